This is an optimization exercise on Yosys and OpenROAD, whose aim is small area, a short achievable clock period and few clock cycles, not a production implementation. Where RTL was checked, it was by simulation tests only, not by an equivalence proof against the original. The runs stand in the order in which they began. Some may have run side by side, so a run need not build on the results above it, and the first need not be the original design. Some runs may be left out. An edit can pass the tests and still lose a function that they never use. For runs 2 to 15 and 17 to 19, only the layout was checked, not whether the RTL still works.

### design/flow/design.v
module md5(
    input clk,
    input reset_n,
    input done,
    input [63:0] pwd,
    output [127:0] hash_pwd,
    output en
);
reg [63:0] passwd;
integer i;
reg [31:0] f;
reg [31:0] w;
reg [31:0] a;
reg [31:0] b;
reg [31:0] c;
reg [31:0] d;
reg [31:0] tmp;
assign en = (i == 66);
assign hash_pwd = {a, b, c, d};
always@(posedge clk)begin
    if(~reset_n)begin
        i = 0;
    end
    else if(!done)
        i <= 0;
    else if(done) begin
        case(i)
             0:begin   a = 32'h67452301; b = 32'hefcdab89; c = 32'h98badcfe; d = 32'h10325476;
                      f = (b & c) | ((~b) & d);   w = a + f + 32'hd76aa478 + pwd[63:32];  tmp = d; d = c; c = b; b = b + ((w <<  7) | (w >> 25)); a = tmp; i = i + 1; end
             1:begin  f = (b & c) | ((~b) & d);   w = a + f + 32'he8c7b756 + pwd[31:0];   tmp = d; d = c; c = b; b = b + ((w << 12) | (w >> 20)); a = tmp; i = i + 1; end
             2:begin  f = (b & c) | ((~b) & d);   w = a + f + 32'h242070db + 32'h80;      tmp = d; d = c; c = b; b = b + ((w << 17) | (w >> 15)); a = tmp; i = i + 1; end
             3:begin  f = (b & c) | ((~b) & d);   w = a + f + 32'hc1bdceee;               tmp = d; d = c; c = b; b = b + ((w << 22) | (w >> 10)); a = tmp; i = i + 1; end
             4:begin  f = (b & c) | ((~b) & d);   w = a + f + 32'hf57c0faf;               tmp = d; d = c; c = b; b = b + ((w <<  7) | (w >> 25)); a = tmp; i = i + 1; end
             5:begin  f = (b & c) | ((~b) & d);   w = a + f + 32'h4787c62a;               tmp = d; d = c; c = b; b = b + ((w << 12) | (w >> 20)); a = tmp; i = i + 1; end
             6:begin  f = (b & c) | ((~b) & d);   w = a + f + 32'ha8304613;               tmp = d; d = c; c = b; b = b + ((w << 17) | (w >> 15)); a = tmp; i = i + 1; end
             7:begin  f = (b & c) | ((~b) & d);   w = a + f + 32'hfd469501;               tmp = d; d = c; c = b; b = b + ((w << 22) | (w >> 10)); a = tmp; i = i + 1; end
             8:begin  f = (b & c) | ((~b) & d);   w = a + f + 32'h698098d8;               tmp = d; d = c; c = b; b = b + ((w <<  7) | (w >> 25)); a = tmp; i = i + 1; end
             9:begin  f = (b & c) | ((~b) & d);   w = a + f + 32'h8b44f7af;               tmp = d; d = c; c = b; b = b + ((w << 12) | (w >> 20)); a = tmp; i = i + 1; end
            10:begin  f = (b & c) | ((~b) & d);   w = a + f + 32'hffff5bb1;               tmp = d; d = c; c = b; b = b + ((w << 17) | (w >> 15)); a = tmp; i = i + 1; end
            11:begin  f = (b & c) | ((~b) & d);   w = a + f + 32'h895cd7be;               tmp = d; d = c; c = b; b = b + ((w << 22) | (w >> 10)); a = tmp; i = i + 1; end
            12:begin  f = (b & c) | ((~b) & d);   w = a + f + 32'h6b901122;               tmp = d; d = c; c = b; b = b + ((w <<  7) | (w >> 25)); a = tmp; i = i + 1; end
            13:begin  f = (b & c) | ((~b) & d);   w = a + f + 32'hfd987193;               tmp = d; d = c; c = b; b = b + ((w << 12) | (w >> 20)); a = tmp; i = i + 1; end
            14:begin  f = (b & c) | ((~b) & d);   w = a + f + 32'ha679438e + 32'h40;      tmp = d; d = c; c = b; b = b + ((w << 17) | (w >> 15)); a = tmp; i = i + 1; end
            15:begin  f = (b & c) | ((~b) & d);   w = a + f + 32'h49b40821;               tmp = d; d = c; c = b; b = b + ((w << 22) | (w >> 10)); a = tmp; i = i + 1; end 
            16:begin  f = (d & b) | ((~d) & c);  w = a + f + 32'hf61e2562 + pwd[31:0];    tmp = d; d = c; c = b; b = b + ((w <<  5) | (w >> 27)); a = tmp; i = i + 1; end  
            17:begin  f = (d & b) | ((~d) & c);  w = a + f + 32'hc040b340;                tmp = d; d = c; c = b; b = b + ((w <<  9) | (w >> 23)); a = tmp; i = i + 1; end  
            18:begin  f = (d & b) | ((~d) & c);  w = a + f + 32'h265e5a51;                tmp = d; d = c; c = b; b = b + ((w << 14) | (w >> 18)); a = tmp; i = i + 1; end  
            19:begin  f = (d & b) | ((~d) & c);  w = a + f + 32'he9b6c7aa + pwd[63:32];   tmp = d; d = c; c = b; b = b + ((w << 20) | (w >> 12)); a = tmp; i = i + 1; end  
            20:begin  f = (d & b) | ((~d) & c);  w = a + f + 32'hd62f105d;                tmp = d; d = c; c = b; b = b + ((w <<  5) | (w >> 27)); a = tmp; i = i + 1; end  
            21:begin  f = (d & b) | ((~d) & c);  w = a + f + 32'h02441453;                tmp = d; d = c; c = b; b = b + ((w <<  9) | (w >> 23)); a = tmp; i = i + 1; end  
            22:begin  f = (d & b) | ((~d) & c);  w = a + f + 32'hd8a1e681;                tmp = d; d = c; c = b; b = b + ((w << 14) | (w >> 18)); a = tmp; i = i + 1; end  
            23:begin  f = (d & b) | ((~d) & c);  w = a + f + 32'he7d3fbc8;                tmp = d; d = c; c = b; b = b + ((w << 20) | (w >> 12)); a = tmp; i = i + 1; end  
            24:begin  f = (d & b) | ((~d) & c);  w = a + f + 32'h21e1cde6;                tmp = d; d = c; c = b; b = b + ((w <<  5) | (w >> 27)); a = tmp; i = i + 1; end  
            25:begin  f = (d & b) | ((~d) & c);  w = a + f + 32'hc33707d6 + 32'h40;       tmp = d; d = c; c = b; b = b + ((w <<  9) | (w >> 23)); a = tmp; i = i + 1; end  
            26:begin  f = (d & b) | ((~d) & c);  w = a + f + 32'hf4d50d87;                tmp = d; d = c; c = b; b = b + ((w << 14) | (w >> 18)); a = tmp; i = i + 1; end  
            27:begin  f = (d & b) | ((~d) & c);  w = a + f + 32'h455a14ed;                tmp = d; d = c; c = b; b = b + ((w << 20) | (w >> 12)); a = tmp; i = i + 1; end  
            28:begin  f = (d & b) | ((~d) & c);  w = a + f + 32'ha9e3e905;                tmp = d; d = c; c = b; b = b + ((w <<  5) | (w >> 27)); a = tmp; i = i + 1; end  
            29:begin  f = (d & b) | ((~d) & c);  w = a + f + 32'hfcefa3f8 + 32'h80;       tmp = d; d = c; c = b; b = b + ((w <<  9) | (w >> 23)); a = tmp; i = i + 1; end  
            30:begin  f = (d & b) | ((~d) & c);  w = a + f + 32'h676f02d9;                tmp = d; d = c; c = b; b = b + ((w << 14) | (w >> 18)); a = tmp; i = i + 1; end  
            31:begin  f = (d & b) | ((~d) & c);  w = a + f + 32'h8d2a4c8a;                tmp = d; d = c; c = b; b = b + ((w << 20) | (w >> 12)); a = tmp; i = i + 1; end  
            32:begin  f = b ^ c ^ d;             w = a + f + 32'hfffa3942;                tmp = d; d = c; c = b; b = b + ((w <<  4) | (w >> 28)); a = tmp; i = i + 1; end  
            33:begin  f = b ^ c ^ d;             w = a + f + 32'h8771f681;                tmp = d; d = c; c = b; b = b + ((w << 11) | (w >> 21)); a = tmp; i = i + 1; end  
            34:begin  f = b ^ c ^ d;             w = a + f + 32'h6d9d6122;                tmp = d; d = c; c = b; b = b + ((w << 16) | (w >> 16)); a = tmp; i = i + 1; end  
            35:begin  f = b ^ c ^ d;             w = a + f + 32'hfde5380c + 32'h40;       tmp = d; d = c; c = b; b = b + ((w << 23) | (w >>  9)); a = tmp; i = i + 1; end  
            36:begin  f = b ^ c ^ d;             w = a + f + 32'ha4beea44 + pwd[31:0];    tmp = d; d = c; c = b; b = b + ((w <<  4) | (w >> 28)); a = tmp; i = i + 1; end  
            37:begin  f = b ^ c ^ d;             w = a + f + 32'h4bdecfa9;                tmp = d; d = c; c = b; b = b + ((w << 11) | (w >> 21)); a = tmp; i = i + 1; end  
            38:begin  f = b ^ c ^ d;             w = a + f + 32'hf6bb4b60;                tmp = d; d = c; c = b; b = b + ((w << 16) | (w >> 16)); a = tmp; i = i + 1; end  
            39:begin  f = b ^ c ^ d;             w = a + f + 32'hbebfbc70;                tmp = d; d = c; c = b; b = b + ((w << 23) | (w >>  9)); a = tmp; i = i + 1; end  
            40:begin  f = b ^ c ^ d;             w = a + f + 32'h289b7ec6;                tmp = d; d = c; c = b; b = b + ((w <<  4) | (w >> 28)); a = tmp; i = i + 1; end  
            41:begin  f = b ^ c ^ d;             w = a + f + 32'heaa127fa + pwd[63:32];   tmp = d; d = c; c = b; b = b + ((w << 11) | (w >> 21)); a = tmp; i = i + 1; end  
            42:begin  f = b ^ c ^ d;             w = a + f + 32'hd4ef3085;                tmp = d; d = c; c = b; b = b + ((w << 16) | (w >> 16)); a = tmp; i = i + 1; end  
            43:begin  f = b ^ c ^ d;             w = a + f + 32'h04881d05;                tmp = d; d = c; c = b; b = b + ((w << 23) | (w >>  9)); a = tmp; i = i + 1; end  
            44:begin  f = b ^ c ^ d;             w = a + f + 32'hd9d4d039;                tmp = d; d = c; c = b; b = b + ((w <<  4) | (w >> 28)); a = tmp; i = i + 1; end  
            45:begin  f = b ^ c ^ d;             w = a + f + 32'he6db99e5;                tmp = d; d = c; c = b; b = b + ((w << 11) | (w >> 21)); a = tmp; i = i + 1; end  
            46:begin  f = b ^ c ^ d;             w = a + f + 32'h1fa27cf8;                tmp = d; d = c; c = b; b = b + ((w << 16) | (w >> 16)); a = tmp; i = i + 1; end  
            47:begin  f = b ^ c ^ d;             w = a + f + 32'hc4ac5665 + 32'h80;       tmp = d; d = c; c = b; b = b + ((w << 23) | (w >>  9)); a = tmp; i = i + 1; end  
            48:begin  f = c ^ (b | (~d));        w = a + f + 32'hf4292244 + pwd[63:32];   tmp = d; d = c; c = b; b = b + ((w <<  6) | (w >> 26)); a = tmp; i = i + 1; end  
            49:begin  f = c ^ (b | (~d));        w = a + f + 32'h432aff97;                tmp = d; d = c; c = b; b = b + ((w << 10) | (w >> 22)); a = tmp; i = i + 1; end  
            50:begin  f = c ^ (b | (~d));        w = a + f + 32'hab9423a7 + 32'h40;       tmp = d; d = c; c = b; b = b + ((w << 15) | (w >> 17)); a = tmp; i = i + 1; end  
            51:begin  f = c ^ (b | (~d));        w = a + f + 32'hfc93a039;                tmp = d; d = c; c = b; b = b + ((w << 21) | (w >> 11)); a = tmp; i = i + 1; end  
            52:begin  f = c ^ (b | (~d));        w = a + f +32'h655b59c3;                 tmp = d; d = c; c = b; b = b + ((w <<  6) | (w >> 26)); a = tmp; i = i + 1; end  
            53:begin  f = c ^ (b | (~d));        w = a + f + 32'h8f0ccc92;                tmp = d; d = c; c = b; b = b + ((w << 10) | (w >> 22)); a = tmp; i = i + 1; end  
            54:begin  f = c ^ (b | (~d));        w = a + f + 32'hffeff47d;                tmp = d; d = c; c = b; b = b + ((w << 15) | (w >> 17)); a = tmp; i = i + 1; end  
            55:begin  f = c ^ (b | (~d));        w = a + f + 32'h85845dd1 + pwd[31:0];    tmp = d; d = c; c = b; b = b + ((w << 21) | (w >> 11)); a = tmp; i = i + 1; end  
            56:begin  f = c ^ (b | (~d));        w = a + f + 32'h6fa87e4f;                tmp = d; d = c; c = b; b = b + ((w <<  6) | (w >> 26)); a = tmp; i = i + 1; end  
            57:begin  f = c ^ (b | (~d));        w = a + f + 32'hfe2ce6e0;                tmp = d; d = c; c = b; b = b + ((w << 10) | (w >> 22)); a = tmp; i = i + 1; end  
            58:begin  f = c ^ (b | (~d));        w = a + f + 32'ha3014314;                tmp = d; d = c; c = b; b = b + ((w << 15) | (w >> 17)); a = tmp; i = i + 1; end  
            59:begin  f = c ^ (b | (~d));        w = a + f + 32'h4e0811a1;                tmp = d; d = c; c = b; b = b + ((w << 21) | (w >> 11)); a = tmp; i = i + 1; end  
            60:begin  f = c ^ (b | (~d));        w = a + f + 32'hf7537e82;                tmp = d; d = c; c = b; b = b + ((w <<  6) | (w >> 26)); a = tmp; i = i + 1; end  
            61:begin  f = c ^ (b | (~d));        w = a + f + 32'hbd3af235;                tmp = d; d = c; c = b; b = b + ((w << 10) | (w >> 22)); a = tmp; i = i + 1; end  
            62:begin  f = c ^ (b | (~d));        w = a + f + 32'h2ad7d2bb + 32'h80;       tmp = d; d = c; c = b; b = b + ((w << 15) | (w >> 17)); a = tmp; i = i + 1; end  
            63:begin  f = c ^ (b | (~d));        w = a + f + 32'heb86d391;                tmp = d; d = c; c = b; b = b + ((w << 21) | (w >> 11)); a = tmp; i = i + 1; end  
            64:begin  a = a + 32'h67452301; b = b + 32'hefcdab89; c = c + 32'h98badcfe; d = d + 32'h10325476; i = i + 1; end 
            65:begin  a = {a[7:0], a[15:8], a[23:16], a[31:24]}; b = {b[7:0],b[15:8], b[23:16], b[31:24]}; c = {c[7:0], c[15:8], c[23:16], c[31:24]}; d = {d[7:0], d[15:8], d[23:16], d[31:24]};i = i + 1;end
            66:begin i = 66; end
        endcase
    end
end
endmodule
### design/flow/run.sh
#!/bin/bash
# synth_recipe.tcl (not shown) runs the flow's synth.tcl, then flattens the netlist and writes it again
# the make line also repeats each setting of config.mk as NAME=value (left out here)
make -C /OpenROAD-flow-scripts/flow DESIGN_CONFIG=/design/flow/config.mk WORK_HOME=/design/flow/orfs CLKGATE_MAP_FILE= SYNTH_SCRIPT=/design/flow/synth_recipe.tcl finish
### design/flow/config.mk
export PLATFORM = sky130hd
export DESIGN_NAME = md5
export DESIGN_NICKNAME = md5
export VERILOG_FILES = /design/flow/design.v
export SDC_FILE = /design/flow/constraint.sdc
export NUM_CORES = 4
export LEC_CHECK = 0
export CAP_MARGIN = 40
export CORE_MARGIN = 2
export CORE_UTILIZATION = 14
export PLACE_DENSITY = 0.25
export SLEW_MARGIN = 30
### design/flow/constraint.sdc
create_clock -name core_clock -period 16.0 [get_ports {clk}]
set_input_delay 3.2000 -clock core_clock [delete_from_list [all_inputs] [get_ports {clk}]]
set_output_delay 3.2000 -clock core_clock [all_outputs]
set_load 0.01 [all_outputs]
==> results of run 1 <==
-- synth_stat cells, types with 78 or more instances --
library cell,count,area [um2]
a31oi_1,186,1160
nand2_1,1050,3940
o21ai_0,817,4090
xnor2_1,1106,9690
a21o_1,195,1460
ha_1,627,7850
and3_1,91,569
xor2_1,179,1570
o31ai_1,88,661
clkbuf_1,710,2670
inv_1,411,1540
o2111ai_1,125,1090
o22ai_1,270,1690
a211oi_1,147,1100
o21a_1,119,893
o221ai_1,118,1030
a2111oi_0,106,928
a221o_1,78,781
nor2_1,968,3630
and2_1,103,644
nand2b_1,101,632
nand3_1,322,1610
nor4_1,123,769
nand4_1,123,769
a22oi_1,168,1260
buf_1,143,537
a21oi_1,880,4400
nor2b_1,89,557
or3_1,96,601
o211ai_1,139,1040
nor3_1,357,1790
edfxtp_1,128,3840
a221oi_1,173,1520
-- worst max-delay path, delay by kind of cell (launching register included) --
| kind | cells | cell delay (ns) |
|---|---|---|
| buffers and inverters | 4 | 0.68 |
| adders and majority gates | 4 | 1.82 |
| xor gates and xnor gates | 3 | 1.07 |
| DFF | 1 | 0.86 |
| and+or+nand+nor | 13 | 3.93 |
| AOI/OAI and AO/OA | 22 | 6.64 |
-- cell families (layout without fill, tap and decap cells) --
group / Yosys count / in the layout / synth area share, %
buffers and inverters: 1340 / 1793 / 6.69
AOI/OAI and AO/OA: 4269 / 4269 / 38.4
xor gates and xnor gates: 1289 / 1289 / 14.9
other: 0 / 119 / 0
muxes: 70 / 70 / 1.01
and+or+nand+nor: 3610 / 3610 / 22.4
DFF: 160 / 160 / 5.92
adders and majority gates: 639 / 639 / 10.7
-- metal layers --
layer | part of all wire [%] | GRT usage, % | vias to the layer above
met3 | 12 | 13.6 | 2020
met2 | 41 | 46.7 | 8391
met5 | 0.062 | 0 | -
met4 | 7.7 | 19.5 | 88
li1 | - | - | 44000
met1 | 40 | 38.5 | 56600
-- layout make-up --
class | instances | share of cell area (%)
clock inverters | 6 | 0.114
multi-input cells | 9877 | 71.8
repair buffers | 1302 | 11.1
clock buffers | 27 | 0.679
inverters | 458 | 1.81
well taps | 7208 | 9.52
diodes | 119 | 0.314
flip-flops and latches | 160 | 4.73
-- metrics by stage --
step	setup TNS, ns	setup slack [ns]
floorplan	0	4.92
detailed placement	0	1.16
global placement	-6.80	-1.54
CTS	0	1.15
finish	0	0.668
global route	0	0.386
-- worst min-delay path by stage --
stage / end / slack [ns]
after CTS: i[19]$_SDFFE_PN0P_ / 0.47
after global placement: i[10]$_SDFFE_PN0P_ / 0.45
final: i[24]$_SDFFE_PN0P_ / 0.46
after floorplan: i[10]$_SDFFE_PN0P_ / 0.43
after global routing: i[15]$_SDFFE_PN0P_ / 0.48
after detailed placement: i[10]$_SDFFE_PN0P_ / 0.45
-- registers in the layout (all words and copies together), names as in the netlist --
name and count:
d 32, b 32, c 32, i 32, a 32
==> out/metrics.csv, run 1 <==
stage,metric,value,unit
min_path,hp-class,flip-flop to flip-flop,
yosys,async_flop_share,0,%
worst_setup_path,r2r-end,b[31]$_DFFE_PP_,
finish,final_cell_area,94800,um2
finish,multiInputGateArea,68000,um2
floorplan,die_y,740,um
global_route,overflow,0,
sta,period_needed,15.33,ns
sta,rsz0062_at_grt,no,
clock_network,cts_resized,0,
routing,drtIter0Drc,17400,
finish,layout_commonest_cell,xnor2_1,
yosys,synth_area_per_cell,6.66,um2
worst_setup_path,crit_required,16.32,ns
finish,regArea,4490,um2
sta,tightest_slew,1.12,ns
finish,fillers,62600,
sta,clock_skew,0.0432,ns
clock_network,clock_path_buffers,3,
finish,layout-drive-gt1-share,13.4,%
placed_design,gp_routability_congestion,1.12,
floorplan,rows,270,
global_route,antenna_found_initial,143,
worst_setup_path,cp_slowest_stage_delay,0.86,ns
finish,nNetsFinal,12500,
yosys,ys_ff_latch,160,
sta,slew_headroom,24.4,%
routing,routed_via_density,5.80,
clock_network,cts-buffers-inserted,25,
global_route,grt_max_degree,72,
min_path,holdPathStages,1,
flow_run,max-cap-violations,0,
floorplan,start_util,14.0,%
finish,post-route-util,17.6,%
worst_setup_path,rr_worst_depth,46,
yosys,syn_area,75800,um2
floorplan,pin_count,196,
finish,layoutNonFillerInstCount,19200,
clock_network,post-cts-setup-buffers,0,
worst_setup_path,path_class,flip-flop to flip-flop,
sta,timing.final.crit_share,95.8,%
floorplan,dieArea,547000,um2
outcome,outcome,"complete, no violations",
placed_design,placed_cells,18900,
floorplan,die_w,740,um
worst_setup_path,startpoint,b[5]$_DFFE_PP_,
sta,setup_viol,0,
routing,wire_per_inst,48.1,um
routing,routed_wl,922,mm
routing,vias,111000,
global_route,grt_pass1_vias,101000,
global_route,track_usage,31.9,%
min_path,hp-start,i[24]$_SDFFE_PN0P_,
yosys,synth-edff-count,128,
clock_network,clk_pin_slew,0.09,ns
floorplan,core_area,540000,um2
sta,hold_violations,0,
worst_setup_path,crit_path_max_fanout,13,
worst_setup_path,critPathSlowestCell,edfxtp_1,
yosys,syn_nets,12100,
placed_design,hpwl,758,mm
sta,timing.hold.ws,0.462,ns
finish,most-common-layout-cells,"1,053 x xnor2_1, 1,049 x nand2_1, 959 x buf_4",
worst_setup_path,ff2ff_setup_slack,0.67,ns
finish,area_delta_synth_final,25.1,%
routing,ant_nets,0,
routing,firstDrtPassIters,7,
clock_network,cts_tree,built,
worst_setup_path,worstSetupStartpointType,flip-flop,
worst_setup_path,endpoint,b[31]$_DFFE_PP_,
worst_setup_path,reg2reg_from,b[5]$_DFFE_PP_,
clock_network,cts_root_buf,clkbuf_16,
yosys,ys_seq_area_share,5.92,%
clock_network,clk_latency,0.56,ns
clock_network,h-tree-depth,4,
yosys,yosysWarnings,1,
routing,drc,0,
placed_design,post_dp_cell_area,93200,um2
placed_design,io_buffers,195,
clock_network,holdBufCountCts,0,
yosys,yosys_most_used_dff,edfxtp_1,
worst_setup_path,crit_arrival,15.65,ns
yosys,yosysUniqueCellTypes,110,
sta,slew_viol_final,0,
worst_setup_path,cp-end-kind,flip-flop,
global_route,grt_first_pass_wirelength,1150,mm
yosys,syn_inst,11400,
clock_network,clock_sinks,160,
sta,max_freq,65.2,MHz
Testbench counts, summed over its fixed seeds: cycles 26,104.
Power of run 1 is not shown: the default activity estimate is doubtful for this run.
==> inputs of run 2 (changes only) <==
==> design/flow/design.v (replaced) <==
module md5(
    input clk,
    input reset_n,
    input done,
    input [63:0] pwd,
    output [127:0] hash_pwd,
    output en
);
reg [31:0] p, b, c, d;
reg [6:0] cnt;
reg en_r;
wire job = reset_n & done;
wire [6:0] cnt_n = !job ? 7'd0 : (cnt == 7'd68) ? cnt : cnt + 7'd1;
reg ld, hold, run, sel0, sel1;
reg [3:0] rf;      
reg [3:0] rj;      
reg [3:0] rt;      
always @(posedge clk) begin
    ld <= !job;
    hold <= (cnt_n == 7'd68);
    run <= (cnt_n >= 7'd1) && (cnt_n <= 7'd64);
    sel0 <= (cnt_n == 7'd0) | (cnt_n == 7'd19) | (cnt_n == 7'd41) | (cnt_n == 7'd48);
    sel1 <= (cnt_n == 7'd1) | (cnt_n == 7'd16) | (cnt_n == 7'd36) | (cnt_n == 7'd55);
    rf <= 4'd0; rj <= 4'd0; rt <= 4'd0;
    case (cnt_n)
        7'd1: begin rf <= 4'd1; rj <= 4'd1; rt <= 4'd8; end
        7'd2: begin rf <= 4'd1; rj <= 4'd2; rt <= 4'd8; end
        7'd3: begin rf <= 4'd1; rj <= 4'd4; rt <= 4'd8; end
        7'd4: begin rf <= 4'd1; rj <= 4'd8; rt <= 4'd4; end
        7'd5: begin rf <= 4'd1; rj <= 4'd1; rt <= 4'd8; end
        7'd6: begin rf <= 4'd1; rj <= 4'd2; rt <= 4'd8; end
        7'd7: begin rf <= 4'd1; rj <= 4'd4; rt <= 4'd8; end
        7'd8: begin rf <= 4'd1; rj <= 4'd8; rt <= 4'd4; end
        7'd9: begin rf <= 4'd1; rj <= 4'd1; rt <= 4'd8; end
        7'd10: begin rf <= 4'd1; rj <= 4'd2; rt <= 4'd8; end
        7'd11: begin rf <= 4'd1; rj <= 4'd4; rt <= 4'd8; end
        7'd12: begin rf <= 4'd1; rj <= 4'd8; rt <= 4'd4; end
        7'd13: begin rf <= 4'd1; rj <= 4'd1; rt <= 4'd8; end
        7'd14: begin rf <= 4'd1; rj <= 4'd2; rt <= 4'd8; end
        7'd15: begin rf <= 4'd1; rj <= 4'd4; rt <= 4'd8; end
        7'd16: begin rf <= 4'd1; rj <= 4'd8; rt <= 4'd4; end
        7'd17: begin rf <= 4'd2; rj <= 4'd1; rt <= 4'd2; end
        7'd18: begin rf <= 4'd2; rj <= 4'd2; rt <= 4'd1; end
        7'd19: begin rf <= 4'd2; rj <= 4'd4; rt <= 4'd1; end
        7'd20: begin rf <= 4'd2; rj <= 4'd8; rt <= 4'd1; end
        7'd21: begin rf <= 4'd2; rj <= 4'd1; rt <= 4'd2; end
        7'd22: begin rf <= 4'd2; rj <= 4'd2; rt <= 4'd1; end
        7'd23: begin rf <= 4'd2; rj <= 4'd4; rt <= 4'd1; end
        7'd24: begin rf <= 4'd2; rj <= 4'd8; rt <= 4'd1; end
        7'd25: begin rf <= 4'd2; rj <= 4'd1; rt <= 4'd2; end
        7'd26: begin rf <= 4'd2; rj <= 4'd2; rt <= 4'd1; end
        7'd27: begin rf <= 4'd2; rj <= 4'd4; rt <= 4'd1; end
        7'd28: begin rf <= 4'd2; rj <= 4'd8; rt <= 4'd1; end
        7'd29: begin rf <= 4'd2; rj <= 4'd1; rt <= 4'd2; end
        7'd30: begin rf <= 4'd2; rj <= 4'd2; rt <= 4'd1; end
        7'd31: begin rf <= 4'd2; rj <= 4'd4; rt <= 4'd1; end
        7'd32: begin rf <= 4'd2; rj <= 4'd8; rt <= 4'd1; end
        7'd33: begin rf <= 4'd4; rj <= 4'd1; rt <= 4'd1; end
        7'd34: begin rf <= 4'd4; rj <= 4'd2; rt <= 4'd4; end
        7'd35: begin rf <= 4'd4; rj <= 4'd4; rt <= 4'd4; end
        7'd36: begin rf <= 4'd4; rj <= 4'd8; rt <= 4'd8; end
        7'd37: begin rf <= 4'd4; rj <= 4'd1; rt <= 4'd1; end
        7'd38: begin rf <= 4'd4; rj <= 4'd2; rt <= 4'd4; end
        7'd39: begin rf <= 4'd4; rj <= 4'd4; rt <= 4'd4; end
        7'd40: begin rf <= 4'd4; rj <= 4'd8; rt <= 4'd8; end
        7'd41: begin rf <= 4'd4; rj <= 4'd1; rt <= 4'd1; end
        7'd42: begin rf <= 4'd4; rj <= 4'd2; rt <= 4'd4; end
        7'd43: begin rf <= 4'd4; rj <= 4'd4; rt <= 4'd4; end
        7'd44: begin rf <= 4'd4; rj <= 4'd8; rt <= 4'd8; end
        7'd45: begin rf <= 4'd4; rj <= 4'd1; rt <= 4'd1; end
        7'd46: begin rf <= 4'd4; rj <= 4'd2; rt <= 4'd4; end
        7'd47: begin rf <= 4'd4; rj <= 4'd4; rt <= 4'd4; end
        7'd48: begin rf <= 4'd4; rj <= 4'd8; rt <= 4'd8; end
        7'd49: begin rf <= 4'd8; rj <= 4'd1; rt <= 4'd4; end
        7'd50: begin rf <= 4'd8; rj <= 4'd2; rt <= 4'd2; end
        7'd51: begin rf <= 4'd8; rj <= 4'd4; rt <= 4'd2; end
        7'd52: begin rf <= 4'd8; rj <= 4'd8; rt <= 4'd2; end
        7'd53: begin rf <= 4'd8; rj <= 4'd1; rt <= 4'd4; end
        7'd54: begin rf <= 4'd8; rj <= 4'd2; rt <= 4'd2; end
        7'd55: begin rf <= 4'd8; rj <= 4'd4; rt <= 4'd2; end
        7'd56: begin rf <= 4'd8; rj <= 4'd8; rt <= 4'd2; end
        7'd57: begin rf <= 4'd8; rj <= 4'd1; rt <= 4'd4; end
        7'd58: begin rf <= 4'd8; rj <= 4'd2; rt <= 4'd2; end
        7'd59: begin rf <= 4'd8; rj <= 4'd4; rt <= 4'd2; end
        7'd60: begin rf <= 4'd8; rj <= 4'd8; rt <= 4'd2; end
        7'd61: begin rf <= 4'd8; rj <= 4'd1; rt <= 4'd4; end
        7'd62: begin rf <= 4'd8; rj <= 4'd2; rt <= 4'd2; end
        7'd63: begin rf <= 4'd8; rj <= 4'd4; rt <= 4'd2; end
        7'd64: begin rf <= 4'd8; rj <= 4'd8; rt <= 4'd2; end
        7'd65: begin rf <= 4'd0; rj <= 4'd1; rt <= 4'd8; end
        7'd66: begin rf <= 4'd0; rj <= 4'd2; rt <= 4'd8; end
        7'd67: begin rf <= 4'd0; rj <= 4'd4; rt <= 4'd8; end
        default: ;
    endcase
end
reg [31:0] kc;
always @(*) begin
    case (cnt)
        7'd0: kc = 32'h3eafc779;
        7'd1: kc = 32'he8c7b756;
        7'd2: kc = 32'h2420715b;
        7'd3: kc = 32'hc1bdceee;
        7'd4: kc = 32'hf57c0faf;
        7'd5: kc = 32'h4787c62a;
        7'd6: kc = 32'ha8304613;
        7'd7: kc = 32'hfd469501;
        7'd8: kc = 32'h698098d8;
        7'd9: kc = 32'h8b44f7af;
        7'd10: kc = 32'hffff5bb1;
        7'd11: kc = 32'h895cd7be;
        7'd12: kc = 32'h6b901122;
        7'd13: kc = 32'hfd987193;
        7'd14: kc = 32'ha67943ce;
        7'd15: kc = 32'h49b40821;
        7'd16: kc = 32'hf61e2562;
        7'd17: kc = 32'hc040b340;
        7'd18: kc = 32'h265e5a51;
        7'd19: kc = 32'he9b6c7aa;
        7'd20: kc = 32'hd62f105d;
        7'd21: kc = 32'h02441453;
        7'd22: kc = 32'hd8a1e681;
        7'd23: kc = 32'he7d3fbc8;
        7'd24: kc = 32'h21e1cde6;
        7'd25: kc = 32'hc3370816;
        7'd26: kc = 32'hf4d50d87;
        7'd27: kc = 32'h455a14ed;
        7'd28: kc = 32'ha9e3e905;
        7'd29: kc = 32'hfcefa478;
        7'd30: kc = 32'h676f02d9;
        7'd31: kc = 32'h8d2a4c8a;
        7'd32: kc = 32'hfffa3942;
        7'd33: kc = 32'h8771f681;
        7'd34: kc = 32'h6d9d6122;
        7'd35: kc = 32'hfde5384c;
        7'd36: kc = 32'ha4beea44;
        7'd37: kc = 32'h4bdecfa9;
        7'd38: kc = 32'hf6bb4b60;
        7'd39: kc = 32'hbebfbc70;
        7'd40: kc = 32'h289b7ec6;
        7'd41: kc = 32'heaa127fa;
        7'd42: kc = 32'hd4ef3085;
        7'd43: kc = 32'h04881d05;
        7'd44: kc = 32'hd9d4d039;
        7'd45: kc = 32'he6db99e5;
        7'd46: kc = 32'h1fa27cf8;
        7'd47: kc = 32'hc4ac56e5;
        7'd48: kc = 32'hf4292244;
        7'd49: kc = 32'h432aff97;
        7'd50: kc = 32'hab9423e7;
        7'd51: kc = 32'hfc93a039;
        7'd52: kc = 32'h655b59c3;
        7'd53: kc = 32'h8f0ccc92;
        7'd54: kc = 32'hffeff47d;
        7'd55: kc = 32'h85845dd1;
        7'd56: kc = 32'h6fa87e4f;
        7'd57: kc = 32'hfe2ce6e0;
        7'd58: kc = 32'ha3014314;
        7'd59: kc = 32'h4e0811a1;
        7'd60: kc = 32'hf7537e82;
        7'd61: kc = 32'hbd3af235;
        7'd62: kc = 32'h2ad7d33b;
        7'd63: kc = 32'heb86d391;
        7'd64: kc = 32'h67452301;
        7'd65: kc = 32'h10325476;
        7'd66: kc = 32'h98badcfe;
        7'd67: kc = 32'hefcdab89;
        default: kc = 32'h00000000;
    endcase
end
wire [31:0] m = ({32{sel0}} & pwd[63:32]) | ({32{sel1}} & pwd[31:0]);
wire [31:0] x = ld ? 32'd0 : d;
wire [31:0] p_next = (x + kc) + m;
wire [31:0] f = ({32{rf[0]}} & ((b & c) | (~b & d)))
              | ({32{rf[1]}} & ((d & b) | (~d & c)))
              | ({32{rf[2]}} & (b ^ c ^ d))
              | ({32{rf[3]}} & (c ^ (b | ~d)));
wire [31:0] w = p + f;
wire [31:0] wt = ({32{rt[0]}} & w)
               | ({32{rt[1]}} & {w[30:0], w[31]})
               | ({32{rt[2]}} & {w[29:0], w[31:30]})
               | ({32{rt[3]}} & {w[28:0], w[31:29]});
wire [31:0] r = ({32{rj[0]}} & {wt[27:0], wt[31:28]})
              | ({32{rj[1]}} & {wt[22:0], wt[31:23]})
              | ({32{rj[2]}} & {wt[17:0], wt[31:18]})
              | ({32{rj[3]}} & {wt[11:0], wt[31:12]});
wire [31:0] b_next = ({32{run}} & b) + r;
always @(posedge clk) begin
    cnt <= cnt_n;
    en_r <= job && (cnt == 7'd67 || cnt == 7'd68);
end
always @(posedge clk) begin
    if (ld) begin
        p <= p_next;
        b <= 32'hefcdab89;
        c <= 32'h98badcfe;
        d <= 32'h10325476;
    end else if (!hold) begin
        p <= p_next;
        b <= b_next;
        c <= b;
        d <= c;
    end
end
function [31:0] bswap(input [31:0] v);
    bswap = {v[7:0], v[15:8], v[23:16], v[31:24]};
endfunction
assign en = en_r;
assign hash_pwd = {bswap({d[6:0], d[31:7]}), bswap(p),
                   bswap({b[16:0], b[31:17]}), bswap({c[11:0], c[31:12]})};
endmodule
==> run 2 against run 1 <==
Clock skew is 0.030 ns lower. Cell count shrank 77%. Maximum frequency increased by 90%. Sequential cell count is 25 higher. Sequential share of layout area up 12 points. Global-route usage decreased by 17 points. Area after synthesis fell by 75%. Non-clock buffer count shrank 1042. Count of clock-buffer cells in the layout is 10 lower. Highest routed layer is now met4.
==> out/metrics.csv, run 2 <==
stage,metric,value,unit
sta,clock_skew,0.0134,ns
yosys,synth-edff-count,32,
outcome,outcome,"complete, no violations",
sta,tns,0,ns
routing,wire_per_inst,23.7,um
sta,max_freq,124,MHz
worst_setup_path,critPathSlowestCell,dfxtp_2,
yosys,syn_area,19100,um2
worst_setup_path,startpoint,rf[0]$_DFF_P_,
clock_network,post-cts-setup-buffers,0,
worst_setup_path,cp_slowest_stage_delay,0.86,ns
clock_network,cts_root_buf,clkbuf_16,
sta,rsz0062_at_grt,no,
yosys,syn_nets,2821,
yosys,yosys-top-cells-count,"375 x nand2_1, 219 x nor2_1, 185 x o21ai_0",
yosys,synth_compound_gate_area_share,27.5,%
placed_design,hpwl,82.5,mm
clock_network,cts_tree,built,
sta,period_needed,8.05,ns
min_path,hp-class,flip-flop to flip-flop,
yosys,synth_area_leaders,"dfxtp_1 16%, ha_1 7.8%, nand2_1 7.4%, xnor2_1 5.3%, edfxtp_1 5.0%",
floorplan,pin_count,196,
sta,slew_headroom,43.5,%
global_route,grt_max_degree,55,
yosys,synth-simple-area-share,21.7,%
yosys,yosysUniqueCellTypes,91,
clock_network,h-tree-depth,4,
yosys,synth_area_per_cell,7.34,um2
routing,drtIter0Drc,1709,
floorplan,start_util,14.1,%
yosys,yosysWarnings,1,
worst_setup_path,crit_arrival,8.53,ns
yosys,synth_top_family_by_area,compound AO/OA/AOI/OAI gates,
routing,routed_wl,107,mm
yosys,syn_inst,2601,
yosys,synth.most_common_cell,nand2_1,
yosys,synthMuxAreaShare,5.05,%
yosys,async_flop_share,0,%
sta,tightest_slew,0.845,ns
global_route,grt_first_pass_wirelength,153,mm
placed_design,gp_routability_congestion,0.872,
global_route,track_usage,15.0,%
routing,firstDrtPassIters,12,
worst_setup_path,crit_required,16.48,ns
clock_network,clock_sinks,185,
yosys,synth_top_cell_area_share,16.1,%
clock_network,cts_resized,0,
clock_network,clock_path_buffers,2,
worst_setup_path,crit_path_max_fanout,33,
sta,slew_viol_final,0,
floorplan,die_w,373,um
finish,final_cell_area,23700,um2
finish,fillers,15200,
yosys,yosys_most_used_dff,dfxtp_1,
finish,most-common-layout-cells,"372 x nand2_1, 216 x nor2_1, 195 x clkdlybuf4s50_1",
floorplan,die_y,373,um
floorplan,dieArea,139000,um2
finish,area_delta_synth_final,24.4,%
yosys,ys_seq_area_share,21.1,%
global_route,overflow,0,
clock_network,clk_latency,0.53,ns
worst_setup_path,worstSetupStartpointType,flip-flop,
routing,vias,20300,
placed_design,io_buffers,195,
routing,routed_via_density,4.52,
sta,hold_violations,0,
floorplan,core_area,135000,um2
placed_design,post_dp_cell_area,23100,um2
sta,setup_viol,0,
worst_setup_path,cp-end-kind,flip-flop,
min_path,hp-start,d[4]$_SDFFE_PP1N_,
routing,drc,0,
finish,multiInputGateArea,13800,um2
clock_network,cts-buffers-inserted,17,
sta,timing.final.crit_share,50.3,%
flow_run,max-cap-violations,0,
global_route,antenna_found_initial,5,
yosys,ys_ff_latch,185,
finish,nNetsFinal,2915,
yosys,synth-xor-area-share,6.79,%
finish,regArea,4040,um2
clock_network,clk_pin_slew,0.08,ns
global_route,grt_pass1_vias,20200,
yosys,synthAdderAreaFrac,11.4,%
placed_design,placed_cells,4455,
worst_setup_path,reg2reg_from,rf[0]$_DFF_P_,
clock_network,holdBufCountCts,0,
yosys,yosysTopAreaCell,dfxtp_1,
worst_setup_path,path_class,flip-flop to flip-flop,
floorplan,rows,135,
routing,ant_nets,0,
finish,layout_commonest_cell,nand2_1,
finish,layout-drive-gt1-share,5.06,%
finish,layoutNonFillerInstCount,4491,
==> run 2: changes by cell type after synthesis, moves of 508 or more <==
| cell | change |
|---|---|
| nand2_1 | -675 |
| o21ai_0 | -632 |
| xnor2_1 | -991 |
| a21oi_1 | -711 |
| ha_1 | -508 |
| nor2_1 | -749 |
| clkbuf_1 | -559 |
==> run 2: area by class of cell <==
| cell class | count | area share (%) |
|---|---|---|
| repair buffers | 260 | 10.6 |
| flip-flops and latches | 185 | 17.0 |
| inverters | 140 | 2.22 |
| well taps | 1781 | 9.39 |
| multi-input cells | 2091 | 58.3 |
| clock inverters | 15 | 0.664 |
| clock buffers | 17 | 1.79 |
| diodes | 2 | 0.0211 |
==> run 2: layer usage <==
layer,up-vias,share of wire [%],global-route usage (%)
met1,10100,46,19.7
met5,-,0,0
met4,0,2.0,3.90
met3,86,3.7,2.04
met2,554,48,25.7
li1,9577,-,-
==> run 2: per-stage QoR <==
stage | utilization [%] | hold WS, ns | setup WS (ns)
final | 17.5 | 0.627 | 7.95
after global routing | 17.5 | 0.663 | 7.35
after global placement | 17.0 | 0.618 | 7.44
after floorplan | - | 0.558 | 9.25
after detailed placement | 17.1 | 0.620 | 7.64
after CTS | 17.5 | 0.641 | 7.91
==> run 2: cell families after synthesis <==
group	Yosys count
and+or+nand+nor	912
muxes	96
adders and majority gates	153
DFF	185
xor gates and xnor gates	148
AOI/OAI and AO/OA	782
buffers and inverters	325
==> run 2: critical path, delay by kind of cell (launching register included) <==
family | cells | cell delay, ns
compound gates | 13 | 3.63
flops | 1 | 0.86
buf+inv | 1 | 0.49
fa+ha+maj | 2 | 0.69
simple gates | 12 | 2.08
xor+xnor | 1 | 0.22
==> run 2: worst paths after layout <==
| kind | to | slack, ns | depth (start not counted) |
|---|---|---|---|
| worst min-delay path | d[4]$_SDFFE_PP1N_ | 0.63 | 2 |
| worst min register to register | d[4]$_SDFFE_PP1N_ | 0.63 | 2 |
| worst max-delay path | b[31]$_SDFFE_PP1N_ | 7.95 | 29 |
| worst max register to register | b[31]$_SDFFE_PP1N_ | 7.95 | 29 |
Power of run 2 is not shown: the default activity estimate is doubtful for this run.
==> inputs of run 3 (changes only) <==
--- a/design/flow/design.v
+++ b/design/flow/design.v
@@ -93,80 +93,41 @@
         default: ;
     endcase
 end
-reg [31:0] kc;
-always @(*) begin
-    case (cnt)
-        7'd0: kc = 32'h3eafc779;
-        7'd1: kc = 32'he8c7b756;
-        7'd2: kc = 32'h2420715b;
-        7'd3: kc = 32'hc1bdceee;
-        7'd4: kc = 32'hf57c0faf;
-        7'd5: kc = 32'h4787c62a;
-        7'd6: kc = 32'ha8304613;
-        7'd7: kc = 32'hfd469501;
-        7'd8: kc = 32'h698098d8;
-        7'd9: kc = 32'h8b44f7af;
-        7'd10: kc = 32'hffff5bb1;
-        7'd11: kc = 32'h895cd7be;
-        7'd12: kc = 32'h6b901122;
-        7'd13: kc = 32'hfd987193;
-        7'd14: kc = 32'ha67943ce;
-        7'd15: kc = 32'h49b40821;
-        7'd16: kc = 32'hf61e2562;
-        7'd17: kc = 32'hc040b340;
-        7'd18: kc = 32'h265e5a51;
-        7'd19: kc = 32'he9b6c7aa;
-        7'd20: kc = 32'hd62f105d;
-        7'd21: kc = 32'h02441453;
-        7'd22: kc = 32'hd8a1e681;
-        7'd23: kc = 32'he7d3fbc8;
-        7'd24: kc = 32'h21e1cde6;
-        7'd25: kc = 32'hc3370816;
-        7'd26: kc = 32'hf4d50d87;
-        7'd27: kc = 32'h455a14ed;
-        7'd28: kc = 32'ha9e3e905;
-        7'd29: kc = 32'hfcefa478;
-        7'd30: kc = 32'h676f02d9;
-        7'd31: kc = 32'h8d2a4c8a;
-        7'd32: kc = 32'hfffa3942;
-        7'd33: kc = 32'h8771f681;
-        7'd34: kc = 32'h6d9d6122;
-        7'd35: kc = 32'hfde5384c;
-        7'd36: kc = 32'ha4beea44;
-        7'd37: kc = 32'h4bdecfa9;
-        7'd38: kc = 32'hf6bb4b60;
-        7'd39: kc = 32'hbebfbc70;
-        7'd40: kc = 32'h289b7ec6;
-        7'd41: kc = 32'heaa127fa;
-        7'd42: kc = 32'hd4ef3085;
-        7'd43: kc = 32'h04881d05;
-        7'd44: kc = 32'hd9d4d039;
-        7'd45: kc = 32'he6db99e5;
-        7'd46: kc = 32'h1fa27cf8;
-        7'd47: kc = 32'hc4ac56e5;
-        7'd48: kc = 32'hf4292244;
-        7'd49: kc = 32'h432aff97;
-        7'd50: kc = 32'hab9423e7;
-        7'd51: kc = 32'hfc93a039;
-        7'd52: kc = 32'h655b59c3;
-        7'd53: kc = 32'h8f0ccc92;
-        7'd54: kc = 32'hffeff47d;
-        7'd55: kc = 32'h85845dd1;
-        7'd56: kc = 32'h6fa87e4f;
-        7'd57: kc = 32'hfe2ce6e0;
-        7'd58: kc = 32'ha3014314;
-        7'd59: kc = 32'h4e0811a1;
-        7'd60: kc = 32'hf7537e82;
-        7'd61: kc = 32'hbd3af235;
-        7'd62: kc = 32'h2ad7d33b;
-        7'd63: kc = 32'heb86d391;
-        7'd64: kc = 32'h67452301;
-        7'd65: kc = 32'h10325476;
-        7'd66: kc = 32'h98badcfe;
-        7'd67: kc = 32'hefcdab89;
-        default: kc = 32'h00000000;
-    endcase
-end
+wire [16:0] hi = 17'd1 << cnt[6:2];
+wire [3:0] lo = 4'd1 << cnt[1:0];
+wire [31:0] kc;
+assign kc[0] = (hi[0] & (lo[0] | lo[2])) | (hi[1] & (lo[0] | lo[2] | lo[3])) | (hi[2] & (lo[1] | lo[2])) | (hi[3] & (lo[1] | lo[3])) | (hi[4] & (lo[2])) | (hi[5] & (lo[0] | lo[1] | lo[2])) | (hi[6] & (lo[2] | lo[3])) | (hi[7] & (lo[0] | lo[2])) | (hi[8] & (lo[1])) | (hi[9] & (lo[1])) | (hi[10] & (lo[2] | lo[3])) | (hi[11] & (lo[0] | lo[1] | lo[3])) | (hi[12] & (lo[1] | lo[2] | lo[3])) | (hi[13] & (lo[0] | lo[2] | lo[3])) | (hi[14] & (lo[0] | lo[3])) | (hi[15] & (lo[1] | lo[2] | lo[3])) | (hi[16] & (lo[0] | lo[3]));
+assign kc[1] = (hi[0] & (lo[1] | lo[2] | lo[3])) | (hi[1] & (lo[0] | lo[1] | lo[2])) | (hi[2] & (lo[1] | lo[3])) | (hi[3] & (lo[0] | lo[1] | lo[2])) | (hi[4] & (lo[0] | lo[3])) | (hi[5] & (lo[1])) | (hi[6] & (lo[0] | lo[1] | lo[2])) | (hi[7] & (lo[3])) | (hi[8] & (lo[0] | lo[2])) | (hi[10] & (lo[0] | lo[1])) | (hi[12] & (lo[1] | lo[2])) | (hi[13] & (lo[0] | lo[1])) | (hi[14] & (lo[0])) | (hi[15] & (lo[0] | lo[2])) | (hi[16] & (lo[1] | lo[2]));
+assign kc[2] = (hi[0] & (lo[1] | lo[3])) | (hi[1] & (lo[0])) | (hi[2] & (lo[1] | lo[3])) | (hi[3] & (lo[2])) | (hi[5] & (lo[0])) | hi[6] | (hi[7] & (lo[0])) | (hi[8] & (lo[3])) | (hi[9] & (lo[0])) | (hi[10] & (lo[0] | lo[2] | lo[3])) | (hi[11] & (lo[1] | lo[3])) | (hi[12] & (lo[0] | lo[1] | lo[2])) | (hi[13] & (lo[2])) | (hi[14] & (lo[0] | lo[2])) | (hi[15] & (lo[1])) | (hi[16] & (lo[1] | lo[2]));
+assign kc[3] = (hi[0] & (lo[0] | lo[2] | lo[3])) | (hi[1] & (lo[0] | lo[1])) | (hi[2] & (lo[0] | lo[1] | lo[3])) | (hi[3] & (lo[2])) | (hi[4] & (lo[3])) | (hi[5] & (lo[0] | lo[3])) | (hi[6] & (lo[3])) | (hi[7] & (lo[1] | lo[2] | lo[3])) | (hi[8] & (lo[3])) | (hi[9] & (lo[1])) | (hi[10] & (lo[1])) | (hi[11] & (lo[0] | lo[2])) | (hi[12] & (lo[3])) | (hi[13] & (lo[2])) | (hi[14] & (lo[0])) | (hi[15] & (lo[2])) | (hi[16] & (lo[2] | lo[3]));
+assign kc[4] = (hi[0] & (lo[0] | lo[1] | lo[2])) | (hi[1] & (lo[2])) | (hi[2] & (lo[0] | lo[2] | lo[3])) | (hi[3] & (lo[1])) | (hi[4] & (lo[2])) | (hi[5] & (lo[0] | lo[1])) | (hi[6] & (lo[1])) | (hi[7] & (lo[1] | lo[2])) | (hi[9] & (lo[3])) | (hi[10] & (lo[1])) | (hi[11] & (lo[0] | lo[2])) | (hi[12] & (lo[1] | lo[3])) | (hi[13] & (lo[1] | lo[2] | lo[3])) | (hi[14] & (lo[2])) | (hi[15] & (lo[1] | lo[2] | lo[3])) | (hi[16] & (lo[1] | lo[2]));
+assign kc[5] = (hi[0] & (lo[0] | lo[3])) | (hi[1] & (lo[0] | lo[1])) | (hi[2] & (lo[1] | lo[2] | lo[3])) | (hi[3] & (lo[0] | lo[3])) | (hi[4] & (lo[0] | lo[3])) | (hi[6] & (lo[0] | lo[3])) | (hi[7] & (lo[1])) | (hi[8] & (lo[2])) | (hi[9] & (lo[1] | lo[2] | lo[3])) | (hi[10] & (lo[1])) | hi[11] | (hi[12] & (lo[2] | lo[3])) | (hi[13] & (lo[2])) | (hi[14] & (lo[1] | lo[3])) | (hi[15] & (lo[1] | lo[2])) | (hi[16] & (lo[1] | lo[2]));
+assign kc[6] = hi[0] | (hi[2] & (lo[0])) | (hi[3] & (lo[2])) | (hi[4] & (lo[0] | lo[1] | lo[2])) | (hi[5] & (lo[0] | lo[1] | lo[3])) | (hi[6] & (lo[0] | lo[3])) | (hi[7] & (lo[1] | lo[2])) | (hi[8] & (lo[0] | lo[3])) | (hi[9] & (lo[0] | lo[2] | lo[3])) | (hi[10] & (lo[0] | lo[1])) | (hi[11] & (lo[1] | lo[2] | lo[3])) | (hi[12] & (lo[0] | lo[2])) | (hi[13] & (lo[0] | lo[2] | lo[3])) | (hi[14] & (lo[0] | lo[1])) | (hi[16] & (lo[1] | lo[2]));
+assign kc[7] = (hi[0] & (lo[3])) | (hi[1] & (lo[0])) | hi[2] | (hi[3] & (lo[1] | lo[2])) | (hi[4] & (lo[3])) | (hi[5] & (lo[2] | lo[3])) | (hi[6] & (lo[0] | lo[2] | lo[3])) | (hi[7] & (lo[2] | lo[3])) | (hi[8] & (lo[1])) | (hi[9] & (lo[1])) | (hi[10] & (lo[0] | lo[1] | lo[2])) | (hi[11] & (lo[1] | lo[2] | lo[3])) | (hi[12] & (lo[1] | lo[2])) | (hi[13] & (lo[0] | lo[1] | lo[3])) | (hi[14] & (lo[1] | lo[3])) | (hi[15] & (lo[0] | lo[3])) | (hi[16] & (lo[2] | lo[3]));
+assign kc[8] = (hi[0] & (lo[0] | lo[1] | lo[2])) | (hi[1] & (lo[0] | lo[3])) | (hi[2] & (lo[1] | lo[2] | lo[3])) | (hi[3] & (lo[0] | lo[1] | lo[2])) | (hi[4] & (lo[0] | lo[1] | lo[3])) | (hi[5] & (lo[3])) | (hi[6] & (lo[0] | lo[2])) | (hi[7] & (lo[0])) | (hi[8] & (lo[0] | lo[2])) | (hi[9] & (lo[1] | lo[2])) | (hi[10] & (lo[1] | lo[3])) | (hi[11] & (lo[1])) | (hi[12] & (lo[1] | lo[2])) | (hi[13] & (lo[0] | lo[3])) | (hi[14] & (lo[2] | lo[3])) | (hi[15] & (lo[2] | lo[3])) | (hi[16] & (lo[0] | lo[3]));
+assign kc[9] = (hi[0] & (lo[0] | lo[1] | lo[3])) | (hi[1] & (lo[0] | lo[1] | lo[2])) | (hi[2] & (lo[1] | lo[2] | lo[3])) | (hi[3] & (lo[2])) | (hi[4] & (lo[1] | lo[2] | lo[3])) | (hi[5] & (lo[2] | lo[3])) | (hi[7] & (lo[2])) | (hi[8] & (lo[1])) | (hi[9] & (lo[0] | lo[1] | lo[2])) | (hi[10] & (lo[0] | lo[1])) | (hi[11] & (lo[3])) | (hi[12] & (lo[0] | lo[1] | lo[2])) | (hi[14] & (lo[0] | lo[1] | lo[2])) | hi[15] | (hi[16] & (lo[0] | lo[3]));
+assign kc[10] = (hi[0] & (lo[0] | lo[1] | lo[3])) | hi[1] | (hi[2] & (lo[1] | lo[3])) | (hi[4] & (lo[0] | lo[3])) | (hi[5] & (lo[1] | lo[2])) | (hi[6] & (lo[0] | lo[2] | lo[3])) | (hi[7] & (lo[1] | lo[3])) | (hi[8] & (lo[1])) | (hi[9] & (lo[1] | lo[3])) | (hi[10] & (lo[0] | lo[1] | lo[3])) | (hi[11] & (lo[2] | lo[3])) | (hi[12] & (lo[1])) | (hi[13] & (lo[1] | lo[2] | lo[3])) | (hi[14] & (lo[0] | lo[1])) | (hi[15] & (lo[0])) | (hi[16] & (lo[1] | lo[2]));
+assign kc[11] = (hi[0] & (lo[3])) | (hi[1] & (lo[0])) | (hi[2] & (lo[0] | lo[2])) | (hi[3] & (lo[3])) | (hi[4] & (lo[2])) | (hi[5] & (lo[3])) | (hi[6] & (lo[0] | lo[1] | lo[2])) | (hi[7] & (lo[0] | lo[3])) | (hi[8] & (lo[0] | lo[3])) | hi[9] | (hi[10] & (lo[0] | lo[3])) | (hi[11] & (lo[1] | lo[2])) | (hi[12] & (lo[1])) | (hi[13] & (lo[0] | lo[1] | lo[3])) | (hi[14] & (lo[0])) | (hi[15] & (lo[0])) | (hi[16] & (lo[2] | lo[3]));
+assign kc[12] = (hi[0] & (lo[1] | lo[2])) | (hi[1] & (lo[3])) | hi[2] | (hi[3] & (lo[0] | lo[1])) | (hi[4] & (lo[1] | lo[2])) | (hi[5] & (lo[0] | lo[1] | lo[3])) | (hi[6] & (lo[3])) | (hi[8] & (lo[0] | lo[1] | lo[3])) | (hi[9] & (lo[3])) | (hi[10] & (lo[0] | lo[2] | lo[3])) | hi[11] | (hi[12] & (lo[1])) | (hi[13] & (lo[0] | lo[2] | lo[3])) | (hi[14] & (lo[0] | lo[3])) | hi[15] | (hi[16] & (lo[1] | lo[2]));
+assign kc[13] = (hi[0] & (lo[1] | lo[2])) | (hi[2] & (lo[1])) | (hi[3] & (lo[1])) | (hi[4] & (lo[0] | lo[1])) | (hi[5] & (lo[2] | lo[3])) | (hi[7] & (lo[0] | lo[1])) | hi[8] | (hi[9] & (lo[0] | lo[3])) | (hi[10] & (lo[0] | lo[1] | lo[2])) | (hi[11] & (lo[2])) | hi[12] | (hi[13] & (lo[2])) | (hi[14] & (lo[0] | lo[1])) | (hi[15] & (lo[0] | lo[1])) | (hi[16] & (lo[0] | lo[3]));
+assign kc[14] = (hi[0] & (lo[0] | lo[2] | lo[3])) | (hi[1] & (lo[1] | lo[2])) | (hi[2] & (lo[1] | lo[2] | lo[3])) | (hi[3] & (lo[1] | lo[2])) | (hi[4] & (lo[2] | lo[3])) | (hi[5] & (lo[2] | lo[3])) | (hi[6] & (lo[0])) | (hi[7] & (lo[0] | lo[3])) | (hi[8] & (lo[1] | lo[2])) | (hi[9] & (lo[0] | lo[1] | lo[2])) | (hi[10] & (lo[0])) | (hi[11] & (lo[0] | lo[2] | lo[3])) | (hi[12] & (lo[1])) | hi[13] | (hi[14] & (lo[0] | lo[1] | lo[2])) | hi[15] | (hi[16] & (lo[1] | lo[2]));
+assign kc[15] = (hi[0] & (lo[0] | lo[1] | lo[3])) | (hi[1] & (lo[1] | lo[3])) | (hi[2] & (lo[0] | lo[1] | lo[3])) | (hi[4] & (lo[1] | lo[3])) | (hi[5] & (lo[2] | lo[3])) | (hi[6] & (lo[0])) | (hi[7] & (lo[0] | lo[1])) | (hi[8] & (lo[1])) | (hi[9] & (lo[0] | lo[1] | lo[3])) | (hi[11] & (lo[0] | lo[1])) | (hi[12] & (lo[1] | lo[3])) | (hi[13] & (lo[1] | lo[2])) | (hi[14] & (lo[1])) | (hi[15] & (lo[1] | lo[2] | lo[3])) | (hi[16] & (lo[2] | lo[3]));
+assign kc[16] = (hi[0] & (lo[0] | lo[1] | lo[3])) | (hi[1] & (lo[1])) | (hi[2] & (lo[2])) | (hi[3] & (lo[2])) | (hi[5] & (lo[0] | lo[2] | lo[3])) | (hi[6] & (lo[0] | lo[1] | lo[2])) | (hi[7] & (lo[0] | lo[1] | lo[2])) | (hi[8] & (lo[1] | lo[2] | lo[3])) | (hi[9] & (lo[2] | lo[3])) | (hi[10] & (lo[0] | lo[1] | lo[2])) | (hi[11] & (lo[1])) | (hi[12] & (lo[0] | lo[3])) | (hi[13] & (lo[0] | lo[2])) | (hi[14] & (lo[2])) | (hi[15] & (lo[0] | lo[2])) | (hi[16] & (lo[0] | lo[3]));
+assign kc[17] = (hi[0] & (lo[0] | lo[1])) | (hi[1] & (lo[1] | lo[3])) | (hi[2] & (lo[2])) | (hi[4] & (lo[0] | lo[2] | lo[3])) | (hi[5] & (lo[0] | lo[3])) | (hi[6] & (lo[1] | lo[3])) | hi[7] | (hi[8] & (lo[0])) | hi[9] | (hi[10] & (lo[0] | lo[2])) | (hi[11] & (lo[1] | lo[2])) | (hi[12] & (lo[1] | lo[3])) | (hi[13] & (lo[0] | lo[2])) | hi[15] | (hi[16] & (lo[1] | lo[2]));
+assign kc[18] = (hi[0] & (lo[0] | lo[1] | lo[3])) | (hi[1] & (lo[0] | lo[1] | lo[3])) | (hi[2] & (lo[1] | lo[2] | lo[3])) | (hi[3] & (lo[3])) | (hi[4] & (lo[0] | lo[2] | lo[3])) | (hi[5] & (lo[0] | lo[1])) | (hi[6] & (lo[1] | lo[2])) | (hi[7] & (lo[1] | lo[2])) | (hi[8] & (lo[2] | lo[3])) | (hi[9] & (lo[0] | lo[1] | lo[3])) | (hi[10] & (lo[2])) | (hi[11] & (lo[0] | lo[3])) | (hi[12] & (lo[2])) | (hi[13] & (lo[1] | lo[2] | lo[3])) | (hi[14] & (lo[1])) | (hi[15] & (lo[2] | lo[3])) | (hi[16] & (lo[0] | lo[3]));
+assign kc[19] = (hi[0] & (lo[0] | lo[3])) | (hi[1] & (lo[0])) | (hi[2] & (lo[2] | lo[3])) | (hi[3] & (lo[1] | lo[2])) | (hi[4] & (lo[0] | lo[2])) | (hi[5] & (lo[0])) | (hi[6] & (lo[3])) | (hi[7] & (lo[1] | lo[2] | lo[3])) | (hi[8] & (lo[0] | lo[2])) | hi[9] | (hi[10] & (lo[0] | lo[2] | lo[3])) | (hi[11] & (lo[1] | lo[3])) | (hi[12] & (lo[0] | lo[1])) | (hi[13] & (lo[0] | lo[1] | lo[2])) | (hi[14] & (lo[0] | lo[1] | lo[3])) | (hi[15] & (lo[1])) | (hi[16] & (lo[2] | lo[3]));
+assign kc[20] = (hi[0] & (lo[3])) | (hi[1] & (lo[0] | lo[2])) | (hi[2] & (lo[2] | lo[3])) | hi[3] | (hi[4] & (lo[0] | lo[2] | lo[3])) | (hi[5] & (lo[3])) | (hi[6] & (lo[1] | lo[2] | lo[3])) | (hi[8] & (lo[0] | lo[1] | lo[2])) | hi[9] | (hi[10] & (lo[0])) | (hi[11] & (lo[0] | lo[1])) | (hi[12] & (lo[2] | lo[3])) | (hi[13] & (lo[0])) | (hi[15] & (lo[0] | lo[1] | lo[2])) | (hi[16] & (lo[1] | lo[2]));
+assign kc[21] = (hi[0] & (lo[0] | lo[2] | lo[3])) | (hi[1] & (lo[0] | lo[2])) | (hi[2] & (lo[2])) | (hi[3] & (lo[2] | lo[3])) | (hi[4] & (lo[3])) | (hi[5] & (lo[0] | lo[2])) | (hi[6] & (lo[0] | lo[1])) | hi[7] | (hi[8] & (lo[0] | lo[1] | lo[3])) | (hi[9] & (lo[0] | lo[2] | lo[3])) | (hi[10] & (lo[1] | lo[2])) | (hi[11] & (lo[2] | lo[3])) | (hi[12] & (lo[0] | lo[1])) | (hi[13] & (lo[2])) | (hi[14] & (lo[0] | lo[1])) | (hi[15] & (lo[1])) | (hi[16] & (lo[1] | lo[2]));
+assign kc[22] = (hi[0] & (lo[1])) | (hi[1] & (lo[0] | lo[3])) | (hi[2] & (lo[1] | lo[2] | lo[3])) | (hi[3] & (lo[2])) | (hi[4] & (lo[1] | lo[2])) | (hi[5] & (lo[1] | lo[3])) | (hi[6] & (lo[0] | lo[2] | lo[3])) | (hi[7] & (lo[0] | lo[1] | lo[2])) | (hi[8] & (lo[0] | lo[1] | lo[3])) | (hi[9] & (lo[1])) | (hi[10] & (lo[2])) | (hi[11] & (lo[0] | lo[1])) | (hi[13] & (lo[0] | lo[2])) | (hi[15] & (lo[0] | lo[2])) | (hi[16] & (lo[0] | lo[3]));
+assign kc[23] = (hi[0] & (lo[0] | lo[1] | lo[3])) | (hi[1] & (lo[1])) | (hi[2] & (lo[0] | lo[2])) | (hi[3] & (lo[0] | lo[1] | lo[3])) | (hi[4] & (lo[3])) | (hi[5] & (lo[2] | lo[3])) | (hi[6] & (lo[0] | lo[2])) | (hi[7] & (lo[0] | lo[1])) | (hi[8] & (lo[0] | lo[2] | lo[3])) | hi[9] | hi[10] | hi[11] | (hi[12] & (lo[2] | lo[3])) | (hi[13] & (lo[2] | lo[3])) | (hi[14] & (lo[0])) | (hi[15] & (lo[2] | lo[3])) | (hi[16] & (lo[2] | lo[3]));
+assign kc[24] = (hi[0] & (lo[3])) | (hi[1] & (lo[0] | lo[1] | lo[3])) | hi[2] | (hi[3] & (lo[0] | lo[1] | lo[3])) | (hi[4] & (lo[3])) | (hi[5] & (lo[3])) | (hi[6] & (lo[0] | lo[1] | lo[3])) | (hi[7] & (lo[0] | lo[2] | lo[3])) | hi[8] | (hi[9] & (lo[1])) | (hi[11] & (lo[0] | lo[2])) | (hi[12] & (lo[1] | lo[2])) | hi[13] | (hi[14] & (lo[0] | lo[2])) | (hi[15] & (lo[0] | lo[1] | lo[3])) | (hi[16] & (lo[0] | lo[3]));
+assign kc[25] = (hi[0] & (lo[0])) | (hi[1] & (lo[1])) | (hi[2] & (lo[1] | lo[2])) | (hi[3] & (lo[0] | lo[2])) | (hi[4] & (lo[0] | lo[2])) | (hi[5] & (lo[0] | lo[1] | lo[3])) | (hi[6] & (lo[1])) | (hi[7] & (lo[2])) | (hi[8] & (lo[0] | lo[1])) | (hi[9] & (lo[1] | lo[2] | lo[3])) | (hi[10] & (lo[1])) | (hi[11] & (lo[1] | lo[2])) | (hi[12] & (lo[1] | lo[2])) | (hi[13] & (lo[1] | lo[2])) | hi[14] | (hi[15] & (lo[0] | lo[2] | lo[3])) | (hi[16] & (lo[0] | lo[3]));
+assign kc[26] = (hi[0] & (lo[0] | lo[2])) | (hi[1] & (lo[0] | lo[1] | lo[3])) | (hi[2] & (lo[2])) | (hi[3] & (lo[1] | lo[2])) | (hi[4] & (lo[0] | lo[2])) | (hi[5] & (lo[0] | lo[3])) | (hi[6] & (lo[2] | lo[3])) | (hi[7] & (lo[1] | lo[2] | lo[3])) | hi[8] | (hi[9] & (lo[0] | lo[2] | lo[3])) | (hi[10] & (lo[2] | lo[3])) | (hi[11] & (lo[1] | lo[2] | lo[3])) | (hi[12] & (lo[0] | lo[3])) | hi[13] | (hi[14] & (lo[0] | lo[1] | lo[3])) | (hi[15] & (lo[0] | lo[1])) | (hi[16] & (lo[0] | lo[3]));
+assign kc[27] = (hi[0] & (lo[0] | lo[1])) | (hi[1] & (lo[2] | lo[3])) | hi[2] | (hi[3] & (lo[0] | lo[1] | lo[3])) | (hi[4] & (lo[3])) | (hi[5] & (lo[2])) | (hi[7] & (lo[0] | lo[1] | lo[3])) | (hi[8] & (lo[0] | lo[2] | lo[3])) | (hi[9] & (lo[1] | lo[3])) | (hi[10] & (lo[0] | lo[1])) | (hi[11] & (lo[0] | lo[2])) | (hi[12] & (lo[2] | lo[3])) | (hi[13] & (lo[1] | lo[2])) | (hi[14] & (lo[0] | lo[1] | lo[3])) | (hi[15] & (lo[1] | lo[2] | lo[3])) | (hi[16] & (lo[2] | lo[3]));
+assign kc[28] = (hi[0] & (lo[0])) | (hi[1] & (lo[0] | lo[3])) | (hi[2] & (lo[2])) | (hi[3] & (lo[1])) | (hi[4] & (lo[0])) | (hi[5] & (lo[0] | lo[2])) | (hi[6] & (lo[2])) | (hi[7] & (lo[1])) | (hi[8] & (lo[0] | lo[3])) | (hi[9] & (lo[2] | lo[3])) | (hi[10] & (lo[2])) | (hi[11] & (lo[0] | lo[2])) | (hi[12] & (lo[0] | lo[3])) | (hi[13] & (lo[2])) | (hi[14] & (lo[1])) | (hi[15] & (lo[0] | lo[1])) | (hi[16] & (lo[1] | lo[2]));
+assign kc[29] = (hi[0] & (lo[0] | lo[1] | lo[2])) | (hi[1] & (lo[0] | lo[2] | lo[3])) | (hi[2] & (lo[0] | lo[2])) | (hi[3] & (lo[0] | lo[1] | lo[2])) | (hi[4] & (lo[0] | lo[2] | lo[3])) | (hi[5] & (lo[3])) | (hi[6] & (lo[0] | lo[2])) | (hi[7] & (lo[0] | lo[1] | lo[2])) | (hi[8] & (lo[0] | lo[2] | lo[3])) | (hi[9] & (lo[0] | lo[2] | lo[3])) | (hi[10] & (lo[0] | lo[1])) | (hi[11] & (lo[1])) | (hi[12] & (lo[0] | lo[2] | lo[3])) | (hi[13] & (lo[0] | lo[2])) | (hi[14] & (lo[0] | lo[1] | lo[2])) | hi[15] | (hi[16] & (lo[0] | lo[3]));
+assign kc[30] = (hi[0] & (lo[1] | lo[3])) | (hi[1] & (lo[0] | lo[1] | lo[3])) | (hi[2] & (lo[0] | lo[2])) | (hi[3] & (lo[0] | lo[1] | lo[3])) | (hi[4] & (lo[0] | lo[1] | lo[3])) | (hi[5] & (lo[0] | lo[2] | lo[3])) | (hi[6] & (lo[1] | lo[2] | lo[3])) | (hi[7] & (lo[1] | lo[2])) | (hi[8] & (lo[0] | lo[2] | lo[3])) | (hi[9] & (lo[1] | lo[2])) | (hi[10] & (lo[1] | lo[2])) | (hi[11] & (lo[0] | lo[1] | lo[3])) | (hi[12] & (lo[0] | lo[1] | lo[3])) | (hi[13] & (lo[0] | lo[2])) | (hi[14] & (lo[0] | lo[1] | lo[3])) | (hi[15] & (lo[0] | lo[3])) | (hi[16] & (lo[0] | lo[3]));
+assign kc[31] = (hi[0] & (lo[1] | lo[3])) | (hi[1] & (lo[0] | lo[2] | lo[3])) | (hi[2] & (lo[1] | lo[2] | lo[3])) | (hi[3] & (lo[1] | lo[2])) | (hi[4] & (lo[0] | lo[1] | lo[3])) | (hi[5] & (lo[0] | lo[2] | lo[3])) | (hi[6] & (lo[1] | lo[2])) | (hi[7] & (lo[0] | lo[1] | lo[3])) | (hi[8] & (lo[0] | lo[1] | lo[3])) | (hi[9] & (lo[0] | lo[2] | lo[3])) | (hi[10] & (lo[1] | lo[2])) | (hi[11] & (lo[0] | lo[1] | lo[3])) | (hi[12] & (lo[0] | lo[2] | lo[3])) | (hi[13] & (lo[1] | lo[2] | lo[3])) | (hi[14] & (lo[1] | lo[2])) | (hi[15] & (lo[0] | lo[1] | lo[3])) | (hi[16] & (lo[2] | lo[3]));
 wire [31:0] m = ({32{sel0}} & pwd[63:32]) | ({32{sel1}} & pwd[31:0]);
 wire [31:0] x = ld ? 32'd0 : d;
 wire [31:0] p_next = (x + kc) + m;
--- a/design/flow/config.mk
+++ b/design/flow/config.mk
@@ -7,6 +7,6 @@
 export LEC_CHECK = 0
 export CAP_MARGIN = 40
 export CORE_MARGIN = 2
-export CORE_UTILIZATION = 14
-export PLACE_DENSITY = 0.25
+export CORE_UTILIZATION = 45
+export PLACE_DENSITY = 0.6
 export SLEW_MARGIN = 30
==> run 3 against run 2 <==
Still clean. Worst setup slack got worse by 0.025 ns. Register-to-register slack got worse by 0.03 ns. Sequential cell count decreased by 32. Cell count decreased by 31%. Count of clock-buffer cells in the layout increased by 1. Non-clock buffer count decreased by 15. Critical path depth increased by 4. Worst hold slack got worse by 0.0022 ns. Clock skew increased by 0.0011 ns. Critical path type unchanged. Critical endpoint is now b[30]$_SDFFE_PP1N_.
==> out/metrics.csv, run 3 <==
stage,metric,value,unit
global_route,overflow,0,
yosys,synth_area_per_cell,7.27,um2
global_route,grt_pass1_vias,18800,
floorplan,die_w,205,um
global_route,grt_max_degree,97,
sta,clock_skew,0.0145,ns
yosys,synth-edff-count,32,
finish,most-common-layout-cells,"381 x nand2_1, 214 x nor2_1, 195 x clkdlybuf4s50_1",
yosys,syn_area,18200,um2
yosys,synth_top_cell_area_share,13.3,%
sta,timing.final.crit_share,50.5,%
routing,vias,20200,
worst_setup_path,cp_slowest_stage_delay,0.58,ns
yosys,ys_ff_latch,153,
floorplan,core_area,39800,um2
routing,firstDrtPassIters,9,
floorplan,pin_count,196,
clock_network,cts_resized,0,
clock_network,h-tree-depth,4,
clock_network,clk_latency,0.50,ns
sta,slew_headroom,37.8,%
clock_network,holdBufCountCts,0,
routing,routed_wl,80.3,mm
yosys,synth_area_leaders,"dfxtp_1 13%, nand2_1 7.9%, ha_1 7.1%, mux2i_1 5.9%, xnor2_1 5.8%",
yosys,yosysUniqueCellTypes,90,
worst_setup_path,crit_arrival,8.50,ns
yosys,synth.most_common_cell,nand2_1,
min_path,hp-class,flip-flop to flip-flop,
floorplan,die_y,205,um
clock_network,cts_root_buf,clkbuf_16,
routing,ant_nets,0,
placed_design,hpwl,61.8,mm
flow_run,max-cap-violations,0,
routing,wire_per_inst,25.8,um
floorplan,dieArea,42100,um2
routing,drc,0,
worst_setup_path,worstSetupStartpointType,flip-flop,
worst_setup_path,path_class,flip-flop to flip-flop,
sta,slew_viol_final,0,
sta,tightest_slew,0.929,ns
finish,multiInputGateArea,13600,um2
finish,fillers,3936,
global_route,grt_first_pass_wirelength,118,mm
finish,regArea,3390,um2
finish,layout_commonest_cell,nand2_1,
worst_setup_path,cp-end-kind,flip-flop,
yosys,async_flop_share,0,%
sta,period_needed,8.08,ns
sta,rsz0062_at_grt,no,
global_route,track_usage,37.7,%
yosys,ys_seq_area_share,18.6,%
yosys,yosys-top-cells-count,"381 x nand2_1, 216 x nor2_1, 185 x a21oi_1",
clock_network,post-cts-setup-buffers,0,
finish,nNetsFinal,2782,
yosys,yosysTopAreaCell,dfxtp_1,
yosys,syn_inst,2505,
floorplan,rows,73,
placed_design,gp_routability_congestion,1.02,
yosys,yosysWarnings,1,
global_route,antenna_found_initial,5,
clock_network,cts-buffers-inserted,17,
sta,tns,0,ns
finish,layout-drive-gt1-share,4.98,%
placed_design,io_buffers,195,
worst_setup_path,crit_path_max_fanout,64,
yosys,syn_nets,2709,
worst_setup_path,crit_path_frequent_cell,nand2_1,
worst_setup_path,critPathSlowestCell,buf_4,
finish,area_delta_synth_final,15.3,%
outcome,outcome,"complete, no violations",
clock_network,cts_tree,built,
sta,hold_violations,0,
clock_network,clk_pin_slew,0.08,ns
sta,max_freq,124,MHz
yosys,yosys_most_used_dff,dfxtp_1,
clock_network,clock_path_buffers,2,
floorplan,start_util,45.7,%
routing,routed_via_density,6.49,
routing,drtIter0Drc,2602,
clock_network,clock_sinks,153,
sta,setup_viol,0,
worst_setup_path,crit_required,16.43,ns
==> run 3: kinds of logic after synthesis <==
logic type / count (synthesis) / synth area share, %
AND/OR/NAND/NOR: 949 / 24.1
buffers and inverters: 288 / 6.70
AO/OA/AOI/OAI: 717 / 26.5
flip-flops: 153 / 18.6
adder cells (fa/ha/maj): 137 / 10.8
multiplexers: 109 / 6.01
XOR/XNOR: 152 / 7.31
==> run 3: critical path: cells and delay by family, from the launching register on <==
family | cells | cell delay (ns)
compound gates | 14 | 3.50
xor+xnor | 1 | 0.28
simple gates | 10 | 1.78
buf+inv | 3 | 0.71
fa+ha+maj | 4 | 1.21
flops | 1 | 0.32
mux | 1 | 0.16
==> run 3: per-stage QoR <==
step	worst slack (ns)	hold WS (ns)	std cells	utilization [%]	instance area, um2
after floorplan	9.32	0.557	2505	-	18200
after global placement	8.09	0.596	3074	50.9	20300
after detailed placement	8.05	0.609	3083	51.1	20400
final	7.92	0.625	3117	52.7	21000
after CTS	8.03	0.622	3115	52.7	21000
after global routing	7.52	0.663	3116	52.7	21000
==> run 3: worst paths after layout <==
kind,start,to,slack [ns],cells after the start
hold reg to reg,d[13]$_SDFFE_PP0N_,d[13]$_SDFFE_PP0N_,0.63,2
hold / removal,d[13]$_SDFFE_PP0N_,d[13]$_SDFFE_PP0N_,0.63,2
setup reg to reg,rf[0]$_DFF_P_,b[30]$_SDFFE_PP1N_,7.92,33
setup / recovery,rf[0]$_DFF_P_,b[30]$_SDFFE_PP1N_,7.92,33
==> run 3: area by class of cell <==
cell class,count,share of cell area (%)
Antenna cell,1,0.0119
Sequential cell,153,16.2
Multi-Input combinational cell,2064,64.9
Timing Repair Buffer,245,11.2
Clock buffer,18,2.15
Inverter,97,1.74
Tap cell,525,3.13
Clock inverter,14,0.769
==> run 3: metal layers <==
layer | vias to the layer above | wire length, um | global-route usage [%] | share of wire (%)
li1 | 9225 | - | - | -
met1 | 9643 | 32400 | 47.4 | 40
met2 | 1127 | 35600 | 58.7 | 44
met3 | 234 | 6870 | 7.72 | 8.6
met4 | 4 | 5480 | 24.2 | 6.8
met5 | - | 32 | 0 | 0.040
Power of run 3 is not shown: the default activity estimate is doubtful for this run.
==> inputs of run 4 (changes only) <==
--- a/design/flow/config.mk
+++ b/design/flow/config.mk
@@ -7,6 +7,6 @@
 export LEC_CHECK = 0
 export CAP_MARGIN = 40
 export CORE_MARGIN = 2
-export CORE_UTILIZATION = 45
-export PLACE_DENSITY = 0.6
+export CORE_UTILIZATION = 14
+export PLACE_DENSITY = 0.25
 export SLEW_MARGIN = 30
==> run 4 against run 3 <==
Worst setup slack better by 0.0061 ns. First-iteration DRC count is 32% lower. Sequential cell count stayed put. Core utilization is 35 points lower. Critical path type unchanged. Critical endpoint is now b[31]$_SDFFE_PP1N_.
==> out/metrics.csv, run 4 <==
stage,metric,value,unit
clock_network,clock_sinks,153,
global_route,grt_max_degree,65,
worst_setup_path,crit_arrival,8.49,ns
placed_design,gp_routability_congestion,0.863,
routing,drc,0,
clock_network,post-cts-setup-buffers,0,
finish,area_delta_synth_final,24.0,%
yosys,syn_nets,2709,
clock_network,clk_pin_slew,0.09,ns
clock_network,cts_root_buf,clkbuf_16,
worst_setup_path,path_class,flip-flop to flip-flop,
routing,met3_length,4.57,mm
outcome,outcome,"complete, no violations",
routing,drtIter0Drc,1782,
yosys,synth_area_leaders,"dfxtp_1 13%, nand2_1 7.9%, ha_1 7.1%, mux2i_1 5.9%, xnor2_1 5.8%",
clock_network,cts_tree,built,
yosys,yosysWarnings,1,
placed_design,pre_cts_slack,7.43,ns
sta,hold_violations,0,
yosys,synth-edff-count,32,
yosys,ys_ff_latch,153,
placed_design,hpwl,83.6,mm
clock_network,h-tree-depth,4,
routing,vias,19700,
sta,clock_skew,0.0257,ns
floorplan,start_util,14.1,%
sta,tns,0,ns
yosys,synth.most_common_cell,nand2_1,
finish,post-route-util,17.5,%
worst_setup_path,critPathSlowestCell,buf_4,
global_route,grt_first_pass_wirelength,147,mm
yosys,syn_inst,2505,
sta,slew_viol_final,0,
worst_setup_path,crit_path_frequent_cell,o21ai_0,
yosys,ys_seq_area_share,18.6,%
routing,top_layer,met4,
floorplan,core_area,129000,um2
yosys,yosysTopAreaCell,dfxtp_1,
routing,wire_per_inst,24.3,um
worst_setup_path,crit_path_max_fanout,51,
finish,layoutNonFillerInstCount,4346,
flow_run,max-cap-violations,0,
routing,firstDrtPassIters,10,
clock_network,cts-buffers-inserted,17,
routing,met2_length,50.2,mm
clock_network,holdBufCountCts,0,
floorplan,die_y,365,um
yosys,yosys_most_used_dff,dfxtp_1,
routing,routed_wl,106,mm
worst_setup_path,cp_slowest_stage_delay,0.48,ns
global_route,grt_pass1_vias,18800,
finish,layout-drive-gt1-share,5.42,%
global_route,overflow,0,
min_path,hp-class,flip-flop to flip-flop,
finish,nNetsFinal,2793,
yosys,yosys-top-cells-count,"381 x nand2_1, 216 x nor2_1, 185 x a21oi_1",
clock_network,clk_latency,0.51,ns
placed_design,placed_cells,4311,
worst_setup_path,rr_worst_depth,30,
floorplan,rows,132,
finish,layout_commonest_cell,nand2_1,
routing,ant_nets,0,
yosys,async_flop_share,0,%
worst_setup_path,worstSetupStartpointType,flip-flop,
min_path,holdPathStages,2,
floorplan,pin_count,196,
routing,route.layer.met1.wl,48.9,mm
placed_design,io_buffers,195,
clock_network,clock_path_buffers,2,
clock_network,cts_resized,0,
sta,tightest_slew,0.952,ns
floorplan,die_w,365,um
sta,layout_setup_ws,7.93,ns
sta,max_freq,124,MHz
sta,setup_viol,0,
finish,fillers,14600,
sta,period_needed,8.07,ns
global_route,antenna_found_initial,5,
routing,routed_via_density,4.53,
yosys,yosysUniqueCellTypes,90,
yosys,synth_top_cell_area_share,13.3,%
worst_setup_path,crit_required,16.42,ns
global_route,track_usage,15.5,%
yosys,synth_area_per_cell,7.27,um2
worst_setup_path,cp-end-kind,flip-flop,
sta,timing.final.crit_share,50.4,%
yosys,syn_area,18200,um2
finish,most-common-layout-cells,"381 x nand2_1, 215 x nor2_1, 195 x clkdlybuf4s50_1",
sta,slew_headroom,36.0,%
sta,rsz0062_at_grt,no,
floorplan,dieArea,133000,um2
==> run 4: cell types whose count changed in the layout (fill, tap and decap cells not counted), sizes merged <==
cell / before / now
clkbuf: 19 / 17
clkinv: 1 / 8
inv: 107 / 103
diode: 1 / 2
clkinvlp: 2 / 0
buf: 49 / 61
==> run 4: stage by stage <==
| step | hold slack [ns] | instance area [um2] |
|---|---|---|
| after global placement | 0.615 | 21900 |
| final | 0.635 | 22600 |
| after CTS | 0.639 | 22600 |
| after global routing | 0.676 | 22600 |
| after detailed placement | 0.624 | 22000 |
| after floorplan | 0.557 | 18200 |
==> run 4: final timing paths <==
check                           slack, ns                  to          startpoint
worst max register to register       7.93  b[31]$_SDFFE_PP1N_       rf[3]$_DFF_P_
worst max-delay path                 7.93  b[31]$_SDFFE_PP1N_       rf[3]$_DFF_P_
worst min-delay path                 0.63  d[31]$_SDFFE_PP0N_  c[31]$_SDFFE_PP1N_
worst min register to register       0.63  d[31]$_SDFFE_PP0N_  c[31]$_SDFFE_PP1N_
==> run 4: area by class of cell <==
cell class                 count  area (um2)  share of cell area [%]
antenna                        2        5.00                  0.0222
multi-input combinational   2064       13600                    60.3
tap                         1742        2180                    9.65
sequential                   153        3390                    15.0
clock inverter                15         159                   0.704
inverter                      97         365                    1.62
clock buffer                  17         425                    1.88
timing repair buffer         256        2430                    10.8
==> run 4: cells by family after synthesis <==
family	count (synthesis)	synth area share, %
compound gates	717	26.5
xor+xnor	152	7.31
fa+ha+maj	137	10.8
buf+inv	288	6.70
flops	153	18.6
mux	109	6.01
simple gates	949	24.1
==> run 4: critical path, delay by kind of cell, from the launching register on <==
kind                       cells  cell delay (ns)
xor gates and xnor gates       2             0.45
adders and majority gates      2             0.73
buffers and inverters          2             0.76
and+or+nand+nor                6             1.40
muxes                          2             0.24
DFF                            1             0.39
AOI/OAI and AO/OA             16             3.95
==> run 4: per-layer routing <==
layer  vias to the layer above  track usage, %
li1                       9243               -
met1                      9751            21.1
met3                        65            1.88
met4                         0            3.44
met5                         -               0
met2                       630            26.1
Power of run 4 is not shown: the default activity estimate is doubtful for this run.
==> inputs of run 5 (changes only) <==
--- a/design/flow/design.v
+++ b/design/flow/design.v
@@ -130,12 +130,19 @@
 assign kc[31] = (hi[0] & (lo[1] | lo[3])) | (hi[1] & (lo[0] | lo[2] | lo[3])) | (hi[2] & (lo[1] | lo[2] | lo[3])) | (hi[3] & (lo[1] | lo[2])) | (hi[4] & (lo[0] | lo[1] | lo[3])) | (hi[5] & (lo[0] | lo[2] | lo[3])) | (hi[6] & (lo[1] | lo[2])) | (hi[7] & (lo[0] | lo[1] | lo[3])) | (hi[8] & (lo[0] | lo[1] | lo[3])) | (hi[9] & (lo[0] | lo[2] | lo[3])) | (hi[10] & (lo[1] | lo[2])) | (hi[11] & (lo[0] | lo[1] | lo[3])) | (hi[12] & (lo[0] | lo[2] | lo[3])) | (hi[13] & (lo[1] | lo[2] | lo[3])) | (hi[14] & (lo[1] | lo[2])) | (hi[15] & (lo[0] | lo[1] | lo[3])) | (hi[16] & (lo[2] | lo[3]));
 wire [31:0] m = ({32{sel0}} & pwd[63:32]) | ({32{sel1}} & pwd[31:0]);
 wire [31:0] x = ld ? 32'd0 : d;
-wire [31:0] p_next = (x + kc) + m;
-wire [31:0] f = ({32{rf[0]}} & ((b & c) | (~b & d)))
-              | ({32{rf[1]}} & ((d & b) | (~d & c)))
-              | ({32{rf[2]}} & (b ^ c ^ d))
-              | ({32{rf[3]}} & (c ^ (b | ~d)));
-wire [31:0] w = p + f;
+wire [31:0] p_next;
+md5_addp u_addp (.x(x), .y(kc), .z(m), .s(p_next));
+wire [31:0] u = ({32{rf[0]}} & c)
+              | ({32{rf[1]}} & (c | d))
+              | ({32{rf[2]}} & ~(c ^ d))
+              | ({32{rf[3]}} & ~c);
+wire [31:0] v = ({32{rf[0]}} & d)
+              | ({32{rf[1]}} & (c & ~d))
+              | ({32{rf[2]}} & (c ^ d))
+              | ({32{rf[3]}} & ~(c ^ d));
+wire [31:0] f = (b & u) | (~b & v);
+wire [31:0] w;
+md5_addw u_addw (.x(p), .y(f), .s(w));
 wire [31:0] wt = ({32{rt[0]}} & w)
                | ({32{rt[1]}} & {w[30:0], w[31]})
                | ({32{rt[2]}} & {w[29:0], w[31:30]})
@@ -144,7 +151,8 @@
               | ({32{rj[1]}} & {wt[22:0], wt[31:23]})
               | ({32{rj[2]}} & {wt[17:0], wt[31:18]})
               | ({32{rj[3]}} & {wt[11:0], wt[31:12]});
-wire [31:0] b_next = ({32{run}} & b) + r;
+wire [31:0] b_next;
+md5_addb u_addb (.x({32{run}} & b), .y(r), .s(b_next));
 always @(posedge clk) begin
     cnt <= cnt_n;
     en_r <= job && (cnt == 7'd67 || cnt == 7'd68);
@@ -169,3 +177,12 @@
 assign hash_pwd = {bswap({d[6:0], d[31:7]}), bswap(p),
                    bswap({b[16:0], b[31:17]}), bswap({c[11:0], c[31:12]})};
 endmodule
+module md5_addp(input [31:0] x, input [31:0] y, input [31:0] z, output [31:0] s);
+assign s = x + y + z;
+endmodule
+module md5_addw(input [31:0] x, input [31:0] y, output [31:0] s);
+assign s = x + y;
+endmodule
+module md5_addb(input [31:0] x, input [31:0] y, output [31:0] s);
+assign s = x + y;
+endmodule
==> design/flow/flow/run.sh (new file) <==
#!/bin/bash
set -o pipefail
MARGIN=$(cat flow/margin.txt)
bash standard.sh SETUP_SLACK_MARGIN=$MARGIN finish > standard.log 2>&1
==> design/flow/flow/margin.txt (new file) <==
10
==> design/flow/standard.sh (new file) <==
#!/bin/bash
# synth_recipe.tcl (not shown) runs the flow's synth.tcl, then flattens the netlist and writes it again
# the make line also repeats each setting of config.mk as NAME=value (left out here)
make -C /OpenROAD-flow-scripts/flow DESIGN_CONFIG=/design/flow/config.mk WORK_HOME=/design/flow/orfs CLKGATE_MAP_FILE= SYNTH_SCRIPT=/design/flow/synth_recipe.tcl "${@:-finish}"
--- a/design/flow/config.mk
+++ b/design/flow/config.mk
@@ -7,6 +7,6 @@
 export LEC_CHECK = 0
 export CAP_MARGIN = 40
 export CORE_MARGIN = 2
-export CORE_UTILIZATION = 14
-export PLACE_DENSITY = 0.25
+export CORE_UTILIZATION = 40
+export PLACE_DENSITY = 0.6
 export SLEW_MARGIN = 30
removed: design/flow/run.sh
==> run 5 against run 4 <==
Still clean. Clock skew down 0.0017 ns. Critical path depth unchanged. Area after synthesis down 2.1%. Critical endpoint unchanged. Synthesized cell count down 7.4%.
==> out/metrics.csv, run 5 <==
stage,metric,value,unit
sta,max_freq,146,MHz
clock_network,holdBufCountCts,0,
worst_setup_path,crit_arrival,7.25,ns
routing,routed_wl,88.4,mm
flow_run,max-cap-violations,0,
finish,layoutNonFillerInstCount,3215,
clock_network,clk_pin_slew,0.08,ns
clock_network,clock_path_buffers,2,
worst_setup_path,worstSetupStartpointType,flip-flop,
floorplan,start_util,40.4,%
yosys,yosysUniqueCellTypes,83,
worst_setup_path,rr_worst_depth,30,
yosys,ys_seq_area_share,19.0,%
global_route,overflow,0,
sta,layout_setup_ws,9.14,ns
yosys,synth_area_per_cell,7.69,um2
sta,slew_viol_final,0,
global_route,use_met1,44.2,%
floorplan,die_y,215,um
routing,ant_nets,0,
placed_design,hpwl,62.3,mm
floorplan,die_w,215,um
worst_setup_path,r2r-end,b[31]$_SDFFE_PP1N_,
yosys,yosys_most_used_dff,dfxtp_1,
worst_setup_path,crit_path_frequent_cell,o21a_1,
min_path,holdPathStages,2,
yosys,synth-edff-count,32,
finish,nNetsFinal,2877,
worst_setup_path,startpoint,rf[0]$_DFF_P_,
global_route,antenna_found_initial,1,
min_path,min_to,d[14]$_SDFFE_PP1N_,
sta,period_needed,6.86,ns
finish,layout_commonest_cell,nand2_1,
clock_network,cts_root_buf,clkbuf_16,
routing,wire_per_inst,27.5,um
floorplan,core_area,44100,um2
finish,fillers,4011,
outcome,outcome,"complete, no violations",
global_route,use_met2,61.7,%
worst_setup_path,path_class,flip-flop to flip-flop,
global_route,grt_first_pass_wirelength,127,mm
min_path,hp-start,d[14]$_SDFFE_PP1N_,
min_path,hp-class,flip-flop to flip-flop,
worst_setup_path,reg2reg_from,rf[0]$_DFF_P_,
worst_setup_path,ff2ff_setup_slack,9.14,ns
yosys,async_flop_share,0,%
worst_setup_path,critPathSlowestCell,or3_4,
sta,rsz0062_at_grt,yes,
global_route,busiest_layer,met2,
worst_setup_path,crit_required,16.39,ns
finish,area_delta_synth_final,38.6,%
sta,tns,0,ns
placed_design,gp_routability_congestion,0.987,
clock_network,clock_sinks,153,
routing,vias,20600,
finish,layout-drive-gt1-share,22.8,%
sta,tightest_slew,0.965,ns
worst_setup_path,cp-end-kind,flip-flop,
routing,firstDrtPassIters,13,
floorplan,dieArea,46300,um2
yosys,syn_inst,2319,
sta,clock_skew,0.0240,ns
routing,drc,0,
yosys,yosys-top-cells-count,"217 x nand2_1, 208 x nor2_1, 167 x ha_1",
clock_network,clk_latency,0.50,ns
yosys,syn_nets,2587,
finish,regArea,3490,um2
yosys,ys_ff_latch,153,
clock_network,cts-buffers-inserted,17,
yosys,yosysWarnings,1,
sta,timing.final.crit_share,42.9,%
yosys,synth.most_common_cell,nand2_1,
finish,multiInputGateArea,15400,um2
yosys,synth_area_leaders,"dfxtp_1 14%, ha_1 12%, edfxtp_1 5.4%, mux2i_1 5.2%, nand2_1 4.6%",
worst_setup_path,crit_path_max_fanout,8,
yosys,synth_top_cell_area_share,13.6,%
clock_network,cts_tree,built,
sta,hold_violations,0,
finish,most-common-layout-cells,"212 x nand2_1, 196 x nor2_1, 182 x buf_4",
sta,slew_headroom,35.2,%
placed_design,pre_cts_slack,8.11,ns
global_route,track_usage,36.5,%
global_route,grt_max_degree,65,
clock_network,h-tree-depth,4,
worst_setup_path,cp_slowest_stage_delay,0.42,ns
routing,drtIter0Drc,2220,
sta,setup_viol,0,
global_route,grtUsageMet3,5.49,%
routing,routed_via_density,6.40,
yosys,syn_area,17800,um2
floorplan,pin_count,196,
global_route,grt_pass1_vias,19800,
placed_design,placed_cells,3007,
placed_design,io_buffers,195,
floorplan,rows,77,
yosys,yosysTopAreaCell,dfxtp_1,
run 5: worst max-delay path: cells and delay by family (launching register included):
kind                     cells  cell delay (ns)
flip-flops                   1             0.36
AO/OA/AOI/OAI               21             4.63
adder cells (fa/ha/maj)      2             0.68
buffers and inverters        3             0.45
AND/OR/NAND/NOR              3             0.50
XOR/XNOR                     1             0.11
run 5: worst max-delay path by stage:
stage,depth (start not counted),end
after floorplan,30,b[31]$_SDFFE_PP1N_
after global placement,28,b[31]$_SDFFE_PP1N_
after detailed placement,29,b[30]$_SDFFE_PP1N_
after CTS,30,b[31]$_SDFFE_PP1N_
after global routing,29,b[31]$_SDFFE_PP1N_
final,30,b[31]$_SDFFE_PP1N_
run 5: layout make-up:
type,count,area share (%)
multi-input cells,1870,62.3
flip-flops and latches,153,14.1
inverters,144,2.21
diodes,1,0.0101
well taps,592,3.00
repair buffers,423,16.1
clock inverters,14,0.461
clock buffers,18,1.74
run 5: kinds of logic after synthesis:
| logic type | synth area share, % |
|---|---|
| xor gates and xnor gates | 4.27 |
| DFF | 19.0 |
| and+or+nand+nor | 18.9 |
| buffers and inverters | 6.27 |
| muxes | 5.22 |
| AOI/OAI and AO/OA | 30.8 |
| adders and majority gates | 15.5 |
run 5: metal layers:
| layer | share of wire, % | vias up |
|---|---|---|
| li1 | - | 9223 |
| met1 | 39 | 10000 |
| met2 | 47 | 1067 |
| met3 | 7.1 | 274 |
| met4 | 6.9 | 0 |
| met5 | 0 | - |
run 5: through the flow:
step,hold WS [ns],instance area [um2],utilization (%)
final,0.526,24700,56.0
after CTS,0.536,23500,53.1
after detailed placement,0.490,20600,46.7
after floorplan,0.501,18100,-
after global placement,0.479,20500,46.5
after global routing,0.554,24700,56.0
run 5: timing repair:
item / CTS / global route
gates cloned: 6 / 0
setup endpoints to repair: 42 / 37
gates resized for setup: 307 / 167
pin swaps: 170 / 151
setup buffers: 118 / 49
Power of run 5 is not shown: the default activity estimate is doubtful for this run.
==> inputs of run 6 (changes only) <==
==> design/flow/run.sh (new file) <==
#!/bin/bash
# synth_recipe.tcl (not shown) runs the flow's synth.tcl, then flattens the netlist and writes it again
# the make line also repeats each setting of config.mk as NAME=value (left out here)
make -C /OpenROAD-flow-scripts/flow DESIGN_CONFIG=/design/flow/config.mk WORK_HOME=/design/flow/orfs CLKGATE_MAP_FILE= SYNTH_SCRIPT=/design/flow/synth_recipe.tcl finish
--- a/design/flow/config.mk
+++ b/design/flow/config.mk
@@ -7,6 +7,6 @@
 export LEC_CHECK = 0
 export CAP_MARGIN = 40
 export CORE_MARGIN = 2
-export CORE_UTILIZATION = 40
-export PLACE_DENSITY = 0.6
+export CORE_UTILIZATION = 14
+export PLACE_DENSITY = 0.25
 export SLEW_MARGIN = 30
removed: design/flow/flow/run.sh
removed: design/flow/flow/margin.txt
removed: design/flow/standard.sh
==> run 6 against run 5 <==
Still clean on timing, DRC and antenna. Via count is 7.6% lower. First-iteration DRC count is 26% lower. Wire length is 19% higher. Critical path depth is 1 lower. Global-route usage is 21 points lower. Non-clock buffer count is 167 lower. Worst hold slack better by 0.035 ns. Design area is 9.3% lower. Maximum frequency is 22% lower. Die area grew to 2.8 times the previous value. Critical endpoint unchanged. Largest cell class unchanged.
==> out/metrics.csv, run 6 <==
stage,metric,value,unit
clock_network,post-cts-setup-buffers,0,
sta,setup_viol,0,
yosys,synth_top_cell_area_share,13.6,%
routing,routed_via_density,4.63,
placed_design,hpwl,84.2,mm
yosys,async_flop_share,0,%
finish,multiInputGateArea,13300,um2
routing,firstDrtPassIters,7,
yosys,ys_ff_latch,153,
yosys,synth-edff-count,32,
worst_setup_path,crit_family,compound AO/OA/AOI/OAI gates,
clock_network,cts_resized,0,
clock_network,clock_sinks,153,
yosys,synth-xor-area-share,4.27,%
yosys,synth_top_family_by_area,compound AO/OA/AOI/OAI gates,
worst_setup_path,crit_arrival,9.21,ns
routing,routed_wl,105,mm
yosys,synth_compound_gate_area_share,30.8,%
yosys,synthMuxAreaShare,5.22,%
worst_setup_path,cp_slowest_stage_delay,0.69,ns
sta,slew_headroom,39.4,%
worst_setup_path,crit_required,16.42,ns
global_route,grt_max_degree,65,
yosys,yosysWarnings,1,
clock_network,cts-buffers-inserted,17,
clock_network,cts_tree,built,
finish,regArea,3400,um2
floorplan,die_w,361,um
clock_network,cts_root_buf,clkbuf_16,
sta,hold_violations,0,
sta,timing.final.crit_share,54.9,%
finish,area_delta_synth_final,25.7,%
floorplan,core_area,126000,um2
finish,fillers,14200,
global_route,grt_first_pass_wirelength,149,mm
worst_setup_path,cp-end-kind,flip-flop,
yosys,ys_seq_area_share,19.0,%
floorplan,dieArea,130000,um2
finish,layout-drive-gt1-share,5.17,%
worst_setup_path,cp_num_buf_inv,3,
sta,period_needed,8.79,ns
sta,tightest_slew,0.905,ns
worst_setup_path,worstSetupStartpointType,flip-flop,
worst_setup_path,path_class,flip-flop to flip-flop,
yosys,synthAdderAreaFrac,15.5,%
min_path,hp-class,flip-flop to flip-flop,
yosys,syn_inst,2319,
outcome,outcome,"complete, no violations",
routing,vias,19000,
yosys,synth-simple-area-share,18.9,%
routing,ant_nets,0,
finish,layoutNonFillerInstCount,4110,
placed_design,io_buffers,195,
finish,most-common-layout-cells,"216 x nand2_1, 207 x nor2_1, 195 x clkdlybuf4s50_1",
yosys,yosys_most_used_dff,dfxtp_1,
sta,slew_viol_final,0,
yosys,synth.most_common_cell,nand2_1,
finish,nNetsFinal,2710,
floorplan,pin_count,196,
floorplan,rows,130,
global_route,grt_pass1_vias,19100,
clock_network,clk_latency,0.51,ns
clock_network,holdBufCountCts,0,
worst_setup_path,crit_path_max_fanout,30,
routing,wire_per_inst,25.6,um
floorplan,start_util,14.2,%
sta,tns,0,ns
routing,drc,0,
yosys,synth_area_leaders,"dfxtp_1 14%, ha_1 12%, edfxtp_1 5.4%, mux2i_1 5.2%, nand2_1 4.6%",
placed_design,gp_routability_congestion,0.896,
yosys,syn_area,17800,um2
sta,clock_skew,0.0175,ns
flow_run,max-cap-violations,0,
floorplan,die_y,361,um
clock_network,clk_pin_slew,0.08,ns
sta,max_freq,114,MHz
yosys,yosys-top-cells-count,"217 x nand2_1, 208 x nor2_1, 167 x ha_1",
global_route,overflow,0,
global_route,track_usage,15.9,%
yosys,synth_area_per_cell,7.69,um2
routing,drtIter0Drc,1638,
yosys,syn_nets,2587,
clock_network,clock_path_buffers,2,
yosys,yosysTopAreaCell,dfxtp_1,
clock_network,h-tree-depth,4,
global_route,antenna_found_initial,7,
finish,layout_commonest_cell,nand2_1,
sta,rsz0062_at_grt,no,
yosys,yosysUniqueCellTypes,83,
placed_design,placed_cells,4070,
worst_setup_path,critPathSlowestCell,a211oi_1,
-- run 6: cell count changes in the layout (fill, tap and decap cells not counted), moves of 19 or more --
cell / change
ha_1: +48
dfxtp_1: +34
ha_4: -30
a21oi_1: +29
dfxtp_4: -21
buf_4: -127
o21ai_0: +26
a21oi_2: -19
a2111oi_0: +23
a31oi_1: +21
clkdlybuf4s50_1: +25
buf_6: -25
-- run 6: path summary, 6_finish.rpt --
kind	to	depth (start not counted)	from	slack (ns)
worst max-delay path	b[31]$_SDFFE_PP1N_	29	rf[1]$_DFF_P_	7.21
worst min register to register	d[20]$_SDFFE_PP1N_	2	d[20]$_SDFFE_PP1N_	0.56
worst max register to register	b[31]$_SDFFE_PP1N_	29	rf[1]$_DFF_P_	7.21
worst min-delay path	d[20]$_SDFFE_PP1N_	2	d[20]$_SDFFE_PP1N_	0.56
-- run 6: tightest hold or removal path, cell delays in order, from the launching register on --
cell and delay, ns:
dfxtp_1 0.35, nand2_1 0.08, o211ai_1 0.07
-- run 6: cell families after synthesis --
logic type	after synthesis
AOI/OAI and AO/OA	770
and+or+nand+nor	720
buffers and inverters	296
adders and majority gates	201
DFF	153
muxes	93
xor gates and xnor gates	86
-- run 6: through the flow --
| stage | util (%) | area, um2 | hold WS [ns] | worst slack, ns |
|---|---|---|---|---|
| after floorplan | - | 17800 | 0.526 | 9.11 |
| after global placement | 17.2 | 21700 | 0.536 | 7.29 |
| after detailed placement | 17.3 | 21700 | 0.540 | 7.18 |
| after CTS | 17.8 | 22400 | 0.567 | 7.13 |
| after global routing | 17.8 | 22400 | 0.600 | 6.51 |
| final | 17.8 | 22400 | 0.560 | 7.21 |
-- run 6: final cells by class --
| cell class | count | share of cell area [%] |
|---|---|---|
| Antenna cell | 5 | 0.0558 |
| Tap cell | 1650 | 9.21 |
| Timing Repair Buffer | 256 | 10.8 |
| Clock inverter | 12 | 0.642 |
| Multi-Input combinational cell | 1870 | 59.6 |
| Clock buffer | 20 | 2.13 |
| Sequential cell | 153 | 15.2 |
| Inverter | 144 | 2.41 |
-- run 6: metal layers --
metal	up-vias	routed length, um	global-route usage, %
met1	9412	48000	20.9
met4	2	2960	5.18
met3	111	4150	1.72
met5	-	13	0
met2	616	50000	26.9
li1	8890	-	-
Power of run 6 is not shown: the default activity estimate is doubtful for this run.
==> inputs of run 7 (changes only) <==
--- a/design/flow/config.mk
+++ b/design/flow/config.mk
@@ -5,6 +5,7 @@
 export SDC_FILE = /design/flow/constraint.sdc
 export NUM_CORES = 4
 export LEC_CHECK = 0
+export ABC_AREA = 1
 export CAP_MARGIN = 40
 export CORE_MARGIN = 2
 export CORE_UTILIZATION = 14
==> run 7 against run 6 <==
Clock skew up 0.010 ns. Core utilization down 0.075 points. Wire length up 18%. Still clean. Via count up 14%. Global-route usage up 2.0 points. Critical path depth up 8. Worst hold slack better by 0.017 ns. Worst setup slack better by 1.5 ns. Area after synthesis up 4.9%. Die area up 4.9%. Highest routed layer is now met4. Register-to-register slack better by 1.5 ns. Maximum frequency up 20%.
==> out/metrics.csv, run 7 <==
stage,metric,value,unit
finish,area_delta_synth_final,26.0,%
finish,layout_commonest_cell,nand2_1,
finish,layout-drive-gt1-share,5.38,%
yosys,ys_seq_area_share,18.1,%
sta,timing.final.crit_share,45.9,%
yosys,syn_area,18700,um2
sta,slew_viol_final,0,
sta,period_needed,7.34,ns
floorplan,pin_count,196,
yosys,yosys_most_used_dff,dfxtp_1,
worst_setup_path,crit_path_frequent_cell,nand2_1,
yosys,synth.most_common_cell,nand2_1,
routing,drtIter0Drc,2034,
global_route,use_met1,24.7,%
global_route,overflow,0,
worst_setup_path,worstSetupStartpointType,flip-flop,
finish,nNetsFinal,3394,
flow_run,max-cap-violations,0,
floorplan,dieArea,137000,um2
clock_network,clock_path_buffers,2,
worst_setup_path,crit_path_max_fanout,33,
yosys,yosysTopAreaCell,dfxtp_1,
floorplan,start_util,14.1,%
routing,routed_via_density,4.44,
sta,tightest_slew,0.978,ns
sta,setup_viol,0,
global_route,use_met2,29.5,%
floorplan,die_w,370,um
clock_network,cts_tree,built,
clock_network,cts-buffers-inserted,17,
sta,tns,0,ns
global_route,busiest_layer,met2,
sta,rsz0062_at_grt,no,
routing,ant_nets,0,
sta,timing.hold.ws,0.577,ns
clock_network,h-tree-depth,4,
floorplan,rows,134,
yosys,ys_ff_latch,153,
routing,wire_per_inst,25.3,um
yosys,synth_area_per_cell,6.32,um2
sta,clock_skew,0.0279,ns
global_route,grt_max_degree,52,
placed_design,io_buffers,195,
clock_network,post-cts-setup-buffers,0,
placed_design,hpwl,102,mm
routing,routed_wl,124,mm
sta,slew_headroom,33.1,%
yosys,yosys-top-cells-count,"642 x nand2_1, 409 x inv_1, 313 x nor2_1",
global_route,antenna_found_initial,10,
worst_setup_path,cp_slowest_stage_delay,0.45,ns
yosys,syn_nets,3226,
clock_network,cts_resized,0,
routing,drc,0,
yosys,synth-edff-count,32,
worst_setup_path,crit_required,16.43,ns
clock_network,clk_latency,0.53,ns
clock_network,holdBufCountCts,0,
yosys,synth_top_cell_area_share,13.0,%
global_route,grt_pass1_vias,21600,
global_route,track_usage,17.9,%
yosys,yosysUniqueCellTypes,61,
clock_network,cts_root_buf,clkbuf_16,
routing,firstDrtPassIters,8,
outcome,outcome,"complete, no violations",
floorplan,die_y,370,um
routing,vias,21800,
yosys,async_flop_share,0,%
yosys,syn_inst,2958,
floorplan,core_area,133000,um2
min_path,hp-class,flip-flop to flip-flop,
worst_setup_path,cp-end-kind,flip-flop,
placed_design,gp_routability_congestion,0.904,
global_route,grt_first_pass_wirelength,173,mm
sta,hold_violations,0,
finish,most-common-layout-cells,"642 x nand2_1, 408 x inv_1, 310 x nor2_1",
worst_setup_path,path_class,flip-flop to flip-flop,
yosys,yosysWarnings,1,
global_route,grtUsageMet3,1.79,%
yosys,synth_area_leaders,"dfxtp_1 13%, nand2_1 13%, ha_1 11%, inv_1 8.2%, a21oi_1 6.8%",
clock_network,clk_pin_slew,0.09,ns
sta,max_freq,136,MHz
worst_setup_path,crit_arrival,7.77,ns
clock_network,clock_sinks,153,
worst_setup_path,critPathSlowestCell,fa_1,
## run 7: critical path, delay by kind of cell, from the launching register on
| kind | cells | cell delay (ns) |
|---|---|---|
| flip-flops | 1 | 0.31 |
| adder cells (fa/ha/maj) | 4 | 1.34 |
| buffers and inverters | 7 | 1.46 |
| AO/OA/AOI/OAI | 9 | 1.88 |
| XOR/XNOR | 1 | 0.39 |
| AND/OR/NAND/NOR | 16 | 1.83 |
## run 7: per-stage QoR
| stage | cells | worst slack [ns] | instance area, um2 | util (%) |
|---|---|---|---|---|
| CTS | 4905 | 8.66 | 23500 | 17.7 |
| floorplan | 2958 | 9.94 | 18700 | - |
| global placement | 4863 | 8.51 | 22800 | 17.2 |
| global route | 4907 | 8.16 | 23600 | 17.7 |
| finish | 4910 | 8.66 | 23600 | 17.7 |
| detailed placement | 4873 | 8.65 | 23000 | 17.3 |
## run 7: kinds of logic (layout without fill, tap and decap cells)
group	count (synthesis)	count (layout)	share of synthesized area, %
XOR/XNOR	51	51	2.39
flip-flops	153	153	18.1
AO/OA/AOI/OAI	668	668	22.6
buffers and inverters	544	725	11.0
other	0	3	0
adder cells (fa/ha/maj)	201	201	14.8
AND/OR/NAND/NOR	1341	1341	31.2
## run 7: cell type report
cell class / count / area, um2
fill: 15300 / 109000
multi-input combinational: 2261 / 13300
sequential: 153 / 3390
timing repair buffer: 251 / 2400
tap: 1768 / 2210
inverter: 442 / 1660
clock buffer: 20 / 468
clock inverter: 12 / 126
antenna: 3 / 7.51
## run 7: final timing paths
check	startpoint	end	slack [ns]	cells after the start
worst max-delay path	rf[2]$_DFF_P_	b[18]$_SDFFE_PP1N_	8.66	37
worst min-delay path	d[2]$_SDFFE_PP1N_	d[2]$_SDFFE_PP1N_	0.58	2
worst max register to register	rf[2]$_DFF_P_	b[18]$_SDFFE_PP1N_	8.66	37
worst min register to register	d[2]$_SDFFE_PP1N_	d[2]$_SDFFE_PP1N_	0.58	2
## run 7: per-layer routing
metal / vias to the layer above / wire length, um / part of all wire, %
li1: 10400 / - / -
met1: 10600 / 59000 / 48
met2: 630 / 57800 / 47
met3: 133 / 4310 / 3.5
met4: 0 / 3030 / 2.4
met5: - / 0 / 0
Power of run 7 is not shown: the default activity estimate is doubtful for this run.
==> inputs of run 8 (changes only) <==
--- a/design/flow/design.v
+++ b/design/flow/design.v
@@ -12,86 +12,106 @@
 wire job = reset_n & done;
 wire [6:0] cnt_n = !job ? 7'd0 : (cnt == 7'd68) ? cnt : cnt + 7'd1;
 reg ld, hold, run, sel0, sel1;
-reg [3:0] rf;      
+reg [3:0] rf_n;    
 reg [3:0] rj;      
 reg [3:0] rt;      
+always @(*) begin
+    rf_n = 4'd0;
+    if (cnt_n >= 7'd1 && cnt_n <= 7'd16) rf_n = 4'd1;
+    if (cnt_n >= 7'd17 && cnt_n <= 7'd32) rf_n = 4'd2;
+    if (cnt_n >= 7'd33 && cnt_n <= 7'd48) rf_n = 4'd4;
+    if (cnt_n >= 7'd49 && cnt_n <= 7'd64) rf_n = 4'd8;
+end
 always @(posedge clk) begin
     ld <= !job;
     hold <= (cnt_n == 7'd68);
     run <= (cnt_n >= 7'd1) && (cnt_n <= 7'd64);
     sel0 <= (cnt_n == 7'd0) | (cnt_n == 7'd19) | (cnt_n == 7'd41) | (cnt_n == 7'd48);
     sel1 <= (cnt_n == 7'd1) | (cnt_n == 7'd16) | (cnt_n == 7'd36) | (cnt_n == 7'd55);
-    rf <= 4'd0; rj <= 4'd0; rt <= 4'd0;
+    rj <= 4'd0; rt <= 4'd0;
     case (cnt_n)
-        7'd1: begin rf <= 4'd1; rj <= 4'd1; rt <= 4'd8; end
-        7'd2: begin rf <= 4'd1; rj <= 4'd2; rt <= 4'd8; end
-        7'd3: begin rf <= 4'd1; rj <= 4'd4; rt <= 4'd8; end
-        7'd4: begin rf <= 4'd1; rj <= 4'd8; rt <= 4'd4; end
-        7'd5: begin rf <= 4'd1; rj <= 4'd1; rt <= 4'd8; end
-        7'd6: begin rf <= 4'd1; rj <= 4'd2; rt <= 4'd8; end
-        7'd7: begin rf <= 4'd1; rj <= 4'd4; rt <= 4'd8; end
-        7'd8: begin rf <= 4'd1; rj <= 4'd8; rt <= 4'd4; end
-        7'd9: begin rf <= 4'd1; rj <= 4'd1; rt <= 4'd8; end
-        7'd10: begin rf <= 4'd1; rj <= 4'd2; rt <= 4'd8; end
-        7'd11: begin rf <= 4'd1; rj <= 4'd4; rt <= 4'd8; end
-        7'd12: begin rf <= 4'd1; rj <= 4'd8; rt <= 4'd4; end
-        7'd13: begin rf <= 4'd1; rj <= 4'd1; rt <= 4'd8; end
-        7'd14: begin rf <= 4'd1; rj <= 4'd2; rt <= 4'd8; end
-        7'd15: begin rf <= 4'd1; rj <= 4'd4; rt <= 4'd8; end
-        7'd16: begin rf <= 4'd1; rj <= 4'd8; rt <= 4'd4; end
-        7'd17: begin rf <= 4'd2; rj <= 4'd1; rt <= 4'd2; end
-        7'd18: begin rf <= 4'd2; rj <= 4'd2; rt <= 4'd1; end
-        7'd19: begin rf <= 4'd2; rj <= 4'd4; rt <= 4'd1; end
-        7'd20: begin rf <= 4'd2; rj <= 4'd8; rt <= 4'd1; end
-        7'd21: begin rf <= 4'd2; rj <= 4'd1; rt <= 4'd2; end
-        7'd22: begin rf <= 4'd2; rj <= 4'd2; rt <= 4'd1; end
-        7'd23: begin rf <= 4'd2; rj <= 4'd4; rt <= 4'd1; end
-        7'd24: begin rf <= 4'd2; rj <= 4'd8; rt <= 4'd1; end
-        7'd25: begin rf <= 4'd2; rj <= 4'd1; rt <= 4'd2; end
-        7'd26: begin rf <= 4'd2; rj <= 4'd2; rt <= 4'd1; end
-        7'd27: begin rf <= 4'd2; rj <= 4'd4; rt <= 4'd1; end
-        7'd28: begin rf <= 4'd2; rj <= 4'd8; rt <= 4'd1; end
-        7'd29: begin rf <= 4'd2; rj <= 4'd1; rt <= 4'd2; end
-        7'd30: begin rf <= 4'd2; rj <= 4'd2; rt <= 4'd1; end
-        7'd31: begin rf <= 4'd2; rj <= 4'd4; rt <= 4'd1; end
-        7'd32: begin rf <= 4'd2; rj <= 4'd8; rt <= 4'd1; end
-        7'd33: begin rf <= 4'd4; rj <= 4'd1; rt <= 4'd1; end
-        7'd34: begin rf <= 4'd4; rj <= 4'd2; rt <= 4'd4; end
-        7'd35: begin rf <= 4'd4; rj <= 4'd4; rt <= 4'd4; end
-        7'd36: begin rf <= 4'd4; rj <= 4'd8; rt <= 4'd8; end
-        7'd37: begin rf <= 4'd4; rj <= 4'd1; rt <= 4'd1; end
-        7'd38: begin rf <= 4'd4; rj <= 4'd2; rt <= 4'd4; end
-        7'd39: begin rf <= 4'd4; rj <= 4'd4; rt <= 4'd4; end
-        7'd40: begin rf <= 4'd4; rj <= 4'd8; rt <= 4'd8; end
-        7'd41: begin rf <= 4'd4; rj <= 4'd1; rt <= 4'd1; end
-        7'd42: begin rf <= 4'd4; rj <= 4'd2; rt <= 4'd4; end
-        7'd43: begin rf <= 4'd4; rj <= 4'd4; rt <= 4'd4; end
-        7'd44: begin rf <= 4'd4; rj <= 4'd8; rt <= 4'd8; end
-        7'd45: begin rf <= 4'd4; rj <= 4'd1; rt <= 4'd1; end
-        7'd46: begin rf <= 4'd4; rj <= 4'd2; rt <= 4'd4; end
-        7'd47: begin rf <= 4'd4; rj <= 4'd4; rt <= 4'd4; end
-        7'd48: begin rf <= 4'd4; rj <= 4'd8; rt <= 4'd8; end
-        7'd49: begin rf <= 4'd8; rj <= 4'd1; rt <= 4'd4; end
-        7'd50: begin rf <= 4'd8; rj <= 4'd2; rt <= 4'd2; end
-        7'd51: begin rf <= 4'd8; rj <= 4'd4; rt <= 4'd2; end
-        7'd52: begin rf <= 4'd8; rj <= 4'd8; rt <= 4'd2; end
-        7'd53: begin rf <= 4'd8; rj <= 4'd1; rt <= 4'd4; end
-        7'd54: begin rf <= 4'd8; rj <= 4'd2; rt <= 4'd2; end
-        7'd55: begin rf <= 4'd8; rj <= 4'd4; rt <= 4'd2; end
-        7'd56: begin rf <= 4'd8; rj <= 4'd8; rt <= 4'd2; end
-        7'd57: begin rf <= 4'd8; rj <= 4'd1; rt <= 4'd4; end
-        7'd58: begin rf <= 4'd8; rj <= 4'd2; rt <= 4'd2; end
-        7'd59: begin rf <= 4'd8; rj <= 4'd4; rt <= 4'd2; end
-        7'd60: begin rf <= 4'd8; rj <= 4'd8; rt <= 4'd2; end
-        7'd61: begin rf <= 4'd8; rj <= 4'd1; rt <= 4'd4; end
-        7'd62: begin rf <= 4'd8; rj <= 4'd2; rt <= 4'd2; end
-        7'd63: begin rf <= 4'd8; rj <= 4'd4; rt <= 4'd2; end
-        7'd64: begin rf <= 4'd8; rj <= 4'd8; rt <= 4'd2; end
-        7'd65: begin rf <= 4'd0; rj <= 4'd1; rt <= 4'd8; end
-        7'd66: begin rf <= 4'd0; rj <= 4'd2; rt <= 4'd8; end
-        7'd67: begin rf <= 4'd0; rj <= 4'd4; rt <= 4'd8; end
+        7'd1: begin rj <= 4'd1; rt <= 4'd8; end
+        7'd2: begin rj <= 4'd2; rt <= 4'd8; end
+        7'd3: begin rj <= 4'd4; rt <= 4'd8; end
+        7'd4: begin rj <= 4'd8; rt <= 4'd4; end
+        7'd5: begin rj <= 4'd1; rt <= 4'd8; end
+        7'd6: begin rj <= 4'd2; rt <= 4'd8; end
+        7'd7: begin rj <= 4'd4; rt <= 4'd8; end
+        7'd8: begin rj <= 4'd8; rt <= 4'd4; end
+        7'd9: begin rj <= 4'd1; rt <= 4'd8; end
+        7'd10: begin rj <= 4'd2; rt <= 4'd8; end
+        7'd11: begin rj <= 4'd4; rt <= 4'd8; end
+        7'd12: begin rj <= 4'd8; rt <= 4'd4; end
+        7'd13: begin rj <= 4'd1; rt <= 4'd8; end
+        7'd14: begin rj <= 4'd2; rt <= 4'd8; end
+        7'd15: begin rj <= 4'd4; rt <= 4'd8; end
+        7'd16: begin rj <= 4'd8; rt <= 4'd4; end
+        7'd17: begin rj <= 4'd1; rt <= 4'd2; end
+        7'd18: begin rj <= 4'd2; rt <= 4'd1; end
+        7'd19: begin rj <= 4'd4; rt <= 4'd1; end
+        7'd20: begin rj <= 4'd8; rt <= 4'd1; end
+        7'd21: begin rj <= 4'd1; rt <= 4'd2; end
+        7'd22: begin rj <= 4'd2; rt <= 4'd1; end
+        7'd23: begin rj <= 4'd4; rt <= 4'd1; end
+        7'd24: begin rj <= 4'd8; rt <= 4'd1; end
+        7'd25: begin rj <= 4'd1; rt <= 4'd2; end
+        7'd26: begin rj <= 4'd2; rt <= 4'd1; end
+        7'd27: begin rj <= 4'd4; rt <= 4'd1; end
+        7'd28: begin rj <= 4'd8; rt <= 4'd1; end
+        7'd29: begin rj <= 4'd1; rt <= 4'd2; end
+        7'd30: begin rj <= 4'd2; rt <= 4'd1; end
+        7'd31: begin rj <= 4'd4; rt <= 4'd1; end
+        7'd32: begin rj <= 4'd8; rt <= 4'd1; end
+        7'd33: begin rj <= 4'd1; rt <= 4'd1; end
+        7'd34: begin rj <= 4'd2; rt <= 4'd4; end
+        7'd35: begin rj <= 4'd4; rt <= 4'd4; end
+        7'd36: begin rj <= 4'd8; rt <= 4'd8; end
+        7'd37: begin rj <= 4'd1; rt <= 4'd1; end
+        7'd38: begin rj <= 4'd2; rt <= 4'd4; end
+        7'd39: begin rj <= 4'd4; rt <= 4'd4; end
+        7'd40: begin rj <= 4'd8; rt <= 4'd8; end
+        7'd41: begin rj <= 4'd1; rt <= 4'd1; end
+        7'd42: begin rj <= 4'd2; rt <= 4'd4; end
+        7'd43: begin rj <= 4'd4; rt <= 4'd4; end
+        7'd44: begin rj <= 4'd8; rt <= 4'd8; end
+        7'd45: begin rj <= 4'd1; rt <= 4'd1; end
+        7'd46: begin rj <= 4'd2; rt <= 4'd4; end
+        7'd47: begin rj <= 4'd4; rt <= 4'd4; end
+        7'd48: begin rj <= 4'd8; rt <= 4'd8; end
+        7'd49: begin rj <= 4'd1; rt <= 4'd4; end
+        7'd50: begin rj <= 4'd2; rt <= 4'd2; end
+        7'd51: begin rj <= 4'd4; rt <= 4'd2; end
+        7'd52: begin rj <= 4'd8; rt <= 4'd2; end
+        7'd53: begin rj <= 4'd1; rt <= 4'd4; end
+        7'd54: begin rj <= 4'd2; rt <= 4'd2; end
+        7'd55: begin rj <= 4'd4; rt <= 4'd2; end
+        7'd56: begin rj <= 4'd8; rt <= 4'd2; end
+        7'd57: begin rj <= 4'd1; rt <= 4'd4; end
+        7'd58: begin rj <= 4'd2; rt <= 4'd2; end
+        7'd59: begin rj <= 4'd4; rt <= 4'd2; end
+        7'd60: begin rj <= 4'd8; rt <= 4'd2; end
+        7'd61: begin rj <= 4'd1; rt <= 4'd4; end
+        7'd62: begin rj <= 4'd2; rt <= 4'd2; end
+        7'd63: begin rj <= 4'd4; rt <= 4'd2; end
+        7'd64: begin rj <= 4'd8; rt <= 4'd2; end
+        7'd65: begin rj <= 4'd1; rt <= 4'd8; end
+        7'd66: begin rj <= 4'd2; rt <= 4'd8; end
+        7'd67: begin rj <= 4'd4; rt <= 4'd8; end
         default: ;
     endcase
+end
+wire [31:0] c_d = ld ? 32'h98badcfe : hold ? c : b;
+wire [31:0] d_d = ld ? 32'h10325476 : hold ? d : c;
+reg [31:0] u, v;
+always @(posedge clk) begin
+    u <= ({32{rf_n[0]}} & c_d)
+       | ({32{rf_n[1]}} & (c_d | d_d))
+       | ({32{rf_n[2]}} & ~(c_d ^ d_d))
+       | ({32{rf_n[3]}} & ~c_d);
+    v <= ({32{rf_n[0]}} & d_d)
+       | ({32{rf_n[1]}} & (c_d & ~d_d))
+       | ({32{rf_n[2]}} & (c_d ^ d_d))
+       | ({32{rf_n[3]}} & ~(c_d ^ d_d));
 end
 wire [16:0] hi = 17'd1 << cnt[6:2];
 wire [3:0] lo = 4'd1 << cnt[1:0];
@@ -132,14 +152,6 @@
 wire [31:0] x = ld ? 32'd0 : d;
 wire [31:0] p_next;
 md5_addp u_addp (.x(x), .y(kc), .z(m), .s(p_next));
-wire [31:0] u = ({32{rf[0]}} & c)
-              | ({32{rf[1]}} & (c | d))
-              | ({32{rf[2]}} & ~(c ^ d))
-              | ({32{rf[3]}} & ~c);
-wire [31:0] v = ({32{rf[0]}} & d)
-              | ({32{rf[1]}} & (c & ~d))
-              | ({32{rf[2]}} & (c ^ d))
-              | ({32{rf[3]}} & ~(c ^ d));
 wire [31:0] f = (b & u) | (~b & v);
 wire [31:0] w;
 md5_addw u_addw (.x(p), .y(f), .s(w));
@@ -161,13 +173,13 @@
     if (ld) begin
         p <= p_next;
         b <= 32'hefcdab89;
-        c <= 32'h98badcfe;
-        d <= 32'h10325476;
+        c <= c_d;
+        d <= d_d;
     end else if (!hold) begin
         p <= p_next;
         b <= b_next;
-        c <= b;
-        d <= c;
+        c <= c_d;
+        d <= d_d;
     end
 end
 function [31:0] bswap(input [31:0] v);
==> run 8 against run 7 <==
Still clean. Cell count rose by 4.8%. Wire length increased by 0.40%. Count of clock-buffer cells in the layout increased by 25. Global-route usage is 1.8 points lower. First-iteration DRC count decreased by 25%. Maximum frequency up 7.9%. Sequential share of layout area grew 5.9 points. Via count increased by 1.7%. Highest routed layer unchanged.
==> out/metrics.csv, run 8 <==
stage,metric,value,unit
sta,rsz0062_at_grt,no,
yosys,yosys_most_used_dff,dfxtp_1,
finish,area_delta_synth_final,26.2,%
yosys,yosysTopAreaCell,nand2_1,
clock_network,cts_resized,0,
sta,tns,0,ns
clock_network,cts-buffers-inserted,28,
clock_network,cts_root_buf,clkbuf_16,
yosys,synth-simple-area-share,29.0,%
worst_setup_path,path_class,primary input to flip-flop,
routing,wire_per_inst,24.2,um
worst_setup_path,crit_required,16.34,ns
routing,routed_wl,125,mm
routing,firstDrtPassIters,6,
yosys,yosys-top-cells-count,"788 x nand2_1, 447 x inv_1, 247 x nor2_1",
clock_network,h-tree-depth,1,
clock_network,clk_latency,0.60,ns
global_route,antenna_found_initial,6,
sta,max_freq,147,MHz
global_route,grt_first_pass_wirelength,174,mm
sta,timing.final.crit_share,42.5,%
sta,slew_headroom,41.8,%
min_path,hp-class,flip-flop to flip-flop,
clock_network,holdBufCountCts,0,
sta,setup_viol,0,
sta,layout_setup_ws,9.20,ns
sta,clock_skew,0.0151,ns
yosys,synth_compound_gate_area_share,18.6,%
finish,most-common-layout-cells,"788 x nand2_1, 446 x inv_1, 244 x nor2_1",
clock_network,cts_tree,built,
routing,drtIter0Drc,1520,
sta,tightest_slew,0.870,ns
routing,routed_via_density,4.30,
floorplan,start_util,14.1,%
finish,nNetsFinal,3465,
yosys,synth.most_common_cell,nand2_1,
floorplan,pin_count,196,
yosys,async_flop_share,0,%
yosys,syn_area,20500,um2
yosys,syn_inst,3024,
yosys,synth-xor-area-share,2.18,%
worst_setup_path,worstSetupStartpointType,primary input,
yosys,synth-edff-count,96,
yosys,synthAdderAreaFrac,13.2,%
yosys,yosysWarnings,1,
clock_network,clk_pin_slew,0.06,ns
yosys,synthMuxAreaShare,0.654,%
placed_design,gp_routability_congestion,0.905,
worst_setup_path,crit_arrival,7.14,ns
sta,hold_violations,0,
floorplan,rows,140,
global_route,grt_max_degree,49,
sta,slew_viol_final,0,
yosys,ys_seq_area_share,25.5,%
routing,vias,22100,
yosys,synth_area_leaders,"nand2_1 14%, edfxtp_1 14%, dfxtp_1 11%, ha_1 9.8%, inv_1 8.2%",
floorplan,die_w,386,um
global_route,overflow,0,
placed_design,io_buffers,195,
yosys,syn_nets,3286,
clock_network,clock_path_buffers,3,
flow_run,max-cap-violations,0,
routing,ant_nets,0,
placed_design,hpwl,99.7,mm
floorplan,dieArea,149000,um2
sta,period_needed,6.80,ns
yosys,synth_area_per_cell,6.77,um2
worst_setup_path,crit_path_max_fanout,3,
floorplan,core_area,145000,um2
global_route,grt_pass1_vias,22200,
finish,layout-drive-gt1-share,5.67,%
finish,layout_commonest_cell,nand2_1,
placed_design,pre_cts_slack,8.50,ns
floorplan,die_y,386,um
routing,drc,0,
clock_network,clock_sinks,213,
yosys,ys_ff_latch,213,
global_route,track_usage,16.1,%
yosys,synth_top_cell_area_share,14.4,%
yosys,synth_top_family_by_area,simple AND/OR/NAND/NOR gates,
worst_setup_path,cp-end-kind,flip-flop,
outcome,outcome,"complete, no violations",
clock_network,post-cts-setup-buffers,0,
yosys,yosysUniqueCellTypes,66,
run 8: cell count changes after synthesis, moves of 14 or more:
cell,previous run,this run
nand3_1,170,156
buf_2,3,20
o22ai_1,29,71
o2111ai_1,21,70
a221oi_1,18,3
o221ai_1,29,6
o21ai_1,7,24
clkbuf_1,86,70
edfxtp_1,32,96
nor2_1,313,247
inv_1,409,447
a21oi_1,256,155
nand2_1,642,788
a22oi_1,48,16
run 8: per-layer routing:
| metal | vias up | wire (um) | global-route usage (%) |
|---|---|---|---|
| met5 | - | 0 | 0 |
| met4 | 0 | 2460 | 3.21 |
| met3 | 115 | 4250 | 1.23 |
| met2 | 551 | 59100 | 27.6 |
| met1 | 10900 | 58800 | 22.1 |
| li1 | 10600 | - | - |
run 8: cells by family (layout without fill, tap and decap cells):
| family | Yosys count | in the layout |
|---|---|---|
| buffers and inverters | 577 | 778 |
| AOI/OAI and AO/OA | 589 | 589 |
| adders and majority gates | 195 | 195 |
| muxes | 12 | 12 |
| DFF | 213 | 213 |
| other | 0 | 2 |
| and+or+nand+nor | 1387 | 1387 |
| xor gates and xnor gates | 51 | 51 |
run 8: worst paths after layout:
| path | slack, ns | cells after the start | from | to |
|---|---|---|---|---|
| worst max-delay path | 9.20 | 16 | pwd[33] | p[27]$_DFFE_PP_ |
| worst max register to register | 9.21 | 21 | cnt[0]$_DFF_P_ | p[27]$_DFFE_PP_ |
| worst min-delay path | 0.58 | 2 | b[3]$_SDFFE_PP1N_ | b[3]$_SDFFE_PP1N_ |
| worst min register to register | 0.58 | 2 | b[3]$_SDFFE_PP1N_ | b[3]$_SDFFE_PP1N_ |
run 8: area by class of cell:
cell class	count	area, um2
fill	16800	120000
clock inverter	7	108
antenna	2	5.00
sequential	213	5230
clock buffer	45	825
timing repair buffer	257	2450
inverter	469	1770
multi-input combinational	2234	13000
tap	1917	2400
run 8: per-stage QoR:
| step | cell area (um2) | util [%] | std cells | hold slack (ns) |
|---|---|---|---|---|
| CTS | 25800 | 17.8 | 5141 | 0.577 |
| global placement | 24800 | 17.1 | 5082 | 0.535 |
| detailed placement | 24900 | 17.1 | 5089 | 0.560 |
| floorplan | 20500 | - | 3024 | 0.532 |
| finish | 25800 | 17.8 | 5144 | 0.581 |
| global route | 25800 | 17.8 | 5142 | 0.603 |
run 8: critical path, stage by stage:
cell	delay, ns
clkdlybuf4s50_1	0.40
a22o_1	0.26
fa_1	0.44
ha_1	0.23
fa_1	0.47
nand3_1	0.09
nand2_1	0.09
a21oi_1	0.25
o21ai_1	0.19
a21boi_0	0.54
o21ai_1	0.17
a21boi_0	0.37
o21ai_1	0.15
nand2_1	0.09
nand2_1	0.06
xor2_1	0.15
Power of run 8 is not shown: the default activity estimate is doubtful for this run.
==> inputs of run 9 (changes only) <==
==> design/flow/flow/run.sh (new file) <==
#!/bin/bash
set -o pipefail
MARGIN=$(cat flow/margin.txt)
bash standard.sh SETUP_SLACK_MARGIN=$MARGIN finish > standard.log 2>&1
==> design/flow/flow/margin.txt (new file) <==
10
==> design/flow/standard.sh (new file) <==
#!/bin/bash
# synth_recipe.tcl (not shown) runs the flow's synth.tcl, then flattens the netlist and writes it again
# the make line also repeats each setting of config.mk as NAME=value (left out here)
make -C /OpenROAD-flow-scripts/flow DESIGN_CONFIG=/design/flow/config.mk WORK_HOME=/design/flow/orfs CLKGATE_MAP_FILE= SYNTH_SCRIPT=/design/flow/synth_recipe.tcl "${@:-finish}"
--- a/design/flow/config.mk
+++ b/design/flow/config.mk
@@ -8,6 +8,6 @@
 export ABC_AREA = 1
 export CAP_MARGIN = 40
 export CORE_MARGIN = 2
-export CORE_UTILIZATION = 14
-export PLACE_DENSITY = 0.25
+export CORE_UTILIZATION = 40
+export PLACE_DENSITY = 0.6
 export SLEW_MARGIN = 30
removed: design/flow/run.sh
==> run 9 against run 8 <==
Critical path depth down 1. Die area down 64%. Highest routed layer is now met5. Core utilization rose by 31 points.
==> out/metrics.csv, run 9 <==
stage,metric,value,unit
outcome,outcome,"complete, no violations",
floorplan,pin_count,196,
yosys,yosysUniqueCellTypes,66,
finish,layout-drive-gt1-share,7.88,%
global_route,track_usage,35.8,%
global_route,overflow,0,
yosys,synth.most_common_cell,nand2_1,
placed_design,post_dp_cell_area,23200,um2
clock_network,cts-buffers-inserted,26,
sta,slew_viol_final,0,
worst_setup_path,r2r-end,p[29]$_DFFE_PP_,
routing,vias,23300,
worst_setup_path,reg2reg_from,cnt[0]$_DFF_P_,
min_path,hp-start,b[0]$_SDFFE_PP1N_,
sta,hold_violations,0,
yosys,yosys_most_used_dff,dfxtp_1,
clock_network,holdBufCountCts,0,
finish,most-common-layout-cells,"783 x nand2_1, 445 x inv_1, 242 x nor2_1",
sta,slew_headroom,35.8,%
min_path,hp-class,flip-flop to flip-flop,
clock_network,clk_latency,0.57,ns
clock_network,clock_sinks,213,
placed_design,io_buffers,195,
sta,rsz0062_at_grt,no,
finish,fillers,5125,
yosys,synth-edff-count,96,
routing,drc,0,
worst_setup_path,crit_path_max_fanout,3,
yosys,ys_ff_latch,213,
flow_run,max-cap-violations,0,
routing,routed_via_density,5.97,
routing,firstDrtPassIters,5,
worst_setup_path,crit_arrival,6.19,ns
finish,area_delta_synth_final,19.8,%
sta,timing.final.crit_share,36.9,%
sta,tns,0,ns
worst_setup_path,worstSetupStartpointType,primary input,
sta,period_needed,5.90,ns
finish,post-route-util,48.7,%
yosys,async_flop_share,0,%
worst_setup_path,path_class,primary input to flip-flop,
floorplan,die_w,230,um
floorplan,start_util,40.6,%
global_route,antenna_found_initial,2,
yosys,yosysTopAreaCell,nand2_1,
yosys,synth_area_leaders,"nand2_1 14%, edfxtp_1 14%, dfxtp_1 11%, ha_1 9.8%, inv_1 8.2%",
floorplan,dieArea,53000,um2
finish,final_cell_area,24500,um2
worst_setup_path,ff2ff_setup_slack,10.17,ns
placed_design,hpwl,77.1,mm
worst_setup_path,cp-end-kind,flip-flop,
finish,n_antenna_cell,0,
yosys,yosysWarnings,1,
placed_design,gp_routability_congestion,1.07,
worst_setup_path,crit_required,16.30,ns
floorplan,rows,82,
finish,layoutNonFillerInstCount,3896,
routing,ant_nets,0,
yosys,yosys-top-cells-count,"788 x nand2_1, 447 x inv_1, 247 x nor2_1",
yosys,syn_inst,3024,
clock_network,h-tree-depth,1,
routing,drtIter0Drc,2689,
clock_network,cts_tree,built,
routing,wire_per_inst,25.1,um
yosys,syn_area,20500,um2
finish,nNetsFinal,3466,
routing,routed_wl,98.0,mm
sta,tightest_slew,0.954,ns
worst_setup_path,endpoint,p[27]$_DFFE_PP_,
sta,clock_skew,0.0293,ns
global_route,grt_first_pass_wirelength,142,mm
global_route,grt_pass1_vias,21800,
yosys,ys_seq_area_share,25.5,%
yosys,syn_nets,3286,
sta,setup_viol,0,
worst_setup_path,rr_worst_depth,19,
yosys,synth_area_per_cell,6.77,um2
global_route,grt_max_degree,78,
placed_design,placed_cells,3830,
floorplan,die_y,230,um
clock_network,clock_path_buffers,3,
worst_setup_path,startpoint,pwd[34],
yosys,synth_top_cell_area_share,14.4,%
sta,max_freq,170,MHz
clock_network,clk_pin_slew,0.06,ns
clock_network,cts_root_buf,clkbuf_16,
finish,layout_commonest_cell,nand2_1,
floorplan,core_area,50400,um2
## run 9: cell counts after synthesis
Identical to the previous run, type by type.
## run 9: kinds of logic (layout without fill, tap and decap cells)
kind of cell,after synthesis,in the layout,share of synthesized area [%]
AO/OA/AOI/OAI,589,589,18.6
XOR/XNOR,51,51,2.18
adder cells (fa/ha/maj),195,195,13.2
buffers and inverters,577,777,10.9
flip-flops,213,213,25.5
multiplexers,12,12,0.654
AND/OR/NAND/NOR,1387,1387,29.0
## run 9: routing by layer
metal | up-vias | track usage (%) | routed length (um)
met4 | 2 | 17.5 | 5460
met3 | 262 | 5.89 | 8980
li1 | 10600 | - | -
met2 | 1330 | 56.1 | 42800
met5 | - | 0 | 10
met1 | 11100 | 47.8 | 40700
## run 9: critical path, cell delays in order
cell and delay, ns:
clkdlybuf4s50_1 0.40, a22o_1 0.26, fa_1 0.50, fa_2 0.42, nand3_2 0.08, nand2_2 0.08, a21oi_4 0.20, o21ai_4 0.11
a21boi_4 0.22, o21ai_2 0.11, a21boi_2 0.24, o21ai_2 0.09, nand2_1 0.09, nand2_1 0.06, xor2_1 0.15
## run 9: timing repair
item                       in CTS  in global routing
gates resized for setup        20                 82
setup endpoints to repair      67                 89
buffers inserted                7                  8
pin swaps                       3                 15
hold endpoints to repair        0                  0
cloned                          0                  0
## run 9: worst min path at each step
stage	to	slack (ns)	depth (start not counted)
final	b[0]$_SDFFE_PP1N_	0.57	2
after floorplan	b[0]$_SDFFE_PP1N_	0.53	2
after detailed placement	b[0]$_SDFFE_PP1N_	0.58	2
after global routing	b[0]$_SDFFE_PP1N_	0.60	2
after global placement	b[0]$_SDFFE_PP1N_	0.56	2
after CTS	b[0]$_SDFFE_PP1N_	0.59	2
## run 9: final cells by class
| cell class | instances | area [um2] | area share [%] |
|---|---|---|---|
| well taps | 672 | 841 | 3.43 |
| clock inverters | 7 | 103 | 0.418 |
| repair buffers | 260 | 2490 | 10.2 |
| inverters | 469 | 1780 | 7.25 |
| clock buffers | 41 | 757 | 3.09 |
| multi-input cells | 2234 | 13300 | 54.2 |
| flip-flops and latches | 213 | 5260 | 21.5 |
## run 9: through the flow
step           setup slack, ns  hold WS [ns]
2_1_floorplan            10.01         0.532
3_3_place_gp              9.13         0.558
3_5_place_dp              9.12         0.577
4_1_cts                   10.0         0.586
5_1_grt                  10.01         0.602
6_report                 10.10         0.568
Power of run 9 is not shown: the default activity estimate is doubtful for this run.
==> inputs of run 10 (changes only) <==
==> design/flow/flow/margin.txt (replaced) <==
11
==> run 10 against run 9 <==
Register-to-register slack better by 0.27 ns. Still clean on timing, DRC and antenna. Highest routed layer is now met4. Via count is 4.4% higher. Sequential share of layout area is 2.3 points lower.
==> out/metrics.csv, run 10 <==
stage,metric,value,unit
outcome,outcome,"complete, no violations",
sta,hold_violations,0,
yosys,yosysWarnings,1,
worst_setup_path,path_cells,buf_6 > a22o_1 > fa_1 > ha_4 > fa_2 > nand3_2 > nand2_2 > a21oi_4 > o21ai_4 > a21boi_2 > o21ai_2 > a21boi_2 > o21ai_2 > nand2_1 > nand2_1 > xor2_1,
clock_network,cts_root_buf,clkbuf_16,
worst_setup_path,crit_arrival,5.90,ns
worst_setup_path,ff2ff_setup_slack,10.44,ns
worst_setup_path,critPathSlowestCell,fa_1,
sta,clock_skew,0.0258,ns
sta,setup_viol,0,
worst_setup_path,worstSetupStartpointType,primary input,
yosys,yosysUniqueCellTypes,66,
routing,wire_per_inst,26.4,um
min_path,hp-class,flip-flop to flip-flop,
floorplan,rows,82,
worst_setup_path,rr_worst_depth,23,
yosys,synth_area_leaders,"nand2_1 14%, edfxtp_1 14%, dfxtp_1 11%, ha_1 9.8%, inv_1 8.2%",
routing,routed_wl,106,mm
placed_design,gp_routability_congestion,1.05,
yosys,ys_seq_area_share,25.5,%
min_path,min_to,b[0]$_SDFFE_PP1N_,
yosys,synth_top_cell_area_share,14.4,%
floorplan,start_util,40.6,%
finish,post-route-util,55.1,%
yosys,yosys-top-cells-count,"788 x nand2_1, 447 x inv_1, 247 x nor2_1",
sta,rsz0062_at_grt,yes,
sta,max_freq,179,MHz
sta,tns,0,ns
sta,slew_viol_final,0,
placed_design,hpwl,78.1,mm
floorplan,pin_count,196,
routing,drtIter0Drc,2753,
routing,firstDrtPassIters,8,
worst_setup_path,path_class,primary input to flip-flop,
worst_setup_path,cp-end-kind,flip-flop,
floorplan,core_area,50400,um2
clock_network,h-tree-depth,1,
global_route,grt_first_pass_wirelength,150,mm
floorplan,dieArea,53000,um2
clock_network,clock_path_buffers,3,
yosys,ys_ff_latch,213,
worst_setup_path,cp_slowest_stage_delay,0.49,ns
sta,tightest_slew,0.929,ns
routing,routed_via_density,6.03,
routing,ant_nets,0,
global_route,antenna_found_initial,1,
clock_network,clk_latency,0.59,ns
sta,slew_headroom,36.5,%
yosys,synth.most_common_cell,nand2_1,
worst_setup_path,r2r-end,p[27]$_DFFE_PP_,
clock_network,clock_sinks,213,
sta,timing.hold.ws,0.515,ns
min_path,holdPathStages,2,
global_route,grt_pass1_vias,22600,
yosys,yosysTopAreaCell,nand2_1,
sta,timing.final.crit_share,34.9,%
finish,layout-drive-gt1-share,21.5,%
finish,nNetsFinal,3597,
finish,layout_commonest_cell,nand2_1,
flow_run,max-cap-violations,0,
placed_design,io_buffers,195,
finish,area_delta_synth_final,35.6,%
worst_setup_path,reg2reg_from,cnt[0]$_DFF_P_,
yosys,synth_area_per_cell,6.77,um2
yosys,syn_inst,3024,
global_route,track_usage,38.1,%
yosys,syn_area,20500,um2
finish,most-common-layout-cells,"716 x nand2_1, 407 x inv_1, 223 x nor2_1",
worst_setup_path,crit_path_max_fanout,3,
yosys,yosys_most_used_dff,dfxtp_1,
clock_network,clk_pin_slew,0.06,ns
floorplan,die_w,230,um
yosys,async_flop_share,0,%
routing,drc,0,
clock_network,cts-buffers-inserted,27,
yosys,synth-edff-count,96,
worst_setup_path,crit_required,16.32,ns
global_route,grt_max_degree,93,
worst_setup_path,cp_num_buf_inv,1,
floorplan,die_y,230,um
yosys,syn_nets,3286,
global_route,overflow,0,
clock_network,cts_tree,built,
min_path,hp-start,b[0]$_SDFFE_PP1N_,
worst_setup_path,crit_family,compound AO/OA/AOI/OAI gates,
sta,period_needed,5.58,ns
routing,vias,24300,
[run 10: layout make-up]
| type | count | area [um2] |
|---|---|---|
| clock inverter | 13 | 165 |
| multi-input combinational | 2237 | 15200 |
| sequential | 213 | 5310 |
| timing repair buffer | 387 | 3690 |
| inverter | 469 | 1820 |
| antenna | 2 | 5.00 |
| clock buffer | 37 | 763 |
| fill | 4649 | 22600 |
| tap | 672 | 841 |
[run 10: cells by family after synthesis]
group                    after synthesis  share of synthesized area, %
flip-flops                           213                          25.5
buffers and inverters                577                          10.9
multiplexers                          12                         0.654
AND/OR/NAND/NOR                     1387                          29.0
adder cells (fa/ha/maj)              195                          13.2
XOR/XNOR                              51                          2.18
AO/OA/AOI/OAI                        589                          18.6
[run 10: worst max-delay path by stage]
stage | start | to | slack, ns | cells past startpoint
after floorplan | pwd[33] | p[27]$_DFFE_PP_ | 10.09 | 15
after global placement | pwd[33] | p[31]$_DFFE_PP_ | 9.46 | 17
after detailed placement | reset_n | v[24]$_DFF_P_ | 9.39 | 14
after CTS | pwd[33] | p[27]$_DFFE_PP_ | 10.54 | 16
after global routing | pwd[33] | p[31]$_DFFE_PP_ | 10.37 | 17
final | pwd[33] | p[27]$_DFFE_PP_ | 10.42 | 16
[run 10: timing repair]
action / in CTS / in global routing
pin swaps: 99 / 157
hold buffers: 0 / 0
gates resized for setup: 328 / 319
setup buffers: 65 / 79
setup endpoints to repair: 122 / 112
cloned: 6 / 0
[run 10: worst register-to-register path, stage by stage (launching register included)]
cell,delay (ns)
dfxtp_1,0.48
inv_1,0.15
ha_1,0.38
clkinvlp_4,0.24
buf_8,0.20
nor2_1,0.14
inv_1,0.31
o211ai_1,0.21
a2111oi_0,0.38
nand3_1,0.31
fa_1,0.58
ha_4,0.19
fa_2,0.37
nand3_2,0.08
nand2_2,0.07
a21oi_4,0.18
o21ai_4,0.09
a21boi_2,0.20
o21ai_2,0.10
a21boi_2,0.21
o21ai_2,0.09
nand2_1,0.08
nand2_1,0.08
xor2_1,0.16
[run 10: through the flow]
step	setup slack (ns)	instances	cell area (um2)
finish	10.42	4030	27800
global route	10.37	4028	27800
CTS	10.54	3948	25900
detailed placement	9.39	3827	23300
global placement	9.46	3822	23200
floorplan	10.09	3024	20600
[run 10: per-layer routing]
layer | global-route usage, % | vias up | wire length (um)
li1 | - | 10900 | -
met1 | 49.0 | 11600 | 41500
met2 | 60.2 | 1441 | 46700
met3 | 7.09 | 374 | 10300
met4 | 20.8 | 0 | 7900
met5 | 0 | - | 0
Power of run 10 is not shown: the default activity estimate is doubtful for this run.
==> inputs of run 11 (changes only) <==
==> design/flow/flow/margin.txt (replaced) <==
12
==> run 11 against run 10 <==
Maximum frequency down 2.2%. Clock skew up 0.027 ns. Critical path depth down 2. Die area unchanged. Core utilization up 8.7 points. Cell count up 6.7%. Via count up 8.6%. Critical path type unchanged.
==> out/metrics.csv, run 11 <==
stage,metric,value,unit
yosys,syn_area,20500,um2
yosys,synth-edff-count,96,
sta,slew_viol_final,0,
floorplan,start_util,40.6,%
yosys,syn_nets,3286,
finish,layout-drive-gt1-share,38.4,%
yosys,synth-simple-area-share,29.0,%
floorplan,pin_count,196,
sta,max_freq,175,MHz
floorplan,rows,82,
finish,final_cell_area,32200,um2
floorplan,die_w,230,um
yosys,async_flop_share,0,%
global_route,track_usage,41.6,%
yosys,synth_area_per_cell,6.77,um2
routing,vias,26400,
placed_design,io_buffers,195,
yosys,synth_top_family_by_area,simple AND/OR/NAND/NOR gates,
sta,tightest_slew,0.879,ns
placed_design,post_dp_cell_area,23600,um2
routing,ant_nets,0,
clock_network,clk_pin_slew,0.06,ns
worst_setup_path,crit_arrival,6.00,ns
sta,period_needed,5.71,ns
floorplan,dieArea,53000,um2
yosys,yosysTopAreaCell,nand2_1,
worst_setup_path,crit_family,compound AO/OA/AOI/OAI gates,
yosys,synth-xor-area-share,2.18,%
finish,layout_commonest_cell,nand2_1,
routing,drc,0,
sta,hold_violations,0,
finish,area_delta_synth_final,57.0,%
worst_setup_path,crit_required,16.29,ns
clock_network,cts-buffers-inserted,25,
sta,tns,0,ns
floorplan,die_y,230,um
global_route,grt_pass1_vias,24700,
routing,routed_via_density,6.14,
floorplan,core_area,50400,um2
worst_setup_path,cp-end-kind,flip-flop,
sta,timing.final.crit_share,35.7,%
sta,slew_headroom,41.3,%
worst_setup_path,path_cells,dlygate4sd2_1 > a22o_1 > fa_2 > ha_4 > a21oi_1 > inv_1 > a31oi_2 > a21boi_4 > o21ai_2 > a21boi_2 > o21ai_2 > nand2_1 > nand2_1 > xor2_1,
routing,routed_wl,119,mm
routing,firstDrtPassIters,6,
yosys,yosys_most_used_dff,dfxtp_1,
clock_network,clock_path_buffers,3,
clock_network,clk_latency,0.59,ns
flow_run,max-cap-violations,0,
sta,rsz0062_at_grt,yes,
finish,nNetsFinal,3868,
yosys,synthMuxAreaShare,0.654,%
clock_network,cts_root_buf,clkbuf_16,
min_path,hp-class,flip-flop to flip-flop,
placed_design,gp_routability_congestion,1.06,
global_route,overflow,0,
global_route,antenna_found_initial,2,
yosys,yosys-top-cells-count,"788 x nand2_1, 447 x inv_1, 247 x nor2_1",
placed_design,hpwl,76.9,mm
sta,setup_viol,0,
finish,fillers,4086,
sta,timing.hold.ws,0.527,ns
yosys,syn_inst,3024,
worst_setup_path,path_class,primary input to flip-flop,
yosys,ys_ff_latch,213,
worst_setup_path,crit_path_max_fanout,2,
routing,wire_per_inst,27.8,um
worst_setup_path,worstSetupStartpointType,primary input,
yosys,synth_area_leaders,"nand2_1 14%, edfxtp_1 14%, dfxtp_1 11%, ha_1 9.8%, inv_1 8.2%",
yosys,yosysWarnings,1,
yosys,synthAdderAreaFrac,13.2,%
yosys,yosysUniqueCellTypes,66,
outcome,outcome,"complete, no violations",
yosys,synth.most_common_cell,nand2_1,
global_route,grt_max_degree,92,
worst_setup_path,critPathSlowestCell,fa_2,
yosys,synth_compound_gate_area_share,18.6,%
finish,most-common-layout-cells,"596 x nand2_1, 396 x inv_1, 302 x buf_4",
sta,clock_skew,0.0528,ns
routing,drtIter0Drc,3433,
global_route,grt_first_pass_wirelength,163,mm
clock_network,clock_sinks,213,
clock_network,h-tree-depth,1,
yosys,ys_seq_area_share,25.5,%
worst_setup_path,cp_num_buf_inv,2,
worst_setup_path,cp_slowest_stage_delay,0.58,ns
yosys,synth_top_cell_area_share,14.4,%
clock_network,cts_tree,built,
[run 11: final cells by class]
cell class | count | area, um2 | area share, %
antenna | 1 | 2.50 | 0.00778
clock buffer | 31 | 658 | 2.05
clock inverter | 15 | 145 | 0.451
inverter | 469 | 1890 | 5.88
multi-input combinational | 2239 | 17000 | 52.9
sequential | 213 | 5350 | 16.6
tap | 672 | 841 | 2.62
timing repair buffer | 656 | 6200 | 19.3
timing repair inverter | 2 | 40.0 | 0.125
[run 11: timing repair]
item / 4_1_cts / 5_1_grt
cloned: 22 / 1
pin swaps: 230 / 200
hold buffers: 0 / 0
setup buffers: 276 / 129
gates resized for setup: 1256 / 458
setup endpoints to repair: 268 / 266
[run 11: worst paths after layout]
kind,startpoint,end,slack [ns],cells after the start
worst max-delay path,pwd[12],p[27]$_DFFE_PP_,10.29,14
worst min-delay path,b[1]$_SDFFE_PP0N_,b[1]$_SDFFE_PP0N_,0.53,2
worst max register to register,cnt[0]$_DFF_P_,p[27]$_DFFE_PP_,10.48,24
worst min register to register,b[1]$_SDFFE_PP0N_,b[1]$_SDFFE_PP0N_,0.53,2
[run 11: per-stage QoR]
step	std cells	setup slack, ns	utilization (%)
6_report	4298	10.29	63.8
3_5_place_dp	3822	9.36	46.9
2_1_floorplan	3024	10.09	-
4_1_cts	4166	10.44	58.2
5_1_grt	4297	10.30	63.8
3_3_place_gp	3817	9.43	46.8
[run 11: kinds of logic (layout without fill, tap and decap cells)]
group,count (synthesis),after routing
buffers and inverters,577,1173
adders and majority gates,195,195
DFF,213,213
and+or+nand+nor,1387,1392
xor gates and xnor gates,51,51
AOI/OAI and AO/OA,589,589
muxes,12,12
other,0,1
[run 11: worst reg2reg max path, delay by kind of cell, from the launching register on]
| family | cells | cell delay [ns] |
|---|---|---|
| buf+inv | 5 | 0.98 |
| compound gates | 8 | 1.40 |
| flops | 1 | 0.44 |
| xor+xnor | 1 | 0.15 |
| fa+ha+maj | 4 | 1.50 |
| simple gates | 6 | 0.79 |
[run 11: layer usage]
| layer | wire length (um) | global-route usage [%] | up-vias |
|---|---|---|---|
| met4 | 9590 | 25.2 | 0 |
| met5 | 0 | 0 | - |
| met1 | 44900 | 53.4 | 12600 |
| met3 | 13200 | 7.50 | 494 |
| met2 | 51700 | 64.9 | 1884 |
| li1 | - | - | 11400 |
Power of run 11 is not shown: the default activity estimate is doubtful for this run.
==> inputs of run 12 (changes only) <==
==> design/flow/design.v (replaced) <==
module md5(
    input clk,
    input reset_n,
    input done,
    input [63:0] pwd,
    output [127:0] hash_pwd,
    output en
);
reg [31:0] p, b, c, d;
reg [6:0] cnt;
reg en_r;
wire job = reset_n & done;
wire [6:0] cnt_s = (cnt == 7'd68) ? cnt : cnt + 7'd1;
wire [6:0] cnt_n = job ? cnt_s : 7'd0;
reg ld, hold, run;
reg [4:0] rf_n;    
reg [3:0] rj;      
reg [3:0] rt;      
always @(*) begin
    rf_n = 5'd0;
    if (cnt_s == 7'd1) rf_n = 5'd16;
    if (cnt_s >= 7'd2 && cnt_s <= 7'd16) rf_n = 5'd1;
    if (cnt_s >= 7'd17 && cnt_s <= 7'd32) rf_n = 5'd2;
    if (cnt_s >= 7'd33 && cnt_s <= 7'd48) rf_n = 5'd4;
    if (cnt_s >= 7'd49 && cnt_s <= 7'd64) rf_n = 5'd8;
end
always @(posedge clk) begin
    ld <= !job;
    hold <= (cnt_s == 7'd68);
    run <= (cnt_s >= 7'd1) && (cnt_s <= 7'd64);
    rj <= 4'd0; rt <= 4'd0;
    case (cnt_s)
        7'd1: begin rj <= 4'd1; rt <= 4'd8; end
        7'd2: begin rj <= 4'd2; rt <= 4'd8; end
        7'd3: begin rj <= 4'd4; rt <= 4'd8; end
        7'd4: begin rj <= 4'd8; rt <= 4'd4; end
        7'd5: begin rj <= 4'd1; rt <= 4'd8; end
        7'd6: begin rj <= 4'd2; rt <= 4'd8; end
        7'd7: begin rj <= 4'd4; rt <= 4'd8; end
        7'd8: begin rj <= 4'd8; rt <= 4'd4; end
        7'd9: begin rj <= 4'd1; rt <= 4'd8; end
        7'd10: begin rj <= 4'd2; rt <= 4'd8; end
        7'd11: begin rj <= 4'd4; rt <= 4'd8; end
        7'd12: begin rj <= 4'd8; rt <= 4'd4; end
        7'd13: begin rj <= 4'd1; rt <= 4'd8; end
        7'd14: begin rj <= 4'd2; rt <= 4'd8; end
        7'd15: begin rj <= 4'd4; rt <= 4'd8; end
        7'd16: begin rj <= 4'd8; rt <= 4'd4; end
        7'd17: begin rj <= 4'd1; rt <= 4'd2; end
        7'd18: begin rj <= 4'd2; rt <= 4'd1; end
        7'd19: begin rj <= 4'd4; rt <= 4'd1; end
        7'd20: begin rj <= 4'd8; rt <= 4'd1; end
        7'd21: begin rj <= 4'd1; rt <= 4'd2; end
        7'd22: begin rj <= 4'd2; rt <= 4'd1; end
        7'd23: begin rj <= 4'd4; rt <= 4'd1; end
        7'd24: begin rj <= 4'd8; rt <= 4'd1; end
        7'd25: begin rj <= 4'd1; rt <= 4'd2; end
        7'd26: begin rj <= 4'd2; rt <= 4'd1; end
        7'd27: begin rj <= 4'd4; rt <= 4'd1; end
        7'd28: begin rj <= 4'd8; rt <= 4'd1; end
        7'd29: begin rj <= 4'd1; rt <= 4'd2; end
        7'd30: begin rj <= 4'd2; rt <= 4'd1; end
        7'd31: begin rj <= 4'd4; rt <= 4'd1; end
        7'd32: begin rj <= 4'd8; rt <= 4'd1; end
        7'd33: begin rj <= 4'd1; rt <= 4'd1; end
        7'd34: begin rj <= 4'd2; rt <= 4'd4; end
        7'd35: begin rj <= 4'd4; rt <= 4'd4; end
        7'd36: begin rj <= 4'd8; rt <= 4'd8; end
        7'd37: begin rj <= 4'd1; rt <= 4'd1; end
        7'd38: begin rj <= 4'd2; rt <= 4'd4; end
        7'd39: begin rj <= 4'd4; rt <= 4'd4; end
        7'd40: begin rj <= 4'd8; rt <= 4'd8; end
        7'd41: begin rj <= 4'd1; rt <= 4'd1; end
        7'd42: begin rj <= 4'd2; rt <= 4'd4; end
        7'd43: begin rj <= 4'd4; rt <= 4'd4; end
        7'd44: begin rj <= 4'd8; rt <= 4'd8; end
        7'd45: begin rj <= 4'd1; rt <= 4'd1; end
        7'd46: begin rj <= 4'd2; rt <= 4'd4; end
        7'd47: begin rj <= 4'd4; rt <= 4'd4; end
        7'd48: begin rj <= 4'd8; rt <= 4'd8; end
        7'd49: begin rj <= 4'd1; rt <= 4'd4; end
        7'd50: begin rj <= 4'd2; rt <= 4'd2; end
        7'd51: begin rj <= 4'd4; rt <= 4'd2; end
        7'd52: begin rj <= 4'd8; rt <= 4'd2; end
        7'd53: begin rj <= 4'd1; rt <= 4'd4; end
        7'd54: begin rj <= 4'd2; rt <= 4'd2; end
        7'd55: begin rj <= 4'd4; rt <= 4'd2; end
        7'd56: begin rj <= 4'd8; rt <= 4'd2; end
        7'd57: begin rj <= 4'd1; rt <= 4'd4; end
        7'd58: begin rj <= 4'd2; rt <= 4'd2; end
        7'd59: begin rj <= 4'd4; rt <= 4'd2; end
        7'd60: begin rj <= 4'd8; rt <= 4'd2; end
        7'd61: begin rj <= 4'd1; rt <= 4'd4; end
        7'd62: begin rj <= 4'd2; rt <= 4'd2; end
        7'd63: begin rj <= 4'd4; rt <= 4'd2; end
        7'd64: begin rj <= 4'd8; rt <= 4'd2; end
        7'd65: begin rj <= 4'd1; rt <= 4'd8; end
        7'd66: begin rj <= 4'd2; rt <= 4'd8; end
        7'd67: begin rj <= 4'd4; rt <= 4'd8; end
        default: ;
    endcase
end
wire [31:0] c_d = ld ? 32'h98badcfe : hold ? c : b;
wire [31:0] d_d = ld ? 32'h10325476 : hold ? d : c;
reg [31:0] u, v;
always @(posedge clk) begin
    u <= ({32{rf_n[0]}} & c_d)
       | ({32{rf_n[1]}} & (c_d | d_d))
       | ({32{rf_n[2]}} & ~(c_d ^ d_d))
       | ({32{rf_n[3]}} & ~c_d)
       | ({32{rf_n[4]}} & 32'hd76aa477);
    v <= ({32{rf_n[0]}} & d_d)
       | ({32{rf_n[1]}} & (c_d & ~d_d))
       | ({32{rf_n[2]}} & (c_d ^ d_d))
       | ({32{rf_n[3]}} & ~(c_d ^ d_d))
       | ({32{rf_n[4]}} & 32'hd76aa477);
end
reg [31:0] mr;
always @(posedge clk)
    mr <= ({32{(cnt_s == 7'd19) | (cnt_s == 7'd41) | (cnt_s == 7'd48)}} & pwd[63:32])
        | ({32{(cnt_s == 7'd1) | (cnt_s == 7'd16) | (cnt_s == 7'd36) | (cnt_s == 7'd55)}} & pwd[31:0]);
wire [16:0] hi = 17'd1 << cnt[6:2];
wire [3:0] lo = 4'd1 << cnt[1:0];
wire [31:0] kc;
assign kc[0] = (hi[0] & (lo[2])) | (hi[1] & (lo[0] | lo[2] | lo[3])) | (hi[2] & (lo[1] | lo[2])) | (hi[3] & (lo[1] | lo[3])) | (hi[4] & (lo[2])) | (hi[5] & (lo[0] | lo[1] | lo[2])) | (hi[6] & (lo[2] | lo[3])) | (hi[7] & (lo[0] | lo[2])) | (hi[8] & (lo[1])) | (hi[9] & (lo[1])) | (hi[10] & (lo[2] | lo[3])) | (hi[11] & (lo[0] | lo[1] | lo[3])) | (hi[12] & (lo[1] | lo[2] | lo[3])) | (hi[13] & (lo[0] | lo[2] | lo[3])) | (hi[14] & (lo[0] | lo[3])) | (hi[15] & (lo[1] | lo[2] | lo[3])) | (hi[16] & (lo[0] | lo[3]));
assign kc[1] = (hi[0] & (lo[1] | lo[2] | lo[3])) | (hi[1] & (lo[0] | lo[1] | lo[2])) | (hi[2] & (lo[1] | lo[3])) | (hi[3] & (lo[0] | lo[1] | lo[2])) | (hi[4] & (lo[0] | lo[3])) | (hi[5] & (lo[1])) | (hi[6] & (lo[0] | lo[1] | lo[2])) | (hi[7] & (lo[3])) | (hi[8] & (lo[0] | lo[2])) | (hi[10] & (lo[0] | lo[1])) | (hi[12] & (lo[1] | lo[2])) | (hi[13] & (lo[0] | lo[1])) | (hi[14] & (lo[0])) | (hi[15] & (lo[0] | lo[2])) | (hi[16] & (lo[1] | lo[2]));
assign kc[2] = (hi[0] & (lo[1] | lo[3])) | (hi[1] & (lo[0])) | (hi[2] & (lo[1] | lo[3])) | (hi[3] & (lo[2])) | (hi[5] & (lo[0])) | hi[6] | (hi[7] & (lo[0])) | (hi[8] & (lo[3])) | (hi[9] & (lo[0])) | (hi[10] & (lo[0] | lo[2] | lo[3])) | (hi[11] & (lo[1] | lo[3])) | (hi[12] & (lo[0] | lo[1] | lo[2])) | (hi[13] & (lo[2])) | (hi[14] & (lo[0] | lo[2])) | (hi[15] & (lo[1])) | (hi[16] & (lo[1] | lo[2]));
assign kc[3] = (hi[0] & (lo[2] | lo[3])) | (hi[1] & (lo[0] | lo[1])) | (hi[2] & (lo[0] | lo[1] | lo[3])) | (hi[3] & (lo[2])) | (hi[4] & (lo[3])) | (hi[5] & (lo[0] | lo[3])) | (hi[6] & (lo[3])) | (hi[7] & (lo[1] | lo[2] | lo[3])) | (hi[8] & (lo[3])) | (hi[9] & (lo[1])) | (hi[10] & (lo[1])) | (hi[11] & (lo[0] | lo[2])) | (hi[12] & (lo[3])) | (hi[13] & (lo[2])) | (hi[14] & (lo[0])) | (hi[15] & (lo[2])) | (hi[16] & (lo[2] | lo[3]));
assign kc[4] = (hi[0] & (lo[1] | lo[2])) | (hi[1] & (lo[2])) | (hi[2] & (lo[0] | lo[2] | lo[3])) | (hi[3] & (lo[1])) | (hi[4] & (lo[2])) | (hi[5] & (lo[0] | lo[1])) | (hi[6] & (lo[1])) | (hi[7] & (lo[1] | lo[2])) | (hi[9] & (lo[3])) | (hi[10] & (lo[1])) | (hi[11] & (lo[0] | lo[2])) | (hi[12] & (lo[1] | lo[3])) | (hi[13] & (lo[1] | lo[2] | lo[3])) | (hi[14] & (lo[2])) | (hi[15] & (lo[1] | lo[2] | lo[3])) | (hi[16] & (lo[1] | lo[2]));
assign kc[5] = (hi[0] & (lo[3])) | (hi[1] & (lo[0] | lo[1])) | (hi[2] & (lo[1] | lo[2] | lo[3])) | (hi[3] & (lo[0] | lo[3])) | (hi[4] & (lo[0] | lo[3])) | (hi[6] & (lo[0] | lo[3])) | (hi[7] & (lo[1])) | (hi[8] & (lo[2])) | (hi[9] & (lo[1] | lo[2] | lo[3])) | (hi[10] & (lo[1])) | hi[11] | (hi[12] & (lo[2] | lo[3])) | (hi[13] & (lo[2])) | (hi[14] & (lo[1] | lo[3])) | (hi[15] & (lo[1] | lo[2])) | (hi[16] & (lo[1] | lo[2]));
assign kc[6] = (hi[0] & (lo[1] | lo[2] | lo[3])) | (hi[2] & (lo[0])) | (hi[3] & (lo[2])) | (hi[4] & (lo[0] | lo[1] | lo[2])) | (hi[5] & (lo[0] | lo[1] | lo[3])) | (hi[6] & (lo[0] | lo[3])) | (hi[7] & (lo[1] | lo[2])) | (hi[8] & (lo[0] | lo[3])) | (hi[9] & (lo[0] | lo[2] | lo[3])) | (hi[10] & (lo[0] | lo[1])) | (hi[11] & (lo[1] | lo[2] | lo[3])) | (hi[12] & (lo[0] | lo[2])) | (hi[13] & (lo[0] | lo[2] | lo[3])) | (hi[14] & (lo[0] | lo[1])) | (hi[16] & (lo[1] | lo[2]));
assign kc[7] = (hi[0] & (lo[3])) | (hi[1] & (lo[0])) | hi[2] | (hi[3] & (lo[1] | lo[2])) | (hi[4] & (lo[3])) | (hi[5] & (lo[2] | lo[3])) | (hi[6] & (lo[0] | lo[2] | lo[3])) | (hi[7] & (lo[2] | lo[3])) | (hi[8] & (lo[1])) | (hi[9] & (lo[1])) | (hi[10] & (lo[0] | lo[1] | lo[2])) | (hi[11] & (lo[1] | lo[2] | lo[3])) | (hi[12] & (lo[1] | lo[2])) | (hi[13] & (lo[0] | lo[1] | lo[3])) | (hi[14] & (lo[1] | lo[3])) | (hi[15] & (lo[0] | lo[3])) | (hi[16] & (lo[2] | lo[3]));
assign kc[8] = (hi[0] & (lo[1] | lo[2])) | (hi[1] & (lo[0] | lo[3])) | (hi[2] & (lo[1] | lo[2] | lo[3])) | (hi[3] & (lo[0] | lo[1] | lo[2])) | (hi[4] & (lo[0] | lo[1] | lo[3])) | (hi[5] & (lo[3])) | (hi[6] & (lo[0] | lo[2])) | (hi[7] & (lo[0])) | (hi[8] & (lo[0] | lo[2])) | (hi[9] & (lo[1] | lo[2])) | (hi[10] & (lo[1] | lo[3])) | (hi[11] & (lo[1])) | (hi[12] & (lo[1] | lo[2])) | (hi[13] & (lo[0] | lo[3])) | (hi[14] & (lo[2] | lo[3])) | (hi[15] & (lo[2] | lo[3])) | (hi[16] & (lo[0] | lo[3]));
assign kc[9] = (hi[0] & (lo[1] | lo[3])) | (hi[1] & (lo[0] | lo[1] | lo[2])) | (hi[2] & (lo[1] | lo[2] | lo[3])) | (hi[3] & (lo[2])) | (hi[4] & (lo[1] | lo[2] | lo[3])) | (hi[5] & (lo[2] | lo[3])) | (hi[7] & (lo[2])) | (hi[8] & (lo[1])) | (hi[9] & (lo[0] | lo[1] | lo[2])) | (hi[10] & (lo[0] | lo[1])) | (hi[11] & (lo[3])) | (hi[12] & (lo[0] | lo[1] | lo[2])) | (hi[14] & (lo[0] | lo[1] | lo[2])) | hi[15] | (hi[16] & (lo[0] | lo[3]));
assign kc[10] = (hi[0] & (lo[1] | lo[3])) | hi[1] | (hi[2] & (lo[1] | lo[3])) | (hi[4] & (lo[0] | lo[3])) | (hi[5] & (lo[1] | lo[2])) | (hi[6] & (lo[0] | lo[2] | lo[3])) | (hi[7] & (lo[1] | lo[3])) | (hi[8] & (lo[1])) | (hi[9] & (lo[1] | lo[3])) | (hi[10] & (lo[0] | lo[1] | lo[3])) | (hi[11] & (lo[2] | lo[3])) | (hi[12] & (lo[1])) | (hi[13] & (lo[1] | lo[2] | lo[3])) | (hi[14] & (lo[0] | lo[1])) | (hi[15] & (lo[0])) | (hi[16] & (lo[1] | lo[2]));
assign kc[11] = (hi[0] & (lo[3])) | (hi[1] & (lo[0])) | (hi[2] & (lo[0] | lo[2])) | (hi[3] & (lo[3])) | (hi[4] & (lo[2])) | (hi[5] & (lo[3])) | (hi[6] & (lo[0] | lo[1] | lo[2])) | (hi[7] & (lo[0] | lo[3])) | (hi[8] & (lo[0] | lo[3])) | hi[9] | (hi[10] & (lo[0] | lo[3])) | (hi[11] & (lo[1] | lo[2])) | (hi[12] & (lo[1])) | (hi[13] & (lo[0] | lo[1] | lo[3])) | (hi[14] & (lo[0])) | (hi[15] & (lo[0])) | (hi[16] & (lo[2] | lo[3]));
assign kc[12] = (hi[0] & (lo[1] | lo[2])) | (hi[1] & (lo[3])) | hi[2] | (hi[3] & (lo[0] | lo[1])) | (hi[4] & (lo[1] | lo[2])) | (hi[5] & (lo[0] | lo[1] | lo[3])) | (hi[6] & (lo[3])) | (hi[8] & (lo[0] | lo[1] | lo[3])) | (hi[9] & (lo[3])) | (hi[10] & (lo[0] | lo[2] | lo[3])) | hi[11] | (hi[12] & (lo[1])) | (hi[13] & (lo[0] | lo[2] | lo[3])) | (hi[14] & (lo[0] | lo[3])) | hi[15] | (hi[16] & (lo[1] | lo[2]));
assign kc[13] = (hi[0] & (lo[1] | lo[2])) | (hi[2] & (lo[1])) | (hi[3] & (lo[1])) | (hi[4] & (lo[0] | lo[1])) | (hi[5] & (lo[2] | lo[3])) | (hi[7] & (lo[0] | lo[1])) | hi[8] | (hi[9] & (lo[0] | lo[3])) | (hi[10] & (lo[0] | lo[1] | lo[2])) | (hi[11] & (lo[2])) | hi[12] | (hi[13] & (lo[2])) | (hi[14] & (lo[0] | lo[1])) | (hi[15] & (lo[0] | lo[1])) | (hi[16] & (lo[0] | lo[3]));
assign kc[14] = (hi[0] & (lo[2] | lo[3])) | (hi[1] & (lo[1] | lo[2])) | (hi[2] & (lo[1] | lo[2] | lo[3])) | (hi[3] & (lo[1] | lo[2])) | (hi[4] & (lo[2] | lo[3])) | (hi[5] & (lo[2] | lo[3])) | (hi[6] & (lo[0])) | (hi[7] & (lo[0] | lo[3])) | (hi[8] & (lo[1] | lo[2])) | (hi[9] & (lo[0] | lo[1] | lo[2])) | (hi[10] & (lo[0])) | (hi[11] & (lo[0] | lo[2] | lo[3])) | (hi[12] & (lo[1])) | hi[13] | (hi[14] & (lo[0] | lo[1] | lo[2])) | hi[15] | (hi[16] & (lo[1] | lo[2]));
assign kc[15] = (hi[0] & (lo[1] | lo[3])) | (hi[1] & (lo[1] | lo[3])) | (hi[2] & (lo[0] | lo[1] | lo[3])) | (hi[4] & (lo[1] | lo[3])) | (hi[5] & (lo[2] | lo[3])) | (hi[6] & (lo[0])) | (hi[7] & (lo[0] | lo[1])) | (hi[8] & (lo[1])) | (hi[9] & (lo[0] | lo[1] | lo[3])) | (hi[11] & (lo[0] | lo[1])) | (hi[12] & (lo[1] | lo[3])) | (hi[13] & (lo[1] | lo[2])) | (hi[14] & (lo[1])) | (hi[15] & (lo[1] | lo[2] | lo[3])) | (hi[16] & (lo[2] | lo[3]));
assign kc[16] = (hi[0] & (lo[1] | lo[3])) | (hi[1] & (lo[1])) | (hi[2] & (lo[2])) | (hi[3] & (lo[2])) | (hi[5] & (lo[0] | lo[2] | lo[3])) | (hi[6] & (lo[0] | lo[1] | lo[2])) | (hi[7] & (lo[0] | lo[1] | lo[2])) | (hi[8] & (lo[1] | lo[2] | lo[3])) | (hi[9] & (lo[2] | lo[3])) | (hi[10] & (lo[0] | lo[1] | lo[2])) | (hi[11] & (lo[1])) | (hi[12] & (lo[0] | lo[3])) | (hi[13] & (lo[0] | lo[2])) | (hi[14] & (lo[2])) | (hi[15] & (lo[0] | lo[2])) | (hi[16] & (lo[0] | lo[3]));
assign kc[17] = (hi[0] & (lo[1])) | (hi[1] & (lo[1] | lo[3])) | (hi[2] & (lo[2])) | (hi[4] & (lo[0] | lo[2] | lo[3])) | (hi[5] & (lo[0] | lo[3])) | (hi[6] & (lo[1] | lo[3])) | hi[7] | (hi[8] & (lo[0])) | hi[9] | (hi[10] & (lo[0] | lo[2])) | (hi[11] & (lo[1] | lo[2])) | (hi[12] & (lo[1] | lo[3])) | (hi[13] & (lo[0] | lo[2])) | hi[15] | (hi[16] & (lo[1] | lo[2]));
assign kc[18] = (hi[0] & (lo[1] | lo[3])) | (hi[1] & (lo[0] | lo[1] | lo[3])) | (hi[2] & (lo[1] | lo[2] | lo[3])) | (hi[3] & (lo[3])) | (hi[4] & (lo[0] | lo[2] | lo[3])) | (hi[5] & (lo[0] | lo[1])) | (hi[6] & (lo[1] | lo[2])) | (hi[7] & (lo[1] | lo[2])) | (hi[8] & (lo[2] | lo[3])) | (hi[9] & (lo[0] | lo[1] | lo[3])) | (hi[10] & (lo[2])) | (hi[11] & (lo[0] | lo[3])) | (hi[12] & (lo[2])) | (hi[13] & (lo[1] | lo[2] | lo[3])) | (hi[14] & (lo[1])) | (hi[15] & (lo[2] | lo[3])) | (hi[16] & (lo[0] | lo[3]));
assign kc[19] = (hi[0] & (lo[3])) | (hi[1] & (lo[0])) | (hi[2] & (lo[2] | lo[3])) | (hi[3] & (lo[1] | lo[2])) | (hi[4] & (lo[0] | lo[2])) | (hi[5] & (lo[0])) | (hi[6] & (lo[3])) | (hi[7] & (lo[1] | lo[2] | lo[3])) | (hi[8] & (lo[0] | lo[2])) | hi[9] | (hi[10] & (lo[0] | lo[2] | lo[3])) | (hi[11] & (lo[1] | lo[3])) | (hi[12] & (lo[0] | lo[1])) | (hi[13] & (lo[0] | lo[1] | lo[2])) | (hi[14] & (lo[0] | lo[1] | lo[3])) | (hi[15] & (lo[1])) | (hi[16] & (lo[2] | lo[3]));
assign kc[20] = (hi[0] & (lo[3])) | (hi[1] & (lo[0] | lo[2])) | (hi[2] & (lo[2] | lo[3])) | hi[3] | (hi[4] & (lo[0] | lo[2] | lo[3])) | (hi[5] & (lo[3])) | (hi[6] & (lo[1] | lo[2] | lo[3])) | (hi[8] & (lo[0] | lo[1] | lo[2])) | hi[9] | (hi[10] & (lo[0])) | (hi[11] & (lo[0] | lo[1])) | (hi[12] & (lo[2] | lo[3])) | (hi[13] & (lo[0])) | (hi[15] & (lo[0] | lo[1] | lo[2])) | (hi[16] & (lo[1] | lo[2]));
assign kc[21] = (hi[0] & (lo[2] | lo[3])) | (hi[1] & (lo[0] | lo[2])) | (hi[2] & (lo[2])) | (hi[3] & (lo[2] | lo[3])) | (hi[4] & (lo[3])) | (hi[5] & (lo[0] | lo[2])) | (hi[6] & (lo[0] | lo[1])) | hi[7] | (hi[8] & (lo[0] | lo[1] | lo[3])) | (hi[9] & (lo[0] | lo[2] | lo[3])) | (hi[10] & (lo[1] | lo[2])) | (hi[11] & (lo[2] | lo[3])) | (hi[12] & (lo[0] | lo[1])) | (hi[13] & (lo[2])) | (hi[14] & (lo[0] | lo[1])) | (hi[15] & (lo[1])) | (hi[16] & (lo[1] | lo[2]));
assign kc[22] = (hi[0] & (lo[1])) | (hi[1] & (lo[0] | lo[3])) | (hi[2] & (lo[1] | lo[2] | lo[3])) | (hi[3] & (lo[2])) | (hi[4] & (lo[1] | lo[2])) | (hi[5] & (lo[1] | lo[3])) | (hi[6] & (lo[0] | lo[2] | lo[3])) | (hi[7] & (lo[0] | lo[1] | lo[2])) | (hi[8] & (lo[0] | lo[1] | lo[3])) | (hi[9] & (lo[1])) | (hi[10] & (lo[2])) | (hi[11] & (lo[0] | lo[1])) | (hi[13] & (lo[0] | lo[2])) | (hi[15] & (lo[0] | lo[2])) | (hi[16] & (lo[0] | lo[3]));
assign kc[23] = (hi[0] & (lo[1] | lo[3])) | (hi[1] & (lo[1])) | (hi[2] & (lo[0] | lo[2])) | (hi[3] & (lo[0] | lo[1] | lo[3])) | (hi[4] & (lo[3])) | (hi[5] & (lo[2] | lo[3])) | (hi[6] & (lo[0] | lo[2])) | (hi[7] & (lo[0] | lo[1])) | (hi[8] & (lo[0] | lo[2] | lo[3])) | hi[9] | hi[10] | hi[11] | (hi[12] & (lo[2] | lo[3])) | (hi[13] & (lo[2] | lo[3])) | (hi[14] & (lo[0])) | (hi[15] & (lo[2] | lo[3])) | (hi[16] & (lo[2] | lo[3]));
assign kc[24] = (hi[0] & (lo[3])) | (hi[1] & (lo[0] | lo[1] | lo[3])) | hi[2] | (hi[3] & (lo[0] | lo[1] | lo[3])) | (hi[4] & (lo[3])) | (hi[5] & (lo[3])) | (hi[6] & (lo[0] | lo[1] | lo[3])) | (hi[7] & (lo[0] | lo[2] | lo[3])) | hi[8] | (hi[9] & (lo[1])) | (hi[11] & (lo[0] | lo[2])) | (hi[12] & (lo[1] | lo[2])) | hi[13] | (hi[14] & (lo[0] | lo[2])) | (hi[15] & (lo[0] | lo[1] | lo[3])) | (hi[16] & (lo[0] | lo[3]));
assign kc[25] = (hi[1] & (lo[1])) | (hi[2] & (lo[1] | lo[2])) | (hi[3] & (lo[0] | lo[2])) | (hi[4] & (lo[0] | lo[2])) | (hi[5] & (lo[0] | lo[1] | lo[3])) | (hi[6] & (lo[1])) | (hi[7] & (lo[2])) | (hi[8] & (lo[0] | lo[1])) | (hi[9] & (lo[1] | lo[2] | lo[3])) | (hi[10] & (lo[1])) | (hi[11] & (lo[1] | lo[2])) | (hi[12] & (lo[1] | lo[2])) | (hi[13] & (lo[1] | lo[2])) | hi[14] | (hi[15] & (lo[0] | lo[2] | lo[3])) | (hi[16] & (lo[0] | lo[3]));
assign kc[26] = (hi[0] & (lo[2])) | (hi[1] & (lo[0] | lo[1] | lo[3])) | (hi[2] & (lo[2])) | (hi[3] & (lo[1] | lo[2])) | (hi[4] & (lo[0] | lo[2])) | (hi[5] & (lo[0] | lo[3])) | (hi[6] & (lo[2] | lo[3])) | (hi[7] & (lo[1] | lo[2] | lo[3])) | hi[8] | (hi[9] & (lo[0] | lo[2] | lo[3])) | (hi[10] & (lo[2] | lo[3])) | (hi[11] & (lo[1] | lo[2] | lo[3])) | (hi[12] & (lo[0] | lo[3])) | hi[13] | (hi[14] & (lo[0] | lo[1] | lo[3])) | (hi[15] & (lo[0] | lo[1])) | (hi[16] & (lo[0] | lo[3]));
assign kc[27] = (hi[0] & (lo[1])) | (hi[1] & (lo[2] | lo[3])) | hi[2] | (hi[3] & (lo[0] | lo[1] | lo[3])) | (hi[4] & (lo[3])) | (hi[5] & (lo[2])) | (hi[7] & (lo[0] | lo[1] | lo[3])) | (hi[8] & (lo[0] | lo[2] | lo[3])) | (hi[9] & (lo[1] | lo[3])) | (hi[10] & (lo[0] | lo[1])) | (hi[11] & (lo[0] | lo[2])) | (hi[12] & (lo[2] | lo[3])) | (hi[13] & (lo[1] | lo[2])) | (hi[14] & (lo[0] | lo[1] | lo[3])) | (hi[15] & (lo[1] | lo[2] | lo[3])) | (hi[16] & (lo[2] | lo[3]));
assign kc[28] = (hi[1] & (lo[0] | lo[3])) | (hi[2] & (lo[2])) | (hi[3] & (lo[1])) | (hi[4] & (lo[0])) | (hi[5] & (lo[0] | lo[2])) | (hi[6] & (lo[2])) | (hi[7] & (lo[1])) | (hi[8] & (lo[0] | lo[3])) | (hi[9] & (lo[2] | lo[3])) | (hi[10] & (lo[2])) | (hi[11] & (lo[0] | lo[2])) | (hi[12] & (lo[0] | lo[3])) | (hi[13] & (lo[2])) | (hi[14] & (lo[1])) | (hi[15] & (lo[0] | lo[1])) | (hi[16] & (lo[1] | lo[2]));
assign kc[29] = (hi[0] & (lo[1] | lo[2])) | (hi[1] & (lo[0] | lo[2] | lo[3])) | (hi[2] & (lo[0] | lo[2])) | (hi[3] & (lo[0] | lo[1] | lo[2])) | (hi[4] & (lo[0] | lo[2] | lo[3])) | (hi[5] & (lo[3])) | (hi[6] & (lo[0] | lo[2])) | (hi[7] & (lo[0] | lo[1] | lo[2])) | (hi[8] & (lo[0] | lo[2] | lo[3])) | (hi[9] & (lo[0] | lo[2] | lo[3])) | (hi[10] & (lo[0] | lo[1])) | (hi[11] & (lo[1])) | (hi[12] & (lo[0] | lo[2] | lo[3])) | (hi[13] & (lo[0] | lo[2])) | (hi[14] & (lo[0] | lo[1] | lo[2])) | hi[15] | (hi[16] & (lo[0] | lo[3]));
assign kc[30] = (hi[0] & (lo[1] | lo[3])) | (hi[1] & (lo[0] | lo[1] | lo[3])) | (hi[2] & (lo[0] | lo[2])) | (hi[3] & (lo[0] | lo[1] | lo[3])) | (hi[4] & (lo[0] | lo[1] | lo[3])) | (hi[5] & (lo[0] | lo[2] | lo[3])) | (hi[6] & (lo[1] | lo[2] | lo[3])) | (hi[7] & (lo[1] | lo[2])) | (hi[8] & (lo[0] | lo[2] | lo[3])) | (hi[9] & (lo[1] | lo[2])) | (hi[10] & (lo[1] | lo[2])) | (hi[11] & (lo[0] | lo[1] | lo[3])) | (hi[12] & (lo[0] | lo[1] | lo[3])) | (hi[13] & (lo[0] | lo[2])) | (hi[14] & (lo[0] | lo[1] | lo[3])) | (hi[15] & (lo[0] | lo[3])) | (hi[16] & (lo[0] | lo[3]));
assign kc[31] = (hi[0] & (lo[1] | lo[3])) | (hi[1] & (lo[0] | lo[2] | lo[3])) | (hi[2] & (lo[1] | lo[2] | lo[3])) | (hi[3] & (lo[1] | lo[2])) | (hi[4] & (lo[0] | lo[1] | lo[3])) | (hi[5] & (lo[0] | lo[2] | lo[3])) | (hi[6] & (lo[1] | lo[2])) | (hi[7] & (lo[0] | lo[1] | lo[3])) | (hi[8] & (lo[0] | lo[1] | lo[3])) | (hi[9] & (lo[0] | lo[2] | lo[3])) | (hi[10] & (lo[1] | lo[2])) | (hi[11] & (lo[0] | lo[1] | lo[3])) | (hi[12] & (lo[0] | lo[2] | lo[3])) | (hi[13] & (lo[1] | lo[2] | lo[3])) | (hi[14] & (lo[1] | lo[2])) | (hi[15] & (lo[0] | lo[1] | lo[3])) | (hi[16] & (lo[2] | lo[3]));
wire [31:0] p_next;
md5_addp u_addp (.x(d), .y(kc), .z(mr), .s(p_next));
wire [31:0] f = (b & u) | (~b & v);
wire [31:0] w;
md5_addw u_addw (.x(p), .y(f), .s(w));
wire [31:0] wt = ({32{rt[0]}} & w)
               | ({32{rt[1]}} & {w[30:0], w[31]})
               | ({32{rt[2]}} & {w[29:0], w[31:30]})
               | ({32{rt[3]}} & {w[28:0], w[31:29]});
wire [31:0] r = ({32{rj[0]}} & {wt[27:0], wt[31:28]})
              | ({32{rj[1]}} & {wt[22:0], wt[31:23]})
              | ({32{rj[2]}} & {wt[17:0], wt[31:18]})
              | ({32{rj[3]}} & {wt[11:0], wt[31:12]});
wire [31:0] b_next;
md5_addb u_addb (.x({32{run}} & b), .y(r), .s(b_next));
always @(posedge clk) begin
    cnt <= cnt_n;
    en_r <= job && (cnt == 7'd67 || cnt == 7'd68);
end
always @(posedge clk) begin
    if (ld) begin
        p <= pwd[63:32];
        b <= 32'hefcdab89;
        c <= c_d;
        d <= d_d;
    end else if (!hold) begin
        p <= p_next;
        b <= b_next;
        c <= c_d;
        d <= d_d;
    end
end
function [31:0] bswap(input [31:0] v);
    bswap = {v[7:0], v[15:8], v[23:16], v[31:24]};
endfunction
assign en = en_r;
assign hash_pwd = {bswap({d[6:0], d[31:7]}), bswap(p),
                   bswap({b[16:0], b[31:17]}), bswap({c[11:0], c[31:12]})};
endmodule
module md5_addp(input [31:0] x, input [31:0] y, input [31:0] z, output [31:0] s);
assign s = x + y + z;
endmodule
module md5_addw(input [31:0] x, input [31:0] y, output [31:0] s);
assign s = x + y;
endmodule
module md5_addb(input [31:0] x, input [31:0] y, output [31:0] s);
assign s = x + y;
endmodule
==> design/flow/flow/margin.txt (replaced) <==
10
==> run 12 against run 11 <==
Via count is 6.6% lower. First-iteration DRC count shrank 18%. Design area is 20% lower. Die area grew 5.9%. Worst setup slack gained 0.012 ns. Worst hold slack improved by 0.031 ns. Wire length down 7.5%. Critical path depth rose by 10. Area after synthesis up 6.0%. Core utilization down 16 points. Sequential cell count is 30 higher. Critical path type is now flip-flop to flip-flop.
==> out/metrics.csv, run 12 <==
stage,metric,value,unit
clock_network,cts-buffers-inserted,30,
min_path,hp-start,b[3]$_SDFFE_PP1N_,
worst_setup_path,rr_worst_depth,24,
routing,routed_wl,110,mm
worst_setup_path,path_class,flip-flop to flip-flop,
worst_setup_path,crit_path_max_fanout,14,
yosys,synth_compound_gate_area_share,18.8,%
yosys,yosys_most_used_dff,dfxtp_1,
finish,layout-drive-gt1-share,7.40,%
yosys,syn_nets,3504,
placed_design,gp_routability_congestion,1.10,
yosys,synth_top_family_by_area,simple AND/OR/NAND/NOR gates,
placed_design,hpwl,87.8,mm
sta,rsz0062_at_grt,no,
clock_network,h-tree-depth,1,
floorplan,core_area,53700,um2
yosys,synth-simple-area-share,28.6,%
worst_setup_path,crit_arrival,6.02,ns
sta,tns,0,ns
sta,slew_viol_final,0,
floorplan,dieArea,56100,um2
clock_network,clock_sinks,243,
routing,drtIter0Drc,2824,
worst_setup_path,worstSetupStartpointType,flip-flop,
routing,wire_per_inst,26.7,um
routing,met3_length,10.2,mm
finish,nNetsFinal,3672,
sta,slew_headroom,40.6,%
routing,routed_via_density,5.96,
yosys,synth.most_common_cell,nand2_1,
routing,drc,0,
worst_setup_path,ff2ff_setup_slack,10.31,ns
yosys,synthAdderAreaFrac,12.4,%
clock_network,cts_root_buf,clkbuf_16,
finish,post-route-util,48.1,%
floorplan,start_util,40.4,%
yosys,synthMuxAreaShare,0.565,%
floorplan,die_w,237,um
finish,most-common-layout-cells,"805 x nand2_1, 501 x inv_1, 244 x nor2_1",
sta,timing.final.crit_share,35.6,%
clock_network,cts_tree,built,
sta,period_needed,5.69,ns
sta,tightest_slew,0.890,ns
yosys,synth_top_cell_area_share,14.0,%
min_path,holdPathStages,2,
yosys,async_flop_share,0,%
placed_design,io_buffers,195,
clock_network,clock_path_buffers,3,
global_route,antenna_found_initial,4,
yosys,synth_area_per_cell,6.69,um2
routing,vias,24600,
flow_run,max-cap-violations,0,
finish,area_delta_synth_final,19.0,%
routing,top_layer,met5,
worst_setup_path,crit_required,16.32,ns
min_path,hp-class,flip-flop to flip-flop,
routing,firstDrtPassIters,8,
global_route,grt_pass1_vias,23600,
floorplan,rows,85,
yosys,syn_area,21700,um2
floorplan,die_y,237,um
yosys,syn_inst,3242,
routing,ant_nets,0,
yosys,yosysUniqueCellTypes,58,
routing,met2_length,48.1,mm
yosys,yosys-top-cells-count,"808 x nand2_1, 504 x inv_1, 255 x nor2_1",
clock_network,clk_latency,0.60,ns
global_route,grt_max_degree,86,
routing,route.layer.met1.wl,44.0,mm
yosys,ys_seq_area_share,26.8,%
worst_setup_path,r2r-end,p[19]$_DFFE_PP_,
global_route,track_usage,38.3,%
finish,layout_commonest_cell,nand2_1,
yosys,synth-edff-count,96,
sta,hold_violations,0,
clock_network,clk_pin_slew,0.06,ns
yosys,yosysWarnings,1,
worst_setup_path,reg2reg_from,cnt[0]$_SDFF_PN0_,
global_route,grt_first_pass_wirelength,159,mm
global_route,overflow,0,
sta,max_freq,176,MHz
yosys,yosysTopAreaCell,nand2_1,
sta,clock_skew,0.0244,ns
outcome,outcome,"complete, no violations",
yosys,synth_area_leaders,"nand2_1 14%, dfxtp_1 14%, edfxtp_1 13%, ha_1 9.3%, inv_1 8.7%",
yosys,synth-xor-area-share,1.48,%
yosys,ys_ff_latch,243,
min_path,min_to,b[3]$_SDFFE_PP1N_,
sta,setup_viol,0,
worst_setup_path,cp-end-kind,flip-flop,
floorplan,pin_count,196,
## run 12: cell count changes after synthesis, moves of 15 or more
cell / before / now
nand2_1: 788 / 808
inv_1: 447 / 504
o21ai_0: 106 / 179
xor2_1: 35 / 20
o22ai_1: 71 / 88
or2_2: 16 / 32
dfxtp_1: 117 / 147
a22o_1: 32 / 0
o211ai_1: 19 / 36
o2111ai_1: 70 / 42
nand4_1: 61 / 76
## run 12: critical path: stages, from the launching register on
cell	delay, ns
dfxtp_1	0.48
ha_1	0.21
buf_4	0.29
clkinvlp_4	0.29
buf_4	0.28
nand2_1	0.22
o2111ai_1	0.22
a2111oi_0	0.33
clkbuf_1	0.23
nand3_1	0.15
fa_1	0.46
ha_1	0.36
inv_1	0.10
o21ai_0	0.11
a21oi_2	0.20
o21ai_1	0.18
a21oi_1	0.26
inv_1	0.11
nand2_1	0.07
nand2_1	0.12
a21oi_1	0.22
inv_1	0.07
or2_2	0.27
nand3_1	0.06
o21ai_0	0.09
## run 12: worst max-delay path by stage
stage	start	endpoint	slack, ns	depth (start not counted)
6_report	cnt[0]$_SDFF_PN0_	p[19]$_DFFE_PP_	10.31	24
5_1_grt	b[6]$_SDFFE_PP0N_	b[18]$_SDFFE_PP1N_	10.01	31
4_1_cts	cnt[0]$_SDFF_PN0_	p[19]$_DFFE_PP_	9.98	23
3_5_place_dp	cnt[0]$_SDFF_PN0_	p[19]$_DFFE_PP_	9.65	24
3_3_place_gp	b[17]$_SDFFE_PP0N_	b[18]$_SDFFE_PP1N_	9.66	30
2_1_floorplan	ld$_DFF_P_	v[17]$_DFF_P_	10.82	9
## run 12: logic make-up after synthesis
group	after synthesis
AOI/OAI and AO/OA	665
and+or+nand+nor	1454
adders and majority gates	195
buffers and inverters	639
muxes	11
xor gates and xnor gates	35
DFF	243
## run 12: through the flow
stage | std cells | area (um2) | hold slack (ns) | setup slack [ns]
6_report | 4133 | 25800 | 0.558 | 10.31
2_1_floorplan | 3242 | 21700 | 0.520 | 10.82
4_1_cts | 4125 | 25500 | 0.563 | 9.98
3_3_place_gp | 4059 | 24400 | 0.536 | 9.66
5_1_grt | 4132 | 25800 | 0.581 | 10.01
3_5_place_dp | 4065 | 24500 | 0.554 | 9.65
## run 12: area by class of cell
type / count / area [um2]
diodes: 3 / 7.51
clock buffers: 47 / 896
clock inverters: 9 / 115
fillers: 5459 / 27900
inverters: 527 / 2000
multi-input cells: 2360 / 13700
flip-flops and latches: 243 / 5860
well taps: 696 / 871
repair buffers: 248 / 2410
## run 12: metal layers
layer / track usage, % / vias up
met1: 49.0 / 11700
met5: 0 / -
li1: - / 11200
met2: 59.6 / 1417
met3: 7.11 / 296
met4: 24.0 / 4
## run 12: what timing repair did
| action | CTS | global route |
|---|---|---|
| resized for setup | 11 | 72 |
| hold endpoints to repair | 0 | 0 |
| hold buffers | 0 | 0 |
| pin swaps | 1 | 2 |
| setup endpoints to repair | 10 | 24 |
| buffers inserted | 4 | 0 |
| cloned | 0 | 0 |
Power of run 12 is not shown: the default activity estimate is doubtful for this run.
==> inputs of run 13 (changes only) <==
==> design/flow/flow/margin.txt (replaced) <==
11
==> run 13 against run 12 <==
Sequential cell count unchanged. First-iteration DRC count down 2.2%. Area after synthesis unchanged. Register-to-register slack better by 0.70 ns. Wire length up 1.8%. Critical path type is now flip-flop to output port. Largest cell class unchanged. Highest routed layer unchanged.
==> out/metrics.csv, run 13 <==
stage,metric,value,unit
outcome,outcome,"complete, no violations",
placed_design,io_buffers,195,
yosys,ys_ff_latch,243,
flow_run,max-cap-violations,0,
yosys,synth_top_family_by_area,simple AND/OR/NAND/NOR gates,
yosys,synthAdderAreaFrac,12.4,%
clock_network,clock_path_buffers,3,
finish,fillers,5267,
yosys,async_flop_share,0,%
clock_network,clk_pin_slew,0.07,ns
routing,drtIter0Drc,2763,
worst_setup_path,crit_required,12.80,ns
floorplan,die_w,237,um
worst_setup_path,crit_family,buffers and inverters,
floorplan,pin_count,196,
worst_setup_path,cp-end-kind,output port,
yosys,synth_area_per_cell,6.69,um2
placed_design,gp_routability_congestion,1.06,
floorplan,die_y,237,um
finish,nNetsFinal,3784,
worst_setup_path,path_cells,clkdlybuf4s50_1,
yosys,synthMuxAreaShare,0.565,%
worst_setup_path,cp_num_buf_inv,1,
sta,clock_skew,0.0135,ns
global_route,use_met2,60.4,%
finish,layoutNonFillerInstCount,4240,
floorplan,core_area,53700,um2
sta,hold_violations,0,
clock_network,clock_sinks,243,
worst_setup_path,ff2ff_setup_slack,11.01,ns
clock_network,clk_latency,0.57,ns
floorplan,start_util,40.4,%
sta,tns,0,ns
sta,tightest_slew,0.874,ns
worst_setup_path,cp_slowest_stage_delay,0.62,ns
worst_setup_path,crit_arrival,1.81,ns
placed_design,hpwl,86.5,mm
sta,period_needed,5.01,ns
global_route,track_usage,38.5,%
routing,routed_via_density,6.01,
yosys,syn_area,21700,um2
yosys,synth.most_common_cell,nand2_1,
clock_network,cts-buffers-inserted,29,
sta,timing.hold.ws,0.513,ns
sta,setup_viol,0,
sta,rsz0062_at_grt,yes,
yosys,yosysTopAreaCell,nand2_1,
yosys,synth_area_leaders,"nand2_1 14%, dfxtp_1 14%, edfxtp_1 13%, ha_1 9.3%, inv_1 8.7%",
placed_design,placed_cells,4067,
yosys,yosysWarnings,1,
yosys,synth-edff-count,96,
sta,slew_headroom,41.2,%
worst_setup_path,cp_num_cells,1,
yosys,synth-xor-area-share,1.48,%
yosys,yosysUniqueCellTypes,58,
clock_network,cts_tree,built,
worst_setup_path,crit_path_max_fanout,2,
routing,drc,0,
worst_setup_path,path_class,flip-flop to output port,
sta,max_freq,200,MHz
finish,most-common-layout-cells,"742 x nand2_1, 473 x inv_1, 202 x nor2_1",
finish,area_delta_synth_final,30.6,%
global_route,overflow,0,
yosys,ys_seq_area_share,26.8,%
routing,routed_wl,112,mm
global_route,grtUsageMet3,5.93,%
worst_setup_path,critPathSlowestCell,clkdlybuf4s50_1,
yosys,yosys_most_used_dff,dfxtp_1,
global_route,grt_max_degree,70,
global_route,grt_first_pass_wirelength,161,mm
clock_network,cts_root_buf,clkbuf_16,
routing,wire_per_inst,26.5,um
global_route,busiest_layer,met2,
worst_setup_path,startpoint,p[18]$_DFFE_PP_,
clock_network,holdBufCountCts,0,
floorplan,dieArea,56100,um2
finish,layout-drive-gt1-share,18.3,%
yosys,synth-simple-area-share,28.6,%
worst_setup_path,r2r-end,p[19]$_DFFE_PP_,
sta,timing.final.crit_share,31.3,%
floorplan,rows,85,
yosys,syn_nets,3504,
yosys,synth_top_cell_area_share,14.0,%
routing,ant_nets,0,
yosys,yosys-top-cells-count,"808 x nand2_1, 504 x inv_1, 255 x nor2_1",
min_path,hp-class,flip-flop to flip-flop,
finish,layout_commonest_cell,nand2_1,
finish,n_antenna_cell,0,
yosys,syn_inst,3242,
global_route,use_met1,49.2,%
worst_setup_path,endpoint,hash_pwd[74],
global_route,grt_pass1_vias,24100,
routing,vias,25500,
routing,firstDrtPassIters,7,
global_route,antenna_found_initial,4,
yosys,synth_compound_gate_area_share,18.8,%
worst_setup_path,reg2reg_from,cnt[0]$_SDFF_PN0_,
clock_network,h-tree-depth,1,
worst_setup_path,rr_worst_depth,22,
sta,slew_viol_final,0,
worst_setup_path,worstSetupStartpointType,flip-flop,
[run 13: per-layer routing]
| layer | vias to the layer above | wire length (um) | share of wire, % |
|---|---|---|---|
| met5 | - | 19 | 0.017 |
| met4 | 4 | 9050 | 8.0 |
| met3 | 375 | 10000 | 8.9 |
| met2 | 1535 | 49200 | 44 |
| met1 | 12100 | 44100 | 39 |
| li1 | 11500 | - | - |
[run 13: how the worst min path moves through the flow]
stage,depth (start not counted),from,endpoint
final,2,b[3]$_SDFFE_PP1N_,b[3]$_SDFFE_PP1N_
after detailed placement,2,b[0]$_SDFFE_PP1N_,b[0]$_SDFFE_PP1N_
after CTS,2,b[0]$_SDFFE_PP1N_,b[0]$_SDFFE_PP1N_
after global placement,2,b[0]$_SDFFE_PP1N_,b[0]$_SDFFE_PP1N_
after floorplan,2,b[7]$_SDFFE_PP1N_,b[7]$_SDFFE_PP1N_
after global routing,2,b[2]$_SDFFE_PP0N_,b[2]$_SDFFE_PP0N_
[run 13: cell families after synthesis]
family,after synthesis
and+or+nand+nor,1454
AOI/OAI and AO/OA,665
buffers and inverters,639
xor gates and xnor gates,35
muxes,11
DFF,243
adders and majority gates,195
[run 13: area by class of cell]
type / instances / area [um2] / share of cell area (%)
clock buffers: 42 / 815 / 2.88
clock inverters: 11 / 111 / 0.393
flip-flops and latches: 243 / 5910 / 20.9
multi-input cells: 2360 / 15200 / 53.7
inverters: 527 / 2060 / 7.28
well taps: 696 / 871 / 3.07
repair buffers: 361 / 3350 / 11.8
[run 13: metrics by stage]
stage          util (%)  instance area [um2]  worst slack (ns)
4_1_cts            49.7                26700             11.00
3_3_place_gp       45.3                24300              9.55
3_5_place_dp       45.6                24500              9.57
6_report           52.7                28300             10.99
5_1_grt            52.7                28300             10.87
2_1_floorplan         -                21700             11.03
[run 13: repair_timing]
item                       CTS  global route
resized for setup          238           264
pin swaps                   27            80
setup buffers               45            73
cloned                       0             1
setup endpoints to repair   63            42
Power of run 13 is not shown: the default activity estimate is doubtful for this run.
==> inputs of run 14 (changes only) <==
==> design/flow/flow/run.sh (replaced) <==
#!/bin/bash
# Own flow: the standard layout (standard.sh: unchanged synthesis, SDC and
# clock period). Two settings differ from the standard ones:
#  - every input and output port still gets its own buffer, but a plain
#    sky130_fd_sc_hd__buf_1 instead of the delay buffer buffer_ports picks.
# All tool output goes to standard.log in this folder.
set -o pipefail
MARGIN=$(cat flow/margin.txt)
bash standard.sh SETUP_SLACK_MARGIN=$MARGIN "BUFFER_PORTS_ARGS=-buffer_cell sky130_fd_sc_hd__buf_1" finish > standard.log 2>&1
==> run 14 against run 13 <==
Maximum frequency up 0.63%. Clock skew up 0.011 ns. Sequential share of layout area up 1.3 points. Register-to-register slack about the same. Via count down 3.6%. Critical path type is now flip-flop to flip-flop. Critical endpoint is now p[26]$_DFFE_PP_.
==> out/metrics.csv, run 14 <==
stage,metric,value,unit
routing,drtIter0Drc,2547,
global_route,use_met1,48.7,%
finish,layoutNonFillerInstCount,4208,
global_route,grtUsageMet3,6.18,%
sta,timing.final.crit_share,31.1,%
routing,routed_wl,106,mm
worst_setup_path,crit_arrival,5.29,ns
clock_network,clock_sinks,243,
sta,period_needed,4.98,ns
sta,rsz0062_at_grt,yes,
clock_network,holdBufCountCts,0,
worst_setup_path,rr_worst_depth,20,
global_route,track_usage,36.5,%
finish,layout-drive-gt1-share,16.7,%
yosys,ys_ff_latch,243,
sta,tightest_slew,0.888,ns
routing,firstDrtPassIters,6,
worst_setup_path,path_cells,inv_2 > ha_4 > buf_12 > clkinvlp_4 > nor2_2 > inv_2 > nand2_1 > nor4_1 > nand4_1 > fa_1 > ha_1 > a21oi_1 > o21ai_0 > a21oi_1 > nand3_2 > nand2_1 > o211ai_1 > or2_2 > nand3_1 > o21ai_0,
yosys,yosysUniqueCellTypes,58,
routing,drc,0,
worst_setup_path,worstSetupStartpointType,flip-flop,
min_path,min_to,b[0]$_SDFFE_PP1N_,
yosys,syn_nets,3504,
placed_design,hpwl,82.2,mm
worst_setup_path,crit_path_max_fanout,26,
worst_setup_path,reg2reg_from,cnt[0]$_SDFF_PN0_,
floorplan,dieArea,56100,um2
yosys,yosys_most_used_dff,dfxtp_1,
yosys,synth-edff-count,96,
sta,slew_viol_final,0,
yosys,synth_compound_gate_area_share,18.8,%
yosys,yosys-top-cells-count,"808 x nand2_1, 504 x inv_1, 255 x nor2_1",
worst_setup_path,ff2ff_setup_slack,11.02,ns
routing,wire_per_inst,25.2,um
sta,clock_skew,0.0247,ns
yosys,synth-xor-area-share,1.48,%
sta,setup_viol,0,
clock_network,cts_tree,built,
clock_network,cts-buffers-inserted,30,
worst_setup_path,cp_num_buf_inv,4,
finish,most-common-layout-cells,"749 x nand2_1, 478 x inv_1, 208 x nor2_1",
min_path,hp-class,flip-flop to flip-flop,
worst_setup_path,cp_slowest_stage_delay,0.47,ns
worst_setup_path,r2r-end,p[26]$_DFFE_PP_,
yosys,synth-simple-area-share,28.6,%
routing,vias,24500,
global_route,overflow,0,
clock_network,clk_pin_slew,0.06,ns
finish,area_delta_synth_final,23.0,%
yosys,synth_area_per_cell,6.69,um2
outcome,outcome,"complete, no violations",
placed_design,io_buffers,195,
worst_setup_path,path_class,flip-flop to flip-flop,
yosys,async_flop_share,0,%
global_route,busiest_layer,met2,
routing,ant_nets,0,
sta,max_freq,201,MHz
worst_setup_path,critPathSlowestCell,fa_1,
yosys,synth_top_family_by_area,simple AND/OR/NAND/NOR gates,
flow_run,max-cap-violations,0,
min_path,hp-start,b[0]$_SDFFE_PP1N_,
global_route,grt_pass1_vias,22300,
clock_network,cts_root_buf,clkbuf_16,
yosys,syn_inst,3242,
worst_setup_path,crit_family,simple AND/OR/NAND/NOR gates,
finish,nNetsFinal,3748,
floorplan,rows,85,
sta,hold_violations,0,
yosys,synth.most_common_cell,nand2_1,
clock_network,h-tree-depth,1,
clock_network,clk_latency,0.63,ns
global_route,grt_first_pass_wirelength,152,mm
yosys,yosysWarnings,1,
routing,routed_via_density,5.83,
global_route,grt_max_degree,78,
placed_design,placed_cells,4070,
placed_design,gp_routability_congestion,1.09,
floorplan,core_area,53700,um2
sta,tns,0,ns
finish,layout_commonest_cell,nand2_1,
sta,slew_headroom,40.8,%
floorplan,pin_count,196,
yosys,synth_top_cell_area_share,14.0,%
yosys,yosysTopAreaCell,nand2_1,
clock_network,clock_path_buffers,3,
floorplan,die_y,237,um
yosys,ys_seq_area_share,26.8,%
worst_setup_path,crit_required,16.32,ns
yosys,synth_area_leaders,"nand2_1 14%, dfxtp_1 14%, edfxtp_1 13%, ha_1 9.3%, inv_1 8.7%",
global_route,antenna_found_initial,5,
global_route,use_met2,57.2,%
floorplan,die_w,237,um
yosys,syn_area,21700,um2
yosys,synthMuxAreaShare,0.565,%
min_path,holdPathStages,2,
yosys,synthAdderAreaFrac,12.4,%
worst_setup_path,cp_num_cells,20,
floorplan,start_util,40.4,%
worst_setup_path,cp-end-kind,flip-flop,
==> run 14: cell counts after synthesis <==
Identical to the previous run, type by type.
==> run 14: through the flow <==
step / util, % / instance area [um2] / setup slack, ns / hold WS [ns]
2_1_floorplan: - / 21700 / 11.03 / 0.520
3_3_place_gp: 43.1 / 23200 / 9.95 / 0.525
3_5_place_dp: 43.3 / 23300 / 9.95 / 0.526
4_1_cts: 47.0 / 25200 / 10.93 / 0.518
5_1_grt: 49.7 / 26700 / 10.91 / 0.536
6_report: 49.7 / 26700 / 11.02 / 0.496
==> run 14: what timing repair did <==
action                                  CTS  global route
endpoints found under the setup margin   49            44
gates resized for setup                 198           249
pin swaps                                14            76
hold endpoints to repair                  0             0
buffers inserted                         17            63
gates cloned                              0             0
==> run 14: how the worst max path moves through the flow <==
| stage | endpoint | startpoint | slack (ns) |
|---|---|---|---|
| floorplan | v[17]$_DFF_P_ | ld$_DFF_P_ | 11.03 |
| global placement | p[19]$_DFFE_PP_ | cnt[0]$_SDFF_PN0_ | 9.95 |
| detailed placement | p[23]$_DFFE_PP_ | cnt[0]$_SDFF_PN0_ | 9.95 |
| CTS | p[31]$_DFFE_PP_ | cnt[0]$_SDFF_PN0_ | 10.93 |
| global route | b[31]$_SDFFE_PP1N_ | b[0]$_SDFFE_PP1N_ | 10.91 |
| finish | p[26]$_DFFE_PP_ | cnt[0]$_SDFF_PN0_ | 11.02 |
==> run 14: kinds of logic (layout without fill, tap and decap cells) <==
group / Yosys count / after routing
mux: 11 / 11
other cells: 0 / 2
compound gates: 665 / 665
flops: 243 / 243
simple gates: 1454 / 1454
buf+inv: 639 / 907
fa+ha+maj: 195 / 195
xor+xnor: 35 / 35
==> run 14: final cells by class <==
cell class | instances | area (um2)
tap | 696 | 871
inverter | 527 | 2060
sequential | 243 | 5920
fill | 5458 | 27000
multi-input combinational | 2360 | 14900
timing repair buffer | 324 | 1810
clock inverter | 13 | 186
clock buffer | 43 | 901
antenna | 2 | 5.00
==> run 14: tightest hold or removal path: cells and delay by family (launching register included) <==
family          cells  cell delay (ns)
compound gates      1             0.06
buf+inv             1             0.07
flops               1             0.34
==> run 14: layer usage <==
layer  vias up  share of wire, %
met5         -             0.026
met4         4               5.6
met3       264               9.1
met2      1301                44
met1     11600                41
li1      11400                 -
Power of run 14 is not shown: the default activity estimate is doubtful for this run.
==> inputs of run 15 (changes only) <==
==> design/flow/design.v (replaced) <==
module md5(
    input clk,
    input reset_n,
    input done,
    input [63:0] pwd,
    output [127:0] hash_pwd,
    output en
);
reg [31:0] p, b, c, d;
reg [6:0] cnt;
reg en_r;
wire job = reset_n & done;
wire [6:0] cnt_s = (cnt == 7'd68) ? cnt : cnt + 7'd1;
wire [6:0] cnt_n = job ? cnt_s : 7'd0;
reg ld, hold, zb;
reg [4:0] rf_n;    
reg [3:0] rj;      
reg [3:0] rt;      
always @(*) begin
    rf_n = 5'd0;
    if (cnt_s == 7'd1) rf_n = 5'd16;
    if (cnt_s >= 7'd2 && cnt_s <= 7'd16) rf_n = 5'd1;
    if (cnt_s >= 7'd17 && cnt_s <= 7'd32) rf_n = 5'd2;
    if (cnt_s >= 7'd33 && cnt_s <= 7'd48) rf_n = 5'd4;
    if (cnt_s >= 7'd49 && cnt_s <= 7'd64) rf_n = 5'd8;
end
always @(posedge clk) begin
    ld <= !job;
    hold <= (cnt_s == 7'd68);
    zb <= (cnt_s >= 7'd65) && (cnt_s <= 7'd67);
    rj <= 4'd0; rt <= 4'd0;
    if (job) case (cnt_s)
        7'd1: begin rj <= 4'd1; rt <= 4'd8; end
        7'd2: begin rj <= 4'd2; rt <= 4'd8; end
        7'd3: begin rj <= 4'd4; rt <= 4'd8; end
        7'd4: begin rj <= 4'd8; rt <= 4'd4; end
        7'd5: begin rj <= 4'd1; rt <= 4'd8; end
        7'd6: begin rj <= 4'd2; rt <= 4'd8; end
        7'd7: begin rj <= 4'd4; rt <= 4'd8; end
        7'd8: begin rj <= 4'd8; rt <= 4'd4; end
        7'd9: begin rj <= 4'd1; rt <= 4'd8; end
        7'd10: begin rj <= 4'd2; rt <= 4'd8; end
        7'd11: begin rj <= 4'd4; rt <= 4'd8; end
        7'd12: begin rj <= 4'd8; rt <= 4'd4; end
        7'd13: begin rj <= 4'd1; rt <= 4'd8; end
        7'd14: begin rj <= 4'd2; rt <= 4'd8; end
        7'd15: begin rj <= 4'd4; rt <= 4'd8; end
        7'd16: begin rj <= 4'd8; rt <= 4'd4; end
        7'd17: begin rj <= 4'd1; rt <= 4'd2; end
        7'd18: begin rj <= 4'd2; rt <= 4'd1; end
        7'd19: begin rj <= 4'd4; rt <= 4'd1; end
        7'd20: begin rj <= 4'd8; rt <= 4'd1; end
        7'd21: begin rj <= 4'd1; rt <= 4'd2; end
        7'd22: begin rj <= 4'd2; rt <= 4'd1; end
        7'd23: begin rj <= 4'd4; rt <= 4'd1; end
        7'd24: begin rj <= 4'd8; rt <= 4'd1; end
        7'd25: begin rj <= 4'd1; rt <= 4'd2; end
        7'd26: begin rj <= 4'd2; rt <= 4'd1; end
        7'd27: begin rj <= 4'd4; rt <= 4'd1; end
        7'd28: begin rj <= 4'd8; rt <= 4'd1; end
        7'd29: begin rj <= 4'd1; rt <= 4'd2; end
        7'd30: begin rj <= 4'd2; rt <= 4'd1; end
        7'd31: begin rj <= 4'd4; rt <= 4'd1; end
        7'd32: begin rj <= 4'd8; rt <= 4'd1; end
        7'd33: begin rj <= 4'd1; rt <= 4'd1; end
        7'd34: begin rj <= 4'd2; rt <= 4'd4; end
        7'd35: begin rj <= 4'd4; rt <= 4'd4; end
        7'd36: begin rj <= 4'd8; rt <= 4'd8; end
        7'd37: begin rj <= 4'd1; rt <= 4'd1; end
        7'd38: begin rj <= 4'd2; rt <= 4'd4; end
        7'd39: begin rj <= 4'd4; rt <= 4'd4; end
        7'd40: begin rj <= 4'd8; rt <= 4'd8; end
        7'd41: begin rj <= 4'd1; rt <= 4'd1; end
        7'd42: begin rj <= 4'd2; rt <= 4'd4; end
        7'd43: begin rj <= 4'd4; rt <= 4'd4; end
        7'd44: begin rj <= 4'd8; rt <= 4'd8; end
        7'd45: begin rj <= 4'd1; rt <= 4'd1; end
        7'd46: begin rj <= 4'd2; rt <= 4'd4; end
        7'd47: begin rj <= 4'd4; rt <= 4'd4; end
        7'd48: begin rj <= 4'd8; rt <= 4'd8; end
        7'd49: begin rj <= 4'd1; rt <= 4'd4; end
        7'd50: begin rj <= 4'd2; rt <= 4'd2; end
        7'd51: begin rj <= 4'd4; rt <= 4'd2; end
        7'd52: begin rj <= 4'd8; rt <= 4'd2; end
        7'd53: begin rj <= 4'd1; rt <= 4'd4; end
        7'd54: begin rj <= 4'd2; rt <= 4'd2; end
        7'd55: begin rj <= 4'd4; rt <= 4'd2; end
        7'd56: begin rj <= 4'd8; rt <= 4'd2; end
        7'd57: begin rj <= 4'd1; rt <= 4'd4; end
        7'd58: begin rj <= 4'd2; rt <= 4'd2; end
        7'd59: begin rj <= 4'd4; rt <= 4'd2; end
        7'd60: begin rj <= 4'd8; rt <= 4'd2; end
        7'd61: begin rj <= 4'd1; rt <= 4'd4; end
        7'd62: begin rj <= 4'd2; rt <= 4'd2; end
        7'd63: begin rj <= 4'd4; rt <= 4'd2; end
        7'd64: begin rj <= 4'd8; rt <= 4'd2; end
        7'd65: begin rj <= 4'd1; rt <= 4'd8; end
        7'd66: begin rj <= 4'd2; rt <= 4'd8; end
        7'd67: begin rj <= 4'd4; rt <= 4'd8; end
        default: ;
    endcase
end
wire [31:0] c_d = ld ? 32'h98badcfe : hold ? c : b;
wire [31:0] d_d = ld ? 32'h10325476 : hold ? d : c;
reg [31:0] u, v;
always @(posedge clk) begin
    u <= ({32{rf_n[0]}} & c_d)
       | ({32{rf_n[1]}} & (c_d | d_d))
       | ({32{rf_n[2]}} & ~(c_d ^ d_d))
       | ({32{rf_n[3]}} & ~c_d)
       | ({32{rf_n[4]}} & 32'hd76aa477);
    v <= ({32{rf_n[0]}} & d_d)
       | ({32{rf_n[1]}} & (c_d & ~d_d))
       | ({32{rf_n[2]}} & (c_d ^ d_d))
       | ({32{rf_n[3]}} & ~(c_d ^ d_d))
       | ({32{rf_n[4]}} & 32'hd76aa477);
end
reg [31:0] mr;
always @(posedge clk)
    mr <= ({32{(cnt_s == 7'd19) | (cnt_s == 7'd41) | (cnt_s == 7'd48)}} & pwd[63:32])
        | ({32{(cnt_s == 7'd1) | (cnt_s == 7'd16) | (cnt_s == 7'd36) | (cnt_s == 7'd55)}} & pwd[31:0]);
wire [16:0] hi = 17'd1 << cnt_s[6:2];
wire [3:0] lo = 4'd1 << cnt_s[1:0];
wire [31:0] kt;
reg [31:0] kc;
always @(posedge clk) kc <= kt;
assign kt[0] = (hi[0] & (lo[2])) | (hi[1] & (lo[0] | lo[2] | lo[3])) | (hi[2] & (lo[1] | lo[2])) | (hi[3] & (lo[1] | lo[3])) | (hi[4] & (lo[2])) | (hi[5] & (lo[0] | lo[1] | lo[2])) | (hi[6] & (lo[2] | lo[3])) | (hi[7] & (lo[0] | lo[2])) | (hi[8] & (lo[1])) | (hi[9] & (lo[1])) | (hi[10] & (lo[2] | lo[3])) | (hi[11] & (lo[0] | lo[1] | lo[3])) | (hi[12] & (lo[1] | lo[2] | lo[3])) | (hi[13] & (lo[0] | lo[2] | lo[3])) | (hi[14] & (lo[0] | lo[3])) | (hi[15] & (lo[1] | lo[2] | lo[3])) | (hi[16] & (lo[0] | lo[3]));
assign kt[1] = (hi[0] & (lo[1] | lo[2] | lo[3])) | (hi[1] & (lo[0] | lo[1] | lo[2])) | (hi[2] & (lo[1] | lo[3])) | (hi[3] & (lo[0] | lo[1] | lo[2])) | (hi[4] & (lo[0] | lo[3])) | (hi[5] & (lo[1])) | (hi[6] & (lo[0] | lo[1] | lo[2])) | (hi[7] & (lo[3])) | (hi[8] & (lo[0] | lo[2])) | (hi[10] & (lo[0] | lo[1])) | (hi[12] & (lo[1] | lo[2])) | (hi[13] & (lo[0] | lo[1])) | (hi[14] & (lo[0])) | (hi[15] & (lo[0] | lo[2])) | (hi[16] & (lo[1] | lo[2]));
assign kt[2] = (hi[0] & (lo[1] | lo[3])) | (hi[1] & (lo[0])) | (hi[2] & (lo[1] | lo[3])) | (hi[3] & (lo[2])) | (hi[5] & (lo[0])) | hi[6] | (hi[7] & (lo[0])) | (hi[8] & (lo[3])) | (hi[9] & (lo[0])) | (hi[10] & (lo[0] | lo[2] | lo[3])) | (hi[11] & (lo[1] | lo[3])) | (hi[12] & (lo[0] | lo[1] | lo[2])) | (hi[13] & (lo[2])) | (hi[14] & (lo[0] | lo[2])) | (hi[15] & (lo[1])) | (hi[16] & (lo[1] | lo[2]));
assign kt[3] = (hi[0] & (lo[2] | lo[3])) | (hi[1] & (lo[0] | lo[1])) | (hi[2] & (lo[0] | lo[1] | lo[3])) | (hi[3] & (lo[2])) | (hi[4] & (lo[3])) | (hi[5] & (lo[0] | lo[3])) | (hi[6] & (lo[3])) | (hi[7] & (lo[1] | lo[2] | lo[3])) | (hi[8] & (lo[3])) | (hi[9] & (lo[1])) | (hi[10] & (lo[1])) | (hi[11] & (lo[0] | lo[2])) | (hi[12] & (lo[3])) | (hi[13] & (lo[2])) | (hi[14] & (lo[0])) | (hi[15] & (lo[2])) | (hi[16] & (lo[2] | lo[3]));
assign kt[4] = (hi[0] & (lo[1] | lo[2])) | (hi[1] & (lo[2])) | (hi[2] & (lo[0] | lo[2] | lo[3])) | (hi[3] & (lo[1])) | (hi[4] & (lo[2])) | (hi[5] & (lo[0] | lo[1])) | (hi[6] & (lo[1])) | (hi[7] & (lo[1] | lo[2])) | (hi[9] & (lo[3])) | (hi[10] & (lo[1])) | (hi[11] & (lo[0] | lo[2])) | (hi[12] & (lo[1] | lo[3])) | (hi[13] & (lo[1] | lo[2] | lo[3])) | (hi[14] & (lo[2])) | (hi[15] & (lo[1] | lo[2] | lo[3])) | (hi[16] & (lo[1] | lo[2]));
assign kt[5] = (hi[0] & (lo[3])) | (hi[1] & (lo[0] | lo[1])) | (hi[2] & (lo[1] | lo[2] | lo[3])) | (hi[3] & (lo[0] | lo[3])) | (hi[4] & (lo[0] | lo[3])) | (hi[6] & (lo[0] | lo[3])) | (hi[7] & (lo[1])) | (hi[8] & (lo[2])) | (hi[9] & (lo[1] | lo[2] | lo[3])) | (hi[10] & (lo[1])) | hi[11] | (hi[12] & (lo[2] | lo[3])) | (hi[13] & (lo[2])) | (hi[14] & (lo[1] | lo[3])) | (hi[15] & (lo[1] | lo[2])) | (hi[16] & (lo[1] | lo[2]));
assign kt[6] = (hi[0] & (lo[1] | lo[2] | lo[3])) | (hi[2] & (lo[0])) | (hi[3] & (lo[2])) | (hi[4] & (lo[0] | lo[1] | lo[2])) | (hi[5] & (lo[0] | lo[1] | lo[3])) | (hi[6] & (lo[0] | lo[3])) | (hi[7] & (lo[1] | lo[2])) | (hi[8] & (lo[0] | lo[3])) | (hi[9] & (lo[0] | lo[2] | lo[3])) | (hi[10] & (lo[0] | lo[1])) | (hi[11] & (lo[1] | lo[2] | lo[3])) | (hi[12] & (lo[0] | lo[2])) | (hi[13] & (lo[0] | lo[2] | lo[3])) | (hi[14] & (lo[0] | lo[1])) | (hi[16] & (lo[1] | lo[2]));
assign kt[7] = (hi[0] & (lo[3])) | (hi[1] & (lo[0])) | hi[2] | (hi[3] & (lo[1] | lo[2])) | (hi[4] & (lo[3])) | (hi[5] & (lo[2] | lo[3])) | (hi[6] & (lo[0] | lo[2] | lo[3])) | (hi[7] & (lo[2] | lo[3])) | (hi[8] & (lo[1])) | (hi[9] & (lo[1])) | (hi[10] & (lo[0] | lo[1] | lo[2])) | (hi[11] & (lo[1] | lo[2] | lo[3])) | (hi[12] & (lo[1] | lo[2])) | (hi[13] & (lo[0] | lo[1] | lo[3])) | (hi[14] & (lo[1] | lo[3])) | (hi[15] & (lo[0] | lo[3])) | (hi[16] & (lo[2] | lo[3]));
assign kt[8] = (hi[0] & (lo[1] | lo[2])) | (hi[1] & (lo[0] | lo[3])) | (hi[2] & (lo[1] | lo[2] | lo[3])) | (hi[3] & (lo[0] | lo[1] | lo[2])) | (hi[4] & (lo[0] | lo[1] | lo[3])) | (hi[5] & (lo[3])) | (hi[6] & (lo[0] | lo[2])) | (hi[7] & (lo[0])) | (hi[8] & (lo[0] | lo[2])) | (hi[9] & (lo[1] | lo[2])) | (hi[10] & (lo[1] | lo[3])) | (hi[11] & (lo[1])) | (hi[12] & (lo[1] | lo[2])) | (hi[13] & (lo[0] | lo[3])) | (hi[14] & (lo[2] | lo[3])) | (hi[15] & (lo[2] | lo[3])) | (hi[16] & (lo[0] | lo[3]));
assign kt[9] = (hi[0] & (lo[1] | lo[3])) | (hi[1] & (lo[0] | lo[1] | lo[2])) | (hi[2] & (lo[1] | lo[2] | lo[3])) | (hi[3] & (lo[2])) | (hi[4] & (lo[1] | lo[2] | lo[3])) | (hi[5] & (lo[2] | lo[3])) | (hi[7] & (lo[2])) | (hi[8] & (lo[1])) | (hi[9] & (lo[0] | lo[1] | lo[2])) | (hi[10] & (lo[0] | lo[1])) | (hi[11] & (lo[3])) | (hi[12] & (lo[0] | lo[1] | lo[2])) | (hi[14] & (lo[0] | lo[1] | lo[2])) | hi[15] | (hi[16] & (lo[0] | lo[3]));
assign kt[10] = (hi[0] & (lo[1] | lo[3])) | hi[1] | (hi[2] & (lo[1] | lo[3])) | (hi[4] & (lo[0] | lo[3])) | (hi[5] & (lo[1] | lo[2])) | (hi[6] & (lo[0] | lo[2] | lo[3])) | (hi[7] & (lo[1] | lo[3])) | (hi[8] & (lo[1])) | (hi[9] & (lo[1] | lo[3])) | (hi[10] & (lo[0] | lo[1] | lo[3])) | (hi[11] & (lo[2] | lo[3])) | (hi[12] & (lo[1])) | (hi[13] & (lo[1] | lo[2] | lo[3])) | (hi[14] & (lo[0] | lo[1])) | (hi[15] & (lo[0])) | (hi[16] & (lo[1] | lo[2]));
assign kt[11] = (hi[0] & (lo[3])) | (hi[1] & (lo[0])) | (hi[2] & (lo[0] | lo[2])) | (hi[3] & (lo[3])) | (hi[4] & (lo[2])) | (hi[5] & (lo[3])) | (hi[6] & (lo[0] | lo[1] | lo[2])) | (hi[7] & (lo[0] | lo[3])) | (hi[8] & (lo[0] | lo[3])) | hi[9] | (hi[10] & (lo[0] | lo[3])) | (hi[11] & (lo[1] | lo[2])) | (hi[12] & (lo[1])) | (hi[13] & (lo[0] | lo[1] | lo[3])) | (hi[14] & (lo[0])) | (hi[15] & (lo[0])) | (hi[16] & (lo[2] | lo[3]));
assign kt[12] = (hi[0] & (lo[1] | lo[2])) | (hi[1] & (lo[3])) | hi[2] | (hi[3] & (lo[0] | lo[1])) | (hi[4] & (lo[1] | lo[2])) | (hi[5] & (lo[0] | lo[1] | lo[3])) | (hi[6] & (lo[3])) | (hi[8] & (lo[0] | lo[1] | lo[3])) | (hi[9] & (lo[3])) | (hi[10] & (lo[0] | lo[2] | lo[3])) | hi[11] | (hi[12] & (lo[1])) | (hi[13] & (lo[0] | lo[2] | lo[3])) | (hi[14] & (lo[0] | lo[3])) | hi[15] | (hi[16] & (lo[1] | lo[2]));
assign kt[13] = (hi[0] & (lo[1] | lo[2])) | (hi[2] & (lo[1])) | (hi[3] & (lo[1])) | (hi[4] & (lo[0] | lo[1])) | (hi[5] & (lo[2] | lo[3])) | (hi[7] & (lo[0] | lo[1])) | hi[8] | (hi[9] & (lo[0] | lo[3])) | (hi[10] & (lo[0] | lo[1] | lo[2])) | (hi[11] & (lo[2])) | hi[12] | (hi[13] & (lo[2])) | (hi[14] & (lo[0] | lo[1])) | (hi[15] & (lo[0] | lo[1])) | (hi[16] & (lo[0] | lo[3]));
assign kt[14] = (hi[0] & (lo[2] | lo[3])) | (hi[1] & (lo[1] | lo[2])) | (hi[2] & (lo[1] | lo[2] | lo[3])) | (hi[3] & (lo[1] | lo[2])) | (hi[4] & (lo[2] | lo[3])) | (hi[5] & (lo[2] | lo[3])) | (hi[6] & (lo[0])) | (hi[7] & (lo[0] | lo[3])) | (hi[8] & (lo[1] | lo[2])) | (hi[9] & (lo[0] | lo[1] | lo[2])) | (hi[10] & (lo[0])) | (hi[11] & (lo[0] | lo[2] | lo[3])) | (hi[12] & (lo[1])) | hi[13] | (hi[14] & (lo[0] | lo[1] | lo[2])) | hi[15] | (hi[16] & (lo[1] | lo[2]));
assign kt[15] = (hi[0] & (lo[1] | lo[3])) | (hi[1] & (lo[1] | lo[3])) | (hi[2] & (lo[0] | lo[1] | lo[3])) | (hi[4] & (lo[1] | lo[3])) | (hi[5] & (lo[2] | lo[3])) | (hi[6] & (lo[0])) | (hi[7] & (lo[0] | lo[1])) | (hi[8] & (lo[1])) | (hi[9] & (lo[0] | lo[1] | lo[3])) | (hi[11] & (lo[0] | lo[1])) | (hi[12] & (lo[1] | lo[3])) | (hi[13] & (lo[1] | lo[2])) | (hi[14] & (lo[1])) | (hi[15] & (lo[1] | lo[2] | lo[3])) | (hi[16] & (lo[2] | lo[3]));
assign kt[16] = (hi[0] & (lo[1] | lo[3])) | (hi[1] & (lo[1])) | (hi[2] & (lo[2])) | (hi[3] & (lo[2])) | (hi[5] & (lo[0] | lo[2] | lo[3])) | (hi[6] & (lo[0] | lo[1] | lo[2])) | (hi[7] & (lo[0] | lo[1] | lo[2])) | (hi[8] & (lo[1] | lo[2] | lo[3])) | (hi[9] & (lo[2] | lo[3])) | (hi[10] & (lo[0] | lo[1] | lo[2])) | (hi[11] & (lo[1])) | (hi[12] & (lo[0] | lo[3])) | (hi[13] & (lo[0] | lo[2])) | (hi[14] & (lo[2])) | (hi[15] & (lo[0] | lo[2])) | (hi[16] & (lo[0] | lo[3]));
assign kt[17] = (hi[0] & (lo[1])) | (hi[1] & (lo[1] | lo[3])) | (hi[2] & (lo[2])) | (hi[4] & (lo[0] | lo[2] | lo[3])) | (hi[5] & (lo[0] | lo[3])) | (hi[6] & (lo[1] | lo[3])) | hi[7] | (hi[8] & (lo[0])) | hi[9] | (hi[10] & (lo[0] | lo[2])) | (hi[11] & (lo[1] | lo[2])) | (hi[12] & (lo[1] | lo[3])) | (hi[13] & (lo[0] | lo[2])) | hi[15] | (hi[16] & (lo[1] | lo[2]));
assign kt[18] = (hi[0] & (lo[1] | lo[3])) | (hi[1] & (lo[0] | lo[1] | lo[3])) | (hi[2] & (lo[1] | lo[2] | lo[3])) | (hi[3] & (lo[3])) | (hi[4] & (lo[0] | lo[2] | lo[3])) | (hi[5] & (lo[0] | lo[1])) | (hi[6] & (lo[1] | lo[2])) | (hi[7] & (lo[1] | lo[2])) | (hi[8] & (lo[2] | lo[3])) | (hi[9] & (lo[0] | lo[1] | lo[3])) | (hi[10] & (lo[2])) | (hi[11] & (lo[0] | lo[3])) | (hi[12] & (lo[2])) | (hi[13] & (lo[1] | lo[2] | lo[3])) | (hi[14] & (lo[1])) | (hi[15] & (lo[2] | lo[3])) | (hi[16] & (lo[0] | lo[3]));
assign kt[19] = (hi[0] & (lo[3])) | (hi[1] & (lo[0])) | (hi[2] & (lo[2] | lo[3])) | (hi[3] & (lo[1] | lo[2])) | (hi[4] & (lo[0] | lo[2])) | (hi[5] & (lo[0])) | (hi[6] & (lo[3])) | (hi[7] & (lo[1] | lo[2] | lo[3])) | (hi[8] & (lo[0] | lo[2])) | hi[9] | (hi[10] & (lo[0] | lo[2] | lo[3])) | (hi[11] & (lo[1] | lo[3])) | (hi[12] & (lo[0] | lo[1])) | (hi[13] & (lo[0] | lo[1] | lo[2])) | (hi[14] & (lo[0] | lo[1] | lo[3])) | (hi[15] & (lo[1])) | (hi[16] & (lo[2] | lo[3]));
assign kt[20] = (hi[0] & (lo[3])) | (hi[1] & (lo[0] | lo[2])) | (hi[2] & (lo[2] | lo[3])) | hi[3] | (hi[4] & (lo[0] | lo[2] | lo[3])) | (hi[5] & (lo[3])) | (hi[6] & (lo[1] | lo[2] | lo[3])) | (hi[8] & (lo[0] | lo[1] | lo[2])) | hi[9] | (hi[10] & (lo[0])) | (hi[11] & (lo[0] | lo[1])) | (hi[12] & (lo[2] | lo[3])) | (hi[13] & (lo[0])) | (hi[15] & (lo[0] | lo[1] | lo[2])) | (hi[16] & (lo[1] | lo[2]));
assign kt[21] = (hi[0] & (lo[2] | lo[3])) | (hi[1] & (lo[0] | lo[2])) | (hi[2] & (lo[2])) | (hi[3] & (lo[2] | lo[3])) | (hi[4] & (lo[3])) | (hi[5] & (lo[0] | lo[2])) | (hi[6] & (lo[0] | lo[1])) | hi[7] | (hi[8] & (lo[0] | lo[1] | lo[3])) | (hi[9] & (lo[0] | lo[2] | lo[3])) | (hi[10] & (lo[1] | lo[2])) | (hi[11] & (lo[2] | lo[3])) | (hi[12] & (lo[0] | lo[1])) | (hi[13] & (lo[2])) | (hi[14] & (lo[0] | lo[1])) | (hi[15] & (lo[1])) | (hi[16] & (lo[1] | lo[2]));
assign kt[22] = (hi[0] & (lo[1])) | (hi[1] & (lo[0] | lo[3])) | (hi[2] & (lo[1] | lo[2] | lo[3])) | (hi[3] & (lo[2])) | (hi[4] & (lo[1] | lo[2])) | (hi[5] & (lo[1] | lo[3])) | (hi[6] & (lo[0] | lo[2] | lo[3])) | (hi[7] & (lo[0] | lo[1] | lo[2])) | (hi[8] & (lo[0] | lo[1] | lo[3])) | (hi[9] & (lo[1])) | (hi[10] & (lo[2])) | (hi[11] & (lo[0] | lo[1])) | (hi[13] & (lo[0] | lo[2])) | (hi[15] & (lo[0] | lo[2])) | (hi[16] & (lo[0] | lo[3]));
assign kt[23] = (hi[0] & (lo[1] | lo[3])) | (hi[1] & (lo[1])) | (hi[2] & (lo[0] | lo[2])) | (hi[3] & (lo[0] | lo[1] | lo[3])) | (hi[4] & (lo[3])) | (hi[5] & (lo[2] | lo[3])) | (hi[6] & (lo[0] | lo[2])) | (hi[7] & (lo[0] | lo[1])) | (hi[8] & (lo[0] | lo[2] | lo[3])) | hi[9] | hi[10] | hi[11] | (hi[12] & (lo[2] | lo[3])) | (hi[13] & (lo[2] | lo[3])) | (hi[14] & (lo[0])) | (hi[15] & (lo[2] | lo[3])) | (hi[16] & (lo[2] | lo[3]));
assign kt[24] = (hi[0] & (lo[3])) | (hi[1] & (lo[0] | lo[1] | lo[3])) | hi[2] | (hi[3] & (lo[0] | lo[1] | lo[3])) | (hi[4] & (lo[3])) | (hi[5] & (lo[3])) | (hi[6] & (lo[0] | lo[1] | lo[3])) | (hi[7] & (lo[0] | lo[2] | lo[3])) | hi[8] | (hi[9] & (lo[1])) | (hi[11] & (lo[0] | lo[2])) | (hi[12] & (lo[1] | lo[2])) | hi[13] | (hi[14] & (lo[0] | lo[2])) | (hi[15] & (lo[0] | lo[1] | lo[3])) | (hi[16] & (lo[0] | lo[3]));
assign kt[25] = (hi[1] & (lo[1])) | (hi[2] & (lo[1] | lo[2])) | (hi[3] & (lo[0] | lo[2])) | (hi[4] & (lo[0] | lo[2])) | (hi[5] & (lo[0] | lo[1] | lo[3])) | (hi[6] & (lo[1])) | (hi[7] & (lo[2])) | (hi[8] & (lo[0] | lo[1])) | (hi[9] & (lo[1] | lo[2] | lo[3])) | (hi[10] & (lo[1])) | (hi[11] & (lo[1] | lo[2])) | (hi[12] & (lo[1] | lo[2])) | (hi[13] & (lo[1] | lo[2])) | hi[14] | (hi[15] & (lo[0] | lo[2] | lo[3])) | (hi[16] & (lo[0] | lo[3]));
assign kt[26] = (hi[0] & (lo[2])) | (hi[1] & (lo[0] | lo[1] | lo[3])) | (hi[2] & (lo[2])) | (hi[3] & (lo[1] | lo[2])) | (hi[4] & (lo[0] | lo[2])) | (hi[5] & (lo[0] | lo[3])) | (hi[6] & (lo[2] | lo[3])) | (hi[7] & (lo[1] | lo[2] | lo[3])) | hi[8] | (hi[9] & (lo[0] | lo[2] | lo[3])) | (hi[10] & (lo[2] | lo[3])) | (hi[11] & (lo[1] | lo[2] | lo[3])) | (hi[12] & (lo[0] | lo[3])) | hi[13] | (hi[14] & (lo[0] | lo[1] | lo[3])) | (hi[15] & (lo[0] | lo[1])) | (hi[16] & (lo[0] | lo[3]));
assign kt[27] = (hi[0] & (lo[1])) | (hi[1] & (lo[2] | lo[3])) | hi[2] | (hi[3] & (lo[0] | lo[1] | lo[3])) | (hi[4] & (lo[3])) | (hi[5] & (lo[2])) | (hi[7] & (lo[0] | lo[1] | lo[3])) | (hi[8] & (lo[0] | lo[2] | lo[3])) | (hi[9] & (lo[1] | lo[3])) | (hi[10] & (lo[0] | lo[1])) | (hi[11] & (lo[0] | lo[2])) | (hi[12] & (lo[2] | lo[3])) | (hi[13] & (lo[1] | lo[2])) | (hi[14] & (lo[0] | lo[1] | lo[3])) | (hi[15] & (lo[1] | lo[2] | lo[3])) | (hi[16] & (lo[2] | lo[3]));
assign kt[28] = (hi[1] & (lo[0] | lo[3])) | (hi[2] & (lo[2])) | (hi[3] & (lo[1])) | (hi[4] & (lo[0])) | (hi[5] & (lo[0] | lo[2])) | (hi[6] & (lo[2])) | (hi[7] & (lo[1])) | (hi[8] & (lo[0] | lo[3])) | (hi[9] & (lo[2] | lo[3])) | (hi[10] & (lo[2])) | (hi[11] & (lo[0] | lo[2])) | (hi[12] & (lo[0] | lo[3])) | (hi[13] & (lo[2])) | (hi[14] & (lo[1])) | (hi[15] & (lo[0] | lo[1])) | (hi[16] & (lo[1] | lo[2]));
assign kt[29] = (hi[0] & (lo[1] | lo[2])) | (hi[1] & (lo[0] | lo[2] | lo[3])) | (hi[2] & (lo[0] | lo[2])) | (hi[3] & (lo[0] | lo[1] | lo[2])) | (hi[4] & (lo[0] | lo[2] | lo[3])) | (hi[5] & (lo[3])) | (hi[6] & (lo[0] | lo[2])) | (hi[7] & (lo[0] | lo[1] | lo[2])) | (hi[8] & (lo[0] | lo[2] | lo[3])) | (hi[9] & (lo[0] | lo[2] | lo[3])) | (hi[10] & (lo[0] | lo[1])) | (hi[11] & (lo[1])) | (hi[12] & (lo[0] | lo[2] | lo[3])) | (hi[13] & (lo[0] | lo[2])) | (hi[14] & (lo[0] | lo[1] | lo[2])) | hi[15] | (hi[16] & (lo[0] | lo[3]));
assign kt[30] = (hi[0] & (lo[1] | lo[3])) | (hi[1] & (lo[0] | lo[1] | lo[3])) | (hi[2] & (lo[0] | lo[2])) | (hi[3] & (lo[0] | lo[1] | lo[3])) | (hi[4] & (lo[0] | lo[1] | lo[3])) | (hi[5] & (lo[0] | lo[2] | lo[3])) | (hi[6] & (lo[1] | lo[2] | lo[3])) | (hi[7] & (lo[1] | lo[2])) | (hi[8] & (lo[0] | lo[2] | lo[3])) | (hi[9] & (lo[1] | lo[2])) | (hi[10] & (lo[1] | lo[2])) | (hi[11] & (lo[0] | lo[1] | lo[3])) | (hi[12] & (lo[0] | lo[1] | lo[3])) | (hi[13] & (lo[0] | lo[2])) | (hi[14] & (lo[0] | lo[1] | lo[3])) | (hi[15] & (lo[0] | lo[3])) | (hi[16] & (lo[0] | lo[3]));
assign kt[31] = (hi[0] & (lo[1] | lo[3])) | (hi[1] & (lo[0] | lo[2] | lo[3])) | (hi[2] & (lo[1] | lo[2] | lo[3])) | (hi[3] & (lo[1] | lo[2])) | (hi[4] & (lo[0] | lo[1] | lo[3])) | (hi[5] & (lo[0] | lo[2] | lo[3])) | (hi[6] & (lo[1] | lo[2])) | (hi[7] & (lo[0] | lo[1] | lo[3])) | (hi[8] & (lo[0] | lo[1] | lo[3])) | (hi[9] & (lo[0] | lo[2] | lo[3])) | (hi[10] & (lo[1] | lo[2])) | (hi[11] & (lo[0] | lo[1] | lo[3])) | (hi[12] & (lo[0] | lo[2] | lo[3])) | (hi[13] & (lo[1] | lo[2] | lo[3])) | (hi[14] & (lo[1] | lo[2])) | (hi[15] & (lo[0] | lo[1] | lo[3])) | (hi[16] & (lo[2] | lo[3]));
wire [31:0] p_next;
md5_addp u_addp (.x(d), .y(kc), .z(mr), .s(p_next));
wire [31:0] f = (b & u) | (~b & v);
wire [31:0] w;
md5_addw u_addw (.x(p), .y(f), .s(w));
wire [31:0] wt = ({32{rt[0]}} & w)
               | ({32{rt[1]}} & {w[30:0], w[31]})
               | ({32{rt[2]}} & {w[29:0], w[31:30]})
               | ({32{rt[3]}} & {w[28:0], w[31:29]});
wire [31:0] r = ({32{rj[0]}} & {wt[27:0], wt[31:28]})
              | ({32{rj[1]}} & {wt[22:0], wt[31:23]})
              | ({32{rj[2]}} & {wt[17:0], wt[31:18]})
              | ({32{rj[3]}} & {wt[11:0], wt[31:12]});
wire [31:0] b_next;
wire [31:0] b_in = ld ? 32'hefcdab89 : zb ? 32'd0 : b;
md5_addb u_addb (.x(b_in), .y(r), .s(b_next));
always @(posedge clk) begin
    cnt <= cnt_n;
    en_r <= job && (cnt == 7'd67 || cnt == 7'd68);
end
always @(posedge clk) begin
    if (ld) begin
        p <= pwd[63:32];
        c <= c_d;
        d <= d_d;
    end else if (!hold) begin
        p <= p_next;
        c <= c_d;
        d <= d_d;
    end
end
always @(posedge clk) b <= b_next;
function [31:0] bswap(input [31:0] v);
    bswap = {v[7:0], v[15:8], v[23:16], v[31:24]};
endfunction
assign en = en_r;
assign hash_pwd = {bswap({d[6:0], d[31:7]}), bswap(p),
                   bswap({b[16:0], b[31:17]}), bswap({c[11:0], c[31:12]})};
endmodule
module md5_addp(input [31:0] x, input [31:0] y, input [31:0] z, output [31:0] s);
assign s = x + y + z;
endmodule
module md5_addw(input [31:0] x, input [31:0] y, output [31:0] s);
assign s = x + y;
endmodule
module md5_addb(input [31:0] x, input [31:0] y, output [31:0] s);
assign s = x + y;
endmodule
==> run 15 against run 14 <==
Still clean. Worst hold slack gained 0.047 ns. Area after synthesis grew 4.9%. Sequential share of layout area grew 2.6 points. Die area grew 4.8%. Maximum frequency grew 3.0%. Wire length grew 4.2%. Critical endpoint is now b[19]$_DFF_P_.
==> out/metrics.csv, run 15 <==
stage,metric,value,unit
outcome,outcome,"complete, no violations",
routing,wire_per_inst,25.2,um
floorplan,start_util,40.4,%
global_route,overflow,0,
yosys,ys_seq_area_share,28.4,%
worst_setup_path,cp_slowest_stage_delay,0.48,ns
worst_setup_path,crit_family,simple AND/OR/NAND/NOR gates,
yosys,yosys-top-cells-count,"943 x nand2_1, 482 x inv_1, 334 x nor2_1",
routing,ant_nets,0,
worst_setup_path,cp-end-kind,flip-flop,
yosys,syn_nets,3680,
sta,tns,0,ns
sta,timing.hold.ws,0.543,ns
sta,slew_viol_final,0,
floorplan,die_w,243,um
worst_setup_path,path_class,flip-flop to flip-flop,
sta,slew_headroom,40.5,%
sta,rsz0062_at_grt,yes,
worst_setup_path,crit_required,16.42,ns
yosys,yosysTopAreaCell,dfxtp_1,
routing,drc,0,
finish,layout_commonest_cell,nand2_1,
routing,vias,25000,
sta,clock_skew,0.0335,ns
floorplan,die_y,243,um
clock_network,cts_root_buf,clkbuf_16,
finish,nNetsFinal,3852,
floorplan,rows,87,
global_route,grt_first_pass_wirelength,158,mm
worst_setup_path,crit_arrival,5.25,ns
placed_design,post_dp_cell_area,24200,um2
finish,regArea,6480,um2
yosys,yosys_most_used_dff,dfxtp_1,
yosys,synth_area_leaders,"dfxtp_1 16%, nand2_1 16%, edfxtp_1 13%, ha_1 8.9%, inv_1 7.9%",
floorplan,core_area,56300,um2
placed_design,io_buffers,195,
floorplan,pin_count,196,
finish,area_delta_synth_final,15.0,%
clock_network,clk_pin_slew,0.06,ns
global_route,antenna_found_initial,6,
min_path,hp-class,flip-flop to flip-flop,
sta,setup_viol,0,
finish,most-common-layout-cells,"919 x nand2_1, 479 x inv_1, 322 x nor2_1",
yosys,synth_top_cell_area_share,15.7,%
worst_setup_path,cp_num_buf_inv,3,
worst_setup_path,worstSetupStartpointType,flip-flop,
routing,firstDrtPassIters,6,
sta,timing.final.crit_share,30.2,%
clock_network,cts_tree,built,
sta,max_freq,207,MHz
sta,tightest_slew,0.883,ns
flow_run,max-cap-violations,0,
sta,hold_violations,0,
clock_network,clock_path_buffers,3,
worst_setup_path,crit_path_max_fanout,5,
routing,routed_wl,110,mm
yosys,syn_inst,3418,
clock_network,holdBufCountCts,0,
global_route,grt_max_degree,58,
clock_network,h-tree-depth,2,
finish,layoutNonFillerInstCount,4376,
routing,routed_via_density,5.72,
floorplan,dieArea,58800,um2
sta,period_needed,4.83,ns
yosys,yosysUniqueCellTypes,63,
finish,fillers,5985,
yosys,async_flop_share,0,%
clock_network,clk_latency,0.58,ns
yosys,ys_ff_latch,275,
global_route,track_usage,36.4,%
yosys,syn_area,22800,um2
clock_network,cts-buffers-inserted,36,
routing,drtIter0Drc,3270,
yosys,yosysWarnings,1,
placed_design,placed_cells,4290,
clock_network,clock_sinks,275,
global_route,grt_pass1_vias,22900,
yosys,synth-edff-count,96,
worst_setup_path,critPathSlowestCell,ha_2,
finish,multiInputGateArea,14600,um2
finish,final_cell_area,26200,um2
placed_design,gp_routability_congestion,1.07,
placed_design,hpwl,87.4,mm
yosys,synth_area_per_cell,6.66,um2
finish,layout-drive-gt1-share,8.51,%
yosys,synth.most_common_cell,nand2_1,
worst_setup_path,crit_path_frequent_cell,nand2_1,
run 15: layer usage:
metal  vias up  track usage, %  part of all wire (%)
met5         -               0                0.0063
met4         2            17.9                   6.0
met3       260            6.20                   8.7
met2      1270            54.9                    43
met1     11900            50.3                    43
li1      11600               -                     -
run 15: logic make-up (layout without fill, tap and decap cells):
| logic type | Yosys count | in the layout | share of synthesized area (%) |
|---|---|---|---|
| compound gates | 495 | 495 | 13.1 |
| xor+xnor | 45 | 45 | 1.85 |
| fa+ha+maj | 195 | 195 | 11.8 |
| buf+inv | 606 | 806 | 10.5 |
| flops | 275 | 275 | 28.4 |
| mux | 2 | 2 | 0.0880 |
| other cells | 0 | 2 | 0 |
| simple gates | 1800 | 1800 | 34.2 |
run 15: worst min-delay path: stages, from the launching register on:
cell and delay [ns]:
dfxtp_1 0.35, nor2_1 0.05, nand2_1 0.05, a211oi_1 0.06
run 15: path summary, 6_finish.rpt:
| check | start | to | slack [ns] | depth (start not counted) |
|---|---|---|---|---|
| hold reg to reg | cnt[3]$_SDFF_PN0_ | en_r$_DFF_P_ | 0.54 | 3 |
| setup reg to reg | b[17]$_DFF_P_ | b[19]$_DFF_P_ | 11.17 | 25 |
| setup / recovery | b[17]$_DFF_P_ | b[19]$_DFF_P_ | 11.17 | 25 |
| hold / removal | cnt[3]$_SDFF_PN0_ | en_r$_DFF_P_ | 0.54 | 3 |
run 15: stage by stage:
step / utilization, % / setup slack (ns)
final: 46.5 / 11.17
after detailed placement: 43.0 / 10.52
after global placement: 42.9 / 10.42
after floorplan: - / 11.78
after global routing: 46.5 / 10.90
after CTS: 45.2 / 10.99
run 15: repair_timing:
action                                  in CTS  in global routing
pin swaps                                    3                 30
hold endpoints to repair                     0                  0
endpoints found under the setup margin      19                 20
setup buffers                                3                 13
gates resized for setup                     20                119
run 15: area by class of cell:
cell class / count / area share [%]
timing repair buffer: 241 / 4.20
clock buffer: 52 / 3.94
inverter: 499 / 7.17
tap: 756 / 3.61
clock inverter: 14 / 0.626
antenna: 2 / 0.0191
sequential: 275 / 24.8
multi-input combinational: 2537 / 55.7
Power of run 15 is not shown: the default activity estimate is doubtful for this run.
==> inputs of run 16 (changes only) <==
--- a/design/flow/design.v
+++ b/design/flow/design.v
@@ -12,7 +12,7 @@
 wire job = reset_n & done;
 wire [6:0] cnt_s = (cnt == 7'd68) ? cnt : cnt + 7'd1;
 wire [6:0] cnt_n = job ? cnt_s : 7'd0;
-reg ld, hold, zb;
+reg ld, hold, run;
 reg [4:0] rf_n;    
 reg [3:0] rj;      
 reg [3:0] rt;      
@@ -27,9 +27,9 @@
 always @(posedge clk) begin
     ld <= !job;
     hold <= (cnt_s == 7'd68);
-    zb <= (cnt_s >= 7'd65) && (cnt_s <= 7'd67);
+    run <= (cnt_s >= 7'd1) && (cnt_s <= 7'd64);
     rj <= 4'd0; rt <= 4'd0;
-    if (job) case (cnt_s)
+    case (cnt_s)
         7'd1: begin rj <= 4'd1; rt <= 4'd8; end
         7'd2: begin rj <= 4'd2; rt <= 4'd8; end
         7'd3: begin rj <= 4'd4; rt <= 4'd8; end
@@ -170,8 +170,7 @@
               | ({32{rj[2]}} & {wt[17:0], wt[31:18]})
               | ({32{rj[3]}} & {wt[11:0], wt[31:12]});
 wire [31:0] b_next;
-wire [31:0] b_in = ld ? 32'hefcdab89 : zb ? 32'd0 : b;
-md5_addb u_addb (.x(b_in), .y(r), .s(b_next));
+md5_addb u_addb (.x({32{run}} & b), .y(r), .s(b_next));
 always @(posedge clk) begin
     cnt <= cnt_n;
     en_r <= job && (cnt == 7'd67 || cnt == 7'd68);
@@ -179,15 +178,16 @@
 always @(posedge clk) begin
     if (ld) begin
         p <= pwd[63:32];
+        b <= 32'hefcdab89;
         c <= c_d;
         d <= d_d;
     end else if (!hold) begin
         p <= p_next;
+        b <= b_next;
         c <= c_d;
         d <= d_d;
     end
 end
-always @(posedge clk) b <= b_next;
 function [31:0] bswap(input [31:0] v);
     bswap = {v[7:0], v[15:8], v[23:16], v[31:24]};
 endfunction
==> run 16 against run 15 <==
Synthesized cell count decreased by 6.1%. Global-route usage decreased by 0.18 points. Die area decreased by 1.6%. Worst setup slack improved by 0.013 ns. Count of clock-buffer cells in the layout decreased by 4. Critical path type unchanged. Critical endpoint is now b[26]$_SDFFE_PP1N_. Largest cell class unchanged.
==> out/metrics.csv, run 16 <==
stage,metric,value,unit
yosys,synth_compound_gate_area_share,19.7,%
yosys,syn_nets,3473,
worst_setup_path,crit_path_frequent_cell,nand2_1,
floorplan,core_area,55200,um2
floorplan,rows,86,
yosys,synth_area_leaders,"dfxtp_1 16%, nand2_1 13%, edfxtp_1 13%, ha_1 9.0%, inv_1 7.8%",
yosys,synth_area_per_cell,6.97,um2
worst_setup_path,cp_num_buf_inv,3,
sta,tns,0,ns
floorplan,start_util,40.6,%
worst_setup_path,crit_required,16.42,ns
worst_setup_path,crit_path_max_fanout,5,
yosys,yosysWarnings,1,
clock_network,clock_path_buffers,3,
finish,nNetsFinal,3665,
yosys,synth_top_cell_area_share,16.0,%
yosys,async_flop_share,0,%
yosys,synth-simple-area-share,27.3,%
sta,rsz0062_at_grt,yes,
routing,routed_via_density,5.80,
sta,timing.final.crit_share,30.1,%
clock_network,clk_latency,0.58,ns
sta,hold_violations,0,
finish,post-route-util,47.6,%
global_route,track_usage,36.3,%
floorplan,dieArea,57900,um2
global_route,grt_first_pass_wirelength,153,mm
finish,layout_commonest_cell,nand2_1,
clock_network,clock_sinks,275,
sta,clock_skew,0.0356,ns
placed_design,io_buffers,195,
placed_design,post_dp_cell_area,24000,um2
yosys,yosysUniqueCellTypes,67,
routing,drtIter0Drc,2953,
yosys,synth-edff-count,96,
finish,fillers,5708,
yosys,yosys_most_used_dff,dfxtp_1,
min_path,hp-class,flip-flop to flip-flop,
yosys,ys_seq_area_share,28.9,%
clock_network,cts_root_buf,clkbuf_16,
yosys,yosys-top-cells-count,"775 x nand2_1, 465 x inv_1, 217 x nor2_1",
worst_setup_path,crit_family,simple AND/OR/NAND/NOR gates,
finish,most-common-layout-cells,"734 x nand2_1, 461 x inv_1, 199 x nor2_1",
worst_setup_path,crit_arrival,5.23,ns
flow_run,max-cap-violations,0,
yosys,synth-xor-area-share,1.21,%
yosys,synthAdderAreaFrac,12.0,%
sta,max_freq,208,MHz
yosys,synth_top_family_by_area,simple AND/OR/NAND/NOR gates,
global_route,overflow,0,
clock_network,h-tree-depth,2,
worst_setup_path,cp_slowest_stage_delay,0.37,ns
routing,ant_nets,0,
sta,tightest_slew,0.887,ns
yosys,syn_inst,3211,
clock_network,clk_pin_slew,0.07,ns
routing,firstDrtPassIters,6,
floorplan,die_w,241,um
global_route,grt_pass1_vias,22600,
finish,final_cell_area,26300,um2
yosys,synthMuxAreaShare,0.296,%
sta,setup_viol,0,
yosys,yosysTopAreaCell,dfxtp_1,
sta,period_needed,4.82,ns
finish,area_delta_synth_final,17.4,%
worst_setup_path,critPathSlowestCell,fa_2,
global_route,grt_max_degree,71,
yosys,syn_area,22400,um2
placed_design,hpwl,83.3,mm
clock_network,cts-buffers-inserted,36,
routing,vias,24200,
global_route,antenna_found_initial,3,
clock_network,cts_tree,built,
placed_design,gp_routability_congestion,1.09,
routing,drc,0,
worst_setup_path,path_class,flip-flop to flip-flop,
floorplan,die_y,241,um
routing,wire_per_inst,25.6,um
sta,slew_viol_final,0,
yosys,ys_ff_latch,275,
worst_setup_path,worstSetupStartpointType,flip-flop,
yosys,synth.most_common_cell,nand2_1,
sta,slew_headroom,40.3,%
finish,layout-drive-gt1-share,12.4,%
worst_setup_path,cp-end-kind,flip-flop,
outcome,outcome,"complete, no violations",
floorplan,pin_count,196,
routing,routed_wl,107,mm
==> run 16: cell count changes after synthesis, sizes merged, moves of 41 or more <==
cell / previous run / this run
o22ai: 53 / 100
nor3: 115 / 45
nor2: 353 / 240
nand2: 955 / 784
nand3: 221 / 166
a21oi: 119 / 181
o211ai: 13 / 54
==> run 16: final cells by class <==
cell class / instances / area (um2) / share of cell area [%]
diodes: 4 / 10.0 / 0.0381
clock buffers: 48 / 966 / 3.67
clock inverters: 17 / 176 / 0.671
inverters: 501 / 1890 / 7.20
multi-input cells: 2328 / 14500 / 55.0
flip-flops and latches: 275 / 6530 / 24.8
well taps: 748 / 936 / 3.56
repair buffers: 261 / 1330 / 5.05
==> run 16: cell families (layout without fill, tap and decap cells) <==
family	count (synthesis)	count (layout)
buffers and inverters	608	827
adders and majority gates	195	195
xor gates and xnor gates	30	30
muxes	6	6
AOI/OAI and AO/OA	704	704
and+or+nand+nor	1393	1393
other	0	4
DFF	275	275
==> run 16: what timing repair did <==
item / 4_1_cts / 5_1_grt
gates resized for setup: 86 / 146
pin swaps: 9 / 34
hold buffers: 0 / 0
gates cloned: 0 / 0
buffers inserted: 10 / 17
endpoints found under the setup margin: 24 / 37
==> run 16: path summary, 6_finish.rpt <==
path                                      endpoint  cells past startpoint                from  slack, ns
worst min-delay path            b[16]$_SDFFE_PP1N_                      2  b[16]$_SDFFE_PP1N_       0.53
worst max register to register  b[26]$_SDFFE_PP1N_                     27   b[0]$_SDFFE_PP1N_      11.18
worst max-delay path            b[26]$_SDFFE_PP1N_                     27   b[0]$_SDFFE_PP1N_      11.18
worst min register to register  b[16]$_SDFFE_PP1N_                      2  b[16]$_SDFFE_PP1N_       0.53
==> run 16: through the flow <==
stage	cells	worst slack [ns]	hold slack (ns)
floorplan	3211	11.31	0.479
global placement	4079	10.25	0.527
detailed placement	4085	10.13	0.518
CTS	4160	11.00	0.539
global route	4179	10.89	0.564
finish	4182	11.18	0.529
==> run 16: worst reg2reg max path: stages, from the launching register on <==
cell	delay, ns
dfxtp_2	0.34
inv_1	0.08
nand2_1	0.07
nand2_1	0.08
ha_4	0.20
fa_2	0.37
nand2_1	0.09
nand2_2	0.09
nand3_1	0.12
nand2_2	0.11
or2_2	0.30
nand2_1	0.12
inv_1	0.07
nand2_1	0.06
nand4_1	0.25
a22oi_1	0.31
nand3_1	0.28
ha_4	0.33
a21oi_1	0.12
inv_1	0.06
a31oi_1	0.23
o21ai_1	0.13
nand2_1	0.09
nand3_2	0.10
a31o_2	0.23
or2_2	0.27
nand3_1	0.07
o211ai_1	0.08
==> run 16: layer usage <==
metal | vias up | GRT usage [%] | share of wire, %
met5 | - | 0 | 0
met4 | 0 | 23.3 | 8.1
met3 | 346 | 6.33 | 8.4
met2 | 1317 | 57.6 | 44
met1 | 11300 | 45.5 | 40
li1 | 11300 | - | -
Testbench counts for the RTL of run 16, summed over its fixed seeds: cycles 26,872.
Power of run 16 is not shown: the default activity estimate is doubtful for this run.
==> inputs of run 17 (changes only) <==
--- a/design/flow/design.v
+++ b/design/flow/design.v
@@ -12,7 +12,7 @@
 wire job = reset_n & done;
 wire [6:0] cnt_s = (cnt == 7'd68) ? cnt : cnt + 7'd1;
 wire [6:0] cnt_n = job ? cnt_s : 7'd0;
-reg ld, hold, run;
+reg ld, hold, zb;
 reg [4:0] rf_n;    
 reg [3:0] rj;      
 reg [3:0] rt;      
@@ -27,9 +27,9 @@
 always @(posedge clk) begin
     ld <= !job;
     hold <= (cnt_s == 7'd68);
-    run <= (cnt_s >= 7'd1) && (cnt_s <= 7'd64);
+    zb <= (cnt_s >= 7'd65) && (cnt_s <= 7'd67);
     rj <= 4'd0; rt <= 4'd0;
-    case (cnt_s)
+    if (job) case (cnt_s)
         7'd1: begin rj <= 4'd1; rt <= 4'd8; end
         7'd2: begin rj <= 4'd2; rt <= 4'd8; end
         7'd3: begin rj <= 4'd4; rt <= 4'd8; end
@@ -170,7 +170,8 @@
               | ({32{rj[2]}} & {wt[17:0], wt[31:18]})
               | ({32{rj[3]}} & {wt[11:0], wt[31:12]});
 wire [31:0] b_next;
-md5_addb u_addb (.x({32{run}} & b), .y(r), .s(b_next));
+wire [31:0] b_in = ld ? 32'hefcdab89 : zb ? 32'd0 : b;
+md5_addb u_addb (.x(b_in), .y(r), .s(b_next));
 always @(posedge clk) begin
     cnt <= cnt_n;
     en_r <= job && (cnt == 7'd67 || cnt == 7'd68);
@@ -178,16 +179,15 @@
 always @(posedge clk) begin
     if (ld) begin
         p <= pwd[63:32];
-        b <= 32'hefcdab89;
         c <= c_d;
         d <= d_d;
     end else if (!hold) begin
         p <= p_next;
-        b <= b_next;
         c <= c_d;
         d <= d_d;
     end
 end
+always @(posedge clk) b <= b_next;
 function [31:0] bswap(input [31:0] v);
     bswap = {v[7:0], v[15:8], v[23:16], v[31:24]};
 endfunction
==> design/flow/flow/margin.txt (replaced) <==
12
==> run 17 against run 16 <==
Global-route usage is 2.4 points higher. Critical path depth grew 4. Maximum frequency up 3.3%. Worst hold slack improved by 0.021 ns. Sequential share of layout area decreased by 2.4 points. Register-to-register slack improved by 0.15 ns. Still clean on timing, DRC and antenna. Largest cell class unchanged. Wire length up 10%. Non-clock buffer count up 171. Synthesized cell count increased by 6.4%. Count of clock-buffer cells in the layout shrank 4.
==> out/metrics.csv, run 17 <==
stage,metric,value,unit
yosys,synth-edff-count,96,
clock_network,h-tree-depth,2,
sta,tns,0,ns
yosys,yosysWarnings,1,
routing,wire_per_inst,25.9,um
global_route,track_usage,38.7,%
yosys,yosysTopAreaCell,dfxtp_1,
placed_design,gp_routability_congestion,1.09,
floorplan,dieArea,58800,um2
yosys,syn_inst,3418,
routing,drc,0,
global_route,grt_pass1_vias,23900,
floorplan,start_util,40.4,%
yosys,syn_nets,3680,
worst_setup_path,crit_path_max_fanout,4,
finish,most-common-layout-cells,"871 x nand2_1, 470 x inv_1, 305 x nor2_1",
worst_setup_path,cp-end-kind,flip-flop,
floorplan,core_area,56300,um2
placed_design,io_buffers,195,
global_route,overflow,0,
min_path,hp-class,flip-flop to flip-flop,
sta,timing.final.crit_share,29.2,%
finish,layout-drive-gt1-share,20.3,%
clock_network,clock_path_buffers,3,
worst_setup_path,crit_required,16.45,ns
sta,slew_viol_final,0,
yosys,synth_top_cell_area_share,15.7,%
sta,max_freq,214,MHz
routing,vias,26000,
floorplan,die_y,243,um
yosys,yosys_most_used_dff,dfxtp_1,
outcome,outcome,"complete, no violations",
yosys,async_flop_share,0,%
routing,routed_wl,118,mm
finish,fillers,5714,
routing,routed_via_density,5.69,
clock_network,cts_tree,built,
clock_network,clk_latency,0.57,ns
routing,drtIter0Drc,3101,
routing,ant_nets,0,
finish,nNetsFinal,4043,
worst_setup_path,path_class,flip-flop to flip-flop,
global_route,grt_first_pass_wirelength,167,mm
clock_network,clk_pin_slew,0.06,ns
clock_network,clock_sinks,275,
finish,area_delta_synth_final,28.8,%
sta,rsz0062_at_grt,yes,
clock_network,cts_root_buf,clkbuf_16,
routing,firstDrtPassIters,8,
placed_design,hpwl,88.9,mm
sta,timing.hold.ws,0.550,ns
yosys,yosysUniqueCellTypes,63,
sta,tightest_slew,1.01,ns
global_route,antenna_found_initial,2,
floorplan,rows,87,
floorplan,die_w,243,um
worst_setup_path,crit_path_frequent_cell,nand2_2,
yosys,ys_seq_area_share,28.4,%
floorplan,pin_count,196,
yosys,ys_ff_latch,275,
worst_setup_path,critPathSlowestCell,edfxtp_1,
worst_setup_path,cp_slowest_stage_delay,0.51,ns
yosys,synth_area_per_cell,6.66,um2
worst_setup_path,ff2ff_setup_slack,11.34,ns
yosys,yosys-top-cells-count,"943 x nand2_1, 482 x inv_1, 334 x nor2_1",
yosys,syn_area,22800,um2
sta,hold_violations,0,
sta,period_needed,4.66,ns
worst_setup_path,crit_arrival,5.12,ns
finish,post-route-util,52.1,%
finish,layout_commonest_cell,nand2_1,
clock_network,cts-buffers-inserted,35,
sta,setup_viol,0,
flow_run,max-cap-violations,0,
sta,clock_skew,0.0268,ns
yosys,synth_area_leaders,"dfxtp_1 16%, nand2_1 16%, edfxtp_1 13%, ha_1 8.9%, inv_1 7.9%",
global_route,grt_max_degree,68,
clock_network,holdBufCountCts,0,
sta,slew_headroom,31.7,%
yosys,synth.most_common_cell,nand2_1,
worst_setup_path,worstSetupStartpointType,flip-flop,
==> run 17: changes by cell type in the layout (fill, tap and decap cells not counted), moves of 67 or more <==
cell     before  now
a21oi_1     165   83
nor2_1      199  305
buf_4        58  198
buf_1       195  102
nand2_1     734  871
buf_6         1   90
nor3_1       41  108
==> run 17: metal layers <==
layer	wire length (um)	GRT usage, %	part of all wire (%)
met5	14	0	0.012
met1	47700	50.6	40
met2	50900	59.6	43
met4	9060	23.3	7.7
met3	10700	6.87	9.0
==> run 17: timing repair <==
action	4_1_cts	5_1_grt
endpoints found under the hold margin	0	0
cloned	1	0
setup endpoints to repair	172	183
buffers inserted	153	53
pin swaps	72	80
gates resized for setup	401	191
==> run 17: path summary, 6_finish.rpt <==
kind	startpoint	end	depth (start not counted)
max	p[1]$_DFFE_PP_	b[28]$_DFF_P_	31
min	cnt[3]$_SDFF_PN0_	en_r$_DFF_P_	3
max reg2reg	p[1]$_DFFE_PP_	b[28]$_DFF_P_	31
min reg2reg	cnt[3]$_SDFF_PN0_	en_r$_DFF_P_	3
==> run 17: cells by family (layout without fill, tap and decap cells) <==
kind of cell / Yosys count / after routing / share of synthesized area, %
AND/OR/NAND/NOR: 1800 / 1801 / 34.2
buffers and inverters: 606 / 995 / 10.5
AO/OA/AOI/OAI: 495 / 495 / 13.1
flip-flops: 275 / 275 / 28.4
adder cells (fa/ha/maj): 195 / 195 / 11.8
XOR/XNOR: 45 / 45 / 1.85
multiplexers: 2 / 2 / 0.0880
other: 0 / 2 / 0
==> run 17: critical path: cells and delay by family (launching register included) <==
family | cells | cell delay [ns]
buffers and inverters | 4 | 0.59
adder cells (fa/ha/maj) | 2 | 0.70
flip-flops | 1 | 0.51
XOR/XNOR | 1 | 0.13
AO/OA/AOI/OAI | 4 | 0.65
AND/OR/NAND/NOR | 20 | 1.96
==> run 17: stage by stage <==
stage	instances	setup WS (ns)	instance area, um2
after floorplan	3418	12.00	22800
after global placement	4289	10.84	24200
after detailed placement	4293	10.87	24300
after CTS	4511	11.43	28100
after global routing	4564	11.23	29300
final	4566	11.34	29300
==> run 17: final cells by class <==
class | count | area (um2) | share of cell area (%)
repair buffers | 432 | 3240 | 11.0
inverters | 499 | 1890 | 6.43
clock buffers | 44 | 982 | 3.35
multi-input cells | 2538 | 15500 | 52.7
flip-flops and latches | 275 | 6570 | 22.4
well taps | 756 | 946 | 3.23
clock inverters | 20 | 245 | 0.836
diodes | 2 | 5.00 | 0.0171
Power of run 17 is not shown: the default activity estimate is doubtful for this run.
==> inputs of run 18 (changes only) <==
==> design/flow/flow/margin.txt (replaced) <==
11
--- a/design/flow/config.mk
+++ b/design/flow/config.mk
@@ -11,3 +11,4 @@
 export CORE_UTILIZATION = 40
 export PLACE_DENSITY = 0.6
 export SLEW_MARGIN = 30
+export TNS_END_PERCENT = 20
==> run 18 against run 17 <==
Still clean. Register-to-register slack got worse by 0.13 ns. Die area unchanged. Cell count fell by 4.1%. Sequential share of layout area rose by 2.4 points. Worst hold slack worse by 0.0078 ns. Area after synthesis unchanged. Critical path type unchanged. Critical endpoint unchanged. Largest cell class unchanged. Highest routed layer unchanged.
==> out/metrics.csv, run 18 <==
stage,metric,value,unit
yosys,yosys-top-cells-count,"943 x nand2_1, 482 x inv_1, 334 x nor2_1",
clock_network,holdBufCountCts,0,
placed_design,gp_routability_congestion,1.07,
global_route,grt_first_pass_wirelength,158,mm
yosys,ys_ff_latch,275,
yosys,async_flop_share,0,%
sta,tns,0,ns
finish,nNetsFinal,3856,
clock_network,clk_latency,0.58,ns
floorplan,dieArea,58800,um2
placed_design,hpwl,87.4,mm
finish,layout-drive-gt1-share,8.64,%
routing,firstDrtPassIters,6,
worst_setup_path,crit_arrival,5.26,ns
clock_network,cts_tree,built,
worst_setup_path,rr_worst_depth,30,
worst_setup_path,cp-end-kind,flip-flop,
floorplan,die_y,243,um
placed_design,pre_cts_slack,10.52,ns
yosys,yosysWarnings,1,
global_route,antenna_found_initial,6,
worst_setup_path,critPathSlowestCell,dfxtp_1,
yosys,syn_area,22800,um2
outcome,outcome,"complete, no violations",
routing,routed_wl,110,mm
clock_network,h-tree-depth,2,
yosys,yosysUniqueCellTypes,63,
global_route,overflow,0,
yosys,syn_inst,3418,
floorplan,rows,87,
placed_design,io_buffers,195,
global_route,track_usage,36.4,%
sta,clock_skew,0.0333,ns
sta,hold_violations,0,
finish,layoutNonFillerInstCount,4380,
placed_design,post_dp_cell_area,24200,um2
worst_setup_path,cp_slowest_stage_delay,0.46,ns
routing,drtIter0Drc,3173,
finish,most-common-layout-cells,"917 x nand2_1, 479 x inv_1, 322 x nor2_1",
yosys,ys_seq_area_share,28.4,%
yosys,yosysTopAreaCell,dfxtp_1,
sta,timing.final.crit_share,30.0,%
yosys,synth-edff-count,96,
finish,layout_commonest_cell,nand2_1,
yosys,synth_area_leaders,"dfxtp_1 16%, nand2_1 16%, edfxtp_1 13%, ha_1 8.9%, inv_1 7.9%",
sta,rsz0062_at_grt,no,
global_route,grt_pass1_vias,22900,
worst_setup_path,crit_path_max_fanout,5,
yosys,synth.most_common_cell,nand2_1,
sta,max_freq,208,MHz
sta,period_needed,4.80,ns
sta,tightest_slew,0.918,ns
routing,vias,25200,
routing,drc,0,
placed_design,placed_cells,4290,
sta,slew_viol_final,0,
clock_network,cts-buffers-inserted,36,
finish,final_cell_area,26200,um2
floorplan,die_w,243,um
yosys,yosys_most_used_dff,dfxtp_1,
clock_network,clk_pin_slew,0.06,ns
clock_network,clock_path_buffers,3,
sta,setup_viol,0,
floorplan,core_area,56300,um2
min_path,holdPathStages,3,
worst_setup_path,crit_path_frequent_cell,nand2_1,
yosys,synth_top_cell_area_share,15.7,%
clock_network,clock_sinks,275,
worst_setup_path,crit_required,16.46,ns
floorplan,start_util,40.4,%
routing,routed_via_density,5.74,
yosys,syn_nets,3680,
worst_setup_path,worstSetupStartpointType,flip-flop,
floorplan,pin_count,196,
sta,layout_setup_ws,11.20,ns
min_path,hp-class,flip-flop to flip-flop,
routing,ant_nets,0,
flow_run,max-cap-violations,0,
global_route,grt_max_degree,58,
worst_setup_path,path_class,flip-flop to flip-flop,
yosys,synth_area_per_cell,6.66,um2
routing,wire_per_inst,25.2,um
clock_network,cts_root_buf,clkbuf_16,
sta,slew_headroom,38.1,%
finish,area_delta_synth_final,15.0,%
[run 18: cell counts after synthesis]
Identical to the previous run, type by type.
[run 18: routing by layer]
metal | routed length (um) | track usage (%)
met4 | 6480 | 17.9
met3 | 10000 | 6.20
met2 | 47100 | 54.9
met1 | 46900 | 50.3
met5 | 13 | 0
[run 18: what timing repair did]
| item | 4_1_cts | 5_1_grt |
|---|---|---|
| gates resized for setup | 17 | 123 |
| pin swaps | 3 | 34 |
| buffers inserted | 3 | 17 |
| setup endpoints to repair | 19 | 20 |
[run 18: final timing paths]
path	startpoint	endpoint	slack, ns
max	b[25]$_DFF_P_	b[28]$_DFF_P_	11.20
min	cnt[3]$_SDFF_PN0_	en_r$_DFF_P_	0.54
max reg2reg	b[25]$_DFF_P_	b[28]$_DFF_P_	11.20
min reg2reg	cnt[3]$_SDFF_PN0_	en_r$_DFF_P_	0.54
[run 18: kinds of logic (layout without fill, tap and decap cells)]
family                     count (synthesis)  in the layout  synth area share, %
buffers and inverters                    606            810                 10.5
adders and majority gates                195            195                 11.8
muxes                                      2              2               0.0880
AOI/OAI and AO/OA                        495            495                 13.1
and+or+nand+nor                         1800           1800                 34.2
DFF                                      275            275                 28.4
xor gates and xnor gates                  45             45                 1.85
other                                      0              2                    0
[run 18: worst max-delay path: cells and delay by family (launching register included)]
kind                     cells  cell delay [ns]
AND/OR/NAND/NOR             18             2.04
AO/OA/AOI/OAI                6             1.08
XOR/XNOR                     1             0.15
buffers and inverters        3             0.22
flip-flops                   1             0.46
adder cells (fa/ha/maj)      2             0.74
[run 18: area by class of cell]
class	instances	area (um2)
Multi-Input combinational cell	2537	14500
Clock inverter	14	164
Fill cell	5985	30100
Sequential cell	275	6480
Tap cell	756	946
Antenna cell	2	5.00
Inverter	499	1880
Timing Repair Buffer	245	1130
Clock buffer	52	1030
[run 18: per-stage QoR]
stage / utilization, % / hold WS [ns]
after floorplan: - / 0.505
after global placement: 42.9 / 0.536
after detailed placement: 43.0 / 0.537
after CTS: 45.2 / 0.551
after global routing: 46.5 / 0.566
final: 46.5 / 0.543
Power of run 18 is not shown: the default activity estimate is doubtful for this run.
==> inputs of run 19 (changes only) <==
==> design/flow/flow/margin.txt (replaced) <==
11.5
==> run 19 against run 18 <==
Core utilization up 2.1 points. Register-to-register slack better by 0.23 ns. Critical endpoint is now hash_pwd[121]. Sequential share of layout area down 0.98 points. Still clean on timing, DRC and antenna.
==> out/metrics.csv, run 19 <==
stage,metric,value,unit
floorplan,core_area,56300,um2
placed_design,post_dp_cell_area,24200,um2
yosys,synth-simple-area-share,34.2,%
min_path,hp-start,cnt[3]$_SDFF_PN0_,
sta,timing.final.crit_share,29.0,%
yosys,ys_ff_latch,275,
yosys,synthMuxAreaShare,0.0880,%
worst_setup_path,cp_slowest_stage_delay,0.66,ns
yosys,synth.most_common_cell,nand2_1,
worst_setup_path,cp_num_buf_inv,1,
yosys,yosysUniqueCellTypes,63,
global_route,grt_max_degree,58,
clock_network,holdBufCountCts,0,
yosys,synth_area_leaders,"dfxtp_1 16%, nand2_1 16%, edfxtp_1 13%, ha_1 8.9%, inv_1 7.9%",
routing,wire_per_inst,25.3,um
sta,slew_viol_final,0,
global_route,grt_pass1_vias,23200,
yosys,synth_top_family_by_area,simple AND/OR/NAND/NOR gates,
floorplan,dieArea,58800,um2
sta,setup_viol,0,
finish,nNetsFinal,3893,
worst_setup_path,critPathSlowestCell,edfxtp_1,
clock_network,clock_path_buffers,3,
routing,drc,0,
clock_network,clk_latency,0.58,ns
worst_setup_path,r2r-end,b[20]$_DFF_P_,
worst_setup_path,rr_worst_depth,30,
worst_setup_path,path_class,flip-flop to output port,
worst_setup_path,crit_arrival,1.45,ns
worst_setup_path,reg2reg_from,b[0]$_DFF_P_,
yosys,syn_area,22800,um2
yosys,yosys-top-cells-count,"943 x nand2_1, 482 x inv_1, 334 x nor2_1",
yosys,synth_compound_gate_area_share,13.1,%
yosys,synth_top_cell_area_share,15.7,%
clock_network,cts_root_buf,clkbuf_16,
placed_design,gp_routability_congestion,1.07,
min_path,min_to,en_r$_DFF_P_,
sta,period_needed,4.65,ns
global_route,overflow,0,
clock_network,h-tree-depth,2,
sta,rsz0062_at_grt,yes,
routing,vias,25400,
sta,tightest_slew,0.991,ns
yosys,syn_inst,3418,
floorplan,die_y,243,um
outcome,outcome,"complete, no violations",
clock_network,clock_sinks,275,
yosys,synth-xor-area-share,1.85,%
finish,final_cell_area,27400,um2
routing,routed_wl,112,mm
yosys,yosysTopAreaCell,dfxtp_1,
finish,most-common-layout-cells,"862 x nand2_1, 471 x inv_1, 306 x nor2_1",
yosys,synth_area_per_cell,6.66,um2
flow_run,max-cap-violations,0,
routing,routed_via_density,5.75,
worst_setup_path,path_cells,buf_1,
sta,max_freq,215,MHz
global_route,track_usage,36.7,%
yosys,async_flop_share,0,%
min_path,holdPathStages,3,
worst_setup_path,crit_path_max_fanout,3,
finish,fillers,5861,
placed_design,hpwl,87.4,mm
sta,tns,0,ns
sta,slew_headroom,33.3,%
worst_setup_path,ff2ff_setup_slack,11.43,ns
floorplan,start_util,40.4,%
worst_setup_path,cp-end-kind,output port,
floorplan,pin_count,196,
worst_setup_path,crit_required,12.80,ns
worst_setup_path,worstSetupStartpointType,flip-flop,
routing,drtIter0Drc,3219,
min_path,hp-class,flip-flop to flip-flop,
sta,hold_violations,0,
yosys,ys_seq_area_share,28.4,%
routing,firstDrtPassIters,7,
global_route,antenna_found_initial,6,
global_route,grt_first_pass_wirelength,160,mm
clock_network,cts_tree,built,
clock_network,cts-buffers-inserted,36,
finish,layout_commonest_cell,nand2_1,
yosys,synthAdderAreaFrac,11.8,%
yosys,syn_nets,3680,
finish,layout-drive-gt1-share,13.8,%
yosys,yosysWarnings,1,
floorplan,die_w,243,um
yosys,yosys_most_used_dff,dfxtp_1,
routing,ant_nets,0,
clock_network,clk_pin_slew,0.06,ns
sta,clock_skew,0.0346,ns
placed_design,io_buffers,195,
floorplan,rows,87,
yosys,synth-edff-count,96,
finish,area_delta_synth_final,20.2,%
worst_setup_path,crit_family,flip-flops,
[run 19: area by class of cell]
cell class / count / area, um2 / area share [%]
Multi-Input combinational cell: 2537 / 15400 / 56.2
Antenna cell: 1 / 2.50 / 0.00915
Inverter: 499 / 1880 / 6.87
Sequential cell: 275 / 6500 / 23.8
Clock inverter: 14 / 164 / 0.599
Clock buffer: 52 / 1030 / 3.77
Timing Repair Buffer: 282 / 1450 / 5.30
Tap cell: 756 / 946 / 3.46
[run 19: logic make-up (layout without fill, tap and decap cells)]
kind of cell,after synthesis,count (layout)
compound gates,495,495
xor+xnor,45,45
fa+ha+maj,195,195
buf+inv,606,847
flops,275,275
mux,2,2
other cells,0,1
simple gates,1800,1800
[run 19: worst max-delay path by stage]
| stage | slack, ns | to | depth (start not counted) | startpoint |
|---|---|---|---|---|
| 2_1_floorplan | 11.78 | b[29]$_DFF_P_ | 26 | b[1]$_DFF_P_ |
| 3_3_place_gp | 10.42 | b[20]$_DFF_P_ | 30 | b[0]$_DFF_P_ |
| 3_5_place_dp | 10.52 | b[20]$_DFF_P_ | 30 | b[0]$_DFF_P_ |
| 4_1_cts | 11.34 | hash_pwd[118] | 1 | d[21]$_DFFE_PP_ |
| 5_1_grt | 11.23 | b[20]$_DFF_P_ | 30 | b[0]$_DFF_P_ |
| 6_report | 11.35 | hash_pwd[121] | 1 | d[8]$_DFFE_PP_ |
[run 19: stage by stage]
step                std cells  utilization, %  hold slack (ns)  setup slack [ns]
detailed placement       4290            43.0            0.537             10.52
global placement         4289            42.9            0.536             10.42
global route             4415            48.6            0.566             11.23
finish                   4416            48.6            0.546             11.35
CTS                      4376            46.7            0.551             11.34
floorplan                3418               -            0.505             11.78
[run 19: what timing repair did]
action	in CTS	in global routing
endpoints found under the setup margin	61	64
pin swaps	21	73
buffers inserted	20	37
gates resized for setup	147	203
[run 19: routing by layer]
metal  vias to the layer above  wire [um]  GRT usage, %
met5                         -         13             0
met4                         2       6580          17.4
met3                       257      10400          5.85
met2                      1394      47900          56.0
met1                     12100      46600          50.6
li1                      11700          -             -
Power of run 19 is not shown: the default activity estimate is doubtful for this run.
==> inputs of run 20 (changes only) <==
--- a/design/flow/design.v
+++ b/design/flow/design.v
@@ -202,5 +202,296 @@
 assign s = x + y;
 endmodule
 module md5_addb(input [31:0] x, input [31:0] y, output [31:0] s);
-assign s = x + y;
+wire [31:0] p0 = x ^ y;
+wire [31:0] g0 = x & y;
+wire g0_1 = g0[1] | (p0[1] & g0[0]);
+wire p0_1 = p0[1] & p0[0];
+wire g0_2 = g0[2] | (p0[2] & g0[1]);
+wire p0_2 = p0[2] & p0[1];
+wire g0_3 = g0[3] | (p0[3] & g0[2]);
+wire p0_3 = p0[3] & p0[2];
+wire g0_4 = g0[4] | (p0[4] & g0[3]);
+wire p0_4 = p0[4] & p0[3];
+wire g0_5 = g0[5] | (p0[5] & g0[4]);
+wire p0_5 = p0[5] & p0[4];
+wire g0_6 = g0[6] | (p0[6] & g0[5]);
+wire p0_6 = p0[6] & p0[5];
+wire g0_7 = g0[7] | (p0[7] & g0[6]);
+wire p0_7 = p0[7] & p0[6];
+wire g0_8 = g0[8] | (p0[8] & g0[7]);
+wire p0_8 = p0[8] & p0[7];
+wire g0_9 = g0[9] | (p0[9] & g0[8]);
+wire p0_9 = p0[9] & p0[8];
+wire g0_10 = g0[10] | (p0[10] & g0[9]);
+wire p0_10 = p0[10] & p0[9];
+wire g0_11 = g0[11] | (p0[11] & g0[10]);
+wire p0_11 = p0[11] & p0[10];
+wire g0_12 = g0[12] | (p0[12] & g0[11]);
+wire p0_12 = p0[12] & p0[11];
+wire g0_13 = g0[13] | (p0[13] & g0[12]);
+wire p0_13 = p0[13] & p0[12];
+wire g0_14 = g0[14] | (p0[14] & g0[13]);
+wire p0_14 = p0[14] & p0[13];
+wire g0_15 = g0[15] | (p0[15] & g0[14]);
+wire p0_15 = p0[15] & p0[14];
+wire g0_16 = g0[16] | (p0[16] & g0[15]);
+wire p0_16 = p0[16] & p0[15];
+wire g0_17 = g0[17] | (p0[17] & g0[16]);
+wire p0_17 = p0[17] & p0[16];
+wire g0_18 = g0[18] | (p0[18] & g0[17]);
+wire p0_18 = p0[18] & p0[17];
+wire g0_19 = g0[19] | (p0[19] & g0[18]);
+wire p0_19 = p0[19] & p0[18];
+wire g0_20 = g0[20] | (p0[20] & g0[19]);
+wire p0_20 = p0[20] & p0[19];
+wire g0_21 = g0[21] | (p0[21] & g0[20]);
+wire p0_21 = p0[21] & p0[20];
+wire g0_22 = g0[22] | (p0[22] & g0[21]);
+wire p0_22 = p0[22] & p0[21];
+wire g0_23 = g0[23] | (p0[23] & g0[22]);
+wire p0_23 = p0[23] & p0[22];
+wire g0_24 = g0[24] | (p0[24] & g0[23]);
+wire p0_24 = p0[24] & p0[23];
+wire g0_25 = g0[25] | (p0[25] & g0[24]);
+wire p0_25 = p0[25] & p0[24];
+wire g0_26 = g0[26] | (p0[26] & g0[25]);
+wire p0_26 = p0[26] & p0[25];
+wire g0_27 = g0[27] | (p0[27] & g0[26]);
+wire p0_27 = p0[27] & p0[26];
+wire g0_28 = g0[28] | (p0[28] & g0[27]);
+wire p0_28 = p0[28] & p0[27];
+wire g0_29 = g0[29] | (p0[29] & g0[28]);
+wire p0_29 = p0[29] & p0[28];
+wire g0_30 = g0[30] | (p0[30] & g0[29]);
+wire p0_30 = p0[30] & p0[29];
+wire g0_31 = g0[31] | (p0[31] & g0[30]);
+wire p0_31 = p0[31] & p0[30];
+wire g1_2 = g0_2 | (p0_2 & g0[0]);
+wire p1_2 = p0_2 & p0[0];
+wire g1_3 = g0_3 | (p0_3 & g0_1);
+wire p1_3 = p0_3 & p0_1;
+wire g1_4 = g0_4 | (p0_4 & g0_2);
+wire p1_4 = p0_4 & p0_2;
+wire g1_5 = g0_5 | (p0_5 & g0_3);
+wire p1_5 = p0_5 & p0_3;
+wire g1_6 = g0_6 | (p0_6 & g0_4);
+wire p1_6 = p0_6 & p0_4;
+wire g1_7 = g0_7 | (p0_7 & g0_5);
+wire p1_7 = p0_7 & p0_5;
+wire g1_8 = g0_8 | (p0_8 & g0_6);
+wire p1_8 = p0_8 & p0_6;
+wire g1_9 = g0_9 | (p0_9 & g0_7);
+wire p1_9 = p0_9 & p0_7;
+wire g1_10 = g0_10 | (p0_10 & g0_8);
+wire p1_10 = p0_10 & p0_8;
+wire g1_11 = g0_11 | (p0_11 & g0_9);
+wire p1_11 = p0_11 & p0_9;
+wire g1_12 = g0_12 | (p0_12 & g0_10);
+wire p1_12 = p0_12 & p0_10;
+wire g1_13 = g0_13 | (p0_13 & g0_11);
+wire p1_13 = p0_13 & p0_11;
+wire g1_14 = g0_14 | (p0_14 & g0_12);
+wire p1_14 = p0_14 & p0_12;
+wire g1_15 = g0_15 | (p0_15 & g0_13);
+wire p1_15 = p0_15 & p0_13;
+wire g1_16 = g0_16 | (p0_16 & g0_14);
+wire p1_16 = p0_16 & p0_14;
+wire g1_17 = g0_17 | (p0_17 & g0_15);
+wire p1_17 = p0_17 & p0_15;
+wire g1_18 = g0_18 | (p0_18 & g0_16);
+wire p1_18 = p0_18 & p0_16;
+wire g1_19 = g0_19 | (p0_19 & g0_17);
+wire p1_19 = p0_19 & p0_17;
+wire g1_20 = g0_20 | (p0_20 & g0_18);
+wire p1_20 = p0_20 & p0_18;
+wire g1_21 = g0_21 | (p0_21 & g0_19);
+wire p1_21 = p0_21 & p0_19;
+wire g1_22 = g0_22 | (p0_22 & g0_20);
+wire p1_22 = p0_22 & p0_20;
+wire g1_23 = g0_23 | (p0_23 & g0_21);
+wire p1_23 = p0_23 & p0_21;
+wire g1_24 = g0_24 | (p0_24 & g0_22);
+wire p1_24 = p0_24 & p0_22;
+wire g1_25 = g0_25 | (p0_25 & g0_23);
+wire p1_25 = p0_25 & p0_23;
+wire g1_26 = g0_26 | (p0_26 & g0_24);
+wire p1_26 = p0_26 & p0_24;
+wire g1_27 = g0_27 | (p0_27 & g0_25);
+wire p1_27 = p0_27 & p0_25;
+wire g1_28 = g0_28 | (p0_28 & g0_26);
+wire p1_28 = p0_28 & p0_26;
+wire g1_29 = g0_29 | (p0_29 & g0_27);
+wire p1_29 = p0_29 & p0_27;
+wire g1_30 = g0_30 | (p0_30 & g0_28);
+wire p1_30 = p0_30 & p0_28;
+wire g1_31 = g0_31 | (p0_31 & g0_29);
+wire p1_31 = p0_31 & p0_29;
+wire g2_4 = g1_4 | (p1_4 & g0[0]);
+wire p2_4 = p1_4 & p0[0];
+wire g2_5 = g1_5 | (p1_5 & g0_1);
+wire p2_5 = p1_5 & p0_1;
+wire g2_6 = g1_6 | (p1_6 & g1_2);
+wire p2_6 = p1_6 & p1_2;
+wire g2_7 = g1_7 | (p1_7 & g1_3);
+wire p2_7 = p1_7 & p1_3;
+wire g2_8 = g1_8 | (p1_8 & g1_4);
+wire p2_8 = p1_8 & p1_4;
+wire g2_9 = g1_9 | (p1_9 & g1_5);
+wire p2_9 = p1_9 & p1_5;
+wire g2_10 = g1_10 | (p1_10 & g1_6);
+wire p2_10 = p1_10 & p1_6;
+wire g2_11 = g1_11 | (p1_11 & g1_7);
+wire p2_11 = p1_11 & p1_7;
+wire g2_12 = g1_12 | (p1_12 & g1_8);
+wire p2_12 = p1_12 & p1_8;
+wire g2_13 = g1_13 | (p1_13 & g1_9);
+wire p2_13 = p1_13 & p1_9;
+wire g2_14 = g1_14 | (p1_14 & g1_10);
+wire p2_14 = p1_14 & p1_10;
+wire g2_15 = g1_15 | (p1_15 & g1_11);
+wire p2_15 = p1_15 & p1_11;
+wire g2_16 = g1_16 | (p1_16 & g1_12);
+wire p2_16 = p1_16 & p1_12;
+wire g2_17 = g1_17 | (p1_17 & g1_13);
+wire p2_17 = p1_17 & p1_13;
+wire g2_18 = g1_18 | (p1_18 & g1_14);
+wire p2_18 = p1_18 & p1_14;
+wire g2_19 = g1_19 | (p1_19 & g1_15);
+wire p2_19 = p1_19 & p1_15;
+wire g2_20 = g1_20 | (p1_20 & g1_16);
+wire p2_20 = p1_20 & p1_16;
+wire g2_21 = g1_21 | (p1_21 & g1_17);
+wire p2_21 = p1_21 & p1_17;
+wire g2_22 = g1_22 | (p1_22 & g1_18);
+wire p2_22 = p1_22 & p1_18;
+wire g2_23 = g1_23 | (p1_23 & g1_19);
+wire p2_23 = p1_23 & p1_19;
+wire g2_24 = g1_24 | (p1_24 & g1_20);
+wire p2_24 = p1_24 & p1_20;
+wire g2_25 = g1_25 | (p1_25 & g1_21);
+wire p2_25 = p1_25 & p1_21;
+wire g2_26 = g1_26 | (p1_26 & g1_22);
+wire p2_26 = p1_26 & p1_22;
+wire g2_27 = g1_27 | (p1_27 & g1_23);
+wire p2_27 = p1_27 & p1_23;
+wire g2_28 = g1_28 | (p1_28 & g1_24);
+wire p2_28 = p1_28 & p1_24;
+wire g2_29 = g1_29 | (p1_29 & g1_25);
+wire p2_29 = p1_29 & p1_25;
+wire g2_30 = g1_30 | (p1_30 & g1_26);
+wire p2_30 = p1_30 & p1_26;
+wire g2_31 = g1_31 | (p1_31 & g1_27);
+wire p2_31 = p1_31 & p1_27;
+wire g3_8 = g2_8 | (p2_8 & g0[0]);
+wire p3_8 = p2_8 & p0[0];
+wire g3_9 = g2_9 | (p2_9 & g0_1);
+wire p3_9 = p2_9 & p0_1;
+wire g3_10 = g2_10 | (p2_10 & g1_2);
+wire p3_10 = p2_10 & p1_2;
+wire g3_11 = g2_11 | (p2_11 & g1_3);
+wire p3_11 = p2_11 & p1_3;
+wire g3_12 = g2_12 | (p2_12 & g2_4);
+wire p3_12 = p2_12 & p2_4;
+wire g3_13 = g2_13 | (p2_13 & g2_5);
+wire p3_13 = p2_13 & p2_5;
+wire g3_14 = g2_14 | (p2_14 & g2_6);
+wire p3_14 = p2_14 & p2_6;
+wire g3_15 = g2_15 | (p2_15 & g2_7);
+wire p3_15 = p2_15 & p2_7;
+wire g3_16 = g2_16 | (p2_16 & g2_8);
+wire p3_16 = p2_16 & p2_8;
+wire g3_17 = g2_17 | (p2_17 & g2_9);
+wire p3_17 = p2_17 & p2_9;
+wire g3_18 = g2_18 | (p2_18 & g2_10);
+wire p3_18 = p2_18 & p2_10;
+wire g3_19 = g2_19 | (p2_19 & g2_11);
+wire p3_19 = p2_19 & p2_11;
+wire g3_20 = g2_20 | (p2_20 & g2_12);
+wire p3_20 = p2_20 & p2_12;
+wire g3_21 = g2_21 | (p2_21 & g2_13);
+wire p3_21 = p2_21 & p2_13;
+wire g3_22 = g2_22 | (p2_22 & g2_14);
+wire p3_22 = p2_22 & p2_14;
+wire g3_23 = g2_23 | (p2_23 & g2_15);
+wire p3_23 = p2_23 & p2_15;
+wire g3_24 = g2_24 | (p2_24 & g2_16);
+wire p3_24 = p2_24 & p2_16;
+wire g3_25 = g2_25 | (p2_25 & g2_17);
+wire p3_25 = p2_25 & p2_17;
+wire g3_26 = g2_26 | (p2_26 & g2_18);
+wire p3_26 = p2_26 & p2_18;
+wire g3_27 = g2_27 | (p2_27 & g2_19);
+wire p3_27 = p2_27 & p2_19;
+wire g3_28 = g2_28 | (p2_28 & g2_20);
+wire p3_28 = p2_28 & p2_20;
+wire g3_29 = g2_29 | (p2_29 & g2_21);
+wire p3_29 = p2_29 & p2_21;
+wire g3_30 = g2_30 | (p2_30 & g2_22);
+wire p3_30 = p2_30 & p2_22;
+wire g3_31 = g2_31 | (p2_31 & g2_23);
+wire p3_31 = p2_31 & p2_23;
+wire g4_16 = g3_16 | (p3_16 & g0[0]);
+wire p4_16 = p3_16 & p0[0];
+wire g4_17 = g3_17 | (p3_17 & g0_1);
+wire p4_17 = p3_17 & p0_1;
+wire g4_18 = g3_18 | (p3_18 & g1_2);
+wire p4_18 = p3_18 & p1_2;
+wire g4_19 = g3_19 | (p3_19 & g1_3);
+wire p4_19 = p3_19 & p1_3;
+wire g4_20 = g3_20 | (p3_20 & g2_4);
+wire p4_20 = p3_20 & p2_4;
+wire g4_21 = g3_21 | (p3_21 & g2_5);
+wire p4_21 = p3_21 & p2_5;
+wire g4_22 = g3_22 | (p3_22 & g2_6);
+wire p4_22 = p3_22 & p2_6;
+wire g4_23 = g3_23 | (p3_23 & g2_7);
+wire p4_23 = p3_23 & p2_7;
+wire g4_24 = g3_24 | (p3_24 & g3_8);
+wire p4_24 = p3_24 & p3_8;
+wire g4_25 = g3_25 | (p3_25 & g3_9);
+wire p4_25 = p3_25 & p3_9;
+wire g4_26 = g3_26 | (p3_26 & g3_10);
+wire p4_26 = p3_26 & p3_10;
+wire g4_27 = g3_27 | (p3_27 & g3_11);
+wire p4_27 = p3_27 & p3_11;
+wire g4_28 = g3_28 | (p3_28 & g3_12);
+wire p4_28 = p3_28 & p3_12;
+wire g4_29 = g3_29 | (p3_29 & g3_13);
+wire p4_29 = p3_29 & p3_13;
+wire g4_30 = g3_30 | (p3_30 & g3_14);
+wire p4_30 = p3_30 & p3_14;
+wire g4_31 = g3_31 | (p3_31 & g3_15);
+wire p4_31 = p3_31 & p3_15;
+assign s[0] = p0[0];
+assign s[1] = p0[1] ^ g0[0];
+assign s[2] = p0[2] ^ g0_1;
+assign s[3] = p0[3] ^ g1_2;
+assign s[4] = p0[4] ^ g1_3;
+assign s[5] = p0[5] ^ g2_4;
+assign s[6] = p0[6] ^ g2_5;
+assign s[7] = p0[7] ^ g2_6;
+assign s[8] = p0[8] ^ g2_7;
+assign s[9] = p0[9] ^ g3_8;
+assign s[10] = p0[10] ^ g3_9;
+assign s[11] = p0[11] ^ g3_10;
+assign s[12] = p0[12] ^ g3_11;
+assign s[13] = p0[13] ^ g3_12;
+assign s[14] = p0[14] ^ g3_13;
+assign s[15] = p0[15] ^ g3_14;
+assign s[16] = p0[16] ^ g3_15;
+assign s[17] = p0[17] ^ g4_16;
+assign s[18] = p0[18] ^ g4_17;
+assign s[19] = p0[19] ^ g4_18;
+assign s[20] = p0[20] ^ g4_19;
+assign s[21] = p0[21] ^ g4_20;
+assign s[22] = p0[22] ^ g4_21;
+assign s[23] = p0[23] ^ g4_22;
+assign s[24] = p0[24] ^ g4_23;
+assign s[25] = p0[25] ^ g4_24;
+assign s[26] = p0[26] ^ g4_25;
+assign s[27] = p0[27] ^ g4_26;
+assign s[28] = p0[28] ^ g4_27;
+assign s[29] = p0[29] ^ g4_28;
+assign s[30] = p0[30] ^ g4_29;
+assign s[31] = p0[31] ^ g4_30;
 endmodule
==> design/flow/flow/margin.txt (replaced) <==
11
--- a/design/flow/config.mk
+++ b/design/flow/config.mk
@@ -11,4 +11,3 @@
 export CORE_UTILIZATION = 40
 export PLACE_DENSITY = 0.6
 export SLEW_MARGIN = 30
-export TNS_END_PERCENT = 20
==> run 20 against run 19 <==
Still clean on timing, DRC and antenna. Worst hold slack improved by 0.047 ns. Synthesized cell count shrank 5.1%. Clock skew rose by 0.0019 ns. Wire length is 4.9% lower. Sequential share of layout area is 1.9 points higher. Cell count fell by 6.3%. Core utilization down 2.4 points. Critical path depth grew 22. Area after synthesis is 3.2% lower. Critical path type is now flip-flop to flip-flop. Critical endpoint is now b[30]$_DFF_P_.
==> out/metrics.csv, run 20 <==
stage,metric,value,unit
min_path,holdPathStages,2,
finish,multiInputGateArea,14000,um2
routing,wire_per_inst,25.6,um
clock_network,cts_root_buf,clkbuf_16,
yosys,yosys_most_used_dff,dfxtp_1,
sta,rsz0062_at_grt,no,
sta,max_freq,209,MHz
yosys,synth_top_cell_area_share,16.3,%
sta,slew_viol_final,0,
yosys,synth_area_per_cell,6.79,um2
clock_network,clk_pin_slew,0.06,ns
yosys,yosysWarnings,1,
finish,layout-drive-gt1-share,7.41,%
worst_setup_path,worstSetupStartpointType,flip-flop,
clock_network,clock_sinks,275,
worst_setup_path,crit_path_max_fanout,4,
sta,tns,0,ns
worst_setup_path,cp-end-kind,flip-flop,
clock_network,clock_path_buffers,3,
yosys,async_flop_share,0,%
yosys,yosys-top-cells-count,"857 x nand2_1, 416 x inv_1, 317 x nor2_1",
sta,period_needed,4.77,ns
floorplan,start_util,40.2,%
finish,nNetsFinal,3666,
routing,ant_nets,0,
yosys,ys_ff_latch,275,
sta,clock_skew,0.0366,ns
finish,regArea,6490,um2
global_route,antenna_found_initial,10,
yosys,yosysUniqueCellTypes,59,
floorplan,die_y,239,um
clock_network,clk_latency,0.58,ns
worst_setup_path,startpoint,b[4]$_DFF_P_,
clock_network,h-tree-depth,2,
floorplan,dieArea,57000,um2
min_path,hp-start,cnt[2]$_SDFF_PN0_,
worst_setup_path,path_class,flip-flop to flip-flop,
yosys,synth_area_leaders,"dfxtp_1 16%, nand2_1 15%, edfxtp_1 13%, ha_1 9.1%, inv_1 7.1%",
worst_setup_path,rr_worst_depth,23,
outcome,outcome,"complete, no violations",
global_route,track_usage,36.3,%
global_route,overflow,0,
worst_setup_path,crit_required,16.50,ns
yosys,syn_inst,3244,
global_route,grt_max_degree,72,
routing,vias,24300,
worst_setup_path,ff2ff_setup_slack,11.23,ns
global_route,grt_first_pass_wirelength,151,mm
yosys,syn_nets,3506,
min_path,min_to,en_r$_DFF_P_,
yosys,ys_seq_area_share,29.4,%
finish,layout_commonest_cell,nand2_1,
floorplan,core_area,54800,um2
sta,hold_violations,0,
worst_setup_path,crit_arrival,5.27,ns
worst_setup_path,reg2reg_from,b[4]$_DFF_P_,
sta,tightest_slew,0.971,ns
sta,setup_viol,0,
floorplan,rows,86,
sta,timing.final.crit_share,29.8,%
routing,routed_wl,106,mm
min_path,hp-class,flip-flop to flip-flop,
worst_setup_path,r2r-end,b[30]$_DFF_P_,
floorplan,die_w,239,um
sta,slew_headroom,35.0,%
routing,drtIter0Drc,3443,
finish,fillers,5715,
global_route,grt_pass1_vias,22200,
yosys,syn_area,22000,um2
finish,most-common-layout-cells,"836 x nand2_1, 416 x inv_1, 309 x nor2_1",
clock_network,cts-buffers-inserted,35,
routing,routed_via_density,5.88,
finish,area_delta_synth_final,14.8,%
clock_network,cts_tree,built,
floorplan,pin_count,196,
placed_design,io_buffers,195,
yosys,synth.most_common_cell,nand2_1,
routing,drc,0,
routing,firstDrtPassIters,9,
placed_design,gp_routability_congestion,1.10,
yosys,yosysTopAreaCell,dfxtp_1,
yosys,synth-edff-count,96,
flow_run,max-cap-violations,0,
placed_design,hpwl,82.1,mm
-- run 20: cell count changes after synthesis, sizes merged, moves of 9 or more --
| cell | previous run | this run |
|---|---|---|
| or2 | 33 | 18 |
| clkbuf | 64 | 73 |
| nor2 | 353 | 329 |
| nor4 | 23 | 45 |
| o21ai | 181 | 209 |
| nand2 | 955 | 865 |
| a21oi | 119 | 134 |
| nor3 | 115 | 95 |
| nand3 | 221 | 181 |
| o22ai | 53 | 37 |
| inv | 497 | 426 |
| o221ai | 4 | 26 |
-- run 20: cell families after synthesis --
group	Yosys count	share of synthesized area (%)
AOI/OAI and AO/OA	543	15.0
xor gates and xnor gates	50	2.02
adders and majority gates	195	12.2
buffers and inverters	540	9.43
DFF	275	29.4
and+or+nand+nor	1641	32.0
-- run 20: area by class of cell --
class	count	share of cell area [%]
timing repair buffer	235	4.22
tap	704	3.48
multi-input combinational	2429	55.5
inverter	428	6.35
clock buffer	46	3.87
antenna	2	0.0198
sequential	275	25.7
clock inverter	17	0.866
-- run 20: through the flow --
step | util [%] | setup slack [ns] | hold slack, ns | cell area (um2) | instances
after floorplan | - | 11.84 | 0.530 | 22000 | 3244
after global placement | 42.7 | 10.69 | 0.579 | 23400 | 4056
after detailed placement | 42.9 | 10.65 | 0.575 | 23500 | 4061
after CTS | 45.1 | 10.95 | 0.594 | 24700 | 4124
after global routing | 46.2 | 10.92 | 0.631 | 25300 | 4135
final | 46.2 | 11.23 | 0.593 | 25300 | 4136
-- run 20: worst max path at each step --
stage,to,cells after the start
after detailed placement,b[28]$_DFF_P_,25
after CTS,b[25]$_DFF_P_,29
after global placement,b[28]$_DFF_P_,25
final,b[30]$_DFF_P_,23
after global routing,b[30]$_DFF_P_,29
after floorplan,b[29]$_DFF_P_,33
-- run 20: layer usage --
metal | vias to the layer above | part of all wire (%) | GRT usage (%)
li1 | 11200 | - | -
met1 | 11300 | 40 | 47.0
met2 | 1430 | 42 | 55.1
met3 | 346 | 10 | 8.48
met4 | 6 | 7.4 | 21.2
met5 | - | 0.041 | 0
-- run 20: timing repair --
action	4_1_cts	5_1_grt
hold endpoints to repair	0	0
cloned	0	0
gates resized for setup	14	104
pin swaps	0	14
buffers inserted	0	9
hold buffers	0	0
setup endpoints to repair	13	22
-- run 20: worst max-delay path, cell delays in order, from the launching register on --
cell     delay (ns)
dfxtp_2        0.41
inv_1          0.12
nand2_1        0.08
nand2_1        0.15
ha_4           0.34
nand2_1        0.08
nor2_1         0.15
nand2_1        0.07
nand3_1        0.21
xor2_2         0.27
o22ai_1        0.11
a21oi_1        0.14
o21ai_0        0.25
a22oi_1        0.34
nand3_1        0.17
ha_1           0.38
nand2_1        0.18
nor4_4         0.33
nand4_1        0.14
nand3_1        0.15
a21o_1         0.19
nand2_1        0.09
a31oi_1        0.16
xor2_1         0.17
Testbench counts for the RTL of run 20, summed over its fixed seeds: cycles 26,872.
Power of run 20 is not shown: the default activity estimate is doubtful for this run.
==> inputs of run 21 (changes only) <==
==> design/flow/flow/margin.txt (replaced) <==
11.5
==> run 21 against run 20 <==
Critical path type is now flip-flop to output port. Clock skew is 0.00062 ns higher. Sequential cell count stayed put. First-iteration DRC count is 0.73% higher. Die area stayed put. Critical path depth is 22 lower. Highest routed layer unchanged. Global-route usage is 1.3 points higher. Still clean on timing, DRC and antenna. Non-clock buffer count is 71 higher.
==> out/metrics.csv, run 21 <==
stage,metric,value,unit
placed_design,gp_routability_congestion,1.10,
yosys,synth_area_leaders,"dfxtp_1 16%, nand2_1 15%, edfxtp_1 13%, ha_1 9.1%, inv_1 7.1%",
sta,setup_viol,0,
global_route,track_usage,37.6,%
sta,clock_skew,0.0372,ns
routing,met3_length,11.5,mm
sta,layout_setup_ws,11.42,ns
finish,regArea,6530,um2
routing,routed_wl,111,mm
routing,ant_nets,0,
floorplan,pin_count,196,
worst_setup_path,path_class,flip-flop to output port,
outcome,outcome,"complete, no violations",
global_route,overflow,0,
yosys,yosysWarnings,1,
worst_setup_path,critPathSlowestCell,edfxtp_1,
worst_setup_path,crit_family,flip-flops,
clock_network,cts_root_buf,clkbuf_16,
finish,area_delta_synth_final,21.7,%
sta,slew_headroom,40.1,%
global_route,grt_first_pass_wirelength,156,mm
clock_network,h-tree-depth,2,
worst_setup_path,crit_arrival,1.38,ns
clock_network,clock_sinks,275,
worst_setup_path,crit_path_max_fanout,2,
finish,layout_commonest_cell,nand2_1,
flow_run,max-cap-violations,0,
yosys,synth_top_cell_area_share,16.3,%
clock_network,clock_path_buffers,3,
routing,vias,25000,
placed_design,hpwl,82.1,mm
global_route,grt_max_degree,72,
floorplan,die_w,239,um
floorplan,dieArea,57000,um2
placed_design,pre_cts_slack,10.65,ns
yosys,synth-edff-count,96,
yosys,yosys-top-cells-count,"857 x nand2_1, 416 x inv_1, 317 x nor2_1",
yosys,async_flop_share,0,%
yosys,yosysUniqueCellTypes,59,
worst_setup_path,cp-end-kind,output port,
finish,nNetsFinal,3737,
routing,route.layer.met1.wl,42.9,mm
routing,met2_length,48.0,mm
sta,slew_viol_final,0,
routing,top_layer,met5,
yosys,syn_inst,3244,
yosys,syn_nets,3506,
clock_network,cts-buffers-inserted,35,
worst_setup_path,path_cells,clkbuf_2,
sta,rsz0062_at_grt,yes,
finish,multiInputGateArea,15000,um2
sta,max_freq,218,MHz
worst_setup_path,worstSetupStartpointType,flip-flop,
finish,post-route-util,49.0,%
routing,wire_per_inst,26.4,um
yosys,yosys_most_used_dff,dfxtp_1,
placed_design,io_buffers,195,
finish,layout-drive-gt1-share,14.5,%
routing,firstDrtPassIters,7,
sta,timing.hold.ws,0.589,ns
yosys,synth_area_per_cell,6.79,um2
floorplan,core_area,54800,um2
global_route,antenna_found_initial,9,
sta,timing.final.crit_share,28.7,%
finish,fillers,5556,
routing,routed_via_density,5.95,
clock_network,cts_tree,built,
floorplan,rows,86,
yosys,synth.most_common_cell,nand2_1,
yosys,ys_seq_area_share,29.4,%
sta,hold_violations,0,
floorplan,die_y,239,um
yosys,yosysTopAreaCell,dfxtp_1,
clock_network,clk_latency,0.59,ns
finish,most-common-layout-cells,"776 x nand2_1, 406 x inv_1, 295 x nor2_1",
yosys,syn_area,22000,um2
routing,drtIter0Drc,3468,
yosys,ys_ff_latch,275,
sta,period_needed,4.58,ns
global_route,grt_pass1_vias,22600,
min_path,hp-class,flip-flop to flip-flop,
sta,tightest_slew,0.895,ns
floorplan,start_util,40.2,%
worst_setup_path,cp_num_buf_inv,1,
worst_setup_path,crit_required,12.80,ns
routing,drc,0,
sta,tns,0,ns
clock_network,clk_pin_slew,0.06,ns
worst_setup_path,cp_slowest_stage_delay,0.58,ns
## run 21: worst paths after layout
| check | slack (ns) | start | endpoint | cells after the start |
|---|---|---|---|---|
| setup / recovery | 11.42 | d[20]$_DFFE_PP_ | hash_pwd[117] | 1 |
| setup reg to reg | 11.57 | b[0]$_DFF_P_ | b[30]$_DFF_P_ | 27 |
| hold reg to reg | 0.59 | cnt[2]$_SDFF_PN0_ | en_r$_DFF_P_ | 2 |
| hold / removal | 0.59 | cnt[2]$_SDFF_PN0_ | en_r$_DFF_P_ | 2 |
## run 21: area by class of cell
| type | count | area share [%] |
|---|---|---|
| Multi-Input combinational cell | 2429 | 55.8 |
| Tap cell | 704 | 3.28 |
| Antenna cell | 5 | 0.0467 |
| Clock buffer | 46 | 3.65 |
| Sequential cell | 275 | 24.4 |
| Clock inverter | 17 | 0.816 |
| Inverter | 428 | 5.99 |
| Timing Repair Buffer | 306 | 6.03 |
## run 21: per-layer routing
metal	GRT usage (%)	vias up
met1	47.4	11700
met3	9.23	383
met2	57.7	1577
met4	23.2	4
met5	0	-
li1	-	11400
## run 21: timing repair
action,in CTS,in global routing
resized for setup,117,233
setup buffers,50,30
pin swaps,28,80
hold buffers,0,0
setup endpoints to repair,59,35
## run 21: kinds of logic after synthesis
| kind of cell | count (synthesis) | share of synthesized area (%) |
|---|---|---|
| xor+xnor | 50 | 2.02 |
| simple gates | 1641 | 32.0 |
| fa+ha+maj | 195 | 12.2 |
| buf+inv | 540 | 9.43 |
| compound gates | 543 | 15.0 |
| flops | 275 | 29.4 |
## run 21: through the flow
stage          std cells  instance area, um2
3_5_place_dp        4061               23500
6_report            4210               26800
2_1_floorplan       3244               22000
3_3_place_gp        4056               23400
4_1_cts             4174               25600
5_1_grt             4206               26800
## run 21: worst reg2reg max path, stage by stage (launching register included)
cell and delay [ns]:
dfxtp_4 0.36, inv_2 0.07, nand2_2 0.06, nand2_4 0.09
ha_4 0.14, inv_2 0.04, fa_2 0.40, nor2_4 0.14
o21ai_2 0.09, nand2_2 0.12, nand2_2 0.08, nand2_2 0.09
nand2_2 0.07, nand2_2 0.09, nand2_1 0.07, nand2_1 0.23
o2111ai_2 0.23, nand2_1 0.11, nand4_1 0.22, ha_4 0.34
a21oi_1 0.26, o21ai_0 0.15, a21oi_1 0.20, nand3_2 0.12
a21o_1 0.21, nand2_2 0.09, a31oi_2 0.09, xor2_1 0.17
Power of run 21 is not shown: the default activity estimate is doubtful for this run.
==> inputs of run 22 (changes only) <==
--- a/design/flow/config.mk
+++ b/design/flow/config.mk
@@ -8,6 +8,6 @@
 export ABC_AREA = 1
 export CAP_MARGIN = 40
 export CORE_MARGIN = 2
-export CORE_UTILIZATION = 40
-export PLACE_DENSITY = 0.6
+export CORE_UTILIZATION = 25
+export PLACE_DENSITY = 0.45
 export SLEW_MARGIN = 30
==> run 22 against run 21 <==
Largest cell class unchanged. Sequential share of layout area is 0.95 points lower. Area after synthesis stayed put. Cell count is 11% higher. First-iteration DRC count is 22% lower.
==> out/metrics.csv, run 22 <==
stage,metric,value,unit
outcome,outcome,"complete, no violations",
yosys,yosysTopAreaCell,dfxtp_1,
global_route,grt_pass1_vias,23000,
clock_network,holdBufCountCts,0,
routing,wire_per_inst,25.4,um
yosys,syn_nets,3506,
clock_network,clk_latency,0.59,ns
yosys,syn_inst,3244,
routing,ant_nets,0,
sta,hold_violations,0,
sta,rsz0062_at_grt,yes,
routing,routed_wl,119,mm
placed_design,hpwl,90.5,mm
sta,tightest_slew,0.978,ns
global_route,grt_first_pass_wirelength,167,mm
yosys,yosysWarnings,1,
global_route,track_usage,25.5,%
clock_network,cts-buffers-inserted,38,
min_path,hp-class,flip-flop to flip-flop,
yosys,ys_ff_latch,275,
sta,clock_skew,0.0301,ns
worst_setup_path,path_cells,clkbuf_2,
placed_design,placed_cells,4513,
sta,slew_viol_final,0,
sta,layout_setup_ws,11.44,ns
routing,routed_via_density,5.22,
finish,n_antenna_cell,0,
yosys,synth_area_leaders,"dfxtp_1 16%, nand2_1 15%, edfxtp_1 13%, ha_1 9.1%, inv_1 7.1%",
finish,nNetsFinal,3768,
worst_setup_path,crit_required,12.80,ns
worst_setup_path,worstSetupStartpointType,flip-flop,
yosys,synth_top_cell_area_share,16.3,%
finish,layoutNonFillerInstCount,4691,
yosys,synth_area_per_cell,6.79,um2
clock_network,clock_sinks,275,
worst_setup_path,ff2ff_setup_slack,11.62,ns
yosys,ys_seq_area_share,29.4,%
yosys,yosys_most_used_dff,dfxtp_1,
yosys,synth.most_common_cell,nand2_1,
floorplan,core_area,87000,um2
min_path,holdPathStages,2,
finish,area_delta_synth_final,26.7,%
worst_setup_path,path_class,flip-flop to output port,
worst_setup_path,crit_family,flip-flops,
clock_network,cts_root_buf,clkbuf_16,
yosys,syn_area,22000,um2
floorplan,pin_count,196,
clock_network,cts_tree,built,
floorplan,start_util,25.3,%
finish,most-common-layout-cells,"779 x nand2_1, 402 x inv_1, 295 x nor2_1",
global_route,overflow,0,
routing,firstDrtPassIters,6,
placed_design,io_buffers,195,
clock_network,clock_path_buffers,3,
routing,drtIter0Drc,2722,
worst_setup_path,crit_arrival,1.36,ns
worst_setup_path,rr_worst_depth,29,
flow_run,max-cap-violations,0,
sta,tns,0,ns
floorplan,dieArea,90500,um2
sta,period_needed,4.56,ns
global_route,antenna_found_initial,11,
worst_setup_path,cp_slowest_stage_delay,0.56,ns
worst_setup_path,crit_path_max_fanout,2,
finish,layout_commonest_cell,nand2_1,
min_path,min_to,en_r$_DFF_P_,
floorplan,die_w,301,um
yosys,async_flop_share,0,%
routing,vias,24500,
yosys,yosys-top-cells-count,"857 x nand2_1, 416 x inv_1, 317 x nor2_1",
finish,layout-drive-gt1-share,16.6,%
worst_setup_path,reg2reg_from,b[0]$_DFF_P_,
routing,drc,0,
sta,setup_viol,0,
worst_setup_path,critPathSlowestCell,edfxtp_1,
global_route,grt_max_degree,57,
yosys,yosysUniqueCellTypes,59,
placed_design,gp_routability_congestion,1.01,
sta,slew_headroom,34.1,%
sta,max_freq,220,MHz
clock_network,h-tree-depth,2,
clock_network,clk_pin_slew,0.06,ns
floorplan,rows,108,
placed_design,pre_cts_slack,10.69,ns
yosys,synth-edff-count,96,
finish,fillers,9551,
worst_setup_path,r2r-end,b[31]$_DFF_P_,
min_path,hp-start,cnt[2]$_SDFF_PN0_,
sta,timing.final.crit_share,28.5,%
worst_setup_path,cp_num_buf_inv,1,
worst_setup_path,cp-end-kind,output port,
floorplan,die_y,301,um
run 22: cell type report:
class / instances / area (um2) / share of cell area (%)
clock buffers: 49 / 1040 / 3.74
clock inverters: 21 / 226 / 0.812
inverters: 428 / 1610 / 5.78
multi-input cells: 2429 / 15100 / 54.2
flip-flops and latches: 275 / 6530 / 23.4
well taps: 1155 / 1450 / 5.18
repair buffers: 334 / 1920 / 6.88
run 22: cells by family (layout without fill, tap and decap cells):
| family | count (synthesis) | after routing | synth area share (%) |
|---|---|---|---|
| XOR/XNOR | 50 | 50 | 2.02 |
| AND/OR/NAND/NOR | 1641 | 1641 | 32.0 |
| flip-flops | 275 | 275 | 29.4 |
| buffers and inverters | 540 | 832 | 9.43 |
| adder cells (fa/ha/maj) | 195 | 195 | 12.2 |
| AO/OA/AOI/OAI | 543 | 543 | 15.0 |
run 22: repair_timing:
item,CTS,global route
resized for setup,175,240
buffers inserted,64,43
pin swaps,29,96
endpoints found under the setup margin,76,50
endpoints found under the hold margin,0,0
run 22: through the flow:
stage	instance area (um2)	util, %	hold slack [ns]
6_report	27900	32.1	0.599
5_1_grt	27900	32.1	0.649
4_1_cts	26600	30.6	0.610
3_5_place_dp	24000	27.6	0.594
3_3_place_gp	24000	27.6	0.599
2_1_floorplan	22000	-	0.530
run 22: worst max path at each step:
stage	start	end	slack (ns)	cells past startpoint
final	d[20]$_DFFE_PP_	hash_pwd[117]	11.44	1
after CTS	d[9]$_DFFE_PP_	hash_pwd[122]	11.42	1
after global placement	b[0]$_DFF_P_	b[28]$_DFF_P_	10.61	25
after global routing	b[0]$_DFF_P_	b[31]$_DFF_P_	11.41	33
after detailed placement	b[0]$_DFF_P_	b[16]$_DFF_P_	10.69	29
after floorplan	b[0]$_DFF_P_	b[29]$_DFF_P_	11.84	33
run 22: metal layers:
layer  track usage (%)  vias up  part of all wire (%)
met1              33.1    11700                    42
li1                  -    11400                     -
met4              12.6        6                   6.1
met2              40.5     1084                    45
met5                 0        -                 0.029
met3              4.55      255                   7.3
run 22: worst register-to-register path: cells and delay by family, from the launching register on:
kind	cells	cell delay (ns)
compound gates	3	0.29
fa+ha+maj	3	0.97
buf+inv	6	0.60
simple gates	17	2.12
flops	1	0.36
Power of run 22 is not shown: the default activity estimate is doubtful for this run.

## afterwards: timing with drivers on the ports
In the flow no input, the clock included, has a driving cell. The finished layouts below were timed again as built, in two steps. Step 1 (the two cells are an assumption about what drives the block):
set clk [get_ports {clk}]
set_driving_cell -lib_cell sky130_fd_sc_hd__clkbuf_16 $clk
set_driving_cell -lib_cell sky130_fd_sc_hd__buf_2 [delete_from_list [all_inputs] $clk]
Step 2 times the ports against the registers' clock, not the clock port: input delays grow and output delays shrink by t, the midpoint of the rising clock arrivals with the driver on. Slacks: no drivers / after step 1 / after step 2; pairs: no drivers / after step 1.
run | t (ns) | setup WS [ns] | worst hold slack (ns) | worst register clock-pin slew, ns
run 1 | 0.628 | 0.668 / 0.668 / 0.668 | 0.462 / 0.462 / 0.462 | 0.09 / 0.09
run 2 | 0.597 | 7.950 / 7.950 / 7.640 | 0.627 / 0.627 / 0.627 | 0.09 / 0.09
run 3 | 0.550 | 7.925 / 7.925 / 7.925 | 0.625 / 0.625 / 0.625 | 0.08 / 0.08
run 4 | 0.571 | 7.931 / 7.931 / 7.439 | 0.635 / 0.635 / 0.635 | 0.09 / 0.09
run 5 | 0.543 | 9.143 / 9.143 / 9.143 | 0.526 / 0.526 / 0.526 | 0.08 / 0.08
run 6 | 0.562 | 7.209 / 7.209 / 7.209 | 0.560 / 0.560 / 0.560 | 0.08 / 0.08
run 7 | 0.585 | 8.661 / 8.661 / 8.661 | 0.577 / 0.577 / 0.577 | 0.09 / 0.09
run 8 | 0.663 | 9.200 / 9.207 / 8.584 | 0.581 / 0.581 / 0.581 | 0.07 / 0.07
run 9 | 0.609 | 10.103 / 10.130 / 9.521 | 0.568 / 0.568 / 0.568 | 0.06 / 0.06
run 10 | 0.634 | 10.422 / 10.437 / 9.803 | 0.515 / 0.515 / 0.515 | 0.08 / 0.08
run 11 | 0.623 | 10.294 / 10.335 / 9.712 | 0.527 / 0.527 / 0.527 | 0.07 / 0.07
run 12 | 0.643 | 10.306 / 10.306 / 10.306 | 0.558 / 0.558 / 0.558 | 0.06 / 0.06
run 13 | 0.624 | 10.992 / 10.933 / 11.011 | 0.513 / 0.513 / 0.513 | 0.07 / 0.07
run 14 | 0.669 | 11.024 / 11.024 / 11.024 | 0.496 / 0.496 / 0.496 | 0.07 / 0.07
run 15 | 0.627 | 11.170 / 11.170 / 11.170 | 0.543 / 0.543 / 0.543 | 0.06 / 0.06
run 16 | 0.613 | 11.183 / 11.183 / 11.183 | 0.529 / 0.529 / 0.529 | 0.07 / 0.07
run 17 | 0.619 | 11.336 / 11.336 / 11.336 | 0.550 / 0.550 / 0.550 | 0.06 / 0.06
run 18 | 0.627 | 11.202 / 11.201 / 11.202 | 0.543 / 0.543 / 0.543 | 0.06 / 0.06
run 19 | 0.626 | 11.355 / 11.293 / 11.426 | 0.546 / 0.546 / 0.546 | 0.06 / 0.06
run 20 | 0.627 | 11.225 / 11.225 / 11.225 | 0.593 / 0.593 / 0.593 | 0.07 / 0.07
run 21 | 0.633 | 11.416 / 11.350 / 11.391 | 0.589 / 0.589 / 0.589 | 0.07 / 0.07
run 22 | 0.640 | 11.444 / 11.379 / 11.537 | 0.599 / 0.599 / 0.599 | 0.07 / 0.07
After both steps setup and hold are still met in every run listed. For run 10, which loses most, drivers alone change the setup slack by +0.015 ns; drivers and shift together by -0.619 ns.
